Context: an optimization exercise on an open-source flow, tuned for small area and a short achievable clock period. The choices shown serve that exercise and are no tape-out recipe.
At most, simulation tests tie the RTL to the original design; equivalence was not proved.
Runs are listed by start time; runs that overlapped did not see each other's results, and the first one shown may already differ from the original design.
Not every run is shown, and edits may drop behaviour that the tests do not exercise.
The RTL of runs 3 to 12, 16 to 18, 21, 25, 27, 30, 33, 34, 36, 39, 47, 51 and 63 was laid out without a check of its function.
Power is estimated from default activity; no workload was simulated.

===== flow/design.v =====
`timescale 1ns / 1ps
module logic_16(
    );
endmodule
module and_16_1(
	input [15:0] x,
	input y,
	output [15:0] z
);
	and(z[0], x[0], y);
	and(z[1], x[1], y);
	and(z[2], x[2], y);
	and(z[3], x[3], y);
	and(z[4], x[4], y);
	and(z[5], x[5], y);
	and(z[6], x[6], y);
	and(z[7], x[7], y);
	and(z[8], x[8], y);
	and(z[9], x[9], y);
	and(z[10], x[10], y);
	and(z[11], x[11], y);
	and(z[12], x[12], y);
	and(z[13], x[13], y);
	and(z[14], x[14], y);
	and(z[15], x[15], y);
endmodule
module or_16_16(
	input [15:0] x,
	input [15:0] y,
	input [15:0] a,
	input [15:0] b,
	input [15:0] c,
	input [15:0] d,
	input [15:0] e,
	input [15:0] f,
	input [15:0] g,
	input [15:0] h,
	input [15:0] i,
	input [15:0] j,
	input [15:0] k,
	input [15:0] l,
	input [15:0] m,
	input [15:0] n,
	output [15:0] z
);
	or(z[0], x[0], y[0], a[0], b[0], c[0], d[0], e[0], f[0], g[0], h[0], i[0], j[0], k[0], l[0], m[0], n[0]);
	or(z[1], x[1], y[1], a[1], b[1], c[1], d[1], e[1], f[1], g[1], h[1], i[1], j[1], k[1], l[1], m[1], n[1]);
	or(z[2], x[2], y[2], a[2], b[2], c[2], d[2], e[2], f[2], g[2], h[2], i[2], j[2], k[2], l[2], m[2], n[2]);
	or(z[3], x[3], y[3], a[3], b[3], c[3], d[3], e[3], f[3], g[3], h[3], i[3], j[3], k[3], l[3], m[3], n[3]);
	or(z[4], x[4], y[4], a[4], b[4], c[4], d[4], e[4], f[4], g[4], h[4], i[4], j[4], k[4], l[4], m[4], n[4]);
	or(z[5], x[5], y[5], a[5], b[5], c[5], d[5], e[5], f[5], g[5], h[5], i[5], j[5], k[5], l[5], m[5], n[5]);
	or(z[6], x[6], y[6], a[6], b[6], c[6], d[6], e[6], f[6], g[6], h[6], i[6], j[6], k[6], l[6], m[6], n[6]);
	or(z[7], x[7], y[7], a[7], b[7], c[7], d[7], e[7], f[7], g[7], h[7], i[7], j[7], k[7], l[7], m[7], n[7]);
	or(z[8], x[8], y[8], a[8], b[8], c[8], d[8], e[8], f[8], g[8], h[8], i[8], j[8], k[8], l[8], m[8], n[8]);
	or(z[9], x[9], y[9], a[9], b[9], c[9], d[9], e[9], f[9], g[9], h[9], i[9], j[9], k[9], l[9], m[9], n[9]);
	or(z[10], x[10], y[10], a[10], b[10], c[10], d[10], e[10], f[10], g[10], h[10], i[10], j[10], k[10], l[10], m[10], n[10]);
	or(z[11], x[11], y[11], a[11], b[11], c[11], d[11], e[11], f[11], g[11], h[11], i[11], j[11], k[11], l[11], m[11], n[11]);
	or(z[12], x[12], y[12], a[12], b[12], c[12], d[12], e[12], f[12], g[12], h[12], i[12], j[12], k[12], l[12], m[12], n[12]);
	or(z[13], x[13], y[13], a[13], b[13], c[13], d[13], e[13], f[13], g[13], h[13], i[13], j[13], k[13], l[13], m[13], n[13]);
	or(z[14], x[14], y[14], a[14], b[14], c[14], d[14], e[14], f[14], g[14], h[14], i[14], j[14], k[14], l[14], m[14], n[14]);
	or(z[15], x[15], y[15], a[15], b[15], c[15], d[15], e[15], f[15], g[15], h[15], i[15], j[15], k[15], l[15], m[15], n[15]);
endmodule
module two_to_one_mux(
	input [15:0] a,
	input [15:0] b,
	input s,
	output [15:0] c
);
	wire [15:0] at, bt;
	wire sn;
	not(sn, s);
	and(at[0], a[0], sn);
	and(at[1], a[1], sn);
	and(at[2], a[2], sn);
	and(at[3], a[3], sn);
	and(at[4], a[4], sn);
	and(at[5], a[5], sn);
	and(at[6], a[6], sn);
	and(at[7], a[7], sn);
	and(at[8], a[8], sn);
	and(at[9], a[9], sn);
	and(at[10], a[10], sn);
	and(at[11], a[11], sn);
	and(at[12], a[12], sn);
	and(at[13], a[13], sn);
	and(at[14], a[14], sn);
	and(at[15], a[15], sn);
	and(bt[0], b[0], s);
	and(bt[1], b[1], s);
	and(bt[2], b[2], s);
	and(bt[3], b[3], s);
	and(bt[4], b[4], s);
	and(bt[5], b[5], s);
	and(bt[6], b[6], s);
	and(bt[7], b[7], s);
	and(bt[8], b[8], s);
	and(bt[9], b[9], s);
	and(bt[10], b[10], s);
	and(bt[11], b[11], s);
	and(bt[12], b[12], s);
	and(bt[13], b[13], s);
	and(bt[14], b[14], s);
	and(bt[15], b[15], s);
	or(c[0], at[0], bt[0]);
	or(c[1], at[1], bt[1]);
	or(c[2], at[2], bt[2]);
	or(c[3], at[3], bt[3]);
	or(c[4], at[4], bt[4]);
	or(c[5], at[5], bt[5]);
	or(c[6], at[6], bt[6]);
	or(c[7], at[7], bt[7]);
	or(c[8], at[8], bt[8]);
	or(c[9], at[9], bt[9]);
	or(c[10], at[10], bt[10]);
	or(c[11], at[11], bt[11]);
	or(c[12], at[12], bt[12]);
	or(c[13], at[13], bt[13]);
	or(c[14], at[14], bt[14]);
	or(c[15], at[15], bt[15]);
endmodule
module two_to_one_mux_4(
	input [3:0] a,
	input [3:0] b,
	input s,
	output [3:0] c
);
	wire [3:0] at, bt;
	wire sn;
	not(sn, s);
	and(at[0], a[0], sn);
	and(at[1], a[1], sn);
	and(at[2], a[2], sn);
	and(at[3], a[3], sn);
	and(bt[0], b[0], s);
	and(bt[1], b[1], s);
	and(bt[2], b[2], s);
	and(bt[3], b[3], s);
	or(c[0], at[0], bt[0]);
	or(c[1], at[1], bt[1]);
	or(c[2], at[2], bt[2]);
	or(c[3], at[3], bt[3]);
endmodule
module D_flip_flop_16(
	input [15:0] data,
	input load,
	input clk,
	input clr,
	output [15:0] Q
);
	D_flip_flop_extended d0 (data[0], load, clk, clr, Q[0]);
	D_flip_flop_extended d1 (data[1], load, clk, clr, Q[1]);
	D_flip_flop_extended d2 (data[2], load, clk, clr, Q[2]);
	D_flip_flop_extended d3 (data[3], load, clk, clr, Q[3]);
	D_flip_flop_extended d4 (data[4], load, clk, clr, Q[4]);
	D_flip_flop_extended d5 (data[5], load, clk, clr, Q[5]);
	D_flip_flop_extended d6 (data[6], load, clk, clr, Q[6]);
	D_flip_flop_extended d7 (data[7], load, clk, clr, Q[7]);
	D_flip_flop_extended d8 (data[8], load, clk, clr, Q[8]);
	D_flip_flop_extended d9 (data[9], load, clk, clr, Q[9]);
	D_flip_flop_extended d10 (data[10], load, clk, clr, Q[10]);
	D_flip_flop_extended d11 (data[11], load, clk, clr, Q[11]);
	D_flip_flop_extended d12 (data[12], load, clk, clr, Q[12]);
	D_flip_flop_extended d13 (data[13], load, clk, clr, Q[13]);
	D_flip_flop_extended d14 (data[14], load, clk, clr, Q[14]);
	D_flip_flop_extended d15 (data[15], load, clk, clr, Q[15]);
endmodule
module two_to_one_mux_1(
	input a,
	input b,
	input s,
	output c
);
	wire sn, at, bt;
	not(sn, s);
	and(at, a, sn);
	and(bt, b, s);
	or(c, at, bt);
endmodule
module sign_extend_4_to_16(
	input [3:0] four_bit_in,
	output [15:0] sixteen_bit_out
);
	or(sixteen_bit_out[0], 1'b0, four_bit_in[0]);
	or(sixteen_bit_out[1], 1'b0, four_bit_in[1]);
	or(sixteen_bit_out[2], 1'b0, four_bit_in[2]);
	or(sixteen_bit_out[3], 1'b0, four_bit_in[3]);
	or(sixteen_bit_out[4], 1'b0, four_bit_in[3]);
	or(sixteen_bit_out[5], 1'b0, four_bit_in[3]);
	or(sixteen_bit_out[6], 1'b0, four_bit_in[3]);
	or(sixteen_bit_out[7], 1'b0, four_bit_in[3]);
	or(sixteen_bit_out[8], 1'b0, four_bit_in[3]);
	or(sixteen_bit_out[9], 1'b0, four_bit_in[3]);
	or(sixteen_bit_out[10], 1'b0, four_bit_in[3]);
	or(sixteen_bit_out[11], 1'b0, four_bit_in[3]);
	or(sixteen_bit_out[12], 1'b0, four_bit_in[3]);
	or(sixteen_bit_out[13], 1'b0, four_bit_in[3]);
	or(sixteen_bit_out[14], 1'b0, four_bit_in[3]);
	or(sixteen_bit_out[15], 1'b0, four_bit_in[3]);
endmodule
module sixteen_to_one_mux(
	input [15:0] i0,
	input [15:0] i1,
	input [15:0] i2,
	input [15:0] i3,
	input [15:0] i4,
	input [15:0] i5,
	input [15:0] i6,
	input [15:0] i7,
	input [15:0] i8,
	input [15:0] i9,
	input [15:0] i10,
	input [15:0] i11,
	input [15:0] i12,
	input [15:0] i13,
	input [15:0] i14,
	input [15:0] i15,
	input [3:0] s,
	output [15:0] out
);
	wire [15:0] s_decoded;
	wire [15:0] out0;
	wire [15:0] out1;
	wire [15:0] out2;
	wire [15:0] out3;
	wire [15:0] out4;
	wire [15:0] out5;
	wire [15:0] out6;
	wire [15:0] out7;
	wire [15:0] out8;
	wire [15:0] out9;
	wire [15:0] out10;
	wire [15:0] out11;
	wire [15:0] out12;
	wire [15:0] out13;
	wire [15:0] out14;
	wire [15:0] out15;
	four_to_sixteen_decoder decode0 (s, 1'b1, s_decoded);
	and_16_1 and0 (i0, s_decoded[0], out0);
	and_16_1 and1 (i1, s_decoded[1], out1);
	and_16_1 and2 (i2, s_decoded[2], out2);
	and_16_1 and3 (i3, s_decoded[3], out3);
	and_16_1 and4 (i4, s_decoded[4], out4);
	and_16_1 and5 (i5, s_decoded[5], out5);
	and_16_1 and6 (i6, s_decoded[6], out6);
	and_16_1 and7 (i7, s_decoded[7], out7);
	and_16_1 and8 (i8, s_decoded[8], out8);
	and_16_1 and9 (i9, s_decoded[9], out9);
	and_16_1 and10 (i10, s_decoded[10], out10);
	and_16_1 and11 (i11, s_decoded[11], out11);
	and_16_1 and12 (i12, s_decoded[12], out12);
	and_16_1 and13 (i13, s_decoded[13], out13);
	and_16_1 and14 (i14, s_decoded[14], out14);
	and_16_1 and15 (i15, s_decoded[15], out15);
	or_16_16 or0 (out0, out1, out2, out3, out4, out5, out6, out7, out8, out9, out10, out11, out12, out13, out14, out15, out);
endmodule
module four_to_sixteen_decoder(
	input [3:0] i,
	input e,
	output [15:0] out
);
	wire [15:0] ni;   
	not(ni[0], i[0]);   
	not(ni[1], i[1]);
	not(ni[2], i[2]);
	not(ni[3], i[3]);
	and(out[0], ni[0], ni[1], ni[2], ni[3], e);   
	and(out[1], i[0], ni[1], ni[2], ni[3], e);
	and(out[2], ni[0], i[1], ni[2], ni[3], e);
	and(out[3], i[0], i[1], ni[2], ni[3], e);
	and(out[4], ni[0], ni[1], i[2], ni[3], e);
	and(out[5], i[0], ni[1], i[2], ni[3], e);
	and(out[6], ni[0], i[1], i[2], ni[3], e);
	and(out[7], i[0], i[1], i[2], ni[3], e);
	and(out[8], ni[0], ni[1], ni[2], i[3], e);
	and(out[9], i[0], ni[1], ni[2], i[3], e);
	and(out[10], ni[0], i[1], ni[2], i[3], e);
	and(out[11], i[0], i[1], ni[2], i[3], e);
	and(out[12], ni[0], ni[1], i[2], i[3], e);
	and(out[13], i[0], ni[1], i[2], i[3], e);
	and(out[14], ni[0], i[1], i[2], i[3], e);
	and(out[15], i[0], i[1], i[2], i[3], e);
endmodule
module jump_combine(
	input [11:0] address,
	input [3:0] pc_in,
	output [15:0] pc_out
);
	or(pc_out[0], 1'b0, address[0]);
	or(pc_out[1], 1'b0, address[1]);
	or(pc_out[2], 1'b0, address[2]);
	or(pc_out[3], 1'b0, address[3]);
	or(pc_out[4], 1'b0, address[4]);
	or(pc_out[5], 1'b0, address[5]);
	or(pc_out[6], 1'b0, address[6]);
	or(pc_out[7], 1'b0, address[7]);
	or(pc_out[8], 1'b0, address[8]);
	or(pc_out[9], 1'b0, address[9]);
	or(pc_out[10], 1'b0, address[10]);
	or(pc_out[11], 1'b0, address[11]);
	or(pc_out[12], 1'b0, pc_in[0]);
	or(pc_out[13], 1'b0, pc_in[1]);
	or(pc_out[14], 1'b0, pc_in[2]);
	or(pc_out[15], 1'b0, pc_in[3]);
endmodule
`timescale 1ns / 1ps
module twos_complement_adder(a, b, s, f, cout);
	input [15:0] a;   
	input [15:0] b;   
	input f;   
	output [15:0] s;   
	output cout;
	wire [14:0] c;   
	wire [15:0] xb;   
	xor(xb[0], b[0], f);
	xor(xb[1], b[1], f);
	xor(xb[2], b[2], f);
	xor(xb[3], b[3], f);
	xor(xb[4], b[4], f);
	xor(xb[5], b[5], f);
	xor(xb[6], b[6], f);
	xor(xb[7], b[7], f);
	xor(xb[8], b[8], f);
	xor(xb[9], b[9], f);
	xor(xb[10], b[10], f);
	xor(xb[11], b[11], f);
	xor(xb[12], b[12], f);
	xor(xb[13], b[13], f);
	xor(xb[14], b[14], f);
	xor(xb[15], b[15], f);
	full_adder add0 (a[0], xb[0], f, s[0], c[0]);
	full_adder add1 (a[1], xb[1], c[0], s[1], c[1]);
	full_adder add2 (a[2], xb[2], c[1], s[2], c[2]);
	full_adder add3 (a[3], xb[3], c[2], s[3], c[3]);
	full_adder add4 (a[4], xb[4], c[3], s[4], c[4]);
	full_adder add5 (a[5], xb[5], c[4], s[5], c[5]);
	full_adder add6 (a[6], xb[6], c[5], s[6], c[6]);
	full_adder add7 (a[7], xb[7], c[6], s[7], c[7]);
	full_adder add8 (a[8], xb[8], c[7], s[8], c[8]);
	full_adder add9 (a[9], xb[9], c[8], s[9], c[9]);
	full_adder add10 (a[10], xb[10], c[9], s[10], c[10]);
	full_adder add11 (a[11], xb[11], c[10], s[11], c[11]);
	full_adder add12 (a[12], xb[12], c[11], s[12], c[12]);
	full_adder add13 (a[13], xb[13], c[12], s[13], c[13]);
	full_adder add14 (a[14], xb[14], c[13], s[14], c[14]);
	full_adder add15 (a[15], xb[15], c[14], s[15], cout);
endmodule
module full_adder(a, b, cin, s, cout);
		input a, b, cin;   
		output s, cout;   
		wire ab, axorb, cab;   
		xor(s, a, b, cin);   
		and(ab, a, b);
		xor(axorb, a, b);
		and(cab, axorb, cin);
		or(cout, ab, cab);
endmodule
`timescale 1ns / 1ps
module ALU(
	input [15:0] rs,
	input [15:0] rt,
	input [3:0] op,
	output [15:0] rd,
	output bne, ov
);
	wire [15:0] and_16;
	wire [15:0] or_16;
	wire [15:0] add_16;
	wire [15:0] slt_16;
	wire cout;
	and(and_16[0], rs[0], rt[0]);
	and(and_16[1], rs[1], rt[1]);
	and(and_16[2], rs[2], rt[2]);
	and(and_16[3], rs[3], rt[3]);
	and(and_16[4], rs[4], rt[4]);
	and(and_16[5], rs[5], rt[5]);
	and(and_16[6], rs[6], rt[6]);
	and(and_16[7], rs[7], rt[7]);
	and(and_16[8], rs[8], rt[8]);
	and(and_16[9], rs[9], rt[9]);
	and(and_16[10], rs[10], rt[10]);
	and(and_16[11], rs[11], rt[11]);
	and(and_16[12], rs[12], rt[12]);
	and(and_16[13], rs[13], rt[13]);
	and(and_16[14], rs[14], rt[14]);
	and(and_16[15], rs[15], rt[15]);
	or(or_16[0], rs[0], rt[0]);
	or(or_16[1], rs[1], rt[1]);
	or(or_16[2], rs[2], rt[2]);
	or(or_16[3], rs[3], rt[3]);
	or(or_16[4], rs[4], rt[4]);
	or(or_16[5], rs[5], rt[5]);
	or(or_16[6], rs[6], rt[6]);
	or(or_16[7], rs[7], rt[7]);
	or(or_16[8], rs[8], rt[8]);
	or(or_16[9], rs[9], rt[9]);
	or(or_16[10], rs[10], rt[10]);
	or(or_16[11], rs[11], rt[11]);
	or(or_16[12], rs[12], rt[12]);
	or(or_16[13], rs[13], rt[13]);
	or(or_16[14], rs[14], rt[14]);
	or(or_16[15], rs[15], rt[15]);
	twos_complement_adder add0 (rs, rt, add_16, op[2], cout);
	and(slt_16[0], 1, add_16[15]);
	and(slt_16[1], 0, 0);
	and(slt_16[2], 0, 0);
	and(slt_16[3], 0, 0);
	and(slt_16[4], 0, 0);
	and(slt_16[5], 0, 0);
	and(slt_16[6], 0, 0);
	and(slt_16[7], 0, 0);
	and(slt_16[8], 0, 0);
	and(slt_16[9], 0, 0);
	and(slt_16[10], 0, 0);
	and(slt_16[11], 0, 0);
	and(slt_16[12], 0, 0);
	and(slt_16[13], 0, 0);
	and(slt_16[14], 0, 0);
	and(slt_16[15], 0, 0);
	sixteen_to_one_mux mux0 (and_16, or_16, add_16, 16'h0000, 16'h0000, 16'h0000, add_16, slt_16, add_16, 16'h0000,
	add_16, 16'h0000, 16'h0000, 16'h0000, 16'h0000, 16'h0000, op, rd);
	or(bne, add_16[0], add_16[1], add_16[2], add_16[3], add_16[4], add_16[5], add_16[6], add_16[7],
	 add_16[8], add_16[9], add_16[10], add_16[11], add_16[12], add_16[13], add_16[14], add_16[15]);
endmodule
`timescale 1ns / 1ps
module D_flip_flop(
	input D,
	input clk,
	input clr,
	output reg Q
);
	always @(posedge clk) begin
		if(!clr)
			Q <= 1'b0;
		else
			Q <= D;
	end
endmodule
module D_flip_flop_extended(
	input data,
	input load,
	input clk,
	input clr,
	output Q
);
	wire D;
	two_to_one_mux_1 mux0 (Q, data, load, D);
	D_flip_flop D0 (D, clk, clr, Q);
endmodule
`timescale 1ns / 1ps
module control_unit(
	input [3:0] op,
	output reg reg_dst, alu_src, mem_to_reg, reg_write,
			 mem_write, branch, jump
);
	always @* begin
		reg_dst=0; alu_src=0; mem_to_reg=0; reg_write=0;
		mem_write=0; branch=0; jump=0;
		case(op)
			4'b0000:
			begin
				reg_dst=1; alu_src=0; mem_to_reg=0; reg_write=1;
				mem_write=0; branch=0; jump=0;
			end
			4'b0001:
			begin
				reg_dst=1; alu_src=0; mem_to_reg=0; reg_write=1;
				mem_write=0; branch=0; jump=0;
			end
			4'b0010:
			begin
				reg_dst=1; alu_src=0; mem_to_reg=0; reg_write=1;
				mem_write=0; branch=0; jump=0;
			end
			4'b0011:
			begin
			end
			4'b0100:
			begin
			end
			4'b0101:
			begin
			end
			4'b0110:
			begin
				reg_dst=1; alu_src=0; mem_to_reg=0; reg_write=1;
				mem_write=0; branch=0; jump=0;
			end
			4'b0111:
			begin
				reg_dst=1; alu_src=0; mem_to_reg=0; reg_write=1;
				mem_write=0; branch=0; jump=0;
			end
			4'b1000:
			begin
				reg_dst=0; alu_src=1; mem_to_reg=1; reg_write=1;
				mem_write=0; branch=0; jump=0;
			end
			4'b1001:
			begin
			end
			4'b1010:
			begin
				alu_src=1; reg_write=0;
				mem_write=1; branch=0; jump=0;
			end
			4'b1011:
			begin
			end
			4'b1100:
			begin
			end
			4'b1101:
			begin
			end
			4'b1110:
			begin
				alu_src=0; reg_write=0; mem_write=0; branch=1; jump=0;
			end
			4'b1111:
			begin
				reg_write=0; jump=1; mem_write=0;
			end
		endcase
	end
endmodule
`timescale 1ns / 1ps
module data_memory(
	input [15:0] address,
	input [15:0] write_data,
	input load,
	input clr,
	input clk,
	output [15:0] output_data
);	
	reg [15:0] memory [3:0];
	always@ (posedge clk) begin
		if(!clr) begin
			memory[0] <= 1;
			memory[1] <= 22;
			memory[2] <= 5;
			memory[3] <= 0;
		end
		else if(load)
			memory[address[1:0]] <= write_data;
	end
	assign output_data = memory[address[1:0]];
endmodule
`timescale 1ns / 1ps
module program_counter(
	input clk,
	input [15:0] pc_in,	
	input clr,
	input en,
	output reg [15:0] pc_out
);
	always@ (posedge clk) begin
		if(clr)
			pc_out <= 0;
		else if(en)
			pc_out <= pc_in;
	end
endmodule
`timescale 1ns / 1ps
module register_file(
	input [3:0] a_addr,
	input [3:0] b_addr,
	input [3:0] c,
	input [15:0] data,
	input load,
	input clr,
	input clk,
	output [15:0] a_data,
	output [15:0] b_data,
	output wire [15:0] R0, R1, R2, R3, R4, R5, R6, R7, R8, R9, R10, R11, R12, R13, R14, R15
);
	wire [15:0] c_decoded;
	four_to_sixteen_decoder decode0 (c, load, c_decoded);
	D_flip_flop_16 reg0 (data, c_decoded[0], clk, clr, R0);
	D_flip_flop_16 reg1 (data, c_decoded[1], clk, clr, R1);
	D_flip_flop_16 reg2 (data, c_decoded[2], clk, clr, R2);
	D_flip_flop_16 reg3 (data, c_decoded[3], clk, clr, R3);
	D_flip_flop_16 reg4 (data, c_decoded[4], clk, clr, R4);
	D_flip_flop_16 reg5 (data, c_decoded[5], clk, clr, R5);
	D_flip_flop_16 reg6 (data, c_decoded[6], clk, clr, R6);
	D_flip_flop_16 reg7 (data, c_decoded[7], clk, clr, R7);
	D_flip_flop_16 reg8 (data, c_decoded[8], clk, clr, R8);
	D_flip_flop_16 reg9 (data, c_decoded[9], clk, clr, R9);
	D_flip_flop_16 reg10 (data, c_decoded[10], clk, clr, R10);
	D_flip_flop_16 reg11 (data, c_decoded[11], clk, clr, R11);
	D_flip_flop_16 reg12 (data, c_decoded[12], clk, clr, R12);
	D_flip_flop_16 reg13 (data, c_decoded[13], clk, clr, R13);
	D_flip_flop_16 reg14 (data, c_decoded[14], clk, clr, R14);
	D_flip_flop_16 reg15 (data, c_decoded[15], clk, clr, R15);
	sixteen_to_one_mux outputmux0 (R0, R1, R2, R3, R4, R5, R6, R7, R8, R9, R10, R11, R12, R13, R14, R15, a_addr, a_data);
	sixteen_to_one_mux outputmux1 (R0, R1, R2, R3, R4, R5, R6, R7, R8, R9, R10, R11, R12, R13, R14, R15, b_addr, b_data);
endmodule
`timescale 1ns / 1ps
module microprocessor(
	input wire clk,
	input wire clr,
	input wire step,
	input wire [15:0] instruction,
	output wire [15:0] pc_out,
	output reg wb_en,
	output reg [3:0] wb_addr,
	output reg [15:0] wb_data,
	output reg st_en,
	output reg [1:0] st_addr,
	output reg [15:0] st_data
);
	wire [15:0] pc_in;
	wire [15:0] pc_inc;
	wire [15:0] offset_extended;
	wire [15:0] pc_bne;
	wire branch_ok;
	wire [15:0] pc0, pc1;
	wire reg_dst, alu_src, mem_to_reg, reg_write, mem_write, branch, jump;
	wire [3:0] reg_addr;
	wire [15:0] reg_data_in;
	wire [15:0] reg_data_out0, reg_data_out1;
	wire [15:0] alu_in, alu_out;
	wire bne;
	wire [15:0] data_memory_out;
	wire [15:0] R0, R1, R2, R3, R4, R5, R6, R7, R8, R9, R10, R11, R12, R13, R14, R15;
	wire reg_load, mem_load;
	and(reg_load, reg_write, step);
	and(mem_load, mem_write, step);
	program_counter program_counter0 (.clk(clk), .pc_in(pc_in), .clr(clr), .en(step), .pc_out(pc_out));
	ALU pc_increment (.rs(pc_out), .rt(16'h0001), .op(4'h02), .rd(pc_inc));
	sign_extend_4_to_16 extend_bne (.four_bit_in(instruction[3:0]), .sixteen_bit_out(offset_extended));
	ALU alu_bne (.rs(pc_inc), .rt(offset_extended), .op(4'h2), .rd(pc_bne));
	two_to_one_mux mux_branch (.a(pc_inc), .b(pc_bne), .s(branch_ok), .c(pc0));
	jump_combine jump_combine0 (.address(instruction[11:0]), .pc_in(pc_inc[15:12]), .pc_out(pc1));
	two_to_one_mux mux_pc_in (.a(pc0), .b(pc1), .s(jump), .c(pc_in));
	control_unit control_unit0 (.op(instruction[15:12]), .reg_dst(reg_dst), .alu_src(alu_src),
										 .mem_to_reg(mem_to_reg), .reg_write(reg_write), .mem_write(mem_write),
										 .branch(branch), .jump(jump));
	two_to_one_mux_4 mux_register_file_in (.a(instruction[7:4]), .b(instruction[3:0]), .s(reg_dst), .c(reg_addr));
	register_file register_file0 (.a_addr(instruction[11:8]), .b_addr(instruction[7:4]), .c(reg_addr), .data(reg_data_in),
											.load(reg_load), .clr(~clr), .clk(clk), .a_data(reg_data_out0), .b_data(reg_data_out1),
											.R0(R0), .R1(R1), .R2(R2), .R3(R3), .R4(R4), .R5(R5), .R6(R6), .R7(R7), .R8(R8), .R9(R9),
											.R10(R10), .R11(R11), .R12(R12), .R13(R13), .R14(R14), .R15(R15));
	two_to_one_mux mux_alu_in (.a(reg_data_out0), .b(offset_extended), .s(alu_src), .c(alu_in));
	ALU alu_main (.rs(reg_data_out1), .rt(alu_in), .op(instruction[15:12]), .rd(alu_out), .bne(bne));
	and(branch_ok, branch, bne);
	data_memory data_memory0 (.address(alu_out), .write_data(reg_data_out1), .load(mem_load), .clr(~clr), .clk(clk), .output_data(data_memory_out));
	two_to_one_mux mux_write_back (.a(alu_out), .b(data_memory_out), .s(mem_to_reg), .c(reg_data_in));
	always@(posedge clk)
	begin
		if(clr)
		begin
			wb_en <= 1'b0;
			st_en <= 1'b0;
		end
		else
		begin
			wb_en <= reg_load;
			st_en <= mem_load;
		end
		if(reg_load)
		begin
			wb_addr <= reg_addr;
			wb_data <= reg_data_in;
		end
		if(mem_load)
		begin
			st_addr <= alu_out[1:0];
			st_data <= reg_data_out1;
		end
	end
endmodule

===== flow/run.sh =====
#!/bin/bash
# synth_recipe.tcl (not shown) runs the flow's synth.tcl, then flattens the netlist and writes it again
# the make line also repeats each setting of config.mk as NAME=value (left out here)
make -C /OpenROAD-flow-scripts/flow DESIGN_CONFIG=/design/flow/config.mk WORK_HOME=/design/flow/orfs CLKGATE_MAP_FILE= SYNTH_SCRIPT=/design/flow/synth_recipe.tcl finish

===== flow/config.mk =====
export PLATFORM = sky130hd
export DESIGN_NAME = microprocessor
export DESIGN_NICKNAME = microprocessor
export VERILOG_FILES = /design/flow/design.v
export SDC_FILE = /design/flow/constraint.sdc
export NUM_CORES = 4
export LEC_CHECK = 0
export CAP_MARGIN = 20
export CORE_MARGIN = 2
export CORE_UTILIZATION = 40
export SETUP_SLACK_MARGIN = 0.3
export SLEW_MARGIN = 20

===== flow/constraint.sdc =====
create_clock -name core_clock -period 10.5 [get_ports {clk}]
set_input_delay 2.1000 -clock core_clock [delete_from_list [all_inputs] [get_ports {clk}]]
set_output_delay 2.1000 -clock core_clock [all_outputs]
set_load 0.01 [all_outputs]

==> metrics.yaml, run 1 <==
global_routing:
  grt_max_degree: 52
  grt_pass1_wl_um: 140000
  antenna_found_initial: 4
  grt_usage_pct: 39.0
  grt_pass1_vias: 18200
  grt_overflow: 0
setup_path:
  crit_path_end_kind: "flop"
  criticalPathCategory: "in2reg"
  worst_setup_path_start_kind: "input port"
  arrival_ns: 10.56
  critPathSlowestCell: "fa_2"
  cp.required_ns: 11.02
  path_max_fanout: 9
  cp_common_cell: "fa_2"
  cp_slowest_stage_delay_ns: 0.38
synth:
  synth-seq-area-share_pct: 43.3
  synth_edf_count: 102
  ys_types: 100
  synth_most_common_cell: "dfxtp_1"
  syn-num-nets: 1990
  synth_flop_cell: "dfxtp_1"
  netlist_instances: 1928
  synth_warnings: 5
  synth_top_area_cell: "dfxtp_1"
  synth_commonest_cells: "274 x dfxtp_1, 225 x a22o_1, 156 x nor2_1"
  yosys-top-cells-area: "dfxtp_1 28%, edfxtp_1 16%, a22o_1 10%"
  yosys.area.top_type_share_pct: 27.8
  synth_seq_cells: 376
  syn_avg_cell_area_um2: 10.2
  synthesis.area_mm2: 0.0197
  synthArstFlopShare_pct: 0
clocking:
  cts_hold_buf: 0
  cts.reportedPaths.clkPinSlew_ns: 0.06
  cts_made_buffers: 44
  cts_tree: "yes"
  insertion_delay_ns: 0.59
  cts_num_sinks: 376
  cts_htree_levels: 2
  cts_root_buffer: "clkbuf_16"
  clockBufferDepth: 3
floorplanning:
  die_h_um: 226
  core_mm2: 0.0488
  die_area_mm2: 0.0511
  die_x_um: 226
  rows: 81
  pin_count: 75
  initial_core_util_pct: 40.4
detailed_routing:
  drt_iter0_drc: 2659
  viasPerCell: 6.79
  drc: 0
  vias: 19100
  wl_per_cell_um: 36.0
  drtAntennaViolNets: 0
  first_pass_iters: 7
  wl_um: 101000
sta:
  setup_ws_ns: 0.462
  worst_slew_pin_slew_ns: 1.18
  clock_skew_ns: 0.0134
  rsz0062_at_grt: "no"
  fin_hold_ws_ns: 0.480
  drv_slew: 0
  period_needed_ns: 10.04
  finalSetupViolations: 0
  setup-tns-final_ns: 0
  relSlewSlack_pct: 21.0
  fin_crit_sh_pct: 95.6
  finalHoldViolations: 0
  fmax_ghz: 0.0996
finish:
  num_antenna_cells: 0
  layout-drive-gt1-share_pct: 23.2
  fillerInstances: 4505
  area_growth_pct: 24.6
  num-nets-final: 2172
worst_hold_path:
  hold_class: "reg2reg"
flow_run:
  drv_cap: 0
power_and_ir_drop:
  worst_ir_drop_vdd_v: 0.000128
  power_leakage_nw: 9.02
  power_density_mw_per_mm2: 153
place:
  dp_hpwl_um: 69200
  io_buffers: 74
  post-place-ws_ns: -0.447
  gp_congestion: 1.01
run_status:
  outcome: "no timing/DRC/antenna violations"
## metal layers
layer | share of wire (%) | global-route usage, % | vias up
met2 | 44 | 60.3 | 1364
met3 | 10 | 7.72 | 342
met1 | 39 | 50.3 | 9539
met5 | 0.085 | 0 | -
met4 | 7.1 | 23.4 | 6
li1 | - | - | 7832
## cell families after synthesis
| logic type | share of synthesized area [%] |
|---|---|
| AOI/OAI and AO/OA | 28.6 |
| xor gates and xnor gates | 0.831 |
| adders and majority gates | 3.84 |
| buffers and inverters | 5.95 |
| DFF | 43.3 |
| muxes | 6.27 |
| and+or+nand+nor | 11.2 |
## worst paths after layout
path                                 endpoint                         from  slack (ns)  cells after the start
hold / removal    program_counter0.pc_out[15]  program_counter0.pc_out[15]        0.48                      2
setup / recovery                         flop               instruction[9]        0.46                     32
setup reg to reg                         flop                         flop        1.98                     29
hold reg to reg   program_counter0.pc_out[15]  program_counter0.pc_out[15]        0.48                      2
## power by group
group          switching, mW  internal, mW  leakage, nW
Clock                  0.665         0.976        0.739
Combinational          0.389         0.202         5.09
Sequential            0.0132          1.51         3.19
## worst max-delay path: cells and delay by family
family                     cells  cell delay, ns
buffers and inverters          8            1.31
xor gates and xnor gates       2            0.47
muxes                          1            0.36
and+or+nand+nor                1            0.23
AOI/OAI and AO/OA              7            1.44
adders and majority gates     13            4.63
## layout by cell type (no fill, tap or decap), types with 28 or more instances in the layout
cell / netlist / routed
mux2i_1: 62 / 62
a22oi_1: 62 / 61
nor3_1: 51 / 38
dfxtp_1: 274 / 274
mux2_2: 45 / 45
a32oi_1: 40 / 40
buf_4: 37 / 218
o21ai_0: 51 / 50
a22o_1: 225 / 225
nand2_1: 94 / 94
a32o_1: 64 / 64
buf_12: 0 / 34
clkdlybuf4s50_1: 0 / 65
a21oi_1: 62 / 43
inv_1: 43 / 43
nor2_1: 156 / 152
clkbuf_16: 0 / 48
nand3_1: 29 / 28
edfxtp_1: 102 / 102
## through the flow
stage,std cells,power [mW],cell area [µm²],util [%]
after floorplan,1928,1.83,19900,-
after global placement,2722,2.12,22900,46.8
after detailed placement,2722,2.12,22900,46.8
after CTS,2803,3.74,24400,49.9
after global routing,2809,3.84,24600,50.3
final,2809,3.76,24600,50.3
## area by class of cell
cell class / instances / area, µm² / area share, %
Multi-Input combinational cell: 1312 / 10400 / 42.4
Sequential cell: 376 / 8550 / 34.8
Timing Repair Buffer: 327 / 3070 / 12.5
Clock buffer: 59 / 1230 / 5.01
Tap cell: 664 / 831 / 3.38
Clock inverter: 22 / 287 / 1.17
Inverter: 49 / 188 / 0.764
## timing repair
action	CTS	global route
cloned	0	2
pin swaps	0	8
setup buffers	0	4
setup endpoints to repair	233	302
resized for setup	2	23
==> run 2: changes to the inputs <==
==> flow/design.v (replaced) <==
`timescale 1ns / 1ps
module microprocessor(
	input wire clk,
	input wire clr,
	input wire step,
	input wire [15:0] instruction,
	output wire [15:0] pc_out,
	output reg wb_en,
	output reg [3:0] wb_addr,
	output wire [15:0] wb_data,
	output reg st_en,
	output reg [1:0] st_addr,
	output reg [15:0] st_data
);
	wire [3:0] op = instruction[15:12];
	wire [3:0] ra = instruction[11:8];
	wire [3:0] rb = instruction[7:4];
	wire [3:0] rc = instruction[3:0];
	reg [15:0] pc;
	reg [15:0] R [0:15];
	reg [15:0] M [0:3];
	reg [15:0] Aq, Bq;
	reg [2:0] q_op;
	reg q_lw;
	reg [1:0] q_laddr;
	wire [15:0] q_sum = Bq + (q_op[2] ? ~Aq : Aq) + {15'd0, q_op[2]};
	reg [15:0] res;
	always @* begin
		if (q_lw)
			res = M[q_laddr];
		else case (q_op[1:0])
			2'd0: res = Bq & Aq;
			2'd1: res = Bq | Aq;
			2'd2: res = q_sum;
			default: res = {15'd0, q_sum[15]};
		endcase
	end
	assign wb_data = res;
	wire [15:0] A = (wb_en && wb_addr == ra) ? res : R[ra];
	wire [15:0] B = (wb_en && wb_addr == rb) ? res : R[rb];
	wire [15:0] imm = {{12{rc[3]}}, rc};
	wire is_alu = (op == 4'd0) | (op == 4'd1) | (op == 4'd2) | (op == 4'd6) | (op == 4'd7);
	wire is_lw = (op == 4'd8);
	wire is_sw = (op == 4'd10);
	wire is_bne = (op == 4'd14);
	wire is_j = (op == 4'd15);
	wire [1:0] maddr = B[1:0] + rc[1:0];
	wire wr = step & (is_alu | is_lw);
	wire st = step & is_sw;
	wire [15:0] pc_inc = pc + 16'd1;
	wire taken = is_bne & (B != A);
	wire [15:0] pc_next = is_j ? {pc_inc[15:12], instruction[11:0]} :
	                      taken ? pc_inc + imm : pc_inc;
	assign pc_out = pc;
	integer i;
	always @(posedge clk) begin
		if (clr) begin
			pc <= 16'd0;
			for (i = 0; i < 16; i = i + 1) R[i] <= 16'd0;
			M[0] <= 16'd1; M[1] <= 16'd22; M[2] <= 16'd5; M[3] <= 16'd0;
			wb_en <= 1'b0;
			st_en <= 1'b0;
		end else begin
			if (step) pc <= pc_next;
			if (wb_en) R[wb_addr] <= res;
			if (st) M[maddr] <= B;
			wb_en <= wr;
			st_en <= st;
		end
		wb_addr <= is_lw ? rb : rc;
		Aq <= A;
		Bq <= B;
		q_op <= op[2:0];
		q_lw <= is_lw;
		q_laddr <= maddr;
		st_addr <= maddr;
		st_data <= B;
	end
endmodule
==> run 2 against run 1 <==
Die area rose by 5.8%; clock-buffer cell count down 7; sequential power rose by 15%; largest power group is now sequential cells; clock skew increased by 0.010 ns; worst hold slack gained 0.053 ns.
==> metrics.yaml, run 2 <==
clocking:
  cts_htree_levels: 2  # unchanged
  cts.repair.resized: 0  # -2
  cts_num_sinks: 380  # +1.1%
  cts_setup_buffers: 0  # unchanged
  clockBufferDepth: 3  # unchanged
  cts.reportedPaths.clkPinSlew_ns: 0.06  # about the same
power_and_ir_drop:
  sw_frac_of_total_pct: 28.5  # +0.079 points
  p_int_mw: 2.96  # +9.9%
  combinationalPowerShare_pct: 20.0  # +4.3 points
  worst_ir_drop_vdd_v: 0.000126  # -0.91%
  power.total_mw: 4.14  # +10%
  seq_power_share_pct: 42.5  # +1.9 points
  power_leakage_nw: 8.67  # -3.9%
  clkPwrFrac_pct: 37.5  # -6.2 points
place:
  dp.cells: 2347  # -14%
  post_dp_cell_area_mm2: 0.0222  # -2.9%
  io_buffers: 74  # unchanged
  post-place-ws_ns: 3.28  # +3.73 ns
  gp_congestion: 0.860  # -15%
  dp_hpwl_um: 41500  # -40%
worst_hold_path:
  hold_class: "reg2reg"
floorplanning:
  core_mm2: 0.0515  # +5.4%
  rows: 83  # +2.5%
  pin_count: 75  # unchanged
  die_h_um: 233  # +2.9%
  initial_core_util_pct: 40.6  # +0.18 points
  die_x_um: 233  # +2.9%
sta:
  relSlewSlack_pct: 23.2  # +2.2 points
  clock_skew_ns: 0.0236  # +0.0103 ns
  finalSetupViolations: 0  # unchanged
  setup_ws_ns: 3.80  # +3.34 ns
  worst_slew_pin_slew_ns: 1.15  # -0.0299 ns
  drv_slew: 0  # unchanged
  setup-tns-final_ns: 0  # unchanged
  fmax_ghz: 0.149  # +50%
detailed_routing:
  wl_um: 60300  # -40%
  vias: 14300  # -25%
  viasPerCell: 5.90  # -13%
  drtAntennaViolNets: 0  # unchanged
  first_pass_iters: 5  # -2
  drt_iter0_drc: 1556  # -41%
synth:
  synth_seq_cells: 380  # +1.1%
  syn-num-nets: 1742  # -12%
  synth_top_area_cell: "edfxtp_1"
  synth_edf_count: 320  # +210%
  ys_types: 80  # -20%
  synth-seq-area-share_pct: 51.7  # +8.4 points
  synth_most_common_cell: "nor2_1"
  synth_warnings: 1  # -4
  yosys-top-cells-area: "edfxtp_1 46%, mux4_2 17%, nor2_1 6.4%"
  netlist_instances: 1687  # -13%
  syn_avg_cell_area_um2: 12.4  # +21%
  synth_flop_cell: "edfxtp_1"
setup_path:
  path_buf_inv: 4  # -4
  critPathSlowestCell: "o41a_1"
  worst_setup_path_start_kind: "flop"
  cp.required_ns: 8.40  # -2.62 ns
  arrival_ns: 4.60  # -5.96 ns
  criticalPathCategory: "reg2out"
finish:
  num-nets-final: 1768  # -19%
  num_antenna_cells: 0  # unchanged
  layout_common_cells: "354 x nor2_1, 320 x edfxtp_1, 155 x mux4_2, 80 x nand2_1, 68 x clkdlybuf4s50_1"
  post-route-util_pct: 45.9  # -4.4 points
  final_common_cell: "nor2_1"
  area_growth_pct: 13.1
global_routing:
  grt_pass1_wl_um: 91100  # -35%
  use_met3_pct: 4.61  # -3.1 points
  grt_use_met1_pct: 31.1  # -19 points
  antenna_found_initial: 0  # -4
flow_run:
  drv_cap: 0  # unchanged
run_status:
  outcome: "no timing/DRC/antenna violations"
==> run 2: kinds of logic (layout without fill, tap and decap cells) <==
| kind of cell | after synthesis | in the layout | share of synthesized area [%] |
|---|---|---|---|
| AND/OR/NAND/NOR | 579 | 579 | 12.1 |
| flip-flops | 380 | 380 | 51.7 |
| AO/OA/AOI/OAI | 224 | 224 | 7.28 |
| multiplexers | 189 | 189 | 18.6 |
| buffers and inverters | 177 | 237 | 3.66 |
| XOR/XNOR | 89 | 89 | 3.73 |
| adder cells (fa/ha/maj) | 49 | 49 | 2.85 |
==> run 2: final timing paths <==
path | depth (start not counted) | slack [ns] | end | from
hold / removal | 2 | 0.53 | pc[13] | pc[13]
setup reg to reg | 18 | 4.00 | M[1][5] | q_op[2]
setup / recovery | 10 | 3.80 | wb_data[10] | q_op[2]
hold reg to reg | 2 | 0.53 | pc[13] | pc[13]
==> run 2: power groups by stage <==
stage          Combinational [mW]  Clock (mW)  Sequential (mW)
6_report                    0.829        1.55             1.76
4_1_cts                     0.823        1.57             1.76
2_1_floorplan               0.538           0             1.77
3_3_place_gp                0.812           0             1.78
3_5_place_dp                0.820           0             1.79
5_1_grt                     0.887        1.63             1.76
==> run 2: final cells by class <==
class | instances | area, µm²
inverter | 50 | 188
clock buffer | 52 | 1150
fill | 4656 | 27900
clock inverter | 27 | 287
multi-input combinational | 1130 | 9380
sequential | 380 | 10800
timing repair buffer | 108 | 975
tap | 680 | 851
==> run 2: routing by layer <==
layer	vias up	wire, µm
li1	6360	-
met1	7263	25100
met2	613	28900
met3	94	4950
met4	0	1330
met5	-	0
==> run 3: changes to the inputs <==
==> flow/design.v (replaced) <==
`timescale 1ns / 1ps
module microprocessor(
	input wire clk,
	input wire clr,
	input wire step,
	input wire [15:0] instruction,
	output wire [15:0] pc_out,
	output reg wb_en,
	output reg [3:0] wb_addr,
	output reg [15:0] wb_data,
	output reg st_en,
	output reg [1:0] st_addr,
	output reg [15:0] st_data
);
	wire [3:0] op = instruction[15:12];
	wire [3:0] ra = instruction[11:8];
	wire [3:0] rb = instruction[7:4];
	wire [3:0] rc = instruction[3:0];
	reg [15:0] pc;
	reg [255:0] R;           
	reg [63:0] M;            
	wire [15:0] r_wdata = wb_data & {16{~clr}};
	genvar gi;
	generate
		for (gi = 0; gi < 16; gi = gi + 1) begin : rf
			wire en = clr | (wb_en & (wb_addr == gi));
			always @(posedge clk)
				if (en) R[16*gi +: 16] <= r_wdata;
		end
	endgenerate
	wire fwd_a = wb_en & (wb_addr == ra);
	wire fwd_b = wb_en & (wb_addr == rb);
	reg [15:0] A, B;
	integer k;
	always @* begin
		A = {16{fwd_a}} & wb_data;
		B = {16{fwd_b}} & wb_data;
		for (k = 0; k < 16; k = k + 1) begin
			A = A | ({16{~fwd_a & (ra == k)}} & R[16*k +: 16]);
			B = B | ({16{~fwd_b & (rb == k)}} & R[16*k +: 16]);
		end
	end
	wire is_logic = (op[3:1] == 3'b000);                  
	wire is_arith = (op == 4'd2) | (op[3:1] == 3'b011);   
	wire is_lw = (op == 4'd8);
	wire is_sw = (op == 4'd10);
	wire is_bne = (op == 4'd14);
	wire is_j = (op == 4'd15);
	wire sub = op[2];
	wire [15:0] x = A ^ {16{sub}};
	wire [15:0] p0 = B ^ x;
	wire [15:0] g0 = B & x;
	wire [15:0] g1, p1, g2, p2, g3, p3, g4, p4;
	assign g1[0] = g0[0] | (p0[0] & sub);
	assign p1[0] = 1'b0;
	generate
		for (gi = 1; gi < 16; gi = gi + 1) begin : ks1
			assign g1[gi] = g0[gi] | (p0[gi] & (gi == 1 ? g1[0] : g0[gi-1]));
			assign p1[gi] = p0[gi] & p0[gi-1];
		end
		for (gi = 0; gi < 16; gi = gi + 1) begin : ks2
			if (gi < 2) begin : lo
				assign g2[gi] = g1[gi];
				assign p2[gi] = p1[gi];
			end else begin : hi
				assign g2[gi] = g1[gi] | (p1[gi] & g1[gi-2]);
				assign p2[gi] = p1[gi] & p1[gi-2];
			end
		end
		for (gi = 0; gi < 16; gi = gi + 1) begin : ks3
			if (gi < 4) begin : lo
				assign g3[gi] = g2[gi];
				assign p3[gi] = p2[gi];
			end else begin : hi
				assign g3[gi] = g2[gi] | (p2[gi] & g2[gi-4]);
				assign p3[gi] = p2[gi] & p2[gi-4];
			end
		end
		for (gi = 0; gi < 16; gi = gi + 1) begin : ks4
			if (gi < 8) begin : lo
				assign g4[gi] = g3[gi];
			end else begin : hi
				assign g4[gi] = g3[gi] | (p3[gi] & g3[gi-8]);
			end
		end
	endgenerate
	wire [15:0] sum = p0 ^ {g4[14:0], sub};
	wire [1:0] maddr = B[1:0] + rc[1:0];
	wire [15:0] lw_data = M[16*maddr +: 16];
	reg [15:0] res;
	always @* begin
		if (is_lw)
			res = lw_data;
		else case ({op[2], op[1:0]})
			3'b000: res = B & A;
			3'b001: res = B | A;
			3'b111: res = {15'd0, sum[15]};
			default: res = sum;
		endcase
	end
	wire wr = step & (is_logic | is_arith | is_lw);
	wire st = step & is_sw;
	wire [63:0] m_init = {16'd0, 16'd5, 16'd22, 16'd1};
	generate
		for (gi = 0; gi < 4; gi = gi + 1) begin : dm
			wire en = clr | (st & (maddr == gi));
			always @(posedge clk)
				if (en) M[16*gi +: 16] <= clr ? m_init[16*gi +: 16] : B;
		end
	endgenerate
	wire [15:0] pc_inc = pc + 16'd1;
	wire taken = is_bne & (B != A);
	wire [15:0] pc_next = is_j ? {pc_inc[15:12], instruction[11:0]} :
	                      taken ? pc_inc + {{12{rc[3]}}, rc} : pc_inc;
	assign pc_out = pc;
	always @(posedge clk) begin
		if (clr) begin
			pc <= 16'd0;
			wb_en <= 1'b0;
			st_en <= 1'b0;
		end else begin
			if (step) pc <= pc_next;
			wb_en <= wr;
			st_en <= st;
		end
		wb_addr <= is_lw ? rb : rc;
		wb_data <= res;
		st_addr <= maddr;
		st_data <= B;
	end
endmodule
==> run 3 against run 2 <==
Worst hold slack got worse by 0.0041 ns; critical endpoint is now pc[15]; highest routed layer unchanged; fmax is 13% lower; first-iteration DRC count rose by 28%; wire length up 4.5%; largest power group unchanged; critical path depth grew 13; register-to-register slack better by 0.46 ns; combinational power grew about 20%; flip-flop and latch count down 4; clock power decreased by 5%.
==> metrics.yaml, run 3 <==
power_and_ir_drop:
  comb_power_mw: 0.995  # +20%
  p_int_mw: 3.22  # +8.9%
  sw_frac_of_total_pct: 30.9  # +2.4 points
  power.total_mw: 4.66  # +13%
  power-top-group: "sequential cells"
  pg_seq_mw: 2.20  # +25%
  seq_power_share_pct: 47.2  # +4.7 points
  worst_ir_drop_vdd_v: 0.000130  # +3.1%
  combinationalPowerShare_pct: 21.3  # +1.3 points
  clkPwrFrac_pct: 31.5  # -6.0 points
  power_leakage_nw: 7.72  # -11%
  powerClk_mw: 1.47  # -5%
setup_path:
  rrSetupSlack_ns: 4.46  # +0.46 ns
  timing.rr.start: "wb_addr[3]"
  cp-startpoint: "instruction[4]"
  arrival_ns: 8.13  # +3.53 ns
  cp-endpoint: "pc[15]"
  cp.required_ns: 10.97  # +2.57 ns
  criticalPathCategory: "in2reg"
  worst_setup_path_start_kind: "input port"
floorplanning:
  pin_count: 75  # unchanged
  rows: 78  # -6.0%
  die_h_um: 219  # -6.0%
  core_mm2: 0.0454  # -12%
  initial_core_util_pct: 40.6  # about the same
  die_x_um: 219  # -6.0%
clocking:
  cts_num_sinks: 376  # -1.1%
  cts.repair.resized: 0  # unchanged
  clockBufferDepth: 3  # unchanged
  cts_htree_levels: 2  # unchanged
synth:
  yosys-top-cells-area: "edfxtp_1 52%, dfxtp_1 6.1%, a22oi_1 4.6%"
  synth_seq_cells: 376  # -1.1%
  synth_warnings: 1  # unchanged
  synth_flop_cell: "edfxtp_1"
  netlist_instances: 1465  # -13%
  synth_edf_count: 320  # unchanged
  syn_avg_cell_area_um2: 12.6  # +1.5%
  synth_top_area_cell: "edfxtp_1"
  ys_types: 78  # -2.5%
global_routing:
  antenna_found_initial: 2  # +2
  grt_pass1_wl_um: 91700  # +0.64%
place:
  io_buffers: 74  # unchanged
  dp.cells: 2100  # -11%
  post-place-ws_ns: 2.29  # -0.992 ns
  post_dp_cell_area_mm2: 0.0200  # -9.8%
  gp_congestion: 0.952  # +11%
detailed_routing:
  drtAntennaViolNets: 0  # unchanged
  drt_iter0_drc: 1999  # +28%
  drc: 0
  first_pass_iters: 8  # +3
  vias: 14200  # -1.2%
  wl_per_cell_um: 29.0
  viasPerCell: 6.51  # +10%
worst_hold_path:
  hold_start: "pc[11]"
  min_to: "pc[11]"
  whs_path_depth: 2  # unchanged
  hold_class: "reg2reg"
sta:
  relSlewSlack_pct: 21.0  # -2.2 points
  worst_slew_pin_slew_ns: 1.18  # +0.0324 ns
  fmax_ghz: 0.130  # -13%
  setup_ws_ns: 2.84  # -0.968 ns
  finalSetupViolations: 0  # unchanged
  setup-tns-final_ns: 0  # unchanged
finish:
  final_common_cell: "edfxtp_1"
  reg_top3: "R: 256 flops, M: 64 flops"
  num_antenna_cells: 0  # unchanged
  area_growth_pct: 16.2
  post-route-util_pct: 47.2  # +1.3 points
  num-nets-final: 1628  # -7.9%
run_status:
  outcome: "no timing/DRC/antenna violations"
flow_run:
  drv_cap: 0  # unchanged
run 3: cell count changes after synthesis, moves of 14 or more:
cell	before	now
nor2_1	354	85
mux4_2	155	18
a22oi_1	40	113
a221oi_1	4	49
a22o_1	5	39
xor2_1	49	16
ha_1	34	63
a222oi_1	0	25
o211ai_1	4	23
buf_1	17	3
run 3: routing by layer:
metal	GRT usage [%]	wire length (µm)
met2	40.9	28200
met1	34.7	24200
met5	0	0
met4	12.8	3670
met3	5.78	7020
run 3: cell type report:
| class | count | area (µm²) |
|---|---|---|
| timing repair buffer | 119 | 1070 |
| sequential | 376 | 10700 |
| fill | 4037 | 24000 |
| clock buffer | 53 | 1120 |
| inverter | 53 | 199 |
| clock inverter | 22 | 269 |
| multi-input combinational | 952 | 7260 |
| tap | 600 | 751 |
run 3: worst max-delay path, stage by stage:
cell	delay, ns
clkdlybuf4s50_1	0.81
xor2_1	0.18
nor3_4	0.34
and2_4	0.58
nor3_2	0.25
buf_4	0.27
a22o_1	0.19
a221oi_1	0.20
nand4_1	0.14
a211oi_2	0.50
inv_1	0.13
ha_1	0.37
nor4_1	0.47
nand4_1	0.25
nand4_1	0.15
buf_4	0.32
nor4b_1	0.10
o211ai_1	0.10
o311ai_1	0.15
xnor2_1	0.16
nor2b_1	0.14
xnor2_1	0.13
nor2_1	0.05
run 3: logic make-up (layout without fill, tap and decap cells):
family / after synthesis / count (layout) / share of synthesized area (%)
adders and majority gates: 65 / 65 / 4.50
xor gates and xnor gates: 66 / 66 / 3.22
and+or+nand+nor: 350 / 350 / 9.66
DFF: 376 / 376 / 58.2
muxes: 43 / 43 / 3.67
buffers and inverters: 137 / 247 / 3.14
AOI/OAI and AO/OA: 428 / 428 / 17.6
==> run 4: changes to the inputs <==
--- a/flow/config.mk
+++ b/flow/config.mk
@@ -9,4 +9,4 @@
 export CORE_MARGIN = 2
 export CORE_UTILIZATION = 40
-export SETUP_SLACK_MARGIN = 0.3
+export SETUP_SLACK_MARGIN = 5
 export SLEW_MARGIN = 20
==> run 4 against run 3 <==
Wire length grew 10%; combinational power grew 36%; non-clock buffer count grew 173; core utilization grew 6.6 points; sequential power is essentially flat; sequential share of layout area shrank 6.2 points; setup slack gained 1.7 ns; global-route usage grew 1.8 points; clock skew shrank 0.016 ns; final cell count grew 8.0%; largest cell class unchanged; highest routed layer is now met5.
==> metrics.yaml, run 4 <==
sta:
  worst_slew_pin_slew_ns: 1.23  # +0.0505 ns
  finalSetupViolations: 0  # unchanged
  fmax_ghz: 0.168  # +29%
  relSlewSlack_pct: 17.7  # -3.4 points
clocking:
  cts_htree_levels: 2  # unchanged
  cts_num_sinks: 376  # unchanged
  cts_made_buffers: 40
  clockBufferDepth: 3  # unchanged
floorplanning:
  die_h_um: 219  # unchanged
  core_mm2: 0.0454  # unchanged
  pin_count: 75  # unchanged
  die_x_um: 219  # unchanged
  rows: 78  # unchanged
  initial_core_util_pct: 40.6  # unchanged
setup_path:
  worst_setup_path_start_kind: "input port"
  critPathSlowestCell: "a222oi_1"
  arrival_ns: 6.47  # -1.66 ns
  cp-endpoint: "wb_data[12]"
  criticalPathCategory: "in2reg"
  rrSetupSlack_ns: 5.49  # +1.03 ns
  cp_slowest_stage_delay_ns: 0.40  # -0.41 ns
  worst-path-stages: 27  # +17%
  cp-startpoint: "instruction[9]"
  path_buf_inv: 8  # +4
  timing.rr.start: "wb_addr[3]"
  crit_family: "compound AO/OA/AOI/OAI gates"
  cp.required_ns: 11.01  # +0.04 ns
worst_hold_path:
  hold_start: "pc[11]"
  min_to: "pc[11]"
  hold_class: "reg2reg"
  whs_path_depth: 2  # unchanged
synth:
  synth_seq_cells: 376  # unchanged
  synth_edf_count: 320  # unchanged
  yosys-top-cells-area: "edfxtp_1 52%, dfxtp_1 6.1%, a22oi_1 4.6%"
  synth_warnings: 1  # unchanged
  synth_top_area_cell: "edfxtp_1"
  syn_avg_cell_area_um2: 12.6  # unchanged
  netlist_instances: 1465  # unchanged
  synth_flop_cell: "edfxtp_1"
place:
  io_buffers: 74  # unchanged
  dp.cells: 2096  # -0.19%
  post_dp_cell_area_mm2: 0.0202  # +0.73%
  gp_congestion: 0.966  # +1.5%
detailed_routing:
  viasPerCell: 6.43  # -1.1%
  m1WireLength_um: 25800  # +6.6%
  drc: 0  # unchanged
  drt_iter0_drc: 1962  # -1.9%
  drtAntennaViolNets: 0  # unchanged
  vias: 15100  # +6.7%
  wl_met2_um: 31000  # +10%
  first_pass_iters: 7  # -1
  dr_wl_met3_um: 7860  # +12%
  wl_per_cell_um: 29.6  # +2.2%
  highest_layer: "met5"
finish:
  layout_common_cells: "320 x edfxtp_1, 136 x buf_4, 110 x a22oi_1, 68 x nor2_1"
  fillerInstances: 3692  # -8.5%
  num-nets-final: 1801  # +11%
  num_antenna_cells: 0  # unchanged
  final_common_cell: "edfxtp_1"
  post-route-util_pct: 53.8  # +6.6 points
  area_growth_pct: 32.5
  multi_input_area_mm2: 0.00836  # +15%
global_routing:
  antenna_found_initial: 3  # +1
  grt_overflow: 0
  use_met2_pct: 44.1  # +3.2 points
  grt_use_met1_pct: 36.2  # +1.4 points
  grt_pass1_wl_um: 97400  # +6.2%
flow_run:
  drv_cap: 0  # unchanged
run_status:
  outcome: "no timing/DRC/antenna violations"
power_and_ir_drop:
  worst_ir_drop_vdd_v: 0.000123  # -5.8%
  power_leakage_nw: 9.11  # +18%
==> run 4: cell types whose count changed in the layout (fill, tap and decap cells not counted), moves of 10 or more <==
cell / previous run / this run
a221oi_1: 49 / 23
a221oi_2: 1 / 27
buf_12: 0 / 29
buf_4: 45 / 136
buf_6: 0 / 46
ha_1: 63 / 47
ha_4: 0 / 16
nand2_1: 79 / 64
nand3_1: 34 / 24
nor2_1: 78 / 68
o21ai_0: 29 / 16
xnor2_1: 48 / 38
==> run 4: per-stage QoR <==
step / hold WS, ns / setup slack, ns / total power [mW]
finish: 0.508 / 4.54 / 4.97
global route: 0.524 / 4.43 / 5.13
CTS: 0.515 / 4.85 / 4.78
detailed placement: 0.505 / 2.64 / 3.22
global placement: 0.494 / 2.67 / 3.21
floorplan: 0.511 / 4.77 / 2.74
==> run 4: final cells by class <==
type | count | share of cell area [%]
Clock buffer | 52 | 4.49
Multi-Input combinational cell | 954 | 34.2
Sequential cell | 376 | 44.0
Clock inverter | 21 | 0.758
Timing Repair Buffer | 292 | 12.7
Inverter | 53 | 0.825
Tap cell | 600 | 3.07
==> run 4: timing repair <==
item	CTS	global route
gates resized for setup	156	132
endpoints found under the hold margin	0	0
setup endpoints to repair	96	92
gates cloned	7	3
pin swaps	62	93
setup buffers	115	53
==> run 4: power by group <==
group	internal (mW)	switching [mW]	leakage [nW]	total [mW]
registers	1.98	0.242	3.73	2.22
clock network	0.793	0.610	0.633	1.40
logic	0.624	0.727	4.74	1.35
==> run 4: cells by family after synthesis <==
kind of cell               after synthesis  share of synthesized area [%]
AOI/OAI and AO/OA                      428                           17.6
adders and majority gates               65                           4.50
buffers and inverters                  137                           3.14
xor gates and xnor gates                66                           3.22
muxes                                   43                           3.67
and+or+nand+nor                        350                           9.66
DFF                                    376                           58.2
==> run 5: changes to the inputs <==
--- a/flow/design.v
+++ b/flow/design.v
@@ -29,16 +29,18 @@
 		end
 	endgenerate
+	reg [15:0] Ar, Br;
+	integer k;
+	always @* begin
+		Ar = 16'd0;
+		Br = 16'd0;
+		for (k = 0; k < 16; k = k + 1) begin
+			Ar = Ar | ({16{ra == k}} & R[16*k +: 16]);
+			Br = Br | ({16{rb == k}} & R[16*k +: 16]);
+		end
+	end
 	wire fwd_a = wb_en & (wb_addr == ra);
 	wire fwd_b = wb_en & (wb_addr == rb);
-	reg [15:0] A, B;
-	integer k;
-	always @* begin
-		A = {16{fwd_a}} & wb_data;
-		B = {16{fwd_b}} & wb_data;
-		for (k = 0; k < 16; k = k + 1) begin
-			A = A | ({16{~fwd_a & (ra == k)}} & R[16*k +: 16]);
-			B = B | ({16{~fwd_b & (rb == k)}} & R[16*k +: 16]);
-		end
-	end
+	wire [15:0] A = fwd_a ? wb_data : Ar;
+	wire [15:0] B = fwd_b ? wb_data : Br;
 	wire is_logic = (op[3:1] == 3'b000);                  
 	wire is_arith = (op == 4'd2) | (op[3:1] == 3'b011);   
--- a/flow/config.mk
+++ b/flow/config.mk
@@ -9,4 +9,4 @@
 export CORE_MARGIN = 2
 export CORE_UTILIZATION = 40
-export SETUP_SLACK_MARGIN = 5
+export SETUP_SLACK_MARGIN = 4
 export SLEW_MARGIN = 20
==> run 5 against run 4 <==
Still clean on timing, DRC and antenna; flip-flop and latch count is the same; highest routed layer unchanged; largest power group unchanged; clock-buffer cell count decreased by 6; fmax fell by 6.3%; synthesized cell count is 4.8% higher; total power decreased by 5.8%; clock skew grew 0.0012 ns; register-to-register slack better by 0.21 ns.
==> metrics.yaml, run 5 <==
synth:
  synth_seq_cells: 376  # unchanged
  synth_warnings: 1  # unchanged
  yosys-top-cells-area: "edfxtp_1 52%, dfxtp_1 6.1%, a22oi_1 5.4%"
  synth_edf_count: 320  # unchanged
  synth_flop_cell: "edfxtp_1"
  synth_top_area_cell: "edfxtp_1"
  syn_avg_cell_area_um2: 12.1  # -4.2%
  netlist_instances: 1536  # +4.8%
finish:
  largest_reg_flops: 256
  num_antenna_cells: 0  # unchanged
  multi_input_area_mm2: 0.00760  # -9.1%
  fillerInstances: 4051  # +9.7%
  area_growth_pct: 18.8
  layout_common_cells: "320 x edfxtp_1, 133 x a22oi_1, 129 x nor2_1, 80 x a21oi_1, 72 x clkdlybuf4s50_1"
  num-nets-final: 1723  # -4.3%
  final_common_cell: "edfxtp_1"
sta:
  relSlewSlack_pct: 24.5  # +6.8 points
  fin_hold_ws_ns: 0.532  # +0.0243 ns
  worst_slew_pin_slew_ns: 1.13  # -0.106 ns
  fmax_ghz: 0.157  # -6.3%
  finalSetupViolations: 0  # unchanged
power_and_ir_drop:
  comb_power_mw: 1.04  # -23%
  combinationalPowerShare_pct: 22.1  # -5.1 points
  clkPwrFrac_pct: 31.4  # +3.2 points
  p_int_mw: 3.26  # -4.0%
  power.total_mw: 4.68  # -5.8%
  powerClk_mw: 1.47  # +5%
  sw_frac_of_total_pct: 30.4  # -1.3 points
  power_leakage_nw: 8.06  # -11%
  power-top-group: "sequential cells"
  seq_power_share_pct: 46.5  # +1.9 points
  pg_seq_mw: 2.18  # -2%
  power.switching_mw: 1.43  # -9.7%
  worst_ir_drop_vdd_v: 0.000149  # +21%
clocking:
  cts_made_buffers: 40  # unchanged
  cts.repair.resized: 28  # -82%
  cts_htree_levels: 2  # unchanged
  clockBufferDepth: 3  # unchanged
  cts_setup_buffers: 4  # -97%
  cts_num_sinks: 376  # unchanged
global_routing:
  grt_pass1_wl_um: 91500  # -6.0%
  grt_overflow: 0  # unchanged
  antenna_found_initial: 1  # -2
detailed_routing:
  viasPerCell: 6.35  # -1.4%
  drtAntennaViolNets: 0  # unchanged
  first_pass_iters: 6  # -1
  drc: 0  # unchanged
  drt_iter0_drc: 2045  # +4.2%
  vias: 14400  # -4.6%
  wl_per_cell_um: 27.9  # -5.7%
floorplanning:
  die_area_mm2: 0.0480
  pin_count: 75  # unchanged
  initial_core_util_pct: 40.7  # +0.097 points
  die_x_um: 219  # +0.22%
  core_mm2: 0.0455  # +0.22%
  die_h_um: 219  # +0.22%
  rows: 78  # unchanged
place:
  gp_congestion: 0.967  # about the same
  io_buffers: 74  # unchanged
setup_path:
  cp_common_cell: "a21o_1"
  worst_setup_path_start_kind: "input port"
  critPathSlowestCell: "clkdlybuf4s50_1"
  criticalPathCategory: "in2reg"
  arrival_ns: 6.83  # +0.36 ns
  path_buf_inv: 3  # -5
  cp.required_ns: 10.97  # -0.04 ns
  cp_slowest_stage_delay_ns: 0.47  # +0.07 ns
  crit_family: "compound AO/OA/AOI/OAI gates"
worst_hold_path:
  hold_class: "reg2reg"
run_status:
  outcome: "no timing/DRC/antenna violations"
flow_run:
  drv_cap: 0  # unchanged
==> run 5: final timing paths <==
kind / startpoint / end / slack [ns] / cells past startpoint
max: instruction[4] / wb_data[15] / 4.14 / 21
min: pc[6] / pc[6] / 0.53 / 2
max reg2reg: wb_addr[0] / wb_data[14] / 5.70 / 18
min reg2reg: pc[6] / pc[6] / 0.53 / 2
==> run 5: logic make-up (layout without fill, tap and decap cells) <==
| group | after synthesis | after routing | share of synthesized area (%) |
|---|---|---|---|
| AOI/OAI and AO/OA | 448 | 448 | 17.3 |
| and+or+nand+nor | 399 | 400 | 10.4 |
| DFF | 376 | 376 | 58.0 |
| buffers and inverters | 141 | 275 | 3.12 |
| adders and majority gates | 65 | 65 | 4.47 |
| xor gates and xnor gates | 65 | 65 | 3.08 |
| muxes | 42 | 42 | 3.62 |
==> run 5: final cells by class <==
| class | instances | area share [%] |
|---|---|---|
| well taps | 600 | 3.41 |
| flip-flops and latches | 376 | 48.8 |
| inverters | 52 | 0.888 |
| repair buffers | 149 | 6.14 |
| clock inverters | 28 | 1.57 |
| multi-input cells | 1020 | 34.5 |
| clock buffers | 46 | 4.65 |
==> run 5: routing by layer <==
metal / wire length [µm] / vias to the layer above / global-route usage [%]
met5: 7 / - / 0
met1: 25100 / 6994 / 35.2
met4: 3100 / 2 / 12.0
met3: 7650 / 244 / 6.65
li1: - / 6191 / -
met2: 27500 / 984 / 39.6
==> run 5: through the flow <==
stage / area (µm²) / cells / setup slack [ns] / utilization (%)
floorplan: 18500 / 1536 / 4.04 / -
global placement: 20300 / 2185 / 3.10 / 44.6
detailed placement: 20300 / 2185 / 2.96 / 44.6
CTS: 21800 / 2263 / 3.99 / 47.9
global route: 22000 / 2271 / 3.96 / 48.4
finish: 22000 / 2271 / 4.14 / 48.4
==> run 6: changes to the inputs <==
==> flow/design.v (replaced) <==
`timescale 1ns / 1ps
module microprocessor(
	input wire clk,
	input wire clr,
	input wire step,
	input wire [15:0] instruction,
	output wire [15:0] pc_out,
	output reg wb_en,
	output reg [3:0] wb_addr,
	output reg [15:0] wb_data,
	output reg st_en,
	output reg [1:0] st_addr,
	output reg [15:0] st_data
);
	wire [3:0] op = instruction[15:12];
	wire [3:0] ra = instruction[11:8];
	wire [3:0] rb = instruction[7:4];
	wire [3:0] rc = instruction[3:0];
	reg [15:0] pc;
	reg [255:0] R;           
	reg [63:0] M;            
	genvar gi;
	integer k;
	wire [15:0] r_wdata = wb_data & {16{~clr}};
	generate
		for (gi = 0; gi < 16; gi = gi + 1) begin : rf
			wire en = clr | (wb_en & (wb_addr == gi));
			always @(posedge clk)
				if (en) R[16*gi +: 16] <= r_wdata;
		end
	endgenerate
	wire [63:0] m_init = {16'd0, 16'd5, 16'd22, 16'd1};
	generate
		for (gi = 0; gi < 4; gi = gi + 1) begin : dm
			wire en = clr | (st_en & (st_addr == gi));
			always @(posedge clk)
				if (en) M[16*gi +: 16] <= clr ? m_init[16*gi +: 16] : st_data;
		end
	endgenerate
	reg [15:0] Ar, Br;
	always @* begin
		Ar = 16'd0;
		Br = 16'd0;
		for (k = 0; k < 16; k = k + 1) begin
			Ar = Ar | ({16{ra == k}} & R[16*k +: 16]);
			Br = Br | ({16{rb == k}} & R[16*k +: 16]);
		end
	end
	wire fwd_a = wb_en & (wb_addr == ra);
	wire fwd_b = wb_en & (wb_addr == rb);
	wire [15:0] A = fwd_a ? wb_data : Ar;
	wire [15:0] B = fwd_b ? wb_data : Br;
	wire is_logic = (op[3:1] == 3'b000);                  
	wire is_arith = (op == 4'd2) | (op[3:1] == 3'b011);   
	wire is_lw = (op == 4'd8);
	wire is_sw = (op == 4'd10);
	wire is_bne = (op == 4'd14);
	wire is_j = (op == 4'd15);
	wire sub = op[2];
	wire [15:0] x = A ^ {16{sub}};
	wire [15:0] p = (B ^ A) ^ {16{sub}};
	wire [15:0] g = B & x;
	wire [15:0] t = B | x;
	wire [15:0] gg = {g[15:1], g[0] | (t[0] & sub)};
	wire [15:0] tt = {t[15:1], 1'b0};
	wire [15:0] G1, T1, G2, T2, G3, T3, G4;
	generate
		for (gi = 0; gi < 16; gi = gi + 1) begin : ks
			if (gi == 0) begin : b0
				assign G1[gi] = gg[gi];
				assign T1[gi] = tt[gi];
			end else begin : b1
				assign G1[gi] = gg[gi] | (tt[gi] & gg[gi-1]);
				assign T1[gi] = tt[gi] & tt[gi-1];
			end
			if (gi < 2) begin : l2a
				assign G2[gi] = G1[gi];
				assign T2[gi] = T1[gi];
			end else begin : l2b
				assign G2[gi] = G1[gi] | (T1[gi] & G1[gi-2]);
				assign T2[gi] = T1[gi] & T1[gi-2];
			end
			if (gi < 4) begin : l3a
				assign G3[gi] = G2[gi];
				assign T3[gi] = T2[gi];
			end else begin : l3b
				assign G3[gi] = G2[gi] | (T2[gi] & G2[gi-4]);
				assign T3[gi] = T2[gi] & T2[gi-4];
			end
			if (gi < 8) begin : l4a
				assign G4[gi] = G3[gi];
			end else begin : l4b
				assign G4[gi] = G3[gi] | (T3[gi] & G3[gi-8]);
			end
		end
	endgenerate
	wire [15:0] sum = p ^ {G4[14:0], sub};
	wire [1:0] maddr = B[1:0] + rc[1:0];
	wire [15:0] lw_data = (st_en && st_addr == maddr) ? st_data : M[16*maddr +: 16];
	reg [15:0] res;
	always @* begin
		if (is_lw)
			res = lw_data;
		else case ({op[2], op[1:0]})
			3'b000: res = B & A;
			3'b001: res = B | A;
			3'b111: res = {15'd0, sum[15]};
			default: res = sum;
		endcase
	end
	wire wr = step & (is_logic | is_arith | is_lw);
	wire st = step & is_sw;
	wire [15:0] pc_c;        
	assign pc_c[0] = 1'b1;
	generate
		for (gi = 1; gi < 16; gi = gi + 1) begin : inc
			assign pc_c[gi] = &pc[gi-1:0];
		end
	endgenerate
	wire [15:0] pc_inc = pc ^ pc_c;
	wire [11:0] hi_inc = pc[15:4] + 12'd1;
	wire [11:0] hi_dec = pc[15:4] - 12'd1;
	wire [4:0] imm1 = {rc[3], rc} + 5'd1;                  
	wire [5:0] lo_sum = {2'b00, pc[3:0]} + {imm1[4], imm1};   
	wire [11:0] hi_br = lo_sum[5] ? hi_dec : (lo_sum[4] ? hi_inc : pc[15:4]);
	wire [15:0] pc_bne = {hi_br, lo_sum[3:0]};
	wire [15:0] pc_jmp = {pc_inc[15:12], instruction[11:0]};
	wire taken = is_bne & (B != A);
	wire [15:0] pc_nt = is_j ? pc_jmp : pc_inc;
	wire [15:0] pc_next = taken ? pc_bne : pc_nt;
	assign pc_out = pc;
	always @(posedge clk) begin
		if (clr) begin
			pc <= 16'd0;
			wb_en <= 1'b0;
			st_en <= 1'b0;
		end else begin
			if (step) pc <= pc_next;
			wb_en <= wr;
			st_en <= st;
		end
		wb_addr <= is_lw ? rb : rc;
		wb_data <= res;
		st_addr <= maddr;
		st_data <= B;
	end
endmodule
==> run 6 against run 5 <==
Non-clock buffer count down 16; clock-buffer cell count is 4 higher; first-iteration DRC count grew 17%; critical path type unchanged.
==> metrics.yaml, run 6 <==
detailed_routing:
  drt_iter0_drc: 2388  # +17%
  drc: 0  # unchanged
  wl_met2_um: 33900  # +23%
  highest_layer: "met4"
  dr_wl_met3_um: 9290  # +21%
  viasPerCell: 6.59  # +3.8%
sta:
  worst_slew_pin_slew_ns: 1.19  # +0.0608 ns
  fmax_ghz: 0.154  # -2.0%
  relSlewSlack_pct: 20.4  # -4.1 points
  finalSetupViolations: 0  # unchanged
power_and_ir_drop:
  power-top-group: "sequential cells"
  power.switching_mw: 1.61  # +13%
  seq_power_share_pct: 43.6  # -2.9 points
  powerClk_mw: 1.59  # +8%
  clkPwrFrac_pct: 31.5  # about the same
  combinationalPowerShare_pct: 24.9  # +2.8 points
  pg_seq_mw: 2.20  # about the same
  worst_ir_drop_vdd_v: 0.0000979  # -34%
  power_leakage_nw: 8.67  # +7.5%
  p_int_mw: 3.44  # +5.6%
  power.total_mw: 5.05  # +7.8%
  comb_power_mw: 1.26  # +21%
global_routing:
  grt_use_met1_pct: 39.0  # +3.8 points
  use_met3_pct: 7.44  # +0.79 points
  grt_pass1_wl_um: 113000  # +24%
  grt_overflow: 0  # unchanged
  busiest_layer: "met2"
  use_met2_pct: 43.0  # +3.4 points
  antenna_found_initial: 1  # unchanged
floorplanning:
  core_mm2: 0.0513  # +13%
  rows: 83  # +6.4%
  die_area_mm2: 0.0537  # +12%
  die_h_um: 232  # +5.7%
  pin_count: 75  # unchanged
  initial_core_util_pct: 40.4  # -0.29 points
  die_x_um: 232  # +5.7%
worst_hold_path:
  whs_path_depth: 2  # unchanged
  hold_start: "pc[15]"
  hold_class: "reg2reg"
setup_path:
  criticalPathCategory: "in2reg"
  critPathSlowestCell: "a222oi_1"
  cp_cell_sequence: "buf_4, buf_12, nor2_2, buf_4, a221oi_1, o221ai_1, a222oi_1, a21oi_2, inv_1, nor3_1, o41ai_2, and3_4, a211o_1, nand3_2, o2111ai_2, nand4b_4, xnor2_1, a211o_1"
  cp-startpoint: "instruction[10]"
  rrSetupSlack_ns: 5.35  # -0.35 ns
  r2r_end: "pc[15]"
  worst_setup_path_start_kind: "input port"
  timing.rr.start: "wb_addr[0]"
  cp-endpoint: "wb_data[10]"
  cp.required_ns: 10.95  # -0.02 ns
  cp_slowest_stage_delay_ns: 0.87  # +0.40 ns
finish:
  largest_reg_flops: 256  # unchanged
  num-nets-final: 1945  # +13%
  num_antenna_cells: 0  # unchanged
  layout_common_cells: "320 x edfxtp_1, 120 x nor2_1, 108 x a21oi_1, 99 x nand2_1, 78 x mux2i_1"
  final_common_cell: "edfxtp_1"
  area_growth_pct: 16.6
synth:
  synth_flop_cell: "edfxtp_1"
  netlist_instances: 1817  # +18%
  synth_edf_count: 320  # unchanged
  synth_top_area_cell: "edfxtp_1"
  synth_warnings: 1  # unchanged
  syn_avg_cell_area_um2: 11.4  # -5.3%
  yosys-top-cells-area: "edfxtp_1 46%, dfxtp_1 5.4%, mux2i_1 3.9%"
run_status:
  outcome: "no timing/DRC/antenna violations"
clocking:
  clockBufferDepth: 3  # unchanged
  cts_num_sinks: 376  # unchanged
  cts_htree_levels: 2  # unchanged
  cts_made_buffers: 41  # +2.5%
place:
  io_buffers: 74  # unchanged
  gp_congestion: 0.979  # +1.3%
flow_run:
  drv_cap: 0  # unchanged
[run 6: cell types whose count changed after synthesis, moves of 26 or more]
| cell | before | now |
|---|---|---|
| a22oi_1 | 133 | 57 |
| mux2i_1 | 13 | 81 |
| o21ai_0 | 45 | 83 |
| mux2_2 | 8 | 42 |
| nor2b_1 | 21 | 54 |
| a21oi_1 | 82 | 110 |
| buf_2 | 11 | 38 |
| nand2_1 | 73 | 99 |
[run 6: critical path: cells and delay by family]
kind / cells / cell delay, ns
xor gates and xnor gates: 1 / 0.17
and+or+nand+nor: 5 / 0.74
buffers and inverters: 4 / 1.01
AOI/OAI and AO/OA: 8 / 2.87
[run 6: metrics by stage]
stage	area, µm²	utilization [%]	hold slack (ns)	instances	setup slack (ns)
after floorplan	20700	-	0.502	1817	4.09
after global placement	22200	43.3	0.512	2496	2.78
after detailed placement	22200	43.3	0.521	2496	2.74
after CTS	23900	46.5	0.530	2576	3.99
after global routing	24200	47.1	0.564	2585	3.97
final	24200	47.1	0.556	2585	4.01
[run 6: logic make-up (layout without fill, tap and decap cells)]
logic type / count (synthesis) / after routing / synth area share (%)
AOI/OAI and AO/OA: 531 / 531 / 18.0
and+or+nand+nor: 455 / 458 / 11.1
DFF: 376 / 376 / 51.8
buffers and inverters: 183 / 268 / 3.98
muxes: 149 / 149 / 8.89
xor gates and xnor gates: 64 / 64 / 2.70
adders and majority gates: 59 / 59 / 3.57
[run 6: cell type report]
cell class,count,area [µm²]
clock buffer,50,1080
clock inverter,26,387
fill,4630,27100
inverter,59,235
multi-input combinational,1261,9600
sequential,376,10700
tap,680,851
timing repair buffer,133,1280
[run 6: repair_timing]
action | 4_1_cts | 5_1_grt
hold buffers | 0 | 0
resized for setup | 42 | 51
buffers inserted | 3 | 7
hold endpoints to repair | 0 | 0
pin swaps | 2 | 8
setup endpoints to repair | 26 | 18
gates cloned | 1 | 2
==> run 7: changes to the inputs <==
==> flow/design.v (replaced) <==
`timescale 1ns / 1ps
module microprocessor(
	input wire clk,
	input wire clr,
	input wire step,
	input wire [15:0] instruction,
	output wire [15:0] pc_out,
	output reg wb_en,
	output reg [3:0] wb_addr,
	output reg [15:0] wb_data,
	output reg st_en,
	output reg [1:0] st_addr,
	output reg [15:0] st_data
);
	wire [3:0] op = instruction[15:12];
	wire [3:0] ra = instruction[11:8];
	wire [3:0] rb = instruction[7:4];
	wire [3:0] rc = instruction[3:0];
	reg [15:0] pc;
	reg [255:0] R;           
	reg [63:0] M;            
	wire [15:0] r_wdata = wb_data & {16{~clr}};
	genvar gi;
	generate
		for (gi = 0; gi < 16; gi = gi + 1) begin : rf
			wire en = clr | (wb_en & (wb_addr == gi));
			always @(posedge clk)
				if (en) R[16*gi +: 16] <= r_wdata;
		end
	endgenerate
	reg [15:0] Ar, Br;
	integer k;
	always @* begin
		Ar = 16'd0;
		Br = 16'd0;
		for (k = 0; k < 16; k = k + 1) begin
			Ar = Ar | ({16{ra == k}} & R[16*k +: 16]);
			Br = Br | ({16{rb == k}} & R[16*k +: 16]);
		end
	end
	wire fwd_a = wb_en & (wb_addr == ra);
	wire fwd_b = wb_en & (wb_addr == rb);
	wire [15:0] A = fwd_a ? wb_data : Ar;
	wire [15:0] B = fwd_b ? wb_data : Br;
	wire is_logic = (op[3:1] == 3'b000);                  
	wire is_arith = (op == 4'd2) | (op[3:1] == 3'b011);   
	wire is_lw = (op == 4'd8);
	wire is_sw = (op == 4'd10);
	wire is_bne = (op == 4'd14);
	wire is_j = (op == 4'd15);
	wire sub = op[2];
	wire [15:0] sum = B + (A ^ {16{sub}}) + {15'd0, sub};
	wire [1:0] maddr = B[1:0] + rc[1:0];
	wire [15:0] lw_data = M[16*maddr +: 16];
	reg [15:0] res;
	always @* begin
		if (is_lw)
			res = lw_data;
		else case ({op[2], op[1:0]})
			3'b000: res = B & A;
			3'b001: res = B | A;
			3'b111: res = {15'd0, sum[15]};
			default: res = sum;
		endcase
	end
	wire wr = step & (is_logic | is_arith | is_lw);
	wire st = step & is_sw;
	wire [63:0] m_init = {16'd0, 16'd5, 16'd22, 16'd1};
	generate
		for (gi = 0; gi < 4; gi = gi + 1) begin : dm
			wire en = clr | (st & (maddr == gi));
			always @(posedge clk)
				if (en) M[16*gi +: 16] <= clr ? m_init[16*gi +: 16] : B;
		end
	endgenerate
	wire [15:0] pc_inc = pc + 16'd1;
	wire taken = is_bne & (B != A);
	wire [15:0] pc_next = is_j ? {pc_inc[15:12], instruction[11:0]} :
	                      taken ? pc_inc + {{12{rc[3]}}, rc} : pc_inc;
	assign pc_out = pc;
	always @(posedge clk) begin
		if (clr) begin
			pc <= 16'd0;
			wb_en <= 1'b0;
			st_en <= 1'b0;
		end else begin
			if (step) pc <= pc_next;
			wb_en <= wr;
			st_en <= st;
		end
		wb_addr <= is_lw ? rb : rc;
		wb_data <= res;
		st_addr <= maddr;
		st_data <= B;
	end
endmodule
==> run 7 against run 6 <==
Fmax rose by 2.0%; first-iteration DRC count fell by 7.6%; clock power fell by 12%; synthesized cell count fell by 15%; clock-buffer cell count fell by 6; global-route usage fell by 3.0 points; clock skew rose by 0.0015 ns; largest power group unchanged.
==> metrics.yaml, run 7 <==
power_and_ir_drop:
  worst_ir_drop_vdd_v: 0.000142  # +45%
  power_leakage_nw: 7.97  # -8.1%
  power.total_mw: 4.59  # -9.1%
place:
  dp.cells: 2182  # -13%
  dp_hpwl_um: 38700
  post-place-ws_ns: 2.57  # -0.166 ns
  io_buffers: 74  # unchanged
sta:
  fmax_ghz: 0.157  # +2.0%
  relSlewSlack_pct: 25.1  # +4.7 points
  fin_crit_sh_pct: 60.5
  clock_skew_ns: 0.0322
  finalHoldViolations: 0
  fin_hold_ws_ns: 0.527  # -0.0293 ns
  setup_ws_ns: 4.14  # +0.128 ns
  finalSetupViolations: 0  # unchanged
synth:
  synthAdderAreaFrac_pct: 4.44  # +0.87 points
  synth_top_family_by_area: "compound AO/OA/AOI/OAI gates"
  synthesis.area_mm2: 0.0187
  synthMuxAreaShare_pct: 3.14  # -5.8 points
  syn_avg_cell_area_um2: 12.0  # +5.4%
  syn-num-nets: 1635
  synth_top_area_cell: "edfxtp_1"
  synth_warnings: 1  # unchanged
  netlist_instances: 1551  # -15%
  synth_flop_cell: "edfxtp_1"
  yosys-top-cells-area: "edfxtp_1 52%, dfxtp_1 6.0%, a22oi_1 5.7%"
  synth_compound_area_share_pct: 17.5  # -0.56 points
  synth-simple-area-share_pct: 11.4  # +0.31 points
  yosys.area.top_type_share_pct: 51.5
  synthXorXnorAreaFrac_pct: 2.86  # +0.16 points
  synth_edf_count: 320  # unchanged
global_routing:
  grt_overflow: 0  # unchanged
  grt_pass1_wl_um: 92000  # -19%
  antenna_found_initial: 0  # -1
detailed_routing:
  drt_iter0_drc: 2207  # -7.6%
  viasPerCell: 6.31  # -4.3%
  drc: 0  # unchanged
  wl_um: 62700
  vias: 14300
floorplanning:
  pin_count: 75  # unchanged
  initial_core_util_pct: 40.3  # -0.083 points
  die_area_mm2: 0.0484  # -9.8%
  die_x_um: 220  # -5.1%
  core_mm2: 0.0463  # -9.8%
  rows: 79  # -4.8%
  die_h_um: 220  # -5.1%
finish:
  num-nets-final: 1718  # -12%
  multi_input_area_mm2: 0.00765  # -20%
  regMostFlops: "R"
  fillerInstances: 4117  # -11%
  instances_no_fill: 2269  # -12%
  final-seq-area_mm2: 0.0107  # unchanged
  layout_common_cells: "320 x edfxtp_1, 142 x a22oi_1, 124 x nor2_1, 76 x a21oi_1"
  post-route-util_pct: 47.3  # +0.19 points
  design_area_mm2: 0.0219  # -9.5%
  final_common_cell: "edfxtp_1"
  largest_reg_flops: 256  # unchanged
  area_growth_pct: 17.3
  num_antenna_cells: 0  # unchanged
clocking:
  cts_hold_buf: 0  # unchanged
  cts_made_buffers: 39  # -4.9%
  clockBufferDepth: 3  # unchanged
  cts_htree_levels: 2  # unchanged
  cts_num_sinks: 376  # unchanged
worst_hold_path:
  hold_class: "reg2reg"
setup_path:
  rrSetupSlack_ns: 5.94  # +0.59 ns
  cp.required_ns: 10.99  # +0.04 ns
  criticalPathCategory: "in2reg"
  arrival_ns: 6.85
flow_run:
  drv_cap: 0  # unchanged
run_status:
  outcome: "no timing/DRC/antenna violations"
[run 7: changes by cell type in the layout (fill, tap and decap cells not counted), sizes merged, moves of 32 or more]
cell / delta
a22oi: +84
mux2i: -69
o21ai: -34
a21oi: -32
nor2b: -36
mux2: -38
[run 7: cell type report]
| cell class | count | area share (%) |
|---|---|---|
| Sequential cell | 376 | 49.0 |
| Multi-Input combinational cell | 1026 | 35.0 |
| Timing Repair Buffer | 140 | 5.81 |
| Clock buffer | 44 | 4.59 |
| Tap cell | 607 | 3.47 |
| Clock inverter | 25 | 1.25 |
| Inverter | 51 | 0.875 |
[run 7: worst max-delay path, stage by stage]
cell and delay [ns]:
clkdlybuf4s50_1 0.45, buf_4 0.32, inv_1 0.27, nor4b_2 0.33, buf_4 0.35, a22oi_1 0.11
nand3_1 0.12, nor2_1 0.08, a21oi_1 0.30, ha_1 0.36, a21oi_1 0.14, o31ai_1 0.08
a41o_1 0.24, o31a_1 0.32, a221o_1 0.41, o41ai_4 0.29, mux2i_1 0.31, nand2_1 0.09
a31oi_1 0.16
[run 7: layer usage]
metal | GRT usage [%] | wire [µm]
met1 | 35.2 | 24600
met3 | 7.40 | 7910
met2 | 38.6 | 27200
met5 | 0 | 0
met4 | 11.8 | 2950
[run 7: repair_timing]
item / CTS / global route
pin swaps: 5 / 2
endpoints found under the setup margin: 26 / 19
gates resized for setup: 25 / 30
buffers inserted: 14 / 3
gates cloned: 0 / 1
[run 7: worst paths after layout]
path             startpoint     endpoint  cells after the start
max reg2reg      wb_addr[1]  wb_data[14]                     20
max          instruction[5]   wb_data[0]                     19
min                  pc[10]       pc[10]                      2
min reg2reg          pc[10]       pc[10]                      2
[run 7: power by group]
part | internal [mW] | switching, mW
registers | 1.98 | 0.205
logic | 0.414 | 0.599
clock network | 0.795 | 0.602
==> run 8: changes to the inputs <==
--- a/flow/design.v
+++ b/flow/design.v
@@ -29,4 +29,12 @@
 		end
 	endgenerate
+	wire [63:0] m_init = {16'd0, 16'd5, 16'd22, 16'd1};
+	generate
+		for (gi = 0; gi < 4; gi = gi + 1) begin : dm
+			wire en = clr | (st_en & (st_addr == gi));
+			always @(posedge clk)
+				if (en) M[16*gi +: 16] <= clr ? m_init[16*gi +: 16] : st_data;
+		end
+	endgenerate
 	reg [15:0] Ar, Br;
 	integer k;
@@ -52,5 +60,5 @@
 	wire [15:0] sum = B + (A ^ {16{sub}}) + {15'd0, sub};
 	wire [1:0] maddr = B[1:0] + rc[1:0];
-	wire [15:0] lw_data = M[16*maddr +: 16];
+	wire [15:0] lw_data = (st_en && st_addr == maddr) ? st_data : M[16*maddr +: 16];
 	reg [15:0] res;
 	always @* begin
@@ -66,12 +74,4 @@
 	wire wr = step & (is_logic | is_arith | is_lw);
 	wire st = step & is_sw;
-	wire [63:0] m_init = {16'd0, 16'd5, 16'd22, 16'd1};
-	generate
-		for (gi = 0; gi < 4; gi = gi + 1) begin : dm
-			wire en = clr | (st & (maddr == gi));
-			always @(posedge clk)
-				if (en) M[16*gi +: 16] <= clr ? m_init[16*gi +: 16] : B;
-		end
-	endgenerate
 	wire [15:0] pc_inc = pc + 16'd1;
 	wire taken = is_bne & (B != A);
==> run 8 against run 7 <==
Clock power up 8%; critical path depth unchanged; critical endpoint is now pc[15]; design area increased by 2.3%; worst hold slack worse by 0.0090 ns; synthesized area grew 1.8%; largest cell class unchanged; sequential share of layout area decreased by 1.1 points; highest routed layer unchanged; critical path type unchanged; register-to-register slack worse by 0.03 ns; clock skew is 0.0099 ns lower; flip-flop and latch count unchanged; combinational power grew 5%; core utilization grew 0.66 points.
==> metrics.yaml, run 8 <==
floorplanning:
  rows: 79  # unchanged
  core_mm2: 0.0467  # +0.85%
  initial_core_util_pct: 40.7  # +0.36 points
  pin_count: 75  # unchanged
  die_area_mm2: 0.0492  # +1.7%
  die_x_um: 222  # +0.86%
flow_run:
  drv_cap: 0  # unchanged
synth:
  synth_edf_count: 320  # unchanged
  synth_top_area_cell: "edfxtp_1"
  netlist_instances: 1576  # +1.6%
  synthesis.area_mm2: 0.0190  # +1.8%
  synth_warnings: 1  # unchanged
  yosys.area.top_type_share_pct: 50.6  # -0.89 points
  synth_flop_cell: "edfxtp_1"
finish:
  design_area_mm2: 0.0224  # +2.3%
  area_growth_pct: 17.9
  regMostFlops: "R"
  instances_no_fill: 2306  # +1.6%
  num-nets-final: 1750  # +1.9%
  largest_reg_flops: 256  # unchanged
global_routing:
  use_met2_pct: 39.2  # +0.60 points
  grt_overflow: 0  # unchanged
  busiest_layer: "met2"
clocking:
  cts_htree_levels: 2  # unchanged
  clockBufferDepth: 3  # unchanged
  cts_made_buffers: 42  # +7.7%
  cts_num_sinks: 376  # unchanged
power_and_ir_drop:
  combinationalPowerShare_pct: 22.2  # about the same
  sw_frac_of_total_pct: 30.6  # -0.032 points
  worst_ir_drop_vdd_v: 0.000107  # -25%
setup_path:
  cp.required_ns: 10.95  # -0.04 ns
  cp_cell_sequence: "clkdlybuf4s50_1, buf_6, nand2b_2, nor3_2, buf_4, a22o_1, a221oi_1, nand3_1, or3_1, o21a_1, ha_1, nor4_1, nand4_1, nand4_1, buf_4, o2111a_1, o21ai_0, xor2_1, nor2_1"
  crit_family: "simple AND/OR/NAND/NOR gates"
  critPathSlowestCell: "clkdlybuf4s50_1"
  path_buf_inv: 4  # unchanged
  arrival_ns: 6.73  # -0.12 ns
sta:
  clock_skew_ns: 0.0222  # -0.00994 ns
  fmax_ghz: 0.159  # +1.3%
  relSlewSlack_pct: 21.8  # -3.3 points
run_status:
  outcome: "no timing/DRC/antenna violations"
place:
  dp_hpwl_um: 38900  # +0.62%
  post-place-ws_ns: 2.76  # +0.185 ns
  dp.cells: 2205  # +1.1%
detailed_routing:
  viasPerCell: 6.33  # +0.40%
  wl_um: 63200  # +0.84%
  drt_iter0_drc: 2194  # -0.59%
  wl_met2_um: 27800  # +2.1%
  drc: 0  # unchanged
worst_hold_path:
  hold_class: "reg2reg"
==> run 8: changes by cell type in the layout (fill, tap and decap cells not counted), sizes merged, moves of 12 or more <==
cell,delta
nor2,-30
a21oi,-23
nor2b,+20
o21a,+17
nand2,+13
clkbuf,+12
==> run 8: area by class of cell <==
type	count	area, µm²
fillers	4163	24300
flip-flops and latches	376	10700
multi-input cells	1053	7990
repair buffers	139	1270
clock buffers	55	1170
well taps	607	759
clock inverters	22	245
inverters	54	203
==> run 8: power by group through the flow <==
stage               sequential, mW  combinational [mW]  clock (mW)
floorplan                     2.13               0.638           0
global placement              2.21                1.01           0
detailed placement            2.21                1.02           0
CTS                           2.18                1.03        1.52
global route                  2.21                1.14        1.59
finish                        2.19                1.06        1.51
==> run 8: path summary, 6_finish.rpt <==
path,from,to,depth (start not counted),slack [ns]
setup / recovery,instruction[6],pc[15],19,4.22
hold / removal,pc[15],pc[15],2,0.52
setup reg to reg,wb_addr[1],wb_data[14],16,5.91
hold reg to reg,pc[15],pc[15],2,0.52
==> run 8: repair_timing <==
item / CTS / global route
pin swaps: 8 / 2
setup endpoints to repair: 31 / 29
buffers inserted: 19 / 5
gates resized for setup: 14 / 29
==> run 8: logic make-up after synthesis <==
| family | count (synthesis) | synth area share [%] |
|---|---|---|
| compound gates | 473 | 18.5 |
| xor+xnor | 62 | 3.07 |
| fa+ha+maj | 65 | 4.36 |
| buf+inv | 147 | 3.17 |
| flops | 376 | 56.5 |
| mux | 41 | 3.44 |
| simple gates | 412 | 10.9 |
==> run 8: per-stage QoR <==
step           hold WS, ns  util [%]  power, mW
2_1_floorplan        0.524         -       2.76
3_3_place_gp         0.509      44.3       3.22
3_5_place_dp         0.513      44.3       3.23
4_1_cts              0.531      47.7       4.74
5_1_grt              0.557      48.0       4.94
6_report             0.518      48.0       4.75
==> run 9: changes to the inputs <==
--- a/flow/design.v
+++ b/flow/design.v
@@ -29,12 +29,4 @@
 		end
 	endgenerate
-	wire [63:0] m_init = {16'd0, 16'd5, 16'd22, 16'd1};
-	generate
-		for (gi = 0; gi < 4; gi = gi + 1) begin : dm
-			wire en = clr | (st_en & (st_addr == gi));
-			always @(posedge clk)
-				if (en) M[16*gi +: 16] <= clr ? m_init[16*gi +: 16] : st_data;
-		end
-	endgenerate
 	reg [15:0] Ar, Br;
 	integer k;
@@ -60,5 +52,5 @@
 	wire [15:0] sum = B + (A ^ {16{sub}}) + {15'd0, sub};
 	wire [1:0] maddr = B[1:0] + rc[1:0];
-	wire [15:0] lw_data = (st_en && st_addr == maddr) ? st_data : M[16*maddr +: 16];
+	wire [15:0] lw_data = M[16*maddr +: 16];
 	reg [15:0] res;
 	always @* begin
@@ -74,4 +66,12 @@
 	wire wr = step & (is_logic | is_arith | is_lw);
 	wire st = step & is_sw;
+	wire [63:0] m_init = {16'd0, 16'd5, 16'd22, 16'd1};
+	generate
+		for (gi = 0; gi < 4; gi = gi + 1) begin : dm
+			wire en = clr | (st & (maddr == gi));
+			always @(posedge clk)
+				if (en) M[16*gi +: 16] <= clr ? m_init[16*gi +: 16] : B;
+		end
+	endgenerate
 	wire [15:0] pc_inc = pc + 16'd1;
 	wire taken = is_bne & (B != A);
==> flow/flow/run.sh (new file) <==
#!/bin/bash
# Own layout flow: the standard flow (standard.sh, the standard synthesis
# script and ORFS) with a few extra ORFS settings:
#  - the port buffers are sky130_fd_sc_hd__buf_4 instead of the resizer's default
#    choice (a slow delay cell);
#  - repair_timing aims for a larger setup margin.
# Each step's full output goes to a log file in the work folder.
set -euo pipefail
W=$(pwd)
X=("BUFFER_PORTS_ARGS=-buffer_cell sky130_fd_sc_hd__buf_4")
if [[ -f flow/extra.txt ]]; then
  while IFS= read -r line; do
    [[ -z "$line" || "$line" == \#* ]] && continue
    X+=("$line")
  done < flow/extra.txt
fi
printf '%s\n' "${X[@]}" > "$W/flow_settings.log"
bash standard.sh "${X[@]}" synth > "$W/flow_synth.log" 2>&1
bash standard.sh "${X[@]}" finish > "$W/flow_layout.log" 2>&1
test -f out/final.def
==> flow/flow/extra.txt (new file) <==
SETUP_SLACK_MARGIN=5
CTS_BUF_LIST=sky130_fd_sc_hd__clkbuf_8
==> flow/standard.sh (new file) <==
#!/bin/bash
# synth_recipe.tcl (not shown) runs the flow's synth.tcl, then flattens the netlist and writes it again
# the make line also repeats each setting of config.mk as NAME=value (left out here)
make -C /OpenROAD-flow-scripts/flow DESIGN_CONFIG=/design/flow/config.mk WORK_HOME=/design/flow/orfs CLKGATE_MAP_FILE= SYNTH_SCRIPT=/design/flow/synth_recipe.tcl "${@:-finish}"
removed: flow/run.sh
==> run 9 against run 8 <==
Fmax increased by 15%; clock power shrank 17%; clock-buffer cell count increased by 8; first-iteration DRC count grew 2.6%; largest power group unchanged; highest routed layer unchanged.
==> metrics.yaml, run 9 <==
run_status:
  outcome: "no timing/DRC/antenna violations"
flow_run:
  drv_cap: 0  # unchanged
place:
  dp.cells: 2164  # -1.9%
  dp_hpwl_um: 38000  # -2.4%
  post-place-ws_ns: 3.26  # +0.499 ns
detailed_routing:
  drc: 0  # unchanged
  drt_iter0_drc: 2250  # +2.6%
  wl_met2_um: 28000  # +0.70%
  m1WireLength_um: 25600
  viasPerCell: 6.33  # about the same
  wl_um: 65200  # +3.1%
  wl_per_cell_um: 27.5
clocking:
  cts.repair.resized: 47  # +33
  cts_made_buffers: 61  # +45%
  cts_setup_buffers: 40  # +21
  clockBufferDepth: 3  # unchanged
  cts_num_sinks: 376  # unchanged
  cts_htree_levels: 2  # unchanged
  cts_hold_buf: 0
synth:
  yosys.area.top_type_share_pct: 51.5  # +0.89 points
  synth_compound_area_share_pct: 17.5  # -1.0 points
  ys_types: 81
  synthesis.area_mm2: 0.0187  # -1.7%
  synthXorXnorAreaFrac_pct: 2.86  # -0.21 points
  synth_top_family_by_area: "compound AO/OA/AOI/OAI gates"
  synth-simple-area-share_pct: 11.4  # +0.47 points
  synth_top_area_cell: "edfxtp_1"
  synth_warnings: 1  # unchanged
  synth_edf_count: 320  # unchanged
  synth_flop_cell: "edfxtp_1"
  synthAdderAreaFrac_pct: 4.44  # +0.076 points
  synthMuxAreaShare_pct: 3.14  # -0.30 points
  yosys-top-cells-area: "edfxtp_1 52%, dfxtp_1 6.0%, a22oi_1 5.7%"
  netlist_instances: 1551  # -1.6%
setup_path:
  arrival_ns: 6.06  # -0.67 ns
  timing.rr.start: "wb_addr[0]"
  criticalPathCategory: "in2reg"
  cp.required_ns: 11.09  # +0.14 ns
  r2r_cells: 17  # +1
  rrSetupSlack_ns: 5.86  # -0.05 ns
  r2r_end: "wb_data[0]"
finish:
  regMostFlops: "R"
  post-route-util_pct: 49.3  # +1.3 points
  design_area_mm2: 0.0228  # +1.9%
  instances_no_fill: 2371  # +2.8%
  num-nets-final: 1795  # +2.6%
  area_growth_pct: 22.2
  largest_reg_flops: 256  # unchanged
floorplanning:
  pin_count: 75  # unchanged
  rows: 79  # unchanged
  die_area_mm2: 0.0484  # -1.7%
  initial_core_util_pct: 40.3  # -0.36 points
  die_x_um: 220  # -0.85%
  core_mm2: 0.0463  # -0.85%
global_routing:
  antenna_found_initial: 2
  grt_overflow: 0  # unchanged
  use_met2_pct: 39.5  # +0.30 points
  grt_pass1_vias: 14500
  busiest_layer: "met2"
sta:
  clock_skew_ns: 0.0638  # +0.0416 ns
  relSlewSlack_pct: 24.6  # +2.8 points
  setup_ws_ns: 5.02
  fin_hold_ws_ns: 0.523  # +0.00472 ns
  fin_crit_sh_pct: 52.2
  fmax_ghz: 0.183  # +15%
power_and_ir_drop:
  worst_ir_drop_vdd_v: 0.000127  # +19%
  power.total_mw: 4.53  # -4.6%
worst_hold_path:
  hold_class: "reg2reg"
  whs_path_depth: 2  # unchanged
  hold_start: "pc[13]"
  min_to: "pc[13]"
==> run 9: worst max-delay path by stage <==
stage	startpoint	end	slack, ns	cells past startpoint
after floorplan	instruction[10]	wb_data[0]	4.87	20
after global placement	instruction[5]	pc[15]	3.37	16
after detailed placement	instruction[5]	pc[15]	3.26	16
after CTS	instruction[9]	wb_data[0]	5.00	19
after global routing	instruction[10]	wb_data[0]	4.90	19
final	instruction[11]	wb_data[0]	5.02	17
==> run 9: cell type report <==
type / count / area [µm²]
Fill cell: 3989 / 23500
Sequential cell: 376 / 10700
Inverter: 51 / 199
Antenna cell: 1 / 2.50
Multi-Input combinational cell: 1028 / 8060
Clock buffer: 63 / 867
Clock inverter: 52 / 324
Timing Repair Buffer: 193 / 1850
Tap cell: 607 / 759
==> run 9: kinds of logic (layout without fill, tap and decap cells) <==
| kind of cell | after synthesis | in the layout |
|---|---|---|
| other | 0 | 1 |
| AOI/OAI and AO/OA | 455 | 455 |
| xor gates and xnor gates | 61 | 61 |
| muxes | 36 | 36 |
| and+or+nand+nor | 409 | 411 |
| adders and majority gates | 65 | 65 |
| DFF | 376 | 376 |
| buffers and inverters | 149 | 359 |
==> run 9: worst max-delay path, stage by stage <==
cell,delay (ns)
buf_12,0.15
and4bb_4,0.64
a22oi_1,0.17
nand3_1,0.16
nor2_4,0.06
a21oi_4,0.17
xor2_2,0.21
ha_4,0.25
a21oi_2,0.15
o31ai_1,0.08
a41o_1,0.25
o31a_1,0.36
a221o_1,0.40
o41ai_4,0.35
mux2i_1,0.28
nand2_1,0.08
a31oi_1,0.18
==> run 9: where the power goes <==
group,total (mW),internal (mW),switching (mW)
clock,1.26,0.638,0.626
combinational,1.09,0.450,0.639
sequential,2.18,1.98,0.204
==> run 10: changes to the inputs <==
==> flow/flow/extra.txt (replaced) <==
SETUP_SLACK_MARGIN=4.5
==> run 10 against run 9 <==
Still clean on timing, DRC and antenna; global-route usage down 0.49 points; synthesized area is the same; first-iteration DRC count decreased by 11%; sequential power hardly changed; critical path type unchanged; critical endpoint is now pc[11].
==> metrics.yaml, run 10 <==
clocking:
  clockBufferDepth: 3  # unchanged
  cts.reportedPaths.clkPinSlew_ns: 0.06
  cts_htree_levels: 2  # unchanged
  cts_made_buffers: 41  # -33%
  cts_num_sinks: 376  # unchanged
setup_path:
  worst_setup_path_start_kind: "input port"
  cp_cell_sequence: "buf_6, and4bb_2, a22o_1, a221oi_1, nand3_1, nor2_1, a21oi_2, ha_1, nor4_1, nand4_1, nand4_1, buf_4, nand2_1, o22ai_1, a21oi_1, mux2i_1, nor2_1"
  cp_slowest_stage_delay_ns: 0.47  # -0.17 ns
  crit_family: "simple AND/OR/NAND/NOR gates"
  cp.required_ns: 10.94  # -0.15 ns
  arrival_ns: 6.26  # +0.20 ns
  path_buf_inv: 2  # +1
  critPathSlowestCell: "and4bb_2"
  criticalPathCategory: "in2reg"
global_routing:
  antenna_found_initial: 0  # -2
  grt_max_degree: 50
  use_met2_pct: 40.1  # +0.60 points
  grt_overflow: 0  # unchanged
  busiest_layer: "met2"
  grt_pass1_vias: 14200  # -1.9%
synth:
  synth_flop_cell: "edfxtp_1"
  synth_edf_count: 320  # unchanged
  synth_top_area_cell: "edfxtp_1"
  ys_types: 81  # unchanged
  synth_warnings: 1  # unchanged
  synthesis.area_mm2: 0.0187  # unchanged
  yosys-top-cells-area: "edfxtp_1 52%, dfxtp_1 6.0%, a22oi_1 5.7%"
  yosys.area.top_type_share_pct: 51.5  # unchanged
  netlist_instances: 1551  # unchanged
detailed_routing:
  vias: 14400
  wl_met2_um: 28200  # +0.74%
  m1WireLength_um: 24700  # -3.4%
  wl_um: 62900  # -3.5%
  drt_iter0_drc: 1992  # -11%
  wl_per_cell_um: 27.9  # +1.4%
  drc: 0  # unchanged
run_status:
  outcome: "no timing/DRC/antenna violations"
place:
  dp_hpwl_um: 37900  # -0.10%
  io_buffers: 74
  dp.cells: 2172  # +0.37%
floorplanning:
  core_mm2: 0.0463  # unchanged
  die_area_mm2: 0.0484  # unchanged
  pin_count: 75  # unchanged
  initial_core_util_pct: 40.3  # unchanged
  rows: 79  # unchanged
finish:
  num_antenna_cells: 0  # -1
  largest_reg_flops: 256  # unchanged
  layout_common_cells: "320 x edfxtp_1, 142 x a22oi_1, 125 x nor2_1, 114 x buf_4, 72 x a21oi_1"
  fillerInstances: 4139  # +3.8%
  area_growth_pct: 16.4
  instances_no_fill: 2256  # -4.9%
  num-nets-final: 1704  # -5.1%
  regMostFlops: "R"
power_and_ir_drop:
  pg_seq_mw: 2.18  # about the same
  comb_power_mw: 0.998  # -8%
  power.switching_mw: 1.41  # -4.4%
  worst_ir_drop_vdd_v: 0.000106  # -16%
  powerClk_mw: 1.47  # +17%
  seq_power_share_pct: 46.9  # -1.2 points
  power-top-group: "sequential cells"
  clkPwrFrac_pct: 31.6  # +3.7 points
  p_int_mw: 3.24  # +5.7%
  combinationalPowerShare_pct: 21.5  # -2.5 points
  sw_frac_of_total_pct: 30.2  # -2.2 points
sta:
  fmax_ghz: 0.172  # -6.0%
  relSlewSlack_pct: 26.5  # +1.9 points
  finalSetupViolations: 0
  setup-tns-final_ns: 0
  clock_skew_ns: 0.0421  # -0.0217 ns
worst_hold_path:
  hold_class: "reg2reg"
flow_run:
  drv_cap: 0  # unchanged
-- run 10: cell counts after synthesis --
No cell type changed its count.
-- run 10: repair_timing --
action	in CTS	in global routing
endpoints found under the setup margin	8	14
hold endpoints to repair	0	0
hold buffers	0	0
pin swaps	2	4
resized for setup	14	30
buffers inserted	5	7
-- run 10: final timing paths --
path	startpoint	end	slack [ns]	cells past startpoint
setup reg to reg	wb_addr[1]	wb_data[14]	5.90	20
hold reg to reg	pc[13]	pc[13]	0.52	2
hold / removal	pc[13]	pc[13]	0.52	2
setup / recovery	instruction[7]	pc[11]	4.68	17
-- run 10: cell type report --
cell class	count	area, µm²	share of cell area, %
Sequential cell	376	10700	49.4
Timing Repair Buffer	124	976	4.50
Clock inverter	20	245	1.13
Inverter	51	195	0.899
Tap cell	607	759	3.50
Clock buffer	52	1110	5.11
Multi-Input combinational cell	1026	7700	35.4
-- run 10: cell families after synthesis --
kind of cell	count (synthesis)	synth area share, %
simple gates	409	11.4
mux	36	3.14
compound gates	455	17.5
flops	376	57.5
buf+inv	149	3.19
xor+xnor	61	2.86
fa+ha+maj	65	4.44
-- run 10: through the flow --
stage | power [mW] | setup slack [ns] | area [µm²] | utilization (%) | hold slack (ns)
6_report | 4.65 | 4.68 | 21700 | 46.9 | 0.523
2_1_floorplan | 2.72 | 4.52 | 18700 | - | 0.529
5_1_grt | 4.83 | 4.51 | 21700 | 46.9 | 0.551
3_3_place_gp | 3.14 | 3.52 | 20100 | 43.5 | 0.511
3_5_place_dp | 3.15 | 3.50 | 20100 | 43.5 | 0.516
4_1_cts | 4.62 | 4.49 | 21500 | 46.6 | 0.525
-- run 10: worst register-to-register path: cells and delay by family, from the launching register on --
kind	cells	cell delay (ns)
compound gates	10	1.67
simple gates	5	0.93
flops	1	0.75
fa+ha+maj	1	0.49
buf+inv	2	0.42
xor+xnor	1	0.14
mux	1	0.13
==> run 11: changes to the inputs <==
==> flow/flow/extra.txt (replaced) <==
SETUP_SLACK_MARGIN=5.5
--- a/flow/config.mk
+++ b/flow/config.mk
@@ -8,5 +8,7 @@
 export CAP_MARGIN = 20
 export CORE_MARGIN = 2
-export CORE_UTILIZATION = 40
+export CORE_UTILIZATION = 50
+export CTS_CLUSTER_DIAMETER = 100
+export CTS_CLUSTER_SIZE = 30
 export SETUP_SLACK_MARGIN = 4
 export SLEW_MARGIN = 20
==> run 11 against run 10 <==
Still clean on timing, DRC and antenna; first-iteration DRC count is 15% higher; fmax is 4.5% higher; wire length is 5.0% higher; final cell count is 3.8% lower; register-to-register slack hardly changed; flip-flop and latch count stayed put; die area is 20% lower; clock power is 46% lower; global-route usage is 7.5 points higher; critical endpoint is now wb_data[15]; highest routed layer unchanged.
==> metrics.yaml, run 11 <==
run_status:
  outcome: "no timing/DRC/antenna violations"
clocking:
  cts_hold_buf: 0  # unchanged
  cts.reportedPaths.clkPinSlew_ns: 0.12  # +0.06 ns
  cts_setup_buffers: 85  # +80
  clockBufferDepth: 3  # unchanged
  cts_htree_levels: 1  # -1
  cts_made_buffers: 17  # -59%
  cts_num_sinks: 376  # unchanged
  cts.repair.resized: 152  # +138
detailed_routing:
  drc: 0  # unchanged
  drt_iter0_drc: 2288  # +15%
  vias: 14900  # +3.9%
  wl_um: 66000  # +5.0%
  wl_per_cell_um: 30.4  # +9.1%
floorplanning:
  die_area_mm2: 0.0389  # -20%
  pin_count: 75  # unchanged
  initial_core_util_pct: 50.8  # +11 points
  core_mm2: 0.0367  # -21%
synth:
  synthesis.area_mm2: 0.0187  # unchanged
  yosys.area.top_type_share_pct: 51.5  # unchanged
  netlist_instances: 1551  # unchanged
  synth_flop_cell: "edfxtp_1"
  synth_edf_count: 320  # unchanged
  synth_top_area_cell: "edfxtp_1"
  yosys-top-cells-area: "edfxtp_1 52%, dfxtp_1 6.0%, a22oi_1 5.7%"
  ys_types: 81  # unchanged
setup_path:
  critPathSlowestCell: "a221o_1"
  cp.required_ns: 10.97  # +0.03 ns
  path_buf_inv: 2  # unchanged
  criticalPathCategory: "in2reg"
  r2r_end: "wb_data[15]"
  crit_family: "compound AO/OA/AOI/OAI gates"
  r2r_cells: 17  # -15%
  arrival_ns: 6.04  # -0.22 ns
  cp-startpoint: "instruction[8]"
  cp_cell_sequence: "bufbuf_16, nand2b_4, nor3b_4, buf_8, a22oi_1, nand3_2, nor2_4, a21oi_4, xor2_1, ha_4, a21oi_2, o31ai_2, a41o_1, o31a_1, a221o_1, o41ai_4, mux2i_2, a21oi_1, nor2_1"
  cp_slowest_stage_delay_ns: 0.41  # -0.06 ns
  worst_setup_path_start_kind: "input port"
  worst-path-stages: 19  # +2
power_and_ir_drop:
  sw_frac_of_total_pct: 33.0  # +2.7 points
  clkPwrFrac_pct: 19.0  # -13 points
  power.switching_mw: 1.38  # -1.5%
  worst_ir_drop_vdd_v: 0.000165  # +55%
  p_int_mw: 2.81  # -13%
  power.total_mw: 4.20  # -9.7%
  seq_power_share_pct: 52.0  # +5.1 points
sta:
  relSlewSlack_pct: 20.1  # -6.4 points
  fmax_ghz: 0.179  # +4.5%
  setup-tns-final_ns: 0  # unchanged
  setup_ws_ns: 4.93  # +0.248 ns
  finalSetupViolations: 0  # unchanged
  clock_skew_ns: 0.0247  # -0.0174 ns
finish:
  largest_reg_flops: 256  # unchanged
  regMostFlops: "R"
  fillerInstances: 2822  # -32%
  area_growth_pct: 23.2
  design_area_mm2: 0.0230  # +5.8%
  num-nets-final: 1780  # +4.5%
  layout_common_cells: "320 x edfxtp_1, 164 x buf_4, 142 x a22oi_1, 103 x nor2_1, 62 x nand3_1"
global_routing:
  grt_max_degree: 51  # +2.0%
  grt_overflow: 0  # unchanged
  antenna_found_initial: 0  # unchanged
worst_hold_path:
  min_to: "pc[10]"
  hold_start: "pc[10]"
  whs_path_depth: 2  # unchanged
  hold_class: "reg2reg"
place:
  post_dp_cell_area_mm2: 0.0200  # -0.35%
  dp_hpwl_um: 37800  # -0.43%
  post-place-ws_ns: 3.36  # -0.140 ns
  io_buffers: 74  # unchanged
flow_run:
  drv_cap: 0  # unchanged
[run 11: changes by cell type in the layout (fill, tap and decap cells not counted), moves of 9 or more]
cell       previous run  this run
a21oi_1              72        49
a21oi_2               6        24
a221oi_1             45        28
a221oi_2              0        17
buf_12                0        24
buf_4               114       164
bufbuf_16             0         9
clkbuf_16            42        18
nor2_1              125       103
nor2_4                2        16
o21ai_0              42        32
[run 11: area by class of cell]
type                    instances  area (µm²)  share of cell area [%]
flip-flops and latches        376       10700                    46.7
multi-input cells            1028        8540                    37.2
repair buffers                222        2420                    10.5
well taps                     468         586                    2.55
clock buffers                  20         437                    1.90
inverters                      51         204                   0.888
clock inverters                 5        62.6                   0.272
diodes                          1        2.50                  0.0109
[run 11: power by group through the flow]
stage	clock (mW)	combinational, mW	sequential (mW)
2_1_floorplan	0	0.634	2.13
3_3_place_gp	0	0.959	2.20
3_5_place_dp	0	0.968	2.20
4_1_cts	0.800	1.11	2.17
5_1_grt	0.854	1.30	2.20
6_report	0.796	1.22	2.18
[run 11: layer usage]
metal	vias to the layer above	track usage, %	wire (µm)
met5	-	0	0
met4	0	13.5	3080
met3	224	7.65	7210
met2	933	52.2	29500
met1	7443	45.5	26200
li1	6324	-	-
[run 11: kinds of logic after synthesis]
group / after synthesis / share of synthesized area [%]
adders and majority gates: 65 / 4.44
DFF: 376 / 57.5
xor gates and xnor gates: 61 / 2.86
muxes: 36 / 3.14
and+or+nand+nor: 409 / 11.4
buffers and inverters: 149 / 3.19
AOI/OAI and AO/OA: 455 / 17.5
[run 11: through the flow]
stage	util [%]	cells
global route	62.6	2170
floorplan	-	1551
detailed placement	54.6	2024
CTS	61.1	2145
finish	62.6	2171
global placement	54.6	2024
==> run 12: changes to the inputs <==
==> flow/flow/extra.txt (replaced) <==
SETUP_SLACK_MARGIN=6
==> run 12 against run 11 <==
Still clean; combinational power is 7% higher; wire length is 1.2% higher; critical path depth is 1 higher; die area stayed put; core utilization is 1.7 points higher; flip-flop and latch count stayed put; sequential share of layout area is 1.2 points lower; largest cell class unchanged; largest power group unchanged.
==> metrics.yaml, run 12 <==
finish:
  fillerInstances: 2685  # -4.9%
  num-nets-final: 1810  # +1.7%
  design_area_mm2: 0.0236  # +2.7%
  multi_input_area_mm2: 0.00884  # +3.5%
  post-route-util_pct: 64.3  # +1.7 points
  instances_no_fill: 2201  # +1.4%
  regMostFlops: "R"
  largest_reg_flops: 256  # unchanged
  num_antenna_cells: 0  # -1
  area_growth_pct: 26.5
  layout_common_cells: "320 x edfxtp_1, 181 x buf_4, 141 x a22oi_1, 92 x nor2_1, 63 x nand3_1"
  final-seq-area_mm2: 0.0107  # unchanged
synth:
  ys_types: 81  # unchanged
  synth_edf_count: 320  # unchanged
  yosys-top-cells-area: "edfxtp_1 52%, dfxtp_1 6.0%, a22oi_1 5.7%"
  synth_flop_cell: "edfxtp_1"
  netlist_instances: 1551  # unchanged
  synthesis.area_mm2: 0.0187  # unchanged
  synth_top_area_cell: "edfxtp_1"
global_routing:
  use_met3_pct: 6.69  # -0.96 points
  busiest_layer: "met2"
  grt_max_degree: 51  # unchanged
  use_met2_pct: 52.8  # +0.54 points
  antenna_found_initial: 0  # unchanged
  grt_use_met1_pct: 46.5  # +0.96 points
power_and_ir_drop:
  seq_power_share_pct: 50.6  # -1.4 points
  p_int_mw: 2.88  # +2.6%
  sw_frac_of_total_pct: 33.0  # about the same
  power.switching_mw: 1.42  # +2.6%
  clkPwrFrac_pct: 19.2  # +0.2 points
  worst_ir_drop_vdd_v: 0.000196  # +19%
  power.total_mw: 4.30  # +2.6%
floorplanning:
  die_h_um: 197
  initial_core_util_pct: 50.8  # unchanged
  pin_count: 75  # unchanged
  core_mm2: 0.0367  # unchanged
  die_area_mm2: 0.0389  # unchanged
detailed_routing:
  wl_per_cell_um: 30.3  # -0.21%
  vias: 15200  # +1.5%
  drc: 0  # unchanged
  wl_um: 66800  # +1.2%
  wl_met2_um: 30100  # +2.0%
  dr_wl_met3_um: 7890  # +9.4%
  m1WireLength_um: 25500  # -2.8%
  drt_iter0_drc: 2031  # -11%
setup_path:
  criticalPathCategory: "in2reg"
  cp.required_ns: 10.98  # about the same
  r2r_cells: 15  # -2
  arrival_ns: 5.97  # -0.07 ns
clocking:
  cts_htree_levels: 1  # unchanged
  clockBufferDepth: 3  # unchanged
  cts_root_buffer: "clkbuf_16"
  cts_made_buffers: 17  # unchanged
  cts_num_sinks: 376  # unchanged
  cts.reportedPaths.clkPinSlew_ns: 0.12  # about the same
  cts_hold_buf: 0  # unchanged
sta:
  setup_ws_ns: 5.01  # +0.0844 ns
  setup-tns-final_ns: 0  # unchanged
  clock_skew_ns: 0.0230  # -0.00179 ns
  period_needed_ns: 5.49
  fin_crit_sh_pct: 52.3
  finalSetupViolations: 0  # unchanged
  relSlewSlack_pct: 24.4  # +4.3 points
  fmax_ghz: 0.182  # +1.5%
run_status:
  outcome: "no timing/DRC/antenna violations"
place:
  dp.cells: 2025  # +0.049%
  dp_hpwl_um: 37700  # -0.17%
  post-place-ws_ns: 3.74  # +0.382 ns
  post_dp_cell_area_mm2: 0.0201  # +0.21%
worst_hold_path:
  whs_path_depth: 2  # unchanged
flow_run:
  drv_cap: 0  # unchanged
-- run 12: cell type report --
cell class	count	share of cell area, %
flip-flops and latches	376	45.5
inverters	51	0.875
multi-input cells	1027	37.4
clock buffers	21	1.87
clock inverters	5	0.371
well taps	468	2.48
repair buffers	253	11.5
-- run 12: logic make-up (layout without fill, tap and decap cells) --
logic type,Yosys count,after routing,share of synthesized area [%]
AOI/OAI and AO/OA,455,455,17.5
and+or+nand+nor,409,410,11.4
DFF,376,376,57.5
buffers and inverters,149,330,3.19
adders and majority gates,65,65,4.44
xor gates and xnor gates,61,61,2.86
muxes,36,36,3.14
-- run 12: power groups by stage --
stage	Clock [mW]	Combinational, mW	Sequential (mW)
after global placement	0	0.961	2.20
after floorplan	0	0.638	2.13
after detailed placement	0	0.971	2.20
after CTS	0.830	1.21	2.17
final	0.825	1.30	2.18
after global routing	0.878	1.38	2.20
-- run 12: worst paths after layout --
kind	startpoint	end	slack, ns
hold reg to reg	pc[10]	pc[10]	0.53
hold / removal	pc[10]	pc[10]	0.53
setup / recovery	instruction[8]	wb_data[0]	5.01
setup reg to reg	wb_addr[1]	wb_data[0]	5.92
-- run 12: worst max-delay path, cell delays in order --
cell and delay [ns]:
buf_16 0.10, nand2b_4 0.18, nor3_2 0.05, buf_6 0.13, a22o_1 0.21, a221oi_4 0.23, nand3_2 0.14, nor2_4 0.20
a21oi_4 0.09, xor2_2 0.16, ha_1 0.31, nand3_1 0.09, o31ai_1 0.07, a41o_1 0.26, o31a_1 0.35, a221o_1 0.41
o41ai_2 0.32, mux2i_1 0.31, nand2_1 0.08, a31oi_1 0.17
-- run 12: timing repair --
item                       in CTS  in global routing
pin swaps                      79                 56
buffers inserted              120                 17
gates cloned                   12                  1
gates resized for setup       242                 64
setup endpoints to repair      97                 90
==> run 13: changes to the inputs <==
==> flow/design.v (replaced) <==
`timescale 1ns / 1ps
module ALU(
	input wire [15:0] A,
	input wire [15:0] B,
	input wire [3:0] op,
	input wire [15:0] lw_data,
	output reg [15:0] res
);
	wire sub = op[2];
	wire [15:0] sum = B + (A ^ {16{sub}}) + {15'd0, sub};
	always @* begin
		if (op[3])
			res = lw_data;
		else case (op[1:0])
			2'd0: res = B & A;
			2'd1: res = B | A;
			2'd2: res = sum;
			default: res = {15'd0, sum[15]};
		endcase
	end
endmodule
`timescale 1ns / 1ps
module program_counter(
	input wire [15:0] pc,
	input wire [15:0] instruction,
	input wire [15:0] A,
	input wire [15:0] B,
	output wire [15:0] pc_next
);
	wire [3:0] op = instruction[15:12];
	wire [15:0] pc_inc = pc + 16'd1;
	wire [15:0] pc_bne = pc_inc + {{12{instruction[3]}}, instruction[3:0]};
	wire taken = (op == 4'd14) & (B != A);
	assign pc_next = (op == 4'd15) ? {pc_inc[15:12], instruction[11:0]} :
	                 taken ? pc_bne : pc_inc;
endmodule
`timescale 1ns / 1ps
module register_file(
	input wire [255:0] R,
	input wire [3:0] addr,
	output wire [15:0] data
);
	assign data = R[16*addr +: 16];
endmodule
`timescale 1ns / 1ps
module microprocessor(
	input wire clk,
	input wire clr,
	input wire step,
	input wire [15:0] instruction,
	output wire [15:0] pc_out,
	output reg wb_en,
	output reg [3:0] wb_addr,
	output reg [15:0] wb_data,
	output reg st_en,
	output reg [1:0] st_addr,
	output reg [15:0] st_data
);
	wire [3:0] op = instruction[15:12];
	wire [3:0] ra = instruction[11:8];
	wire [3:0] rb = instruction[7:4];
	wire [3:0] rc = instruction[3:0];
	reg [15:0] pc;
	reg [255:0] R;           
	reg [63:0] M;            
	genvar gi;
	wire [15:0] r_wdata = wb_data & {16{~clr}};
	generate
		for (gi = 0; gi < 16; gi = gi + 1) begin : rf
			wire en = clr | (wb_en & (wb_addr == gi));
			always @(posedge clk)
				if (en) R[16*gi +: 16] <= r_wdata;
		end
	endgenerate
	wire [63:0] m_init = {16'd0, 16'd5, 16'd22, 16'd1};
	generate
		for (gi = 0; gi < 4; gi = gi + 1) begin : dm
			wire en = clr | (st_en & (st_addr == gi));
			always @(posedge clk)
				if (en) M[16*gi +: 16] <= clr ? m_init[16*gi +: 16] : st_data;
		end
	endgenerate
	wire [15:0] Ar, Br;
	register_file read_a (.R(R), .addr(ra), .data(Ar));
	register_file read_b (.R(R), .addr(rb), .data(Br));
	wire [15:0] A = (wb_en && wb_addr == ra) ? wb_data : Ar;
	wire [15:0] B = (wb_en && wb_addr == rb) ? wb_data : Br;
	wire is_lw = (op == 4'd8);
	wire wr = step & ((op[3:1] == 3'b000) | (op == 4'd2) | (op[3:1] == 3'b011) | is_lw);
	wire st = step & (op == 4'd10);
	wire [1:0] maddr = B[1:0] + rc[1:0];
	wire [15:0] lw_data = (st_en && st_addr == maddr) ? st_data : M[16*maddr +: 16];
	wire [15:0] res;
	ALU alu0 (.A(A), .B(B), .op(op), .lw_data(lw_data), .res(res));
	wire [15:0] pc_next;
	program_counter pc0 (.pc(pc), .instruction(instruction), .A(A), .B(B), .pc_next(pc_next));
	assign pc_out = pc;
	always @(posedge clk) begin
		if (clr) begin
			pc <= 16'd0;
			wb_en <= 1'b0;
			st_en <= 1'b0;
		end else begin
			if (step) pc <= pc_next;
			wb_en <= wr;
			st_en <= st;
		end
		wb_addr <= is_lw ? rb : rc;
		wb_data <= res;
		st_addr <= maddr;
		st_data <= B;
	end
endmodule
==> flow/run.sh (new file) <==
#!/bin/bash
# synth_recipe.tcl (not shown) runs the flow's synth.tcl, then flattens the netlist and writes it again
# the make line also repeats each setting of config.mk as NAME=value (left out here)
make -C /OpenROAD-flow-scripts/flow DESIGN_CONFIG=/design/flow/config.mk WORK_HOME=/design/flow/orfs CLKGATE_MAP_FILE= SYNTH_SCRIPT=/design/flow/synth_recipe.tcl finish
--- a/flow/config.mk
+++ b/flow/config.mk
@@ -8,7 +8,7 @@
 export CAP_MARGIN = 20
 export CORE_MARGIN = 2
-export CORE_UTILIZATION = 50
-export CTS_CLUSTER_DIAMETER = 100
-export CTS_CLUSTER_SIZE = 30
-export SETUP_SLACK_MARGIN = 4
+export CORE_UTILIZATION = 40
+export CTS_BUF_LIST = sky130_fd_sc_hd__clkbuf_8
+export SETUP_SLACK_MARGIN = 5
 export SLEW_MARGIN = 20
+export SYNTH_HIERARCHICAL = 1
removed: flow/flow/run.sh
removed: flow/flow/extra.txt
removed: flow/standard.sh
==> run 13 against run 12 <==
Critical path depth is 5 lower; design area decreased by 3.5%; combinational power is 18% lower; sequential share of layout area is 1.7 points higher; setup slack gained 0.19 ns; clock power grew 53%; first-iteration DRC count decreased by 44%; flip-flop and latch count stayed put; worst hold slack better by 0.023 ns; critical path type unchanged; critical endpoint is now pc[2]; largest power group unchanged.
==> metrics.yaml, run 13 <==
synth:
  synth_commonest_cells: "320 x edfxtp_1, 108 x mux4_2, 77 x mux2i_1"
  synth_flop_cell: "edfxtp_1"
  syn-num-nets: 1444
  netlist_instances: 1386  # -11%
  synth-simple-area-share_pct: 7.19  # -4.2 points
  synthXorXnorAreaFrac_pct: 3.66  # +0.80 points
  synth_edf_count: 320  # unchanged
  ys_types: 63  # -22%
  synth_warnings: 8
  synthesis.area_mm2: 0.0199  # +6.5%
  synthAdderAreaFrac_pct: 2.99  # -1.5 points
  yosys-top-cells-area: "edfxtp_1 48%, mux4_2 12%, dfxtp_1 5.6%"
  synth_top_family_by_area: "multiplexers"
  synth_compound_area_share_pct: 8.28  # -9.2 points
  synth_top_area_cell: "edfxtp_1"
  synth-seq-area-share_pct: 54.0
  synthMuxAreaShare_pct: 21.0  # +18 points
finish:
  design_area_mm2: 0.0228  # -3.5%
  regMostFlops: "R"
  layout_common_cells: "320 x edfxtp_1, 108 x mux4_2, 76 x mux2i_1, 74 x a22oi_1, 65 x clkdlybuf4s50_1"
  largest_reg_flops: 256  # unchanged
  num_antenna_cells: 0  # unchanged
  fillerInstances: 4283  # +60%
  num-nets-final: 1526  # -16%
  instances_no_fill: 2184  # -0.77%
  area_growth_pct: 14.6
sta:
  setup_ws_ns: 5.20  # +0.189 ns
  relSlewSlack_pct: 19.2  # -5.2 points
  setup-tns-final_ns: 0  # unchanged
  drv_slew: 0
  finalSetupViolations: 0  # unchanged
  period_needed_ns: 5.30  # -0.189 ns
  fmax_ghz: 0.189  # +3.6%
  clock_skew_ns: 0.0293  # +0.00637 ns
flow_run:
  drv_cap: 0  # unchanged
detailed_routing:
  m1WireLength_um: 22900  # -9.9%
  dr_wl_met3_um: 3340  # -58%
  wl_um: 53000  # -21%
  wl_per_cell_um: 24.3  # -20%
  drt_iter0_drc: 1131  # -44%
  vias: 12700  # -16%
  wl_met2_um: 25500  # -15%
place:
  dp_hpwl_um: 34000  # -9.7%
  post_dp_cell_area_mm2: 0.0213  # +6.0%
  dp.cells: 2065  # +2.0%
clocking:
  cts.reportedPaths.clkPinSlew_ns: 0.06  # -0.06 ns
  cts_made_buffers: 61  # +44
  cts.repair.resized: 18  # -93%
  cts_htree_levels: 2  # +1
  clockBufferDepth: 3  # unchanged
  cts_num_sinks: 376  # unchanged
  cts_setup_buffers: 1  # -99%
  cts_hold_buf: 0  # unchanged
  cts_root_buffer: "clkbuf_8"
floorplanning:
  core_mm2: 0.0490  # +33%
  pin_count: 75  # unchanged
  die_h_um: 227  # +15%
global_routing:
  grt_pass1_vias: 12600
  grt_max_degree: 66  # +29%
  use_met3_pct: 4.22  # -2.5 points
  grt_use_met1_pct: 28.0  # -19 points
  antenna_found_initial: 1  # +1
  use_met2_pct: 33.0  # -20 points
setup_path:
  cp.required_ns: 11.02  # +0.04 ns
  criticalPathCategory: "in2reg"
  arrival_ns: 5.82  # -0.15 ns
  rrSetupSlack_ns: 6.45  # +0.53 ns
power_and_ir_drop:
  worst_ir_drop_vdd_v: 0.000100  # -49%
  power.total_mw: 4.35  # +1.0%
  power_density_mw_per_mm2: 191
run_status:
  outcome: "no timing/DRC/antenna violations"
run 13: changes by cell type after synthesis, sizes merged, moves of 45 or more:
| cell | previous run | this run |
|---|---|---|
| a22o | 46 | 0 |
| mux4 | 17 | 128 |
| a22oi | 142 | 74 |
| nor2 | 129 | 53 |
| mux2i | 12 | 77 |
| a221oi | 45 | 0 |
| nand3 | 67 | 16 |
run 13: power breakdown:
group          internal [mW]  switching (mW)  leakage, nW
clock network          0.662           0.596        0.681
logic                  0.486           0.583         3.88
registers               1.88           0.139         3.74
total                   3.03            1.32         8.30
run 13: cell type report:
| class | instances | area (µm²) | area share (%) |
|---|---|---|---|
| well taps | 664 | 831 | 3.65 |
| clock inverters | 51 | 320 | 1.41 |
| clock buffers | 64 | 881 | 3.87 |
| repair buffers | 113 | 1190 | 5.25 |
| multi-input cells | 898 | 8740 | 38.4 |
| inverters | 18 | 70.1 | 0.308 |
| flip-flops and latches | 376 | 10700 | 47.1 |
run 13: critical path, cell delays in order:
cell and delay [ns]:
buf_4 0.39, buf_8 0.37, mux4_1 0.38, a22oi_1 0.28, nand2_1 0.21, mux2_2 0.39
xnor2_1 0.18, nand4_1 0.17, nor4_4 0.45, nor3_2 0.08, buf_4 0.24, mux2i_1 0.17
a21oi_1 0.09, mux2i_1 0.21, nor2_1 0.06
run 13: worst paths after layout:
kind / start / end / cells past startpoint
setup reg to reg: wb_addr[1] / wb_data[8] / 14
hold reg to reg: pc[15] / pc[15] / 2
setup / recovery: instruction[5] / pc[2] / 15
hold / removal: pc[15] / pc[15] / 2
run 13: per-stage QoR:
stage	hold WS (ns)	util (%)
global route	0.602	46.5
CTS	0.568	46.2
global placement	0.525	43.5
detailed placement	0.557	43.5
floorplan	0.554	-
finish	0.558	46.5
==> run 14: changes to the inputs <==
==> flow/flow/run.sh (new file) <==
#!/bin/bash
# Own layout flow: the standard flow (standard.sh, the standard synthesis
# script and ORFS) with a few extra ORFS settings:
#  - the port buffers are sky130_fd_sc_hd__buf_4 instead of the resizer's default
#    choice (a slow delay cell);
#  - repair_timing aims for a larger setup margin.
# Each step's full output goes to a log file in the work folder.
set -euo pipefail
W=$(pwd)
X=("BUFFER_PORTS_ARGS=-buffer_cell sky130_fd_sc_hd__buf_4")
if [[ -f flow/extra.txt ]]; then
  while IFS= read -r line; do
    [[ -z "$line" || "$line" == \#* ]] && continue
    X+=("$line")
  done < flow/extra.txt
fi
printf '%s\n' "${X[@]}" > "$W/flow_settings.log"
bash standard.sh "${X[@]}" synth > "$W/flow_synth.log" 2>&1
bash standard.sh "${X[@]}" finish > "$W/flow_layout.log" 2>&1
test -f out/final.def
==> flow/flow/extra.txt (new file) <==
SETUP_SLACK_MARGIN=5.5
==> flow/standard.sh (new file) <==
#!/bin/bash
# synth_recipe.tcl (not shown) runs the flow's synth.tcl, then flattens the netlist and writes it again
# the make line also repeats each setting of config.mk as NAME=value (left out here)
make -C /OpenROAD-flow-scripts/flow DESIGN_CONFIG=/design/flow/config.mk WORK_HOME=/design/flow/orfs CLKGATE_MAP_FILE= SYNTH_SCRIPT=/design/flow/synth_recipe.tcl "${@:-finish}"
removed: flow/run.sh
==> run 14 against run 13 <==
Synthesized cell count is the same; worst hold slack lost 0.0057 ns; synthesized area is the same; clock skew is essentially flat; clock-buffer cell count grew 3; sequential power is essentially flat; critical endpoint is now wb_data[15]; highest routed layer is now met5.
==> metrics.yaml, run 14 <==
power_and_ir_drop:
  sw_frac_of_total_pct: 31.1  # +0.83 points
  combinationalPowerShare_pct: 24.8  # +0.2 points
  worst_ir_drop_vdd_v: 0.000146  # +46%
  seq_power_share_pct: 45.5  # -1.0 points
  powerClk_mw: 1.32  # +5%
  power-top-group: "sequential cells"
  p_int_mw: 3.06  # +1.1%
  power.switching_mw: 1.38  # +5.1%
  clkPwrFrac_pct: 29.6  # +0.7 points
  power_density_mw_per_mm2: 193  # +0.87%
  pg_seq_mw: 2.03  # about the same
finish:
  multi_input_cells: 899  # +0.11%
  layout_common_cells: "320 x edfxtp_1, 109 x mux4_2, 108 x buf_4, 76 x mux2i_1, 69 x a22oi_1"
  nClkBuffers: 67  # +4.7%
  instances_no_fill: 2208  # +1.1%
  largestClassByArea: "flip-flops and latches"
  clk_share_pct: 5.46  # +0.19 points
  multi_input_area_mm2: 0.00884  # +1.2%
  multi_input_area_share_pct: 38.3  # -0.089 points
  nFlopsAndLatches: 376  # unchanged
  num-nets-final: 1549  # +1.5%
  regMostFlops: "R"
  final-seq-area_mm2: 0.0107  # unchanged
  area_growth_pct: 16.2
  seq_share_pct: 46.5  # -0.66 points
  num_antenna_cells: 0  # unchanged
  num-nonclk-buffers: 130  # +15%
  design_area_mm2: 0.0231  # +1.4%
sta:
  fmax_ghz: 0.203  # +7.5%
  relSlewSlack_pct: 27.4  # +8.2 points
  setup-tns-final_ns: 0  # unchanged
  clock_skew_ns: 0.0291  # -0.000232 ns
  period_needed_ns: 4.93  # -0.370 ns
  setup_ws_ns: 5.57  # +0.370 ns
  fin_hold_ws_ns: 0.552  # -0.00575 ns
worst_hold_path:
  whs_path_depth: 2  # unchanged
  hold_start: "pc[15]"
floorplanning:
  core_mm2: 0.0490  # unchanged
  die_h_um: 227  # unchanged
  pin_count: 75  # unchanged
  nWellTaps: 664  # unchanged
global_routing:
  grt_max_degree: 65  # -1.5%
  grt_pass1_vias: 12700  # +1.4%
detailed_routing:
  vias: 12900  # +1.4%
  wl_um: 56100  # +5.9%
  drt_iter0_drc: 1003  # -11%
  wl_per_cell_um: 25.4  # +4.7%
synth:
  synth_top_area_cell: "edfxtp_1"
  netlist_instances: 1386  # unchanged
  synth_warnings: 8  # unchanged
  ys_types: 63  # unchanged
  synth-seq-area-share_pct: 54.0  # unchanged
  synth_edf_count: 320  # unchanged
  synth_commonest_cells: "320 x edfxtp_1, 108 x mux4_2, 77 x mux2i_1"
  synth_flop_cell: "edfxtp_1"
  syn-num-nets: 1444  # unchanged
clocking:
  cts_made_buffers: 66  # +8.2%
  cts_root_buffer: "clkbuf_8"
  cts_num_sinks: 376  # unchanged
  cts_htree_levels: 3  # +1
  cts.reportedPaths.clkPinSlew_ns: 0.06  # about the same
run_status:
  outcome: "no timing/DRC/antenna violations"
setup_path:
  path_buf_inv: 3  # unchanged
  rrSetupSlack_ns: 6.55  # +0.10 ns
  critPathSlowestCell: "mux4_2"
  cp.required_ns: 11.00  # -0.02 ns
  cp_common_cell: "buf_12"
  r2r_end: "wb_data[15]"
  timing.rr.start: "wb_addr[0]"
  r2r_cells: 12  # -2
place:
  dp_hpwl_um: 33400  # -2.0%
## run 14: cell count changes in the layout (fill, tap and decap cells not counted), moves of 5 or more
cell             before  now
buf_4                30  108
clkdlybuf4s50_1      65    0
a22oi_1              74   69
buf_16                3   11
a22oi_2               0    5
clkinv_2             10   17
## run 14: per-layer routing
| metal | vias up | wire length (µm) | track usage (%) |
|---|---|---|---|
| li1 | 5751 | - | - |
| met1 | 6590 | 23900 | 29.0 |
| met2 | 424 | 27100 | 35.5 |
| met3 | 82 | 3890 | 5.17 |
| met4 | 4 | 1190 | 5.31 |
| met5 | - | 20 | 0 |
## run 14: repair_timing
action | 4_1_cts | 5_1_grt
endpoints found under the setup margin | 33 | 25
resized for setup | 37 | 19
pin swaps | 7 | 6
gates cloned | 6 | 5
buffers inserted | 8 | 5
## run 14: worst max-delay path by stage
stage | startpoint | endpoint | slack [ns] | cells past startpoint
final | instruction[8] | wb_data[15] | 5.57 | 14
after floorplan | instruction[8] | wb_data[0] | 5.36 | 15
after global routing | instruction[8] | wb_data[14] | 5.48 | 14
after global placement | instruction[4] | wb_data[0] | 3.39 | 13
after detailed placement | instruction[4] | wb_data[13] | 3.28 | 14
after CTS | instruction[8] | wb_data[15] | 5.50 | 14
## run 14: kinds of logic (layout without fill, tap and decap cells)
family | after synthesis | count (layout) | synth area share [%]
compound gates | 245 | 245 | 8.28
xor+xnor | 83 | 83 | 3.66
fa+ha+maj | 48 | 48 | 2.99
buf+inv | 112 | 269 | 2.84
flops | 376 | 376 | 54.0
mux | 245 | 245 | 21.0
simple gates | 277 | 278 | 7.19
## run 14: modules after synthesis, one instance, submodules excluded
| module | cell area (µm²) | flip-flops and latches | times used |
|---|---|---|---|
| microprocessor | 13100 | 376 | 1 |
| register_file | 1930 | 0 | 2 |
| program_counter | 1430 | 0 | 1 |
| ALU | 1420 | 0 | 1 |
==> run 15: changes to the inputs <==
==> flow/flow/extra.txt (replaced) <==
SETUP_SLACK_MARGIN=6.2
==> run 15 against run 14 <==
Clock-buffer cell count increased by 11; clock skew rose by 0.0066 ns; combinational power rose by 19%; global-route usage up 1.3 points; clock power up 3%; sequential power about the same; wire length up 4.9%; synthesized area unchanged; critical path type unchanged; critical endpoint unchanged; largest power group unchanged; highest routed layer is now met4.
==> metrics.yaml, run 15 <==
global_routing:
  grt_usage_pct: 23.0
  grt_pass1_vias: 13600  # +6.5%
  grt_max_degree: 64  # -1.5%
clocking:
  cts_num_sinks: 376  # unchanged
  cts_root_buffer: "clkbuf_8"
  cts_htree_levels: 3  # unchanged
  cts_made_buffers: 70  # +6.1%
  cts.reportedPaths.clkPinSlew_ns: 0.06  # about the same
power_and_ir_drop:
  combinationalPowerShare_pct: 27.9  # +3.1 points
  sw_frac_of_total_pct: 30.8  # -0.29 points
  power.switching_mw: 1.45  # +4.6%
  clkPwrFrac_pct: 28.9  # -0.7 points
  power_density_mw_per_mm2: 193  # +0.28%
  p_int_mw: 3.25  # +6.0%
  power_leakage_nw: 9.07
  power.total_mw: 4.70
  worst_ir_drop_vdd_v: 0.0000851  # -42%
  seq_power_share_pct: 43.1  # -2.4 points
finish:
  fillerInstances: 4086
  instances_no_fill: 2250  # +1.9%
  area_growth_pct: 22.4
  regMostFlops: "R"
  design_area_mm2: 0.0243  # +5.3%
  post-route-util_pct: 49.7
  num_antenna_cells: 0  # unchanged
  largest_reg_flops: 256
  layout_common_cells: "320 x edfxtp_1, 135 x buf_4, 110 x mux4_2, 78 x clkbuf_8, 76 x mux2i_1"
  num-nets-final: 1594  # +2.9%
synth:
  ys_types: 63  # unchanged
  netlist_instances: 1386  # unchanged
  syn-num-nets: 1444  # unchanged
  synthesis.area_mm2: 0.0199
  synth_flop_cell: "edfxtp_1"
  synth_edf_count: 320  # unchanged
  synth_top_area_cell: "edfxtp_1"
  synthArstFlopShare_pct: 0
  synth-seq-area-share_pct: 54.0  # unchanged
  synth_warnings: 8  # unchanged
  synth_commonest_cells: "320 x edfxtp_1, 108 x mux4_2, 77 x mux2i_1"
setup_path:
  cp.required_ns: 10.99  # about the same
  path_buf_inv: 2  # -1
  crit_family: "multiplexers"
  cp_common_cell: "buf_16"
  critPathSlowestCell: "mux4_1"
sta:
  period_needed_ns: 4.78  # -0.149 ns
  clock_skew_ns: 0.0356  # +0.00655 ns
  fin_hold_ws_ns: 0.557  # +0.00470 ns
  fmax_ghz: 0.209  # +3.1%
  fin_crit_sh_pct: 45.6
  setup-tns-final_ns: 0  # unchanged
  setup_ws_ns: 5.72  # +0.149 ns
  relSlewSlack_pct: 20.7  # -6.7 points
detailed_routing:
  drtAntennaViolNets: 0
  wl_per_cell_um: 26.2  # +3.0%
  m1WireLength_um: 24100  # +0.76%
  drt_iter0_drc: 1190  # +19%
  dr_wl_met3_um: 4060  # +4.5%
  wl_um: 58900  # +4.9%
  wl_met2_um: 28600  # +5.6%
  vias: 13500  # +4.7%
  highest_layer: "met4"
  first_pass_iters: 5
place:
  dp_hpwl_um: 34100  # +2.3%
  post-place-ws_ns: 3.86
  io_buffers: 74
  gp_congestion: 0.832
floorplanning:
  die_area_mm2: 0.0515
  die_h_um: 227  # unchanged
  core_mm2: 0.0490  # unchanged
  pin_count: 75  # unchanged
run_status:
  outcome: "no timing/DRC/antenna violations"
==> run 15: cell counts after synthesis <==
No cell type changed its count.
==> run 15: worst paths after layout <==
path,start,to,slack [ns],depth (start not counted)
worst max-delay path,instruction[8],wb_data[15],5.72,13
worst min-delay path,pc[15],pc[15],0.56,2
worst min register to register,pc[15],pc[15],0.56,2
worst max register to register,wb_addr[1],pc[15],6.69,14
==> run 15: what timing repair did <==
| action | in CTS | in global routing |
|---|---|---|
| pin swaps | 70 | 31 |
| resized for setup | 153 | 35 |
| cloned | 14 | 1 |
| setup buffers | 46 | 7 |
| setup endpoints to repair | 36 | 32 |
==> run 15: cell families after synthesis <==
logic type | share of synthesized area [%]
flops | 54.0
mux | 21.0
compound gates | 8.28
fa+ha+maj | 2.99
xor+xnor | 3.66
buf+inv | 2.84
simple gates | 7.19
==> run 15: final cells by class <==
cell class                 instances  area (µm²)  area share (%)
sequential                       376       10700            44.1
multi-input combinational        899        9500            39.1
timing repair buffer             171        1840            7.55
clock buffer                      78        1070            4.42
tap                              664         831            3.42
clock inverter                    44         263            1.08
inverter                          18        75.1           0.309
==> run 15: metal layers <==
layer / track usage, % / up-vias
li1: - / 5853
met1: 30.5 / 6939
met2: 37.9 / 530
met3: 3.69 / 139
met4: 8.64 / 0
met5: 0 / -
==> run 15: power by group through the flow <==
stage / logic [mW] / registers (mW) / clock network [mW]
floorplan: 0.749 / 2.00 / 0
global route: 1.40 / 2.05 / 1.45
detailed placement: 1.05 / 2.05 / 0
finish: 1.31 / 2.03 / 1.36
global placement: 1.04 / 2.04 / 0
CTS: 1.26 / 2.02 / 1.39
==> run 15: per-module statistics from Yosys (local to each module, per instance) <==
module / times used / cell area [µm²]
microprocessor: 1 / 13100
register_file: 2 / 1930
program_counter: 1 / 1430
ALU: 1 / 1420
==> run 16: changes to the inputs <==
--- a/flow/design.v
+++ b/flow/design.v
@@ -26,12 +26,16 @@
 	input wire [15:0] A,
 	input wire [15:0] B,
-	output wire [15:0] pc_next
+	input wire step,
+	input wire clr,
+	output wire [15:0] pc_d
 );
 	wire [3:0] op = instruction[15:12];
 	wire [15:0] pc_inc = pc + 16'd1;
 	wire [15:0] pc_bne = pc_inc + {{12{instruction[3]}}, instruction[3:0]};
+	wire [15:0] pc_nt = (op == 4'd15) ? {pc_inc[15:12], instruction[11:0]} : pc_inc;
+	wire [15:0] d_nt = clr ? 16'd0 : step ? pc_nt : pc;
+	wire [15:0] d_bne = clr ? 16'd0 : step ? pc_bne : pc;
 	wire taken = (op == 4'd14) & (B != A);
-	assign pc_next = (op == 4'd15) ? {pc_inc[15:12], instruction[11:0]} :
-	                 taken ? pc_bne : pc_inc;
+	assign pc_d = taken ? d_bne : d_nt;
 endmodule
 `timescale 1ns / 1ps
@@ -39,7 +43,11 @@
 	input wire [255:0] R,
 	input wire [3:0] addr,
+	input wire [15:0] W,
+	input wire [3:0] w_addr,
+	input wire w_en,
 	output wire [15:0] data
 );
-	assign data = R[16*addr +: 16];
+	wire fwd = w_en & (w_addr == addr);
+	assign data = fwd ? W : R[16*addr +: 16];
 endmodule
 `timescale 1ns / 1ps
@@ -81,9 +89,7 @@
 		end
 	endgenerate
-	wire [15:0] Ar, Br;
-	register_file read_a (.R(R), .addr(ra), .data(Ar));
-	register_file read_b (.R(R), .addr(rb), .data(Br));
-	wire [15:0] A = (wb_en && wb_addr == ra) ? wb_data : Ar;
-	wire [15:0] B = (wb_en && wb_addr == rb) ? wb_data : Br;
+	wire [15:0] A, B;
+	register_file read_a (.R(R), .addr(ra), .W(wb_data), .w_addr(wb_addr), .w_en(wb_en), .data(A));
+	register_file read_b (.R(R), .addr(rb), .W(wb_data), .w_addr(wb_addr), .w_en(wb_en), .data(B));
 	wire is_lw = (op == 4'd8);
 	wire wr = step & ((op[3:1] == 3'b000) | (op == 4'd2) | (op[3:1] == 3'b011) | is_lw);
@@ -93,17 +99,16 @@
 	wire [15:0] res;
 	ALU alu0 (.A(A), .B(B), .op(op), .lw_data(lw_data), .res(res));
-	wire [15:0] pc_next;
-	program_counter pc0 (.pc(pc), .instruction(instruction), .A(A), .B(B), .pc_next(pc_next));
+	wire [15:0] pc_d;
+	program_counter pc0 (.pc(pc), .instruction(instruction), .A(A), .B(B), .step(step), .clr(clr), .pc_d(pc_d));
 	assign pc_out = pc;
 	always @(posedge clk) begin
 		if (clr) begin
-			pc <= 16'd0;
 			wb_en <= 1'b0;
 			st_en <= 1'b0;
 		end else begin
-			if (step) pc <= pc_next;
 			wb_en <= wr;
 			st_en <= st;
 		end
+		pc <= pc_d;
 		wb_addr <= is_lw ? rb : rc;
 		wb_data <= res;
==> flow/flow/extra.txt (replaced) <==
SETUP_SLACK_MARGIN=5.5
==> run 16 against run 15 <==
Still clean; non-clock buffer count fell by 64; synthesized cell count rose by 3.1%; final cell count fell by 0.44%; combinational power rose by 6%; clock power fell by 4%; first-iteration DRC count rose by 7.6%; flip-flop and latch count did not move; wire length fell by 7.3%; register-to-register slack barely moved; clock skew rose by 0.0092 ns; total power rose by 2.3%; critical path type unchanged.
==> metrics.yaml, run 16 <==
run_status:
  outcome: "no timing/DRC/antenna violations"
synth:
  synth_flop_cell: "edfxtp_1"
  synth-seq-area-share_pct: 52.3  # -1.7 points
  syn-num-nets: 1486  # +2.9%
  synth_seq_cells: 376
  synth-simple-area-share_pct: 7.50  # +0.31 points
  synth_commonest_cells: "320 x edfxtp_1, 128 x mux4_2, 124 x mux2i_1"
  netlist_instances: 1429  # +3.1%
  synth_top_family_by_area: "multiplexers"
  synthesis.area_mm2: 0.0205  # +3.3%
  synthAdderAreaFrac_pct: 2.83  # -0.16 points
  synth_edf_count: 320  # unchanged
  synth_top_area_cell: "edfxtp_1"
  synthXorXnorAreaFrac_pct: 3.57  # -0.094 points
  synth_compound_area_share_pct: 7.23  # -1.1 points
  ys_types: 77  # +22%
power_and_ir_drop:
  sw_frac_of_total_pct: 32.3  # +1.5 points
  p_int_mw: 3.25  # +0.14%
  clkPwrFrac_pct: 27.0  # -1.9 points
  worst_ir_drop_vdd_v: 0.0000938  # +10%
  seq_power_share_pct: 44.1  # +1.0 points
  power.total_mw: 4.81  # +2.3%
  combinationalPowerShare_pct: 28.9  # +1.0 points
  power_leakage_nw: 8.75  # -3.5%
floorplanning:
  die_area_mm2: 0.0532  # +3.3%
  pin_count: 75  # unchanged
  core_mm2: 0.0510  # +4.2%
  die_h_um: 231  # +1.6%
flow_run:
  drv_cap: 0
sta:
  setup_ws_ns: 5.62  # -0.0962 ns
  relSlewSlack_pct: 25.0  # +4.3 points
  clock_skew_ns: 0.0449  # +0.00924 ns
  setup-tns-final_ns: 0  # unchanged
  period_needed_ns: 4.88  # +0.0962 ns
  fmax_ghz: 0.205  # -2.0%
  fin_hold_ws_ns: 0.543  # -0.0139 ns
  fin_crit_sh_pct: 46.5  # +0.92 points
setup_path:
  timing.rr.start: "wb_addr[2]"
  critPathSlowestCell: "mux4_2"
  cp-endpoint: "wb_data[15]"
  r2r_end: "wb_data[14]"
  r2r_cells: 11  # -3
  cp_common_cell: "mux2i_1"
  cp.required_ns: 11.03  # +0.04 ns
  cp-startpoint: "instruction[8]"
  cp_cell_sequence: "buf_16, clkbuf_16, mux4_2, mux2i_1, mux2i_1, mux2_2, xor2_1, ha_1, a21oi_1, o21ai_0, a22oi_2, o311ai_4, xnor2_1, a221o_1"
  rrSetupSlack_ns: 6.70  # about the same
detailed_routing:
  vias: 13100  # -3.0%
  first_pass_iters: 5  # unchanged
  drt_iter0_drc: 1280  # +7.6%
  wl_per_cell_um: 24.4  # -6.9%
  drtAntennaViolNets: 0  # unchanged
clocking:
  cts_root_buffer: "clkbuf_8"
  cts_made_buffers: 68  # -2.9%
  cts_htree_levels: 3  # unchanged
finish:
  post-route-util_pct: 45.9  # -3.7 points
  design_area_mm2: 0.0234  # -3.7%
  num-nets-final: 1569  # -1.6%
  area_growth_pct: 14.0
  regMostFlops: "R"
  largest_reg_flops: 256  # unchanged
  layout_common_cells: "320 x edfxtp_1, 128 x mux4_2, 121 x mux2i_1, 85 x buf_4, 79 x clkbuf_8"
place:
  io_buffers: 74  # unchanged
  post-place-ws_ns: 3.80  # -0.0570 ns
  dp_hpwl_um: 33300  # -2.5%
  gp_congestion: 0.868  # +4.3%
  dp.cells: 2106
  post_dp_cell_area_mm2: 0.0216
worst_hold_path:
  hold_start: "pc[10]"
global_routing:
  grt_pass1_vias: 13100  # -3.6%
  grt_max_degree: 66  # +3.1%
run 16: power by group through the flow:
stage / sequential (mW) / clock, mW / combinational (mW)
2_1_floorplan: 2.08 / 0 / 0.954
6_report: 2.12 / 1.30 / 1.39
3_3_place_gp: 2.13 / 0 / 1.29
5_1_grt: 2.14 / 1.39 / 1.51
4_1_cts: 2.12 / 1.33 / 1.34
3_5_place_dp: 2.14 / 0 / 1.31
run 16: timing repair:
item,in CTS,in global routing
pin swaps,2,8
hold endpoints to repair,0,0
gates resized for setup,29,27
endpoints found under the setup margin,32,27
buffers inserted,2,7
cloned,3,4
run 16: layout make-up:
| type | count | area, µm² |
|---|---|---|
| timing repair buffer | 107 | 1130 |
| multi-input combinational | 940 | 9360 |
| fill | 4482 | 27600 |
| antenna | 2 | 5.00 |
| clock buffer | 78 | 1070 |
| inverter | 19 | 71.3 |
| clock inverter | 38 | 193 |
| tap | 680 | 851 |
| sequential | 376 | 10700 |
run 16: critical path, delay by kind of cell:
| kind | cells | cell delay, ns |
|---|---|---|
| adders and majority gates | 1 | 0.38 |
| muxes | 4 | 1.19 |
| AOI/OAI and AO/OA | 5 | 1.08 |
| buffers and inverters | 2 | 0.32 |
| xor gates and xnor gates | 2 | 0.32 |
run 16: metal layers:
metal	wire length, µm	GRT usage (%)
met5	0	0
met4	1280	6.90
met3	3130	4.00
met2	26900	33.5
met1	23300	26.7
run 16: per-module statistics from Yosys, one instance, submodules excluded:
module | cell area (µm²) | cells inside | times used | flops+latches
microprocessor | 12600 | 655 | 1 | 376
ALU | 1420 | 201 | 1 | 0
program_counter | 1910 | 263 | 1 | 0
register_file | 2300 | 155 | 2 | 0
==> run 17: changes to the inputs <==
==> flow/flow/extra.txt (replaced) <==
SETUP_SLACK_MARGIN=6.0
==> run 17 against run 16 <==
Sequential share of layout area fell by 2.6 points; still clean; wire length rose by 7.9%; total power rose by 7.2%; critical endpoint is now wb_data[8]; design area rose by 6.0%; first-iteration DRC count rose by 7.2%.
==> metrics.yaml, run 17 <==
power_and_ir_drop:
  combinationalPowerShare_pct: 30.9  # +2.0 points
  clkPwrFrac_pct: 28.0  # +1.0 points
  p_int_mw: 3.50  # +7.7%
  pg_seq_mw: 2.12  # about the same
  worst_ir_drop_vdd_v: 0.0000816  # -13%
  seq_power_share_pct: 41.1  # -3.0 points
  power-top-group: "sequential cells"
  powerClk_mw: 1.44  # +11%
  comb_power_mw: 1.59  # +14%
  power_leakage_nw: 9.40  # +7.5%
  power.total_mw: 5.15  # +7.2%
sta:
  period_needed_ns: 4.77  # -0.105 ns
  relSlewSlack_pct: 23.9  # -1.1 points
  setup_ws_ns: 5.73  # +0.105 ns
  fmax_ghz: 0.209  # +2.2%
  fin_crit_sh_pct: 45.5  # -1.0 points
  fin_hold_ws_ns: 0.547  # +0.00357 ns
  setup-tns-final_ns: 0  # unchanged
  clock_skew_ns: 0.0420  # -0.00286 ns
  rsz0062_at_grt: "yes"
floorplanning:
  die_h_um: 231  # unchanged
  die_area_mm2: 0.0532  # unchanged
  pin_count: 75  # unchanged
  core_mm2: 0.0510  # unchanged
setup_path:
  crit_family: "buffers and inverters"
  cp.required_ns: 11.02  # about the same
  cp_cell_sequence: "buf_16, xor2_2, nor4_4, buf_4, clkbuf_4, mux2_4, mux2i_4, inv_1, fa_2, a21oi_4, o211ai_1, buf_4, a21o_1, a21oi_2, xor2_1, o21ai_0"
  path_buf_inv: 5  # +3
  critPathSlowestCell: "fa_2"
  cp_common_cell: "buf_4"
synth:
  synth_commonest_cells: "320 x edfxtp_1, 128 x mux4_2, 124 x mux2i_1"
  synth_top_area_cell: "edfxtp_1"
  synthXorXnorAreaFrac_pct: 3.57  # unchanged
  synth_seq_cells: 376  # unchanged
  syn-num-nets: 1486  # unchanged
  synth-simple-area-share_pct: 7.50  # unchanged
  synth_warnings: 8
  synth_edf_count: 320  # unchanged
  synth_top_family_by_area: "multiplexers"
  synth-seq-area-share_pct: 52.3  # unchanged
  ys_types: 77  # unchanged
  netlist_instances: 1429  # unchanged
  synth_flop_cell: "edfxtp_1"
  synthAdderAreaFrac_pct: 2.83  # unchanged
  synth_compound_area_share_pct: 7.23  # unchanged
  synthesis.area_mm2: 0.0205  # unchanged
clocking:
  cts_tree: "yes"
  cts_root_buffer: "clkbuf_8"
  cts_made_buffers: 69  # +1.5%
  cts_htree_levels: 3  # unchanged
finish:
  num-nets-final: 1640  # +4.5%
  largest_reg_flops: 256  # unchanged
  fillerInstances: 4308  # -3.9%
  post-route-util_pct: 48.7  # +2.8 points
  design_area_mm2: 0.0248  # +6.0%
  layout_common_cells: "320 x edfxtp_1, 128 x mux4_2, 127 x buf_4, 115 x mux2i_1, 70 x clkbuf_8"
  area_growth_pct: 20.9
  regMostFlops: "R"
place:
  dp_hpwl_um: 33500  # +0.80%
  post-place-ws_ns: 3.84  # +0.0370 ns
  dp.cells: 2108  # +0.095%
  io_buffers: 74  # unchanged
  gp_congestion: 0.832  # -4.1%
global_routing:
  grt_pass1_wl_um: 85400
  grt_max_degree: 51  # -23%
detailed_routing:
  drtAntennaViolNets: 0  # unchanged
  wl_per_cell_um: 25.4  # +4.3%
  vias: 13600  # +3.8%
  first_pass_iters: 6  # +1
run_status:
  outcome: "no timing/DRC/antenna violations"
flow_run:
  drv_cap: 0  # unchanged
==> run 17: cell count changes in the layout (fill, tap and decap cells not counted), moves of 7 or more <==
cell,delta
buf_16,+9
buf_4,+42
bufinv_16,+7
clkbuf_8,-9
clkinv_1,+11
mux2_2,-20
mux2_4,+20
o21ai_0,-7
o21ai_1,+7
==> run 17: worst paths after layout <==
path	startpoint	end	slack, ns	cells past startpoint
setup / recovery	instruction[10]	wb_data[8]	5.73	16
hold / removal	pc[11]	pc[11]	0.55	2
setup reg to reg	wb_addr[2]	wb_data[8]	6.74	15
hold reg to reg	pc[11]	pc[11]	0.55	2
==> run 17: modules after synthesis (local to each module, per instance) <==
module	area [µm²]	flip-flops and latches
register_file	2300	0
program_counter	1910	0
ALU	1420	0
microprocessor	12600	376
==> run 17: metal layers <==
| layer | track usage, % | vias to the layer above | wire length [µm] |
|---|---|---|---|
| li1 | - | 6014 | - |
| met1 | 28.1 | 6920 | 23900 |
| met2 | 36.5 | 523 | 29400 |
| met3 | 3.53 | 107 | 3780 |
| met4 | 8.10 | 0 | 1810 |
| met5 | 0 | - | 0 |
==> run 17: layout make-up <==
type | instances | area, µm² | share of cell area [%]
clock buffer | 70 | 963 | 3.88
sequential | 376 | 10700 | 43.2
antenna | 1 | 2.50 | 0.0101
tap | 680 | 851 | 3.43
multi-input combinational | 942 | 9690 | 39.1
timing repair buffer | 175 | 2070 | 8.35
clock inverter | 54 | 433 | 1.74
inverter | 19 | 71.3 | 0.287
==> run 17: what timing repair did <==
action                     4_1_cts  5_1_grt
buffers inserted                39       23
gates cloned                    13        9
setup endpoints to repair       33       31
gates resized for setup         81       36
pin swaps                       29       29
hold endpoints to repair         0        0
==> run 18: changes to the inputs <==
--- a/flow/design.v
+++ b/flow/design.v
@@ -22,19 +22,12 @@
 `timescale 1ns / 1ps
 module program_counter(
-	input wire [15:0] pc,
-	input wire [15:0] instruction,
+	input wire is_bne,
 	input wire [15:0] A,
 	input wire [15:0] B,
-	input wire step,
-	input wire clr,
+	input wire [15:0] d_bne,
+	input wire [15:0] d_nt,
 	output wire [15:0] pc_d
 );
-	wire [3:0] op = instruction[15:12];
-	wire [15:0] pc_inc = pc + 16'd1;
-	wire [15:0] pc_bne = pc_inc + {{12{instruction[3]}}, instruction[3:0]};
-	wire [15:0] pc_nt = (op == 4'd15) ? {pc_inc[15:12], instruction[11:0]} : pc_inc;
-	wire [15:0] d_nt = clr ? 16'd0 : step ? pc_nt : pc;
-	wire [15:0] d_bne = clr ? 16'd0 : step ? pc_bne : pc;
-	wire taken = (op == 4'd14) & (B != A);
+	wire taken = is_bne & (B != A);
 	assign pc_d = taken ? d_bne : d_nt;
 endmodule
@@ -99,6 +92,11 @@
 	wire [15:0] res;
 	ALU alu0 (.A(A), .B(B), .op(op), .lw_data(lw_data), .res(res));
+	wire [15:0] pc_inc = pc + 16'd1;
+	wire [15:0] pc_bne = pc_inc + {{12{rc[3]}}, rc};
+	wire [15:0] pc_nt = (op == 4'd15) ? {pc_inc[15:12], instruction[11:0]} : pc_inc;
+	wire [15:0] d_nt = clr ? 16'd0 : step ? pc_nt : pc;
+	wire [15:0] d_bne = clr ? 16'd0 : step ? pc_bne : pc;
 	wire [15:0] pc_d;
-	program_counter pc0 (.pc(pc), .instruction(instruction), .A(A), .B(B), .step(step), .clr(clr), .pc_d(pc_d));
+	program_counter pc0 (.is_bne(op == 4'd14), .A(A), .B(B), .d_bne(d_bne), .d_nt(d_nt), .pc_d(pc_d));
 	assign pc_out = pc;
 	always @(posedge clk) begin
==> flow/flow/extra.txt (replaced) <==
SETUP_SLACK_MARGIN=5.5
==> run 18 against run 17 <==
Via count down 11%; global-route usage shrank 1.3 points; synthesized area fell by 2.6%; combinational power down 21%; clock-buffer cell count grew 2; worst hold slack improved by 0.075 ns.
==> metrics.yaml, run 18 <==
power_and_ir_drop:
  power_leakage_nw: 8.62  # -8.3%
  worst_ir_drop_vdd_v: 0.0000898  # +10%
finish:
  final_common_cell: "edfxtp_1"
  reg_top3: "R: 256 flops, M: 64 flops"
  largest_reg_flops: 256  # unchanged
  num_antenna_cells: 0  # -1
  design_area_mm2: 0.0232  # -6.4%
  layout-drive-gt1-share_pct: 33.7
  area_growth_pct: 16.2
  regMostFlops: "R"
  fillerInstances: 4250  # -1.3%
  num-nets-final: 1482  # -9.6%
  layout_common_cells: "320 x edfxtp_1, 144 x mux4_2, 99 x buf_4, 88 x mux2i_1, 72 x clkbuf_8"
synth:
  synth_top_area_cell: "edfxtp_1"
  synth_commonest_cells: "320 x edfxtp_1, 144 x mux4_2, 102 x mux2i_1"
  synth_edf_count: 320  # unchanged
  synth_warnings: 8  # unchanged
  synth_most_common_cell: "edfxtp_1"
  ys_types: 68  # -12%
  netlist_instances: 1314  # -8.0%
  synth_seq_cells: 376  # unchanged
  synthesis.area_mm2: 0.0200  # -2.6%
  synth_flop_cell: "edfxtp_1"
  syn-num-nets: 1371  # -7.7%
  synth-seq-area-share_pct: 53.7  # +1.4 points
setup_path:
  cp.required_ns: 11.00  # -0.02 ns
  r2r_cells: 12  # -3
  path_buf_inv: 3  # -2
  worst_setup_path_start_kind: "input port"
  critPathSlowestCell: "mux2_2"
  crit_family: "multiplexers"
  cp_cell_sequence: "buf_8, buf_16, mux4_2, mux2i_1, mux2i_1, mux2_2, xnor2_4, xnor2_4, buf_4, mux4_2, mux2_2, a221o_1"
  worst-path-stages: 12  # -4
  path_max_fanout: 36
clocking:
  cts_made_buffers: 67  # -2.9%
  cts_num_sinks: 376
  cts_tree: "yes"
  cts_root_buffer: "clkbuf_8"
  cts_htree_levels: 3  # unchanged
sta:
  clock_skew_ns: 0.0182  # -0.0238 ns
  setup_ws_ns: 5.60  # -0.127 ns
  finalHoldViolations: 0
  worst_slew_pin_slew_ns: 1.14
  fin_crit_sh_pct: 46.7  # +1.2 points
  period_needed_ns: 4.90  # +0.127 ns
  fmax_ghz: 0.204  # -2.6%
  rsz0062_at_grt: "no"
  setup-tns-final_ns: 0  # unchanged
  relSlewSlack_pct: 23.8  # -0.080 points
detailed_routing:
  vias: 12100  # -11%
  drtAntennaViolNets: 0  # unchanged
  first_pass_iters: 5  # -1
  drc: 0
  wl_um: 53000
  wl_per_cell_um: 24.8  # -2.6%
global_routing:
  grt_usage_pct: 20.3
  grt_pass1_wl_um: 76700  # -10%
  grt_overflow: 0
  grt_max_degree: 57  # +12%
floorplanning:
  pin_count: 75  # unchanged
  core_mm2: 0.0492  # -3.6%
  die_h_um: 228  # -1.3%
  die_area_mm2: 0.0518  # -2.6%
flow_run:
  drv_cap: 0  # unchanged
place:
  io_buffers: 74  # unchanged
  post-place-ws_ns: 3.32  # -0.518 ns
  post_dp_cell_area_mm2: 0.0212
  gp_congestion: 0.852  # +2.3%
  dp_hpwl_um: 32100  # -4.4%
run_status:
  outcome: "no timing/DRC/antenna violations"
worst_hold_path:
  whs_path_depth: 1  # -1
[run 18: cell type report]
class / count / area, µm² / area share, %
Sequential cell: 376 / 10700 / 46.2
Timing Repair Buffer: 124 / 1300 / 5.61
Tap cell: 664 / 831 / 3.58
Multi-Input combinational cell: 838 / 8970 / 38.6
Inverter: 18 / 67.6 / 0.291
Clock inverter: 48 / 332 / 1.43
Clock buffer: 72 / 991 / 4.27
[run 18: layer usage]
metal / wire length (µm) / vias up / track usage (%)
met5: 13 / - / 0
met4: 1090 / 2 / 5.61
met3: 3070 / 82 / 4.03
met2: 26400 / 401 / 34.5
met1: 22400 / 6188 / 26.7
li1: - / 5459 / -
[run 18: what timing repair did]
action / CTS / global route
endpoints found under the setup margin: 32 / 31
setup buffers: 4 / 9
hold buffers: 0 / 0
pin swaps: 4 / 6
cloned: 5 / 6
resized for setup: 31 / 35
[run 18: path summary, 6_finish.rpt]
kind                                startpoint         end  slack [ns]
worst max-delay path            instruction[7]  wb_data[0]        5.60
worst min-delay path                st_data[4]       M[20]        0.62
worst min register to register      st_data[4]       M[20]        0.62
worst max register to register      wb_addr[1]  wb_data[0]        6.55
[run 18: kinds of logic after synthesis]
group           synth area share [%]
flops                           53.7
mux                             25.7
simple gates                    5.74
compound gates                  5.52
buf+inv                         2.70
xor+xnor                        3.77
fa+ha+maj                       2.90
[run 18: where the power goes]
part | switching, mW | total (mW) | internal, mW
clock network | 0.618 | 1.36 | 0.738
logic | 0.649 | 1.26 | 0.615
registers | 0.162 | 2.09 | 1.93
[run 18: through the flow]
step	utilization, %	instances	hold WS [ns]	total power [mW]
finish	47.2	2140	0.621	4.71
global route	47.2	2140	0.637	4.93
CTS	46.5	2125	0.612	4.71
detailed placement	43.2	1996	0.594	3.31
global placement	43.2	1996	0.593	3.29
floorplan	-	1314	0.594	2.92
==> run 19: changes to the inputs <==
==> flow/design.v: back to that of run 13 <==
--- a/flow/flow/run.sh
+++ b/flow/flow/run.sh
@@ -2,5 +2,5 @@
 # Own layout flow: the standard flow (standard.sh, the standard synthesis
 # script and ORFS) with a few extra ORFS settings:
-#  - the port buffers are sky130_fd_sc_hd__buf_4 instead of the resizer's default
+#  - the port buffers are sky130_fd_sc_hd__buf_2 instead of the resizer's default
 #    choice (a slow delay cell);
 #  - repair_timing aims for a larger setup margin.
@@ -8,5 +8,5 @@
 set -euo pipefail
 W=$(pwd)
-X=("BUFFER_PORTS_ARGS=-buffer_cell sky130_fd_sc_hd__buf_4")
+X=("BUFFER_PORTS_ARGS=-buffer_cell sky130_fd_sc_hd__buf_2")
 if [[ -f flow/extra.txt ]]; then
   while IFS= read -r line; do
--- a/flow/config.mk
+++ b/flow/config.mk
@@ -8,5 +8,5 @@
 export CAP_MARGIN = 20
 export CORE_MARGIN = 2
-export CORE_UTILIZATION = 40
+export CORE_UTILIZATION = 55
 export CTS_BUF_LIST = sky130_fd_sc_hd__clkbuf_8
 export SETUP_SLACK_MARGIN = 5
==> run 19 against run 18 <==
First-iteration DRC count rose by 15%; critical path type unchanged; sequential power is 3% lower; critical endpoint is now wb_data[6]; clock power fell by 4%; setup slack lost 0.087 ns; flip-flop and latch count unchanged; still clean.
==> metrics.yaml, run 19 <==
finish:
  layout-drive-gt1-share_pct: 28.4  # -5.3 points
  instances_no_fill: 2023  # -5.5%
  multi_input_area_mm2: 0.00885  # -1.3%
  largest_reg_flops: 256  # unchanged
  buffer_area_share_pct: 5.84  # +0.23 points
  num-nonclk-buffers: 148  # +19%
  nFlopsAndLatches: 376  # unchanged
  layout_common_cells: "320 x edfxtp_1, 109 x mux4_2, 76 x mux2i_1, 70 x clkbuf_8, 70 x buf_2"
  clk_share_pct: 5.58  # -0.11 points
  num-nets-final: 1567  # +5.7%
  final-seq-area_mm2: 0.0107  # unchanged
  design_area_mm2: 0.0228  # -1.6%
  area_growth_pct: 15.0
  largestClassByArea: "flip-flops and latches"
  regMostFlops: "R"
  num_antenna_cells: 0  # unchanged
  final_common_cell: "edfxtp_1"
  multi_input_cells: 898  # +7.2%
  multi_input_area_share_pct: 38.7  # +0.12 points
  nClkBuffers: 70  # -2.8%
detailed_routing:
  drtAntennaViolNets: 0  # unchanged
  wl_um: 55600  # +5.0%
  wl_per_cell_um: 27.5  # +11%
  first_pass_iters: 5  # unchanged
clocking:
  cts_tree: "yes"
  cts_made_buffers: 67  # unchanged
  cts_hold_buf: 0  # unchanged
  cts_num_sinks: 376  # unchanged
  cts_root_buffer: "clkbuf_8"
  cts_htree_levels: 3  # unchanged
sta:
  worst_slew_pin_slew_ns: 1.15  # +0.0126 ns
  relSlewSlack_pct: 22.9  # -0.87 points
  fmax_ghz: 0.200  # -1.7%
  finalHoldViolations: 0  # unchanged
  period_needed_ns: 4.99  # +0.0872 ns
  rsz0062_at_grt: "yes"
  setup_ws_ns: 5.51  # -0.0872 ns
  fin_crit_sh_pct: 47.5  # +0.83 points
power_and_ir_drop:
  worst_ir_drop_vdd_v: 0.000159  # +78%
  power.total_mw: 4.41  # -6.4%
  power_leakage_nw: 8.66  # +0.38%
global_routing:
  grt_pass1_wl_um: 80700  # +5.2%
  grt_usage_pct: 28.9  # +8.5 points
  grt_max_degree: 66  # +16%
  grt_overflow: 0  # unchanged
setup_path:
  worst_setup_path_start_kind: "input port"
  critPathSlowestCell: "mux4_2"
  path_buf_inv: 5  # +2
  crit_family: "multiplexers"
  cp.required_ns: 11.00  # about the same
  path_max_fanout: 15  # -58%
place:
  dp_hpwl_um: 32500  # +1.3%
  post-place-ws_ns: 3.81  # +0.483 ns
  dp.cells: 1862  # -6.7%
  io_buffers: 74  # unchanged
  post_dp_cell_area_mm2: 0.0207  # -2.3%
  gp_congestion: 0.866  # +1.6%
synth:
  synthesis.area_mm2: 0.0199  # -0.64%
  syn-num-nets: 1444  # +5.3%
  ys_types: 63  # -7.4%
  netlist_instances: 1386  # +5.5%
  synth_seq_cells: 376  # unchanged
  synth_commonest_cells: "320 x edfxtp_1, 108 x mux4_2, 77 x mux2i_1"
  synth_edf_count: 320  # unchanged
  synth_warnings: 8  # unchanged
run_status:
  outcome: "no timing/DRC/antenna violations"
floorplanning:
  die_area_mm2: 0.0377  # -27%
  die_h_um: 194  # -15%
  core_mm2: 0.0356  # -28%
  nWellTaps: 461  # -31%
flow_run:
  drv_cap: 0  # unchanged
-- run 19: cell types whose count changed in the layout (fill, tap and decap cells not counted), moves of 28 or more --
cell | previous run | this run
buf_2 | 0 | 70
a22oi_1 | 9 | 69
buf_4 | 99 | 52
mux4_2 | 144 | 109
nor3_1 | 4 | 35
mux2_2 | 60 | 30
o211ai_1 | 8 | 36
-- run 19: Yosys stat by module, one instance, submodules excluded --
module           copies in the design  cells inside
program_counter                     1           198
microprocessor                      1           713
register_file                       2           137
ALU                                 1           201
-- run 19: metal layers --
metal	vias up	GRT usage (%)	share of wire (%)
li1	5786	-	-
met1	6708	39.1	41
met2	533	47.3	49
met3	91	6.00	7.2
met4	0	9.01	2.4
met5	-	0	0
-- run 19: report_power, final --
group | switching (mW) | internal [mW]
sequential | 0.139 | 1.88
combinational | 0.602 | 0.483
clock | 0.610 | 0.696
-- run 19: final timing paths --
path,startpoint,endpoint,slack (ns),depth (start not counted)
setup / recovery,instruction[8],wb_data[6],5.51,16
hold / removal,pc[15],pc[15],0.55,2
setup reg to reg,wb_addr[1],wb_data[6],6.56,15
hold reg to reg,pc[15],pc[15],0.55,2
-- run 19: kinds of logic after synthesis --
group | Yosys count | synth area share [%]
flops | 376 | 54.0
fa+ha+maj | 48 | 2.99
xor+xnor | 83 | 3.66
mux | 245 | 21.0
simple gates | 277 | 7.19
compound gates | 245 | 8.28
buf+inv | 112 | 2.84
-- run 19: what timing repair did --
item / 4_1_cts / 5_1_grt
gates cloned: 4 / 6
pin swaps: 3 / 9
gates resized for setup: 34 / 39
buffers inserted: 2 / 26
endpoints found under the setup margin: 33 / 29
==> run 20: changes to the inputs <==
--- a/flow/flow/run.sh
+++ b/flow/flow/run.sh
@@ -2,5 +2,5 @@
 # Own layout flow: the standard flow (standard.sh, the standard synthesis
 # script and ORFS) with a few extra ORFS settings:
-#  - the port buffers are sky130_fd_sc_hd__buf_2 instead of the resizer's default
+#  - the port buffers are sky130_fd_sc_hd__buf_4 instead of the resizer's default
 #    choice (a slow delay cell);
 #  - repair_timing aims for a larger setup margin.
@@ -8,5 +8,5 @@
 set -euo pipefail
 W=$(pwd)
-X=("BUFFER_PORTS_ARGS=-buffer_cell sky130_fd_sc_hd__buf_2")
+X=("BUFFER_PORTS_ARGS=-buffer_cell sky130_fd_sc_hd__buf_4")
 if [[ -f flow/extra.txt ]]; then
   while IFS= read -r line; do
--- a/flow/config.mk
+++ b/flow/config.mk
@@ -8,6 +8,7 @@
 export CAP_MARGIN = 20
 export CORE_MARGIN = 2
-export CORE_UTILIZATION = 55
-export CTS_BUF_LIST = sky130_fd_sc_hd__clkbuf_8
+export CORE_UTILIZATION = 40
+export CTS_CLUSTER_DIAMETER = 60
+export CTS_CLUSTER_SIZE = 16
 export SETUP_SLACK_MARGIN = 5
 export SLEW_MARGIN = 20
==> run 20 against run 19 <==
Critical endpoint is now wb_data[0]; setup slack improved by 0.074 ns; highest routed layer is now met5; global-route usage fell by 7.1 points; design area is 2.5% higher; via count is 2.1% lower; combinational power grew 6%; non-clock buffer count is 8 higher; largest cell class unchanged; synthesized area did not move; wire length up 2.3%; critical path type unchanged; clock skew decreased by 0.020 ns; clock-buffer cell count decreased by 28.
==> metrics.yaml, run 20 <==
sta:
  finalSetupViolations: 0
  period_needed_ns: 4.91  # -0.0743 ns
  worst_slew_pin_slew_ns: 1.09  # -0.0660 ns
  relSlewSlack_pct: 27.3  # +4.4 points
  finalHoldViolations: 0  # unchanged
  rsz0062_at_grt: "yes"
  fmax_ghz: 0.203  # +1.5%
detailed_routing:
  drtAntennaViolNets: 0  # unchanged
  wl_per_cell_um: 26.2  # -4.6%
  first_pass_iters: 7  # +2
  wl_um: 56900  # +2.3%
clocking:
  cts.reportedPaths.clkPinSlew_ns: 0.07
  cts_num_sinks: 376  # unchanged
  cts_made_buffers: 35  # -48%
  cts_hold_buf: 0  # unchanged
  cts_tree: "yes"
  cts_setup_buffers: 14  # +12
  cts_root_buffer: "clkbuf_16"
  cts_htree_levels: 2  # -1
finish:
  num_antenna_cells: 0  # unchanged
  layout-drive-gt1-share_pct: 29.3  # +0.89 points
  num-nets-final: 1545  # -1.4%
  area_growth_pct: 17.9
  multi_input_cells: 900  # +0.22%
  nFlopsAndLatches: 376  # unchanged
  buffer_area_share_pct: 7.18  # +1.3 points
  final-seq-area_mm2: 0.0107  # unchanged
  design_area_mm2: 0.0234  # +2.5%
  final_common_cell: "edfxtp_1"
  clk_share_pct: 4.66  # -0.92 points
  multi_input_area_share_pct: 38.5  # -0.23 points
  layout_common_cells: "320 x edfxtp_1, 125 x buf_4, 110 x mux4_2, 76 x mux2i_1"
  num-nonclk-buffers: 156  # +5.4%
  instances_no_fill: 2168  # +7.2%
  regMostFlops: "R"
  multi_input_area_mm2: 0.00902  # +1.9%
place:
  dp_hpwl_um: 33400  # +2.6%
  dp.cells: 2063  # +11%
  gp_congestion: 0.824  # -4.8%
  post_dp_cell_area_mm2: 0.0212  # +2.0%
synth:
  syn-num-nets: 1444  # unchanged
  synth_warnings: 8  # unchanged
  synthesis.area_mm2: 0.0199  # unchanged
  synth_seq_cells: 376  # unchanged
  netlist_instances: 1386  # unchanged
  synth_commonest_cells: "320 x edfxtp_1, 108 x mux4_2, 77 x mux2i_1"
  ys_types: 63  # unchanged
power_and_ir_drop:
  clkPwrFrac_pct: 28.4  # -1.2 points
  pg_seq_mw: 2.02  # about the same
  combinationalPowerShare_pct: 26.0  # +1.4 points
  power-top-group: "sequential cells"
  powerClk_mw: 1.26  # -4%
  seq_power_share_pct: 45.6  # -0.2 points
  power.switching_mw: 1.36  # +0.79%
  power.total_mw: 4.44  # +0.49%
  p_int_mw: 3.07  # +0.36%
  sw_frac_of_total_pct: 30.7  # +0.090 points
floorplanning:
  core_mm2: 0.0490  # +38%
  die_area_mm2: 0.0515  # +37%
  pin_count: 75
  die_h_um: 227  # +17%
  nWellTaps: 664  # +44%
global_routing:
  grt_overflow: 0  # unchanged
  grt_max_degree: 64  # -3.0%
  grt_pass1_wl_um: 81700  # +1.2%
  grt_usage_pct: 21.8  # -7.1 points
flow_run:
  drv_cap: 0  # unchanged
setup_path:
  criticalPathCategory: "in2reg"
  cp.required_ns: 10.93  # -0.07 ns
  path_max_fanout: 6  # -9
run_status:
  outcome: "no timing/DRC/antenna violations"
[run 20: cell counts after synthesis]
No cell type changed its count.
[run 20: worst max-delay path, cell delays in order]
cell and delay, ns:
buf_16 0.14, buf_4 0.16, mux4_1 0.57, a22oi_2 0.22
nand2_1 0.16, mux2_4 0.34, xor2_1 0.17, ha_1 0.37
nand4_1 0.19, inv_1 0.07, a22oi_2 0.17, o311ai_2 0.15
xnor2_1 0.19, a221o_1 0.31
[run 20: per-layer routing]
metal	routed length, µm	up-vias	part of all wire [%]	track usage [%]
met4	1140	4	2.0	5.39
met1	24800	6630	44	29.7
met3	3500	75	6.2	3.87
li1	-	5736	-	-
met5	18	-	0.032	0
met2	27400	392	48	36.1
[run 20: final timing paths]
path	start	endpoint	slack, ns	depth (start not counted)
setup / recovery	instruction[8]	wb_data[0]	5.59	14
hold / removal	pc[15]	pc[15]	0.55	2
setup reg to reg	wb_addr[0]	wb_data[0]	6.63	13
hold reg to reg	pc[15]	pc[15]	0.55	2
[run 20: cell families after synthesis]
logic type / after synthesis / share of synthesized area [%]
AO/OA/AOI/OAI: 245 / 8.28
XOR/XNOR: 83 / 3.66
adder cells (fa/ha/maj): 48 / 2.99
buffers and inverters: 112 / 2.84
flip-flops: 376 / 54.0
multiplexers: 245 / 21.0
AND/OR/NAND/NOR: 277 / 7.19
[run 20: Yosys stat by module (local to each module, per instance)]
module | copies in the design | area, µm² | flip-flops and latches | cells inside
ALU | 1 | 1420 | 0 | 201
program_counter | 1 | 1430 | 0 | 198
register_file | 2 | 1930 | 0 | 137
microprocessor | 1 | 13100 | 376 | 713
[run 20: per-stage QoR]
stage | setup slack (ns) | hold WS [ns]
6_report | 5.59 | 0.553
4_1_cts | 5.51 | 0.549
3_3_place_gp | 3.39 | 0.530
2_1_floorplan | 5.36 | 0.554
5_1_grt | 5.46 | 0.601
3_5_place_dp | 3.28 | 0.536
==> run 21: changes to the inputs <==
==> flow/design.v (replaced) <==
`timescale 1ns / 1ps
module ALU(
	input wire [15:0] p,
	input wire [15:0] g,
	input wire cin,
	input wire sel_lw,
	input wire sel_and,
	input wire sel_or,
	input wire sel_slt,
	input wire [15:0] lw_data,
	output reg [15:0] res
);
	wire [15:0] g0 = {g[15:1], g[0] | (p[0] & cin)};
	wire [15:0] p0 = {p[15:1], 1'b0};
	wire [15:0] g1, p1, g2, p2, g3, p3, g4;
	genvar i;
	generate
		for (i = 0; i < 16; i = i + 1) begin : ks
			if (i >= 1) begin : a1
				assign g1[i] = g0[i] | (p0[i] & g0[i-1]);
				assign p1[i] = p0[i] & p0[i-1];
			end else begin : b1
				assign g1[i] = g0[i];
				assign p1[i] = p0[i];
			end
			if (i >= 2) begin : a2
				assign g2[i] = g1[i] | (p1[i] & g1[i-2]);
				assign p2[i] = p1[i] & p1[i-2];
			end else begin : b2
				assign g2[i] = g1[i];
				assign p2[i] = p1[i];
			end
			if (i >= 4) begin : a3
				assign g3[i] = g2[i] | (p2[i] & g2[i-4]);
				assign p3[i] = p2[i] & p2[i-4];
			end else begin : b3
				assign g3[i] = g2[i];
				assign p3[i] = p2[i];
			end
			if (i >= 8) begin : a4
				assign g4[i] = g3[i] | (p3[i] & g3[i-8]);
			end else begin : b4
				assign g4[i] = g3[i];
			end
		end
	endgenerate
	wire [15:0] c = {g4[14:0], cin};
	wire [15:0] sum = p ^ c;
	always @* begin
		if (sel_lw)
			res = lw_data;
		else if (sel_and)
			res = g;
		else if (sel_or)
			res = p | g;
		else if (sel_slt)
			res = {15'd0, sum[15]};
		else
			res = sum;
	end
endmodule
`timescale 1ns / 1ps
module program_counter(
	input wire [15:0] pc,
	input wire [15:0] instruction,
	input wire step,
	input wire clr,
	output wire [15:0] d_nt,
	output wire [15:0] d_br
);
	wire [15:0] pc_inc = pc + 16'd1;
	wire is_j = (instruction[15:12] == 4'd15);
	assign d_nt = clr ? 16'd0 : !step ? pc :
	              is_j ? {pc_inc[15:12], instruction[11:0]} : pc_inc;
	assign d_br = pc_inc + {{12{instruction[3]}}, instruction[3:0]};
endmodule
`timescale 1ns / 1ps
module register_file(
	input wire [255:0] R,
	input wire [3:0] addr,
	output wire [15:0] data
);
	assign data = R[16*addr +: 16];
endmodule
`timescale 1ns / 1ps
module microprocessor(
	input wire clk,
	input wire clr,
	input wire step,
	input wire [15:0] instruction,
	output wire [15:0] pc_out,
	output reg wb_en,
	output reg [3:0] wb_addr,
	output wire [15:0] wb_data,
	output reg st_en,
	output reg [1:0] st_addr,
	output reg [15:0] st_data
);
	wire [3:0] op = instruction[15:12];
	wire [3:0] ra = instruction[11:8];
	wire [3:0] rb = instruction[7:4];
	wire [3:0] rc = instruction[3:0];
	reg [255:0] R;           
	reg [63:0] M;            
	reg [15:0] qp, qg;
	reg q_sub, q_lw, q_and, q_or, q_slt, q_bne;
	reg [1:0] q_laddr;
	reg [15:0] pc_nt, pc_br;
	genvar gi;
	wire [15:0] res;
	ALU alu0 (.p(qp), .g(qg), .cin(q_sub), .sel_lw(q_lw), .sel_and(q_and),
	          .sel_or(q_or), .sel_slt(q_slt), .lw_data(M[16*q_laddr +: 16]), .res(res));
	assign wb_data = res;
	wire taken = q_bne & ~(&qp);
	wire [15:0] pc = taken ? pc_br : pc_nt;
	assign pc_out = pc;
	wire [15:0] r_wdata = res & {16{~clr}};
	generate
		for (gi = 0; gi < 16; gi = gi + 1) begin : rf
			wire en = clr | (wb_en & (wb_addr == gi));
			always @(posedge clk)
				if (en) R[16*gi +: 16] <= r_wdata;
		end
	endgenerate
	wire [63:0] m_init = {16'd0, 16'd5, 16'd22, 16'd1};
	generate
		for (gi = 0; gi < 4; gi = gi + 1) begin : dm
			wire en = clr | (st_en & (st_addr == gi));
			always @(posedge clk)
				if (en) M[16*gi +: 16] <= clr ? m_init[16*gi +: 16] : st_data;
		end
	endgenerate
	wire [15:0] Ar, Br;
	register_file read_a (.R(R), .addr(ra), .data(Ar));
	register_file read_b (.R(R), .addr(rb), .data(Br));
	wire [15:0] A = (wb_en && wb_addr == ra) ? res : Ar;
	wire [15:0] B = (wb_en && wb_addr == rb) ? res : Br;
	wire sub = op[2];
	wire [15:0] x = A ^ {16{sub}};
	wire is_lw = (op == 4'd8);
	wire wr = step & ((op[3:1] == 3'b000) | (op == 4'd2) | (op[3:1] == 3'b011) | is_lw);
	wire st = step & (op == 4'd10);
	wire [1:0] maddr = B[1:0] + rc[1:0];
	wire [15:0] d_nt, d_br;
	program_counter pc0 (.pc(pc), .instruction(instruction), .step(step), .clr(clr),
	                     .d_nt(d_nt), .d_br(d_br));
	always @(posedge clk) begin
		if (clr) begin
			wb_en <= 1'b0;
			st_en <= 1'b0;
			q_bne <= 1'b0;
		end else begin
			wb_en <= wr;
			st_en <= st;
			q_bne <= step & (op == 4'd14);
		end
		pc_nt <= d_nt;
		pc_br <= d_br;
		qp <= B ^ x;
		qg <= B & x;
		q_sub <= sub;
		q_lw <= is_lw;
		q_and <= (op == 4'd0);
		q_or <= (op == 4'd1);
		q_slt <= (op == 4'd7);
		q_laddr <= maddr;
		wb_addr <= is_lw ? rb : rc;
		st_addr <= maddr;
		st_data <= B;
	end
endmodule
--- a/flow/config.mk
+++ b/flow/config.mk
@@ -9,6 +9,5 @@
 export CORE_MARGIN = 2
 export CORE_UTILIZATION = 40
-export CTS_CLUSTER_DIAMETER = 60
-export CTS_CLUSTER_SIZE = 16
+export CTS_BUF_LIST = sky130_fd_sc_hd__clkbuf_8
 export SETUP_SLACK_MARGIN = 5
 export SLEW_MARGIN = 20
==> run 21 against run 20 <==
Register-to-register slack got worse by 0.81 ns; worst hold slack got worse by 0.0068 ns; sequential power grew 23%; setup slack lost 0.20 ns; combinational power grew 23%.
==> metrics.yaml, run 21 <==
run_status:
  outcome: "no timing/DRC/antenna violations"
sta:
  fin_hold_ws_ns: 0.547  # -0.00680 ns
  fmax_ghz: 0.196  # -3.8%
  worst_slew_pin_slew_ns: 1.12  # +0.0294 ns
  finalSetupViolations: 0  # unchanged
  period_needed_ns: 5.11  # +0.197 ns
  setup_ws_ns: 5.39  # -0.197 ns
  rsz0062_at_grt: "yes"
global_routing:
  grt_max_degree: 67  # +4.7%
  grt_overflow: 0  # unchanged
  grt_usage_pct: 20.1  # -1.7 points
  grt_pass1_wl_um: 79100  # -3.2%
clocking:
  cts_made_buffers: 67  # +91%
  cts_num_sinks: 414  # +10%
  cts.reportedPaths.clkPinSlew_ns: 0.06  # about the same
  cts_tree: "yes"
  cts_root_buffer: "clkbuf_8"
  cts_htree_levels: 3  # +1
setup_path:
  path_max_fanout: 4  # -2
  cp-startpoint: "qp[0]"
  timing.rr.start: "qp[8]"
  cp.required_ns: 8.40  # -2.53 ns
  criticalPathCategory: "reg2out"
finish:
  regMostFlops: "R"
  num_antenna_cells: 0  # unchanged
  area_growth_pct: 14.0
  post-route-util_pct: 46.1
  multi_input_area_mm2: 0.00852  # -5.5%
  final-seq-area_mm2: 0.0115  # +7.1%
  layout-drive-gt1-share_pct: 28.8  # -0.44 points
  final_common_cell: "edfxtp_1"
  layout_common_cells: "320 x edfxtp_1, 124 x mux4_2, 112 x buf_4, 91 x dfxtp_1, 86 x nand2_1"
power_and_ir_drop:
  seq_power_share_pct: 47.8  # +2.2 points
  power.switching_mw: 1.60  # +18%
  sw_frac_of_total_pct: 30.7  # +0.042 points
  combinationalPowerShare_pct: 27.3  # +1.3 points
  worst_ir_drop_vdd_v: 0.0000945
  power.total_mw: 5.22  # +18%
  clkPwrFrac_pct: 24.9  # -3.5 points
  powerClk_mw: 1.30  # +3%
  pg_seq_mw: 2.49  # +23%
  p_int_mw: 3.61  # +18%
  power-top-group: "sequential cells"
synth:
  ys_types: 76  # +21%
  synthesis.area_mm2: 0.0203  # +2.0%
  syn-num-nets: 1426  # -1.2%
  synthXorXnorAreaFrac_pct: 2.64  # -1.0 points
  synth_seq_cells: 414  # +10%
  synth_warnings: 8  # unchanged
  syn_avg_cell_area_um2: 14.8
  netlist_instances: 1370  # -1.2%
  synth-simple-area-share_pct: 7.43  # +0.24 points
  synthMuxAreaShare_pct: 19.5  # -1.6 points
  synthAdderAreaFrac_pct: 2.32  # -0.66 points
  synth_commonest_cells: "320 x edfxtp_1, 124 x mux4_2, 94 x dfxtp_1"
  synth_top_family_by_area: "multiplexers"
  synth_compound_area_share_pct: 8.80  # +0.51 points
place:
  dp_hpwl_um: 33700  # +1.1%
  post-place-ws_ns: 5.26  # +1.98 ns
  gp_congestion: 0.852  # +3.4%
floorplanning:
  pin_count: 75  # unchanged
  die_h_um: 229  # +0.95%
  core_mm2: 0.0501  # +2.3%
  die_area_mm2: 0.0525  # +1.9%
detailed_routing:
  drc: 0
  wl_per_cell_um: 24.1  # -8.2%
  wl_um: 52600  # -7.5%
  first_pass_iters: 7  # unchanged
  drtAntennaViolNets: 0  # unchanged
flow_run:
  drv_cap: 0  # unchanged
worst_hold_path:
  hold_start: "st_data[1]"
## run 21: critical path, cell delays in order (launching register included)
cell and delay (ns):
dfxtp_4 0.36, ha_4 0.16, or2_4 0.23, ha_4 0.15
o211ai_1 0.24, a21oi_2 0.16, nor3_4 0.25, mux2i_2 0.28
a2bb2oi_2 0.20, o221ai_4 0.18, buf_6 0.17
## run 21: cell type report
cell class              count  share of cell area (%)
flip-flops and latches    414                    49.8
inverters                  17                   0.276
clock buffers              78                    4.65
well taps                 672                    3.64
repair buffers            120                    4.05
clock inverters            33                   0.656
multi-input cells         851                    36.9
## run 21: path summary, 6_finish.rpt
check | end | slack [ns] | depth (start not counted)
worst max-delay path | wb_data[8] | 5.39 | 10
worst min-delay path | M[17] | 0.55 | 1
worst max register to register | pc_br[14] | 5.82 | 14
worst min register to register | M[17] | 0.55 | 1
## run 21: what timing repair did
| item | CTS | global route |
|---|---|---|
| setup endpoints to repair | 25 | 14 |
| gates resized for setup | 42 | 12 |
| pin swaps | 15 | 15 |
| setup buffers | 5 | 7 |
## run 21: logic make-up after synthesis
family                   after synthesis
AO/OA/AOI/OAI                        258
multiplexers                         202
adder cells (fa/ha/maj)               37
XOR/XNOR                              61
buffers and inverters                105
AND/OR/NAND/NOR                      293
flip-flops                           414
## run 21: metrics by stage
| stage | instance area (µm²) | std cells |
|---|---|---|
| after floorplan | 20300 | 1370 |
| after detailed placement | 21500 | 2061 |
| after global routing | 23100 | 2185 |
| after CTS | 22900 | 2177 |
| after global placement | 21500 | 2061 |
| final | 23100 | 2185 |
## run 21: layer usage
layer	vias to the layer above	GRT usage, %	share of wire [%]	routed length [µm]
li1	5650	-	-	-
met1	6397	26.5	42	22100
met2	442	33.4	49	25700
met3	91	3.62	6.7	3520
met4	0	6.90	2.4	1280
met5	-	0	0	0
==> run 22: changes to the inputs <==
==> flow/design.v (replaced) <==
`timescale 1ns / 1ps
module ALU(
	input wire [15:0] A,
	input wire [15:0] B,
	input wire [3:0] op,
	output wire [7:0] lo,
	output wire c8,
	output wire [7:0] hi0,
	output wire [7:0] hi1,
	output wire [15:0] logic_res,
	output wire neq
);
	wire sub = op[2];
	wire [15:0] x = A ^ {16{sub}};
	assign {c8, lo} = {1'b0, B[7:0]} + {1'b0, x[7:0]} + {8'd0, sub};
	assign hi0 = B[15:8] + x[15:8];
	assign hi1 = B[15:8] + x[15:8] + 8'd1;
	assign logic_res = op[0] ? (B | A) : (B & A);
	assign neq = (B != A);
endmodule
`timescale 1ns / 1ps
module program_counter(
	input wire [15:0] pc,
	input wire [15:0] instruction,
	input wire step,
	input wire clr,
	output wire [15:0] d_nt,
	output wire [15:0] d_br
);
	wire [15:0] pc_inc = pc + 16'd1;
	wire is_j = (instruction[15:12] == 4'd15);
	assign d_nt = clr ? 16'd0 : !step ? pc :
	              is_j ? {pc_inc[15:12], instruction[11:0]} : pc_inc;
	assign d_br = pc_inc + {{12{instruction[3]}}, instruction[3:0]};
endmodule
`timescale 1ns / 1ps
module register_file(
	input wire [255:0] R,
	input wire [3:0] addr,
	output wire [15:0] data
);
	assign data = R[16*addr +: 16];
endmodule
`timescale 1ns / 1ps
module microprocessor(
	input wire clk,
	input wire clr,
	input wire step,
	input wire [15:0] instruction,
	output wire [15:0] pc_out,
	output reg wb_en,
	output reg [3:0] wb_addr,
	output wire [15:0] wb_data,
	output reg st_en,
	output reg [1:0] st_addr,
	output reg [15:0] st_data
);
	wire [3:0] op = instruction[15:12];
	wire [3:0] ra = instruction[11:8];
	wire [3:0] rb = instruction[7:4];
	wire [3:0] rc = instruction[3:0];
	reg [255:0] R;           
	reg [63:0] M;            
	reg [7:0] q_lo, q_hi0, q_hi1;
	reg q_c8;
	reg [15:0] q_logic;
	reg q_lw, q_log, q_slt, q_taken;
	reg [1:0] q_laddr;
	reg [15:0] pc_nt, pc_br;
	genvar gi;
	wire [7:0] hi = q_c8 ? q_hi1 : q_hi0;
	wire [15:0] res = q_lw ? M[16*q_laddr +: 16] :
	                  q_log ? q_logic :
	                  q_slt ? {15'd0, hi[7]} : {hi, q_lo};
	assign wb_data = res;
	wire [15:0] pc = q_taken ? pc_br : pc_nt;
	assign pc_out = pc;
	wire [15:0] r_wdata = res & {16{~clr}};
	generate
		for (gi = 0; gi < 16; gi = gi + 1) begin : rf
			wire en = clr | (wb_en & (wb_addr == gi));
			always @(posedge clk)
				if (en) R[16*gi +: 16] <= r_wdata;
		end
	endgenerate
	wire [63:0] m_init = {16'd0, 16'd5, 16'd22, 16'd1};
	generate
		for (gi = 0; gi < 4; gi = gi + 1) begin : dm
			wire en = clr | (st_en & (st_addr == gi));
			always @(posedge clk)
				if (en) M[16*gi +: 16] <= clr ? m_init[16*gi +: 16] : st_data;
		end
	endgenerate
	wire [15:0] Ar, Br;
	register_file read_a (.R(R), .addr(ra), .data(Ar));
	register_file read_b (.R(R), .addr(rb), .data(Br));
	wire [15:0] A = (wb_en && wb_addr == ra) ? res : Ar;
	wire [15:0] B = (wb_en && wb_addr == rb) ? res : Br;
	wire [7:0] lo, hi0, hi1;
	wire c8, neq;
	wire [15:0] logic_res;
	ALU alu0 (.A(A), .B(B), .op(op), .lo(lo), .c8(c8), .hi0(hi0), .hi1(hi1),
	          .logic_res(logic_res), .neq(neq));
	wire is_lw = (op == 4'd8);
	wire wr = step & ((op[3:1] == 3'b000) | (op == 4'd2) | (op[3:1] == 3'b011) | is_lw);
	wire st = step & (op == 4'd10);
	wire [1:0] maddr = B[1:0] + rc[1:0];
	wire [15:0] d_nt, d_br;
	program_counter pc0 (.pc(pc), .instruction(instruction), .step(step), .clr(clr),
	                     .d_nt(d_nt), .d_br(d_br));
	always @(posedge clk) begin
		if (clr) begin
			wb_en <= 1'b0;
			st_en <= 1'b0;
			q_taken <= 1'b0;
		end else begin
			wb_en <= wr;
			st_en <= st;
			q_taken <= step & (op == 4'd14) & neq;
		end
		pc_nt <= d_nt;
		pc_br <= d_br;
		q_lo <= lo;
		q_c8 <= c8;
		q_hi0 <= hi0;
		q_hi1 <= hi1;
		q_logic <= logic_res;
		q_lw <= is_lw;
		q_log <= (op[3:1] == 3'b000);
		q_slt <= (op == 4'd7);
		q_laddr <= maddr;
		wb_addr <= is_lw ? rb : rc;
		st_addr <= maddr;
		st_data <= B;
	end
endmodule
==> run 22 against run 21 <==
Still clean on timing, DRC and antenna; via count fell by 2.2%; design area up 2.1%; clock skew is 0.013 ns lower; sequential power shrank 6%; worst hold slack gained 0.022 ns; setup slack better by 0.28 ns; core utilization shrank 0.17 points; fmax up 5.7%; total power fell by 5.1%.
==> metrics.yaml, run 22 <==
power_and_ir_drop:
  powerClk_mw: 1.36  # +5%
  power.switching_mw: 1.46  # -8.8%
  seq_power_share_pct: 47.2  # -0.6 points
  clkPwrFrac_pct: 27.5  # +2.6 points
  combinationalPowerShare_pct: 25.3  # -2.0 points
  worst_ir_drop_vdd_v: 0.0000852  # -9.8%
  p_int_mw: 3.49  # -3.5%
  power-top-group: "sequential cells"
  sw_frac_of_total_pct: 29.6  # -1.2 points
setup_path:
  cp-startpoint: "instruction[9]"
  timing.rr.start: "q_taken"
  cp.required_ns: 11.00  # +2.60 ns
  path_max_fanout: 46  # +42
  criticalPathCategory: "in2reg"
  rrSetupSlack_ns: 6.43  # +0.61 ns
  r2r_cells: 12  # -2
  r2r_end: "pc_br[15]"
  cp-endpoint: "q_c8"
worst_hold_path:
  whs_path_depth: 1  # unchanged
detailed_routing:
  m1WireLength_um: 21900  # -1.2%
  wl_met2_um: 26400  # +2.8%
  drc: 0  # unchanged
  wl_per_cell_um: 23.9  # -0.93%
  first_pass_iters: 4  # -3
  vias: 12300
  viasPerCell: 5.58
  dr_wl_met3_um: 2970  # -16%
  wl_um: 52600  # about the same
  drtAntennaViolNets: 0  # unchanged
  highest_layer: "met4"
sta:
  fmax_ghz: 0.207  # +5.7%
  rsz0062_at_grt: "yes"
  finalSetupViolations: 0  # unchanged
  worst_slew_pin_slew_ns: 0.893  # -0.224 ns
  period_needed_ns: 4.83  # -0.276 ns
  relSlewSlack_pct: 40.2
finish:
  post-route-util_pct: 45.9  # -0.17 points
  final_common_cell: "edfxtp_1"
  layout_common_cells: "320 x edfxtp_1, 122 x mux4_2, 101 x buf_4, 101 x dfxtp_1, 83 x a22oi_1"
  area_growth_pct: 13.6
  num_antenna_cells: 0  # unchanged
  regMostFlops: "R"
global_routing:
  grt_usage_pct: 19.8  # -0.32 points
  grt_pass1_wl_um: 78300  # -1.0%
  grt_use_met1_pct: 24.7  # -1.8 points
  use_met2_pct: 34.2  # +0.77 points
  grt_overflow: 0  # unchanged
  use_met3_pct: 3.69  # +0.068 points
  grt_max_degree: 47  # -30%
clocking:
  cts_root_buffer: "clkbuf_8"
  cts_setup_buffers: 0  # -5
  cts_num_sinks: 421  # +1.7%
  cts.reportedPaths.clkPinSlew_ns: 0.06  # about the same
  cts_htree_levels: 3  # unchanged
  cts_tree: "yes"
  cts_made_buffers: 70  # +4.5%
synth:
  syn-num-nets: 1459  # +2.3%
  netlist_instances: 1369  # -0.073%
  synth_top_area_cell: "edfxtp_1"
  synth_seq_cells: 421  # +1.7%
  synth_commonest_cells: "320 x edfxtp_1, 122 x mux4_2, 101 x dfxtp_1"
  syn_avg_cell_area_um2: 15.1  # +2.5%
  synthesis.area_mm2: 0.0207  # +2.4%
place:
  dp_hpwl_um: 32800  # -2.7%
floorplanning:
  core_mm2: 0.0513  # +2.5%
  die_area_mm2: 0.0537  # +2.3%
  die_h_um: 232  # +1.2%
  pin_count: 75  # unchanged
  die_x_um: 232
run_status:
  outcome: "no timing/DRC/antenna violations"
flow_run:
  drv_cap: 0  # unchanged
run 22: cell count changes after synthesis, sizes merged, moves of 19 or more:
cell | before | now
a21oi | 49 | 29
and2 | 5 | 24
ha | 36 | 68
inv | 17 | 56
mux2 | 35 | 60
nor2 | 61 | 27
xor2 | 15 | 36
run 22: worst max-delay path, stage by stage:
cell	delay [ns]
buf_6	0.23
buf_16	0.31
mux4_1	0.34
a22oi_1	0.26
nand2_1	0.21
mux2_2	0.36
mux2_2	0.31
fa_1	0.41
a21o_1	0.19
a21oi_2	0.17
o21bai_1	0.08
a21oi_1	0.20
o21ai_1	0.11
run 22: metrics by stage:
step                cell area, µm²  hold slack [ns]  setup WS (ns)  instances  power, mW
floorplan                    20800            0.578           5.51       1369       3.17
global placement             22000            0.528           4.05       2078       3.57
detailed placement           22000            0.555           4.05       2078       3.61
CTS                          23500            0.565           5.50       2204       4.98
global route                 23600            0.608           5.44       2206       5.20
finish                       23600            0.569           5.67       2206       4.95
run 22: cell families (layout without fill, tap and decap cells):
group,count (synthesis),in the layout,share of synthesized area [%]
AOI/OAI and AO/OA,209,209,6.96
xor gates and xnor gates,75,75,3.20
adders and majority gates,71,71,4.39
buffers and inverters,136,293,3.23
DFF,421,421,56.1
muxes,222,222,20.1
and+or+nand+nor,235,235,6.03
run 22: per-module statistics from Yosys, one instance, submodules excluded:
module | cells inside | times used | area [µm²]
ALU | 208 | 1 | 1640
register_file | 137 | 2 | 1930
microprocessor | 679 | 1 | 13800
program_counter | 208 | 1 | 1440
run 22: cell type report:
type	instances	area, µm²
clock inverters	46	224
repair buffers	112	1020
clock buffers	79	1090
fillers	4559	27700
inverters	56	210
multi-input cells	812	8540
flip-flops and latches	421	11600
well taps	680	851
run 22: timing repair:
action / CTS / global route
cloned: 1 / 2
gates resized for setup: 19 / 13
setup endpoints to repair: 28 / 8
==> run 23: changes to the inputs <==
==> flow/flow/extra.txt (replaced) <==
SETUP_SLACK_MARGIN=6.5
==> run 23 against run 22 <==
Combinational power increased by about 30%; design area increased by 8.0%; final cell count increased by 4.0%; wire length increased by 9.8%; largest cell class unchanged; still clean; critical path depth increased by 1; flip-flop and latch count unchanged; sequential share of layout area decreased by 3.6 points; clock-buffer cell count decreased by 3; die area unchanged; synthesized area unchanged; synthesized cell count unchanged.
==> metrics.yaml, run 23 <==
global_routing:
  grt_pass1_wl_um: 83200  # +6.3%
  grt_overflow: 0  # unchanged
  grt_max_degree: 43  # -8.5%
  grt_pass1_vias: 12900
setup_path:
  cp_common_cell: "buf_16"
  crit_family: "multiplexers"
  cp_cell_sequence: "buf_16, buf_16, mux4_2, a22oi_2, nand2_1, mux2_4, xor2_1, ha_2, fa_2, nand3_4, a211o_1, a31oi_1, nand4_1, xnor2_1"
  rrSetupSlack_ns: 6.90  # +0.47 ns
  path_max_fanout: 7  # -85%
  cp.required_ns: 11.01  # about the same
  path_buf_inv: 2  # unchanged
  cp_slowest_stage_delay_ns: 0.51  # +0.10 ns
  arrival_ns: 5.06
  criticalPathCategory: "in2reg"
  critPathSlowestCell: "mux4_2"
  r2r_end: "pc_br[15]"
  r2r_cells: 12  # unchanged
detailed_routing:
  drc: 0  # unchanged
  wl_per_cell_um: 25.2  # +5.5%
  drtAntennaViolNets: 0  # unchanged
  wl_um: 57800  # +9.8%
  first_pass_iters: 5  # +1
  viasPerCell: 5.62  # +0.70%
finish:
  final_common_cell: "edfxtp_1"
  area_growth_pct: 22.8
  num_antenna_cells: 0  # unchanged
  fillerInstances: 4305  # -5.6%
  layout_common_cells: "320 x edfxtp_1, 141 x buf_4, 127 x mux4_2, 94 x dfxtp_1, 85 x inv_1"
  regMostFlops: "R"
floorplanning:
  core_mm2: 0.0513  # unchanged
  die_area_mm2: 0.0537  # unchanged
  die_h_um: 232  # unchanged
  pin_count: 75  # unchanged
clocking:
  cts.repair.resized: 148  # +129
  cts_htree_levels: 3  # unchanged
  cts_tree: "yes"
  cts_root_buffer: "clkbuf_8"
  cts.reportedPaths.clkPinSlew_ns: 0.06  # about the same
  cts_num_sinks: 421  # unchanged
  cts_setup_buffers: 42  # +42
place:
  dp_hpwl_um: 33400  # +1.9%
  post-place-ws_ns: 4.31  # +0.261 ns
power_and_ir_drop:
  clkPwrFrac_pct: 25.4  # -2.1 points
  power.switching_mw: 1.59  # +8.7%
  worst_ir_drop_vdd_v: 0.0000804  # -5.7%
  p_int_mw: 3.74  # +7.4%
  power-top-group: "sequential cells"
  pg_seq_mw: 2.35
  combinationalPowerShare_pct: 30.6  # +5.3 points
  powerClk_mw: 1.35  # about the same
  sw_frac_of_total_pct: 29.8  # +0.26 points
  seq_power_share_pct: 44.0  # -3.2 points
synth:
  synth_compound_area_share_pct: 6.96  # unchanged
  synthMuxAreaShare_pct: 20.1  # unchanged
  synth_top_area_cell: "edfxtp_1"
  synth_top_family_by_area: "multiplexers"
  synth_commonest_cells: "320 x edfxtp_1, 122 x mux4_2, 101 x dfxtp_1"
  synthesis.area_mm2: 0.0207  # unchanged
  netlist_instances: 1369  # unchanged
  synthAdderAreaFrac_pct: 4.39  # unchanged
  syn_avg_cell_area_um2: 15.1  # unchanged
  synthXorXnorAreaFrac_pct: 3.20  # unchanged
  syn-num-nets: 1459  # unchanged
sta:
  fmax_ghz: 0.220  # +6.2%
  worst_slew_pin_slew_ns: 1.06  # +0.165 ns
  setup_ws_ns: 5.95  # +0.280 ns
  period_needed_ns: 4.55  # -0.280 ns
  relSlewSlack_pct: 29.2  # -11 points
run_status:
  outcome: "no timing/DRC/antenna violations"
flow_run:
  drv_cap: 0  # unchanged
worst_hold_path:
  whs_path_depth: 1  # unchanged
[run 23: worst max-delay path by stage]
stage | start | slack [ns] | depth (start not counted) | endpoint
3_5_place_dp | instruction[4] | 4.31 | 13 | q_lo[6]
6_report | instruction[8] | 5.95 | 14 | q_hi1[7]
2_1_floorplan | instruction[8] | 5.61 | 13 | q_hi1[7]
4_1_cts | instruction[8] | 6.03 | 14 | q_hi1[7]
3_3_place_gp | instruction[4] | 4.32 | 13 | q_c8
5_1_grt | instruction[8] | 5.88 | 13 | q_hi1[7]
[run 23: cell families (layout without fill, tap and decap cells)]
group	count (synthesis)	count (layout)
fa+ha+maj	71	71
buf+inv	136	380
xor+xnor	75	75
flops	421	421
compound gates	209	209
simple gates	235	236
mux	222	222
[run 23: routing by layer]
metal | routed length [µm] | GRT usage (%)
met5 | 0 | 0
met2 | 29000 | 36.6
met1 | 22800 | 26.9
met4 | 1800 | 8.09
met3 | 4110 | 3.79
[run 23: through the flow]
| stage | util (%) | cells | power, mW | instance area (µm²) | hold slack (ns) |
|---|---|---|---|---|---|
| after floorplan | - | 1369 | 3.21 | 21000 | 0.578 |
| after global placement | 43.2 | 2078 | 3.61 | 22200 | 0.561 |
| after detailed placement | 43.2 | 2078 | 3.65 | 22200 | 0.563 |
| after CTS | 48.4 | 2258 | 5.24 | 24800 | 0.582 |
| after global routing | 49.6 | 2294 | 5.57 | 25500 | 0.619 |
| final | 49.6 | 2294 | 5.33 | 25500 | 0.593 |
[run 23: final cells by class]
cell class                      instances  area, µm²  share of cell area [%]
Sequential cell                       421      11700                    45.8
Multi-Input combinational cell        813       9170                    36.0
Timing Repair Buffer                  203       2300                    9.02
Clock buffer                           76       1050                    4.11
Tap cell                              680        851                    3.34
Clock inverter                         45        231                   0.909
Inverter                               56        210                   0.826
==> run 24: changes to the inputs <==
==> flow/flow/extra.txt (replaced) <==
SETUP_SLACK_MARGIN=6.0
==> run 24 against run 23 <==
Still clean; critical path depth is 1 lower; synthesized area stayed put; register-to-register slack worse by 0.15 ns; core utilization is 2.7 points lower; highest routed layer unchanged; combinational power is 17% lower; sequential power hardly changed; critical path type unchanged; via count is 2.3% lower; total power is 5.6% lower.
==> metrics.yaml, run 24 <==
power_and_ir_drop:
  power.total_mw: 5.04  # -5.6%
  power.switching_mw: 1.52  # -4.7%
  p_int_mw: 3.52  # -6.0%
  clkPwrFrac_pct: 26.6  # +1.2 points
  worst_ir_drop_vdd_v: 0.0000916  # +14%
  seq_power_share_pct: 46.4  # +2.4 points
  sw_frac_of_total_pct: 30.1  # +0.29 points
  combinationalPowerShare_pct: 27.0  # -3.6 points
clocking:
  cts_htree_levels: 3  # unchanged
  cts_tree: "yes"
  cts_root_buffer: "clkbuf_8"
  cts_num_sinks: 421  # unchanged
  cts.reportedPaths.clkPinSlew_ns: 0.06  # about the same
synth:
  synthAdderAreaFrac_pct: 4.39  # unchanged
  synth_top_area_cell: "edfxtp_1"
  synthMuxAreaShare_pct: 20.1  # unchanged
  synth_commonest_cells: "320 x edfxtp_1, 122 x mux4_2, 101 x dfxtp_1"
  synthesis.area_mm2: 0.0207  # unchanged
  syn_avg_cell_area_um2: 15.1  # unchanged
  syn-num-nets: 1459  # unchanged
  synth_top_family_by_area: "multiplexers"
  synth_compound_area_share_pct: 6.96  # unchanged
  synthXorXnorAreaFrac_pct: 3.20  # unchanged
  netlist_instances: 1369  # unchanged
sta:
  fin_crit_sh_pct: 42.8
  worst_slew_pin_slew_ns: 0.951  # -0.107 ns
  setup_ws_ns: 6.00  # +0.0571 ns
  period_needed_ns: 4.50  # -0.0571 ns
  relSlewSlack_pct: 35.7  # +6.5 points
  setup-tns-final_ns: 0
detailed_routing:
  drc: 0  # unchanged
  first_pass_iters: 7  # +2
  viasPerCell: 5.65  # +0.51%
  wl_um: 54500  # -5.6%
  drtAntennaViolNets: 0  # unchanged
  wl_per_cell_um: 24.5  # -2.8%
place:
  io_buffers: 74
  dp_hpwl_um: 33400  # -0.22%
  post_dp_cell_area_mm2: 0.0221  # -0.16%
  post-place-ws_ns: 4.16  # -0.157 ns
finish:
  design_area_mm2: 0.0241  # -5.4%
  layout_common_cells: "320 x edfxtp_1, 123 x mux4_2, 114 x buf_4, 99 x dfxtp_1, 81 x inv_1"
  instances_no_fill: 2229  # -2.8%
  post-route-util_pct: 46.9  # -2.7 points
  multi_input_area_mm2: 0.00877  # -4.3%
  final-seq-area_mm2: 0.0116  # -0.18%
  layout-drive-gt1-share_pct: 31.5
  area_growth_pct: 16.1
  regMostFlops: "R"
  fillerInstances: 4431  # +2.9%
  final_common_cell: "edfxtp_1"
setup_path:
  cp.required_ns: 11.07  # +0.06 ns
  path_buf_inv: 2  # unchanged
  path_max_fanout: 10  # +3
  crit_family: "multiplexers"
  cp_common_cell: "buf_16"
  cp_cell_sequence: "buf_16, buf_16, mux4_1, a22oi_1, nand2_1, mux2_4, xor2_1, ha_4, and2b_4, a2111oi_4, a31oi_1, nand4_1, xnor2_1"
  cp_slowest_stage_delay_ns: 0.55  # +0.04 ns
  critPathSlowestCell: "mux4_1"
  criticalPathCategory: "in2reg"
floorplanning:
  core_mm2: 0.0513  # unchanged
  die_x_um: 232
  die_area_mm2: 0.0537  # unchanged
  die_h_um: 232  # unchanged
  pin_count: 75  # unchanged
global_routing:
  grt_max_degree: 47  # +9.3%
  grt_pass1_wl_um: 81100  # -2.5%
  grt_pass1_vias: 12500  # -3.0%
  grt_overflow: 0  # unchanged
flow_run:
  drv_cap: 0  # unchanged
run_status:
  outcome: "no timing/DRC/antenna violations"
## run 24: cell type report
class | count | area share, %
flip-flops and latches | 421 | 48.3
well taps | 680 | 3.53
multi-input cells | 812 | 36.4
clock buffers | 73 | 4.17
inverters | 56 | 0.873
repair buffers | 134 | 5.54
clock inverters | 52 | 1.12
diodes | 1 | 0.0104
## run 24: worst paths after layout
| kind | start | endpoint | slack [ns] | cells past startpoint |
|---|---|---|---|---|
| hold reg to reg | st_data[1] | M[17] | 0.59 | 1 |
| setup reg to reg | q_taken | pc_br[15] | 6.75 | 12 |
| hold / removal | st_data[1] | M[17] | 0.59 | 1 |
| setup / recovery | instruction[8] | q_hi1[7] | 6.00 | 13 |
## run 24: power by group through the flow
stage	clock [mW]	sequential [mW]	combinational [mW]
finish	1.34	2.34	1.36
global route	1.44	2.37	1.48
CTS	1.38	2.34	1.33
detailed placement	0	2.37	1.26
global placement	0	2.35	1.25
floorplan	0	2.32	0.886
## run 24: layer usage
metal,global-route usage (%),share of wire (%),vias to the layer above
met1,26.9,41,6334
met3,4.45,7.4,115
li1,-,-,5652
met5,0,0,-
met2,33.4,49,485
met4,7.89,2.9,0
## run 24: cell families after synthesis
| logic type | count (synthesis) |
|---|---|
| and+or+nand+nor | 235 |
| DFF | 421 |
| xor gates and xnor gates | 75 |
| adders and majority gates | 71 |
| AOI/OAI and AO/OA | 209 |
| muxes | 222 |
| buffers and inverters | 136 |
## run 24: repair_timing
action | in CTS | in global routing
pin swaps | 5 | 8
setup endpoints to repair | 40 | 21
setup buffers | 12 | 4
cloned | 6 | 2
gates resized for setup | 52 | 25
## run 24: per-module statistics from Yosys, one instance, submodules excluded
module	flops+latches	area, µm²
ALU	0	1640
microprocessor	421	13800
program_counter	0	1440
register_file	0	1930
==> run 25: changes to the inputs <==
--- a/flow/design.v
+++ b/flow/design.v
@@ -1,7 +1,11 @@
 `timescale 1ns / 1ps
 module ALU(
-	input wire [15:0] A,
-	input wire [15:0] B,
+	input wire [15:0] Ar,
+	input wire [15:0] Br,
+	input wire [15:0] W,
+	input wire fwd_a,
+	input wire fwd_b,
 	input wire [3:0] op,
+	output wire [15:0] B,
 	output wire [7:0] lo,
 	output wire c8,
@@ -11,4 +15,6 @@
 	output wire neq
 );
+	wire [15:0] A = fwd_a ? W : Ar;
+	assign B = fwd_b ? W : Br;
 	wire sub = op[2];
 	wire [15:0] x = A ^ {16{sub}};
@@ -95,10 +101,10 @@
 	register_file read_a (.R(R), .addr(ra), .data(Ar));
 	register_file read_b (.R(R), .addr(rb), .data(Br));
-	wire [15:0] A = (wb_en && wb_addr == ra) ? res : Ar;
-	wire [15:0] B = (wb_en && wb_addr == rb) ? res : Br;
+	wire [15:0] B;
 	wire [7:0] lo, hi0, hi1;
 	wire c8, neq;
 	wire [15:0] logic_res;
-	ALU alu0 (.A(A), .B(B), .op(op), .lo(lo), .c8(c8), .hi0(hi0), .hi1(hi1),
+	ALU alu0 (.Ar(Ar), .Br(Br), .W(res), .fwd_a(wb_en && wb_addr == ra),
+	          .fwd_b(wb_en && wb_addr == rb), .op(op), .B(B), .lo(lo), .c8(c8), .hi0(hi0), .hi1(hi1),
 	          .logic_res(logic_res), .neq(neq));
 	wire is_lw = (op == 4'd8);
==> run 25 against run 24 <==
Register-to-register slack worse by 0.30 ns; largest cell class unchanged; synthesized cell count is 0.15% higher; still clean on timing, DRC and antenna; clock power grew 6%.
==> metrics.yaml, run 25 <==
run_status:
  outcome: "no timing/DRC/antenna violations"
synth:
  synthesis.area_mm2: 0.0209  # +0.59%
  netlist_instances: 1371  # +0.15%
  syn_avg_cell_area_um2: 15.2  # +0.44%
  syn-num-nets: 1460  # +0.069%
clocking:
  cts_htree_levels: 3  # unchanged
  cts_root_buffer: "clkbuf_8"
  cts_num_sinks: 421  # unchanged
  cts.reportedPaths.clkPinSlew_ns: 0.07  # about the same
  cts_tree: "yes"
setup_path:
  path_buf_inv: 2  # unchanged
  path_max_fanout: 8  # -2
  crit_family: "multiplexers"
  r2r_end: "pc_br[15]"
  cp_common_cell: "buf_16"
  cp_cell_sequence: "buf_16, buf_16, mux4_2, a22oi_2, nand2_2, mux2i_4, xnor2_2, ha_4, fa_2, a211oi_2, nor2_1, xor2_1, and3_4, nand3_2, xnor2_1"
  criticalPathCategory: "in2reg"
  cp.required_ns: 11.02  # -0.05 ns
  r2r_cells: 12  # unchanged
  cp_slowest_stage_delay_ns: 0.51  # -0.04 ns
  timing.rr.start: "q_taken"
  rrSetupSlack_ns: 6.45  # -0.30 ns
  cp-endpoint: "q_hi1[7]"
finish:
  final_common_cell: "edfxtp_1"
  design_area_mm2: 0.0252  # +4.5%
  layout_common_cells: "320 x edfxtp_1, 174 x buf_4, 111 x mux4_2, 100 x dfxtp_1"
  num_antenna_cells: 0  # -1
  regMostFlops: "R"
  area_growth_pct: 20.6
  instances_no_fill: 2302  # +3.3%
  post-route-util_pct: 48.9  # +2.0 points
  fillerInstances: 4373  # -1.3%
sta:
  period_needed_ns: 4.74  # +0.240 ns
  fin_crit_sh_pct: 45.1  # +2.3 points
  worst_slew_pin_slew_ns: 1.06  # +0.112 ns
  setup-tns-final_ns: 0  # unchanged
  relSlewSlack_pct: 29.1  # -6.6 points
  setup_ws_ns: 5.76  # -0.240 ns
detailed_routing:
  wl_um: 57200  # +4.9%
  drtAntennaViolNets: 0  # unchanged
  wl_met2_um: 28300  # +6.3%
  drc: 0  # unchanged
  wl_per_cell_um: 24.8  # +1.5%
  m1WireLength_um: 23200  # +3.8%
  viasPerCell: 5.72  # +1.3%
power_and_ir_drop:
  p_int_mw: 3.69  # +4.9%
  sw_frac_of_total_pct: 30.1  # +0.045 points
  combinationalPowerShare_pct: 28.9  # +1.9 points
  power.switching_mw: 1.59  # +5.1%
  power-top-group: "sequential cells"
  powerClk_mw: 1.42  # +6%
  pg_seq_mw: 2.34  # about the same
  comb_power_mw: 1.53  # +12%
  power.total_mw: 5.28  # +4.9%
place:
  post-place-ws_ns: 4.15  # -0.00731 ns
  post_dp_cell_area_mm2: 0.0223  # +0.83%
  dp_hpwl_um: 34300  # +2.7%
  io_buffers: 74  # unchanged
floorplanning:
  pin_count: 75  # unchanged
  die_h_um: 232  # +0.29%
  die_x_um: 232  # +0.29%
  die_area_mm2: 0.0540  # +0.58%
  core_mm2: 0.0514  # +0.20%
global_routing:
  grt_pass1_wl_um: 83000  # +2.3%
  busiest_layer: "met2"
  use_met3_pct: 4.35  # -0.11 points
  grt_use_met1_pct: 26.9  # about the same
  grt_overflow: 0  # unchanged
  grt_pass1_vias: 13200  # +5.0%
  use_met2_pct: 35.0  # +1.6 points
flow_run:
  drv_cap: 0  # unchanged
run 25: changes by cell type after synthesis, moves of 12 or more:
| cell | change |
|---|---|
| mux2_2 | -25 |
| nand2_1 | -23 |
| and2_1 | -17 |
| a221oi_1 | +14 |
| mux4_2 | -12 |
| a22oi_1 | -13 |
| mux2i_1 | +28 |
run 25: final cells by class:
cell class / count / area (µm²) / share of cell area [%]
clock buffers: 75 / 1030 / 4.10
inverters: 56 / 210 / 0.835
repair buffers: 209 / 2130 / 8.46
well taps: 680 / 851 / 3.38
flip-flops and latches: 421 / 11600 / 46.2
clock inverters: 51 / 322 / 1.28
multi-input cells: 810 / 8990 / 35.7
run 25: worst min path at each step:
stage | start | to | slack, ns | cells after the start
after floorplan | st_data[1] | M[17] | 0.58 | 1
after global placement | st_data[4] | M[20] | 0.55 | 1
after detailed placement | st_data[4] | M[20] | 0.56 | 1
after CTS | st_data[1] | M[17] | 0.57 | 1
after global routing | st_data[4] | M[20] | 0.60 | 1
final | st_data[1] | M[17] | 0.57 | 1
run 25: cell families (layout without fill, tap and decap cells):
group                      Yosys count  after routing  share of synthesized area [%]
buffers and inverters              140            391                           3.44
xor gates and xnor gates            77             77                           3.34
muxes                              220            220                           19.5
DFF                                421            421                           55.8
and+or+nand+nor                    220            220                           5.63
AOI/OAI and AO/OA                  223            223                           8.06
adders and majority gates           70             70                           4.31
run 25: Yosys stat by module (local to each module, per instance):
| module | flops+latches | times used | area (µm²) |
|---|---|---|---|
| program_counter | 0 | 1 | 1440 |
| ALU | 0 | 1 | 2020 |
| register_file | 0 | 2 | 1930 |
| microprocessor | 421 | 1 | 13500 |
run 25: timing repair:
item                                    4_1_cts  5_1_grt
endpoints found under the setup margin       42       21
resized for setup                            67       37
hold endpoints to repair                      0        0
gates cloned                                 10        3
pin swaps                                     7       20
setup buffers                                33       39
==> run 26: changes to the inputs <==
--- a/flow/design.v
+++ b/flow/design.v
@@ -1,11 +1,7 @@
 `timescale 1ns / 1ps
 module ALU(
-	input wire [15:0] Ar,
-	input wire [15:0] Br,
-	input wire [15:0] W,
-	input wire fwd_a,
-	input wire fwd_b,
+	input wire [15:0] A,
+	input wire [15:0] B,
 	input wire [3:0] op,
-	output wire [15:0] B,
 	output wire [7:0] lo,
 	output wire c8,
@@ -15,6 +11,4 @@
 	output wire neq
 );
-	wire [15:0] A = fwd_a ? W : Ar;
-	assign B = fwd_b ? W : Br;
 	wire sub = op[2];
 	wire [15:0] x = A ^ {16{sub}};
@@ -101,10 +95,10 @@
 	register_file read_a (.R(R), .addr(ra), .data(Ar));
 	register_file read_b (.R(R), .addr(rb), .data(Br));
-	wire [15:0] B;
+	wire [15:0] A = (wb_en && wb_addr == ra) ? res : Ar;
+	wire [15:0] B = (wb_en && wb_addr == rb) ? res : Br;
 	wire [7:0] lo, hi0, hi1;
 	wire c8, neq;
 	wire [15:0] logic_res;
-	ALU alu0 (.Ar(Ar), .Br(Br), .W(res), .fwd_a(wb_en && wb_addr == ra),
-	          .fwd_b(wb_en && wb_addr == rb), .op(op), .B(B), .lo(lo), .c8(c8), .hi0(hi0), .hi1(hi1),
+	ALU alu0 (.A(A), .B(B), .op(op), .lo(lo), .c8(c8), .hi0(hi0), .hi1(hi1),
 	          .logic_res(logic_res), .neq(neq));
 	wire is_lw = (op == 4'd8);
==> flow/flow/extra.txt (replaced) <==
SETUP_SLACK_MARGIN=6.2
==> run 26 against run 25 <==
Clock power fell by 3%; flip-flop and latch count did not move; wire length fell by 1.1%; critical endpoint unchanged.
==> metrics.yaml, run 26 <==
setup_path:
  path_max_fanout: 8  # unchanged
  r2r_cells: 12  # unchanged
  arrival_ns: 5.00
  crit_family: "multiplexers"
  cp_common_cell: "buf_16"
  r2r_end: "pc_br[15]"
  criticalPathCategory: "in2reg"
  path_buf_inv: 3  # +1
  cp_slowest_stage_delay_ns: 0.49  # -0.02 ns
  cp.required_ns: 11.01  # about the same
  rrSetupSlack_ns: 6.76  # +0.31 ns
  cp_cell_sequence: "buf_16, buf_16, buf_4, mux4_2, a22oi_1, nand2_1, mux2_2, xor2_1, ha_4, nand3_2, a211o_1, a31oi_1, nand4_1, xnor2_1"
  timing.rr.start: "q_taken"
finish:
  design_area_mm2: 0.0251  # -0.25%
  final_common_cell: "edfxtp_1"
  regMostFlops: "R"
  area_growth_pct: 21.0
  num_antenna_cells: 0  # unchanged
  instances_no_fill: 2265  # -1.6%
  layout_common_cells: "320 x edfxtp_1, 129 x buf_4, 124 x mux4_2, 97 x dfxtp_1, 76 x clkbuf_8"
  largest_reg_flops: 256
  post-route-util_pct: 48.9  # about the same
  reg_top3: "R: 256 flops, M: 64 flops"
sta:
  setup_ws_ns: 6.01  # +0.244 ns
  period_needed_ns: 4.49  # -0.244 ns
  worst_slew_pin_slew_ns: 0.908  # -0.156 ns
  relSlewSlack_pct: 39.3  # +10 points
  finalSetupViolations: 0
  fin_crit_sh_pct: 42.8  # -2.3 points
  setup-tns-final_ns: 0  # unchanged
synth:
  synth_commonest_cells: "320 x edfxtp_1, 122 x mux4_2, 101 x dfxtp_1"
  syn-num-nets: 1459  # -0.068%
  synthArstFlopShare_pct: 0
  synthesis.area_mm2: 0.0207  # -0.59%
  syn_avg_cell_area_um2: 15.1  # -0.44%
  synth_top_area_cell: "edfxtp_1"
  netlist_instances: 1369  # -0.15%
detailed_routing:
  m1WireLength_um: 22100  # -4.8%
  wl_met2_um: 28900  # +2.3%
  drc: 0  # unchanged
  wl_per_cell_um: 25.0  # +0.52%
  viasPerCell: 5.70  # -0.28%
  drtAntennaViolNets: 0  # unchanged
  wl_um: 56600  # -1.1%
  drt_iter0_drc: 1010
floorplanning:
  core_mm2: 0.0513  # -0.20%
  initial_core_util_pct: 40.4
  die_x_um: 232  # -0.29%
  pin_count: 75  # unchanged
  die_area_mm2: 0.0537  # -0.58%
  die_h_um: 232  # -0.29%
clocking:
  cts_htree_levels: 3  # unchanged
  cts_num_sinks: 421  # unchanged
  cts_root_buffer: "clkbuf_8"
  cts_tree: "yes"
  cts.reportedPaths.clkPinSlew_ns: 0.06  # about the same
run_status:
  outcome: "no timing/DRC/antenna violations"
worst_hold_path:
  hold_start: "st_data[4]"
  whs_path_depth: 1  # unchanged
  min_to: "M[20]"
  hold_class: "reg2reg"
power_and_ir_drop:
  power.total_mw: 5.23  # -0.94%
place:
  io_buffers: 74  # unchanged
  post_dp_cell_area_mm2: 0.0221  # -0.73%
  post-place-ws_ns: 4.26  # +0.106 ns
  dp_hpwl_um: 33400  # -2.5%
  dp.cells: 2079
global_routing:
  grt_pass1_vias: 13000  # -1.4%
  grt_pass1_wl_um: 82800  # -0.22%
  grt_overflow: 0  # unchanged
flow_run:
  drv_cap: 0  # unchanged
run 26: changes by cell type in the layout (fill, tap and decap cells not counted), sizes merged, moves of 8 or more:
cell,previous run,this run
a211oi,16,5
a221oi,17,0
a22oi,70,83
and2,7,24
buf,201,166
mux2,36,60
mux2i,49,19
mux4,135,143
nand2,57,80
nor2,40,27
o21ai,28,41
xnor2,50,39
xor2,27,36
run 26: layer usage:
metal / vias to the layer above / track usage (%)
li1: 5718 / -
met1: 6604 / 26.5
met2: 495 / 36.3
met3: 102 / 3.91
met4: 0 / 7.27
met5: - / 0
run 26: layout make-up:
type | instances | area, µm²
clock buffers | 76 | 1050
clock inverters | 46 | 267
fillers | 4377 | 26200
inverters | 56 | 210
multi-input cells | 812 | 9110
flip-flops and latches | 421 | 11600
well taps | 680 | 851
repair buffers | 174 | 1980
run 26: kinds of logic after synthesis:
group                      synth area share (%)
AOI/OAI and AO/OA                          6.96
xor gates and xnor gates                   3.20
adders and majority gates                  4.39
buffers and inverters                      3.23
DFF                                        56.1
muxes                                      20.1
and+or+nand+nor                            6.03
run 26: timing repair:
| action | in CTS | in global routing |
|---|---|---|
| resized for setup | 104 | 58 |
| endpoints found under the setup margin | 75 | 32 |
| hold endpoints to repair | 0 | 0 |
| setup buffers | 27 | 22 |
| gates cloned | 13 | 2 |
| pin swaps | 13 | 19 |
run 26: power breakdown:
part           internal [mW]  total [mW]  switching, mW
Clock                  0.737        1.38          0.641
Sequential              2.21        2.35          0.140
Combinational          0.738        1.51          0.770
Total                   3.68        5.23           1.55
run 26: worst max path at each step:
stage                          end  slack (ns)  depth (start not counted)
after floorplan           q_hi1[7]        5.61                         13
after global placement    q_hi1[7]        4.26                         13
after detailed placement  q_hi1[7]        4.26                         13
after CTS                 q_hi1[7]        6.02                         13
after global routing      q_hi1[7]        5.91                         14
final                     q_hi1[7]        6.01                         14
==> run 27: changes to the inputs <==
--- a/flow/design.v
+++ b/flow/design.v
@@ -38,7 +38,12 @@
 	input wire [255:0] R,
 	input wire [3:0] addr,
-	output wire [15:0] data
+	output reg [15:0] data
 );
-	assign data = R[16*addr +: 16];
+	integer k;
+	always @* begin
+		data = 16'd0;
+		for (k = 0; k < 16; k = k + 1)
+			data = data | ({16{addr == k}} & R[16*k +: 16]);
+	end
 endmodule
 `timescale 1ns / 1ps
==> flow/flow/extra.txt (replaced) <==
SETUP_SLACK_MARGIN=6.0
==> run 27 against run 26 <==
Still clean on timing, DRC and antenna; final cell count up 15%; worst hold slack better by 0.0046 ns; via count increased by 21%; register-to-register slack worse by 0.05 ns; critical path depth shrank 1; flip-flop and latch count stayed put; synthesized cell count grew 26%; total power shrank 1.4%; critical endpoint unchanged; largest power group unchanged.
==> metrics.yaml, run 27 <==
finish:
  largest_reg_flops: 256  # unchanged
  layout-drive-gt1-share_pct: 27.3
  design_area_mm2: 0.0256  # +2.1%
  final-seq-area_mm2: 0.0116  # about the same
  multi_input_area_mm2: 0.00958  # +5.2%
  regMostFlops: "R"
  instances_no_fill: 2595  # +15%
  layout_common_cells: "320 x edfxtp_1, 136 x buf_4, 108 x a22oi_1, 99 x dfxtp_1, 80 x clkbuf_8"
  area_growth_pct: 19.6
  reg_top3: "R: 256 flops, M: 64 flops"
  final_common_cell: "edfxtp_1"
setup_path:
  path_max_fanout: 7  # -1
  cp_cell_sequence: "buf_12, bufbuf_16, mux2_2, a22oi_1, nand3_1, a211o_1, mux2_2, ha_4, a21oi_1, a21boi_1, nor4_4, nand4_1, xnor2_1"
  arrival_ns: 5.18  # +0.18 ns
  worst-path-stages: 13  # -1
  cp-endpoint: "q_hi1[7]"
  cp_common_cell: "mux2_2"
  r2r_end: "pc_br[13]"
  rrSetupSlack_ns: 6.71  # -0.05 ns
  cp_slowest_stage_delay_ns: 0.39  # -0.10 ns
  path_buf_inv: 2  # -1
  cp.required_ns: 11.02  # about the same
  crit_family: "compound AO/OA/AOI/OAI gates"
  criticalPathCategory: "in2reg"
  timing.rr.start: "q_taken"
synth:
  synth_top_area_cell: "edfxtp_1"
  synth_compound_area_share_pct: 16.2  # +9.2 points
  synthAdderAreaFrac_pct: 4.25  # -0.14 points
  synth_top_family_by_area: "compound AO/OA/AOI/OAI gates"
  syn_avg_cell_area_um2: 12.4  # -18%
  synth_commonest_cells: "320 x edfxtp_1, 115 x a22oi_1, 101 x dfxtp_1"
  synthXorXnorAreaFrac_pct: 3.06  # -0.14 points
  synthArstFlopShare_pct: 0  # unchanged
  synthMuxAreaShare_pct: 7.42  # -13 points
  syn-num-nets: 1819  # +25%
clocking:
  cts.reportedPaths.clkPinSlew_ns: 0.06  # about the same
  cts_hold_buf: 0
  cts_htree_levels: 3  # unchanged
  cts_num_sinks: 421  # unchanged
sta:
  fin_crit_sh_pct: 44.3  # +1.5 points
  setup-tns-final_ns: 0  # unchanged
  finalSetupViolations: 0  # unchanged
worst_hold_path:
  whs_path_depth: 1  # unchanged
  hold_class: "reg2reg"
floorplanning:
  die_area_mm2: 0.0554  # +3.3%
  die_x_um: 235  # +1.6%
  die_h_um: 235  # +1.6%
  core_mm2: 0.0528  # +2.8%
  pin_count: 75  # unchanged
  initial_core_util_pct: 40.6  # +0.19 points
power_and_ir_drop:
  sw_frac_of_total_pct: 31.2  # +1.5 points
  p_int_mw: 3.55  # -3.6%
  power.total_mw: 5.16  # -1.4%
  combinationalPowerShare_pct: 26.5  # -2.3 points
  power.switching_mw: 1.61  # +3.6%
detailed_routing:
  drtAntennaViolNets: 0  # unchanged
  wl_met2_um: 30800  # +6.5%
  drc: 0  # unchanged
  wl_um: 65200  # +15%
  wl_per_cell_um: 25.1  # +0.61%
global_routing:
  grt_pass1_vias: 15800  # +22%
  grt_pass1_wl_um: 97600  # +18%
  use_met2_pct: 37.4  # +1.1 points
  busiest_layer: "met2"
flow_run:
  drv_cap: 0  # unchanged
place:
  dp.cells: 2395  # +15%
  post_dp_cell_area_mm2: 0.0225  # +1.8%
  dp_hpwl_um: 39700  # +19%
  io_buffers: 74  # unchanged
  gp_congestion: 0.948
run_status:
  outcome: "no timing/DRC/antenna violations"
## run 27: cell types whose count changed after synthesis, moves of 33 or more
cell / delta
a221oi_1: +42
buf_2: +34
mux4_2: -108
nor2_1: +43
o22ai_1: +33
## run 27: power groups by stage
stage | logic, mW | registers (mW) | clock network (mW)
finish | 1.37 | 2.35 | 1.44
global route | 1.47 | 2.38 | 1.54
CTS | 1.30 | 2.34 | 1.47
detailed placement | 1.17 | 2.37 | 0
global placement | 1.15 | 2.36 | 0
floorplan | 0.796 | 2.32 | 0
## run 27: layout make-up
class / instances / area share, %
multi-input combinational: 1123 / 37.4
clock buffer: 80 / 4.30
inverter: 53 / 0.776
tap: 688 / 3.36
timing repair buffer: 179 / 7.68
antenna: 1 / 0.00977
sequential: 421 / 45.4
clock inverter: 50 / 1.08
## run 27: cell families (layout without fill, tap and decap cells)
kind of cell             after synthesis  after routing
AO/OA/AOI/OAI                        463            463
XOR/XNOR                              74             74
adder cells (fa/ha/maj)               71             71
buffers and inverters                188            362
flip-flops                           421            421
multiplexers                         128            128
other                                  0              1
AND/OR/NAND/NOR                      384            387
## run 27: worst min path at each step
stage / endpoint / slack, ns / startpoint
2_1_floorplan: M[17] / 0.58 / st_data[1]
3_3_place_gp: M[32] / 0.55 / st_data[0]
3_5_place_dp: M[32] / 0.56 / st_data[0]
4_1_cts: M[32] / 0.58 / st_data[0]
5_1_grt: M[32] / 0.60 / st_data[0]
6_report: M[32] / 0.57 / st_data[0]
## run 27: per-stage QoR
step / setup WS [ns] / util (%)
after floorplan: 5.47 / -
after global placement: 4.45 / 42.7
after detailed placement: 4.41 / 42.7
after CTS: 5.92 / 47.9
after global routing: 5.77 / 48.6
final: 5.84 / 48.6
## run 27: repair_timing
action	in CTS	in global routing
endpoints found under the setup margin	37	23
pin swaps	56	37
cloned	17	0
gates resized for setup	132	50
buffers inserted	44	8
==> run 28: changes to the inputs <==
--- a/flow/design.v
+++ b/flow/design.v
@@ -38,12 +38,7 @@
 	input wire [255:0] R,
 	input wire [3:0] addr,
-	output reg [15:0] data
+	output wire [15:0] data
 );
-	integer k;
-	always @* begin
-		data = 16'd0;
-		for (k = 0; k < 16; k = k + 1)
-			data = data | ({16{addr == k}} & R[16*k +: 16]);
-	end
+	assign data = R[16*addr +: 16];
 endmodule
 `timescale 1ns / 1ps
--- a/flow/config.mk
+++ b/flow/config.mk
@@ -9,5 +9,5 @@
 export CORE_MARGIN = 2
 export CORE_UTILIZATION = 40
-export CTS_BUF_LIST = sky130_fd_sc_hd__clkbuf_8
+export CTS_BUF_LIST = sky130_fd_sc_hd__clkbuf_4
 export SETUP_SLACK_MARGIN = 5
 export SLEW_MARGIN = 20
==> run 28 against run 27 <==
Combinational power about the same; first-iteration DRC count down 24%; clock-buffer cell count up 65; wire length down 16%; via count down 18%; setup slack better by 0.12 ns; final cell count down 12%; synthesized cell count down 21%; synthesized area down 3.2%; clock power about the same; die area down 3.2%; critical path depth unchanged; critical endpoint unchanged.
==> metrics.yaml, run 28 <==
clocking:
  cts_htree_levels: 3  # unchanged
  cts_hold_buf: 0  # unchanged
  cts_num_sinks: 421  # unchanged
  cts.reportedPaths.clkPinSlew_ns: 0.07  # about the same
  cts_tree: "yes"
power_and_ir_drop:
  combinationalPowerShare_pct: 26.9  # +0.4 points
  powerClk_mw: 1.42  # about the same
  sw_frac_of_total_pct: 30.0  # -1.2 points
  power.switching_mw: 1.54  # -4.0%
  pg_seq_mw: 2.34  # about the same
  power.total_mw: 5.14  # -0.29%
  p_int_mw: 3.60  # +1.4%
  comb_power_mw: 1.39  # about the same
  power-top-group: "sequential cells"
setup_path:
  cp_cell_sequence: "buf_16, buf_16, mux4_2, a22oi_1, nand2_1, mux2_2, xor2_1, ha_1, a21o_1, or3_1, o22ai_2, xnor2_1, xnor2_1"
  path_max_fanout: 19  # +12
  r2r_end: "pc_br[15]"
  rrSetupSlack_ns: 6.74  # +0.03 ns
  criticalPathCategory: "in2reg"
  cp_slowest_stage_delay_ns: 0.51  # +0.12 ns
  path_buf_inv: 2  # unchanged
  timing.rr.start: "q_taken"
  arrival_ns: 5.23  # +0.05 ns
  critPathSlowestCell: "mux4_2"
  crit_family: "multiplexers"
  cp.required_ns: 11.20  # +0.18 ns
finish:
  post-route-util_pct: 47.1  # -1.5 points
  reg_top3: "R: 256 flops, M: 64 flops"
  layout-drive-gt1-share_pct: 34.4  # +7.1 points
  design_area_mm2: 0.0242  # -5.7%
  regMostFlops: "R"
  num-nets-final: 1612
  layout_common_cells: "320 x edfxtp_1, 145 x clkbuf_4, 123 x mux4_2, 104 x buf_4, 98 x dfxtp_1"
  instances_no_fill: 2292  # -12%
  final_common_cell: "edfxtp_1"
  area_growth_pct: 16.6
place:
  post_dp_cell_area_mm2: 0.0221  # -1.8%
  dp_hpwl_um: 33400  # -16%
  io_buffers: 74  # unchanged
  gp_congestion: 0.785  # -17%
  dp.cells: 2079  # -13%
worst_hold_path:
  whs_path_depth: 1  # unchanged
  hold_class: "reg2reg"
  hold_start: "st_data[0]"
  min_to: "M[0]"
floorplanning:
  die_x_um: 232  # -1.6%
  initial_core_util_pct: 40.4  # -0.19 points
  die_area_mm2: 0.0537  # -3.2%
  core_mm2: 0.0513  # -2.8%
  pin_count: 75  # unchanged
  die_h_um: 232  # -1.6%
detailed_routing:
  drc: 0  # unchanged
  wl_um: 54800  # -16%
  drtAntennaViolNets: 0  # unchanged
  wl_per_cell_um: 23.9  # -4.9%
synth:
  synth_commonest_cells: "320 x edfxtp_1, 122 x mux4_2, 101 x dfxtp_1"
  syn-num-nets: 1459  # -20%
  synth_seq_cells: 421
  synthArstFlopShare_pct: 0  # unchanged
  synth-seq-area-share_pct: 56.1
  syn_avg_cell_area_um2: 15.1  # +22%
  synth_top_area_cell: "edfxtp_1"
sta:
  setup-tns-final_ns: 0  # unchanged
  worst_slew_pin_slew_ns: 0.889
  fin_crit_sh_pct: 43.2  # -1.2 points
  setup_ws_ns: 5.97  # +0.122 ns
  rsz0062_at_grt: "yes"
  finalSetupViolations: 0  # unchanged
run_status:
  outcome: "no timing/DRC/antenna violations"
flow_run:
  drv_cap: 0  # unchanged
global_routing:
  grt_pass1_wl_um: 81000  # -17%
## run 28: area by class of cell
| type | count | area, µm² | share of cell area [%] |
|---|---|---|---|
| Tap cell | 680 | 851 | 3.52 |
| Sequential cell | 421 | 11600 | 48.2 |
| Inverter | 56 | 210 | 0.870 |
| Multi-Input combinational cell | 812 | 8810 | 36.5 |
| Clock buffer | 145 | 1090 | 4.50 |
| Timing Repair Buffer | 126 | 1250 | 5.16 |
| Clock inverter | 51 | 318 | 1.31 |
| Antenna cell | 1 | 2.50 | 0.0104 |
## run 28: how the worst max path moves through the flow
stage | end | cells past startpoint | slack [ns]
after CTS | wb_data[14] | 6 | 5.89
after detailed placement | q_taken | 11 | 4.16
after floorplan | q_hi1[7] | 13 | 5.61
after global placement | q_taken | 11 | 4.23
after global routing | q_hi1[7] | 13 | 5.85
final | q_hi1[7] | 13 | 5.97
## run 28: cell families after synthesis
kind of cell,after synthesis,synth area share [%]
AOI/OAI and AO/OA,209,6.96
xor gates and xnor gates,75,3.20
adders and majority gates,71,4.39
buffers and inverters,136,3.23
DFF,421,56.1
muxes,222,20.1
and+or+nand+nor,235,6.03
## run 28: what timing repair did
item                                    in CTS  in global routing
pin swaps                                    0                  4
resized for setup                           62                 27
hold endpoints to repair                     0                  0
buffers inserted                             3                  6
gates cloned                                 4                  3
endpoints found under the setup margin      55                 23
## run 28: per-layer routing
layer	GRT usage (%)	vias up	routed length, µm
met5	0	-	0
met1	26.7	6464	22600
met3	4.32	111	3770
met4	7.69	0	1570
li1	-	5768	-
met2	33.6	489	26800
## run 28: modules after synthesis (local to each module, per instance)
module | area, µm² | flip-flops and latches | cells
program_counter | 1440 | 0 | 208
ALU | 1640 | 0 | 208
microprocessor | 13800 | 421 | 679
register_file | 1930 | 0 | 137
==> run 29: changes to the inputs <==
--- a/flow/config.mk
+++ b/flow/config.mk
@@ -8,6 +8,6 @@
 export CAP_MARGIN = 20
 export CORE_MARGIN = 2
-export CORE_UTILIZATION = 40
-export CTS_BUF_LIST = sky130_fd_sc_hd__clkbuf_4
+export CORE_UTILIZATION = 50
+export CTS_BUF_LIST = sky130_fd_sc_hd__clkbuf_8
 export SETUP_SLACK_MARGIN = 5
 export SLEW_MARGIN = 20
==> run 29 against run 28 <==
Clock power fell by 6%; flip-flop and latch count is the same; die area decreased by 20%; clock-buffer cell count decreased by 68; synthesized area stayed put; sequential share of layout area down 0.10 points; fmax shrank 0.45%; global-route usage grew 4.7 points; sequential power barely moved; setup slack lost 0.021 ns; largest power group unchanged; total power decreased by 0.86%; critical endpoint unchanged.
==> metrics.yaml, run 29 <==
run_status:
  outcome: "no timing/DRC/antenna violations"
sta:
  finalSetupViolations: 0  # unchanged
  fmax_ghz: 0.220
  setup_ws_ns: 5.94  # -0.0206 ns
  finalHoldViolations: 0
  worst_slew_pin_slew_ns: 1.08  # +0.187 ns
  fin_crit_sh_pct: 43.4  # +0.20 points
  rsz0062_at_grt: "yes"
  setup-tns-final_ns: 0  # unchanged
  period_needed_ns: 4.56
clocking:
  cts.reportedPaths.clkPinSlew_ns: 0.06  # about the same
  cts_tree: "yes"
  cts_htree_levels: 3  # unchanged
  cts_num_sinks: 421  # unchanged
finish:
  reg_top3: "R: 256 flops, M: 64 flops"
  layout-drive-gt1-share_pct: 32.5  # -1.9 points
  num_antenna_cells: 0  # -1
  final_common_cell: "edfxtp_1"
  multi_input_area_mm2: 0.00894  # +1.4%
  final-seq-area_mm2: 0.0116  # about the same
  design_area_mm2: 0.0242  # +0.18%
  regMostFlops: "R"
  num-nets-final: 1590  # -1.4%
  layout_common_cells: "320 x edfxtp_1, 122 x mux4_2, 113 x buf_4, 99 x dfxtp_1, 80 x inv_1"
  area_growth_pct: 16.8
place:
  gp_congestion: 0.807  # +2.9%
  post_dp_cell_area_mm2: 0.0219  # -0.84%
  dp_hpwl_um: 32800  # -1.7%
  dp.cells: 1924  # -7.5%
  io_buffers: 74  # unchanged
setup_path:
  cp-endpoint: "q_hi1[7]"
  timing.rr.start: "q_taken"
  r2r_end: "pc_br[15]"
  cp.required_ns: 11.04  # -0.16 ns
  arrival_ns: 5.09  # -0.14 ns
  rrSetupSlack_ns: 6.43  # -0.31 ns
  path_max_fanout: 6  # -13
  criticalPathCategory: "in2reg"
floorplanning:
  pin_count: 75  # unchanged
  core_mm2: 0.0409  # -20%
  die_h_um: 208  # -10%
  die_area_mm2: 0.0431  # -20%
  initial_core_util_pct: 50.7  # +10 points
  die_x_um: 208  # -10%
synth:
  synth_top_family_by_area: "multiplexers"
  synthMuxAreaShare_pct: 20.1  # unchanged
  synth_top_area_cell: "edfxtp_1"
  synth_seq_cells: 421  # unchanged
  synth-simple-area-share_pct: 6.03  # unchanged
  synthXorXnorAreaFrac_pct: 3.20  # unchanged
  syn-num-nets: 1459  # unchanged
  syn_avg_cell_area_um2: 15.1  # unchanged
  synthArstFlopShare_pct: 0  # unchanged
  synthAdderAreaFrac_pct: 4.39  # unchanged
  synth_commonest_cells: "320 x edfxtp_1, 122 x mux4_2, 101 x dfxtp_1"
global_routing:
  use_met2_pct: 41.4  # +7.9 points
  use_met3_pct: 5.07  # +0.75 points
  busiest_layer: "met2"
  grt_use_met1_pct: 33.7  # +7.0 points
detailed_routing:
  drc: 0  # unchanged
  m1WireLength_um: 22400  # -1.1%
  dr_wl_met3_um: 4250  # +13%
  wl_um: 54600  # -0.33%
  drtAntennaViolNets: 0  # unchanged
  highest_layer: "met4"
  wl_met2_um: 26400  # -1.5%
  wl_per_cell_um: 26.1  # +9.4%
flow_run:
  drv_cap: 0  # unchanged
worst_hold_path:
  whs_path_depth: 1  # unchanged
  hold_class: "reg2reg"
power_and_ir_drop:
  power.total_mw: 5.10  # -0.86%
[run 29: cell counts after synthesis]
No cell type changed its count.
[run 29: power by group]
part / internal [mW] / total [mW] / switching, mW
Sequential: 2.21 / 2.33 / 0.127
Clock: 0.681 / 1.33 / 0.654
Combinational: 0.676 / 1.43 / 0.755
[run 29: worst max-delay path: stages]
cell     delay (ns)
buf_16         0.14
buf_4          0.19
mux4_2         0.50
a22oi_1        0.20
nand2_1        0.08
mux2_2         0.31
xor2_2         0.20
ha_1           0.35
a21o_1         0.21
or3_1          0.34
o22ai_2        0.13
xnor2_1        0.18
xnor2_1        0.14
[run 29: worst min path at each step]
stage,from,to,slack [ns]
5_1_grt,st_data[4],M[20],0.58
6_report,st_data[1],M[17],0.56
2_1_floorplan,st_data[1],M[17],0.58
3_3_place_gp,st_data[1],M[17],0.53
4_1_cts,st_data[1],M[17],0.55
3_5_place_dp,st_data[1],M[17],0.54
[run 29: final cells by class]
class / count / share of cell area [%]
clock buffers: 77 / 4.38
clock inverters: 51 / 0.977
inverters: 56 / 0.868
multi-input cells: 812 / 36.9
flip-flops and latches: 421 / 48.1
well taps: 532 / 2.75
repair buffers: 139 / 6.06
[run 29: repair_timing]
item,4_1_cts,5_1_grt
buffers inserted,6,19
pin swaps,9,29
hold buffers,0,0
resized for setup,63,41
setup endpoints to repair,42,25
cloned,8,3
[run 29: logic make-up (layout without fill, tap and decap cells)]
group                    count (synthesis)  count (layout)
AND/OR/NAND/NOR                        235             235
adder cells (fa/ha/maj)                 71              71
multiplexers                           222             222
XOR/XNOR                                75              75
flip-flops                             421             421
AO/OA/AOI/OAI                          209             209
buffers and inverters                  136             323
[run 29: Yosys stat by module, one instance, submodules excluded]
module / cell area (µm²) / cells inside
microprocessor: 13800 / 679
ALU: 1640 / 208
register_file: 1930 / 137
program_counter: 1440 / 208
==> run 30: changes to the inputs <==
--- a/flow/design.v
+++ b/flow/design.v
@@ -38,7 +38,14 @@
 	input wire [255:0] R,
 	input wire [3:0] addr,
-	output wire [15:0] data
+	input wire [15:0] W,
+	input wire fwd,
+	output reg [15:0] data
 );
-	assign data = R[16*addr +: 16];
+	integer j;
+	always @* begin
+		data = {16{fwd}} & W;
+		for (j = 0; j < 4; j = j + 1)
+			data = data | ({16{~fwd & (addr[3:2] == j)}} & R[16*(4*j + addr[1:0]) +: 16]);
+	end
 endmodule
 `timescale 1ns / 1ps
@@ -92,9 +99,7 @@
 		end
 	endgenerate
-	wire [15:0] Ar, Br;
-	register_file read_a (.R(R), .addr(ra), .data(Ar));
-	register_file read_b (.R(R), .addr(rb), .data(Br));
-	wire [15:0] A = (wb_en && wb_addr == ra) ? res : Ar;
-	wire [15:0] B = (wb_en && wb_addr == rb) ? res : Br;
+	wire [15:0] A, B;
+	register_file read_a (.R(R), .addr(ra), .W(res), .fwd(wb_en && wb_addr == ra), .data(A));
+	register_file read_b (.R(R), .addr(rb), .W(res), .fwd(wb_en && wb_addr == rb), .data(B));
 	wire [7:0] lo, hi0, hi1;
 	wire c8, neq;
--- a/flow/config.mk
+++ b/flow/config.mk
@@ -8,5 +8,5 @@
 export CAP_MARGIN = 20
 export CORE_MARGIN = 2
-export CORE_UTILIZATION = 50
+export CORE_UTILIZATION = 40
 export CTS_BUF_LIST = sky130_fd_sc_hd__clkbuf_8
 export SETUP_SLACK_MARGIN = 5
==> run 30 against run 29 <==
Register-to-register slack better by 0.12 ns; still clean on timing, DRC and antenna; sequential share of layout area decreased by 1.0 points; global-route usage down 4.5 points; non-clock buffer count increased by 21; critical path type unchanged; via count is 2.9% higher.
==> metrics.yaml, run 30 <==
setup_path:
  rrSetupSlack_ns: 6.55  # +0.12 ns
  path_buf_inv: 2  # unchanged
  cp_slowest_stage_delay_ns: 0.35  # -0.15 ns
  timing.rr.start: "q_taken"
  cp_common_cell: "xor2_2"
  critPathSlowestCell: "ha_4"
  worst-path-stages: 15  # +2
  cp-endpoint: "q_hi1[7]"
  cp.required_ns: 11.03  # about the same
  crit_family: "simple AND/OR/NAND/NOR gates"
  path_max_fanout: 7  # +1
floorplanning:
  core_mm2: 0.0512  # +25%
  die_h_um: 232  # +11%
  die_area_mm2: 0.0536  # +24%
  initial_core_util_pct: 40.4  # -10 points
  pin_count: 75  # unchanged
  nWellTaps: 680  # +28%
  die_x_um: 232  # +11%
finish:
  reg_top3: "R: 256 flops, M: 64 flops"
  nFlopsAndLatches: 421  # unchanged
  num-nonclk-buffers: 160  # +15%
  clk_share_pct: 5.43  # +0.077 points
  multi_input_cells: 827  # +1.8%
  layout-drive-gt1-share_pct: 35.9  # +3.3 points
  num_antenna_cells: 1  # +1
  regMostFlops: "R"
  layout_common_cells: "320 x edfxtp_1, 131 x mux4_2, 127 x buf_4, 99 x dfxtp_1"
  multi_input_area_share_pct: 36.8  # -0.17 points
  final_common_cell: "edfxtp_1"
  num-nets-final: 1630  # +2.5%
  buffer_area_share_pct: 6.42  # +0.36 points
  final-seq-area_mm2: 0.0116  # unchanged
  area_growth_pct: 19.5
  multi_input_area_mm2: 0.00909  # +1.7%
  inverters: 61  # +8.9%
detailed_routing:
  vias: 13000
  highest_layer: "met4"
  drc: 0  # unchanged
  wl_met2_um: 26500  # +0.28%
  wl_um: 55300  # +1.4%
  m1WireLength_um: 23800  # +6.1%
  dr_wl_met3_um: 3620  # -15%
  drtAntennaViolNets: 0  # unchanged
  wl_per_cell_um: 24.3  # -7.0%
sta:
  rsz0062_at_grt: "yes"
  finalSetupViolations: 0  # unchanged
  worst_slew_pin_slew_ns: 1.14  # +0.0590 ns
  setup-tns-final_ns: 0  # unchanged
  fin_hold_ws_ns: 0.586
  finalHoldViolations: 0  # unchanged
  fmax_ghz: 0.217  # -1.1%
clocking:
  cts_htree_levels: 3  # unchanged
  cts_hold_buf: 0  # unchanged
  cts.reportedPaths.clkPinSlew_ns: 0.07  # about the same
  cts_num_sinks: 421  # unchanged
  cts_tree: "yes"
synth:
  syn-num-nets: 1476  # +1.2%
  synthArstFlopShare_pct: 0  # unchanged
  synth_top_family_by_area: "multiplexers"
  synth_seq_cells: 421  # unchanged
  synth-simple-area-share_pct: 7.23  # +1.2 points
  synth_top_area_cell: "edfxtp_1"
  synthMuxAreaShare_pct: 17.7  # -2.4 points
place:
  dp_hpwl_um: 35100  # +7.1%
  gp_congestion: 0.871  # +7.9%
  io_buffers: 74  # unchanged
worst_hold_path:
  whs_path_depth: 1  # unchanged
  min_to: "M[20]"
  hold_class: "reg2reg"
run_status:
  outcome: "no timing/DRC/antenna violations"
flow_run:
  drv_cap: 0  # unchanged
[run 30: cell types whose count changed after synthesis, sizes merged, moves of 9 or more]
cell     change
nor2        +19
and2        -18
a221oi      +18
nor3        +16
a22oi       -14
o21ai       -14
mux2        -23
a2111oi      +9
nand3       +32
[run 30: metrics by stage]
step	area (µm²)	util, %	setup WS [ns]	std cells	total power, mW
6_report	24700	48.3	5.90	2276	5.24
5_1_grt	24700	48.3	5.75	2275	5.49
4_1_cts	24300	47.5	5.86	2262	5.19
3_5_place_dp	22100	43.3	4.12	2105	3.68
3_3_place_gp	22100	43.2	4.11	2104	3.65
2_1_floorplan	20900	-	5.62	1386	3.23
[run 30: Yosys stat by module, one instance, submodules excluded]
module / flops+latches / area, µm² / times used
microprocessor: 421 / 13500 / 1
program_counter: 0 / 1510 / 1
register_file: 0 / 2010 / 2
ALU: 0 / 1640 / 1
[run 30: what timing repair did]
item                       CTS  global route
gates resized for setup     96            49
gates cloned                 8             2
buffers inserted            23            11
setup endpoints to repair   69            28
pin swaps                   19            25
[run 30: worst register-to-register path: stages, from the launching register on]
cell and delay, ns:
dfxtp_2 0.71, mux2_2 0.39, ha_1 0.29, nand2_1 0.20, nor3_1 0.49, xor2_1 0.16, ha_1 0.43, nand2_1 0.11
nor2_1 0.12, nand4_1 0.14, o211a_1 0.24, or4_1 0.53
[run 30: metal layers]
metal	vias to the layer above	track usage [%]
met3	81	4.39
met4	0	8.23
met2	495	33.0
met5	-	0
li1	5797	-
met1	6596	27.6
[run 30: power breakdown]
group / switching [mW] / internal [mW] / leakage [nW] / total, mW
registers: 0.135 / 2.21 / 4.11 / 2.34
clock network: 0.652 / 0.739 / 0.757 / 1.39
logic: 0.805 / 0.701 / 4.43 / 1.51
==> run 31: changes to the inputs <==
--- a/flow/design.v
+++ b/flow/design.v
@@ -38,14 +38,7 @@
 	input wire [255:0] R,
 	input wire [3:0] addr,
-	input wire [15:0] W,
-	input wire fwd,
-	output reg [15:0] data
+	output wire [15:0] data
 );
-	integer j;
-	always @* begin
-		data = {16{fwd}} & W;
-		for (j = 0; j < 4; j = j + 1)
-			data = data | ({16{~fwd & (addr[3:2] == j)}} & R[16*(4*j + addr[1:0]) +: 16]);
-	end
+	assign data = R[16*addr +: 16];
 endmodule
 `timescale 1ns / 1ps
@@ -99,7 +92,9 @@
 		end
 	endgenerate
-	wire [15:0] A, B;
-	register_file read_a (.R(R), .addr(ra), .W(res), .fwd(wb_en && wb_addr == ra), .data(A));
-	register_file read_b (.R(R), .addr(rb), .W(res), .fwd(wb_en && wb_addr == rb), .data(B));
+	wire [15:0] Ar, Br;
+	register_file read_a (.R(R), .addr(ra), .data(Ar));
+	register_file read_b (.R(R), .addr(rb), .data(Br));
+	wire [15:0] A = (wb_en && wb_addr == ra) ? res : Ar;
+	wire [15:0] B = (wb_en && wb_addr == rb) ? res : Br;
 	wire [7:0] lo, hi0, hi1;
 	wire c8, neq;
==> flow/flow/extra.txt (replaced) <==
SETUP_SLACK_MARGIN=5.8
==> run 31 against run 30 <==
Still clean on timing, DRC and antenna; register-to-register slack got worse by 0.29 ns; via count decreased by 2.3%; clock-buffer cell count unchanged; final cell count fell by 1.7%; worst hold slack got worse by 0.0098 ns; core utilization down 1.2 points; critical endpoint is now q_hi1[5]; highest routed layer unchanged.
==> metrics.yaml, run 31 <==
sta:
  worst_slew_pin_slew_ns: 0.987  # -0.148 ns
  setup-tns-final_ns: 0  # unchanged
  finalHoldViolations: 0  # unchanged
  setup_ws_ns: 5.85  # -0.0436 ns
  fmax_ghz: 0.215  # -0.94%
  rsz0062_at_grt: "yes"
  drv_slew: 0
  finalSetupViolations: 0  # unchanged
synth:
  netlist_instances: 1369
  synth_most_common_cell: "edfxtp_1"
  syn_avg_cell_area_um2: 15.1
  synth_flop_cell: "edfxtp_1"
  synthArstFlopShare_pct: 0  # unchanged
  synth_top_area_cell: "edfxtp_1"
  syn-num-nets: 1459  # -1.2%
  synth_seq_cells: 421  # unchanged
finish:
  instances_no_fill: 2238  # -1.7%
  layout_common_cells: "320 x edfxtp_1, 122 x mux4_2, 121 x buf_4, 100 x dfxtp_1, 81 x inv_1"
  num-nets-final: 1592  # -2.3%
  final_common_cell: "edfxtp_1"
  reg_top3: "R: 256 flops, M: 64 flops"
  post-route-util_pct: 47.1  # -1.2 points
  regMostFlops: "R"
  final-seq-area_mm2: 0.0116  # about the same
  multi_input_area_mm2: 0.00874  # -3.9%
  layout-drive-gt1-share_pct: 31.1  # -4.8 points
  area_growth_pct: 16.6
place:
  io_buffers: 74  # unchanged
  post-place-ws_ns: 4.10  # -0.0208 ns
  dp_hpwl_um: 34200  # -2.5%
  gp_congestion: 0.804  # -7.7%
  dp.cells: 2078  # -1.3%
worst_hold_path:
  whs_path_depth: 1  # unchanged
  hold_class: "reg2reg"
clocking:
  cts_num_sinks: 421  # unchanged
  cts_hold_buf: 0  # unchanged
  insertion_delay_ns: 0.65
  cts.reportedPaths.clkPinSlew_ns: 0.06  # about the same
  cts_htree_levels: 3  # unchanged
  cts_root_buffer: "clkbuf_8"
  cts_tree: "yes"
power_and_ir_drop:
  power_density_mw_per_mm2: 212
  power_leakage_nw: 9.21
global_routing:
  grt_overflow: 0
  antenna_found_initial: 2
detailed_routing:
  wl_um: 54400  # -1.6%
  drtAntennaViolNets: 0  # unchanged
  wl_per_cell_um: 24.3  # about the same
  drc: 0  # unchanged
  vias: 12700  # -2.3%
setup_path:
  cp-startpoint: "instruction[5]"
  cp_slowest_stage_delay_ns: 0.42  # +0.07 ns
  critPathSlowestCell: "fa_2"
  worst-path-stages: 13  # -2
  crit_path_end_kind: "flop"
  timing.rr.start: "q_taken"
  cp-endpoint: "q_hi1[5]"
  path_max_fanout: 42  # +35
  rrSetupSlack_ns: 6.26  # -0.29 ns
  crit_family: "multiplexers"
  path_buf_inv: 2  # unchanged
  cp_common_cell: "nand2_1"
  cp.required_ns: 11.00  # -0.03 ns
floorplanning:
  core_mm2: 0.0513  # +0.20%
  die_h_um: 232  # about the same
  initial_core_util_pct: 40.4  # about the same
  die_area_mm2: 0.0537  # +0.14%
  pin_count: 75  # unchanged
  die_x_um: 232  # about the same
flow_run:
  drv_cap: 0  # unchanged
run_status:
  outcome: "no timing/DRC/antenna violations"
[run 31: how the worst min path moves through the flow]
stage | to
global route | M[0]
global placement | M[32]
detailed placement | M[17]
finish | M[17]
CTS | M[0]
floorplan | M[17]
[run 31: modules after synthesis (local to each module, per instance)]
module           cell area, µm²  flops+latches  times used
program_counter            1440              0           1
microprocessor            13800            421           1
register_file              1930              0           2
ALU                        1640              0           1
[run 31: repair_timing]
item / 4_1_cts / 5_1_grt
gates cloned: 3 / 4
pin swaps: 0 / 7
setup endpoints to repair: 40 / 15
resized for setup: 29 / 35
setup buffers: 5 / 19
[run 31: cell type report]
class                      instances  share of cell area (%)
multi-input combinational        812                    36.2
sequential                       421                    48.1
antenna                            1                  0.0103
clock buffer                      79                    4.50
clock inverter                    49                    1.30
timing repair buffer             140                    5.55
inverter                          56                   0.869
tap                              680                    3.52
[run 31: per-stage QoR]
step	area [µm²]	power [mW]	hold WS, ns
global route	24200	5.39	0.591
detailed placement	22100	3.64	0.561
global placement	22100	3.60	0.553
CTS	23800	5.12	0.582
finish	24200	5.13	0.576
floorplan	20900	3.20	0.578
[run 31: layer usage]
metal | GRT usage [%] | share of wire (%) | vias up
met5 | 0 | 0 | -
li1 | - | - | 5668
met3 | 3.15 | 6.0 | 83
met2 | 34.3 | 50 | 455
met4 | 7.81 | 2.3 | 0
met1 | 26.1 | 41 | 6462
[run 31: cell families after synthesis]
family,count (synthesis),synth area share [%]
flops,421,56.1
simple gates,235,6.03
mux,222,20.1
compound gates,209,6.96
buf+inv,136,3.23
xor+xnor,75,3.20
fa+ha+maj,71,4.39
[run 31: power breakdown]
part           internal, mW  switching (mW)
logic                 0.625           0.713
clock network         0.789           0.657
registers              2.21           0.140
total                  3.62            1.51
==> run 32: changes to the inputs <==
==> flow/flow/extra.txt (replaced) <==
SETUP_SLACK_MARGIN=6.1
==> run 32 against run 31 <==
Final cell count up 1.3%; sequential power about the same; first-iteration DRC count down 1.3%.
==> metrics.yaml, run 32 <==
setup_path:
  crit_path_end_kind: "flop"
  cp_cell_sequence: "buf_16, buf_12, buf_16, mux4_2, a22oi_1, nand2_1, mux2_4, xor2_2, ha_4, and2b_4, a2111oi_4, nand3_1, xnor2_1"
  cp_common_cell: "buf_16"
  cp.required_ns: 11.03  # +0.03 ns
  path_max_fanout: 6  # -86%
  cp_slowest_stage_delay_ns: 0.50  # +0.08 ns
  critPathSlowestCell: "mux4_2"
  timing.rr.start: "q_taken"
  crit_family: "multiplexers"
  path_buf_inv: 3  # +1
place:
  post_dp_cell_area_mm2: 0.0222  # +0.22%
  gp_congestion: 0.828  # +3.1%
  io_buffers: 74  # unchanged
  post-place-ws_ns: 4.16  # +0.0625 ns
finish:
  layout_common_cells: "320 x edfxtp_1, 140 x buf_4, 125 x mux4_2, 97 x dfxtp_1, 80 x inv_1"
  final_common_cell: "edfxtp_1"
  num-nets-final: 1623  # +1.9%
  area_growth_pct: 19.1
  num_antenna_cells: 0  # -1
  reg_top3: "R: 256 flops, M: 64 flops"
  regMostFlops: "R"
  layout-drive-gt1-share_pct: 34.2  # +3.1 points
  design_area_mm2: 0.0247  # +2.1%
sta:
  rsz0062_at_grt: "yes"
  finalSetupViolations: 0  # unchanged
  fin_hold_ws_ns: 0.566  # -0.0107 ns
  setup-tns-final_ns: 0  # unchanged
  drv_slew: 0  # unchanged
  fmax_ghz: 0.225  # +4.4%
  period_needed_ns: 4.45
  setup_ws_ns: 6.05  # +0.198 ns
  finalHoldViolations: 0  # unchanged
  worst_slew_pin_slew_ns: 0.844  # -0.143 ns
clocking:
  cts.repair.resized: 88  # +200%
  cts_hold_buf: 0  # unchanged
  cts_made_buffers: 71
  cts_root_buffer: "clkbuf_8"
  cts_setup_buffers: 36  # +31
  cts_tree: "yes"
  insertion_delay_ns: 0.64  # about the same
  cts_htree_levels: 3  # unchanged
detailed_routing:
  highest_layer: "met4"
  m1WireLength_um: 22700  # +1.5%
  drtAntennaViolNets: 0  # unchanged
  viasPerCell: 5.67
  vias: 12900  # +1.4%
  drc: 0  # unchanged
  wl_per_cell_um: 24.4  # +0.34%
  wl_um: 55300  # +1.7%
  dr_wl_met3_um: 3570  # +8.9%
  wl_met2_um: 27600  # +0.51%
power_and_ir_drop:
  power_density_mw_per_mm2: 208  # -1.9%
  power.total_mw: 5.14  # +0.13%
global_routing:
  antenna_found_initial: 0  # -2
  grt_overflow: 0  # unchanged
  grt_pass1_wl_um: 81700
floorplanning:
  die_h_um: 232  # unchanged
  initial_core_util_pct: 40.4  # unchanged
  die_x_um: 232  # unchanged
  pin_count: 75  # unchanged
  die_area_mm2: 0.0537  # unchanged
  core_mm2: 0.0513  # unchanged
synth:
  syn_avg_cell_area_um2: 15.1  # unchanged
  netlist_instances: 1369  # unchanged
  synth_top_area_cell: "edfxtp_1"
  syn-num-nets: 1459  # unchanged
  synth_seq_cells: 421  # unchanged
  synth_flop_cell: "edfxtp_1"
flow_run:
  drv_cap: 0  # unchanged
run_status:
  outcome: "no timing/DRC/antenna violations"
worst_hold_path:
  hold_class: "reg2reg"
-- run 32: cell counts after synthesis --
Identical to the previous run, type by type.
-- run 32: metal layers --
layer	global-route usage, %	up-vias
li1	-	5712
met1	26.7	6613
met2	34.6	429
met3	4.33	97
met4	7.37	0
met5	0	-
-- run 32: metrics by stage --
stage | util [%] | instances
floorplan | - | 1369
global placement | 43.2 | 2082
detailed placement | 43.2 | 2082
CTS | 47.7 | 2257
global route | 48.1 | 2268
finish | 48.1 | 2268
-- run 32: per-module statistics from Yosys, one instance, submodules excluded --
module | cells | copies in the design | area (µm²)
ALU | 208 | 1 | 1640
register_file | 137 | 2 | 1930
microprocessor | 679 | 1 | 13800
program_counter | 208 | 1 | 1440
-- run 32: final timing paths --
check | end | cells after the start | slack [ns]
hold reg to reg | M[20] | 1 | 0.57
setup / recovery | q_hi1[6] | 13 | 6.05
hold / removal | M[20] | 1 | 0.57
setup reg to reg | pc_br[15] | 12 | 6.70
-- run 32: report_power, final --
part / internal, mW / total (mW) / switching (mW)
registers: 2.21 / 2.35 / 0.143
logic: 0.689 / 1.43 / 0.739
clock network: 0.699 / 1.36 / 0.658
-- run 32: cells by family (layout without fill, tap and decap cells) --
kind of cell / after synthesis / in the layout / synth area share (%)
fa+ha+maj: 71 / 71 / 4.39
mux: 222 / 222 / 20.1
xor+xnor: 75 / 75 / 3.20
compound gates: 209 / 209 / 6.96
flops: 421 / 421 / 56.1
buf+inv: 136 / 355 / 3.23
simple gates: 235 / 235 / 6.03
-- run 32: cell type report --
type,instances,area [µm²]
clock inverters,51,240
multi-input cells,812,8910
flip-flops and latches,421,11600
well taps,680,851
inverters,56,210
fillers,4423,26600
repair buffers,171,1780
clock buffers,77,1060
==> run 33: changes to the inputs <==
--- a/flow/design.v
+++ b/flow/design.v
@@ -13,7 +13,51 @@
 	wire sub = op[2];
 	wire [15:0] x = A ^ {16{sub}};
-	assign {c8, lo} = {1'b0, B[7:0]} + {1'b0, x[7:0]} + {8'd0, sub};
-	assign hi0 = B[15:8] + x[15:8];
-	assign hi1 = B[15:8] + x[15:8] + 8'd1;
+	wire [15:0] p = B ^ x;
+	wire [15:0] g = B & x;
+	wire [7:0] gl0 = {g[7:1], g[0] | (p[0] & sub)};
+	wire [7:0] pl0 = {p[7:1], 1'b0};
+	wire [7:0] gh0 = g[15:8];
+	wire [7:0] ph0 = p[15:8];
+	wire [7:0] gl1, pl1, gl2, pl2, gl3, gh1, ph1, gh2, ph2, gh3, ph3;
+	genvar i;
+	generate
+		for (i = 0; i < 8; i = i + 1) begin : ks
+			if (i >= 1) begin : a1
+				assign gl1[i] = gl0[i] | (pl0[i] & gl0[i-1]);
+				assign pl1[i] = pl0[i] & pl0[i-1];
+				assign gh1[i] = gh0[i] | (ph0[i] & gh0[i-1]);
+				assign ph1[i] = ph0[i] & ph0[i-1];
+			end else begin : b1
+				assign gl1[i] = gl0[i];
+				assign pl1[i] = pl0[i];
+				assign gh1[i] = gh0[i];
+				assign ph1[i] = ph0[i];
+			end
+			if (i >= 2) begin : a2
+				assign gl2[i] = gl1[i] | (pl1[i] & gl1[i-2]);
+				assign pl2[i] = pl1[i] & pl1[i-2];
+				assign gh2[i] = gh1[i] | (ph1[i] & gh1[i-2]);
+				assign ph2[i] = ph1[i] & ph1[i-2];
+			end else begin : b2
+				assign gl2[i] = gl1[i];
+				assign pl2[i] = pl1[i];
+				assign gh2[i] = gh1[i];
+				assign ph2[i] = ph1[i];
+			end
+			if (i >= 4) begin : a3
+				assign gl3[i] = gl2[i] | (pl2[i] & gl2[i-4]);
+				assign gh3[i] = gh2[i] | (ph2[i] & gh2[i-4]);
+				assign ph3[i] = ph2[i] & ph2[i-4];
+			end else begin : b3
+				assign gl3[i] = gl2[i];
+				assign gh3[i] = gh2[i];
+				assign ph3[i] = ph2[i];
+			end
+		end
+	endgenerate
+	assign lo = p[7:0] ^ {gl3[6:0], sub};
+	assign c8 = gl3[7];
+	assign hi0 = p[15:8] ^ {gh3[6:0], 1'b0};
+	assign hi1 = p[15:8] ^ {gh3[6:0] | ph3[6:0], 1'b1};
 	assign logic_res = op[0] ? (B | A) : (B & A);
 	assign neq = (B != A);
==> flow/flow/extra.txt (replaced) <==
SETUP_SLACK_MARGIN=6.0
==> run 33 against run 32 <==
Global-route usage shrank 0.70 points; core utilization shrank 1.0 points; non-clock buffer count shrank 39; sequential share of layout area grew 0.92 points; critical path type unchanged; largest cell class unchanged.
==> metrics.yaml, run 33 <==
finish:
  reg_top3: "R: 256 flops, M: 64 flops"
  area_growth_pct: 16.2
  largestClassByArea: "flip-flops and latches"
  multi_input_area_share_pct: 36.3  # +0.22 points
  regMostFlops: "R"
  buffer_area_share_pct: 5.69  # -1.5 points
  inverters: 59  # +5.4%
  final_common_cell: "edfxtp_1"
  nFlopsAndLatches: 421  # unchanged
  fillerInstances: 4417  # -0.14%
  multi_input_area_mm2: 0.00879  # -1.4%
floorplanning:
  initial_core_util_pct: 40.5  # +0.096 points
  die_x_um: 232  # +0.22%
  die_area_mm2: 0.0539  # +0.43%
  core_mm2: 0.0514  # +0.20%
  die_h_um: 232  # +0.22%
  pin_count: 75  # unchanged
clocking:
  insertion_delay_ns: 0.62  # -0.02 ns
  cts_setup_buffers: 1  # -97%
  cts_made_buffers: 70  # -1.4%
  cts_htree_levels: 3  # unchanged
  cts_hold_buf: 0  # unchanged
  cts_root_buffer: "clkbuf_8"
  cts_tree: "yes"
  cts.repair.resized: 50  # -43%
synth:
  synth_flop_cell: "edfxtp_1"
  syn_avg_cell_area_um2: 15.0  # -0.65%
  synth_top_area_cell: "edfxtp_1"
  synth_seq_cells: 421  # unchanged
global_routing:
  grt_pass1_wl_um: 80200  # -1.8%
  grt_use_met1_pct: 25.1  # -1.6 points
  use_met3_pct: 3.30  # -1.0 points
  antenna_found_initial: 1  # +1
  grt_overflow: 0  # unchanged
  use_met2_pct: 34.9  # +0.29 points
  busiest_layer: "met2"
detailed_routing:
  wl_met2_um: 27700  # +0.49%
  dr_wl_met3_um: 2830  # -21%
  wl_um: 54400  # -1.7%
  drtAntennaViolNets: 0  # unchanged
  vias: 12600  # -2.0%
  wl_per_cell_um: 24.2  # -0.68%
  m1WireLength_um: 22300  # -1.8%
  viasPerCell: 5.61  # -0.95%
  highest_layer: "met4"
power_and_ir_drop:
  p_int_mw: 3.52  # -2.1%
  power_density_mw_per_mm2: 206  # -0.96%
  sw_frac_of_total_pct: 29.4  # -0.58 points
  seq_power_share_pct: 46.4  # +0.6 points
  power.switching_mw: 1.47  # -4.8%
sta:
  fin_hold_ws_ns: 0.551  # -0.0146 ns
  fmax_ghz: 0.218  # -3.0%
  rsz0062_at_grt: "yes"
  period_needed_ns: 4.59  # +0.137 ns
  finalHoldViolations: 0  # unchanged
  finalSetupViolations: 0  # unchanged
  drv_slew: 0  # unchanged
setup_path:
  critPathSlowestCell: "mux4_2"
  cp_common_cell: "buf_16"
  path_max_fanout: 6  # unchanged
  cp_cell_sequence: "buf_16, buf_16, mux4_2, a22oi_2, nand2_2, mux2_4, xor2_2, ha_1, a2111o_1, a31o_1, a211o_1, o211ai_2"
  crit_family: "compound AO/OA/AOI/OAI gates"
  rrSetupSlack_ns: 6.75  # +0.05 ns
  cp_slowest_stage_delay_ns: 0.52  # +0.02 ns
  cp.required_ns: 11.05  # +0.02 ns
  path_buf_inv: 2  # -1
  crit_path_end_kind: "flop"
flow_run:
  drv_cap: 0  # unchanged
place:
  io_buffers: 74  # unchanged
run_status:
  outcome: "no timing/DRC/antenna violations"
worst_hold_path:
  hold_class: "reg2reg"
## run 33: cell count changes after synthesis, moves of 2 or more
cell,delta
o211ai_1,+3
a21oi_1,+2
ha_1,+2
inv_1,+3
a21o_1,-2
nor2_1,+3
o21ai_0,+3
nand3_1,-2
a2111o_1,+2
nand4_1,-2
nor3_1,+5
mux2i_1,-2
## run 33: metrics by stage
stage,power (mW),cells,utilization (%),worst slack (ns),cell area (µm²)
after floorplan,3.15,1384,-,5.65,21000
after global placement,3.53,2091,43.1,4.21,22200
after detailed placement,3.57,2091,43.1,4.21,22200
after CTS,4.99,2228,46.5,5.96,23900
after global routing,5.24,2244,47.1,5.91,24200
final,4.99,2244,47.1,5.91,24200
## run 33: path summary, 6_finish.rpt
kind                                     start  depth (start not counted)         to
worst min register to register      st_data[4]                          1      M[20]
worst max register to register         q_taken                         12  pc_br[15]
worst min-delay path                st_data[4]                          1      M[20]
worst max-delay path            instruction[8]                         12    q_lo[7]
## run 33: power by group through the flow
| stage | Sequential (mW) | Clock (mW) | Combinational [mW] |
|---|---|---|---|
| 6_report | 2.31 | 1.38 | 1.29 |
| 5_1_grt | 2.35 | 1.49 | 1.40 |
| 3_5_place_dp | 2.34 | 0 | 1.22 |
| 2_1_floorplan | 2.30 | 0 | 0.854 |
| 4_1_cts | 2.31 | 1.42 | 1.26 |
| 3_3_place_gp | 2.33 | 0 | 1.21 |
## run 33: logic make-up after synthesis
kind of cell               Yosys count  share of synthesized area (%)
buffers and inverters              140                           3.35
xor gates and xnor gates            74                           3.11
DFF                                421                           55.8
AOI/OAI and AO/OA                  221                           7.35
adders and majority gates           73                           4.49
muxes                              220                           19.9
and+or+nand+nor                    235                           5.94
==> run 34: changes to the inputs <==
==> flow/flow/extra.txt (replaced) <==
SETUP_SLACK_MARGIN=6.3
==> run 34 against run 33 <==
Still clean; wire length rose by 6.5%; sequential power barely moved; final cell count rose by 2.3%; register-to-register slack improved by 0.13 ns; non-clock buffer count rose by 56; total power rose by 5.3%; first-iteration DRC count rose by 37%; clock-buffer cell count fell by 1; largest cell class unchanged; highest routed layer unchanged.
==> metrics.yaml, run 34 <==
floorplanning:
  core_mm2: 0.0514  # unchanged
  die_h_um: 232  # unchanged
  die_area_mm2: 0.0539  # unchanged
  die_x_um: 232  # unchanged
  initial_core_util_pct: 40.5  # unchanged
  pin_count: 75  # unchanged
sta:
  fin_hold_ws_ns: 0.570  # +0.0194 ns
  finalHoldViolations: 0  # unchanged
  drv_slew: 0  # unchanged
  fmax_ghz: 0.226  # +3.6%
  period_needed_ns: 4.43  # -0.158 ns
  setup-tns-final_ns: 0
  setup_ws_ns: 6.07  # +0.158 ns
  worst_slew_pin_slew_ns: 0.978
  rsz0062_at_grt: "yes"
  finalSetupViolations: 0  # unchanged
power_and_ir_drop:
  worst_ir_drop_vdd_v: 0.0000909
  power.total_mw: 5.25  # +5.3%
  power_density_mw_per_mm2: 207  # +0.63%
finish:
  area_growth_pct: 21.7
  regMostFlops: "R"
  final_common_cell: "edfxtp_1"
  instances_no_fill: 2295  # +2.3%
  reg_top3: "R: 256 flops, M: 64 flops"
  largest_reg_flops: 256
  multi_input_area_mm2: 0.00925  # +5.3%
  design_area_mm2: 0.0253  # +4.7%
  post-route-util_pct: 49.3  # +2.2 points
  num-nets-final: 1655
  layout_common_cells: "320 x edfxtp_1, 132 x buf_4, 129 x mux4_2, 96 x dfxtp_1, 83 x inv_1"
  fillerInstances: 4317  # -2.3%
synth:
  synth_seq_cells: 421  # unchanged
  synth_most_common_cell: "edfxtp_1"
  syn_avg_cell_area_um2: 15.0  # unchanged
  synth_top_area_cell: "edfxtp_1"
  synth_commonest_cells: "320 x edfxtp_1, 122 x mux4_2, 101 x dfxtp_1"
  synth_flop_cell: "edfxtp_1"
setup_path:
  path_max_fanout: 8  # +2
  cp_common_cell: "buf_16"
  crit_family: "multiplexers"
  crit_path_end_kind: "flop"
  cp_cell_sequence: "buf_16, buf_16, buf_6, mux4_2, a22oi_2, nand2_2, mux2_4, xor2_4, fa_2, a21o_1, a21oi_2, buf_4, o211ai_1, xor2_1"
  critPathSlowestCell: "mux4_2"
  path_buf_inv: 4  # +2
  cp_slowest_stage_delay_ns: 0.50  # -0.02 ns
  rrSetupSlack_ns: 6.88  # +0.13 ns
  cp.required_ns: 11.01  # -0.04 ns
detailed_routing:
  viasPerCell: 5.71  # +1.8%
  drtAntennaViolNets: 0  # unchanged
  wl_per_cell_um: 25.2  # +4.2%
  wl_um: 57900  # +6.5%
  vias: 13100  # +4.1%
global_routing:
  antenna_found_initial: 2  # +1
  grt_pass1_wl_um: 84900  # +5.8%
  grt_overflow: 0  # unchanged
  grt_pass1_vias: 13300
clocking:
  cts_root_buffer: "clkbuf_8"
  insertion_delay_ns: 0.64  # +0.02 ns
  cts.reportedPaths.clkPinSlew_ns: 0.06
  cts_htree_levels: 3  # unchanged
  cts_hold_buf: 0  # unchanged
  cts_tree: "yes"
  cts_made_buffers: 69  # -1.4%
place:
  post_dp_cell_area_mm2: 0.0222  # +0.24%
  dp.cells: 2092  # +0.048%
  dp_hpwl_um: 35000
  post-place-ws_ns: 4.25  # +0.0387 ns
  io_buffers: 74  # unchanged
worst_hold_path:
  hold_class: "reg2reg"
run_status:
  outcome: "no timing/DRC/antenna violations"
flow_run:
  drv_cap: 0  # unchanged
[run 34: worst paths after layout]
| kind | startpoint | end | cells past startpoint |
|---|---|---|---|
| max | instruction[8] | q_lo[6] | 14 |
| min | st_data[4] | M[20] | 1 |
| max reg2reg | q_taken | pc_br[15] | 12 |
| min reg2reg | st_data[4] | M[20] | 1 |
[run 34: kinds of logic (layout without fill, tap and decap cells)]
group                      Yosys count  count (layout)  share of synthesized area [%]
adders and majority gates           73              73                           4.49
DFF                                421             421                           55.8
muxes                              220             220                           19.9
AOI/OAI and AO/OA                  221             221                           7.35
and+or+nand+nor                    235             236                           5.94
buffers and inverters              140             370                           3.35
xor gates and xnor gates            74              74                           3.11
[run 34: cell type report]
type                    instances  share of cell area (%)
repair buffers                188                    8.20
clock inverters                46                   0.874
inverters                      59                   0.884
clock buffers                  77                    4.18
well taps                     680                    3.36
flip-flops and latches        421                    46.0
multi-input cells             824                    36.5
[run 34: routing by layer]
layer  part of all wire [%]  vias to the layer above  wire [µm]  global-route usage, %
li1                       -                     5795          -                      -
met1                     40                     6701      23100                   26.9
met2                     50                      498      28800                   36.5
met3                    7.0                      115       4030                   4.46
met4                    3.4                        0       1970                   8.53
met5                      0                        -          0                      0
[run 34: where the power goes]
group / switching [mW] / internal (mW)
Sequential: 0.140 / 2.19
Clock: 0.657 / 0.697
Combinational: 0.785 / 0.781
[run 34: repair_timing]
| item | in CTS | in global routing |
|---|---|---|
| pin swaps | 43 | 29 |
| gates resized for setup | 127 | 84 |
| setup endpoints to repair | 72 | 32 |
| gates cloned | 14 | 0 |
| setup buffers | 43 | 23 |
[run 34: modules after synthesis, one instance, submodules excluded]
module	flip-flops and latches	cell area, µm²
program_counter	0	1440
ALU	0	1730
register_file	0	1930
microprocessor	421	13800
==> run 35: changes to the inputs <==
--- a/flow/design.v
+++ b/flow/design.v
@@ -13,51 +13,7 @@
 	wire sub = op[2];
 	wire [15:0] x = A ^ {16{sub}};
-	wire [15:0] p = B ^ x;
-	wire [15:0] g = B & x;
-	wire [7:0] gl0 = {g[7:1], g[0] | (p[0] & sub)};
-	wire [7:0] pl0 = {p[7:1], 1'b0};
-	wire [7:0] gh0 = g[15:8];
-	wire [7:0] ph0 = p[15:8];
-	wire [7:0] gl1, pl1, gl2, pl2, gl3, gh1, ph1, gh2, ph2, gh3, ph3;
-	genvar i;
-	generate
-		for (i = 0; i < 8; i = i + 1) begin : ks
-			if (i >= 1) begin : a1
-				assign gl1[i] = gl0[i] | (pl0[i] & gl0[i-1]);
-				assign pl1[i] = pl0[i] & pl0[i-1];
-				assign gh1[i] = gh0[i] | (ph0[i] & gh0[i-1]);
-				assign ph1[i] = ph0[i] & ph0[i-1];
-			end else begin : b1
-				assign gl1[i] = gl0[i];
-				assign pl1[i] = pl0[i];
-				assign gh1[i] = gh0[i];
-				assign ph1[i] = ph0[i];
-			end
-			if (i >= 2) begin : a2
-				assign gl2[i] = gl1[i] | (pl1[i] & gl1[i-2]);
-				assign pl2[i] = pl1[i] & pl1[i-2];
-				assign gh2[i] = gh1[i] | (ph1[i] & gh1[i-2]);
-				assign ph2[i] = ph1[i] & ph1[i-2];
-			end else begin : b2
-				assign gl2[i] = gl1[i];
-				assign pl2[i] = pl1[i];
-				assign gh2[i] = gh1[i];
-				assign ph2[i] = ph1[i];
-			end
-			if (i >= 4) begin : a3
-				assign gl3[i] = gl2[i] | (pl2[i] & gl2[i-4]);
-				assign gh3[i] = gh2[i] | (ph2[i] & gh2[i-4]);
-				assign ph3[i] = ph2[i] & ph2[i-4];
-			end else begin : b3
-				assign gl3[i] = gl2[i];
-				assign gh3[i] = gh2[i];
-				assign ph3[i] = ph2[i];
-			end
-		end
-	endgenerate
-	assign lo = p[7:0] ^ {gl3[6:0], sub};
-	assign c8 = gl3[7];
-	assign hi0 = p[15:8] ^ {gh3[6:0], 1'b0};
-	assign hi1 = p[15:8] ^ {gh3[6:0] | ph3[6:0], 1'b1};
+	assign {c8, lo} = {1'b0, B[7:0]} + {1'b0, x[7:0]} + {8'd0, sub};
+	assign hi0 = B[15:8] + x[15:8];
+	assign hi1 = B[15:8] + x[15:8] + 8'd1;
 	assign logic_res = op[0] ? (B | A) : (B & A);
 	assign neq = (B != A);
--- a/flow/flow/run.sh
+++ b/flow/flow/run.sh
@@ -2,5 +2,5 @@
 # Own layout flow: the standard flow (standard.sh, the standard synthesis
 # script and ORFS) with a few extra ORFS settings:
-#  - the port buffers are sky130_fd_sc_hd__buf_4 instead of the resizer's default
+#  - the port buffers are sky130_fd_sc_hd__buf_1 instead of the resizer's default
 #    choice (a slow delay cell);
 #  - repair_timing aims for a larger setup margin.
@@ -8,5 +8,5 @@
 set -euo pipefail
 W=$(pwd)
-X=("BUFFER_PORTS_ARGS=-buffer_cell sky130_fd_sc_hd__buf_4")
+X=("BUFFER_PORTS_ARGS=-buffer_cell sky130_fd_sc_hd__buf_1")
 if [[ -f flow/extra.txt ]]; then
   while IFS= read -r line; do
==> flow/flow/extra.txt (replaced) <==
SETUP_SLACK_MARGIN=6.0
==> run 35 against run 34 <==
Still clean; global-route usage shrank 1.1 points; flip-flop and latch count unchanged; clock power up 4%; critical endpoint is now q_hi1[7]; highest routed layer unchanged.
==> metrics.yaml, run 35 <==
sta:
  period_needed_ns: 4.52  # +0.0939 ns
  fin_hold_ws_ns: 0.559  # -0.0115 ns
  setup-tns-final_ns: 0  # unchanged
  finalHoldViolations: 0  # unchanged
  rsz0062_at_grt: "yes"
  worst_slew_pin_slew_ns: 1.04  # +0.0657 ns
  finalSetupViolations: 0  # unchanged
detailed_routing:
  viasPerCell: 5.69  # -0.36%
  wl_met2_um: 27000  # -6.5%
  drtAntennaViolNets: 0  # unchanged
  wl_per_cell_um: 24.6  # -2.6%
  m1WireLength_um: 22800  # -1.3%
  vias: 12900  # -1.5%
clocking:
  cts_hold_buf: 0  # unchanged
  insertion_delay_ns: 0.65  # about the same
  cts.reportedPaths.clkPinSlew_ns: 0.06  # about the same
  cts_setup_buffers: 12  # -72%
  cts_htree_levels: 3  # unchanged
  cts.repair.resized: 49  # -61%
  cts_made_buffers: 69  # unchanged
  cts_tree: "yes"
  cts_root_buffer: "clkbuf_8"
synth:
  syn_avg_cell_area_um2: 15.1  # +0.65%
  synth_most_common_cell: "edfxtp_1"
  synth_seq_cells: 421  # unchanged
  synth_edf_count: 320
  synth_commonest_cells: "320 x edfxtp_1, 122 x mux4_2, 101 x dfxtp_1"
  synth_flop_cell: "edfxtp_1"
  synth_top_area_cell: "edfxtp_1"
setup_path:
  crit_path_end_kind: "flop"
  r2r_end: "pc_br[15]"
  cp-endpoint: "q_hi1[7]"
  path_max_fanout: 8  # unchanged
  cp-startpoint: "instruction[8]"
  r2r_cells: 12  # unchanged
  rrSetupSlack_ns: 6.70  # -0.18 ns
  cp.required_ns: 11.02  # about the same
  timing.rr.start: "q_taken"
worst_hold_path:
  hold_class: "reg2reg"
  hold_start: "st_data[4]"
  whs_path_depth: 1  # unchanged
finish:
  final_common_cell: "edfxtp_1"
  reg_top3: "R: 256 flops, M: 64 flops"
  area_growth_pct: 18.1
  fillerInstances: 4430  # +2.6%
  regMostFlops: "R"
  multi_input_area_mm2: 0.00889  # -3.9%
  layout_common_cells: "320 x edfxtp_1, 126 x mux4_2, 97 x dfxtp_1, 82 x clkbuf_8"
  num-nets-final: 1624  # -1.9%
power_and_ir_drop:
  power.switching_mw: 1.54  # -2.8%
  power_density_mw_per_mm2: 209  # +0.77%
  power_leakage_nw: 9.17
  p_int_mw: 3.58  # -2.5%
  clkPwrFrac_pct: 27.6  # +1.8 points
  sw_frac_of_total_pct: 30.1  # -0.050 points
  combinationalPowerShare_pct: 26.5  # -3.3 points
  seq_power_share_pct: 45.9  # +1.5 points
place:
  dp_hpwl_um: 33000  # -5.8%
  io_buffers: 74  # unchanged
flow_run:
  drv_cap: 0  # unchanged
global_routing:
  grt_pass1_vias: 12900  # -2.8%
  grt_overflow: 0  # unchanged
  grt_pass1_wl_um: 80300  # -5.4%
  antenna_found_initial: 0  # -2
floorplanning:
  core_mm2: 0.0513  # -0.20%
  initial_core_util_pct: 40.4  # -0.096 points
  die_h_um: 232  # -0.22%
  pin_count: 75  # unchanged
  die_x_um: 232  # -0.22%
  die_area_mm2: 0.0537  # -0.43%
run_status:
  outcome: "no timing/DRC/antenna violations"
==> run 35: routing by layer <==
layer	vias up	global-route usage (%)
met5	-	0
li1	5711	-
met3	120	4.38
met2	518	33.7
met1	6559	26.3
met4	0	7.81
==> run 35: power by group through the flow <==
stage | sequential [mW] | combinational, mW | clock, mW
floorplan | 2.32 | 0.886 | 0
CTS | 2.35 | 1.25 | 1.44
finish | 2.35 | 1.35 | 1.41
global route | 2.38 | 1.47 | 1.51
detailed placement | 2.38 | 1.21 | 0
global placement | 2.36 | 1.19 | 0
==> run 35: area by class of cell <==
cell class | count | share of cell area (%)
flip-flops and latches | 421 | 47.5
multi-input cells | 812 | 36.3
repair buffers | 174 | 6.33
clock buffers | 80 | 4.50
well taps | 680 | 3.47
clock inverters | 45 | 1.02
inverters | 56 | 0.858
==> run 35: worst max-delay path, cell delays in order <==
cell and delay [ns]:
clkbuf_16 0.18, buf_12 0.12, mux4_2 0.48, a22oi_1 0.24
nand2_2 0.14, mux2_2 0.34, xor2_2 0.19, buf_4 0.16
ha_4 0.23, nor4b_4 0.35, a2111oi_4 0.06, a31oi_1 0.17
nand4_1 0.12, xnor2_1 0.15
==> run 35: metrics by stage <==
| stage | utilization [%] | worst slack (ns) | area (µm²) | instances |
|---|---|---|---|---|
| floorplan | - | 5.61 | 20900 | 1369 |
| global placement | 42.7 | 4.18 | 21900 | 2083 |
| detailed placement | 42.7 | 4.15 | 21900 | 2083 |
| CTS | 46.4 | 5.95 | 23800 | 2229 |
| global route | 47.7 | 5.89 | 24500 | 2268 |
| finish | 47.7 | 5.98 | 24500 | 2268 |
==> run 35: cells by family after synthesis <==
group                    share of synthesized area (%)
AO/OA/AOI/OAI                                     6.96
adder cells (fa/ha/maj)                           4.39
AND/OR/NAND/NOR                                   6.03
flip-flops                                        56.1
multiplexers                                      20.1
XOR/XNOR                                          3.20
buffers and inverters                             3.23
==> run 36: changes to the inputs <==
--- a/flow/design.v
+++ b/flow/design.v
@@ -13,7 +13,51 @@
 	wire sub = op[2];
 	wire [15:0] x = A ^ {16{sub}};
-	assign {c8, lo} = {1'b0, B[7:0]} + {1'b0, x[7:0]} + {8'd0, sub};
-	assign hi0 = B[15:8] + x[15:8];
-	assign hi1 = B[15:8] + x[15:8] + 8'd1;
+	wire [15:0] p = B ^ x;
+	wire [15:0] g = B & x;
+	wire [7:0] gl0 = {g[7:1], g[0] | (p[0] & sub)};
+	wire [7:0] pl0 = {p[7:1], 1'b0};
+	wire [7:0] gh0 = g[15:8];
+	wire [7:0] ph0 = p[15:8];
+	wire [7:0] gl1, pl1, gl2, pl2, gl3, gh1, ph1, gh2, ph2, gh3, ph3;
+	genvar i;
+	generate
+		for (i = 0; i < 8; i = i + 1) begin : ks
+			if (i >= 1) begin : a1
+				assign gl1[i] = gl0[i] | (pl0[i] & gl0[i-1]);
+				assign pl1[i] = pl0[i] & pl0[i-1];
+				assign gh1[i] = gh0[i] | (ph0[i] & gh0[i-1]);
+				assign ph1[i] = ph0[i] & ph0[i-1];
+			end else begin : b1
+				assign gl1[i] = gl0[i];
+				assign pl1[i] = pl0[i];
+				assign gh1[i] = gh0[i];
+				assign ph1[i] = ph0[i];
+			end
+			if (i >= 2) begin : a2
+				assign gl2[i] = gl1[i] | (pl1[i] & gl1[i-2]);
+				assign pl2[i] = pl1[i] & pl1[i-2];
+				assign gh2[i] = gh1[i] | (ph1[i] & gh1[i-2]);
+				assign ph2[i] = ph1[i] & ph1[i-2];
+			end else begin : b2
+				assign gl2[i] = gl1[i];
+				assign pl2[i] = pl1[i];
+				assign gh2[i] = gh1[i];
+				assign ph2[i] = ph1[i];
+			end
+			if (i >= 4) begin : a3
+				assign gl3[i] = gl2[i] | (pl2[i] & gl2[i-4]);
+				assign gh3[i] = gh2[i] | (ph2[i] & gh2[i-4]);
+				assign ph3[i] = ph2[i] & ph2[i-4];
+			end else begin : b3
+				assign gl3[i] = gl2[i];
+				assign gh3[i] = gh2[i];
+				assign ph3[i] = ph2[i];
+			end
+		end
+	endgenerate
+	assign lo = p[7:0] ^ {gl3[6:0], sub};
+	assign c8 = gl3[7];
+	assign hi0 = p[15:8] ^ {gh3[6:0], 1'b0};
+	assign hi1 = p[15:8] ^ {gh3[6:0] | ph3[6:0], 1'b1};
 	assign logic_res = op[0] ? (B | A) : (B & A);
 	assign neq = (B != A);
==> run 36 against run 35 <==
Clock power decreased by 4%; setup slack got worse by 0.039 ns; highest routed layer is now met5; clock skew increased by 0.011 ns; worst hold slack improved by 0.0094 ns; via count decreased by 0.46%; total power decreased by 3.0%; largest cell class unchanged; sequential share of layout area increased by 0.58 points; combinational power decreased by 5%; synthesized area increased by 0.44%; non-clock buffer count decreased by 11.
==> metrics.yaml, run 36 <==
global_routing:
  antenna_found_initial: 2  # +2
  grt_overflow: 0  # unchanged
  grt_pass1_vias: 13000  # +0.62%
  use_met2_pct: 35.2  # +1.5 points
  busiest_layer: "met2"
detailed_routing:
  wl_met2_um: 27700  # +2.8%
  wl_per_cell_um: 24.2  # -1.7%
  vias: 12800  # -0.46%
  drtAntennaViolNets: 0  # unchanged
  viasPerCell: 5.65  # -0.68%
  m1WireLength_um: 22000  # -3.4%
sta:
  drv_slew: 0
  finalSetupViolations: 0  # unchanged
  setup-tns-final_ns: 0  # unchanged
  finalHoldViolations: 0  # unchanged
  worst_slew_pin_slew_ns: 1.02  # -0.0265 ns
  period_needed_ns: 4.56  # +0.0389 ns
floorplanning:
  pin_count: 75  # unchanged
  die_h_um: 232  # +0.22%
  initial_core_util_pct: 40.5  # +0.096 points
  die_x_um: 232  # +0.22%
  die_area_mm2: 0.0539  # +0.43%
  core_mm2: 0.0514  # +0.20%
finish:
  multi_input_area_mm2: 0.00887  # -0.23%
  clk_share_pct: 5.39  # -0.12 points
  buffer_area_share_pct: 5.40  # -0.92 points
  final_common_cell: "edfxtp_1"
  num-nets-final: 1630  # +0.37%
  nFlopsAndLatches: 421  # unchanged
  instances_no_fill: 2273  # +0.22%
  multi_input_area_share_pct: 36.7  # +0.36 points
  nClkBuffers: 75  # -6.3%
  reg_top3: "R: 256 flops, M: 64 flops"
  inverters: 59  # +5.4%
  layout_common_cells: "320 x edfxtp_1, 124 x mux4_2, 98 x dfxtp_1, 82 x inv_1, 78 x clkbuf_8"
  area_growth_pct: 16.2
  fillerInstances: 4451  # +0.47%
  largestClassByArea: "flip-flops and latches"
  num-nonclk-buffers: 163  # -6.3%
clocking:
  insertion_delay_ns: 0.65  # about the same
  cts.reportedPaths.clkPinSlew_ns: 0.06  # about the same
  cts_root_buffer: "clkbuf_8"
  cts_htree_levels: 3  # unchanged
  cts_tree: "yes"
power_and_ir_drop:
  combinationalPowerShare_pct: 25.7  # -0.8 points
  seq_power_share_pct: 46.9  # +1.0 points
  sw_frac_of_total_pct: 29.9  # -0.17 points
  clkPwrFrac_pct: 27.4  # -0.2 points
  power_leakage_nw: 9.07  # -1.2%
  p_int_mw: 3.48  # -2.8%
  power_density_mw_per_mm2: 205  # -1.8%
  power.switching_mw: 1.48  # -3.6%
setup_path:
  path_buf_inv: 3  # unchanged
  cp-startpoint: "instruction[8]"
  cp_cell_sequence: "clkbuf_16, buf_16, buf_6, mux4_2, a22oi_2, nand2_1, mux2_4, xor2_2, ha_2, fa_2, a21o_1, a21oi_4, or4b_4, o2111ai_2"
  path_max_fanout: 7  # -1
  crit_path_end_kind: "flop"
  crit_family: "multiplexers"
  timing.rr.start: "q_taken"
  critPathSlowestCell: "mux4_2"
  cp_slowest_stage_delay_ns: 0.49  # about the same
place:
  io_buffers: 74  # unchanged
  dp.cells: 2095  # +0.58%
  dp_hpwl_um: 33200  # +0.59%
run_status:
  outcome: "no timing/DRC/antenna violations"
worst_hold_path:
  hold_start: "st_data[4]"
synth:
  syn_avg_cell_area_um2: 15.0  # -0.65%
  synth_most_common_cell: "edfxtp_1"
  synth_seq_cells: 421  # unchanged
  synth_top_area_cell: "edfxtp_1"
flow_run:
  drv_cap: 0  # unchanged
==> run 36: path summary, 6_finish.rpt <==
kind / endpoint / slack (ns) / cells past startpoint
worst max-delay path: q_hi0[6] / 5.94 / 14
worst min-delay path: M[20] / 0.57 / 1
worst max register to register: pc_br[15] / 6.70 / 12
worst min register to register: M[20] / 0.57 / 1
==> run 36: cells by family (layout without fill, tap and decap cells) <==
group	Yosys count	count (layout)	share of synthesized area, %
compound gates	221	221	7.35
xor+xnor	74	74	3.11
fa+ha+maj	73	73	4.49
buf+inv	140	349	3.35
flops	421	421	55.8
mux	220	220	19.9
simple gates	235	235	5.94
==> run 36: power groups by stage <==
| stage | clock network (mW) | registers, mW | logic [mW] |
|---|---|---|---|
| after CTS | 1.39 | 2.32 | 1.22 |
| final | 1.36 | 2.32 | 1.28 |
| after detailed placement | 0 | 2.36 | 1.17 |
| after floorplan | 0 | 2.30 | 0.854 |
| after global placement | 0 | 2.34 | 1.15 |
| after global routing | 1.46 | 2.36 | 1.38 |
==> run 36: through the flow <==
| stage | hold WS (ns) | worst slack (ns) | utilization, % | instance area (µm²) |
|---|---|---|---|---|
| 3_5_place_dp | 0.564 | 4.20 | 42.6 | 21900 |
| 2_1_floorplan | 0.578 | 5.65 | - | 21000 |
| 6_report | 0.568 | 5.94 | 47.1 | 24200 |
| 4_1_cts | 0.574 | 5.97 | 46.3 | 23800 |
| 5_1_grt | 0.596 | 5.87 | 47.1 | 24200 |
| 3_3_place_gp | 0.546 | 4.20 | 42.6 | 21900 |
==> run 36: what timing repair did <==
| item | in CTS | in global routing |
|---|---|---|
| buffers inserted | 13 | 27 |
| hold buffers | 0 | 0 |
| endpoints found under the setup margin | 51 | 15 |
| gates resized for setup | 46 | 50 |
| pin swaps | 2 | 17 |
| cloned | 9 | 2 |
==> run 37: changes to the inputs <==
--- a/flow/design.v
+++ b/flow/design.v
@@ -13,51 +13,7 @@
 	wire sub = op[2];
 	wire [15:0] x = A ^ {16{sub}};
-	wire [15:0] p = B ^ x;
-	wire [15:0] g = B & x;
-	wire [7:0] gl0 = {g[7:1], g[0] | (p[0] & sub)};
-	wire [7:0] pl0 = {p[7:1], 1'b0};
-	wire [7:0] gh0 = g[15:8];
-	wire [7:0] ph0 = p[15:8];
-	wire [7:0] gl1, pl1, gl2, pl2, gl3, gh1, ph1, gh2, ph2, gh3, ph3;
-	genvar i;
-	generate
-		for (i = 0; i < 8; i = i + 1) begin : ks
-			if (i >= 1) begin : a1
-				assign gl1[i] = gl0[i] | (pl0[i] & gl0[i-1]);
-				assign pl1[i] = pl0[i] & pl0[i-1];
-				assign gh1[i] = gh0[i] | (ph0[i] & gh0[i-1]);
-				assign ph1[i] = ph0[i] & ph0[i-1];
-			end else begin : b1
-				assign gl1[i] = gl0[i];
-				assign pl1[i] = pl0[i];
-				assign gh1[i] = gh0[i];
-				assign ph1[i] = ph0[i];
-			end
-			if (i >= 2) begin : a2
-				assign gl2[i] = gl1[i] | (pl1[i] & gl1[i-2]);
-				assign pl2[i] = pl1[i] & pl1[i-2];
-				assign gh2[i] = gh1[i] | (ph1[i] & gh1[i-2]);
-				assign ph2[i] = ph1[i] & ph1[i-2];
-			end else begin : b2
-				assign gl2[i] = gl1[i];
-				assign pl2[i] = pl1[i];
-				assign gh2[i] = gh1[i];
-				assign ph2[i] = ph1[i];
-			end
-			if (i >= 4) begin : a3
-				assign gl3[i] = gl2[i] | (pl2[i] & gl2[i-4]);
-				assign gh3[i] = gh2[i] | (ph2[i] & gh2[i-4]);
-				assign ph3[i] = ph2[i] & ph2[i-4];
-			end else begin : b3
-				assign gl3[i] = gl2[i];
-				assign gh3[i] = gh2[i];
-				assign ph3[i] = ph2[i];
-			end
-		end
-	endgenerate
-	assign lo = p[7:0] ^ {gl3[6:0], sub};
-	assign c8 = gl3[7];
-	assign hi0 = p[15:8] ^ {gh3[6:0], 1'b0};
-	assign hi1 = p[15:8] ^ {gh3[6:0] | ph3[6:0], 1'b1};
+	assign {c8, lo} = {1'b0, B[7:0]} + {1'b0, x[7:0]} + {8'd0, sub};
+	assign hi0 = B[15:8] + x[15:8];
+	assign hi1 = B[15:8] + x[15:8] + 8'd1;
 	assign logic_res = op[0] ? (B | A) : (B & A);
 	assign neq = (B != A);
--- a/flow/flow/run.sh
+++ b/flow/flow/run.sh
@@ -2,5 +2,5 @@
 # Own layout flow: the standard flow (standard.sh, the standard synthesis
 # script and ORFS) with a few extra ORFS settings:
-#  - the port buffers are sky130_fd_sc_hd__buf_1 instead of the resizer's default
+#  - the port buffers are sky130_fd_sc_hd__buf_4 instead of the resizer's default
 #    choice (a slow delay cell);
 #  - repair_timing aims for a larger setup margin.
@@ -8,5 +8,5 @@
 set -euo pipefail
 W=$(pwd)
-X=("BUFFER_PORTS_ARGS=-buffer_cell sky130_fd_sc_hd__buf_1")
+X=("BUFFER_PORTS_ARGS=-buffer_cell sky130_fd_sc_hd__buf_4")
 if [[ -f flow/extra.txt ]]; then
   while IFS= read -r line; do
==> flow/flow/extra.txt (replaced) <==
SETUP_SLACK_MARGIN=6.0
TNS_END_PERCENT=10
==> run 37 against run 36 <==
Register-to-register slack got worse by 0.37 ns; setup slack gained 0.0055 ns; design area down 1.1%; final cell count down 2.7%; wire length about the same; clock-buffer cell count is the same; die area fell by 0.43%; critical path depth fell by 1; worst hold slack got worse by 0.019 ns; synthesized cell count decreased by 1.1%; critical path type unchanged; critical endpoint is now q_c8.
==> metrics.yaml, run 37 <==
run_status:
  outcome: "no timing/DRC/antenna violations"
power_and_ir_drop:
  p_int_mw: 3.49  # +0.34%
  power-top-group: "sequential cells"
  combinationalPowerShare_pct: 26.9  # +1.2 points
  sw_frac_of_total_pct: 29.9  # +0.037 points
  pg_seq_mw: 2.35  # about the same
  power_leakage_nw: 9.09  # +0.29%
  seq_power_share_pct: 47.1  # +0.2 points
  power.switching_mw: 1.49  # +0.52%
  clkPwrFrac_pct: 25.9  # -1.5 points
  powerClk_mw: 1.29  # -5%
sta:
  fin_hold_ws_ns: 0.549  # -0.0194 ns
  finalSetupViolations: 0  # unchanged
  setup_ws_ns: 5.94  # +0.00546 ns
  drv_slew: 0  # unchanged
  period_needed_ns: 4.56  # -0.00546 ns
  finalHoldViolations: 0  # unchanged
  worst_slew_pin_slew_ns: 1.10  # +0.0776 ns
  setup-tns-final_ns: 0  # unchanged
global_routing:
  use_met2_pct: 35.3  # +0.058 points
  busiest_layer: "met2"
  antenna_found_initial: 1  # -1
  grt_pass1_vias: 12900  # -0.13%
  grt_overflow: 0  # unchanged
synth:
  synth-simple-area-share_pct: 6.03  # +0.099 points
  synth_most_common_cell: "edfxtp_1"
  synthXorXnorAreaFrac_pct: 3.20  # +0.092 points
  synth_top_area_cell: "edfxtp_1"
  synth_compound_area_share_pct: 6.96  # -0.39 points
  synth_seq_cells: 421  # unchanged
  synth_top_family_by_area: "multiplexers"
  synthMuxAreaShare_pct: 20.1  # +0.17 points
  synthAdderAreaFrac_pct: 4.39  # -0.10 points
place:
  post-place-ws_ns: 4.18  # -0.0206 ns
  dp_hpwl_um: 33200  # about the same
  post_dp_cell_area_mm2: 0.0221  # +0.77%
  io_buffers: 74  # unchanged
  dp.cells: 2077  # -0.86%
setup_path:
  path_max_fanout: 9  # +2
  path_buf_inv: 2  # -1
  cp_slowest_stage_delay_ns: 0.55  # +0.06 ns
  critPathSlowestCell: "mux4_1"
  crit_family: "multiplexers"
  rrSetupSlack_ns: 6.33  # -0.37 ns
  r2r_end: "pc_br[15]"
  r2r_cells: 12  # unchanged
floorplanning:
  rows: 83
  die_h_um: 232  # -0.22%
  die_x_um: 232  # -0.22%
  core_mm2: 0.0513  # -0.20%
  initial_core_util_pct: 40.4  # -0.096 points
  pin_count: 75  # unchanged
  die_area_mm2: 0.0537  # -0.43%
flow_run:
  drv_cap: 0  # unchanged
detailed_routing:
  vias: 12600  # -2.1%
  wl_per_cell_um: 24.8  # +2.7%
  viasPerCell: 5.69  # +0.64%
  m1WireLength_um: 22600  # +2.5%
  drtAntennaViolNets: 0  # unchanged
clocking:
  cts_tree: "yes"
  cts_htree_levels: 3  # unchanged
  insertion_delay_ns: 0.64  # about the same
  cts_root_buffer: "clkbuf_8"
finish:
  instances_no_fill: 2211  # -2.7%
  area_growth_pct: 15.4
  reg_top3: "R: 256 flops, M: 64 flops"
  layout_common_cells: "320 x edfxtp_1, 122 x mux4_2, 103 x buf_4, 99 x dfxtp_1"
  num-nets-final: 1574  # -3.4%
worst_hold_path:
  min_to: "M[17]"
  whs_path_depth: 1  # unchanged
  hold_start: "st_data[1]"
==> run 37: cell types whose count changed in the layout (fill, tap and decap cells not counted), moves of 4 or more <==
| cell | before | now |
|---|---|---|
| mux2_2 | 54 | 59 |
| buf_4 | 67 | 103 |
| clkbuf_2 | 5 | 0 |
| buf_1 | 65 | 0 |
| mux2_4 | 6 | 1 |
| nand2_1 | 75 | 79 |
| buf_6 | 7 | 3 |
| nor3_1 | 7 | 2 |
| clkinv_1 | 18 | 8 |
| a22oi_2 | 9 | 2 |
| a22oi_1 | 74 | 81 |
| buf_12 | 4 | 0 |
==> run 37: what timing repair did <==
action / 4_1_cts / 5_1_grt
gates cloned: 9 / 1
gates resized for setup: 48 / 18
hold buffers: 0 / 0
endpoints found under the hold margin: 0 / 0
endpoints found under the setup margin: 50 / 34
buffers inserted: 4 / 2
pin swaps: 5 / 2
==> run 37: layout make-up <==
cell class,instances,area (µm²)
Clock buffer,75,1030
Multi-Input combinational cell,812,8730
Inverter,56,210
Tap cell,680,851
Clock inverter,43,188
Sequential cell,421,11600
Timing Repair Buffer,124,1290
Fill cell,4469,27400
==> run 37: worst max path at each step <==
stage                      end  slack (ns)  cells past startpoint
detailed placement    q_hi1[7]        4.18                     13
CTS                 wb_data[8]        5.83                      5
floorplan             q_hi1[6]        5.61                     13
finish                    q_c8        5.94                     13
global route          q_hi1[7]        5.84                     13
global placement      q_hi1[7]        4.22                     14
==> run 37: cells by family (layout without fill, tap and decap cells) <==
family / Yosys count / in the layout
flip-flops: 421 / 421
AND/OR/NAND/NOR: 235 / 235
multiplexers: 222 / 222
AO/OA/AOI/OAI: 209 / 209
buffers and inverters: 136 / 298
XOR/XNOR: 75 / 75
adder cells (fa/ha/maj): 71 / 71
==> run 38: changes to the inputs <==
==> flow/flow/extra.txt (replaced) <==
SETUP_SLACK_MARGIN=6.4
TNS_END_PERCENT=10
==> run 38 against run 37 <==
Critical path type unchanged; largest power group unchanged; fmax up 1.0%; synthesized cell count stayed put; register-to-register slack better by 0.31 ns; still clean on timing, DRC and antenna; first-iteration DRC count up 8.0%.
==> metrics.yaml, run 38 <==
run_status:
  outcome: "no timing/DRC/antenna violations"
detailed_routing:
  drc: 0
  vias: 12800  # +1.5%
  viasPerCell: 5.68  # about the same
  drtAntennaViolNets: 0  # unchanged
  wl_per_cell_um: 24.7  # -0.60%
place:
  gp_congestion: 0.796
  post-place-ws_ns: 4.17  # -0.0107 ns
  dp.cells: 2078  # +0.048%
  post_dp_cell_area_mm2: 0.0221  # about the same
  dp_hpwl_um: 33300  # +0.34%
  io_buffers: 74  # unchanged
clocking:
  cts_root_buffer: "clkbuf_8"
  cts_tree: "yes"
  clockBufferDepth: 3
  insertion_delay_ns: 0.64  # about the same
  cts_htree_levels: 3  # unchanged
  cts_made_buffers: 70
  cts_hold_buf: 0  # unchanged
synth:
  ys_types: 72
  yosys-top-cells-area: "edfxtp_1 46%, mux4_2 13%, dfxtp_1 9.8%"
  synth_seq_cells: 421  # unchanged
  syn_avg_cell_area_um2: 15.1
  synth_top_area_cell: "edfxtp_1"
  synth_most_common_cell: "edfxtp_1"
global_routing:
  grt_pass1_wl_um: 83300
  grt_overflow: 0  # unchanged
  grt_usage_pct: 21.0
  grt_max_degree: 43
  antenna_found_initial: 1  # unchanged
  grt_pass1_vias: 13000  # +0.65%
floorplanning:
  core_mm2: 0.0513  # unchanged
  die_x_um: 232  # unchanged
  die_h_um: 232  # unchanged
  rows: 83  # unchanged
  initial_core_util_pct: 40.4  # unchanged
  die_area_mm2: 0.0537  # unchanged
  pin_count: 75  # unchanged
finish:
  instances_no_fill: 2246  # +1.6%
  area_growth_pct: 17.9
  layout_common_cells: "320 x edfxtp_1, 128 x mux4_2, 126 x buf_4, 98 x dfxtp_1"
  layout-drive-gt1-share_pct: 33.6
  design_area_mm2: 0.0244
  final_common_cell: "edfxtp_1"
  reg_top3: "R: 256 flops, M: 64 flops"
  num-nets-final: 1602  # +1.8%
  regMostFlops: "R"
sta:
  setup-tns-final_ns: 0  # unchanged
  rsz0062_at_grt: "yes"
  finalSetupViolations: 0  # unchanged
  period_needed_ns: 4.51  # -0.0469 ns
  finalHoldViolations: 0  # unchanged
  clock_skew_ns: 0.0321
  fin_hold_ws_ns: 0.550  # +0.000963 ns
  setup_ws_ns: 5.99  # +0.0469 ns
  worst_slew_pin_slew_ns: 0.970  # -0.125 ns
  drv_slew: 0  # unchanged
setup_path:
  path_max_fanout: 10  # +1
  cp_slowest_stage_delay_ns: 0.49  # -0.06 ns
  arrival_ns: 5.03
  critPathSlowestCell: "mux4_2"
  worst_setup_path_start_kind: "input port"
  r2r_cells: 12  # unchanged
  cp.required_ns: 11.02
worst_hold_path:
  hold_class: "reg2reg"
  whs_path_depth: 1  # unchanged
power_and_ir_drop:
  worst_ir_drop_vdd_v: 0.000109
  power.total_mw: 5.19
  power_density_mw_per_mm2: 212
  power_leakage_nw: 9.27  # +1.9%
flow_run:
  drv_cap: 0  # unchanged
[run 38: final cells by class]
type	instances	area, µm²
Sequential cell	421	11600
Tap cell	680	851
Clock buffer	73	1000
Antenna cell	2	5.00
Multi-Input combinational cell	812	8840
Timing Repair Buffer	151	1530
Inverter	56	210
Fill cell	4428	26900
Clock inverter	51	355
[run 38: worst paths after layout]
kind                  start        end  slack [ns]
max          instruction[8]    q_taken        5.99
min              st_data[1]      M[17]        0.55
max reg2reg         q_taken  pc_br[15]        6.64
min reg2reg      st_data[1]      M[17]        0.55
[run 38: cells by family after synthesis]
family / synth area share (%)
flip-flops: 56.1
XOR/XNOR: 3.20
adder cells (fa/ha/maj): 4.39
AND/OR/NAND/NOR: 6.03
buffers and inverters: 3.23
multiplexers: 20.1
AO/OA/AOI/OAI: 6.96
[run 38: repair_timing]
action / 4_1_cts / 5_1_grt
setup buffers: 27 / 5
endpoints found under the setup margin: 84 / 45
cloned: 10 / 0
pin swaps: 35 / 7
gates resized for setup: 107 / 10
[run 38: metal layers]
metal,GRT usage [%],routed length [µm]
met5,0,0
met4,6.41,1120
met3,3.32,3540
met2,35.4,27700
met1,28.0,23000
[run 38: power by group]
group | leakage (nW) | total (mW) | switching, mW | internal, mW
Combinational | 4.41 | 1.41 | 0.733 | 0.677
Sequential | 4.11 | 2.35 | 0.140 | 2.21
Clock | 0.751 | 1.44 | 0.665 | 0.771
[run 38: worst max-delay path, delay by kind of cell]
family / cells / cell delay, ns
AO/OA/AOI/OAI: 1 / 0.27
adder cells (fa/ha/maj): 1 / 0.25
buffers and inverters: 5 / 0.65
multiplexers: 2 / 0.83
AND/OR/NAND/NOR: 4 / 0.90
==> run 39: changes to the inputs <==
--- a/flow/design.v
+++ b/flow/design.v
@@ -13,7 +13,51 @@
 	wire sub = op[2];
 	wire [15:0] x = A ^ {16{sub}};
-	assign {c8, lo} = {1'b0, B[7:0]} + {1'b0, x[7:0]} + {8'd0, sub};
-	assign hi0 = B[15:8] + x[15:8];
-	assign hi1 = B[15:8] + x[15:8] + 8'd1;
+	wire [15:0] p = B ^ x;
+	wire [15:0] g = B & x;
+	wire [7:0] gl0 = {g[7:1], g[0] | (p[0] & sub)};
+	wire [7:0] pl0 = {p[7:1], 1'b0};
+	wire [7:0] gh0 = g[15:8];
+	wire [7:0] ph0 = p[15:8];
+	wire [7:0] gl1, pl1, gl2, pl2, gl3, gh1, ph1, gh2, ph2, gh3, ph3;
+	genvar i;
+	generate
+		for (i = 0; i < 8; i = i + 1) begin : ks
+			if (i >= 1) begin : a1
+				assign gl1[i] = gl0[i] | (pl0[i] & gl0[i-1]);
+				assign pl1[i] = pl0[i] & pl0[i-1];
+				assign gh1[i] = gh0[i] | (ph0[i] & gh0[i-1]);
+				assign ph1[i] = ph0[i] & ph0[i-1];
+			end else begin : b1
+				assign gl1[i] = gl0[i];
+				assign pl1[i] = pl0[i];
+				assign gh1[i] = gh0[i];
+				assign ph1[i] = ph0[i];
+			end
+			if (i >= 2) begin : a2
+				assign gl2[i] = gl1[i] | (pl1[i] & gl1[i-2]);
+				assign pl2[i] = pl1[i] & pl1[i-2];
+				assign gh2[i] = gh1[i] | (ph1[i] & gh1[i-2]);
+				assign ph2[i] = ph1[i] & ph1[i-2];
+			end else begin : b2
+				assign gl2[i] = gl1[i];
+				assign pl2[i] = pl1[i];
+				assign gh2[i] = gh1[i];
+				assign ph2[i] = ph1[i];
+			end
+			if (i >= 4) begin : a3
+				assign gl3[i] = gl2[i] | (pl2[i] & gl2[i-4]);
+				assign gh3[i] = gh2[i] | (ph2[i] & gh2[i-4]);
+				assign ph3[i] = ph2[i] & ph2[i-4];
+			end else begin : b3
+				assign gl3[i] = gl2[i];
+				assign gh3[i] = gh2[i];
+				assign ph3[i] = ph2[i];
+			end
+		end
+	endgenerate
+	assign lo = p[7:0] ^ {gl3[6:0], sub};
+	assign c8 = gl3[7];
+	assign hi0 = p[15:8] ^ {gh3[6:0], 1'b0};
+	assign hi1 = p[15:8] ^ {gh3[6:0] | ph3[6:0], 1'b1};
 	assign logic_res = op[0] ? (B | A) : (B & A);
 	assign neq = (B != A);
==> flow/flow/extra.txt (replaced) <==
SETUP_SLACK_MARGIN=6.2
TNS_END_PERCENT=10
==> run 39 against run 38 <==
Clock power is 3% higher; register-to-register slack better by 0.11 ns; final cell count is 0.98% higher; total power is 1.1% lower; critical endpoint is now q_lo[7]; highest routed layer unchanged.
==> metrics.yaml, run 39 <==
run_status:
  outcome: "no timing/DRC/antenna violations"
setup_path:
  cp.required_ns: 11.04  # +0.02 ns
  crit_family: "compound AO/OA/AOI/OAI gates"
  arrival_ns: 5.09  # +0.06 ns
  path_buf_inv: 2  # -3
  r2r_end: "pc_br[15]"
  worst_setup_path_start_kind: "input port"
  r2r_cells: 12  # unchanged
  path_max_fanout: 8  # -2
  timing.rr.start: "q_taken"
  rrSetupSlack_ns: 6.75  # +0.11 ns
  critPathSlowestCell: "mux4_2"
floorplanning:
  core_mm2: 0.0514  # +0.20%
  pin_count: 75  # unchanged
  rows: 83  # unchanged
  die_area_mm2: 0.0539  # +0.43%
  initial_core_util_pct: 40.5  # +0.096 points
synth:
  synth_top_area_cell: "edfxtp_1"
  synth_seq_cells: 421  # unchanged
  synth_most_common_cell: "edfxtp_1"
  ys_types: 73  # +1.4%
  yosys-top-cells-area: "edfxtp_1 46%, mux4_2 13%, dfxtp_1 9.7%"
  syn_avg_cell_area_um2: 15.0  # -0.65%
power_and_ir_drop:
  seq_power_share_pct: 45.0  # -0.2 points
  p_int_mw: 3.65  # -0.23%
  power_density_mw_per_mm2: 209  # -1.6%
  combinationalPowerShare_pct: 26.0  # -1.2 points
  clkPwrFrac_pct: 29.0  # +1.3 points
  power.switching_mw: 1.49  # -3.1%
  sw_frac_of_total_pct: 29.0  # -0.61 points
worst_hold_path:
  min_to: "M[18]"
  hold_class: "reg2reg"
finish:
  seq_share_pct: 47.3  # -0.27 points
  largestClassByArea: "flip-flops and latches"
  num_antenna_cells: 0  # -2
  regMostFlops: "R"
  layout-drive-gt1-share_pct: 33.1  # -0.51 points
  final_common_cell: "edfxtp_1"
  final-seq-area_mm2: 0.0116  # about the same
  num-nets-final: 1625  # +1.4%
  num-nonclk-buffers: 157  # +4.0%
  inverters: 59  # +5.4%
  nClkBuffers: 78  # +6.8%
  nFlopsAndLatches: 421  # unchanged
  multi_input_cells: 823  # +1.4%
detailed_routing:
  highest_layer: "met4"
  wl_per_cell_um: 24.1  # -2.4%
  vias: 12800  # +0.11%
  m1WireLength_um: 22600  # -1.7%
  viasPerCell: 5.64  # -0.86%
clocking:
  cts_htree_levels: 3  # unchanged
  cts_made_buffers: 71  # +1.4%
  cts_hold_buf: 0  # unchanged
  cts_root_buffer: "clkbuf_8"
  insertion_delay_ns: 0.63  # about the same
  clockBufferDepth: 3  # unchanged
global_routing:
  grt_pass1_vias: 13000  # +0.18%
  grt_use_met1_pct: 26.5  # -1.6 points
  use_met2_pct: 35.4  # about the same
  antenna_found_initial: 0  # -1
  grt_usage_pct: 20.5  # -0.50 points
  grt_overflow: 0  # unchanged
sta:
  finalHoldViolations: 0  # unchanged
  worst_slew_pin_slew_ns: 0.890  # -0.0807 ns
  fin_hold_ws_ns: 0.588  # +0.0379 ns
  drv_slew: 0  # unchanged
  setup-tns-final_ns: 0  # unchanged
  clock_skew_ns: 0.0258  # -0.00622 ns
place:
  dp.cells: 2091  # +0.63%
  io_buffers: 74  # unchanged
flow_run:
  drv_cap: 0  # unchanged
-- run 39: cell count changes in the layout (fill, tap and decap cells not counted), moves of 4 or more --
cell / change
buf_4: +6
ha_2: +6
buf_16: -5
clkbuf_8: +5
nor3_1: +5
a21oi_1: +4
a21oi_2: -4
nor2_1: +4
xor2_1: +4
-- run 39: logic make-up (layout without fill, tap and decap cells) --
logic type	after synthesis	after routing	share of synthesized area [%]
AOI/OAI and AO/OA	221	221	7.35
adders and majority gates	73	73	4.49
and+or+nand+nor	235	235	5.94
DFF	421	421	55.8
xor gates and xnor gates	74	74	3.11
buffers and inverters	140	344	3.35
muxes	220	220	19.9
-- run 39: power by group through the flow --
stage | clock network, mW | logic, mW | registers (mW)
final | 1.49 | 1.33 | 2.31
after global routing | 1.60 | 1.45 | 2.34
after CTS | 1.53 | 1.32 | 2.31
after detailed placement | 0 | 1.21 | 2.35
after global placement | 0 | 1.19 | 2.33
after floorplan | 0 | 0.844 | 2.30
-- run 39: how the worst max path moves through the flow --
stage	start	end	cells after the start
2_1_floorplan	instruction[8]	q_c8	12
3_3_place_gp	instruction[8]	q_lo[7]	12
3_5_place_dp	instruction[8]	q_lo[7]	12
4_1_cts	q_c8	wb_data[15]	4
5_1_grt	instruction[8]	q_lo[7]	12
6_report	instruction[8]	q_lo[7]	12
-- run 39: timing repair --
action	CTS	global route
pin swaps	30	5
setup buffers	38	2
setup endpoints to repair	67	31
hold endpoints to repair	0	0
resized for setup	93	7
gates cloned	8	1
-- run 39: stage by stage --
stage                     power, mW  utilization, %  instance area, µm²
final                          5.14            47.8               24600
after global routing           5.39            47.8               24600
after CTS                      5.16            47.7               24500
after detailed placement       3.56            43.0               22100
after global placement         3.52            43.0               22100
after floorplan                3.14               -               20900
==> run 40: changes to the inputs <==
--- a/flow/design.v
+++ b/flow/design.v
@@ -13,51 +13,7 @@
 	wire sub = op[2];
 	wire [15:0] x = A ^ {16{sub}};
-	wire [15:0] p = B ^ x;
-	wire [15:0] g = B & x;
-	wire [7:0] gl0 = {g[7:1], g[0] | (p[0] & sub)};
-	wire [7:0] pl0 = {p[7:1], 1'b0};
-	wire [7:0] gh0 = g[15:8];
-	wire [7:0] ph0 = p[15:8];
-	wire [7:0] gl1, pl1, gl2, pl2, gl3, gh1, ph1, gh2, ph2, gh3, ph3;
-	genvar i;
-	generate
-		for (i = 0; i < 8; i = i + 1) begin : ks
-			if (i >= 1) begin : a1
-				assign gl1[i] = gl0[i] | (pl0[i] & gl0[i-1]);
-				assign pl1[i] = pl0[i] & pl0[i-1];
-				assign gh1[i] = gh0[i] | (ph0[i] & gh0[i-1]);
-				assign ph1[i] = ph0[i] & ph0[i-1];
-			end else begin : b1
-				assign gl1[i] = gl0[i];
-				assign pl1[i] = pl0[i];
-				assign gh1[i] = gh0[i];
-				assign ph1[i] = ph0[i];
-			end
-			if (i >= 2) begin : a2
-				assign gl2[i] = gl1[i] | (pl1[i] & gl1[i-2]);
-				assign pl2[i] = pl1[i] & pl1[i-2];
-				assign gh2[i] = gh1[i] | (ph1[i] & gh1[i-2]);
-				assign ph2[i] = ph1[i] & ph1[i-2];
-			end else begin : b2
-				assign gl2[i] = gl1[i];
-				assign pl2[i] = pl1[i];
-				assign gh2[i] = gh1[i];
-				assign ph2[i] = ph1[i];
-			end
-			if (i >= 4) begin : a3
-				assign gl3[i] = gl2[i] | (pl2[i] & gl2[i-4]);
-				assign gh3[i] = gh2[i] | (ph2[i] & gh2[i-4]);
-				assign ph3[i] = ph2[i] & ph2[i-4];
-			end else begin : b3
-				assign gl3[i] = gl2[i];
-				assign gh3[i] = gh2[i];
-				assign ph3[i] = ph2[i];
-			end
-		end
-	endgenerate
-	assign lo = p[7:0] ^ {gl3[6:0], sub};
-	assign c8 = gl3[7];
-	assign hi0 = p[15:8] ^ {gh3[6:0], 1'b0};
-	assign hi1 = p[15:8] ^ {gh3[6:0] | ph3[6:0], 1'b1};
+	assign {c8, lo} = {1'b0, B[7:0]} + {1'b0, x[7:0]} + {8'd0, sub};
+	assign hi0 = B[15:8] + x[15:8];
+	assign hi1 = B[15:8] + x[15:8] + 8'd1;
 	assign logic_res = op[0] ? (B | A) : (B & A);
 	assign neq = (B != A);
==> run 40 against run 39 <==
First-iteration DRC count grew 11%; worst hold slack lost 0.038 ns; critical path depth up 1; total power up 1.0%; core utilization fell by 0.091 points; sequential share of layout area rose by 0.20 points; register-to-register slack got worse by 0.10 ns; via count up 0.45%; non-clock buffer count down 4; critical endpoint is now q_hi1[7].
==> metrics.yaml, run 40 <==
run_status:
  outcome: "no timing/DRC/antenna violations"
finish:
  regMostFlops: "R"
  num-nets-final: 1604  # -1.3%
  multi_input_area_mm2: 0.00884
  final_common_cell: "edfxtp_1"
  layout-drive-gt1-share_pct: 33.8  # +0.72 points
  largest_reg_flops: 256
  final-seq-area_mm2: 0.0116  # about the same
detailed_routing:
  wl_per_cell_um: 24.8  # +2.9%
  vias: 12800  # +0.45%
  m1WireLength_um: 22800  # +0.89%
  wl_met2_um: 27900
  viasPerCell: 5.71  # +1.4%
  drt_iter0_drc: 1210
  highest_layer: "met4"
floorplanning:
  core_mm2: 0.0513  # -0.20%
  pin_count: 75  # unchanged
  die_area_mm2: 0.0537  # -0.43%
  initial_core_util_pct: 40.4  # -0.096 points
  rows: 83  # unchanged
setup_path:
  arrival_ns: 5.03  # -0.06 ns
  worst_setup_path_start_kind: "input port"
  rrSetupSlack_ns: 6.65  # -0.10 ns
  crit_family: "multiplexers"
  path_buf_inv: 2  # unchanged
  cp.required_ns: 11.05  # about the same
  critPathSlowestCell: "mux4_2"
  path_max_fanout: 6  # -2
  worst-path-stages: 13  # +1
  cp-startpoint: "instruction[8]"
  cp-endpoint: "q_hi1[7]"
  timing.rr.start: "q_taken"
  r2r_cells: 12  # unchanged
  r2r_end: "pc_br[15]"
power_and_ir_drop:
  sw_frac_of_total_pct: 29.7  # +0.68 points
  seq_power_share_pct: 45.2  # +0.2 points
  clkPwrFrac_pct: 27.7  # -1.3 points
  power.switching_mw: 1.54  # +3.4%
  p_int_mw: 3.65  # about the same
  power.total_mw: 5.19  # +1.0%
  power_density_mw_per_mm2: 212  # +1.4%
clocking:
  clockBufferDepth: 3  # unchanged
  cts_root_buffer: "clkbuf_8"
  insertion_delay_ns: 0.64  # about the same
  cts_htree_levels: 3  # unchanged
worst_hold_path:
  hold_class: "reg2reg"
synth:
  synth_top_area_cell: "edfxtp_1"
  syn_avg_cell_area_um2: 15.1  # +0.65%
  ys_types: 72  # -1.4%
  synth_top_family_by_area: "multiplexers"
  synthXorXnorAreaFrac_pct: 3.20  # +0.092 points
  yosys-top-cells-area: "edfxtp_1 46%, mux4_2 13%, dfxtp_1 9.8%"
  synthMuxAreaShare_pct: 20.1  # +0.17 points
  synth_seq_cells: 421  # unchanged
place:
  io_buffers: 74  # unchanged
  dp.cells: 2078  # -0.62%
  post-place-ws_ns: 4.17
sta:
  clock_skew_ns: 0.0281  # +0.00227 ns
  finalHoldViolations: 0  # unchanged
  drv_slew: 0  # unchanged
  fin_hold_ws_ns: 0.550  # -0.0378 ns
  setup-tns-final_ns: 0  # unchanged
  worst_slew_pin_slew_ns: 0.953  # +0.0629 ns
  setup_ws_ns: 6.02
global_routing:
  antenna_found_initial: 1  # +1
  grt_pass1_vias: 13000  # -0.31%
  grt_overflow: 0  # unchanged
  grt_usage_pct: 21.0  # +0.47 points
  grt_use_met1_pct: 28.0  # +1.6 points
  use_met2_pct: 35.3  # -0.10 points
flow_run:
  drv_cap: 0  # unchanged
run 40: changes by cell type after synthesis, sizes merged, moves of 3 or more:
| cell | before | now |
|---|---|---|
| o211ai | 9 | 5 |
| nor3 | 7 | 2 |
| inv | 59 | 56 |
| nor2 | 30 | 27 |
run 40: layout make-up:
class	instances	area share [%]
timing repair buffer	153	6.45
inverter	56	0.859
clock buffer	73	4.10
sequential	421	47.5
tap	680	3.48
antenna	1	0.0102
clock inverter	51	1.45
multi-input combinational	812	36.1
run 40: stage by stage:
stage	instance area (µm²)	utilization, %
2_1_floorplan	20900	-
3_3_place_gp	22100	43.1
3_5_place_dp	22100	43.1
4_1_cts	24300	47.4
5_1_grt	24500	47.7
6_report	24500	47.7
run 40: power by group through the flow:
stage | Sequential [mW] | Combinational, mW | Clock (mW)
floorplan | 2.32 | 0.882 | 0
global placement | 2.36 | 1.24 | 0
detailed placement | 2.38 | 1.25 | 0
CTS | 2.35 | 1.37 | 1.47
global route | 2.39 | 1.52 | 1.53
finish | 2.35 | 1.41 | 1.44
run 40: how the worst min path moves through the flow:
stage | startpoint | endpoint | slack, ns | cells after the start
floorplan | st_data[1] | M[17] | 0.58 | 1
global placement | st_data[1] | M[17] | 0.55 | 1
detailed placement | st_data[1] | M[17] | 0.55 | 1
CTS | st_data[1] | M[17] | 0.56 | 1
global route | st_data[1] | M[17] | 0.59 | 1
finish | st_data[1] | M[17] | 0.55 | 1
run 40: repair_timing:
| item | CTS | global route |
|---|---|---|
| resized for setup | 93 | 21 |
| endpoints found under the setup margin | 74 | 33 |
| setup buffers | 27 | 5 |
| hold buffers | 0 | 0 |
| pin swaps | 24 | 14 |
| cloned | 10 | 2 |
run 40: modules after synthesis, one instance, submodules excluded:
module	cell area, µm²	flops+latches	copies in the design	cells
microprocessor	13800	421	1	679
program_counter	1440	0	1	208
register_file	1930	0	2	137
ALU	1640	0	1	208
==> run 41: changes to the inputs <==
==> flow/flow/extra.txt (replaced) <==
SETUP_SLACK_MARGIN=6.0
--- a/flow/config.mk
+++ b/flow/config.mk
@@ -9,5 +9,6 @@
 export CORE_MARGIN = 2
 export CORE_UTILIZATION = 40
-export CTS_BUF_LIST = sky130_fd_sc_hd__clkbuf_8
+export CTS_CLUSTER_DIAMETER = 80
+export CTS_CLUSTER_SIZE = 20
 export SETUP_SLACK_MARGIN = 5
 export SLEW_MARGIN = 20
==> run 41 against run 40 <==
Non-clock buffer count increased by 4; clock skew shrank 0.0013 ns; first-iteration DRC count is 1.6% lower; via count down 2.9%; fmax decreased by 0.89%; flip-flop and latch count unchanged; critical endpoint unchanged; total power decreased by 7.7%; critical path depth unchanged; critical path type unchanged; synthesized area stayed put; still clean.
==> metrics.yaml, run 41 <==
run_status:
  outcome: "no timing/DRC/antenna violations"
power_and_ir_drop:
  power-top-group: "sequential cells"
  powerClk_mw: 1.06  # -26%
  pg_seq_mw: 2.33  # about the same
  power.total_mw: 4.79  # -7.7%
  power_density_mw_per_mm2: 200  # -5.5%
  power.switching_mw: 1.42  # -7.7%
  sw_frac_of_total_pct: 29.7  # about the same
  comb_power_mw: 1.40  # about the same
  p_int_mw: 3.37  # -7.7%
  seq_power_share_pct: 48.7  # +3.5 points
  clkPwrFrac_pct: 22.1  # -5.6 points
synth:
  yosys-top-cells-area: "edfxtp_1 46%, mux4_2 13%, dfxtp_1 9.8%"
  synthXorXnorAreaFrac_pct: 3.20  # unchanged
  ys_types: 72  # unchanged
  synth_top_area_cell: "edfxtp_1"
  synth_seq_cells: 421  # unchanged
  syn_avg_cell_area_um2: 15.1  # unchanged
  synthMuxAreaShare_pct: 20.1  # unchanged
place:
  dp.cells: 2079  # +0.048%
  post_dp_cell_area_mm2: 0.0221  # +0.12%
  post-place-ws_ns: 4.16  # -0.0104 ns
  io_buffers: 74  # unchanged
worst_hold_path:
  whs_path_depth: 1  # unchanged
  hold_class: "reg2reg"
finish:
  buffer_area_share_pct: 6.61  # +0.16 points
  inverters: 56  # unchanged
  num-nonclk-buffers: 157  # +2.6%
  nFlopsAndLatches: 421  # unchanged
  nClkBuffers: 43  # -41%
  largest_reg_flops: 256  # unchanged
  final-seq-area_mm2: 0.0116  # about the same
  design_area_mm2: 0.0239  # -2.3%
  seq_share_pct: 48.7  # +1.1 points
  multi_input_area_share_pct: 36.9  # +0.82 points
  layout-drive-gt1-share_pct: 30.1  # -3.7 points
  multi_input_cells: 812  # unchanged
  final_common_cell: "edfxtp_1"
  num_antenna_cells: 0  # -1
  multi_input_area_mm2: 0.00883  # -0.11%
  largestClassByArea: "flip-flops and latches"
  clk_share_pct: 3.37  # -2.2 points
detailed_routing:
  vias: 12500  # -2.9%
  viasPerCell: 5.73  # +0.37%
  drtAntennaViolNets: 0
  wl_per_cell_um: 25.0  # +0.68%
  drt_iter0_drc: 1191  # -1.6%
clocking:
  cts_htree_levels: 1  # -2
  cts_root_buffer: "clkbuf_16"
  cts_hold_buf: 0  # unchanged
  cts_tree: "yes"
  clockBufferDepth: 3  # unchanged
sta:
  drv_slew: 0  # unchanged
  setup-tns-final_ns: 0  # unchanged
  worst_slew_pin_slew_ns: 1.02  # +0.0653 ns
  setup_ws_ns: 5.97  # -0.0403 ns
  finalHoldViolations: 0  # unchanged
setup_path:
  critPathSlowestCell: "mux4_1"
  arrival_ns: 5.00  # -0.03 ns
  worst_setup_path_start_kind: "input port"
  r2r_cells: 12  # unchanged
  rrSetupSlack_ns: 6.35  # -0.30 ns
  cp.required_ns: 10.97  # -0.08 ns
floorplanning:
  rows: 83  # unchanged
  core_mm2: 0.0513  # unchanged
  pin_count: 75  # unchanged
  die_area_mm2: 0.0537  # unchanged
global_routing:
  grt_usage_pct: 20.1  # -0.88 points
  grt_pass1_vias: 12300  # -5.7%
  grt_overflow: 0  # unchanged
  antenna_found_initial: 0  # -1
## run 41: through the flow
stage          utilization (%)  hold slack [ns]
2_1_floorplan                -            0.578
3_5_place_dp              43.1            0.564
3_3_place_gp              43.1            0.545
5_1_grt                   46.6            0.614
6_report                  46.6            0.588
4_1_cts                   46.0            0.590
## run 41: what timing repair did
item                                    4_1_cts  5_1_grt
pin swaps                                    13       21
endpoints found under the setup margin       46       16
setup buffers                                18       19
gates resized for setup                      65       20
gates cloned                                  8        2
## run 41: Yosys stat by module (local to each module, per instance)
module           area, µm²  times used  flops+latches  cells
program_counter       1440           1              0    208
register_file         1930           2              0    137
microprocessor       13800           1            421    679
ALU                   1640           1              0    208
## run 41: routing by layer
metal  global-route usage, %  part of all wire (%)
met2                    33.4                    49
met5                       0                     0
met3                    3.37                   6.9
met4                    5.35                   2.2
met1                    27.4                    42
## run 41: logic make-up (layout without fill, tap and decap cells)
family / after synthesis / after routing
XOR/XNOR: 75 / 75
flip-flops: 421 / 421
AO/OA/AOI/OAI: 209 / 209
multiplexers: 222 / 222
AND/OR/NAND/NOR: 235 / 235
buffers and inverters: 136 / 261
adder cells (fa/ha/maj): 71 / 71
## run 41: worst max-delay path: cells and delay by family
kind | cells | cell delay (ns)
XOR/XNOR | 2 | 0.41
multiplexers | 2 | 0.85
AND/OR/NAND/NOR | 2 | 0.28
buffers and inverters | 3 | 0.42
adder cells (fa/ha/maj) | 1 | 0.26
AO/OA/AOI/OAI | 3 | 0.66
## run 41: final timing paths
check            startpoint        end
max reg2reg         q_taken  pc_br[15]
max          instruction[8]   q_hi1[7]
min              st_data[4]      M[20]
min reg2reg      st_data[4]      M[20]
==> run 42: changes to the inputs <==
--- a/flow/design.v
+++ b/flow/design.v
@@ -4,16 +4,34 @@
 	input wire [15:0] B,
 	input wire [3:0] op,
-	output wire [7:0] lo,
-	output wire c8,
-	output wire [7:0] hi0,
-	output wire [7:0] hi1,
+	output wire [3:0] s0,
+	output wire c4,
+	output wire [3:0] s1_0, s1_1, s2_0, s2_1, s3_0, s3_1,
+	output wire c8_0, c8_1, c12_0, c12_1,
 	output wire [15:0] logic_res,
 	output wire neq
 );
+	function [4:0] cla4(input [3:0] p, input [3:0] g, input c);
+		reg c1, c2, c3, c4;
+		begin
+			c1 = g[0] | (p[0] & c);
+			c2 = g[1] | (p[1] & g[0]) | (p[1] & p[0] & c);
+			c3 = g[2] | (p[2] & g[1]) | (p[2] & p[1] & g[0]) | (p[2] & p[1] & p[0] & c);
+			c4 = g[3] | (p[3] & g[2]) | (p[3] & p[2] & g[1]) | (p[3] & p[2] & p[1] & g[0])
+			     | (p[3] & p[2] & p[1] & p[0] & c);
+			cla4 = {c4, p ^ {c3, c2, c1, c}};
+		end
+	endfunction
 	wire sub = op[2];
 	wire [15:0] x = A ^ {16{sub}};
-	assign {c8, lo} = {1'b0, B[7:0]} + {1'b0, x[7:0]} + {8'd0, sub};
-	assign hi0 = B[15:8] + x[15:8];
-	assign hi1 = B[15:8] + x[15:8] + 8'd1;
+	wire [15:0] p = B ^ x;
+	wire [15:0] g = B & x;
+	wire c16_0, c16_1;
+	assign {c4, s0} = cla4(p[3:0], g[3:0], sub);
+	assign {c8_0, s1_0} = cla4(p[7:4], g[7:4], 1'b0);
+	assign {c8_1, s1_1} = cla4(p[7:4], g[7:4], 1'b1);
+	assign {c12_0, s2_0} = cla4(p[11:8], g[11:8], 1'b0);
+	assign {c12_1, s2_1} = cla4(p[11:8], g[11:8], 1'b1);
+	assign {c16_0, s3_0} = cla4(p[15:12], g[15:12], 1'b0);
+	assign {c16_1, s3_1} = cla4(p[15:12], g[15:12], 1'b1);
 	assign logic_res = op[0] ? (B | A) : (B & A);
 	assign neq = (B != A);
@@ -62,15 +80,19 @@
 	reg [255:0] R;           
 	reg [63:0] M;            
-	reg [7:0] q_lo, q_hi0, q_hi1;
-	reg q_c8;
+	reg [3:0] q_s0, q_s1_0, q_s1_1, q_s2_0, q_s2_1, q_s3_0, q_s3_1;
+	reg q_c4, q_c8_0, q_c8_1, q_c12_0, q_c12_1;
 	reg [15:0] q_logic;
-	reg q_lw, q_log, q_slt, q_taken;
-	reg [1:0] q_laddr;
+	reg q_log, q_sum, q_slt, q_taken;
+	reg [3:0] q_lsel;        
 	reg [15:0] pc_nt, pc_br;
 	genvar gi;
-	wire [7:0] hi = q_c8 ? q_hi1 : q_hi0;
-	wire [15:0] res = q_lw ? M[16*q_laddr +: 16] :
-	                  q_log ? q_logic :
-	                  q_slt ? {15'd0, hi[7]} : {hi, q_lo};
+	wire c8 = q_c8_0 | (q_c8_1 & q_c4);
+	wire c12 = q_c12_0 | (q_c12_1 & c8);
+	wire [15:0] sum = {c12 ? q_s3_1 : q_s3_0, c8 ? q_s2_1 : q_s2_0,
+	                   q_c4 ? q_s1_1 : q_s1_0, q_s0};
+	wire [15:0] res = ({16{q_lsel[0]}} & M[15:0]) | ({16{q_lsel[1]}} & M[31:16]) |
+	                  ({16{q_lsel[2]}} & M[47:32]) | ({16{q_lsel[3]}} & M[63:48]) |
+	                  ({16{q_log}} & q_logic) | ({16{q_sum}} & sum) |
+	                  {15'd0, q_slt & sum[15]};
 	assign wb_data = res;
 	wire [15:0] pc = q_taken ? pc_br : pc_nt;
@@ -97,9 +119,10 @@
 	wire [15:0] A = (wb_en && wb_addr == ra) ? res : Ar;
 	wire [15:0] B = (wb_en && wb_addr == rb) ? res : Br;
-	wire [7:0] lo, hi0, hi1;
-	wire c8, neq;
+	wire [3:0] s0, s1_0, s1_1, s2_0, s2_1, s3_0, s3_1;
+	wire c4, c8_0, c8_1, c12_0, c12_1, neq;
 	wire [15:0] logic_res;
-	ALU alu0 (.A(A), .B(B), .op(op), .lo(lo), .c8(c8), .hi0(hi0), .hi1(hi1),
-	          .logic_res(logic_res), .neq(neq));
+	ALU alu0 (.A(A), .B(B), .op(op), .s0(s0), .c4(c4), .s1_0(s1_0), .s1_1(s1_1),
+	          .s2_0(s2_0), .s2_1(s2_1), .s3_0(s3_0), .s3_1(s3_1), .c8_0(c8_0), .c8_1(c8_1),
+	          .c12_0(c12_0), .c12_1(c12_1), .logic_res(logic_res), .neq(neq));
 	wire is_lw = (op == 4'd8);
 	wire wr = step & ((op[3:1] == 3'b000) | (op == 4'd2) | (op[3:1] == 3'b011) | is_lw);
@@ -121,13 +144,21 @@
 		pc_nt <= d_nt;
 		pc_br <= d_br;
-		q_lo <= lo;
-		q_c8 <= c8;
-		q_hi0 <= hi0;
-		q_hi1 <= hi1;
+		q_s0 <= s0;
+		q_c4 <= c4;
+		q_s1_0 <= s1_0;
+		q_s1_1 <= s1_1;
+		q_c8_0 <= c8_0;
+		q_c8_1 <= c8_1;
+		q_s2_0 <= s2_0;
+		q_s2_1 <= s2_1;
+		q_c12_0 <= c12_0;
+		q_c12_1 <= c12_1;
+		q_s3_0 <= s3_0;
+		q_s3_1 <= s3_1;
 		q_logic <= logic_res;
-		q_lw <= is_lw;
 		q_log <= (op[3:1] == 3'b000);
+		q_sum <= (op == 4'd2) | (op == 4'd6);
 		q_slt <= (op == 4'd7);
-		q_laddr <= maddr;
+		q_lsel <= {4{is_lw}} & (4'b0001 << maddr);
 		wb_addr <= is_lw ? rb : rc;
 		st_addr <= maddr;
--- a/flow/config.mk
+++ b/flow/config.mk
@@ -9,6 +9,5 @@
 export CORE_MARGIN = 2
 export CORE_UTILIZATION = 40
-export CTS_CLUSTER_DIAMETER = 80
-export CTS_CLUSTER_SIZE = 20
+export CTS_BUF_LIST = sky130_fd_sc_hd__clkbuf_8
 export SETUP_SLACK_MARGIN = 5
 export SLEW_MARGIN = 20
==> run 42 against run 41 <==
Still clean on timing, DRC and antenna; total power decreased by 8.8%; register-to-register slack improved by 0.21 ns; non-clock buffer count decreased by 37; design area increased by 0.48%; setup slack improved by 0.10 ns; global-route usage increased by 0.11 points; synthesized area increased by 0.92%; flip-flop and latch count increased by 12; via count increased by 4.5%; critical path depth decreased by 11; wire length increased by 0.32%; critical path type is now reg2out; critical endpoint is now pc_out[3]; highest routed layer unchanged.
==> metrics.yaml, run 42 <==
worst_hold_path:
  min_to: "M[34]"
  whs_path_depth: 1  # unchanged
  hold_start: "st_data[2]"
synth:
  yosys.area.top_type_share_pct: 45.9
  synth_top_area_cell: "edfxtp_1"
  synth_seq_cells: 433  # +2.9%
  syn_avg_cell_area_um2: 14.6  # -3.8%
  yosys-top-cells-area: "edfxtp_1 46%, mux4_2 12%, dfxtp_1 11%"
  synth_flop_cell: "edfxtp_1"
  ys_types: 67  # -6.9%
setup_path:
  arrival_ns: 2.32  # -2.68 ns
  cp.required_ns: 8.40  # -2.57 ns
  worst_setup_path_start_kind: "flop"
  crit_family: "flip-flops"
  r2r_end: "pc_br[15]"
  path_max_fanout: 16
  rrSetupSlack_ns: 6.56  # +0.21 ns
  path_buf_inv: 1  # -2
  r2r_cells: 11  # -1
  timing.rr.start: "q_taken"
  criticalPathCategory: "reg2out"
sta:
  finalHoldViolations: 0  # unchanged
  rsz0062_at_grt: "yes"
  setup-tns-final_ns: 0  # unchanged
  worst_slew_pin_slew_ns: 1.15  # +0.134 ns
  drv_slew: 0  # unchanged
global_routing:
  use_met2_pct: 34.7  # +1.4 points
  use_met3_pct: 3.63  # +0.26 points
  grt_usage_pct: 20.2  # +0.11 points
  grt_overflow: 0  # unchanged
  grt_use_met1_pct: 25.6  # -1.8 points
  antenna_found_initial: 0  # unchanged
  busiest_layer: "met2"
  grt_pass1_vias: 13200  # +7.9%
power_and_ir_drop:
  clkPwrFrac_pct: 33.4  # +11 points
  powerClk_mw: 1.46  # +38%
  p_int_mw: 3.19  # -5.3%
  seq_power_share_pct: 49.3  # +0.6 points
  power-top-group: "sequential cells"
  pg_seq_mw: 2.15  # -8%
  comb_power_mw: 0.758  # -46%
  sw_frac_of_total_pct: 27.0  # -2.7 points
  power.total_mw: 4.37  # -8.8%
finish:
  final_common_cell: "edfxtp_1"
  largest_reg_flops: 256  # unchanged
  layout-drive-gt1-share_pct: 26.6  # -3.4 points
  num_antenna_cells: 0  # unchanged
  regMostFlops: "R"
detailed_routing:
  highest_layer: "met4"
  dr_wl_met3_um: 3090  # -18%
  drtAntennaViolNets: 0  # unchanged
  m1WireLength_um: 22600  # -0.79%
  viasPerCell: 5.69  # -0.79%
  wl_met2_um: 27100  # +2.5%
  drt_iter0_drc: 1246  # +4.6%
  vias: 13000  # +4.5%
  wl_per_cell_um: 23.8  # -4.8%
floorplanning:
  rows: 83  # unchanged
  pin_count: 75  # unchanged
  core_mm2: 0.0515  # +0.40%
  die_area_mm2: 0.0542  # +0.90%
clocking:
  cts_tree: "yes"
  cts_root_buffer: "clkbuf_8"
  cts_setup_buffers: 9  # -9
  cts_hold_buf: 0  # unchanged
  cts.repair.resized: 25  # -62%
  clockBufferDepth: 3  # unchanged
  cts_htree_levels: 3  # +2
run_status:
  outcome: "no timing/DRC/antenna violations"
place:
  io_buffers: 74  # unchanged
  dp.cells: 2143  # +3.1%
-- run 42: cell count changes after synthesis, sizes merged, moves of 13 or more --
cell,previous run,this run
and2,24,11
mux4,143,128
a21oi,29,48
nor2,27,73
-- run 42: final cells by class --
cell class / instances / area [µm²] / share of cell area [%]
flip-flops and latches: 433 / 11900 / 49.5
multi-input cells: 867 / 8590 / 35.8
clock buffers: 84 / 1160 / 4.81
repair buffers: 120 / 1080 / 4.49
well taps: 680 / 851 / 3.54
clock inverters: 49 / 250 / 1.04
inverters: 57 / 214 / 0.891
-- run 42: through the flow --
step           instance area, µm²  hold slack, ns  setup slack, ns  util (%)
2_1_floorplan               21000           0.578             5.98         -
3_3_place_gp                22200           0.568             4.09      43.2
4_1_cts                     23900           0.574             5.88      46.4
3_5_place_dp                22300           0.566             4.13      43.2
5_1_grt                     24000           0.600             5.98      46.6
6_report                    24000           0.570             6.08      46.6
-- run 42: how the worst max path moves through the flow --
| stage | from | end | slack (ns) | cells past startpoint |
|---|---|---|---|---|
| 6_report | q_taken | pc_out[3] | 6.08 | 2 |
| 4_1_cts | instruction[4] | q_taken | 5.88 | 12 |
| 3_5_place_dp | instruction[4] | q_taken | 4.13 | 12 |
| 3_3_place_gp | instruction[4] | q_taken | 4.09 | 12 |
| 2_1_floorplan | instruction[8] | q_s3_1[3] | 5.98 | 12 |
| 5_1_grt | instruction[4] | q_taken | 5.98 | 13 |
-- run 42: logic make-up (layout without fill, tap and decap cells) --
kind of cell               count (synthesis)  in the layout  synth area share [%]
muxes                                    188            188                  17.3
adders and majority gates                 74             74                  4.57
and+or+nand+nor                          272            272                  6.55
xor gates and xnor gates                  77             77                  3.26
DFF                                      433            433                  56.7
AOI/OAI and AO/OA                        256            256                  8.53
buffers and inverters                    136            310                  3.07
==> run 43: changes to the inputs <==
==> flow/flow/extra.txt (replaced) <==
SETUP_SLACK_MARGIN=6.5
==> run 43 against run 42 <==
Register-to-register slack improved by 0.54 ns; fmax grew 6.5%; clock power about the same; synthesized area unchanged; die area did not move; global-route usage is 1.6 points higher; via count up 3.8%; largest power group unchanged.
==> metrics.yaml, run 43 <==
place:
  io_buffers: 74  # unchanged
  dp.cells: 2148  # +0.23%
  post-place-ws_ns: 4.19  # +0.0622 ns
  post_dp_cell_area_mm2: 0.0224  # +0.47%
global_routing:
  grt_usage_pct: 21.9  # +1.6 points
  antenna_found_initial: 0  # unchanged
  grt_overflow: 0  # unchanged
  grt_pass1_vias: 13800  # +4.2%
synth:
  ys_types: 67  # unchanged
  synth_seq_cells: 433  # unchanged
  synthMuxAreaShare_pct: 17.3  # unchanged
  synthXorXnorAreaFrac_pct: 3.26  # unchanged
  synth_flop_cell: "edfxtp_1"
  synth_top_family_by_area: "multiplexers"
  yosys-top-cells-area: "edfxtp_1 46%, mux4_2 12%, dfxtp_1 11%"
  synth_compound_area_share_pct: 8.53  # unchanged
  synthAdderAreaFrac_pct: 4.57  # unchanged
  syn_avg_cell_area_um2: 14.6  # unchanged
  yosys.area.top_type_share_pct: 45.9  # unchanged
  synth_top_area_cell: "edfxtp_1"
  synth-simple-area-share_pct: 6.55  # unchanged
finish:
  final_common_cell: "edfxtp_1"
  layout_common_cells: "320 x edfxtp_1, 171 x buf_4, 114 x mux4_2, 105 x dfxtp_1, 85 x clkbuf_8"
  design_area_mm2: 0.0258  # +7.4%
  num_antenna_cells: 0  # unchanged
  largest_reg_flops: 256  # unchanged
  instances_no_fill: 2385
  area_growth_pct: 23.3
  layout-drive-gt1-share_pct: 36.4  # +9.8 points
  regMostFlops: "R"
  reg_top3: "R: 256 flops, M: 64 flops"
  post-route-util_pct: 50.1  # +3.4 points
floorplanning:
  die_area_mm2: 0.0542  # unchanged
  die_h_um: 233
  initial_core_util_pct: 40.6
  core_mm2: 0.0515  # unchanged
  pin_count: 75  # unchanged
  rows: 83  # unchanged
sta:
  finalHoldViolations: 0  # unchanged
  worst_slew_pin_slew_ns: 0.959  # -0.193 ns
  setup_ws_ns: 6.35  # +0.269 ns
  setup-tns-final_ns: 0  # unchanged
  drv_slew: 0  # unchanged
  clock_skew_ns: 0.0287
  rsz0062_at_grt: "yes"
detailed_routing:
  vias: 13500  # +3.8%
  drtAntennaViolNets: 0  # unchanged
  drt_iter0_drc: 1277  # +2.5%
  drc: 0
  viasPerCell: 5.67  # -0.31%
  wl_per_cell_um: 24.9  # +4.6%
setup_path:
  cp-startpoint: "q_c4"
  r2r_end: "pc_br[15]"
  worst_setup_path_start_kind: "flop"
  timing.rr.start: "q_taken"
  rrSetupSlack_ns: 7.10  # +0.54 ns
  r2r_cells: 11  # unchanged
  arrival_ns: 2.05  # -0.27 ns
  criticalPathCategory: "reg2out"
  path_max_fanout: 3  # -13
  cp.required_ns: 8.40  # about the same
  cp-endpoint: "wb_data[14]"
clocking:
  clockBufferDepth: 3  # unchanged
  cts_htree_levels: 3  # unchanged
  cts_num_sinks: 433
  cts_hold_buf: 0  # unchanged
  cts_tree: "yes"
worst_hold_path:
  hold_start: "st_data[4]"
  whs_path_depth: 1  # unchanged
  min_to: "M[20]"
run_status:
  outcome: "no timing/DRC/antenna violations"
[run 43: critical path, cell delays in order, from the launching register on]
cell and delay (ns):
dfxtp_4 0.36, a21o_1 0.21, a21oi_4 0.20, mux2i_1 0.23
o211ai_1 0.12, buf_4 0.18, buf_6 0.12
[run 43: cell type report]
| class | count | area, µm² | area share (%) |
|---|---|---|---|
| Inverter | 57 | 216 | 0.839 |
| Sequential cell | 433 | 11900 | 46.1 |
| Clock buffer | 85 | 1170 | 4.54 |
| Clock inverter | 47 | 251 | 0.975 |
| Multi-Input combinational cell | 867 | 9190 | 35.6 |
| Timing Repair Buffer | 216 | 2220 | 8.60 |
| Tap cell | 680 | 851 | 3.30 |
[run 43: repair_timing]
action	in CTS	in global routing
setup buffers	64	26
resized for setup	129	69
endpoints found under the setup margin	97	35
pin swaps	43	44
cloned	12	3
[run 43: per-module statistics from Yosys, one instance, submodules excluded]
module / cells inside / cell area (µm²) / flip-flops and latches / times used
microprocessor: 725 / 13900 / 433 / 1
register_file: 137 / 1930 / 0 / 2
program_counter: 236 / 1550 / 0 / 1
ALU: 201 / 1570 / 0 / 1
[run 43: metrics by stage]
stage	hold slack, ns	total power, mW
5_1_grt	0.594	4.75
6_report	0.576	4.56
4_1_cts	0.576	4.52
3_5_place_dp	0.556	2.93
3_3_place_gp	0.556	2.92
2_1_floorplan	0.578	2.68
[run 43: layer usage]
layer / GRT usage [%] / share of wire, %
met1: 27.3 / 40
met2: 37.9 / 50
met3: 3.71 / 6.8
met4: 8.40 / 3.2
met5: 0 / 0
[run 43: where the power goes]
part | switching [mW] | internal, mW
Sequential | 0.0886 | 2.06
Clock | 0.681 | 0.786
Combinational | 0.485 | 0.454
==> run 44: changes to the inputs <==
==> flow/flow/extra.txt (replaced) <==
SETUP_SLACK_MARGIN=6.2
TNS_END_PERCENT=10
--- a/flow/config.mk
+++ b/flow/config.mk
@@ -9,5 +9,6 @@
 export CORE_MARGIN = 2
 export CORE_UTILIZATION = 40
-export CTS_BUF_LIST = sky130_fd_sc_hd__clkbuf_8
+export CTS_CLUSTER_DIAMETER = 80
+export CTS_CLUSTER_SIZE = 20
 export SETUP_SLACK_MARGIN = 5
 export SLEW_MARGIN = 20
==> run 44 against run 43 <==
Combinational power shrank 17%; largest power group unchanged; highest routed layer is now met5; worst hold slack improved by 0.015 ns; die area did not move; critical path type is now in2reg; largest cell class unchanged.
==> metrics.yaml, run 44 <==
sta:
  finalHoldViolations: 0  # unchanged
  rsz0062_at_grt: "yes"
  drv_slew: 0  # unchanged
  worst_slew_pin_slew_ns: 1.07  # +0.113 ns
  clock_skew_ns: 0.0347  # +0.00603 ns
  fin_hold_ws_ns: 0.591  # +0.0150 ns
  setup-tns-final_ns: 0  # unchanged
floorplanning:
  die_h_um: 233  # unchanged
  die_area_mm2: 0.0542  # unchanged
  rows: 83  # unchanged
  initial_core_util_pct: 40.6  # unchanged
  core_mm2: 0.0515  # unchanged
  pin_count: 75  # unchanged
setup_path:
  arrival_ns: 4.86  # +2.81 ns
  critPathSlowestCell: "mux4_2"
  cp_slowest_stage_delay_ns: 0.49  # +0.13 ns
  r2r_end: "pc_br[15]"
  rrSetupSlack_ns: 6.89  # -0.21 ns
  criticalPathCategory: "in2reg"
  timing.rr.start: "q_taken"
  cp-endpoint: "q_s3_1[3]"
  cp_cell_sequence: "buf_16, bufbuf_16, mux4_2, a22oi_1, nand2_1, mux2_4, xor2_2, ha_1, a21o_2, a211oi_4, xor2_1"
  crit_family: "multiplexers"
  path_max_fanout: 11  # +8
  worst-path-stages: 11  # +5
  cp-startpoint: "instruction[8]"
  cp.required_ns: 11.03  # +2.63 ns
place:
  post_dp_cell_area_mm2: 0.0223  # -0.17%
  io_buffers: 74  # unchanged
finish:
  multi_input_area_mm2: 0.00866  # -5.7%
  final-seq-area_mm2: 0.0119  # -0.12%
  design_area_mm2: 0.0239  # -7.4%
  area_growth_pct: 14.1
  layout-drive-gt1-share_pct: 26.1  # -10 points
  largest_reg_flops: 256  # unchanged
  regMostFlops: "R"
  final_common_cell: "edfxtp_1"
  num_antenna_cells: 0  # unchanged
  layout_common_cells: "320 x edfxtp_1, 120 x buf_4, 109 x mux4_2, 106 x dfxtp_1, 93 x a22oi_1"
  instances_no_fill: 2227  # -6.6%
  num-nets-final: 1618
global_routing:
  grt_pass1_vias: 12600  # -8.4%
  grt_usage_pct: 20.0  # -1.8 points
  antenna_found_initial: 1  # +1
  grt_overflow: 0  # unchanged
clocking:
  cts_root_buffer: "clkbuf_16"
  cts_tree: "yes"
  cts_htree_levels: 1  # -2
  cts_hold_buf: 0  # unchanged
  cts.repair.resized: 37  # -71%
  cts_setup_buffers: 10  # -84%
  cts_num_sinks: 433  # unchanged
detailed_routing:
  wl_per_cell_um: 24.5  # -1.5%
  wl_um: 54500
  drc: 0  # unchanged
  drtAntennaViolNets: 0  # unchanged
  viasPerCell: 5.73  # +0.97%
  vias: 12800  # -5.7%
  drt_iter0_drc: 1208  # -5.4%
synth:
  yosys.area.top_type_share_pct: 45.9  # unchanged
  synth_warnings: 8
  synth_top_area_cell: "edfxtp_1"
  yosys-top-cells-area: "edfxtp_1 46%, mux4_2 12%, dfxtp_1 11%"
  ys_types: 67  # unchanged
  syn_avg_cell_area_um2: 14.6  # unchanged
  synth_seq_cells: 433  # unchanged
  synth_flop_cell: "edfxtp_1"
worst_hold_path:
  hold_start: "st_data[1]"
  min_to: "M[17]"
  whs_path_depth: 1  # unchanged
run_status:
  outcome: "no timing/DRC/antenna violations"
-- run 44: kinds of logic (layout without fill, tap and decap cells) --
kind of cell / Yosys count / in the layout / share of synthesized area (%)
DFF: 433 / 433 / 56.7
and+or+nand+nor: 272 / 272 / 6.55
AOI/OAI and AO/OA: 256 / 256 / 8.53
muxes: 188 / 188 / 17.3
buffers and inverters: 136 / 247 / 3.07
xor gates and xnor gates: 77 / 77 / 3.26
adders and majority gates: 74 / 74 / 4.57
-- run 44: where the power goes --
group | switching (mW) | internal (mW)
Combinational | 0.423 | 0.362
Clock | 0.581 | 0.564
Sequential | 0.0908 | 2.06
Total | 1.09 | 2.99
-- run 44: final cells by class --
cell class / count / share of cell area [%]
clock buffers: 45 / 3.37
clock inverters: 7 / 0.435
inverters: 57 / 0.896
multi-input cells: 867 / 36.3
flip-flops and latches: 433 / 49.8
well taps: 680 / 3.56
repair buffers: 138 / 5.69
-- run 44: worst reg2reg max path: stages (launching register included) --
cell and delay [ns]:
dfxtp_2 0.67, mux2_2 0.35, ha_1 0.28, nand2_1 0.22
nor3_2 0.41, xor2_1 0.17, ha_1 0.38, and2_1 0.24
and3_1 0.25, nand3_1 0.11, o31ai_1 0.27, xnor2_1 0.12
-- run 44: layer usage --
| layer | track usage (%) | vias up | share of wire [%] |
|---|---|---|---|
| met2 | 34.7 | 434 | 50 |
| met4 | 5.27 | 2 | 2.6 |
| li1 | - | 5772 | - |
| met1 | 26.5 | 6465 | 42 |
| met5 | 0 | - | 0.024 |
| met3 | 2.62 | 81 | 5.5 |
-- run 44: stage by stage --
step                      util (%)  total power [mW]  setup slack [ns]
after CTS                     46.1              4.10              5.89
after detailed placement      43.4              2.92              4.34
after global placement        43.3              2.90              4.30
final                         46.4              4.08              6.16
after global routing          46.4              4.25              6.05
after floorplan                  -              2.67              5.99
==> run 45: changes to the inputs <==
==> flow/flow/extra.txt (replaced) <==
SETUP_SLACK_MARGIN=6.2
TNS_END_PERCENT=100
==> run 45 against run 44 <==
Still clean; final cell count shrank 0.40%; sequential power is essentially flat; die area is the same; non-clock buffer count shrank 9; synthesized area is the same; critical path type unchanged.
==> metrics.yaml, run 45 <==
synth:
  synth_warnings: 8  # unchanged
  yosys-top-cells-area: "edfxtp_1 46%, mux4_2 12%, dfxtp_1 11%"
  ys_types: 67  # unchanged
  syn_avg_cell_area_um2: 14.6  # unchanged
  syn-num-nets: 1529
  yosys.area.top_type_share_pct: 45.9  # unchanged
  synth_top_area_cell: "edfxtp_1"
  synth_commonest_cells: "320 x edfxtp_1, 113 x dfxtp_1, 108 x mux4_2"
  synth_seq_cells: 433  # unchanged
  synth_flop_cell: "edfxtp_1"
floorplanning:
  die_h_um: 233  # unchanged
  core_mm2: 0.0515  # unchanged
  rows: 83  # unchanged
  initial_core_util_pct: 40.6  # unchanged
  die_x_um: 233
  die_area_mm2: 0.0542  # unchanged
  pin_count: 75  # unchanged
place:
  io_buffers: 74  # unchanged
  post-place-ws_ns: 4.39  # +0.0474 ns
setup_path:
  arrival_ns: 4.72  # -0.14 ns
  cp.required_ns: 10.98  # -0.05 ns
  criticalPathCategory: "in2reg"
  timing.rr.start: "q_taken"
  path_max_fanout: 42  # +31
  crit_path_end_kind: "flop"
  cp_cell_sequence: "buf_6, buf_16, mux4_2, a22oi_1, nand2_1, o21ai_2, o21ai_1, inv_1, ha_1, nor4_4, nand4_1, nand2_1, nor2_1"
  r2r_end: "pc_br[15]"
  worst-path-stages: 13  # +2
  cp_slowest_stage_delay_ns: 0.35  # -0.14 ns
  critPathSlowestCell: "mux4_2"
  cp-startpoint: "instruction[5]"
  crit_family: "simple AND/OR/NAND/NOR gates"
  cp-endpoint: "q_taken"
  rrSetupSlack_ns: 6.84  # -0.05 ns
clocking:
  cts_tree: "yes"
  cts_root_buffer: "clkbuf_16"
  cts_htree_levels: 1  # unchanged
  cts_num_sinks: 433  # unchanged
global_routing:
  grt_overflow: 0  # unchanged
  antenna_found_initial: 0  # -1
  grt_pass1_vias: 12600  # -0.49%
  grt_usage_pct: 20.0  # -0.061 points
  grt_max_degree: 43
power_and_ir_drop:
  power_leakage_nw: 8.97
sta:
  relSlewSlack_pct: 26.2
  setup-tns-final_ns: 0  # unchanged
  clock_skew_ns: 0.0168  # -0.0179 ns
  drv_slew: 0  # unchanged
  rsz0062_at_grt: "yes"
  finalHoldViolations: 0  # unchanged
  setup_ws_ns: 6.25  # +0.0906 ns
  worst_slew_pin_slew_ns: 1.10  # +0.0321 ns
detailed_routing:
  wl_per_cell_um: 24.5  # about the same
  viasPerCell: 5.73  # about the same
  wl_um: 54300  # -0.39%
  drc: 0  # unchanged
  drtAntennaViolNets: 0  # unchanged
  drt_iter0_drc: 1080  # -11%
finish:
  layout-drive-gt1-share_pct: 26.4  # +0.28 points
  num-nets-final: 1609  # -0.56%
  regMostFlops: "R"
  final_common_cell: "edfxtp_1"
  num_antenna_cells: 0  # unchanged
  layout_common_cells: "320 x edfxtp_1, 110 x buf_4, 109 x mux4_2, 106 x dfxtp_1, 88 x a22oi_1"
  largest_reg_flops: 256  # unchanged
  instances_no_fill: 2218  # -0.40%
  area_growth_pct: 13.9
worst_hold_path:
  min_to: "M[20]"
  whs_path_depth: 1  # unchanged
  hold_start: "st_data[4]"
run_status:
  outcome: "no timing/DRC/antenna violations"
## run 45: modules after synthesis, one instance, submodules excluded
module	flops+latches	times used	cells inside	area, µm²
microprocessor	433	1	725	13900
register_file	0	2	137	1930
ALU	0	1	201	1570
program_counter	0	1	236	1550
## run 45: power by group
group          total (mW)  internal, mW  switching (mW)  leakage [nW]
sequential           2.15          2.06          0.0890          4.24
combinational       0.787         0.365           0.422          4.30
clock                1.14         0.555           0.588         0.432
## run 45: logic make-up after synthesis
logic type	synth area share [%]
flops	56.7
simple gates	6.55
compound gates	8.53
mux	17.3
buf+inv	3.07
xor+xnor	3.26
fa+ha+maj	4.57
## run 45: final cells by class
type | instances | area, µm²
tap | 680 | 851
inverter | 57 | 214
fill | 4511 | 27700
multi-input combinational | 867 | 8710
timing repair buffer | 129 | 1280
clock buffer | 43 | 788
clock inverter | 9 | 108
sequential | 433 | 11900
## run 45: timing repair
action / 4_1_cts / 5_1_grt
pin swaps: 6 / 4
gates resized for setup: 46 / 25
endpoints found under the setup margin: 75 / 23
setup buffers: 7 / 1
gates cloned: 5 / 3
hold buffers: 0 / 0
## run 45: stage by stage
step,hold WS (ns),util [%],area (µm²),power [mW]
floorplan,0.578,-,21100,2.68
global placement,0.549,43.4,22400,2.91
detailed placement,0.548,43.4,22400,2.93
CTS,0.567,45.9,23700,4.10
global route,0.598,46.3,23800,4.26
finish,0.574,46.3,23800,4.08
## run 45: layer usage
| metal | part of all wire (%) | global-route usage (%) | vias up |
|---|---|---|---|
| met1 | 43 | 26.8 | 6504 |
| met2 | 50 | 34.4 | 374 |
| met3 | 5.1 | 2.61 | 61 |
| met4 | 2.0 | 4.68 | 0 |
| li1 | - | - | 5763 |
| met5 | 0 | 0 | - |
==> run 46: changes to the inputs <==
==> flow/flow/extra.txt (replaced) <==
SETUP_SLACK_MARGIN=6.4
TNS_END_PERCENT=100
==> run 46 against run 45 <==
Still clean on timing, DRC and antenna; synthesized area did not move; non-clock buffer count rose by 67; synthesized cell count did not move; clock skew rose by 0.0028 ns; sequential share of layout area fell by 2.5 points; critical endpoint unchanged.
==> metrics.yaml, run 46 <==
sta:
  finalHoldViolations: 0  # unchanged
  setup-tns-final_ns: 0  # unchanged
  clock_skew_ns: 0.0196  # +0.00279 ns
  fin_hold_ws_ns: 0.625  # +0.0515 ns
  drv_slew: 0  # unchanged
  worst_slew_pin_slew_ns: 1.17  # +0.0623 ns
  setup_ws_ns: 6.30  # +0.0462 ns
  relSlewSlack_pct: 22.0  # -4.2 points
  rsz0062_at_grt: "yes"
setup_path:
  critPathSlowestCell: "nor4_4"
  cp_cell_sequence: "buf_8, buf_16, xnor2_1, nand4_2, nor2_4, buf_12, buf_4, mux2_2, inv_1, ha_1, nor4_4, nand4_1, nand2_1, nor2_1"
  path_max_fanout: 17  # -60%
  cp_slowest_stage_delay_ns: 0.38  # +0.03 ns
  cp.required_ns: 10.99  # about the same
  arrival_ns: 4.69  # -0.03 ns
  crit_family: "simple AND/OR/NAND/NOR gates"
  crit_path_end_kind: "flop"
finish:
  instances_no_fill: 2286  # +3.1%
  layout_common_cells: "320 x edfxtp_1, 151 x buf_4, 112 x mux4_2, 106 x dfxtp_1, 73 x a22oi_1"
  fillerInstances: 4372  # -3.1%
  final-seq-area_mm2: 0.0119  # about the same
  post-route-util_pct: 48.7  # +2.5 points
  layout-drive-gt1-share_pct: 33.7  # +7.3 points
  multi_input_area_mm2: 0.00917  # +5.2%
  largest_reg_flops: 256  # unchanged
  num_antenna_cells: 0  # unchanged
  area_growth_pct: 20.0
  num-nets-final: 1677  # +4.2%
  design_area_mm2: 0.0251  # +5.3%
  regMostFlops: "R"
synth:
  synth_warnings: 8  # unchanged
  syn_avg_cell_area_um2: 14.6  # unchanged
  synth_flop_cell: "edfxtp_1"
  synth_seq_cells: 433  # unchanged
  yosys.area.top_type_share_pct: 45.9  # unchanged
  ys_types: 67  # unchanged
  yosys-top-cells-area: "edfxtp_1 46%, mux4_2 12%, dfxtp_1 11%"
  syn-num-nets: 1529  # unchanged
  synth_top_area_cell: "edfxtp_1"
clocking:
  cts_num_sinks: 433  # unchanged
  cts_tree: "yes"
  cts_htree_levels: 1  # unchanged
place:
  io_buffers: 74  # unchanged
  post_dp_cell_area_mm2: 0.0224  # -0.10%
  post-place-ws_ns: 4.20  # -0.183 ns
floorplanning:
  rows: 83  # unchanged
  die_h_um: 233  # unchanged
  pin_count: 75  # unchanged
  core_mm2: 0.0515  # unchanged
run_status:
  outcome: "no timing/DRC/antenna violations"
power_and_ir_drop:
  p_int_mw: 3.07  # +3.1%
  power_leakage_nw: 9.58  # +6.8%
  seq_power_share_pct: 50.8  # -1.9 points
  pg_seq_mw: 2.15  # about the same
  sw_frac_of_total_pct: 27.5  # +0.55 points
  power.total_mw: 4.24  # +3.9%
  comb_power_mw: 0.934  # +19%
  powerClk_mw: 1.15  # about the same
  worst_ir_drop_vdd_v: 0.000130
  power.switching_mw: 1.16  # +6.0%
  combinationalPowerShare_pct: 22.1  # +2.8 points
detailed_routing:
  drc: 0  # unchanged
  wl_um: 55800  # +2.7%
  wl_per_cell_um: 24.4  # -0.35%
  drtAntennaViolNets: 0  # unchanged
  drt_iter0_drc: 1302  # +21%
  viasPerCell: 5.75  # +0.39%
global_routing:
  grt_max_degree: 52  # +21%
  antenna_found_initial: 0  # unchanged
  grt_usage_pct: 20.5  # +0.59 points
  grt_overflow: 0  # unchanged
## run 46: final cells by class
cell class	instances	share of cell area, %
clock buffer	43	3.26
multi-input combinational	867	36.5
tap	680	3.39
sequential	433	47.4
clock inverter	10	0.399
timing repair buffer	196	8.20
inverter	57	0.862
## run 46: final timing paths
| path | startpoint | endpoint | slack (ns) | depth (start not counted) |
|---|---|---|---|---|
| hold / removal | st_data[1] | M[17] | 0.63 | 1 |
| setup reg to reg | q_taken | pc_br[13] | 7.11 | 11 |
| setup / recovery | instruction[5] | q_taken | 6.30 | 14 |
| hold reg to reg | st_data[1] | M[17] | 0.63 | 1 |
## run 46: kinds of logic after synthesis
family                   Yosys count  share of synthesized area [%]
XOR/XNOR                          77                           3.26
adder cells (fa/ha/maj)           74                           4.57
AND/OR/NAND/NOR                  272                           6.55
AO/OA/AOI/OAI                    256                           8.53
buffers and inverters            136                           3.07
multiplexers                     188                           17.3
flip-flops                       433                           56.7
## run 46: timing repair
item / CTS / global route
hold endpoints to repair: 0 / 0
resized for setup: 112 / 71
buffers inserted: 54 / 20
endpoints found under the setup margin: 101 / 40
cloned: 11 / 0
pin swaps: 28 / 38
## run 46: layer usage
layer / vias to the layer above / track usage [%] / part of all wire (%)
met5: - / 0 / 0
met4: 0 / 7.13 / 3.2
met3: 97 / 2.28 / 5.6
met2: 431 / 35.8 / 50
met1: 6711 / 26.6 / 41
li1: 5904 / - / -
## run 46: modules after synthesis (local to each module, per instance)
module           flip-flops and latches  copies in the design  cell area, µm²  cells inside
ALU                                   0                     1            1570           201
register_file                         0                     2            1930           137
program_counter                       0                     1            1550           236
microprocessor                      433                     1           13900           725
==> run 47: changes to the inputs <==
--- a/flow/design.v
+++ b/flow/design.v
@@ -56,7 +56,14 @@
 	input wire [255:0] R,
 	input wire [3:0] addr,
-	output wire [15:0] data
+	input wire [15:0] W,
+	input wire fwd,
+	output reg [15:0] data
 );
-	assign data = R[16*addr +: 16];
+	integer j;
+	always @* begin
+		data = {16{fwd}} & W;
+		for (j = 0; j < 4; j = j + 1)
+			data = data | ({16{~fwd & (addr[3:2] == j)}} & R[16*(4*j + addr[1:0]) +: 16]);
+	end
 endmodule
 `timescale 1ns / 1ps
@@ -114,9 +121,7 @@
 		end
 	endgenerate
-	wire [15:0] Ar, Br;
-	register_file read_a (.R(R), .addr(ra), .data(Ar));
-	register_file read_b (.R(R), .addr(rb), .data(Br));
-	wire [15:0] A = (wb_en && wb_addr == ra) ? res : Ar;
-	wire [15:0] B = (wb_en && wb_addr == rb) ? res : Br;
+	wire [15:0] A, B;
+	register_file read_a (.R(R), .addr(ra), .W(res), .fwd(wb_en && wb_addr == ra), .data(A));
+	register_file read_b (.R(R), .addr(rb), .W(res), .fwd(wb_en && wb_addr == rb), .data(B));
 	wire [3:0] s0, s1_0, s1_1, s2_0, s2_1, s3_0, s3_1;
 	wire c4, c8_0, c8_1, c12_0, c12_1, neq;
==> flow/flow/extra.txt (replaced) <==
SETUP_SLACK_MARGIN=6.2
TNS_END_PERCENT=100
==> run 47 against run 46 <==
Clock-buffer cell count fell by 2; worst hold slack got worse by 0.029 ns; fmax fell by 2.0%; design area shrank 4.0%; total power shrank 3.2%; final cell count shrank 2.5%; combinational power shrank 12%; die area shrank 0.88%; register-to-register slack lost 0.38 ns; sequential share of layout area rose by 1.9 points.
==> metrics.yaml, run 47 <==
detailed_routing:
  wl_um: 54800  # -1.8%
  drt_iter0_drc: 1096  # -16%
  wl_per_cell_um: 24.6  # +0.70%
  drtAntennaViolNets: 0  # unchanged
  viasPerCell: 5.84  # +1.6%
synth:
  synth_seq_cells: 433  # unchanged
  synth_flop_cell: "edfxtp_1"
  synth_warnings: 9  # +1
  ys_types: 71  # +6.0%
  yosys-top-cells-area: "edfxtp_1 46%, mux4_2 14%, dfxtp_1 11%"
  syn_avg_cell_area_um2: 14.5  # -0.27%
  syn-num-nets: 1520  # -0.59%
sta:
  clock_skew_ns: 0.0306  # +0.0111 ns
  fin_hold_ws_ns: 0.596  # -0.0291 ns
  relSlewSlack_pct: 25.3  # +3.3 points
  setup_ws_ns: 6.21  # -0.0864 ns
  drv_slew: 0  # unchanged
  worst_slew_pin_slew_ns: 1.12  # -0.0466 ns
  setup-tns-final_ns: 0  # unchanged
finish:
  layout_common_cells: "320 x edfxtp_1, 129 x buf_4, 128 x mux4_2, 106 x dfxtp_1, 96 x nand2_1"
  layout-drive-gt1-share_pct: 31.1  # -2.6 points
  largest_reg_flops: 256  # unchanged
  instances_no_fill: 2229  # -2.5%
  area_growth_pct: 16.2
  regMostFlops: "R"
  design_area_mm2: 0.0241  # -4.0%
  post-route-util_pct: 47.0  # -1.8 points
  num_antenna_cells: 0  # unchanged
power_and_ir_drop:
  comb_power_mw: 0.824  # -12%
  worst_ir_drop_vdd_v: 0.000111  # -14%
  pg_seq_mw: 2.16  # about the same
  seq_power_share_pct: 52.8  # +2.0 points
  power_leakage_nw: 9.00  # -6.1%
  p_int_mw: 2.97  # -3.2%
  combinationalPowerShare_pct: 20.1  # -2.0 points
  power.switching_mw: 1.13  # -3.3%
  sw_frac_of_total_pct: 27.5  # about the same
  clkPwrFrac_pct: 27.1
setup_path:
  cp.required_ns: 11.01  # +0.02 ns
  cp_slowest_stage_delay_ns: 0.34  # -0.04 ns
  path_max_fanout: 7  # -10
  timing.rr.start: "q_taken"
  r2r_cells: 11  # unchanged
  criticalPathCategory: "in2reg"
  cp_cell_sequence: "buf_6, xor2_2, nor4_4, buf_8, and3b_1, a22oi_1, nand3_2, xor2_2, inv_1, ha_4, and3_1, a211oi_2, xor2_1"
  r2r_end: "pc_br[15]"
  crit_family: "simple AND/OR/NAND/NOR gates"
  cp_common_cell: "xor2_2"
  rrSetupSlack_ns: 6.73  # -0.38 ns
  critPathSlowestCell: "nor4_4"
  crit_path_end_kind: "flop"
  arrival_ns: 4.79  # +0.10 ns
place:
  io_buffers: 74  # unchanged
  post_dp_cell_area_mm2: 0.0222  # -0.91%
  post-place-ws_ns: 4.39  # +0.190 ns
worst_hold_path:
  whs_path_depth: 1  # unchanged
  hold_class: "reg2reg"
  hold_start: "st_data[4]"
  min_to: "M[20]"
floorplanning:
  core_mm2: 0.0513  # -0.40%
  pin_count: 75  # unchanged
  die_h_um: 232  # -0.44%
run_status:
  outcome: "no timing/DRC/antenna violations"
global_routing:
  grt_overflow: 0  # unchanged
  grt_max_degree: 64  # +23%
  grt_usage_pct: 19.7  # -0.88 points
  antenna_found_initial: 0  # unchanged
clocking:
  cts_tree: "yes"
  clockBufferDepth: 3
  cts_num_sinks: 433  # unchanged
  cts_htree_levels: 1  # unchanged
## run 47: modules after synthesis, one instance, submodules excluded
module | flops+latches | cells | times used | area [µm²]
program_counter | 0 | 230 | 1 | 1570
ALU | 0 | 201 | 1 | 1570
register_file | 0 | 153 | 2 | 2010
microprocessor | 433 | 690 | 1 | 13600
## run 47: logic make-up (layout without fill, tap and decap cells)
logic type,Yosys count,count (layout),share of synthesized area (%)
multiplexers,160,160,15.6
AND/OR/NAND/NOR,309,311,7.98
AO/OA/AOI/OAI,236,236,7.96
adder cells (fa/ha/maj),74,74,4.61
buffers and inverters,140,260,3.44
XOR/XNOR,75,75,3.17
flip-flops,433,433,57.2
## run 47: timing repair
| item | CTS | global route |
|---|---|---|
| resized for setup | 61 | 69 |
| cloned | 4 | 4 |
| setup endpoints to repair | 86 | 26 |
| hold endpoints to repair | 0 | 0 |
| hold buffers | 0 | 0 |
| pin swaps | 8 | 31 |
| setup buffers | 14 | 19 |
## run 47: area by class of cell
cell class	count	area (µm²)
clock buffers	41	781
well taps	680	851
repair buffers	151	1420
multi-input cells	856	8860
fillers	4445	27200
clock inverters	10	86.3
flip-flops and latches	433	11900
inverters	58	218
## run 47: worst max-delay path by stage
stage | start | to | slack (ns) | cells after the start
finish | instruction[10] | q_s3_1[3] | 6.21 | 13
global route | instruction[9] | q_s3_1[3] | 6.11 | 14
CTS | instruction[5] | q_taken | 6.12 | 14
detailed placement | instruction[4] | q_taken | 4.39 | 13
global placement | instruction[4] | q_taken | 4.44 | 13
floorplan | instruction[9] | q_s3_1[3] | 6.02 | 13
## run 47: per-layer routing
metal | vias up | GRT usage (%) | part of all wire [%]
met1 | 6706 | 28.7 | 44
met5 | - | 0 | 0
li1 | 5787 | - | -
met4 | 0 | 3.55 | 1.7
met2 | 462 | 32.2 | 48
met3 | 62 | 2.09 | 5.8
==> run 48: changes to the inputs <==
--- a/flow/design.v
+++ b/flow/design.v
@@ -56,14 +56,7 @@
 	input wire [255:0] R,
 	input wire [3:0] addr,
-	input wire [15:0] W,
-	input wire fwd,
-	output reg [15:0] data
+	output wire [15:0] data
 );
-	integer j;
-	always @* begin
-		data = {16{fwd}} & W;
-		for (j = 0; j < 4; j = j + 1)
-			data = data | ({16{~fwd & (addr[3:2] == j)}} & R[16*(4*j + addr[1:0]) +: 16]);
-	end
+	assign data = R[16*addr +: 16];
 endmodule
 `timescale 1ns / 1ps
@@ -121,7 +114,9 @@
 		end
 	endgenerate
-	wire [15:0] A, B;
-	register_file read_a (.R(R), .addr(ra), .W(res), .fwd(wb_en && wb_addr == ra), .data(A));
-	register_file read_b (.R(R), .addr(rb), .W(res), .fwd(wb_en && wb_addr == rb), .data(B));
+	wire [15:0] Ar, Br;
+	register_file read_a (.R(R), .addr(ra), .data(Ar));
+	register_file read_b (.R(R), .addr(rb), .data(Br));
+	wire [15:0] A = (wb_en && wb_addr == ra) ? res : Ar;
+	wire [15:0] B = (wb_en && wb_addr == rb) ? res : Br;
 	wire [3:0] s0, s1_0, s1_1, s2_0, s2_1, s3_0, s3_1;
 	wire c4, c8_0, c8_1, c12_0, c12_1, neq;
--- a/flow/config.mk
+++ b/flow/config.mk
@@ -8,5 +8,5 @@
 export CAP_MARGIN = 20
 export CORE_MARGIN = 2
-export CORE_UTILIZATION = 40
+export CORE_UTILIZATION = 50
 export CTS_CLUSTER_DIAMETER = 80
 export CTS_CLUSTER_SIZE = 20
==> run 48 against run 47 <==
Design area is 0.99% lower; register-to-register slack hardly changed; critical path depth stayed put; worst hold slack better by 0.043 ns; setup slack worse by 0.0014 ns; still clean on timing, DRC and antenna; clock skew is 0.011 ns lower; wire length is 2.9% higher; final cell count is 6.0% lower; die area is 19% lower.
==> metrics.yaml, run 48 <==
finish:
  area_growth_pct: 14.0
  instances_no_fill: 2095  # -6.0%
  regMostFlops: "R"
  multi_input_area_mm2: 0.00870  # -1.8%
  post-route-util_pct: 58.0  # +11 points
  largest_reg_flops: 256  # unchanged
  fillerInstances: 3262  # -27%
  layout-drive-gt1-share_pct: 27.1  # -3.9 points
  design_area_mm2: 0.0239  # -0.99%
  final-seq-area_mm2: 0.0119  # about the same
clocking:
  cts_tree: "yes"
  cts_num_sinks: 433  # unchanged
  clockBufferDepth: 3  # unchanged
  cts_setup_buffers: 11  # -3
  cts.repair.resized: 38  # -38%
  cts_hold_buf: 0  # unchanged
  cts_htree_levels: 1  # unchanged
  insertion_delay_ns: 0.60
synth:
  synth_seq_cells: 433  # unchanged
  yosys-top-cells-area: "edfxtp_1 46%, mux4_2 12%, dfxtp_1 11%"
  synthArstFlopShare_pct: 0
  syn_avg_cell_area_um2: 14.6  # +0.27%
  synth_flop_cell: "edfxtp_1"
  synth_warnings: 8  # -1
  syn-num-nets: 1529  # +0.59%
  ys_types: 67  # -5.6%
power_and_ir_drop:
  combinationalPowerShare_pct: 19.6  # -0.5 points
  clkPwrFrac_pct: 28.3  # +1.2 points
  power_leakage_nw: 9.09  # +1.1%
  worst_ir_drop_vdd_v: 0.000174  # +56%
  power.switching_mw: 1.14  # +0.92%
  seq_power_share_pct: 52.1  # -0.7 points
  p_int_mw: 2.99  # +0.64%
floorplanning:
  core_mm2: 0.0411  # -20%
  die_h_um: 209  # -10%
sta:
  drv_slew: 0  # unchanged
  worst_slew_pin_slew_ns: 1.17  # +0.0452 ns
  setup-tns-final_ns: 0  # unchanged
  rsz0062_at_grt: "yes"
  relSlewSlack_pct: 22.1  # -3.2 points
  clock_skew_ns: 0.0200  # -0.0107 ns
  fin_hold_ws_ns: 0.639  # +0.0429 ns
  setup_ws_ns: 6.21  # -0.00137 ns
setup_path:
  crit_family: "multiplexers"
  path_max_fanout: 17  # +10
  rrSetupSlack_ns: 6.73  # about the same
  r2r_cells: 11  # unchanged
  r2r_end: "pc_br[13]"
  criticalPathCategory: "in2reg"
  timing.rr.start: "q_taken"
  critPathSlowestCell: "mux4_2"
  crit_path_end_kind: "flop"
  cp_slowest_stage_delay_ns: 0.49  # +0.15 ns
  cp-startpoint: "instruction[4]"
  arrival_ns: 4.77  # -0.02 ns
global_routing:
  grt_overflow: 0  # unchanged
  grt_usage_pct: 25.4  # +5.7 points
  grt_max_degree: 67  # +4.7%
  antenna_found_initial: 0  # unchanged
detailed_routing:
  drt_iter0_drc: 1442  # +32%
  wl_um: 56300  # +2.9%
  wl_per_cell_um: 26.9  # +9.5%
  drtAntennaViolNets: 0  # unchanged
worst_hold_path:
  hold_start: "st_data[12]"
  whs_path_depth: 1  # unchanged
  hold_class: "reg2reg"
  min_to: "M[60]"
place:
  io_buffers: 74  # unchanged
  post-place-ws_ns: 4.31  # -0.0872 ns
  dp.cells: 1997
run_status:
  outcome: "no timing/DRC/antenna violations"
## run 48: logic make-up after synthesis
logic type	synth area share, %
AOI/OAI and AO/OA	8.53
xor gates and xnor gates	3.26
adders and majority gates	4.57
buffers and inverters	3.07
DFF	56.7
muxes	17.3
and+or+nand+nor	6.55
## run 48: worst register-to-register path: stages, from the launching register on
cell and delay (ns):
dfxtp_2 0.66, mux2_2 0.36, ha_1 0.32, nand2_1 0.23, nor3_2 0.45, xor2_1 0.28, ha_1 0.27, a21oi_1 0.34
o21ai_0 0.26, nor3_1 0.18, mux2i_1 0.09, and4b_1 0.19
## run 48: per-layer routing
layer,share of wire [%],GRT usage [%]
met5,0,0
met4,2.3,6.55
met3,6.8,3.80
met2,46,40.0
met1,45,37.3
## run 48: final cells by class
cell class | instances | area share [%]
multi-input combinational | 867 | 36.5
timing repair buffer | 152 | 6.19
tap | 532 | 2.79
inverter | 57 | 0.897
sequential | 433 | 49.8
clock inverter | 11 | 0.577
clock buffer | 43 | 3.26
## run 48: worst max-delay path by stage
stage | end | slack [ns] | cells after the start
2_1_floorplan | q_s3_1[3] | 5.99 | 10
4_1_cts | q_taken | 6.09 | 12
3_3_place_gp | q_taken | 4.32 | 12
5_1_grt | q_taken | 6.10 | 12
6_report | q_taken | 6.21 | 13
3_5_place_dp | q_taken | 4.31 | 12
## run 48: power by group through the flow
| stage | clock (mW) | sequential, mW | combinational [mW] |
|---|---|---|---|
| finish | 1.17 | 2.15 | 0.810 |
| global route | 1.25 | 2.18 | 0.874 |
| CTS | 1.19 | 2.15 | 0.783 |
| detailed placement | 0 | 2.19 | 0.750 |
| global placement | 0 | 2.18 | 0.745 |
| floorplan | 0 | 2.16 | 0.524 |
==> run 49: changes to the inputs <==
--- a/flow/config.mk
+++ b/flow/config.mk
@@ -8,7 +8,8 @@
 export CAP_MARGIN = 20
 export CORE_MARGIN = 2
-export CORE_UTILIZATION = 50
+export CORE_UTILIZATION = 40
 export CTS_CLUSTER_DIAMETER = 80
 export CTS_CLUSTER_SIZE = 20
+export PLACE_DENSITY = 0.75
 export SETUP_SLACK_MARGIN = 5
 export SLEW_MARGIN = 20
==> run 49 against run 48 <==
Core utilization down 12 points; non-clock buffer count down 9; flip-flop and latch count unchanged; clock power down 15%; highest routed layer is now met5; critical path depth down 1; via count up 3.5%; critical endpoint is now q_s3_1[3]; sequential share of layout area about the same; largest cell class unchanged; combinational power up 0.9%.
==> metrics.yaml, run 49 <==
sta:
  fmax_ghz: 0.234
  setup-tns-final_ns: 0  # unchanged
  drv_slew: 0  # unchanged
  setup_ws_ns: 6.23  # +0.0182 ns
  relSlewSlack_pct: 29.4  # +7.3 points
  finalSetupViolations: 0
  worst_slew_pin_slew_ns: 1.06  # -0.107 ns
  clock_skew_ns: 0.0272  # +0.00721 ns
  rsz0062_at_grt: "yes"
  finalHoldViolations: 0
worst_hold_path:
  hold_class: "reg2reg"
  whs_path_depth: 1  # unchanged
setup_path:
  r2r_cells: 11  # unchanged
  crit_path_end_kind: "flop"
  rrSetupSlack_ns: 6.90  # +0.17 ns
  worst-path-stages: 12  # -1
  cp_slowest_stage_delay_ns: 0.52  # +0.03 ns
  path_max_fanout: 14  # -3
  arrival_ns: 4.77  # about the same
  crit_family: "multiplexers"
  critPathSlowestCell: "mux4_2"
  criticalPathCategory: "in2reg"
synth:
  synth_seq_cells: 433  # unchanged
  yosys-top-cells-area: "edfxtp_1 46%, mux4_2 12%, dfxtp_1 11%"
  synth_edf_count: 320
  synth_most_common_cell: "edfxtp_1"
  synth_commonest_cells: "320 x edfxtp_1, 113 x dfxtp_1, 108 x mux4_2"
  synth_flop_cell: "edfxtp_1"
  synthArstFlopShare_pct: 0  # unchanged
  yosys.area.top_type_share_pct: 45.9
  syn-num-nets: 1529  # unchanged
  synth_warnings: 8  # unchanged
  ys_types: 67  # unchanged
  syn_avg_cell_area_um2: 14.6  # unchanged
clocking:
  cts_tree: "yes"
  clockBufferDepth: 3  # unchanged
  cts_root_buffer: "clkbuf_16"
  insertion_delay_ns: 0.58  # -0.02 ns
  cts.repair.resized: 50  # +32%
  cts_setup_buffers: 12  # +1
  cts_num_sinks: 433  # unchanged
  cts_htree_levels: 1  # unchanged
  cts_hold_buf: 0  # unchanged
flow_run:
  drv_cap: 0
global_routing:
  grt_pass1_vias: 13300
  antenna_found_initial: 2  # +2
  grt_max_degree: 52  # -22%
  grt_usage_pct: 20.6  # -4.8 points
  grt_overflow: 0  # unchanged
detailed_routing:
  drt_iter0_drc: 1621  # +12%
  drtAntennaViolNets: 0  # unchanged
  wl_per_cell_um: 25.5  # -5.1%
  viasPerCell: 6.03
  wl_um: 56800  # +0.73%
power_and_ir_drop:
  worst_ir_drop_vdd_v: 0.000144  # -17%
  power_density_mw_per_mm2: 166
  power_leakage_nw: 8.99  # -1.1%
finish:
  fillerInstances: 4396  # +35%
  regMostFlops: "R"
  area_growth_pct: 14.1
  final_common_cell: "edfxtp_1"
  design_area_mm2: 0.0239  # +0.14%
  largest_reg_flops: 256  # unchanged
  layout-drive-gt1-share_pct: 26.9  # -0.25 points
floorplanning:
  die_h_um: 233  # +12%
  core_mm2: 0.0515  # +25%
  initial_core_util_pct: 40.6
  die_x_um: 233
run_status:
  outcome: "no timing/DRC/antenna violations"
place:
  io_buffers: 74  # unchanged
  post-place-ws_ns: 4.43  # +0.123 ns
-- run 49: cell type report --
| class | count | area (µm²) | area share, % |
|---|---|---|---|
| timing repair buffer | 143 | 1480 | 6.21 |
| clock inverter | 2 | 17.5 | 0.0733 |
| tap | 680 | 851 | 3.56 |
| clock buffer | 42 | 689 | 2.89 |
| sequential | 433 | 11900 | 49.8 |
| inverter | 57 | 214 | 0.896 |
| multi-input combinational | 867 | 8750 | 36.6 |
-- run 49: worst paths after layout --
check	start	end
worst max-delay path	instruction[8]	q_s3_1[3]
worst min-delay path	st_data[2]	M[18]
worst max register to register	q_taken	pc_br[15]
worst min register to register	st_data[2]	M[18]
-- run 49: kinds of logic (layout without fill, tap and decap cells) --
kind of cell / count (synthesis) / in the layout / synth area share [%]
DFF: 433 / 433 / 56.7
xor gates and xnor gates: 77 / 77 / 3.26
AOI/OAI and AO/OA: 256 / 256 / 8.53
adders and majority gates: 74 / 74 / 4.57
and+or+nand+nor: 272 / 272 / 6.55
buffers and inverters: 136 / 244 / 3.07
muxes: 188 / 188 / 17.3
-- run 49: power by group --
part / internal (mW) / leakage [nW] / switching, mW
Sequential: 2.06 / 4.24 / 0.0969
Combinational: 0.373 / 4.42 / 0.444
Clock: 0.451 / 0.337 / 0.543
Total: 2.88 / 8.99 / 1.08
-- run 49: through the flow --
step / hold slack, ns / cells / util [%] / power (mW)
detailed placement: 0.543 / 2147 / 43.4 / 2.93
floorplan: 0.578 / 1436 / - / 2.68
finish: 0.560 / 2224 / 46.4 / 3.97
CTS: 0.557 / 2212 / 45.9 / 3.95
global placement: 0.526 / 2146 / 43.4 / 2.90
global route: 0.565 / 2224 / 46.4 / 4.12
-- run 49: layer usage --
metal  GRT usage [%]  share of wire [%]
met1            25.0                 37
met2            34.7                 49
met3            4.63                9.4
met4            9.71                4.5
met5               0              0.044
==> run 50: changes to the inputs <==
--- a/flow/config.mk
+++ b/flow/config.mk
@@ -11,5 +11,5 @@
 export CTS_CLUSTER_DIAMETER = 80
 export CTS_CLUSTER_SIZE = 20
-export PLACE_DENSITY = 0.75
+export PLACE_DENSITY = 0.5
 export SETUP_SLACK_MARGIN = 5
 export SLEW_MARGIN = 20
==> run 50 against run 49 <==
Still clean on timing, DRC and antenna; design area up 1.2%; core utilization up 0.55 points; synthesized area unchanged; die area unchanged; clock-buffer cell count down 6; clock skew down 0.0021 ns; sequential power about the same; critical path depth down 1; first-iteration DRC count down 29%; total power up 6.3%; fmax up 0.17%; worst hold slack better by 0.027 ns; largest cell class unchanged; highest routed layer is now met4.
==> metrics.yaml, run 50 <==
sta:
  drv_slew: 0  # unchanged
  clock_skew_ns: 0.0251  # -0.00211 ns
  fin_hold_ws_ns: 0.586  # +0.0266 ns
  finalSetupViolations: 0  # unchanged
  finalHoldViolations: 0  # unchanged
  relSlewSlack_pct: 28.5  # -0.91 points
  worst_slew_pin_slew_ns: 1.07  # +0.0148 ns
  setup-tns-final_ns: 0  # unchanged
  setup_ws_ns: 6.24  # +0.00723 ns
  rsz0062_at_grt: "yes"
detailed_routing:
  wl_per_cell_um: 27.0  # +5.7%
  wl_um: 60100  # +5.9%
  drtAntennaViolNets: 0  # unchanged
  viasPerCell: 5.79  # -3.9%
  drt_iter0_drc: 1159  # -29%
setup_path:
  timing.rr.start: "q_taken"
  rrSetupSlack_ns: 6.98  # +0.08 ns
  r2r_end: "pc_br[15]"
  cp_slowest_stage_delay_ns: 0.51  # about the same
  r2r_cells: 12  # +1
  worst-path-stages: 11  # -1
  path_max_fanout: 15  # +1
  cp-startpoint: "instruction[8]"
  criticalPathCategory: "in2reg"
  critPathSlowestCell: "mux4_2"
  crit_family: "multiplexers"
  cp-endpoint: "q_s3_0[3]"
finish:
  final-seq-area_mm2: 0.0119  # about the same
  largest_reg_flops: 256  # unchanged
  design_area_mm2: 0.0242  # +1.2%
  area_growth_pct: 15.5
  post-route-util_pct: 46.9  # +0.55 points
  fillerInstances: 4560  # +3.7%
  layout-drive-gt1-share_pct: 28.5  # +1.6 points
  multi_input_area_mm2: 0.00884  # +1.0%
  instances_no_fill: 2228  # +0.18%
  final_common_cell: "edfxtp_1"
clocking:
  cts_hold_buf: 0  # unchanged
  cts_root_buffer: "clkbuf_16"
  cts_htree_levels: 1  # unchanged
  insertion_delay_ns: 0.60  # +0.02 ns
  cts_num_sinks: 433  # unchanged
  cts_tree: "yes"
global_routing:
  grt_pass1_vias: 12900  # -3.5%
  grt_usage_pct: 22.0  # +1.4 points
  grt_overflow: 0  # unchanged
synth:
  synth_seq_cells: 433  # unchanged
  syn_avg_cell_area_um2: 14.6  # unchanged
  yosys.area.top_type_share_pct: 45.9  # unchanged
  syn-num-nets: 1529  # unchanged
  synth_warnings: 8  # unchanged
  synth_commonest_cells: "320 x edfxtp_1, 113 x dfxtp_1, 108 x mux4_2"
  synth_edf_count: 320  # unchanged
  synth_flop_cell: "edfxtp_1"
  synth_most_common_cell: "edfxtp_1"
  yosys-top-cells-area: "edfxtp_1 46%, mux4_2 12%, dfxtp_1 11%"
  ys_types: 67  # unchanged
floorplanning:
  die_h_um: 233  # unchanged
  die_x_um: 233  # unchanged
  core_mm2: 0.0515  # unchanged
run_status:
  outcome: "no timing/DRC/antenna violations"
power_and_ir_drop:
  power_density_mw_per_mm2: 175  # +5.1%
  power.total_mw: 4.22  # +6.3%
  power_leakage_nw: 9.10  # +1.1%
  worst_ir_drop_vdd_v: 0.000113  # -22%
place:
  io_buffers: 74  # unchanged
  post-place-ws_ns: 4.30  # -0.130 ns
  dp.cells: 2146  # -0.047%
worst_hold_path:
  hold_class: "reg2reg"
  hold_start: "st_data[1]"
flow_run:
  drv_cap: 0  # unchanged
run 50: cell counts after synthesis:
Identical to the previous run, type by type.
run 50: cell families after synthesis:
group,count (synthesis),synth area share (%)
AOI/OAI and AO/OA,256,8.53
xor gates and xnor gates,77,3.26
adders and majority gates,74,4.57
buffers and inverters,136,3.07
DFF,433,56.7
muxes,188,17.3
and+or+nand+nor,272,6.55
run 50: metal layers:
metal | vias to the layer above | part of all wire [%] | GRT usage (%)
met5 | - | 0 | 0
met1 | 6627 | 45 | 32.8
met3 | 77 | 6.4 | 3.26
met2 | 411 | 46 | 33.8
li1 | 5785 | - | -
met4 | 0 | 2.5 | 5.45
run 50: timing repair:
| action | 4_1_cts | 5_1_grt |
|---|---|---|
| setup buffers | 6 | 18 |
| endpoints found under the hold margin | 0 | 0 |
| gates resized for setup | 47 | 30 |
| setup endpoints to repair | 76 | 22 |
| pin swaps | 5 | 11 |
| gates cloned | 6 | 2 |
run 50: area by class of cell:
cell class              count  share of cell area [%]
clock buffers              36                    3.37
multi-input cells         867                    36.6
flip-flops and latches    433                    49.2
repair buffers            141                    5.70
inverters                  57                   0.885
well taps                 680                    3.52
clock inverters            14                   0.761
run 50: worst min-delay path by stage:
stage | endpoint | cells after the start | slack, ns
2_1_floorplan | M[17] | 1 | 0.58
3_3_place_gp | M[20] | 1 | 0.60
3_5_place_dp | M[20] | 1 | 0.60
4_1_cts | M[17] | 1 | 0.61
5_1_grt | M[17] | 1 | 0.64
6_report | M[17] | 1 | 0.59
run 50: report_power, final:
| group | leakage (nW) | switching (mW) | internal, mW |
|---|---|---|---|
| registers | 4.24 | 0.0918 | 2.06 |
| clock network | 0.483 | 0.615 | 0.616 |
| logic | 4.38 | 0.455 | 0.381 |
| total | 9.10 | 1.16 | 3.06 |
==> run 51: changes to the inputs <==
--- a/flow/design.v
+++ b/flow/design.v
@@ -48,7 +48,8 @@
 	wire [15:0] pc_inc = pc + 16'd1;
 	wire is_j = (instruction[15:12] == 4'd15);
-	assign d_nt = clr ? 16'd0 : !step ? pc :
-	              is_j ? {pc_inc[15:12], instruction[11:0]} : pc_inc;
-	assign d_br = pc_inc + {{12{instruction[3]}}, instruction[3:0]};
+	wire [15:0] nt = is_j ? {pc_inc[15:12], instruction[11:0]} : pc_inc;
+	assign d_nt = clr ? 16'd0 : step ? nt : pc;
+	wire [4:0] imm1 = {instruction[3], instruction[3:0]} + 5'd1;
+	assign d_br = pc + {{11{imm1[4]}}, imm1};
 endmodule
 `timescale 1ns / 1ps
--- a/flow/config.mk
+++ b/flow/config.mk
@@ -11,5 +11,4 @@
 export CTS_CLUSTER_DIAMETER = 80
 export CTS_CLUSTER_SIZE = 20
-export PLACE_DENSITY = 0.5
 export SETUP_SLACK_MARGIN = 5
 export SLEW_MARGIN = 20
==> run 51 against run 50 <==
Largest cell class unchanged; setup slack got worse by 0.0056 ns; flip-flop and latch count did not move; total power fell by 4.9%; non-clock buffer count rose by 2; global-route usage fell by 1.3 points; critical path depth did not move; core utilization fell by 0.62 points; clock-buffer cell count rose by 7; sequential share of layout area rose by 0.87 points; clock skew rose by 0.0050 ns; fmax fell by 0.13%; largest power group unchanged; design area fell by 1.7%.
==> metrics.yaml, run 51 <==
run_status:
  outcome: "no timing/DRC/antenna violations"
floorplanning:
  core_mm2: 0.0513  # -0.40%
  die_h_um: 232  # -0.46%
setup_path:
  r2r_cells: 10  # -2
  rrSetupSlack_ns: 7.22  # +0.24 ns
  timing.rr.start: "wb_addr[1]"
  critPathSlowestCell: "mux4_2"
  path_max_fanout: 17  # +2
  crit_family: "multiplexers"
power_and_ir_drop:
  sw_frac_of_total_pct: 27.1  # -0.46 points
  worst_ir_drop_vdd_v: 0.000115  # +1.8%
  pg_seq_mw: 2.15  # about the same
  comb_power_mw: 0.810  # -3.1%
  power.switching_mw: 1.09  # -6.5%
  seq_power_share_pct: 53.6  # +2.6 points
  power.total_mw: 4.01  # -4.9%
  power_leakage_nw: 8.94  # -1.7%
  combinationalPowerShare_pct: 20.2  # +0.4 points
  power_density_mw_per_mm2: 169  # -3.2%
  power-top-group: "sequential cells"
  clkPwrFrac_pct: 26.2  # -3.0 points
synth:
  synthAdderAreaFrac_pct: 4.55  # -0.017 points
  synth_top_family_by_area: "multiplexers"
  synth_compound_area_share_pct: 8.95  # +0.43 points
  yosys.area.top_type_share_pct: 46.4  # +0.44 points
  synthMuxAreaShare_pct: 17.5  # +0.21 points
  synth_seq_cells: 433  # unchanged
  syn-num-nets: 1488  # -2.7%
  synth_commonest_cells: "320 x edfxtp_1, 113 x dfxtp_1, 108 x mux4_2"
  synth_flop_cell: "edfxtp_1"
  synthXorXnorAreaFrac_pct: 2.91  # -0.35 points
  synth_most_common_cell: "edfxtp_1"
  synth_edf_count: 320  # unchanged
  yosys-top-cells-area: "edfxtp_1 46%, mux4_2 12%, dfxtp_1 11%"
  ys_types: 71  # +6.0%
  synth-simple-area-share_pct: 5.73  # -0.82 points
  syn_avg_cell_area_um2: 14.8  # +1.9%
sta:
  fin_hold_ws_ns: 0.564  # -0.0226 ns
  rsz0062_at_grt: "yes"
  setup_ws_ns: 6.23  # -0.00557 ns
  relSlewSlack_pct: 24.5  # -4.0 points
  finalSetupViolations: 0  # unchanged
  worst_slew_pin_slew_ns: 1.13  # +0.0555 ns
  finalHoldViolations: 0  # unchanged
  drv_slew: 0  # unchanged
global_routing:
  grt_pass1_vias: 12500  # -2.6%
  grt_overflow: 0  # unchanged
place:
  dp.cells: 2117  # -1.4%
  io_buffers: 74  # unchanged
  post-place-ws_ns: 4.52  # +0.222 ns
flow_run:
  drv_cap: 0  # unchanged
clocking:
  cts_hold_buf: 0  # unchanged
  cts.repair.resized: 54  # +15%
  cts_htree_levels: 1  # unchanged
  cts_setup_buffers: 7  # +1
  cts_tree: "yes"
  cts_root_buffer: "clkbuf_16"
detailed_routing:
  wl_per_cell_um: 25.5  # -5.4%
  wl_um: 55900  # -7.0%
  drt_iter0_drc: 1300  # +12%
finish:
  final_common_cell: "edfxtp_1"
  largest_reg_flops: 256  # unchanged
  design_area_mm2: 0.0238  # -1.7%
  post-route-util_pct: 46.3  # -0.62 points
  instances_no_fill: 2190  # -1.7%
  layout-drive-gt1-share_pct: 27.9  # -0.54 points
  fillerInstances: 4464  # -2.1%
worst_hold_path:
  hold_class: "reg2reg"
  hold_start: "st_data[4]"
  whs_path_depth: 1  # unchanged
  min_to: "M[20]"
run 51: cell types whose count changed after synthesis, sizes merged, moves of 4 or more:
| cell | change |
|---|---|
| nand2 | -9 |
| nand3 | -8 |
| a31oi | -5 |
| a22oi | +4 |
| a21o | -4 |
| nor3 | -4 |
| and3 | +6 |
| nand4 | -5 |
| xor2 | -5 |
| xnor2 | -4 |
| nor2 | -5 |
run 51: area by class of cell:
type | count | area [µm²] | area share (%)
clock buffer | 43 | 746 | 3.14
clock inverter | 4 | 31.3 | 0.132
inverter | 59 | 221 | 0.932
multi-input combinational | 828 | 8580 | 36.1
sequential | 433 | 11900 | 50.1
tap | 680 | 851 | 3.58
timing repair buffer | 143 | 1440 | 6.04
run 51: modules after synthesis, one instance, submodules excluded:
| module | area, µm² | copies in the design |
|---|---|---|
| microprocessor | 13900 | 1 |
| register_file | 1930 | 2 |
| ALU | 1570 | 1 |
| program_counter | 1350 | 1 |
run 51: metal layers:
metal / up-vias / global-route usage [%] / part of all wire (%)
li1: 5638 / - / -
met4: 0 / 6.61 / 3.0
met1: 6496 / 27.0 / 41
met3: 98 / 2.88 / 6.1
met5: - / 0 / 0
met2: 441 / 35.6 / 49
run 51: kinds of logic after synthesis:
family,after synthesis
flip-flops,433
AO/OA/AOI/OAI,258
AND/OR/NAND/NOR,240
multiplexers,189
buffers and inverters,135
adder cells (fa/ha/maj),73
XOR/XNOR,68
run 51: worst max-delay path by stage:
stage	from	endpoint	slack (ns)	cells after the start
CTS	q_c4	wb_data[14]	6.21	5
floorplan	instruction[9]	q_s3_1[3]	5.99	10
finish	instruction[8]	q_c4	6.23	11
detailed placement	instruction[8]	q_s2_0[3]	4.52	11
global placement	instruction[8]	q_s2_0[3]	4.60	11
global route	instruction[4]	q_taken	6.18	12
==> run 52: changes to the inputs <==
--- a/flow/design.v
+++ b/flow/design.v
@@ -35,5 +35,5 @@
 	assign {c16_1, s3_1} = cla4(p[15:12], g[15:12], 1'b1);
 	assign logic_res = op[0] ? (B | A) : (B & A);
-	assign neq = (B != A);
+	assign neq = ~&p;
 endmodule
 `timescale 1ns / 1ps
==> run 52 against run 51 <==
Still clean on timing, DRC and antenna; sequential share of layout area rose by 1.1 points; total power is 0.58% lower; core utilization grew 0.11 points; via count decreased by 2.0%; clock-buffer cell count up 1; worst hold slack gained 0.016 ns; critical path type unchanged; largest cell class unchanged.
==> metrics.yaml, run 52 <==
global_routing:
  antenna_found_initial: 0
  grt_overflow: 0  # unchanged
  grt_pass1_vias: 12300  # -1.9%
sta:
  relSlewSlack_pct: 23.7  # -0.83 points
  rsz0062_at_grt: "yes"
  fin_crit_sh_pct: 41.2
  worst_slew_pin_slew_ns: 1.14  # +0.0139 ns
  drv_slew: 0  # unchanged
  finalHoldViolations: 0  # unchanged
  finalSetupViolations: 0  # unchanged
  fin_hold_ws_ns: 0.580  # +0.0159 ns
finish:
  layout-drive-gt1-share_pct: 29.7  # +1.7 points
  post-route-util_pct: 46.4  # +0.11 points
  instances_no_fill: 2107  # -3.8%
  largest_reg_flops: 256  # unchanged
  final-seq-area_mm2: 0.0119  # -0.12%
  design_area_mm2: 0.0232  # -2.2%
  final_common_cell: "edfxtp_1"
  multi_input_area_mm2: 0.00824  # -3.9%
  reg_top3: "R: 256 flops, M: 64 flops"
  fillerInstances: 4409  # -1.2%
synth:
  synthArstFlopShare_pct: 0
  yosys.area.top_type_share_pct: 47.5  # +1.1 points
  synthAdderAreaFrac_pct: 3.55  # -1.0 points
  synth_most_common_cell: "edfxtp_1"
  synth_top_family_by_area: "multiplexers"
  syn_avg_cell_area_um2: 15.3  # +3.0%
  synth-simple-area-share_pct: 5.67  # -0.057 points
  ys_types: 72  # +1.4%
  synth_compound_area_share_pct: 8.86  # -0.089 points
  synth_commonest_cells: "320 x edfxtp_1, 113 x dfxtp_1, 108 x mux4_2"
  yosys-top-cells-area: "edfxtp_1 47%, mux4_2 12%, dfxtp_1 11%"
  synthMuxAreaShare_pct: 17.7  # +0.23 points
  synth_seq_cells: 433  # unchanged
  synth_edf_count: 320  # unchanged
  synth_flop_cell: "edfxtp_1"
  syn-num-nets: 1385  # -6.9%
  synthXorXnorAreaFrac_pct: 2.96  # +0.053 points
setup_path:
  rrSetupSlack_ns: 7.14  # -0.08 ns
  r2r_cells: 11  # +1
  timing.rr.start: "wb_addr[0]"
  r2r_end: "q_taken"
  crit_family: "multiplexers"
  path_max_fanout: 13  # -4
  critPathSlowestCell: "mux4_2"
clocking:
  cts_htree_levels: 1  # unchanged
  cts_root_buffer: "clkbuf_16"
  clockBufferDepth: 3
  cts_hold_buf: 0  # unchanged
  cts_num_sinks: 433
  cts_tree: "yes"
place:
  dp_hpwl_um: 33600
  post-place-ws_ns: 4.53  # +0.0102 ns
  io_buffers: 74  # unchanged
  dp.cells: 2027  # -4.3%
run_status:
  outcome: "no timing/DRC/antenna violations"
worst_hold_path:
  whs_path_depth: 1  # unchanged
  hold_class: "reg2reg"
  min_to: "M[20]"
  hold_start: "st_data[4]"
power_and_ir_drop:
  power_density_mw_per_mm2: 172  # +1.6%
  power_leakage_nw: 8.53  # -4.6%
  worst_ir_drop_vdd_v: 0.000134  # +17%
  power.total_mw: 3.99  # -0.58%
detailed_routing:
  wl_um: 54800  # -1.9%
  drt_iter0_drc: 1136  # -13%
  wl_per_cell_um: 26.0  # +2.0%
floorplanning:
  rows: 82
  die_h_um: 229  # -1.2%
  core_mm2: 0.0501  # -2.4%
flow_run:
  drv_cap: 0  # unchanged
==> run 52: cell count changes after synthesis, sizes merged, moves of 4 or more <==
| cell | change |
|---|---|
| a21oi | -10 |
| ha | -30 |
| inv | -31 |
| maj3 | +15 |
| mux2i | -4 |
| nor2 | -9 |
==> run 52: worst max path at each step <==
stage          slack, ns  endpoint      startpoint  cells after the start
2_1_floorplan       5.97   q_taken  instruction[8]                     13
3_3_place_gp        4.49   q_taken  instruction[8]                     14
3_5_place_dp        4.53   q_taken  instruction[8]                     14
4_1_cts             5.97   q_taken  instruction[5]                     12
5_1_grt             6.03   q_taken  instruction[9]                     13
6_report            6.18   q_taken  instruction[8]                     13
==> run 52: kinds of logic after synthesis <==
group,after synthesis
flip-flops,433
adder cells (fa/ha/maj),58
multiplexers,185
buffers and inverters,103
XOR/XNOR,66
AO/OA/AOI/OAI,248
AND/OR/NAND/NOR,230
==> run 52: timing repair <==
item,CTS,global route
gates resized for setup,37,30
setup endpoints to repair,79,40
pin swaps,4,7
cloned,5,4
setup buffers,7,16
==> run 52: per-layer routing <==
| layer | part of all wire (%) | track usage, % | vias up |
|---|---|---|---|
| li1 | - | - | 5439 |
| met1 | 42 | 27.9 | 6451 |
| met2 | 49 | 34.0 | 452 |
| met3 | 6.3 | 2.99 | 72 |
| met4 | 2.1 | 5.46 | 0 |
| met5 | 0 | 0 | - |
==> run 52: final cells by class <==
type	count	area share (%)
multi-input combinational	787	35.5
inverter	28	0.452
clock buffer	44	3.18
sequential	433	51.1
tap	672	3.62
clock inverter	4	0.210
timing repair buffer	139	5.95
==> run 52: power breakdown <==
part / internal (mW) / switching [mW] / total [mW]
combinational: 0.364 / 0.418 / 0.782
clock: 0.499 / 0.558 / 1.06
sequential: 2.06 / 0.0911 / 2.15
total: 2.92 / 1.07 / 3.99
==> run 53: changes to the inputs <==
==> flow/flow/extra.txt (replaced) <==
SETUP_SLACK_MARGIN=6.3
TNS_END_PERCENT=100
==> run 53 against run 52 <==
Largest cell class unchanged; highest routed layer unchanged; first-iteration DRC count rose by 13%; setup slack got worse by 0.00078 ns; via count rose by 0.15%.
==> metrics.yaml, run 53 <==
synth:
  synth_compound_area_share_pct: 8.86  # unchanged
  synthAdderAreaFrac_pct: 3.55  # unchanged
  synthMuxAreaShare_pct: 17.7  # unchanged
  syn_avg_cell_area_um2: 15.3  # unchanged
  synth_most_common_cell: "edfxtp_1"
  yosys.area.top_type_share_pct: 47.5  # unchanged
  synthArstFlopShare_pct: 0  # unchanged
  synth_edf_count: 320  # unchanged
  synth_top_family_by_area: "multiplexers"
  synth_commonest_cells: "320 x edfxtp_1, 113 x dfxtp_1, 108 x mux4_2"
  syn-num-nets: 1385  # unchanged
  synth_seq_cells: 433  # unchanged
  yosys-top-cells-area: "edfxtp_1 47%, mux4_2 12%, dfxtp_1 11%"
  synth-simple-area-share_pct: 5.67  # unchanged
  ys_types: 72  # unchanged
setup_path:
  timing.rr.start: "q_taken"
  path_max_fanout: 16  # +3
  crit_family: "flip-flops"
  r2r_cells: 10  # -1
  cp_slowest_stage_delay_ns: 0.95
  rrSetupSlack_ns: 7.16  # +0.02 ns
  r2r_end: "pc_br[14]"
power_and_ir_drop:
  powerClk_mw: 0.994  # -6%
  power_density_mw_per_mm2: 167  # -2.6%
  combinationalPowerShare_pct: 21.0  # +1.4 points
  clkPwrFrac_pct: 25.0  # -1.5 points
  comb_power_mw: 0.836  # +6.9%
  seq_power_share_pct: 54.0  # about the same
  sw_frac_of_total_pct: 26.6  # -0.11 points
  pg_seq_mw: 2.15  # about the same
  power.switching_mw: 1.06  # -0.67%
  worst_ir_drop_vdd_v: 0.000115  # -14%
  p_int_mw: 2.92  # -0.13%
  power_leakage_nw: 8.79  # +3.0%
run_status:
  outcome: "no timing/DRC/antenna violations"
finish:
  num_antenna_cells: 0
  layout-drive-gt1-share_pct: 32.6  # +2.9 points
  fillerInstances: 4313  # -2.2%
  reg_top3: "R: 256 flops, M: 64 flops"
  final-seq-area_mm2: 0.0119  # +0.12%
  multi_input_area_mm2: 0.00838  # +1.7%
  instances_no_fill: 2140  # +1.6%
floorplanning:
  core_mm2: 0.0501  # unchanged
  rows: 82  # unchanged
  die_h_um: 229  # unchanged
worst_hold_path:
  hold_class: "reg2reg"
  min_to: "M[20]"
  whs_path_depth: 1  # unchanged
sta:
  relSlewSlack_pct: 23.4  # -0.26 points
  rsz0062_at_grt: "yes"
  fin_crit_sh_pct: 41.2  # about the same
  worst_slew_pin_slew_ns: 1.15  # +0.00386 ns
  finalHoldViolations: 0  # unchanged
  drv_slew: 0  # unchanged
global_routing:
  antenna_found_initial: 0  # unchanged
  grt_overflow: 0  # unchanged
  grt_pass1_vias: 12200  # -0.79%
clocking:
  cts_num_sinks: 433  # unchanged
  cts_root_buffer: "clkbuf_16"
  cts_hold_buf: 0  # unchanged
  cts_htree_levels: 1  # unchanged
  cts_tree: "yes"
detailed_routing:
  drc: 0
  wl_per_cell_um: 25.5  # -1.9%
  drt_iter0_drc: 1279  # +13%
  wl_um: 54600  # -0.34%
place:
  dp.cells: 2028  # +0.049%
  post-place-ws_ns: 4.43  # -0.0988 ns
  io_buffers: 74  # unchanged
  dp_hpwl_um: 33700  # +0.42%
flow_run:
  drv_cap: 0  # unchanged
==> run 53: cell count changes in the layout (fill, tap and decap cells not counted), moves of 6 or more <==
cell,delta
buf_12,+7
ha_4,+6
dfxtp_4,+6
ha_1,-6
o21ai_2,+6
dfxtp_2,-7
buf_4,+22
==> run 53: stage by stage <==
step / util (%) / hold WS, ns / power (mW) / instance area (µm²)
6_report: 47.5 / 0.578 / 3.98 / 23800
2_1_floorplan: - / 0.578 / 2.66 / 20400
4_1_cts: 46.4 / 0.580 / 3.94 / 23300
3_3_place_gp: 43.3 / 0.537 / 2.89 / 21700
3_5_place_dp: 43.3 / 0.562 / 2.90 / 21700
5_1_grt: 47.5 / 0.603 / 4.13 / 23800
==> run 53: layer usage <==
layer,GRT usage [%],vias to the layer above,part of all wire (%)
li1,-,5511,-
met1,26.2,6387,40
met2,35.9,444,50
met3,3.26,91,6.7
met4,5.70,0,2.8
met5,0,-,0
==> run 53: cell type report <==
class | instances | share of cell area (%)
Clock inverter | 3 | 0.0789
Clock buffer | 43 | 2.93
Multi-Input combinational cell | 787 | 35.2
Inverter | 28 | 0.442
Timing Repair Buffer | 174 | 7.76
Sequential cell | 433 | 50.0
Tap cell | 672 | 3.54
==> run 53: modules after synthesis, one instance, submodules excluded <==
module	flip-flops and latches	copies in the design
ALU	0	1
register_file	0	2
program_counter	0	1
microprocessor	433	1
==> run 53: how the worst max path moves through the flow <==
stage                               from  slack [ns]         to  cells after the start
after floorplan           instruction[8]        5.97    q_taken                     13
after global placement    instruction[8]        4.40    q_taken                     14
after detailed placement  instruction[8]        4.43    q_taken                     14
after CTS                 instruction[8]        6.10    q_taken                     13
after global routing      instruction[8]        6.10    q_taken                     15
final                            q_taken        6.18  pc_out[6]                      2
==> run 54: changes to the inputs <==
--- a/flow/design.v
+++ b/flow/design.v
@@ -49,7 +49,6 @@
 	wire is_j = (instruction[15:12] == 4'd15);
 	wire [15:0] nt = is_j ? {pc_inc[15:12], instruction[11:0]} : pc_inc;
-	assign d_nt = clr ? 16'd0 : step ? nt : pc;
-	wire [4:0] imm1 = {instruction[3], instruction[3:0]} + 5'd1;
-	assign d_br = pc + {{11{imm1[4]}}, imm1};
+	assign d_nt = {16{~clr}} & (step ? nt : pc);
+	assign d_br = pc + {{12{instruction[3]}}, instruction[3:0]} + 16'd1;
 endmodule
 `timescale 1ns / 1ps
==> flow/flow/extra.txt (replaced) <==
SETUP_SLACK_MARGIN=6.2
TNS_END_PERCENT=100
==> run 54 against run 53 <==
Via count is 0.18% higher; first-iteration DRC count is 10% lower; sequential power hardly changed; setup slack worse by 0.015 ns; clock skew is 0.0071 ns higher; still clean on timing, DRC and antenna; final cell count is 0.65% lower; design area is 2.3% lower; critical path type is now in2reg; critical path depth is 14 higher; largest cell class unchanged; critical endpoint is now q_taken; wire length is 0.42% higher.
==> metrics.yaml, run 54 <==
synth:
  synth_seq_cells: 433  # unchanged
  synth-simple-area-share_pct: 5.78  # +0.11 points
  synthAdderAreaFrac_pct: 3.43  # -0.12 points
  yosys-top-cells-area: "edfxtp_1 48%, mux4_2 12%, dfxtp_1 11%"
  synth_top_family_by_area: "multiplexers"
  synth_commonest_cells: "320 x edfxtp_1, 113 x dfxtp_1, 108 x mux4_2"
  synthArstFlopShare_pct: 0  # unchanged
  syn-num-nets: 1392  # +0.51%
  syn_avg_cell_area_um2: 15.2  # -0.79%
  synthMuxAreaShare_pct: 17.6  # -0.13 points
  synth_most_common_cell: "edfxtp_1"
  yosys.area.top_type_share_pct: 47.6  # +0.056 points
  synth_edf_count: 320  # unchanged
  ys_types: 71  # -1.4%
detailed_routing:
  wl_per_cell_um: 25.8  # +1.1%
  drc: 0  # unchanged
  wl_um: 54900  # +0.42%
  drt_iter0_drc: 1145  # -10%
finish:
  nClkBuffers: 42  # -2.3%
  num-nonclk-buffers: 152  # -13%
  layout-drive-gt1-share_pct: 29.6  # -3.0 points
  nFlopsAndLatches: 433  # unchanged
  fillerInstances: 4306  # -0.16%
  seq_share_pct: 51.2  # +1.2 points
  final-seq-area_mm2: 0.0119  # about the same
  design_area_mm2: 0.0232  # -2.3%
  num_antenna_cells: 0  # unchanged
  multi_input_cells: 791  # +0.51%
  reg_top3: "R: 256 flops, M: 64 flops"
  inverters: 30  # +7.1%
  largestClassByArea: "flip-flops and latches"
  multi_input_area_mm2: 0.00814  # -2.9%
  post-route-util_pct: 46.5  # -1.0 points
global_routing:
  grt_overflow: 0  # unchanged
  antenna_found_initial: 0  # unchanged
clocking:
  cts_tree: "yes"
  cts_root_buffer: "clkbuf_16"
  cts_htree_levels: 1  # unchanged
  insertion_delay_ns: 0.58
  cts_num_sinks: 433  # unchanged
power_and_ir_drop:
  worst_ir_drop_vdd_v: 0.000118  # +2.0%
  comb_power_mw: 0.774  # -7.4%
  combinationalPowerShare_pct: 19.5  # -1.5 points
  p_int_mw: 2.91  # -0.43%
  clkPwrFrac_pct: 26.4  # +1.4 points
  power_leakage_nw: 8.58  # -2.3%
  power.total_mw: 3.97  # -0.14%
  power_density_mw_per_mm2: 171  # +2.2%
  seq_power_share_pct: 54.1  # about the same
  sw_frac_of_total_pct: 26.9  # +0.21 points
  power.switching_mw: 1.07  # +0.66%
  powerClk_mw: 1.05  # +6%
place:
  post_dp_cell_area_mm2: 0.0217  # about the same
  io_buffers: 74  # unchanged
  dp_hpwl_um: 35000  # +4.0%
setup_path:
  rrSetupSlack_ns: 7.13  # -0.03 ns
  path_max_fanout: 11  # -5
  r2r_end: "q_taken"
  r2r_cells: 11  # +1
worst_hold_path:
  whs_path_depth: 1  # unchanged
  hold_class: "reg2reg"
  min_to: "M[32]"
sta:
  relSlewSlack_pct: 35.5  # +12 points
  drv_slew: 0  # unchanged
  fin_crit_sh_pct: 41.3  # +0.15 points
  worst_slew_pin_slew_ns: 0.965  # -0.181 ns
  fin_hold_ws_ns: 0.570  # -0.00866 ns
floorplanning:
  die_h_um: 229  # about the same
  rows: 82  # unchanged
run_status:
  outcome: "no timing/DRC/antenna violations"
flow_run:
  drv_cap: 0  # unchanged
-- run 54: cell count changes after synthesis, sizes merged, moves of 4 or more --
cell / before / now
a22oi: 99 / 94
nor2: 59 / 55
nand4: 7 / 12
o21ai: 39 / 44
a21o: 13 / 18
a31oi: 9 / 15
-- run 54: worst max path at each step --
stage          endpoint  slack, ns  cells past startpoint      startpoint
2_1_floorplan   q_taken       5.99                     13  instruction[8]
3_3_place_gp    q_taken       4.55                     14  instruction[8]
3_5_place_dp    q_taken       4.52                     14  instruction[8]
4_1_cts         q_taken       6.09                     12  instruction[4]
5_1_grt         q_taken       6.02                     16  instruction[8]
6_report        q_taken       6.16                     16  instruction[8]
-- run 54: through the flow --
stage,std cells,setup slack [ns]
2_1_floorplan,1332,5.99
3_3_place_gp,2038,4.55
3_5_place_dp,2039,4.52
4_1_cts,2102,6.09
5_1_grt,2126,6.02
6_report,2126,6.16
-- run 54: worst max-delay path, cell delays in order --
cell and delay (ns):
buf_16 0.12, buf_16 0.13, buf_12 0.14, buf_12 0.11
mux4_2 0.49, a22oi_2 0.17, nand2_1 0.08, mux2_4 0.31
xor2_2 0.15, inv_1 0.09, ha_4 0.30, nand4_1 0.11
nor4_2 0.23, nand4_1 0.11, nand2_1 0.07, nor2_1 0.05
-- run 54: Yosys stat by module (local to each module, per instance) --
module | cells inside | times used
microprocessor | 725 | 1
register_file | 137 | 2
program_counter | 205 | 1
ALU | 128 | 1
-- run 54: layer usage --
metal	up-vias	routed length [µm]	track usage, %
li1	5496	-	-
met3	75	3190	2.46
met5	-	0	0
met1	6440	22800	27.3
met2	444	27400	34.9
met4	0	1470	5.49
-- run 54: what timing repair did --
item                                    in CTS  in global routing
resized for setup                           41                 33
cloned                                       4                  2
hold endpoints to repair                     0                  0
setup buffers                               11                 22
endpoints found under the setup margin      77                 26
pin swaps                                    5                 10
hold buffers                                 0                  0
==> run 55: changes to the inputs <==
--- a/flow/design.v
+++ b/flow/design.v
@@ -49,6 +49,7 @@
 	wire is_j = (instruction[15:12] == 4'd15);
 	wire [15:0] nt = is_j ? {pc_inc[15:12], instruction[11:0]} : pc_inc;
-	assign d_nt = {16{~clr}} & (step ? nt : pc);
-	assign d_br = pc + {{12{instruction[3]}}, instruction[3:0]} + 16'd1;
+	assign d_nt = clr ? 16'd0 : step ? nt : pc;
+	wire [4:0] imm1 = {instruction[3], instruction[3:0]} + 5'd1;
+	assign d_br = pc + {{11{imm1[4]}}, imm1};
 endmodule
 `timescale 1ns / 1ps
--- a/flow/config.mk
+++ b/flow/config.mk
@@ -11,4 +11,5 @@
 export CTS_CLUSTER_DIAMETER = 80
 export CTS_CLUSTER_SIZE = 20
+export PLACE_DENSITY = 0.75
 export SETUP_SLACK_MARGIN = 5
 export SLEW_MARGIN = 20
==> run 55 against run 54 <==
Critical path depth unchanged; highest routed layer unchanged; clock-buffer cell count up 2; setup slack worse by 0.11 ns; total power down 1.3%; still clean; register-to-register slack worse by 0.20 ns; sequential power about the same; synthesized area up 0.12%; core utilization down 0.098 points.
==> metrics.yaml, run 55 <==
setup_path:
  r2r_cells: 14  # +3
  cp-startpoint: "instruction[9]"
  rrSetupSlack_ns: 6.93  # -0.20 ns
  path_max_fanout: 8  # -3
  cp-endpoint: "q_taken"
  r2r_end: "q_taken"
sta:
  relSlewSlack_pct: 31.9  # -3.5 points
  drv_slew: 0  # unchanged
  setup_ws_ns: 6.05  # -0.109 ns
  finalSetupViolations: 0
  fin_hold_ws_ns: 0.554  # -0.0159 ns
  fin_crit_sh_pct: 42.4  # +1.0 points
  worst_slew_pin_slew_ns: 1.02  # +0.0538 ns
worst_hold_path:
  hold_class: "reg2reg"
  whs_path_depth: 1  # unchanged
clocking:
  cts_tree: "yes"
  cts_num_sinks: 433  # unchanged
  cts_hold_buf: 0  # unchanged
  cts_root_buffer: "clkbuf_16"
  insertion_delay_ns: 0.57  # about the same
  cts_htree_levels: 1  # unchanged
flow_run:
  drv_cap: 0  # unchanged
finish:
  reg_top3: "R: 256 flops, M: 64 flops"
  num_antenna_cells: 0  # unchanged
  final-seq-area_mm2: 0.0119  # -0.12%
  fillerInstances: 4271  # -0.81%
  final_common_cell: "edfxtp_1"
  post-route-util_pct: 46.4  # -0.098 points
  design_area_mm2: 0.0232  # about the same
  layout_common_cells: "320 x edfxtp_1, 122 x buf_4, 112 x mux4_2, 106 x dfxtp_1, 96 x a22oi_1"
  instances_no_fill: 2114  # -0.56%
detailed_routing:
  drc: 0  # unchanged
  m1WireLength_um: 20000  # -12%
  drt_iter0_drc: 1572  # +37%
  dr_wl_met3_um: 4450  # +40%
  highest_layer: "met4"
  wl_um: 53200  # -3.0%
  wl_per_cell_um: 25.2  # -2.4%
synth:
  yosys.area.top_type_share_pct: 47.5  # -0.056 points
  synth_commonest_cells: "320 x edfxtp_1, 113 x dfxtp_1, 108 x mux4_2"
  syn-num-nets: 1385  # -0.50%
  synth_most_common_cell: "edfxtp_1"
  synthArstFlopShare_pct: 0  # unchanged
  synth_seq_cells: 433  # unchanged
  ys_types: 72  # +1.4%
  yosys-top-cells-area: "edfxtp_1 47%, mux4_2 12%, dfxtp_1 11%"
  synth_edf_count: 320  # unchanged
  syn_avg_cell_area_um2: 15.3  # +0.80%
place:
  post_dp_cell_area_mm2: 0.0217  # about the same
  io_buffers: 74  # unchanged
  dp.cells: 2026  # -0.64%
  dp_hpwl_um: 32700  # -6.8%
  post-place-ws_ns: 4.50  # -0.0161 ns
power_and_ir_drop:
  combinationalPowerShare_pct: 19.7  # +0.2 points
  worst_ir_drop_vdd_v: 0.000119  # +1.6%
  power.total_mw: 3.92  # -1.3%
  power_density_mw_per_mm2: 169  # -1.2%
  clkPwrFrac_pct: 25.3  # -1.1 points
  p_int_mw: 2.88  # -0.98%
  seq_power_share_pct: 55.0  # +0.9 points
  power.switching_mw: 1.05  # -2.0%
  power_leakage_nw: 8.52  # -0.80%
run_status:
  outcome: "no timing/DRC/antenna violations"
floorplanning:
  rows: 82  # unchanged
  die_h_um: 229  # about the same
  die_area_mm2: 0.0524
global_routing:
  use_met3_pct: 2.74  # +0.29 points
  grt_overflow: 0  # unchanged
  busiest_layer: "met2"
  grt_use_met1_pct: 24.6  # -2.8 points
  use_met2_pct: 34.7  # -0.13 points
-- run 55: changes by cell type in the layout (fill, tap and decap cells not counted), sizes merged, moves of 5 or more --
cell   before  now
a31oi      15    9
o21ai      44   39
buf       148  142
nand4      12    7
a21o       18   13
a22oi      94   99
-- run 55: area by class of cell --
class	count	area share (%)
inverters	28	0.469
clock inverters	2	0.0754
clock buffers	44	3.00
multi-input cells	787	35.3
well taps	672	3.62
repair buffers	148	6.38
flip-flops and latches	433	51.1
-- run 55: kinds of logic (layout without fill, tap and decap cells) --
kind of cell / count (synthesis) / in the layout / synth area share, %
multiplexers: 185 / 185 / 17.7
adder cells (fa/ha/maj): 58 / 58 / 3.55
AO/OA/AOI/OAI: 248 / 248 / 8.86
flip-flops: 433 / 433 / 58.7
XOR/XNOR: 66 / 66 / 2.96
AND/OR/NAND/NOR: 230 / 230 / 5.67
buffers and inverters: 103 / 222 / 2.54
-- run 55: worst max-delay path: stages --
cell and delay [ns]:
buf_6 0.13, buf_16 0.14, xnor2_2 0.13, nand2_2 0.10, nor4_4 0.32, buf_6 0.18, buf_12 0.14, buf_6 0.11
mux2_4 0.33, xor2_4 0.20, ha_4 0.33, nand4_1 0.10, nor4_1 0.30, nand4_1 0.15, nand2_1 0.09, nor2_1 0.05
-- run 55: what timing repair did --
item	in CTS	in global routing
buffers inserted	14	18
cloned	5	5
pin swaps	7	14
setup endpoints to repair	80	57
resized for setup	31	46
endpoints found under the hold margin	0	0
-- run 55: power groups by stage --
stage	logic [mW]	registers [mW]	clock network [mW]
global route	0.825	2.18	1.06
CTS	0.735	2.15	1.00
finish	0.775	2.16	0.993
floorplan	0.501	2.15	0
global placement	0.693	2.17	0
detailed placement	0.709	2.19	0
==> run 56: changes to the inputs <==
--- a/flow/design.v
+++ b/flow/design.v
@@ -49,7 +49,6 @@
 	wire is_j = (instruction[15:12] == 4'd15);
 	wire [15:0] nt = is_j ? {pc_inc[15:12], instruction[11:0]} : pc_inc;
-	assign d_nt = clr ? 16'd0 : step ? nt : pc;
-	wire [4:0] imm1 = {instruction[3], instruction[3:0]} + 5'd1;
-	assign d_br = pc + {{11{imm1[4]}}, imm1};
+	assign d_nt = {16{~clr}} & (step ? nt : pc);
+	assign d_br = pc + {{12{instruction[3]}}, instruction[3:0]} + 16'd1;
 endmodule
 `timescale 1ns / 1ps
==> run 56 against run 55 <==
Setup slack improved by 0.13 ns; critical path depth fell by 2; combinational power barely moved; register-to-register slack improved by 0.26 ns; via count fell by 0.24%; total power fell by 0.18%; non-clock buffer count fell by 12; largest cell class unchanged; highest routed layer unchanged.
==> metrics.yaml, run 56 <==
run_status:
  outcome: "no timing/DRC/antenna violations"
setup_path:
  cp-startpoint: "instruction[8]"
  r2r_cells: 12  # -2
  timing.rr.start: "wb_addr[0]"
  rrSetupSlack_ns: 7.19  # +0.26 ns
  r2r_end: "q_taken"
  cp-endpoint: "q_taken"
synth:
  synth_compound_area_share_pct: 9.00  # +0.14 points
  synthMuxAreaShare_pct: 17.6  # -0.13 points
  syn_avg_cell_area_um2: 15.2  # -0.79%
  synth_top_family_by_area: "multiplexers"
  ys_types: 71  # -1.4%
  synth_edf_count: 320  # unchanged
  synth_most_common_cell: "edfxtp_1"
  synthXorXnorAreaFrac_pct: 2.79  # -0.17 points
  synth_top_area_cell: "edfxtp_1"
  yosys-top-cells-area: "edfxtp_1 48%, mux4_2 12%, dfxtp_1 11%"
  synthAdderAreaFrac_pct: 3.43  # -0.12 points
  synth_seq_cells: 433  # unchanged
  yosys.area.top_type_share_pct: 47.6  # +0.056 points
  syn-num-nets: 1392  # +0.51%
detailed_routing:
  wl_um: 54000  # +1.5%
  wl_per_cell_um: 25.6  # +1.7%
  drc: 0  # unchanged
  drt_iter0_drc: 1501  # -4.5%
  dr_wl_met3_um: 4460  # +0.25%
  highest_layer: "met4"
  m1WireLength_um: 19700  # -1.6%
clocking:
  cts_root_buffer: "clkbuf_16"
  cts_hold_buf: 0  # unchanged
  cts_htree_levels: 1  # unchanged
  cts_tree: "yes"
  insertion_delay_ns: 0.58  # about the same
finish:
  num_antenna_cells: 0  # unchanged
  instances_no_fill: 2108  # -0.28%
  reg_top3: "R: 256 flops, M: 64 flops"
  design_area_mm2: 0.0231  # -0.42%
  post-route-util_pct: 46.3  # -0.10 points
  final_common_cell: "edfxtp_1"
  layout_common_cells: "320 x edfxtp_1, 114 x mux4_2, 112 x buf_4, 105 x dfxtp_1, 91 x a22oi_1"
  fillerInstances: 4226  # -1.1%
sta:
  drv_slew: 0  # unchanged
  finalSetupViolations: 0  # unchanged
  rsz0062_at_grt: "yes"
  worst_slew_pin_slew_ns: 1.05  # +0.0334 ns
  fin_crit_sh_pct: 41.1  # -1.2 points
power_and_ir_drop:
  power_leakage_nw: 8.50  # -0.23%
  power.switching_mw: 1.04  # -0.41%
  clkPwrFrac_pct: 25.3  # about the same
  combinationalPowerShare_pct: 19.7  # about the same
  power_density_mw_per_mm2: 169  # +0.24%
  worst_ir_drop_vdd_v: 0.000124  # +4.0%
  p_int_mw: 2.87  # about the same
  powerClk_mw: 0.992  # about the same
  seq_power_share_pct: 55.0  # about the same
  power-top-group: "sequential cells"
place:
  io_buffers: 74  # unchanged
  dp_hpwl_um: 32500  # -0.48%
  dp.cells: 2028  # +0.099%
  post_dp_cell_area_mm2: 0.0216  # -0.44%
floorplanning:
  core_mm2: 0.0500
  die_area_mm2: 0.0523  # -0.11%
  rows: 82  # unchanged
global_routing:
  grt_use_met1_pct: 24.0  # -0.58 points
  busiest_layer: "met2"
  use_met2_pct: 35.3  # +0.57 points
  use_met3_pct: 2.62  # -0.12 points
  grt_overflow: 0  # unchanged
worst_hold_path:
  hold_start: "st_data[1]"
  whs_path_depth: 1  # unchanged
flow_run:
  drv_cap: 0  # unchanged
==> run 56: cell types whose count changed after synthesis, sizes merged, moves of 4 or more <==
cell | before | now
a31oi | 9 | 15
nand4 | 7 | 12
nor2 | 59 | 55
a21o | 13 | 18
a22oi | 99 | 94
o21ai | 39 | 44
==> run 56: worst max-delay path: stages <==
cell and delay (ns):
buf_16 0.16, buf_16 0.15, mux4_2 0.51, a22oi_2 0.20, nand2_1 0.13, mux2_4 0.30
xor2_2 0.16, inv_1 0.09, ha_4 0.30, nand4_1 0.19, nor4_2 0.25, nand4_1 0.11
nand2_1 0.08, nor2_1 0.04
==> run 56: kinds of logic after synthesis <==
group,after synthesis
adder cells (fa/ha/maj),56
AND/OR/NAND/NOR,233
flip-flops,433
multiplexers,182
AO/OA/AOI/OAI,258
buffers and inverters,108
XOR/XNOR,62
==> run 56: cell type report <==
cell class                 instances  area [µm²]  share of cell area, %
sequential                       433       11900                   51.4
multi-input combinational        791        8160                   35.3
clock buffer                      44         697                   3.01
inverter                          30         113                  0.487
timing repair buffer             136        1420                   6.13
clock inverter                     2        17.5                 0.0757
tap                              672         841                   3.63
==> run 56: metrics by stage <==
step / hold WS, ns / power (mW) / setup slack, ns
final: 0.571 / 3.92 / 6.18
after global routing: 0.608 / 4.06 / 6.07
after CTS: 0.570 / 3.89 / 6.05
after detailed placement: 0.548 / 2.89 / 4.61
after global placement: 0.541 / 2.86 / 4.58
after floorplan: 0.578 / 2.65 / 5.99
==> run 56: Yosys stat by module, one instance, submodules excluded <==
module           flip-flops and latches  cells
register_file                         0    137
ALU                                   0    128
program_counter                       0    205
microprocessor                      433    725
==> run 56: what timing repair did <==
item,4_1_cts,5_1_grt
resized for setup,41,24
cloned,5,8
pin swaps,5,8
setup buffers,5,16
setup endpoints to repair,82,26
==> run 57: changes to the inputs <==
==> flow/flow/extra.txt (replaced) <==
SETUP_SLACK_MARGIN=6.2
TNS_END_PERCENT=50
==> run 57 against run 56 <==
Wire length decreased by 3.1%; clock power grew 0.6%; synthesized area unchanged; sequential share of layout area rose by 0.64 points; still clean; die area unchanged; highest routed layer unchanged; via count increased by 0.26%; non-clock buffer count decreased by 12; synthesized cell count stayed put.
==> metrics.yaml, run 57 <==
worst_hold_path:
  hold_start: "st_data[1]"
setup_path:
  rrSetupSlack_ns: 6.91  # -0.28 ns
  cp-startpoint: "q_taken"
  r2r_end: "pc_br[12]"
  cp-endpoint: "pc_out[6]"
  timing.rr.start: "q_taken"
  r2r_cells: 10  # -2
  path_max_fanout: 16
finish:
  multi_input_cells: 791  # unchanged
  post-route-util_pct: 45.7  # -0.58 points
  num-nonclk-buffers: 124  # -8.8%
  inverters: 30  # unchanged
  final-seq-area_mm2: 0.0119  # about the same
  reg_top3: "R: 256 flops, M: 64 flops"
  clk_share_pct: 3.13  # +0.039 points
  buffer_area_share_pct: 5.38  # -0.75 points
  final_common_cell: "edfxtp_1"
  seq_share_pct: 52.0  # +0.64 points
  largestClassByArea: "flip-flops and latches"
  layout_common_cells: "320 x edfxtp_1, 113 x mux4_2, 107 x dfxtp_1, 106 x buf_4, 93 x a22oi_1"
  num_antenna_cells: 0  # unchanged
  nFlopsAndLatches: 433  # unchanged
  nClkBuffers: 44  # unchanged
  multi_input_area_mm2: 0.00807  # -1.2%
floorplanning:
  rows: 82  # unchanged
  nWellTaps: 672  # unchanged
  die_area_mm2: 0.0523  # unchanged
detailed_routing:
  highest_layer: "met4"
  wl_per_cell_um: 25.0  # -2.5%
  drc: 0  # unchanged
  wl_met2_um: 26100
  viasPerCell: 6.09
  m1WireLength_um: 19500  # -0.76%
  wl_um: 52300  # -3.1%
  drt_iter0_drc: 1488  # -0.87%
power_and_ir_drop:
  worst_ir_drop_vdd_v: 0.000124  # about the same
  power_leakage_nw: 8.39  # -1.2%
  power_density_mw_per_mm2: 171  # +0.74%
  power.total_mw: 3.90  # -0.52%
global_routing:
  grt_use_met1_pct: 24.8  # +0.79 points
  busiest_layer: "met2"
  use_met2_pct: 33.1  # -2.2 points
  grt_usage_pct: 19.5
  grt_overflow: 0  # unchanged
synth:
  yosys-top-cells-area: "edfxtp_1 48%, mux4_2 12%, dfxtp_1 11%"
  synth_edf_count: 320  # unchanged
  ys_types: 71  # unchanged
  synth_seq_cells: 433  # unchanged
  syn_avg_cell_area_um2: 15.2  # unchanged
  synth_top_area_cell: "edfxtp_1"
  syn-num-nets: 1392  # unchanged
  synthesis.area_mm2: 0.0202
  synth_most_common_cell: "edfxtp_1"
  yosys.area.top_type_share_pct: 47.6  # unchanged
sta:
  finalSetupViolations: 0  # unchanged
  rsz0062_at_grt: "yes"
  worst_slew_pin_slew_ns: 1.16  # +0.105 ns
  drv_slew: 0  # unchanged
  fin_crit_sh_pct: 42.2  # +1.1 points
  setup_ws_ns: 6.07  # -0.111 ns
place:
  post_dp_cell_area_mm2: 0.0216  # -0.19%
  io_buffers: 74  # unchanged
  post-place-ws_ns: 4.52  # -0.0955 ns
  dp_hpwl_um: 32600  # +0.10%
  gp_congestion: 0.820
clocking:
  insertion_delay_ns: 0.58  # about the same
  cts_hold_buf: 0  # unchanged
  cts_root_buffer: "clkbuf_16"
  cts_tree: "yes"
run_status:
  outcome: "no timing/DRC/antenna violations"
flow_run:
  drv_cap: 0  # unchanged
-- run 57: cell counts after synthesis --
No cell type changed its count.
-- run 57: per-module statistics from Yosys (local to each module, per instance) --
module	cells inside	flip-flops and latches	area (µm²)
ALU	128	0	1070
microprocessor	725	433	13900
program_counter	205	0	1330
register_file	137	0	1930
-- run 57: worst min-delay path by stage --
| stage | endpoint | slack (ns) | cells past startpoint |
|---|---|---|---|
| after floorplan | M[17] | 0.58 | 1 |
| after global placement | M[20] | 0.53 | 1 |
| after detailed placement | M[17] | 0.55 | 1 |
| after CTS | M[17] | 0.57 | 1 |
| after global routing | M[17] | 0.59 | 1 |
| final | M[17] | 0.58 | 1 |
-- run 57: kinds of logic (layout without fill, tap and decap cells) --
logic type	count (synthesis)	after routing	share of synthesized area (%)
AO/OA/AOI/OAI	258	258	9.00
flip-flops	433	433	58.7
XOR/XNOR	62	62	2.79
buffers and inverters	108	200	2.64
adder cells (fa/ha/maj)	56	56	3.43
AND/OR/NAND/NOR	233	233	5.78
multiplexers	182	182	17.6
-- run 57: where the power goes --
part | internal, mW | switching (mW)
clock | 0.454 | 0.544
combinational | 0.346 | 0.400
sequential | 2.06 | 0.0917
-- run 57: per-stage QoR --
| step | cells | hold WS (ns) |
|---|---|---|
| 2_1_floorplan | 1332 | 0.578 |
| 3_3_place_gp | 2030 | 0.533 |
| 3_5_place_dp | 2030 | 0.554 |
| 4_1_cts | 2082 | 0.573 |
| 5_1_grt | 2096 | 0.590 |
| 6_report | 2096 | 0.582 |
-- run 57: repair_timing --
item	in CTS	in global routing
setup buffers	2	9
gates cloned	4	4
pin swaps	2	6
resized for setup	40	18
hold endpoints to repair	0	0
setup endpoints to repair	81	46
-- run 57: critical path: stages, from the launching register on --
cell and delay, ns:
dfxtp_1 1.02, mux2_2 0.52, buf_4 0.17
==> run 58: changes to the inputs <==
==> flow/flow/extra.txt (replaced) <==
SETUP_SLACK_MARGIN=6.3
TNS_END_PERCENT=100
==> run 58 against run 57 <==
Clock-buffer cell count decreased by 1; setup slack improved by 0.16 ns; sequential power about the same; largest cell class unchanged; clock skew increased by 0.011 ns; fmax increased by 3.7%; global-route usage about the same; combinational power increased by 8.8%; still clean on timing, DRC and antenna.
==> metrics.yaml, run 58 <==
clocking:
  cts_root_buffer: "clkbuf_16"
  cts.reportedPaths.clkPinSlew_ns: 0.08
  cts_tree: "yes"
  insertion_delay_ns: 0.59  # about the same
  cts_hold_buf: 0  # unchanged
  cts_num_sinks: 433
detailed_routing:
  wl_met2_um: 27200  # +4.4%
  highest_layer: "met4"
  viasPerCell: 6.02  # -1.1%
  drc: 0  # unchanged
  drt_iter0_drc: 1547  # +4.0%
  wl_um: 54100  # +3.4%
  wl_per_cell_um: 25.5  # +2.2%
  m1WireLength_um: 19600  # +0.46%
sta:
  clock_skew_ns: 0.0235
  finalSetupViolations: 0  # unchanged
  fin_hold_ws_ns: 0.577  # -0.00551 ns
  worst_slew_pin_slew_ns: 1.16  # +0.00644 ns
  finalHoldViolations: 0
  rsz0062_at_grt: "yes"
  relSlewSlack_pct: 22.2
  drv_slew: 0  # unchanged
  setup_ws_ns: 6.23  # +0.157 ns
  fin_crit_sh_pct: 40.7  # -1.5 points
place:
  io_buffers: 74  # unchanged
  dp_hpwl_um: 32600  # +0.22%
  gp_congestion: 0.814  # -0.70%
  post_dp_cell_area_mm2: 0.0216  # +0.23%
  dp.cells: 2028  # -0.099%
  post-place-ws_ns: 4.56  # +0.0468 ns
synth:
  synthesis.area_mm2: 0.0202  # unchanged
  yosys.area.top_type_share_pct: 47.6  # unchanged
  syn-num-nets: 1392  # unchanged
  ys_types: 71  # unchanged
  synth_seq_cells: 433  # unchanged
  synth_top_area_cell: "edfxtp_1"
  synth_commonest_cells: "320 x edfxtp_1, 113 x dfxtp_1, 108 x mux4_2"
  synth_most_common_cell: "edfxtp_1"
  syn_avg_cell_area_um2: 15.2  # unchanged
  yosys-top-cells-area: "edfxtp_1 48%, mux4_2 12%, dfxtp_1 11%"
  synth_edf_count: 320  # unchanged
power_and_ir_drop:
  power_leakage_nw: 8.59  # +2.3%
  power_density_mw_per_mm2: 171  # about the same
  power.total_mw: 3.98  # +2.3%
  worst_ir_drop_vdd_v: 0.000109  # -12%
finish:
  layout_common_cells: "320 x edfxtp_1, 125 x buf_4, 113 x mux4_2, 105 x dfxtp_1, 81 x a22oi_1"
  final_common_cell: "edfxtp_1"
  largest_reg_flops: 256
  regMostFlops: "R"
  reg_top3: "R: 256 flops, M: 64 flops"
  instances_no_fill: 2120  # +1.1%
  num_antenna_cells: 0  # unchanged
  post-route-util_pct: 46.8  # +1.0 points
flow_run:
  drv_cap: 0  # unchanged
floorplanning:
  rows: 82  # unchanged
  die_area_mm2: 0.0523  # unchanged
  die_h_um: 229
setup_path:
  cp-startpoint: "instruction[8]"
  arrival_ns: 4.73
  cp_cell_sequence: "buf_16, clkbuf_16, mux4_2, a22oi_1, nand2_1, mux2_2, xor2_1, ha_1, nand4_1, nor4_2, nand4_1, nand2_1, nor2_1"
  cp_slowest_stage_delay_ns: 0.51  # -0.51 ns
  worst_setup_path_start_kind: "input port"
  path_max_fanout: 6  # -10
  path_buf_inv: 2  # +1
  crit_family: "multiplexers"
  timing.rr.start: "wb_addr[0]"
  critPathSlowestCell: "mux4_2"
global_routing:
  grt_overflow: 0  # unchanged
  grt_usage_pct: 19.5  # -0.028 points
run_status:
  outcome: "no timing/DRC/antenna violations"
worst_hold_path:
  hold_start: "st_data[1]"
[run 58: kinds of logic after synthesis]
logic type      share of synthesized area [%]
compound gates                           9.00
xor+xnor                                 2.79
buf+inv                                  2.64
flops                                    58.7
fa+ha+maj                                3.43
mux                                      17.6
simple gates                             5.78
[run 58: repair_timing]
| item | CTS | global route |
|---|---|---|
| pin swaps | 10 | 24 |
| buffers inserted | 12 | 21 |
| gates resized for setup | 51 | 41 |
| endpoints found under the setup margin | 88 | 28 |
| cloned | 5 | 8 |
[run 58: cell type report]
class	instances	area, µm²
clock buffer	43	693
fill	4147	26600
sequential	433	11900
tap	672	841
multi-input combinational	791	8270
inverter	30	113
clock inverter	3	43.8
timing repair buffer	148	1510
[run 58: per-module statistics from Yosys, one instance, submodules excluded]
module	cells inside	cell area (µm²)	flops+latches
register_file	137	1930	0
program_counter	205	1330	0
ALU	128	1070	0
microprocessor	725	13900	433
[run 58: power breakdown]
group | internal (mW) | switching, mW
clock | 0.477 | 0.542
combinational | 0.385 | 0.427
sequential | 2.06 | 0.0935
total | 2.92 | 1.06
[run 58: layer usage]
layer	GRT usage (%)	vias up
li1	-	5499
met1	24.4	6433
met2	33.8	684
met3	2.99	154
met4	7.84	0
met5	0	-
[run 58: final timing paths]
check	endpoint	slack (ns)	cells past startpoint
max	q_taken	6.23	13
min	M[17]	0.58	1
min reg2reg	M[17]	0.58	1
max reg2reg	q_taken	7.23	12
[run 58: worst register-to-register path, delay by kind of cell, from the launching register on]
family | cells | cell delay, ns
flops | 1 | 0.81
simple gates | 6 | 0.98
mux | 1 | 0.38
buf+inv | 2 | 0.31
xor+xnor | 2 | 0.40
fa+ha+maj | 1 | 0.29
==> run 59: changes to the inputs <==
==> flow/flow/extra.txt (replaced) <==
SETUP_SLACK_MARGIN=6.2
TNS_END_PERCENT=100
--- a/flow/config.mk
+++ b/flow/config.mk
@@ -8,5 +8,5 @@
 export CAP_MARGIN = 20
 export CORE_MARGIN = 2
-export CORE_UTILIZATION = 40
+export CORE_UTILIZATION = 45
 export CTS_CLUSTER_DIAMETER = 80
 export CTS_CLUSTER_SIZE = 20
==> run 59 against run 58 <==
Still clean on timing, DRC and antenna; largest cell class unchanged; synthesized cell count did not move; first-iteration DRC count fell by 6.6%; non-clock buffer count fell by 14; sequential share of layout area rose by 0.69 points.
==> metrics.yaml, run 59 <==
sta:
  finalSetupViolations: 0  # unchanged
  relSlewSlack_pct: 23.6  # +1.3 points
  finalHoldViolations: 0  # unchanged
  rsz0062_at_grt: "yes"
  drv_slew: 0  # unchanged
  setup_ws_ns: 6.15  # -0.0762 ns
  worst_slew_pin_slew_ns: 1.14  # -0.0201 ns
  setup-tns-final_ns: 0
  period_needed_ns: 4.35
  clock_skew_ns: 0.0202  # -0.00326 ns
  fin_crit_sh_pct: 41.4  # +0.73 points
clocking:
  clockBufferDepth: 3
  insertion_delay_ns: 0.59  # about the same
  cts_setup_buffers: 9  # -3
  cts.repair.resized: 41  # -20%
  cts_root_buffer: "clkbuf_16"
  cts.reportedPaths.clkPinSlew_ns: 0.08  # about the same
  cts_num_sinks: 433  # unchanged
  cts_tree: "yes"
  cts_hold_buf: 0  # unchanged
synth:
  synth_commonest_cells: "320 x edfxtp_1, 113 x dfxtp_1, 108 x mux4_2"
  synth_most_common_cell: "edfxtp_1"
  synth_top_area_cell: "edfxtp_1"
  syn_avg_cell_area_um2: 15.2  # unchanged
  syn-num-nets: 1392  # unchanged
  synth_edf_count: 320  # unchanged
  ys_types: 71  # unchanged
  synth-seq-area-share_pct: 58.7
  yosys.area.top_type_share_pct: 47.6  # unchanged
  yosys-top-cells-area: "edfxtp_1 48%, mux4_2 12%, dfxtp_1 11%"
  synthesis.area_mm2: 0.0202  # unchanged
  synth_flop_cell: "edfxtp_1"
  synth_seq_cells: 433  # unchanged
setup_path:
  worst_setup_path_start_kind: "input port"
  path_max_fanout: 9  # +3
  arrival_ns: 4.83  # +0.10 ns
  rrSetupSlack_ns: 7.19  # -0.04 ns
power_and_ir_drop:
  worst_ir_drop_vdd_v: 0.000122  # +12%
  power.total_mw: 3.94  # -1.2%
  power_density_mw_per_mm2: 171  # +0.25%
  power_leakage_nw: 8.49  # -1.2%
floorplanning:
  die_h_um: 216  # -5.6%
  die_area_mm2: 0.0466  # -11%
  rows: 77  # -6.1%
  die_x_um: 216
  initial_core_util_pct: 45.6
finish:
  post-route-util_pct: 52.0  # +5.2 points
  reg_top3: "R: 256 flops, M: 64 flops"
  design_area_mm2: 0.0230
  num_antenna_cells: 0  # unchanged
  largest_reg_flops: 256  # unchanged
  final_common_cell: "edfxtp_1"
  layout_common_cells: "320 x edfxtp_1, 113 x mux4_2, 111 x buf_4, 105 x dfxtp_1, 84 x a22oi_1"
  instances_no_fill: 2026  # -4.4%
  regMostFlops: "R"
global_routing:
  grt_pass1_vias: 12600
  grt_pass1_wl_um: 77200
  grt_overflow: 0  # unchanged
place:
  dp_hpwl_um: 33000  # +1.1%
  post-place-ws_ns: 4.56  # +0.000740 ns
  gp_congestion: 0.849  # +4.3%
  post_dp_cell_area_mm2: 0.0215  # -0.46%
  dp.cells: 1947  # -4.0%
  io_buffers: 74  # unchanged
flow_run:
  drv_cap: 0  # unchanged
run_status:
  outcome: "no timing/DRC/antenna violations"
detailed_routing:
  drt_iter0_drc: 1445  # -6.6%
  viasPerCell: 6.29  # +4.4%
  drc: 0  # unchanged
  wl_um: 53600  # -0.94%
  wl_per_cell_um: 26.5  # +3.7%
[run 59: cell counts after synthesis]
No cell type changed its count.
[run 59: routing by layer]
layer	GRT usage (%)	wire length [µm]	part of all wire (%)	vias to the layer above
met5	0	0	0	-
met4	7.90	1900	3.5	0
met3	2.41	4360	8.1	109
met2	39.2	27500	51	706
met1	27.7	19900	37	6467
li1	-	-	-	5458
[run 59: power breakdown]
part           internal (mW)  switching, mW  total [mW]
Clock                  0.455          0.548        1.00
Combinational          0.363          0.412       0.775
Sequential              2.06         0.0998        2.16
Total                   2.88           1.06        3.94
[run 59: final timing paths]
check                                    start  endpoint  cells past startpoint
worst max-delay path            instruction[8]      q_c4                     13
worst min register to register      st_data[1]     M[17]                      1
worst min-delay path                st_data[1]     M[17]                      1
worst max register to register      wb_addr[1]      q_c4                     12
[run 59: layout make-up]
class,instances,area [µm²]
tap,592,741
inverter,30,113
fill,3518,21300
sequential,433,11900
multi-input combinational,791,8190
timing repair buffer,134,1390
clock buffer,44,697
clock inverter,2,17.5
[run 59: modules after synthesis, one instance, submodules excluded]
module | cells | cell area (µm²) | flip-flops and latches
program_counter | 205 | 1330 | 0
ALU | 128 | 1070 | 0
register_file | 137 | 1930 | 0
microprocessor | 725 | 13900 | 433
[run 59: cell families after synthesis]
group / Yosys count / synth area share, %
buffers and inverters: 108 / 2.64
AOI/OAI and AO/OA: 258 / 9.00
adders and majority gates: 56 / 3.43
muxes: 182 / 17.6
and+or+nand+nor: 233 / 5.78
DFF: 433 / 58.7
xor gates and xnor gates: 62 / 2.79
[run 59: worst max-delay path, cell delays in order]
cell and delay [ns]:
buf_16 0.16, buf_16 0.17, mux4_1 0.61, a22oi_2 0.16
nand2_2 0.11, nor2_1 0.12, a21oi_1 0.10, xor2_1 0.20
ha_1 0.38, buf_4 0.16, a211oi_2 0.22, o21bai_2 0.14
a21o_1 0.20
==> run 60: changes to the inputs <==
--- a/flow/config.mk
+++ b/flow/config.mk
@@ -8,7 +8,7 @@
 export CAP_MARGIN = 20
 export CORE_MARGIN = 2
-export CORE_UTILIZATION = 45
-export CTS_CLUSTER_DIAMETER = 80
-export CTS_CLUSTER_SIZE = 20
+export CORE_UTILIZATION = 40
+export CTS_CLUSTER_DIAMETER = 90
+export CTS_CLUSTER_SIZE = 24
 export PLACE_DENSITY = 0.75
 export SETUP_SLACK_MARGIN = 5
==> run 60 against run 59 <==
Combinational power grew 2.7%; core utilization shrank 5.3 points; sequential power is essentially flat; clock power shrank 4%; die area grew 12%; global-route usage shrank 2.3 points; final cell count grew 4.9%; total power shrank 0.86%; worst hold slack lost 0.012 ns; clock skew grew 0.012 ns; synthesized area is the same; sequential share of layout area shrank 0.67 points; highest routed layer unchanged.
==> metrics.yaml, run 60 <==
setup_path:
  cp_common_cell: "buf_12"
  crit_family: "simple AND/OR/NAND/NOR gates"
  arrival_ns: 4.79  # -0.04 ns
  path_max_fanout: 8  # -1
  worst_setup_path_start_kind: "input port"
  cp_cell_sequence: "buf_16, buf_12, buf_4, xor2_2, nor4_4, buf_12, buf_12, mux2_2, xor2_2, inv_1, ha_4, nand4_1, nor4_2, nand4_1, nand2_1, nor2_1"
  path_buf_inv: 6  # +3
global_routing:
  grt_pass1_wl_um: 77600  # +0.47%
  busiest_layer: "met2"
  use_met2_pct: 35.1  # -4.2 points
  grt_overflow: 0  # unchanged
floorplanning:
  die_h_um: 229  # +6.0%
  die_area_mm2: 0.0523  # +12%
  rows: 82  # +6.5%
  die_x_um: 229  # +6.0%
  initial_core_util_pct: 40.4  # -5.2 points
power_and_ir_drop:
  clkPwrFrac_pct: 24.5  # -1.0 points
  seq_power_share_pct: 55.1  # +0.2 points
  p_int_mw: 2.85  # -0.96%
  sw_frac_of_total_pct: 27.0  # +0.073 points
  power_density_mw_per_mm2: 167  # -2.1%
  combinationalPowerShare_pct: 20.4  # +0.7 points
  worst_ir_drop_vdd_v: 0.000104  # -15%
  power.switching_mw: 1.05  # -0.59%
detailed_routing:
  highest_layer: "met4"
  drt_iter0_drc: 1628  # +13%
  wl_um: 54900  # +2.3%
  wl_met2_um: 27700  # +1.0%
  m1WireLength_um: 19600  # -1.7%
synth:
  yosys.area.top_type_share_pct: 47.6  # unchanged
  synth_commonest_cells: "320 x edfxtp_1, 113 x dfxtp_1, 108 x mux4_2"
  ys_types: 71  # unchanged
  synth_most_common_cell: "edfxtp_1"
  synth_top_area_cell: "edfxtp_1"
  syn_avg_cell_area_um2: 15.2  # unchanged
  synth_seq_cells: 433  # unchanged
  synth-seq-area-share_pct: 58.7  # unchanged
  yosys-top-cells-area: "edfxtp_1 48%, mux4_2 12%, dfxtp_1 11%"
finish:
  multi_input_area_mm2: 0.00822  # +0.35%
  final_common_cell: "edfxtp_1"
  regMostFlops: "R"
  nClkBuffers: 36  # -18%
  seq_share_pct: 50.9  # -0.67 points
  reg_top3: "R: 256 flops, M: 64 flops"
  buffer_area_share_pct: 6.97  # +0.93 points
  clk_share_pct: 2.79  # -0.31 points
  inverters: 30  # unchanged
  largest_reg_flops: 256  # unchanged
  fillerInstances: 4197  # +19%
  multi_input_area_share_pct: 35.2  # -0.33 points
  layout_common_cells: "320 x edfxtp_1, 136 x buf_4, 114 x mux4_2, 105 x dfxtp_1, 87 x a22oi_1"
  design_area_mm2: 0.0233  # +1.3%
place:
  dp_hpwl_um: 32500  # -1.4%
  dp.cells: 2028  # +4.2%
  post_dp_cell_area_mm2: 0.0216  # +0.42%
  gp_congestion: 0.803  # -5.4%
  io_buffers: 74  # unchanged
sta:
  finalSetupViolations: 0  # unchanged
  finalHoldViolations: 0  # unchanged
  rsz0062_at_grt: "yes"
  setup-tns-final_ns: 0  # unchanged
  relSlewSlack_pct: 31.0  # +7.4 points
  period_needed_ns: 4.34  # -0.0124 ns
  clock_skew_ns: 0.0327  # +0.0125 ns
clocking:
  clockBufferDepth: 3  # unchanged
  cts.repair.resized: 40  # -2.4%
  cts_hold_buf: 0  # unchanged
  cts_root_buffer: "clkbuf_16"
  cts.reportedPaths.clkPinSlew_ns: 0.09  # about the same
flow_run:
  drv_cap: 0  # unchanged
run_status:
  outcome: "no timing/DRC/antenna violations"
==> run 60: cell counts after synthesis <==
Identical to the previous run, type by type.
==> run 60: cells by family after synthesis <==
group,after synthesis,share of synthesized area (%)
AOI/OAI and AO/OA,258,9.00
muxes,182,17.6
DFF,433,58.7
adders and majority gates,56,3.43
xor gates and xnor gates,62,2.79
and+or+nand+nor,233,5.78
buffers and inverters,108,2.64
==> run 60: modules after synthesis (local to each module, per instance) <==
module,cells inside,times used,flip-flops and latches
ALU,128,1,0
microprocessor,725,1,433
program_counter,205,1,0
register_file,137,2,0
==> run 60: path summary, 6_finish.rpt <==
kind              to  slack [ns]      startpoint  cells after the start
max          q_taken        6.16  instruction[8]                     16
min            M[18]        0.58      st_data[2]                      1
max reg2reg  q_taken        7.17      wb_addr[1]                     14
min reg2reg    M[18]        0.58      st_data[2]                      1
==> run 60: through the flow <==
stage                     setup WS, ns  utilization, %  hold WS (ns)  total power, mW
final                             6.16            46.7         0.583             3.90
after global routing              6.08            46.7         0.612             4.05
after CTS                         6.04            45.3         0.573             3.84
after detailed placement          4.61            43.2         0.548             2.89
after global placement            4.58            43.1         0.541             2.86
after floorplan                   5.99               -         0.578             2.65
==> run 60: power by group through the flow <==
stage	Combinational [mW]	Sequential, mW	Clock (mW)
2_1_floorplan	0.498	2.15	0
3_3_place_gp	0.688	2.17	0
3_5_place_dp	0.706	2.18	0
4_1_cts	0.730	2.15	0.962
5_1_grt	0.850	2.17	1.02
6_report	0.796	2.15	0.956
==> run 60: worst register-to-register path, delay by kind of cell, from the launching register on <==
kind / cells / cell delay [ns]
and+or+nand+nor: 7 / 1.05
muxes: 1 / 0.38
adders and majority gates: 1 / 0.28
buffers and inverters: 3 / 0.38
DFF: 1 / 0.75
xor gates and xnor gates: 2 / 0.37
==> run 61: changes to the inputs <==
==> flow/flow/extra.txt (replaced) <==
SETUP_SLACK_MARGIN=6.0
TNS_END_PERCENT=100
--- a/flow/config.mk
+++ b/flow/config.mk
@@ -9,6 +9,6 @@
 export CORE_MARGIN = 2
 export CORE_UTILIZATION = 40
-export CTS_CLUSTER_DIAMETER = 90
-export CTS_CLUSTER_SIZE = 24
+export CTS_CLUSTER_DIAMETER = 80
+export CTS_CLUSTER_SIZE = 20
 export PLACE_DENSITY = 0.75
 export SETUP_SLACK_MARGIN = 5
==> run 61 against run 60 <==
Fmax is 1.9% lower; sequential share of layout area up 1.3 points; wire length decreased by 6.7%; die area unchanged; combinational power decreased by 9.2%; final cell count down 1.1%; critical path type is now reg2out.
==> metrics.yaml, run 61 <==
power_and_ir_drop:
  power-top-group: "sequential cells"
  power.total_mw: 3.86  # -1.2%
  power_density_mw_per_mm2: 170  # +1.4%
  powerClk_mw: 0.984  # +2.9%
  power.switching_mw: 1.01  # -3.8%
  combinationalPowerShare_pct: 18.7  # -1.7 points
  p_int_mw: 2.84  # -0.21%
  seq_power_share_pct: 55.7  # +0.6 points
  clkPwrFrac_pct: 25.5  # +1.0 points
  sw_frac_of_total_pct: 26.3  # -0.72 points
  pg_seq_mw: 2.15  # about the same
  comb_power_mw: 0.723  # -9.2%
  worst_ir_drop_vdd_v: 0.000146  # +40%
floorplanning:
  rows: 82  # unchanged
  initial_core_util_pct: 40.4  # unchanged
  die_x_um: 229  # unchanged
  die_h_um: 229  # unchanged
  die_area_mm2: 0.0523  # unchanged
sta:
  finalHoldViolations: 0  # unchanged
  relSlewSlack_pct: 21.0  # -10 points
  clock_skew_ns: 0.0301  # -0.00261 ns
  finalSetupViolations: 0  # unchanged
  setup-tns-final_ns: 0  # unchanged
  rsz0062_at_grt: "yes"
  period_needed_ns: 4.42  # +0.0831 ns
clocking:
  cts_root_buffer: "clkbuf_16"
  cts.reportedPaths.clkPinSlew_ns: 0.08  # about the same
  cts_made_buffers: 25
  clockBufferDepth: 3  # unchanged
  cts_hold_buf: 0  # unchanged
worst_hold_path:
  whs_path_depth: 1  # unchanged
  hold_class: "reg2reg"
  hold_start: "st_data[2]"
  min_to: "M[18]"
setup_path:
  rrSetupSlack_ns: 6.98  # -0.19 ns
  crit_family: "compound AO/OA/AOI/OAI gates"
  cp_cell_sequence: "a21o_1, a21oi_2, mux2i_1, o211ai_1, buf_4"
  r2r_end: "pc_br[12]"
  worst_setup_path_start_kind: "flop"
  arrival_ns: 2.32  # -2.47 ns
  path_buf_inv: 1  # -5
  timing.rr.start: "q_taken"
  r2r_cells: 10  # -4
  criticalPathCategory: "reg2out"
  path_max_fanout: 6  # -2
place:
  dp_hpwl_um: 32500  # -0.20%
  io_buffers: 74  # unchanged
  gp_congestion: 0.852  # +6.2%
synth:
  yosys-top-cells-area: "edfxtp_1 48%, mux4_2 12%, dfxtp_1 11%"
  synth_commonest_cells: "320 x edfxtp_1, 113 x dfxtp_1, 108 x mux4_2"
  synth_seq_cells: 433  # unchanged
  synth_most_common_cell: "edfxtp_1"
  synth-seq-area-share_pct: 58.7  # unchanged
  syn_avg_cell_area_um2: 15.2  # unchanged
  ys_types: 71  # unchanged
  synth_top_area_cell: "edfxtp_1"
  yosys.area.top_type_share_pct: 47.6  # unchanged
run_status:
  outcome: "no timing/DRC/antenna violations"
finish:
  fillerInstances: 4252  # +1.3%
  layout_common_cells: "320 x edfxtp_1, 113 x buf_4, 112 x mux4_2, 110 x dfxtp_1, 94 x a22oi_1"
  largest_reg_flops: 256  # unchanged
  regMostFlops: "R"
  reg_top3: "R: 256 flops, M: 64 flops"
  final_common_cell: "edfxtp_1"
  post-route-util_pct: 45.5  # -1.2 points
flow_run:
  drv_cap: 0  # unchanged
detailed_routing:
  drt_iter0_drc: 1524  # -6.4%
  wl_um: 51200  # -6.7%
global_routing:
  grt_max_degree: 51
  grt_overflow: 0  # unchanged
  grt_pass1_wl_um: 75900  # -2.2%
## run 61: Yosys stat by module, one instance, submodules excluded
module	times used	flip-flops and latches	cells
program_counter	1	0	205
microprocessor	1	433	725
ALU	1	0	128
register_file	2	0	137
## run 61: per-stage QoR
step           setup WS (ns)  cells  hold WS [ns]  area, µm²
3_5_place_dp            4.59   2031         0.568      21500
2_1_floorplan           5.99   1332         0.578      20300
3_3_place_gp            4.54   2031         0.555      21500
4_1_cts                 5.98   2080         0.591      22400
6_report                6.08   2103         0.593      22700
5_1_grt                 5.97   2103         0.620      22700
## run 61: cells by family after synthesis
kind of cell	count (synthesis)	share of synthesized area, %
XOR/XNOR	62	2.79
buffers and inverters	108	2.64
AO/OA/AOI/OAI	258	9.00
flip-flops	433	58.7
adder cells (fa/ha/maj)	56	3.43
multiplexers	182	17.6
AND/OR/NAND/NOR	233	5.78
## run 61: how the worst max path moves through the flow
stage	from	endpoint	depth (start not counted)
after floorplan	instruction[8]	q_taken	13
after global placement	instruction[8]	q_taken	13
after detailed placement	instruction[8]	q_taken	13
after CTS	instruction[9]	q_taken	14
after global routing	instruction[8]	q_taken	14
final	q_c4	wb_data[13]	5
## run 61: what timing repair did
item,in CTS,in global routing
gates cloned,2,4
gates resized for setup,24,15
setup endpoints to repair,50,24
pin swaps,1,2
setup buffers,1,19
## run 61: area by class of cell
cell class	count	area (µm²)	share of cell area, %
Timing Repair Buffer	131	1260	5.55
Multi-Input combinational cell	791	7950	34.9
Sequential cell	433	11900	52.2
Clock buffer	43	693	3.05
Inverter	30	113	0.495
Tap cell	672	841	3.70
Clock inverter	3	18.8	0.0825
## run 61: metal layers
layer	GRT usage, %	vias to the layer above	part of all wire, %
li1	-	5449	-
met4	6.03	0	3.1
met1	24.2	6158	38
met3	2.88	97	8.9
met5	0	-	0
met2	32.8	648	50
==> run 62: changes to the inputs <==
==> flow/flow/extra.txt (replaced) <==
SETUP_SLACK_MARGIN=6.1
TNS_END_PERCENT=100
==> run 62 against run 61 <==
Still clean; combinational power is 2% higher; final cell count shrank 0.71%; core utilization down 0.12 points; total power is 1.3% higher; highest routed layer unchanged; wire length up 1.1%; clock-buffer cell count stayed put; register-to-register slack lost 0.06 ns.
==> metrics.yaml, run 62 <==
synth:
  syn_avg_cell_area_um2: 15.2  # unchanged
  synth_top_family_by_area: "multiplexers"
  synth_commonest_cells: "320 x edfxtp_1, 113 x dfxtp_1, 108 x mux4_2"
  synth-seq-area-share_pct: 58.7  # unchanged
  synth-simple-area-share_pct: 5.78  # unchanged
  synth_seq_cells: 433  # unchanged
  synthAdderAreaFrac_pct: 3.43  # unchanged
  synthXorXnorAreaFrac_pct: 2.79  # unchanged
  yosys.area.top_type_share_pct: 47.6  # unchanged
  synth_most_common_cell: "edfxtp_1"
  synth_compound_area_share_pct: 9.00  # unchanged
  synth_top_area_cell: "edfxtp_1"
  ys_types: 71  # unchanged
  yosys-top-cells-area: "edfxtp_1 48%, mux4_2 12%, dfxtp_1 11%"
  synthMuxAreaShare_pct: 17.6  # unchanged
place:
  dp.cells: 2028  # -0.15%
  gp_congestion: 0.813  # -4.7%
  io_buffers: 74  # unchanged
  post-place-ws_ns: 4.61  # +0.0193 ns
  post_dp_cell_area_mm2: 0.0216  # +0.18%
  dp_hpwl_um: 32800  # +1.2%
floorplanning:
  rows: 82  # unchanged
  die_x_um: 229  # unchanged
  die_area_mm2: 0.0523  # unchanged
  initial_core_util_pct: 40.4  # unchanged
clocking:
  cts_hold_buf: 0  # unchanged
  cts_root_buffer: "clkbuf_16"
  cts_made_buffers: 25  # unchanged
  cts.reportedPaths.clkPinSlew_ns: 0.08  # about the same
  clockBufferDepth: 3  # unchanged
global_routing:
  grt_use_met1_pct: 24.4  # +0.28 points
  grt_pass1_wl_um: 76900  # +1.2%
  use_met3_pct: 3.23  # +0.35 points
  use_met2_pct: 33.3  # +0.54 points
  busiest_layer: "met2"
  grt_overflow: 0  # unchanged
finish:
  largest_reg_flops: 256  # unchanged
  reg_top3: "R: 256 flops, M: 64 flops"
  fillerInstances: 4261  # +0.21%
  num-nets-final: 1457
  design_area_mm2: 0.0227  # -0.26%
  layout_common_cells: "320 x edfxtp_1, 113 x mux4_2, 107 x dfxtp_1, 104 x buf_4, 94 x a22oi_1"
  regMostFlops: "R"
  post-route-util_pct: 45.4  # -0.12 points
  final_common_cell: "edfxtp_1"
sta:
  setup_ws_ns: 6.08  # +0.00158 ns
  period_needed_ns: 4.42  # -0.00158 ns
  finalHoldViolations: 0  # unchanged
  fin_hold_ws_ns: 0.572  # -0.0207 ns
  clock_skew_ns: 0.0121  # -0.0180 ns
  relSlewSlack_pct: 23.2  # +2.2 points
  worst_slew_pin_slew_ns: 1.15
  rsz0062_at_grt: "yes"
  setup-tns-final_ns: 0  # unchanged
setup_path:
  arrival_ns: 2.32  # about the same
  cp_cell_sequence: "mux2_2, buf_4"
  worst_setup_path_start_kind: "flop"
  criticalPathCategory: "reg2out"
  path_max_fanout: 16  # +10
  crit_family: "flip-flops"
detailed_routing:
  wl_um: 51800  # +1.1%
  dr_wl_met3_um: 4620  # +1.0%
  drt_iter0_drc: 1461  # -4.1%
  first_pass_iters: 7
  wl_met2_um: 26100  # +1.8%
  m1WireLength_um: 19300  # -0.14%
  highest_layer: "met4"
power_and_ir_drop:
  power_density_mw_per_mm2: 172  # +1.6%
  worst_ir_drop_vdd_v: 0.0000884  # -39%
run_status:
  outcome: "no timing/DRC/antenna violations"
flow_run:
  drv_cap: 0  # unchanged
## run 62: per-module statistics from Yosys, one instance, submodules excluded
| module | flip-flops and latches | cells inside | area, µm² | copies in the design |
|---|---|---|---|---|
| program_counter | 0 | 205 | 1330 | 1 |
| register_file | 0 | 137 | 1930 | 2 |
| ALU | 0 | 128 | 1070 | 1 |
| microprocessor | 433 | 725 | 13900 | 1 |
## run 62: worst register-to-register path, cell delays in order, from the launching register on
cell,delay [ns]
dfxtp_1,1.02
mux2_2,0.50
inv_1,0.09
ha_1,0.18
inv_1,0.06
fa_1,0.40
a21o_1,0.23
a221oi_2,0.41
o21ai_2,0.17
a311oi_2,0.30
xnor2_1,0.14
## run 62: logic make-up after synthesis
kind of cell	count (synthesis)
buf+inv	108
compound gates	258
xor+xnor	62
flops	433
fa+ha+maj	56
simple gates	233
mux	182
## run 62: cell type report
class	instances	area, µm²	area share (%)
sequential	433	11900	52.4
multi-input combinational	791	8050	35.5
timing repair buffer	116	1070	4.73
tap	672	841	3.71
clock buffer	43	693	3.06
inverter	30	113	0.496
clock inverter	3	43.8	0.193
## run 62: what timing repair did
item / CTS / global route
resized for setup: 26 / 17
pin swaps: 6 / 0
endpoints found under the setup margin: 63 / 35
setup buffers: 10 / 0
cloned: 3 / 1
## run 62: power by group
group	leakage, nW	switching [mW]	total, mW	internal [mW]
combinational	3.72	0.399	0.739	0.339
sequential	4.24	0.0958	2.16	2.06
clock	0.352	0.538	1.01	0.477
## run 62: path summary, 6_finish.rpt
check,cells after the start,endpoint,start,slack (ns)
worst max-delay path,2,pc_out[6],q_taken,6.08
worst min-delay path,1,M[17],st_data[1],0.57
worst max register to register,10,pc_br[12],q_taken,6.92
worst min register to register,1,M[17],st_data[1],0.57
==> run 63: changes to the inputs <==
--- a/flow/design.v
+++ b/flow/design.v
@@ -56,7 +56,14 @@
 	input wire [255:0] R,
 	input wire [3:0] addr,
-	output wire [15:0] data
+	input wire [15:0] W,
+	input wire fwd,
+	output reg [15:0] data
 );
-	assign data = R[16*addr +: 16];
+	integer j;
+	always @* begin
+		data = {16{fwd}} & W;
+		for (j = 0; j < 4; j = j + 1)
+			data = data | ({16{~fwd & (addr[3:2] == j)}} & R[16*(4*j + addr[1:0]) +: 16]);
+	end
 endmodule
 `timescale 1ns / 1ps
@@ -114,9 +121,7 @@
 		end
 	endgenerate
-	wire [15:0] Ar, Br;
-	register_file read_a (.R(R), .addr(ra), .data(Ar));
-	register_file read_b (.R(R), .addr(rb), .data(Br));
-	wire [15:0] A = (wb_en && wb_addr == ra) ? res : Ar;
-	wire [15:0] B = (wb_en && wb_addr == rb) ? res : Br;
+	wire [15:0] A, B;
+	register_file read_a (.R(R), .addr(ra), .W(res), .fwd(wb_en && wb_addr == ra), .data(A));
+	register_file read_b (.R(R), .addr(rb), .W(res), .fwd(wb_en && wb_addr == rb), .data(B));
 	wire [3:0] s0, s1_0, s1_1, s2_0, s2_1, s3_0, s3_1;
 	wire c4, c8_0, c8_1, c12_0, c12_1, neq;
==> flow/flow/extra.txt (replaced) <==
SETUP_SLACK_MARGIN=6.2
TNS_END_PERCENT=100
==> run 63 against run 62 <==
Register-to-register slack better by 0.22 ns; critical path depth up 2; via count up 3.0%; design area up 3.8%; critical endpoint is now wb_data[13]; global-route usage up 0.35 points; final cell count up 2.5%; combinational power up 13%; fmax up 2.4%; non-clock buffer count up 66; still clean on timing, DRC and antenna; core utilization up 2.5 points; largest power group unchanged; clock power about the same.
==> metrics.yaml, run 63 <==
synth:
  synth_commonest_cells: "320 x edfxtp_1, 128 x mux4_2, 113 x dfxtp_1"
  syn_avg_cell_area_um2: 15.1  # -0.51%
  ys_types: 63  # -11%
  synth_flop_cell: "edfxtp_1"
  yosys.area.top_type_share_pct: 48.0  # +0.46 points
  yosys-top-cells-area: "edfxtp_1 48%, mux4_2 14%, dfxtp_1 11%"
  synth_top_area_cell: "edfxtp_1"
  synth_most_common_cell: "edfxtp_1"
  synth_seq_cells: 433  # unchanged
  synth-seq-area-share_pct: 59.3  # +0.57 points
power_and_ir_drop:
  power_density_mw_per_mm2: 170  # -1.5%
  worst_ir_drop_vdd_v: 0.000109  # +24%
global_routing:
  grt_max_degree: 66
  grt_pass1_wl_um: 77000  # +0.18%
  grt_overflow: 0  # unchanged
sta:
  fin_hold_ws_ns: 0.607  # +0.0346 ns
  period_needed_ns: 4.31  # -0.105 ns
  worst_slew_pin_slew_ns: 1.08  # -0.0740 ns
  rsz0062_at_grt: "yes"
  fmax_ghz: 0.232
  setup-tns-final_ns: 0  # unchanged
  finalHoldViolations: 0  # unchanged
  clock_skew_ns: 0.0242  # +0.0121 ns
  fin_crit_sh_pct: 41.1
  setup_ws_ns: 6.19  # +0.105 ns
finish:
  design_area_mm2: 0.0235  # +3.8%
  multi_input_area_mm2: 0.00837  # +4.0%
  post-route-util_pct: 47.9  # +2.5 points
  seq_share_pct: 50.5  # -1.9 points
  multi_input_area_share_pct: 35.6  # +0.093 points
  largestClassByArea: "flip-flops and latches"
  inverters: 29  # -3.3%
  multi_input_cells: 788  # -0.38%
  num-nonclk-buffers: 182  # +57%
  final-seq-area_mm2: 0.0119  # about the same
  largest_reg_flops: 256  # unchanged
  num-nets-final: 1519  # +4.3%
  clk_share_pct: 3.00  # -0.25 points
  buffer_area_share_pct: 6.95  # +2.2 points
  nClkBuffers: 44  # +2.3%
  final_common_cell: "edfxtp_1"
  regMostFlops: "R"
  layout_common_cells: "320 x edfxtp_1, 156 x buf_4, 128 x mux4_2, 105 x dfxtp_1, 78 x nand2_1"
  reg_top3: "R: 256 flops, M: 64 flops"
  nFlopsAndLatches: 433  # unchanged
floorplanning:
  nWellTaps: 664  # -1.2%
  die_x_um: 228  # -0.47%
  die_area_mm2: 0.0518  # -0.94%
  rows: 81  # -1.2%
  initial_core_util_pct: 40.7  # +0.28 points
place:
  io_buffers: 74  # unchanged
  gp_congestion: 0.878  # +8.1%
  post-place-ws_ns: 4.34  # -0.269 ns
  post_dp_cell_area_mm2: 0.0213  # -1.0%
  dp.cells: 2019  # -0.44%
  dp_hpwl_um: 33400  # +1.6%
setup_path:
  crit_family: "compound AO/OA/AOI/OAI gates"
  worst_setup_path_start_kind: "flop"
  criticalPathCategory: "reg2out"
  cp_cell_sequence: "a21o_4, or2_4, o211ai_1, buf_4"
detailed_routing:
  wl_um: 53300  # +3.0%
  drt_iter0_drc: 1537  # +5.2%
  drtAntennaViolNets: 0
  first_pass_iters: 6  # -1
clocking:
  clockBufferDepth: 3  # unchanged
  cts_made_buffers: 25  # unchanged
  cts_root_buffer: "clkbuf_16"
  cts.reportedPaths.clkPinSlew_ns: 0.08  # about the same
  cts_hold_buf: 0  # unchanged
flow_run:
  drv_cap: 0  # unchanged
run_status:
  outcome: "no timing/DRC/antenna violations"
==> run 63: cell count changes after synthesis, sizes merged, moves of 8 or more <==
cell | before | now
and3 | 9 | 17
and2 | 8 | 0
a22oi | 94 | 86
nor2 | 55 | 38
o21ai | 44 | 36
nand2 | 71 | 79
a21oi | 36 | 22
nand3 | 15 | 61
mux2 | 48 | 24
==> run 63: timing repair <==
action	4_1_cts	5_1_grt
setup buffers	23	44
pin swaps	11	44
gates resized for setup	66	81
endpoints found under the hold margin	0	0
gates cloned	3	5
endpoints found under the setup margin	79	43
==> run 63: where the power goes <==
group          switching, mW  internal (mW)  leakage [nW]
sequential            0.0966           2.07          4.24
combinational          0.442          0.393          3.98
clock                  0.542          0.452         0.335
==> run 63: worst paths after layout <==
kind	from	end	slack, ns	cells past startpoint
hold / removal	st_data[4]	M[20]	0.61	1
setup / recovery	q_c8_0	wb_data[13]	6.19	4
setup reg to reg	wb_addr[1]	q_taken	7.14	16
hold reg to reg	st_data[4]	M[20]	0.61	1
==> run 63: kinds of logic (layout without fill, tap and decap cells) <==
| group | after synthesis | after routing | share of synthesized area [%] |
|---|---|---|---|
| AO/OA/AOI/OAI | 240 | 240 | 8.57 |
| XOR/XNOR | 61 | 61 | 2.74 |
| adder cells (fa/ha/maj) | 56 | 56 | 3.46 |
| buffers and inverters | 108 | 256 | 2.94 |
| flip-flops | 433 | 433 | 59.3 |
| multiplexers | 155 | 155 | 15.9 |
| AND/OR/NAND/NOR | 273 | 276 | 7.07 |
==> run 63: per-layer routing <==
| layer | up-vias | part of all wire [%] | track usage (%) |
|---|---|---|---|
| li1 | 5542 | - | - |
| met1 | 6623 | 40 | 26.9 |
| met2 | 703 | 49 | 32.7 |
| met3 | 121 | 8.5 | 2.87 |
| met4 | 0 | 3.3 | 5.63 |
| met5 | - | 0 | 0 |

-- what the ideal ports hide --
How much do the figures lean on ideal ports? The routed layouts below were timed once more, with nothing changed but the port constraints.
Step 1, drivers: a clkbuf_16 drives clk and a buf_2 each remaining input, both assumed.
Step 2 also shifts input and output timing later by t, the mid clock arrival at the registers, as if the neighbouring blocks saw the same clock.
Slacks: ideal / step 1 / step 2; pairs: ideal / step 1.
| run | t (ns) | slack for setup (ns) | hold WS [ns] | worst setup path at the end |
|---|---|---|---|---|
| run 1 | 0.642 | 0.462 / 0.474 / -0.168 | 0.480 / 0.480 / 0.480 | input to register |
| run 2 | 0.617 | 3.804 / 3.748 / 3.271 | 0.534 / 0.534 / 0.534 | input to register |
| run 3 | 0.639 | 2.836 / 2.869 / 2.231 | 0.529 / 0.529 / 0.529 | input to register |
| run 4 | 0.634 | 4.540 / 4.579 / 3.945 | 0.508 / 0.508 / 0.508 | input to register |
| run 5 | 0.641 | 4.141 / 4.159 / 3.518 | 0.532 / 0.532 / 0.532 | input to register |
| run 6 | 0.639 | 4.015 / 4.041 / 3.402 | 0.556 / 0.556 / 0.556 | input to register |
| run 7 | 0.619 | 4.143 / 4.151 / 3.532 | 0.527 / 0.527 / 0.527 | input to register |
| run 8 | 0.631 | 4.222 / 4.255 / 3.624 | 0.518 / 0.518 / 0.518 | input to register |
| run 9 | 0.744 | 5.024 / 4.968 / 4.224 | 0.523 / 0.523 / 0.523 | input to register |
| run 10 | 0.636 | 4.677 / 4.690 / 4.054 | 0.523 / 0.523 / 0.523 | input to register |
| run 11 | 0.593 | 4.925 / 4.860 / 4.267 | 0.525 / 0.525 / 0.525 | input to register |
| run 12 | 0.595 | 5.010 / 4.889 / 4.293 | 0.535 / 0.535 / 0.535 | input to register |
| run 13 | 0.712 | 5.198 / 5.136 / 4.425 | 0.558 / 0.558 / 0.558 | input to register |
| run 14 | 0.675 | 5.569 / 5.425 / 4.750 | 0.552 / 0.552 / 0.552 | input to register |
| run 15 | 0.668 | 5.717 / 5.446 / 4.778 | 0.557 / 0.557 / 0.557 | input to register |
| run 16 | 0.688 | 5.621 / 5.477 / 4.789 | 0.543 / 0.543 / 0.543 | input to register |
| run 17 | 0.694 | 5.726 / 5.603 / 4.909 | 0.547 / 0.547 / 0.547 | input to register |
| run 18 | 0.669 | 5.599 / 5.414 / 4.744 | 0.621 / 0.621 / 0.621 | input to register |
| run 19 | 0.655 | 5.511 / 5.332 / 4.678 | 0.549 / 0.549 / 0.549 | input to register |
| run 20 | 0.597 | 5.586 / 5.403 / 4.806 | 0.553 / 0.553 / 0.553 | input to register |
| run 21 | 0.679 | 5.389 / 5.337 / 5.325 | 0.547 / 0.547 / 0.547 | input to register |
| run 22 | 0.674 | 5.665 / 5.581 / 4.907 | 0.569 / 0.569 / 0.569 | input to register |
| run 23 | 0.674 | 5.945 / 5.831 / 5.157 | 0.593 / 0.593 / 0.593 | input to register |
| run 24 | 0.683 | 6.003 / 5.883 / 5.199 | 0.590 / 0.590 / 0.590 | input to register |
| run 25 | 0.681 | 5.762 / 5.639 / 4.957 | 0.567 / 0.567 / 0.567 | input to register |
| run 26 | 0.673 | 6.006 / 5.813 / 5.141 | 0.563 / 0.563 / 0.563 | input to register |
| run 27 | 0.701 | 5.844 / 5.713 / 5.012 | 0.568 / 0.568 / 0.568 | input to register |
| run 28 | 0.867 | 5.965 / 5.856 / 4.989 | 0.580 / 0.580 / 0.580 | input to register |
| run 29 | 0.667 | 5.944 / 5.840 / 5.173 | 0.556 / 0.556 / 0.556 | input to register |
| run 30 | 0.679 | 5.896 / 5.816 / 5.137 | 0.586 / 0.586 / 0.586 | input to register |
| run 31 | 0.682 | 5.852 / 5.736 / 5.054 | 0.576 / 0.576 / 0.576 | input to register |
| run 32 | 0.681 | 6.050 / 5.887 / 5.205 | 0.566 / 0.566 / 0.566 | input to register |
| run 33 | 0.667 | 5.912 / 5.746 / 5.080 | 0.551 / 0.551 / 0.551 | input to register |
| run 34 | 0.682 | 6.070 / 5.806 / 5.124 | 0.570 / 0.570 / 0.570 | input to register |
| run 35 | 0.687 | 5.977 / 5.881 / 5.194 | 0.559 / 0.559 / 0.559 | input to register |
| run 36 | 0.682 | 5.938 / 5.834 / 5.152 | 0.568 / 0.568 / 0.568 | input to register |
| run 37 | 0.678 | 5.943 / 5.819 / 5.141 | 0.549 / 0.549 / 0.549 | input to register |
| run 38 | 0.682 | 5.990 / 5.773 / 5.091 | 0.550 / 0.550 / 0.550 | input to register |
| run 39 | 0.675 | 5.950 / 5.795 / 5.120 | 0.588 / 0.588 / 0.588 | input to register |
| run 40 | 0.683 | 6.015 / 5.842 / 5.159 | 0.550 / 0.550 / 0.550 | input to register |
| run 41 | 0.635 | 5.975 / 5.795 / 5.160 | 0.588 / 0.588 / 0.588 | input to register |
| run 42 | 0.685 | 6.078 / 6.026 / 5.479 | 0.570 / 0.570 / 0.570 | input to register |
| run 43 | 0.685 | 6.348 / 6.147 / 5.462 | 0.576 / 0.576 / 0.576 | input to register |
| run 44 | 0.635 | 6.163 / 6.047 / 5.412 | 0.591 / 0.591 / 0.591 | input to register |
| run 45 | 0.641 | 6.254 / 6.142 / 5.500 | 0.574 / 0.574 / 0.574 | input to register |
| run 46 | 0.641 | 6.300 / 6.192 / 5.550 | 0.625 / 0.625 / 0.625 | input to register |
| run 47 | 0.627 | 6.214 / 6.165 / 5.538 | 0.596 / 0.596 / 0.596 | input to register |
| run 48 | 0.649 | 6.212 / 6.062 / 5.414 | 0.639 / 0.639 / 0.639 | input to register |
| run 49 | 0.627 | 6.231 / 6.115 / 5.488 | 0.560 / 0.560 / 0.560 | input to register |
| run 50 | 0.644 | 6.238 / 6.109 / 5.465 | 0.586 / 0.586 / 0.586 | input to register |
| run 51 | 0.636 | 6.232 / 6.124 / 5.488 | 0.564 / 0.564 / 0.564 | input to register |
| run 52 | 0.625 | 6.177 / 6.048 / 5.423 | 0.580 / 0.580 / 0.580 | input to register |
| run 53 | 0.610 | 6.177 / 6.013 / 5.403 | 0.578 / 0.578 / 0.578 | input to register |
| run 54 | 0.630 | 6.161 / 6.041 / 5.411 | 0.570 / 0.570 / 0.570 | input to register |
| run 55 | 0.617 | 6.053 / 5.916 / 5.299 | 0.554 / 0.554 / 0.554 | input to register |
| run 56 | 0.619 | 6.179 / 6.014 / 5.395 | 0.571 / 0.571 / 0.571 | input to register |
| run 57 | 0.635 | 6.069 / 5.968 / 5.333 | 0.582 / 0.582 / 0.582 | input to register |
| run 58 | 0.631 | 6.226 / 6.060 / 5.429 | 0.577 / 0.577 / 0.577 | input to register |
| run 59 | 0.634 | 6.149 / 6.025 / 5.391 | 0.595 / 0.595 / 0.595 | input to register |
| run 60 | 0.614 | 6.162 / 6.024 / 5.410 | 0.583 / 0.583 / 0.583 | input to register |
| run 61 | 0.605 | 6.079 / 5.928 / 5.324 | 0.593 / 0.593 / 0.593 | input to register |
| run 62 | 0.633 | 6.080 / 5.999 / 5.367 | 0.572 / 0.572 / 0.572 | input to register |
| run 63 | 0.629 | 6.186 / 6.102 / 5.472 | 0.607 / 0.607 / 0.607 | input to register |
With both steps, setup timing fails in run 1, where it was met with ideal ports. The setup slack of run 28, which loses most, moves by -0.109 ns with the drivers and by -0.976 ns with both steps.
